From an optimization exercise on the open Yosys and OpenROAD flow, aimed at small area and a short achievable clock period; shortcuts taken in it are not production practice.
RTL that was checked went through simulation tests only; none was proved equivalent to the original.
Runs are listed by start time; runs that overlapped did not see each other's results, and the first one shown may already differ from the original design.
The series may have gaps, and a smaller design here may also do less where the tests do not look.
Only the layout flow was run in runs 1 to 3, 7 to 11, 20 and 22; the RTL was not checked for function there.

File: flow/design.v
`timescale 1ns / 1ps
module butterfly_top_module_8_point(
    input clk,
    input rst,
    input new_input_flag,
    input [15:0] input_real0,
    input [15:0] input_real1,
    input [15:0] input_real2,
    input [15:0] input_real3,
    input [15:0] input_real4,
    input [15:0] input_real5,
    input [15:0] input_real6,
    input [15:0] input_real7,
    input [15:0] input_imag0,
    input [15:0] input_imag1,
    input [15:0] input_imag2,
    input [15:0] input_imag3,
    input [15:0] input_imag4,
    input [15:0] input_imag5,
    input [15:0] input_imag6,
    input [15:0] input_imag7,
    output [15:0] output_real0,
    output [15:0] output_real1,
    output [15:0] output_real2,
    output [15:0] output_real3,
    output [15:0] output_real4,
    output [15:0] output_real5,
    output [15:0] output_real6,
    output [15:0] output_real7,
    output [15:0] output_imag0,
    output [15:0] output_imag1,
    output [15:0] output_imag2,
    output [15:0] output_imag3,
    output [15:0] output_imag4,
    output [15:0] output_imag5,
    output [15:0] output_imag6,
    output [15:0] output_imag7,
    output fft_ready_flag
);
  wire [15:0] x0r = input_real0;
  wire [15:0] x0i = input_imag0;
  wire [15:0] x1r = input_real1;
  wire [15:0] x1i = input_imag1;
  wire [15:0] x2r = input_real2;
  wire [15:0] x2i = input_imag2;
  wire [15:0] x3r = input_real3;
  wire [15:0] x3i = input_imag3;
  wire [15:0] x4r = input_real4;
  wire [15:0] x4i = input_imag4;
  wire [15:0] x5r = input_real5;
  wire [15:0] x5i = input_imag5;
  wire [15:0] x6r = input_real6;
  wire [15:0] x6i = input_imag6;
  wire [15:0] x7r = input_real7;
  wire [15:0] x7i = input_imag7;
  wire [15:0] l1_04r_g = (~x4r[15] & (|x4r[14:0])) ? x4r - 16'd1 : {x4r[15:1], x4r[0] | (x4r[15] & ~(|x4r[14:0]))};
  wire [15:0] l1_04r_0 = x0r_p1 + l1_04r_g_p1;
  wire [15:0] l1_04r_1 = x0r_p1 - l1_04r_g_p1;
  wire [15:0] l1_04i_g = (~x4i[15] & (|x4i[14:0])) ? x4i - 16'd1 : {x4i[15:1], x4i[0] | (x4i[15] & ~(|x4i[14:0]))};
  wire [15:0] l1_04i_0 = x0i_p1 + l1_04i_g_p1;
  wire [15:0] l1_04i_1 = x0i_p1 - l1_04i_g_p1;
  wire [15:0] l1_26r_g = (~x6r[15] & (|x6r[14:0])) ? x6r - 16'd1 : {x6r[15:1], x6r[0] | (x6r[15] & ~(|x6r[14:0]))};
  wire [15:0] l1_26r_0 = x2r_p1 + l1_26r_g_p1;
  wire [15:0] l1_26r_1 = x2r_p1 - l1_26r_g_p1;
  wire [15:0] l1_26i_g = (~x6i[15] & (|x6i[14:0])) ? x6i - 16'd1 : {x6i[15:1], x6i[0] | (x6i[15] & ~(|x6i[14:0]))};
  wire [15:0] l1_26i_0 = x2i_p1 + l1_26i_g_p1;
  wire [15:0] l1_26i_1 = x2i_p1 - l1_26i_g_p1;
  wire [15:0] l1_15r_g = (~x5r[15] & (|x5r[14:0])) ? x5r - 16'd1 : {x5r[15:1], x5r[0] | (x5r[15] & ~(|x5r[14:0]))};
  wire [15:0] l1_15r_0 = x1r_p1 + l1_15r_g_p1;
  wire [15:0] l1_15r_1 = x1r_p1 - l1_15r_g_p1;
  wire [15:0] l1_15i_g = (~x5i[15] & (|x5i[14:0])) ? x5i - 16'd1 : {x5i[15:1], x5i[0] | (x5i[15] & ~(|x5i[14:0]))};
  wire [15:0] l1_15i_0 = x1i_p1 + l1_15i_g_p1;
  wire [15:0] l1_15i_1 = x1i_p1 - l1_15i_g_p1;
  wire [15:0] l1_37r_g = (~x7r[15] & (|x7r[14:0])) ? x7r - 16'd1 : {x7r[15:1], x7r[0] | (x7r[15] & ~(|x7r[14:0]))};
  wire [15:0] l1_37r_0 = x3r_p1 + l1_37r_g_p1;
  wire [15:0] l1_37r_1 = x3r_p1 - l1_37r_g_p1;
  wire [15:0] l1_37i_g = (~x7i[15] & (|x7i[14:0])) ? x7i - 16'd1 : {x7i[15:1], x7i[0] | (x7i[15] & ~(|x7i[14:0]))};
  wire [15:0] l1_37i_0 = x3i_p1 + l1_37i_g_p1;
  wire [15:0] l1_37i_1 = x3i_p1 - l1_37i_g_p1;
  wire [15:0] l2_02r_g = (~l1_26r_0[15] & (|l1_26r_0[14:0])) ? l1_26r_0 - 16'd1 : {l1_26r_0[15:1], l1_26r_0[0] | (l1_26r_0[15] & ~(|l1_26r_0[14:0]))};
  wire [15:0] l2_02r_0 = l1_04r_0_p2 + l2_02r_g_p2;
  wire [15:0] l2_02r_1 = l1_04r_0_p2 - l2_02r_g_p2;
  wire [15:0] l2_02i_g = (~l1_26i_0[15] & (|l1_26i_0[14:0])) ? l1_26i_0 - 16'd1 : {l1_26i_0[15:1], l1_26i_0[0] | (l1_26i_0[15] & ~(|l1_26i_0[14:0]))};
  wire [15:0] l2_02i_0 = l1_04i_0_p2 + l2_02i_g_p2;
  wire [15:0] l2_02i_1 = l1_04i_0_p2 - l2_02i_g_p2;
  wire [15:0] l2_46r_g = (~l1_26i_1[15] & (|l1_26i_1[14:0])) ? l1_26i_1 - 16'd1 : {l1_26i_1[15:1], l1_26i_1[0] | (l1_26i_1[15] & ~(|l1_26i_1[14:0]))};
  wire [15:0] l2_46r_0 = l1_04r_1_p2 + l2_46r_g_p2;
  wire [15:0] l2_46r_1 = l1_04r_1_p2 - l2_46r_g_p2;
  wire [15:0] l2_46i_0 = l1_04i_1_p2 + ~l1_26r_1_p2 + {15'd0, ~l1_26r_1_p2[15]};
  wire [15:0] l2_46i_1 = l1_04i_1_p2 + l1_26r_1_p2 + {15'd0, l1_26r_1_p2[15]};
  wire [15:0] l2_13r_g = (~l1_37r_0[15] & (|l1_37r_0[14:0])) ? l1_37r_0 - 16'd1 : {l1_37r_0[15:1], l1_37r_0[0] | (l1_37r_0[15] & ~(|l1_37r_0[14:0]))};
  wire [15:0] l2_13r_0 = l1_15r_0_p2 + l2_13r_g_p2;
  wire [15:0] l2_13r_1 = l1_15r_0_p2 - l2_13r_g_p2;
  wire [15:0] l2_13i_g = (~l1_37i_0[15] & (|l1_37i_0[14:0])) ? l1_37i_0 - 16'd1 : {l1_37i_0[15:1], l1_37i_0[0] | (l1_37i_0[15] & ~(|l1_37i_0[14:0]))};
  wire [15:0] l2_13i_0 = l1_15i_0_p2 + l2_13i_g_p2;
  wire [15:0] l2_13i_1 = l1_15i_0_p2 - l2_13i_g_p2;
  wire [15:0] l2_57r_g = (~l1_37i_1[15] & (|l1_37i_1[14:0])) ? l1_37i_1 - 16'd1 : {l1_37i_1[15:1], l1_37i_1[0] | (l1_37i_1[15] & ~(|l1_37i_1[14:0]))};
  wire [15:0] l2_57r_0 = l1_15r_1_p2 + l2_57r_g_p2;
  wire [15:0] l2_57r_1 = l1_15r_1_p2 - l2_57r_g_p2;
  wire [15:0] l2_57i_0 = l1_15i_1_p2 + ~l1_37r_1_p2 + {15'd0, ~l1_37r_1_p2[15]};
  wire [15:0] l2_57i_1 = l1_15i_1_p2 + l1_37r_1_p2 + {15'd0, l1_37r_1_p2[15]};
  wire [15:0] l3_04r_g = (~l2_13r_0[15] & (|l2_13r_0[14:0])) ? l2_13r_0 - 16'd1 : {l2_13r_0[15:1], l2_13r_0[0] | (l2_13r_0[15] & ~(|l2_13r_0[14:0]))};
  wire [15:0] l3_04r_0 = l2_02r_0_p3 + l3_04r_g_p3;
  wire [15:0] l3_04r_1 = l2_02r_0_p3 - l3_04r_g_p3;
  wire [15:0] l3_04i_g = (~l2_13i_0[15] & (|l2_13i_0[14:0])) ? l2_13i_0 - 16'd1 : {l2_13i_0[15:1], l2_13i_0[0] | (l2_13i_0[15] & ~(|l2_13i_0[14:0]))};
  wire [15:0] l3_04i_0 = l2_02i_0_p3 + l3_04i_g_p3;
  wire [15:0] l3_04i_1 = l2_02i_0_p3 - l3_04i_g_p3;
  wire [15:0] l3_26r_g = (~l2_13i_1[15] & (|l2_13i_1[14:0])) ? l2_13i_1 - 16'd1 : {l2_13i_1[15:1], l2_13i_1[0] | (l2_13i_1[15] & ~(|l2_13i_1[14:0]))};
  wire [15:0] l3_26r_0 = l2_02r_1_p3 + l3_26r_g_p3;
  wire [15:0] l3_26r_1 = l2_02r_1_p3 - l3_26r_g_p3;
  wire [15:0] l3_26i_0 = l2_02i_1_p3 + ~l2_13r_1_p3 + {15'd0, ~l2_13r_1_p3[15]};
  wire [15:0] l3_26i_1 = l2_02i_1_p3 + l2_13r_1_p3 + {15'd0, l2_13r_1_p3[15]};
  wire [16:0] s5 = {l2_57r_0[15],l2_57r_0} + {l2_57i_0[15],l2_57i_0};
  wire [16:0] d5 = {l2_57i_0[15],l2_57i_0} - {l2_57r_0[15],l2_57r_0};
  wire [30:0] Ps5 = $signed(s5_p3) * $signed(15'sd11585);
  wire [15:0] Ms5 = Ps5[29:14];
  wire [30:0] Pd5 = $signed(d5_p3) * $signed(15'sd11585);
  wire [15:0] Md5 = Pd5[29:14];
  wire [16:0] s7 = {l2_57r_1[15],l2_57r_1} + {l2_57i_1[15],l2_57i_1};
  wire [16:0] d7 = {l2_57i_1[15],l2_57i_1} - {l2_57r_1[15],l2_57r_1};
  wire [30:0] Ps7 = $signed(s7_p3) * $signed(15'sd11585);
  wire [15:0] Ms7 = Ps7[29:14];
  wire [30:0] Pd7 = $signed(d7_p3) * $signed(15'sd11585);
  wire [15:0] Md7 = Pd7[29:14];
  wire [0:0] nz7 = |s7[13:0];
  wire [15:0] l3_15r_0 = l2_46r_0_p4 + Ms5_p4;
  wire [15:0] l3_15r_1 = l2_46r_0_p4 - Ms5_p4;
  wire [15:0] l3_15i_0 = l2_46i_0_p4 + Md5_p4;
  wire [15:0] l3_15i_1 = l2_46i_0_p4 - Md5_p4;
  wire [15:0] l3_37r_0 = l2_46r_1_p4 + Md7_p4;
  wire [15:0] l3_37r_1 = l2_46r_1_p4 - Md7_p4;
  wire [15:0] l3_37i_0 = l2_46i_1_p4 + ~Ms7_p4 + {15'd0, ~nz7_p4};
  wire [15:0] l3_37i_1 = l2_46i_1_p4 + Ms7_p4 + {15'd0, nz7_p4};
  reg [15:0] x0r_p1;
  reg [15:0] l1_04r_g_p1;
  reg [15:0] x0i_p1;
  reg [15:0] l1_04i_g_p1;
  reg [15:0] x2r_p1;
  reg [15:0] l1_26r_g_p1;
  reg [15:0] x2i_p1;
  reg [15:0] l1_26i_g_p1;
  reg [15:0] x1r_p1;
  reg [15:0] l1_15r_g_p1;
  reg [15:0] x1i_p1;
  reg [15:0] l1_15i_g_p1;
  reg [15:0] x3r_p1;
  reg [15:0] l1_37r_g_p1;
  reg [15:0] x3i_p1;
  reg [15:0] l1_37i_g_p1;
  reg [15:0] l1_04r_0_p2;
  reg [15:0] l2_02r_g_p2;
  reg [15:0] l1_04i_0_p2;
  reg [15:0] l2_02i_g_p2;
  reg [15:0] l1_04r_1_p2;
  reg [15:0] l2_46r_g_p2;
  reg [15:0] l1_26r_1_p2;
  reg [15:0] l1_04i_1_p2;
  reg [15:0] l1_15r_0_p2;
  reg [15:0] l2_13r_g_p2;
  reg [15:0] l1_15i_0_p2;
  reg [15:0] l2_13i_g_p2;
  reg [15:0] l1_15r_1_p2;
  reg [15:0] l2_57r_g_p2;
  reg [15:0] l1_37r_1_p2;
  reg [15:0] l1_15i_1_p2;
  reg [15:0] l2_02r_0_p3;
  reg [15:0] l3_04r_g_p3;
  reg [15:0] l2_02i_0_p3;
  reg [15:0] l3_04i_g_p3;
  reg [15:0] l2_02r_1_p3;
  reg [15:0] l3_26r_g_p3;
  reg [15:0] l2_13r_1_p3;
  reg [15:0] l2_02i_1_p3;
  reg [16:0] s5_p3;
  reg [16:0] d5_p3;
  reg [16:0] s7_p3;
  reg [16:0] d7_p3;
  reg [15:0] l2_46r_0_p3;
  reg [15:0] l2_46r_0_p4;
  reg [15:0] Ms5_p4;
  reg [15:0] l2_46i_0_p3;
  reg [15:0] l2_46i_0_p4;
  reg [15:0] Md5_p4;
  reg [15:0] l2_46r_1_p3;
  reg [15:0] l2_46r_1_p4;
  reg [15:0] Md7_p4;
  reg [0:0] nz7_p3;
  reg [0:0] nz7_p4;
  reg [15:0] l2_46i_1_p3;
  reg [15:0] l2_46i_1_p4;
  reg [15:0] Ms7_p4;
  reg [15:0] l3_04r_0_p4;
  reg [15:0] l3_04r_0_p5;
  reg [15:0] l3_04i_0_p4;
  reg [15:0] l3_04i_0_p5;
  reg [15:0] l3_15r_0_p5;
  reg [15:0] l3_15i_0_p5;
  reg [15:0] l3_26r_0_p4;
  reg [15:0] l3_26r_0_p5;
  reg [15:0] l3_26i_0_p4;
  reg [15:0] l3_26i_0_p5;
  reg [15:0] l3_37r_0_p5;
  reg [15:0] l3_37i_0_p5;
  reg [15:0] l3_04r_1_p4;
  reg [15:0] l3_04r_1_p5;
  reg [15:0] l3_04i_1_p4;
  reg [15:0] l3_04i_1_p5;
  reg [15:0] l3_15r_1_p5;
  reg [15:0] l3_15i_1_p5;
  reg [15:0] l3_26r_1_p4;
  reg [15:0] l3_26r_1_p5;
  reg [15:0] l3_26i_1_p4;
  reg [15:0] l3_26i_1_p5;
  reg [15:0] l3_37r_1_p5;
  reg [15:0] l3_37i_1_p5;
  always @(posedge clk) begin
    x0r_p1 <= x0r;
    l1_04r_g_p1 <= l1_04r_g;
    x0i_p1 <= x0i;
    l1_04i_g_p1 <= l1_04i_g;
    x2r_p1 <= x2r;
    l1_26r_g_p1 <= l1_26r_g;
    x2i_p1 <= x2i;
    l1_26i_g_p1 <= l1_26i_g;
    x1r_p1 <= x1r;
    l1_15r_g_p1 <= l1_15r_g;
    x1i_p1 <= x1i;
    l1_15i_g_p1 <= l1_15i_g;
    x3r_p1 <= x3r;
    l1_37r_g_p1 <= l1_37r_g;
    x3i_p1 <= x3i;
    l1_37i_g_p1 <= l1_37i_g;
    l1_04r_0_p2 <= l1_04r_0;
    l2_02r_g_p2 <= l2_02r_g;
    l1_04i_0_p2 <= l1_04i_0;
    l2_02i_g_p2 <= l2_02i_g;
    l1_04r_1_p2 <= l1_04r_1;
    l2_46r_g_p2 <= l2_46r_g;
    l1_26r_1_p2 <= l1_26r_1;
    l1_04i_1_p2 <= l1_04i_1;
    l1_15r_0_p2 <= l1_15r_0;
    l2_13r_g_p2 <= l2_13r_g;
    l1_15i_0_p2 <= l1_15i_0;
    l2_13i_g_p2 <= l2_13i_g;
    l1_15r_1_p2 <= l1_15r_1;
    l2_57r_g_p2 <= l2_57r_g;
    l1_37r_1_p2 <= l1_37r_1;
    l1_15i_1_p2 <= l1_15i_1;
    l2_02r_0_p3 <= l2_02r_0;
    l3_04r_g_p3 <= l3_04r_g;
    l2_02i_0_p3 <= l2_02i_0;
    l3_04i_g_p3 <= l3_04i_g;
    l2_02r_1_p3 <= l2_02r_1;
    l3_26r_g_p3 <= l3_26r_g;
    l2_13r_1_p3 <= l2_13r_1;
    l2_02i_1_p3 <= l2_02i_1;
    s5_p3 <= s5;
    d5_p3 <= d5;
    s7_p3 <= s7;
    d7_p3 <= d7;
    l2_46r_0_p3 <= l2_46r_0;
    l2_46r_0_p4 <= l2_46r_0_p3;
    Ms5_p4 <= Ms5;
    l2_46i_0_p3 <= l2_46i_0;
    l2_46i_0_p4 <= l2_46i_0_p3;
    Md5_p4 <= Md5;
    l2_46r_1_p3 <= l2_46r_1;
    l2_46r_1_p4 <= l2_46r_1_p3;
    Md7_p4 <= Md7;
    nz7_p3 <= nz7;
    nz7_p4 <= nz7_p3;
    l2_46i_1_p3 <= l2_46i_1;
    l2_46i_1_p4 <= l2_46i_1_p3;
    Ms7_p4 <= Ms7;
    l3_04r_0_p4 <= l3_04r_0;
    l3_04r_0_p5 <= l3_04r_0_p4;
    l3_04i_0_p4 <= l3_04i_0;
    l3_04i_0_p5 <= l3_04i_0_p4;
    l3_15r_0_p5 <= l3_15r_0;
    l3_15i_0_p5 <= l3_15i_0;
    l3_26r_0_p4 <= l3_26r_0;
    l3_26r_0_p5 <= l3_26r_0_p4;
    l3_26i_0_p4 <= l3_26i_0;
    l3_26i_0_p5 <= l3_26i_0_p4;
    l3_37r_0_p5 <= l3_37r_0;
    l3_37i_0_p5 <= l3_37i_0;
    l3_04r_1_p4 <= l3_04r_1;
    l3_04r_1_p5 <= l3_04r_1_p4;
    l3_04i_1_p4 <= l3_04i_1;
    l3_04i_1_p5 <= l3_04i_1_p4;
    l3_15r_1_p5 <= l3_15r_1;
    l3_15i_1_p5 <= l3_15i_1;
    l3_26r_1_p4 <= l3_26r_1;
    l3_26r_1_p5 <= l3_26r_1_p4;
    l3_26i_1_p4 <= l3_26i_1;
    l3_26i_1_p5 <= l3_26i_1_p4;
    l3_37r_1_p5 <= l3_37r_1;
    l3_37i_1_p5 <= l3_37i_1;
  end
  assign output_real0 = l3_04r_0_p5;
  assign output_imag0 = l3_04i_0_p5;
  assign output_real1 = l3_15r_0_p5;
  assign output_imag1 = l3_15i_0_p5;
  assign output_real2 = l3_26r_0_p5;
  assign output_imag2 = l3_26i_0_p5;
  assign output_real3 = l3_37r_0_p5;
  assign output_imag3 = l3_37i_0_p5;
  assign output_real4 = l3_04r_1_p5;
  assign output_imag4 = l3_04i_1_p5;
  assign output_real5 = l3_15r_1_p5;
  assign output_imag5 = l3_15i_1_p5;
  assign output_real6 = l3_26r_1_p5;
  assign output_imag6 = l3_26i_1_p5;
  assign output_real7 = l3_37r_1_p5;
  assign output_imag7 = l3_37i_1_p5;
  reg [4:0] valid;
  always @(posedge clk) begin
    if (rst) valid <= 0;
    else valid <= {valid[3:0], new_input_flag};
  end
  assign fft_ready_flag = valid[4];
endmodule
File: flow/run.sh
#!/bin/bash
# synth_recipe.tcl (not shown) runs the flow's synth.tcl, then flattens the netlist and writes it again
# the make line also repeats each setting of config.mk as NAME=value (left out here)
make -C /OpenROAD-flow-scripts/flow DESIGN_CONFIG=/design/flow/config.mk WORK_HOME=/design/flow/orfs CLKGATE_MAP_FILE= SYNTH_SCRIPT=/design/flow/synth_recipe.tcl finish
File: flow/config.mk
export PLATFORM = sky130hd
export DESIGN_NAME = butterfly_top_module_8_point
export DESIGN_NICKNAME = butterfly_top_module_8_point
export VERILOG_FILES = /design/flow/design.v
export SDC_FILE = /design/flow/constraint.sdc
export NUM_CORES = 4
export LEC_CHECK = 0
export ABC_CLOCK_PERIOD_IN_PS = 3000
export CAP_MARGIN = 20
export CORE_MARGIN = 2
export CORE_UTILIZATION = 40
export SLEW_MARGIN = 20
File: flow/constraint.sdc
create_clock -name core_clock -period 10.0 [get_ports {clk}]
set_input_delay 2.0000 -clock core_clock [delete_from_list [all_inputs] [get_ports {clk}]]
set_output_delay 2.0000 -clock core_clock [all_outputs]
set_load 0.01 [all_outputs]
==> results.json, run 1 <==
{
  "status": "timing/DRC/antenna clean",
  "ys.flop_type": "dfxtp_1",
  "ys_seq_area_share_pct": 31.0,
  "synth_fp_nets": 10705,
  "min_path_type": "reg2reg",
  "hpwl_mm": 196,
  "skew_ns": 0.0682,
  "final_area_um2": 95100,
  "yosysWarnings": 1,
  "crit_fanout": 18,
  "place_congestion": 0.952,
  "crit-reg2reg-launch": "d7_p3[16]",
  "fmax_mhz": 166,
  "nNetsFinal": 11165,
  "wl_met3_mm": 9.55,
  "r2r_setup_slack_ns": 3.99,
  "hold_buffers": 0,
  "antenna_found_initial": 23,
  "wirelength_mm": 233,
  "whs_path_depth": 0,
  "via_per_inst": 5.07,
  "rows": 166,
  "root_buffer": "clkbuf_16",
  "cts.sinks": 1271,
  "yosys-top-cells-area": "dfxtp_1 (31%), ha_1 (20%), fa_1 (7.5%), xnor2_1 (6.9%), inv_1 (5.9%)",
  "synthCells": 8848,
  "initial_core_util_pct": 40.2,
  "grt_pass1_vias": 61138,
  "ctsResizeCount": 0,
  "core_area_um2": 204000,
  "critPathLaunch": "d7_p3[16]",
  "path_class": "reg2reg",
  "synth-seq-cells": 1271,
  "maxSlewHeadroom_pct": 19.5,
  "reg.largest.list": "d5_p3 x17, d7_p3 x17",
  "drtIter0Drc": 3712,
  "synthDominantCellAreaShare_pct": 31.0,
  "crit_chain": "ha_1, fa_1, fa_1, fa_1, fa_1, inv_1, ha_1, ha_1, inv_1, nor3_1, nand2_1, o21ai_0, a31oi_1, a2111oi_0, o21a_1, o21a_1, nor2_1, xnor2_1",
  "grt-ovfl-total": 0,
  "maxUsedRoutingLayer": "met4",
  "hold_ws_ns": 0.301,
  "syn2layout_area_growth_pct": 15.9,
  "crit_path_frequent_cell": "fa_1",
  "worst_pin_slew_ns": 1.19,
  "vias": 61413,
  "finalCritPeriodShare_pct": 60.1,
  "die_width_um": 457,
  "hold_violations": 0,
  "grt_use_total_pct": 21.9,
  "post-cts-setup-buffers": 0,
  "synth_cell_types": 107,
  "drv_cap": 0,
  "setup.worst_path.start_class": "flop",
  "critPathCaptureType": "flop",
  "drt_first_pass_iters": 7,
  "htree_levels": 4,
  "wl_met1_mm": 104,
  "min_period_ns": 6.01,
  "numCtsBuffers": 147,
  "routedWlPerCell_um": 19.3,
  "clock_path_buffers": 3,
  "cpMaxStageDelayCell": "a2111oi_0",
  "cts_tree": "yes",
  "crit_end": "Md7_p4[15]",
  "syn_area_um2": 82100,
  "antenna_left": 0,
  "grt_max_degree": 20,
  "fp.dieH_um": 457,
  "clk_latency_ns": 0.83,
  "r2r_end": "Md7_p4[15]",
  "n_fill_cell": 19478,
  "route.met2.wl_mm": 110,
  "finalSetupViolations": 0,
  "ff2ff_path_depth": 18,
  "grt_pass1_wl_mm": 355,
  "clkTransAtPathRegs_ns": 0.06,
  "dieArea_um2": 209000,
  "cp.required_ns": 10.68,
  "cpPeakStageDelay_ns": 0.93,
  "drv_slew": 0,
  "drive_gt1_share_pct": 3.84,
  "post_dp_cell_area_um2": 89800,
  "post-synth-top-area-cell": "dfxtp_1",
  "numPortBuffers": 515,
  "synth_area_per_cell_um2": 9.28,
  "rsz0062_at_grt": "no",
  "synth_edf_count": 0,
  "min_from": "l3_26i_1_p4[14]",
  "synthArstFlopShare_pct": 0,
  "cp.arrival_ns": 6.68,
  "ios": 516,
  "drc": 0,
  "final.setup.tns_ns": 0
}
## worst max-delay path: cells and delay by family (launching register included)
| kind | cells | cell delay [ns] |
|---|---|---|
| flops | 1 | 0.83 |
| simple gates | 3 | 0.39 |
| buf+inv | 2 | 0.11 |
| fa+ha+maj | 7 | 2.98 |
| xor+xnor | 1 | 0.12 |
| compound gates | 5 | 1.45 |
## layout make-up
class	count	area (um^2)	share of cell area (%)
antenna	3	7.51	0.00789
clock buffer	182	3990	4.19
clock inverter	89	1360	1.43
inverter	1298	4870	5.12
multi-input combinational	6074	50900	53.5
sequential	1271	25400	26.7
tap	2688	3360	3.54
timing repair buffer	516	5160	5.43
## stage by stage
stage | setup WS (ns) | util, % | std cells
floorplan | 4.61 | - | 8848
global placement | 4.02 | 43.9 | 11847
detailed placement | 4.01 | 43.9 | 11847
CTS | 3.98 | 46.5 | 12118
global route | 3.61 | 46.5 | 12120
finish | 3.99 | 46.5 | 12121
## kinds of logic after synthesis
family	after synthesis	share of synthesized area, %
compound gates	1515	12.2
xor+xnor	924	9.87
fa+ha+maj	1598	27.2
buf+inv	1503	6.97
flops	1271	31.0
mux	17	0.210
simple gates	2020	12.6
## layout by cell type (no fill, tap or decap), drive strengths merged, types with 17 or more instances in the layout
master         synthesis  routed
a21oi                472     472
nor4                  74      74
nand2                332     332
a2111oi               26      26
a31o                  34      34
or3                   75      75
and3                 101     101
a211o                 35      35
bufinv                 0      18
ha                  1290    1290
and2                  46      46
dfxtp               1271    1271
a21o                  96      96
o21bai               106     106
or4                   40      40
nand4                 53      53
o31ai                 54      54
nand3                158     158
a31oi                 39      39
xnor2                643     643
a211oi                81      81
o41ai                 41      41
xor2                 281     281
or2                   26      26
nor3                 240     240
nand2b               113     113
clkinv                 1      41
o2111ai               33      33
clkbuf               161     182
nor2b                122     122
o21ai                261     261
o211ai                28      28
inv                 1297    1315
nor3b                 33      33
fa                   308     308
nor2                 537     537
clkdlybuf4s50          0     515
nand3b                25      25
o21a                  48      48
a221oi                17      17
## metal layers
layer	track usage (%)	vias up
li1	-	30472
met1	28.0	29289
met2	37.2	1338
met3	2.74	314
met4	8.86	0
met5	0	-
## cells in the mapped netlist, types with 101 or more instances
library cell  count
nand2b_1        113
inv_1          1296
nor2_1          537
xor2_1          280
dfxtp_1        1271
nor3_1          237
fa_1            308
o21ai_0         257
nor2b_1         122
nand2_1         329
clkbuf_1        161
a21oi_1         468
and3_1          101
o21bai_1        105
nand3_1         158
xnor2_1         643
ha_1           1290
## worst min path at each step
stage / endpoint / slack (ns)
2_1_floorplan: l2_46i_0_p4[0] / 0.31
3_3_place_gp: l2_46r_0_p4[14] / 0.31
3_5_place_dp: l3_26i_0_p5[12] / 0.31
4_1_cts: l3_26i_1_p5[14] / 0.30
5_1_grt: l3_26i_1_p5[14] / 0.31
6_report: l3_26i_1_p5[14] / 0.30
Power of run 1 is not shown: default switching activity piles up to over one toggle a cycle in this logic, so the estimate is an artifact.
==> run 2: changes to the inputs <==
==> flow/design.v (replaced) <==
`timescale 1ns / 1ps
module butterfly_top_module_8_point(
    input clk,
    input rst,
    input new_input_flag,
    input [15:0] input_real0,
    input [15:0] input_real1,
    input [15:0] input_real2,
    input [15:0] input_real3,
    input [15:0] input_real4,
    input [15:0] input_real5,
    input [15:0] input_real6,
    input [15:0] input_real7,
    input [15:0] input_imag0,
    input [15:0] input_imag1,
    input [15:0] input_imag2,
    input [15:0] input_imag3,
    input [15:0] input_imag4,
    input [15:0] input_imag5,
    input [15:0] input_imag6,
    input [15:0] input_imag7,
    output [15:0] output_real0,
    output [15:0] output_real1,
    output [15:0] output_real2,
    output [15:0] output_real3,
    output [15:0] output_real4,
    output [15:0] output_real5,
    output [15:0] output_real6,
    output [15:0] output_real7,
    output [15:0] output_imag0,
    output [15:0] output_imag1,
    output [15:0] output_imag2,
    output [15:0] output_imag3,
    output [15:0] output_imag4,
    output [15:0] output_imag5,
    output [15:0] output_imag6,
    output [15:0] output_imag7,
    output fft_ready_flag
);
  wire [15:0] x0r = input_real0;
  wire [15:0] x0i = input_imag0;
  wire [15:0] x1r = input_real1;
  wire [15:0] x1i = input_imag1;
  wire [15:0] x2r = input_real2;
  wire [15:0] x2i = input_imag2;
  wire [15:0] x3r = input_real3;
  wire [15:0] x3i = input_imag3;
  wire [15:0] x4r = input_real4;
  wire [15:0] x4i = input_imag4;
  wire [15:0] x5r = input_real5;
  wire [15:0] x5i = input_imag5;
  wire [15:0] x6r = input_real6;
  wire [15:0] x6i = input_imag6;
  wire [15:0] x7r = input_real7;
  wire [15:0] x7i = input_imag7;
  wire l1_04r_g_nz = |x4r[14:0];
  wire l1_04r_g_pos = ~x4r[15] & l1_04r_g_nz;
  wire l1_04r_g_mn = x4r[15] & ~l1_04r_g_nz;
  wire [15:0] l1_04r_g = l1_04r_g_pos ? x4r - 16'd1 : {x4r[15:1], x4r[0] | l1_04r_g_mn};
  wire [15:0] l1_04r_0 = x0r + l1_04r_g + {15'd0, 1'b0};
  wire [15:0] l1_04r_1 = x0r + ~l1_04r_g + {15'd0, 1'b1};
  wire l1_04i_g_nz = |x4i[14:0];
  wire l1_04i_g_pos = ~x4i[15] & l1_04i_g_nz;
  wire l1_04i_g_mn = x4i[15] & ~l1_04i_g_nz;
  wire [15:0] l1_04i_g = l1_04i_g_pos ? x4i - 16'd1 : {x4i[15:1], x4i[0] | l1_04i_g_mn};
  wire [15:0] l1_04i_0 = x0i + l1_04i_g + {15'd0, 1'b0};
  wire [15:0] l1_04i_1 = x0i + ~l1_04i_g + {15'd0, 1'b1};
  wire l1_26r_g_nz = |x6r[14:0];
  wire l1_26r_g_pos = ~x6r[15] & l1_26r_g_nz;
  wire l1_26r_g_mn = x6r[15] & ~l1_26r_g_nz;
  wire [15:0] l1_26r_g = l1_26r_g_pos ? x6r - 16'd1 : {x6r[15:1], x6r[0] | l1_26r_g_mn};
  wire [15:0] l1_26r_0 = x2r + l1_26r_g + {15'd0, 1'b0};
  wire [15:0] l1_26r_1 = x2r + ~l1_26r_g + {15'd0, 1'b1};
  wire l1_26i_g_nz = |x6i[14:0];
  wire l1_26i_g_pos = ~x6i[15] & l1_26i_g_nz;
  wire l1_26i_g_mn = x6i[15] & ~l1_26i_g_nz;
  wire [15:0] l1_26i_g = l1_26i_g_pos ? x6i - 16'd1 : {x6i[15:1], x6i[0] | l1_26i_g_mn};
  wire [15:0] l1_26i_0 = x2i + l1_26i_g + {15'd0, 1'b0};
  wire [15:0] l1_26i_1 = x2i + ~l1_26i_g + {15'd0, 1'b1};
  wire l1_15r_g_nz = |x5r[14:0];
  wire l1_15r_g_pos = ~x5r[15] & l1_15r_g_nz;
  wire l1_15r_g_mn = x5r[15] & ~l1_15r_g_nz;
  wire [15:0] l1_15r_g = l1_15r_g_pos ? x5r - 16'd1 : {x5r[15:1], x5r[0] | l1_15r_g_mn};
  wire [15:0] l1_15r_0 = x1r + l1_15r_g + {15'd0, 1'b0};
  wire [15:0] l1_15r_1 = x1r + ~l1_15r_g + {15'd0, 1'b1};
  wire l1_15i_g_nz = |x5i[14:0];
  wire l1_15i_g_pos = ~x5i[15] & l1_15i_g_nz;
  wire l1_15i_g_mn = x5i[15] & ~l1_15i_g_nz;
  wire [15:0] l1_15i_g = l1_15i_g_pos ? x5i - 16'd1 : {x5i[15:1], x5i[0] | l1_15i_g_mn};
  wire [15:0] l1_15i_0 = x1i + l1_15i_g + {15'd0, 1'b0};
  wire [15:0] l1_15i_1 = x1i + ~l1_15i_g + {15'd0, 1'b1};
  wire l1_37r_g_nz = |x7r[14:0];
  wire l1_37r_g_pos = ~x7r[15] & l1_37r_g_nz;
  wire l1_37r_g_mn = x7r[15] & ~l1_37r_g_nz;
  wire [15:0] l1_37r_g = l1_37r_g_pos ? x7r - 16'd1 : {x7r[15:1], x7r[0] | l1_37r_g_mn};
  wire [15:0] l1_37r_0 = x3r + l1_37r_g + {15'd0, 1'b0};
  wire [15:0] l1_37r_1 = x3r + ~l1_37r_g + {15'd0, 1'b1};
  wire l1_37i_g_nz = |x7i[14:0];
  wire l1_37i_g_pos = ~x7i[15] & l1_37i_g_nz;
  wire l1_37i_g_mn = x7i[15] & ~l1_37i_g_nz;
  wire [15:0] l1_37i_g = l1_37i_g_pos ? x7i - 16'd1 : {x7i[15:1], x7i[0] | l1_37i_g_mn};
  wire [15:0] l1_37i_0 = x3i + l1_37i_g + {15'd0, 1'b0};
  wire [15:0] l1_37i_1 = x3i + ~l1_37i_g + {15'd0, 1'b1};
  wire l2_02r_g_nz = |l1_26r_0[14:0];
  wire l2_02r_g_pos = ~l1_26r_0[15] & l2_02r_g_nz;
  wire l2_02r_g_mn = l1_26r_0[15] & ~l2_02r_g_nz;
  wire [15:0] l2_02r_g = l2_02r_g_pos ? l1_26r_0 - 16'd1 : {l1_26r_0[15:1], l1_26r_0[0] | l2_02r_g_mn};
  wire [15:0] l2_02r_0 = l1_04r_0_p1 + l2_02r_g_p1 + {15'd0, 1'b0};
  wire [15:0] l2_02r_1 = l1_04r_0_p1 + ~l2_02r_g_p1 + {15'd0, 1'b1};
  wire l2_02i_g_nz = |l1_26i_0[14:0];
  wire l2_02i_g_pos = ~l1_26i_0[15] & l2_02i_g_nz;
  wire l2_02i_g_mn = l1_26i_0[15] & ~l2_02i_g_nz;
  wire [15:0] l2_02i_g = l2_02i_g_pos ? l1_26i_0 - 16'd1 : {l1_26i_0[15:1], l1_26i_0[0] | l2_02i_g_mn};
  wire [15:0] l2_02i_0 = l1_04i_0_p1 + l2_02i_g_p1 + {15'd0, 1'b0};
  wire [15:0] l2_02i_1 = l1_04i_0_p1 + ~l2_02i_g_p1 + {15'd0, 1'b1};
  wire l2_46r_g_nz = |l1_26i_1[14:0];
  wire l2_46r_g_pos = ~l1_26i_1[15] & l2_46r_g_nz;
  wire l2_46r_g_mn = l1_26i_1[15] & ~l2_46r_g_nz;
  wire [15:0] l2_46r_g = l2_46r_g_pos ? l1_26i_1 - 16'd1 : {l1_26i_1[15:1], l1_26i_1[0] | l2_46r_g_mn};
  wire [15:0] l2_46r_0 = l1_04r_1_p1 + l2_46r_g_p1 + {15'd0, 1'b0};
  wire [15:0] l2_46r_1 = l1_04r_1_p1 + ~l2_46r_g_p1 + {15'd0, 1'b1};
  wire [15:0] l2_46i_0 = l1_04i_1_p1 + ~l1_26r_1_p1 + {15'd0, ~l1_26r_1_p1[15]};
  wire [15:0] l2_46i_1 = l1_04i_1_p1 + l1_26r_1_p1 + {15'd0, l1_26r_1_p1[15]};
  wire l2_13r_g_nz = |l1_37r_0[14:0];
  wire l2_13r_g_pos = ~l1_37r_0[15] & l2_13r_g_nz;
  wire l2_13r_g_mn = l1_37r_0[15] & ~l2_13r_g_nz;
  wire [15:0] l2_13r_g = l2_13r_g_pos ? l1_37r_0 - 16'd1 : {l1_37r_0[15:1], l1_37r_0[0] | l2_13r_g_mn};
  wire [15:0] l2_13r_0 = l1_15r_0_p1 + l2_13r_g_p1 + {15'd0, 1'b0};
  wire [15:0] l2_13r_1 = l1_15r_0_p1 + ~l2_13r_g_p1 + {15'd0, 1'b1};
  wire l2_13i_g_nz = |l1_37i_0[14:0];
  wire l2_13i_g_pos = ~l1_37i_0[15] & l2_13i_g_nz;
  wire l2_13i_g_mn = l1_37i_0[15] & ~l2_13i_g_nz;
  wire [15:0] l2_13i_g = l2_13i_g_pos ? l1_37i_0 - 16'd1 : {l1_37i_0[15:1], l1_37i_0[0] | l2_13i_g_mn};
  wire [15:0] l2_13i_0 = l1_15i_0_p1 + l2_13i_g_p1 + {15'd0, 1'b0};
  wire [15:0] l2_13i_1 = l1_15i_0_p1 + ~l2_13i_g_p1 + {15'd0, 1'b1};
  wire l2_57r_g_nz = |l1_37i_1[14:0];
  wire l2_57r_g_pos = ~l1_37i_1[15] & l2_57r_g_nz;
  wire l2_57r_g_mn = l1_37i_1[15] & ~l2_57r_g_nz;
  wire [15:0] l2_57r_g = l2_57r_g_pos ? l1_37i_1 - 16'd1 : {l1_37i_1[15:1], l1_37i_1[0] | l2_57r_g_mn};
  wire [15:0] l2_57r_0 = l1_15r_1_p1 + l2_57r_g_p1 + {15'd0, 1'b0};
  wire [15:0] l2_57r_1 = l1_15r_1_p1 + ~l2_57r_g_p1 + {15'd0, 1'b1};
  wire [15:0] l2_57i_0 = l1_15i_1_p1 + ~l1_37r_1_p1 + {15'd0, ~l1_37r_1_p1[15]};
  wire [15:0] l2_57i_1 = l1_15i_1_p1 + l1_37r_1_p1 + {15'd0, l1_37r_1_p1[15]};
  wire l3_04r_g_nz = |l2_13r_0[14:0];
  wire l3_04r_g_pos = ~l2_13r_0[15] & l3_04r_g_nz;
  wire l3_04r_g_mn = l2_13r_0[15] & ~l3_04r_g_nz;
  wire [15:0] l3_04r_g = l3_04r_g_pos ? l2_13r_0 - 16'd1 : {l2_13r_0[15:1], l2_13r_0[0] | l3_04r_g_mn};
  wire [15:0] l3_04r_0 = l2_02r_0 + l3_04r_g + {15'd0, 1'b0};
  wire [15:0] l3_04r_1 = l2_02r_0 + ~l3_04r_g + {15'd0, 1'b1};
  wire l3_04i_g_nz = |l2_13i_0[14:0];
  wire l3_04i_g_pos = ~l2_13i_0[15] & l3_04i_g_nz;
  wire l3_04i_g_mn = l2_13i_0[15] & ~l3_04i_g_nz;
  wire [15:0] l3_04i_g = l3_04i_g_pos ? l2_13i_0 - 16'd1 : {l2_13i_0[15:1], l2_13i_0[0] | l3_04i_g_mn};
  wire [15:0] l3_04i_0 = l2_02i_0 + l3_04i_g + {15'd0, 1'b0};
  wire [15:0] l3_04i_1 = l2_02i_0 + ~l3_04i_g + {15'd0, 1'b1};
  wire l3_26r_g_nz = |l2_13i_1[14:0];
  wire l3_26r_g_pos = ~l2_13i_1[15] & l3_26r_g_nz;
  wire l3_26r_g_mn = l2_13i_1[15] & ~l3_26r_g_nz;
  wire [15:0] l3_26r_g = l3_26r_g_pos ? l2_13i_1 - 16'd1 : {l2_13i_1[15:1], l2_13i_1[0] | l3_26r_g_mn};
  wire [15:0] l3_26r_0 = l2_02r_1 + l3_26r_g + {15'd0, 1'b0};
  wire [15:0] l3_26r_1 = l2_02r_1 + ~l3_26r_g + {15'd0, 1'b1};
  wire [15:0] l3_26i_0 = l2_02i_1 + ~l2_13r_1 + {15'd0, ~l2_13r_1[15]};
  wire [15:0] l3_26i_1 = l2_02i_1 + l2_13r_1 + {15'd0, l2_13r_1[15]};
  wire [16:0] s5 = {l2_57r_0[15],l2_57r_0} + {l2_57i_0[15],l2_57i_0};
  wire [16:0] d5 = {l2_57i_0[15],l2_57i_0} - {l2_57r_0[15],l2_57r_0};
  wire ms5_s1 = s5_p2[3] ^ s5_p2[5];
  wire ms5_c1 = s5_p2[3] & s5_p2[5];
  wire ms5_s2 = s5_p2[4] ^ s5_p2[6];
  wire ms5_c2 = s5_p2[4] & s5_p2[6];
  wire ms5_s3 = s5_p2[5] ^ s5_p2[7];
  wire ms5_c3 = s5_p2[5] & s5_p2[7];
  wire ms5_s4 = s5_p2[6] ^ s5_p2[8];
  wire ms5_c4 = s5_p2[6] & s5_p2[8];
  wire ms5_s5 = s5_p2[7] ^ s5_p2[9];
  wire ms5_c5 = s5_p2[7] & s5_p2[9];
  wire ms5_s6 = s5_p2[8] ^ s5_p2[10];
  wire ms5_c6 = s5_p2[8] & s5_p2[10];
  wire ms5_s7 = s5_p2[0] ^ s5_p2[1];
  wire ms5_c7 = s5_p2[0] & s5_p2[1];
  wire ms5_s8 = s5_p2[1] ^ s5_p2[2] ^ s5_p2[4];
  wire ms5_c8 = (s5_p2[1] & s5_p2[2]) | (s5_p2[1] & s5_p2[4]) | (s5_p2[2] & s5_p2[4]);
  wire ms5_s9 = s5_p2[0] ^ s5_p2[2] ^ s5_p2[3];
  wire ms5_c9 = (s5_p2[0] & s5_p2[2]) | (s5_p2[0] & s5_p2[3]) | (s5_p2[2] & s5_p2[3]);
  wire ms5_s10 = s5_p2[5] ^ s5_p2[7];
  wire ms5_c10 = s5_p2[5] & s5_p2[7];
  wire ms5_s11 = s5_p2[1] ^ s5_p2[3] ^ s5_p2[4];
  wire ms5_c11 = (s5_p2[1] & s5_p2[3]) | (s5_p2[1] & s5_p2[4]) | (s5_p2[3] & s5_p2[4]);
  wire ms5_s12 = s5_p2[6] ^ s5_p2[8] ^ s5_p2[14];
  wire ms5_c12 = (s5_p2[6] & s5_p2[8]) | (s5_p2[6] & s5_p2[14]) | (s5_p2[8] & s5_p2[14]);
  wire ms5_s13 = s5_p2[2] ^ s5_p2[4] ^ s5_p2[5];
  wire ms5_c13 = (s5_p2[2] & s5_p2[4]) | (s5_p2[2] & s5_p2[5]) | (s5_p2[4] & s5_p2[5]);
  wire ms5_s14 = s5_p2[7] ^ s5_p2[9] ^ s5_p2[15];
  wire ms5_c14 = (s5_p2[7] & s5_p2[9]) | (s5_p2[7] & s5_p2[15]) | (s5_p2[9] & s5_p2[15]);
  wire ms5_s15 = ms5_s1 ^ s5_p2[6] ^ s5_p2[8];
  wire ms5_c15 = (ms5_s1 & s5_p2[6]) | (ms5_s1 & s5_p2[8]) | (s5_p2[6] & s5_p2[8]);
  wire ms5_s16 = s5_p2[10] ^ ~s5_p2[16] ^ 1'b1;
  wire ms5_c16 = (s5_p2[10] & ~s5_p2[16]) | (s5_p2[10] & 1'b1) | (~s5_p2[16] & 1'b1);
  wire ms5_s17 = ms5_c1 ^ ms5_s2 ^ s5_p2[7];
  wire ms5_c17 = (ms5_c1 & ms5_s2) | (ms5_c1 & s5_p2[7]) | (ms5_s2 & s5_p2[7]);
  wire ms5_s18 = s5_p2[9] ^ s5_p2[11] ^ 1'b1;
  wire ms5_c18 = (s5_p2[9] & s5_p2[11]) | (s5_p2[9] & 1'b1) | (s5_p2[11] & 1'b1);
  wire ms5_s19 = ms5_c2 ^ ms5_s3 ^ s5_p2[8];
  wire ms5_c19 = (ms5_c2 & ms5_s3) | (ms5_c2 & s5_p2[8]) | (ms5_s3 & s5_p2[8]);
  wire ms5_s20 = s5_p2[10] ^ s5_p2[12] ^ 1'b1;
  wire ms5_c20 = (s5_p2[10] & s5_p2[12]) | (s5_p2[10] & 1'b1) | (s5_p2[12] & 1'b1);
  wire ms5_s21 = ms5_c3 ^ ms5_s4 ^ s5_p2[9];
  wire ms5_c21 = (ms5_c3 & ms5_s4) | (ms5_c3 & s5_p2[9]) | (ms5_s4 & s5_p2[9]);
  wire ms5_s22 = s5_p2[11] ^ s5_p2[13] ^ 1'b1;
  wire ms5_c22 = (s5_p2[11] & s5_p2[13]) | (s5_p2[11] & 1'b1) | (s5_p2[13] & 1'b1);
  wire ms5_s23 = ms5_c4 ^ ms5_s5 ^ s5_p2[10];
  wire ms5_c23 = (ms5_c4 & ms5_s5) | (ms5_c4 & s5_p2[10]) | (ms5_s5 & s5_p2[10]);
  wire ms5_s24 = s5_p2[12] ^ s5_p2[14] ^ 1'b1;
  wire ms5_c24 = (s5_p2[12] & s5_p2[14]) | (s5_p2[12] & 1'b1) | (s5_p2[14] & 1'b1);
  wire ms5_s25 = ms5_c5 ^ ms5_s6 ^ s5_p2[11];
  wire ms5_c25 = (ms5_c5 & ms5_s6) | (ms5_c5 & s5_p2[11]) | (ms5_s6 & s5_p2[11]);
  wire ms5_s26 = s5_p2[13] ^ s5_p2[15] ^ 1'b1;
  wire ms5_c26 = (s5_p2[13] & s5_p2[15]) | (s5_p2[13] & 1'b1) | (s5_p2[15] & 1'b1);
  wire ms5_s27 = ms5_c6 ^ s5_p2[9] ^ s5_p2[11];
  wire ms5_c27 = (ms5_c6 & s5_p2[9]) | (ms5_c6 & s5_p2[11]) | (s5_p2[9] & s5_p2[11]);
  wire ms5_s28 = s5_p2[12] ^ s5_p2[14] ^ ~s5_p2[16];
  wire ms5_c28 = (s5_p2[12] & s5_p2[14]) | (s5_p2[12] & ~s5_p2[16]) | (s5_p2[14] & ~s5_p2[16]);
  wire ms5_s29 = s5_p2[10] ^ s5_p2[12] ^ s5_p2[13];
  wire ms5_c29 = (s5_p2[10] & s5_p2[12]) | (s5_p2[10] & s5_p2[13]) | (s5_p2[12] & s5_p2[13]);
  wire ms5_s30 = s5_p2[15] ^ 1'b1;
  wire ms5_c30 = s5_p2[15] & 1'b1;
  wire ms5_s31 = s5_p2[11] ^ s5_p2[13] ^ s5_p2[14];
  wire ms5_c31 = (s5_p2[11] & s5_p2[13]) | (s5_p2[11] & s5_p2[14]) | (s5_p2[13] & s5_p2[14]);
  wire ms5_s32 = s5_p2[12] ^ s5_p2[14];
  wire ms5_c32 = s5_p2[12] & s5_p2[14];
  wire ms5_s33 = s5_p2[0] ^ s5_p2[2];
  wire ms5_c33 = s5_p2[0] & s5_p2[2];
  wire ms5_s34 = ms5_s7 ^ s5_p2[3] ^ s5_p2[5];
  wire ms5_c34 = (ms5_s7 & s5_p2[3]) | (ms5_s7 & s5_p2[5]) | (s5_p2[3] & s5_p2[5]);
  wire ms5_s35 = ms5_c7 ^ ms5_s8 ^ s5_p2[6];
  wire ms5_c35 = (ms5_c7 & ms5_s8) | (ms5_c7 & s5_p2[6]) | (ms5_s8 & s5_p2[6]);
  wire ms5_s36 = ms5_c8 ^ ms5_s9 ^ ms5_s10;
  wire ms5_c36 = (ms5_c8 & ms5_s9) | (ms5_c8 & ms5_s10) | (ms5_s9 & ms5_s10);
  wire ms5_s37 = ms5_c9 ^ ms5_c10 ^ ms5_s11;
  wire ms5_c37 = (ms5_c9 & ms5_c10) | (ms5_c9 & ms5_s11) | (ms5_c10 & ms5_s11);
  wire ms5_s38 = ms5_c11 ^ ms5_c12 ^ ms5_s13;
  wire ms5_c38 = (ms5_c11 & ms5_c12) | (ms5_c11 & ms5_s13) | (ms5_c12 & ms5_s13);
  wire ms5_s39 = ms5_c13 ^ ms5_c14 ^ ms5_s15;
  wire ms5_c39 = (ms5_c13 & ms5_c14) | (ms5_c13 & ms5_s15) | (ms5_c14 & ms5_s15);
  wire ms5_s40 = ms5_c15 ^ ms5_c16 ^ ms5_s17;
  wire ms5_c40 = (ms5_c15 & ms5_c16) | (ms5_c15 & ms5_s17) | (ms5_c16 & ms5_s17);
  wire ms5_s41 = ms5_c17 ^ ms5_c18 ^ ms5_s19;
  wire ms5_c41 = (ms5_c17 & ms5_c18) | (ms5_c17 & ms5_s19) | (ms5_c18 & ms5_s19);
  wire ms5_s42 = ms5_c19 ^ ms5_c20 ^ ms5_s21;
  wire ms5_c42 = (ms5_c19 & ms5_c20) | (ms5_c19 & ms5_s21) | (ms5_c20 & ms5_s21);
  wire ms5_s43 = ms5_c21 ^ ms5_c22 ^ ms5_s23;
  wire ms5_c43 = (ms5_c21 & ms5_c22) | (ms5_c21 & ms5_s23) | (ms5_c22 & ms5_s23);
  wire ms5_s44 = ms5_c23 ^ ms5_c24 ^ ms5_s25;
  wire ms5_c44 = (ms5_c23 & ms5_c24) | (ms5_c23 & ms5_s25) | (ms5_c24 & ms5_s25);
  wire ms5_s45 = ms5_c25 ^ ms5_c26 ^ ms5_s27;
  wire ms5_c45 = (ms5_c25 & ms5_c26) | (ms5_c25 & ms5_s27) | (ms5_c26 & ms5_s27);
  wire ms5_s46 = ms5_c27 ^ ms5_c28 ^ ms5_s29;
  wire ms5_c46 = (ms5_c27 & ms5_c28) | (ms5_c27 & ms5_s29) | (ms5_c28 & ms5_s29);
  wire ms5_s47 = ms5_c29 ^ ms5_c30 ^ ms5_s31;
  wire ms5_c47 = (ms5_c29 & ms5_c30) | (ms5_c29 & ms5_s31) | (ms5_c30 & ms5_s31);
  wire ms5_s48 = ms5_c31 ^ ms5_s32 ^ s5_p2[15];
  wire ms5_c48 = (ms5_c31 & ms5_s32) | (ms5_c31 & s5_p2[15]) | (ms5_s32 & s5_p2[15]);
  wire ms5_s49 = ms5_c32 ^ s5_p2[13] ^ s5_p2[15];
  wire ms5_c49 = (ms5_c32 & s5_p2[13]) | (ms5_c32 & s5_p2[15]) | (s5_p2[13] & s5_p2[15]);
  wire ms5_s50 = s5_p2[0] ^ s5_p2[2];
  wire ms5_c50 = s5_p2[0] & s5_p2[2];
  wire ms5_s51 = s5_p2[1] ^ s5_p2[3] ^ s5_p2[9];
  wire ms5_c51 = (s5_p2[1] & s5_p2[3]) | (s5_p2[1] & s5_p2[9]) | (s5_p2[3] & s5_p2[9]);
  wire ms5_s52 = ms5_s33 ^ s5_p2[4] ^ s5_p2[10];
  wire ms5_c52 = (ms5_s33 & s5_p2[4]) | (ms5_s33 & s5_p2[10]) | (s5_p2[4] & s5_p2[10]);
  wire ms5_s53 = ms5_c33 ^ ms5_s34 ^ s5_p2[11];
  wire ms5_c53 = (ms5_c33 & ms5_s34) | (ms5_c33 & s5_p2[11]) | (ms5_s34 & s5_p2[11]);
  wire ms5_s54 = ms5_c34 ^ ms5_s35 ^ s5_p2[12];
  wire ms5_c54 = (ms5_c34 & ms5_s35) | (ms5_c34 & s5_p2[12]) | (ms5_s35 & s5_p2[12]);
  wire ms5_s55 = ms5_c35 ^ ms5_s36 ^ s5_p2[13];
  wire ms5_c55 = (ms5_c35 & ms5_s36) | (ms5_c35 & s5_p2[13]) | (ms5_s36 & s5_p2[13]);
  wire ms5_s56 = ms5_c36 ^ ms5_s37 ^ ms5_s12;
  wire ms5_c56 = (ms5_c36 & ms5_s37) | (ms5_c36 & ms5_s12) | (ms5_s37 & ms5_s12);
  wire ms5_s57 = ms5_c37 ^ ms5_s38 ^ ms5_s14;
  wire ms5_c57 = (ms5_c37 & ms5_s38) | (ms5_c37 & ms5_s14) | (ms5_s38 & ms5_s14);
  wire ms5_s58 = ms5_c38 ^ ms5_s39 ^ ms5_s16;
  wire ms5_c58 = (ms5_c38 & ms5_s39) | (ms5_c38 & ms5_s16) | (ms5_s39 & ms5_s16);
  wire ms5_s59 = ms5_c39 ^ ms5_s40 ^ ms5_s18;
  wire ms5_c59 = (ms5_c39 & ms5_s40) | (ms5_c39 & ms5_s18) | (ms5_s40 & ms5_s18);
  wire ms5_s60 = ms5_c40 ^ ms5_s41 ^ ms5_s20;
  wire ms5_c60 = (ms5_c40 & ms5_s41) | (ms5_c40 & ms5_s20) | (ms5_s41 & ms5_s20);
  wire ms5_s61 = ms5_c41 ^ ms5_s42 ^ ms5_s22;
  wire ms5_c61 = (ms5_c41 & ms5_s42) | (ms5_c41 & ms5_s22) | (ms5_s42 & ms5_s22);
  wire ms5_s62 = ms5_c42 ^ ms5_s43 ^ ms5_s24;
  wire ms5_c62 = (ms5_c42 & ms5_s43) | (ms5_c42 & ms5_s24) | (ms5_s43 & ms5_s24);
  wire ms5_s63 = ms5_c43 ^ ms5_s44 ^ ms5_s26;
  wire ms5_c63 = (ms5_c43 & ms5_s44) | (ms5_c43 & ms5_s26) | (ms5_s44 & ms5_s26);
  wire ms5_s64 = ms5_c44 ^ ms5_s45 ^ ms5_s28;
  wire ms5_c64 = (ms5_c44 & ms5_s45) | (ms5_c44 & ms5_s28) | (ms5_s45 & ms5_s28);
  wire ms5_s65 = ms5_c45 ^ ms5_s46 ^ ms5_s30;
  wire ms5_c65 = (ms5_c45 & ms5_s46) | (ms5_c45 & ms5_s30) | (ms5_s46 & ms5_s30);
  wire ms5_s66 = ms5_c46 ^ ms5_s47 ^ ~s5_p2[16];
  wire ms5_c66 = (ms5_c46 & ms5_s47) | (ms5_c46 & ~s5_p2[16]) | (ms5_s47 & ~s5_p2[16]);
  wire ms5_s67 = ms5_c47 ^ ms5_s48 ^ 1'b1;
  wire ms5_c67 = (ms5_c47 & ms5_s48) | (ms5_c47 & 1'b1) | (ms5_s48 & 1'b1);
  wire ms5_s68 = ms5_c48 ^ ms5_s49 ^ ~s5_p2[16];
  wire ms5_c68 = (ms5_c48 & ms5_s49) | (ms5_c48 & ~s5_p2[16]) | (ms5_s49 & ~s5_p2[16]);
  wire ms5_s69 = ms5_c49 ^ s5_p2[14] ^ ~s5_p2[16];
  wire ms5_c69 = (ms5_c49 & s5_p2[14]) | (ms5_c49 & ~s5_p2[16]) | (s5_p2[14] & ~s5_p2[16]);
  wire ms5_s70 = s5_p2[15] ^ 1'b1;
  wire ms5_c70 = s5_p2[15] & 1'b1;
  wire [29:0] ms5_X = {ms5_c70, ms5_c69, ms5_c68, ms5_c67, ms5_c66, ms5_c65, ms5_c64, ms5_c63, ms5_c62, ms5_c61, ms5_c60, ms5_c59, ms5_c58, ms5_c57, ms5_c56, ms5_c55, ms5_c54, ms5_c53, ms5_c52, ms5_c51, ms5_c50, ms5_s50, s5_p2[1], s5_p2[0], s5_p2[5], s5_p2[4], s5_p2[3], s5_p2[2], s5_p2[1], s5_p2[0]};
  wire [29:0] ms5_Y = {~s5_p2[16], ms5_s70, ms5_s69, ms5_s68, ms5_s67, ms5_s66, ms5_s65, ms5_s64, ms5_s63, ms5_s62, ms5_s61, ms5_s60, ms5_s59, ms5_s58, ms5_s57, ms5_s56, ms5_s55, ms5_s54, ms5_s53, ms5_s52, ms5_s51, s5_p2[8], s5_p2[7], s5_p2[6], 1'b0, 1'b0, 1'b0, 1'b0, 1'b0, 1'b0};
  wire [14:0] ms5_lo = {1'b0, ms5_X[13:0]} + {1'b0, ms5_Y[13:0]};
  wire [0:0] ms5_c = ms5_lo[14];
  wire [15:0] ms5_xh = ms5_X[29:14];
  wire [15:0] ms5_yh = ms5_Y[29:14];
  wire md5_s1 = d5_p2[3] ^ d5_p2[5];
  wire md5_c1 = d5_p2[3] & d5_p2[5];
  wire md5_s2 = d5_p2[4] ^ d5_p2[6];
  wire md5_c2 = d5_p2[4] & d5_p2[6];
  wire md5_s3 = d5_p2[5] ^ d5_p2[7];
  wire md5_c3 = d5_p2[5] & d5_p2[7];
  wire md5_s4 = d5_p2[6] ^ d5_p2[8];
  wire md5_c4 = d5_p2[6] & d5_p2[8];
  wire md5_s5 = d5_p2[7] ^ d5_p2[9];
  wire md5_c5 = d5_p2[7] & d5_p2[9];
  wire md5_s6 = d5_p2[8] ^ d5_p2[10];
  wire md5_c6 = d5_p2[8] & d5_p2[10];
  wire md5_s7 = d5_p2[0] ^ d5_p2[1];
  wire md5_c7 = d5_p2[0] & d5_p2[1];
  wire md5_s8 = d5_p2[1] ^ d5_p2[2] ^ d5_p2[4];
  wire md5_c8 = (d5_p2[1] & d5_p2[2]) | (d5_p2[1] & d5_p2[4]) | (d5_p2[2] & d5_p2[4]);
  wire md5_s9 = d5_p2[0] ^ d5_p2[2] ^ d5_p2[3];
  wire md5_c9 = (d5_p2[0] & d5_p2[2]) | (d5_p2[0] & d5_p2[3]) | (d5_p2[2] & d5_p2[3]);
  wire md5_s10 = d5_p2[5] ^ d5_p2[7];
  wire md5_c10 = d5_p2[5] & d5_p2[7];
  wire md5_s11 = d5_p2[1] ^ d5_p2[3] ^ d5_p2[4];
  wire md5_c11 = (d5_p2[1] & d5_p2[3]) | (d5_p2[1] & d5_p2[4]) | (d5_p2[3] & d5_p2[4]);
  wire md5_s12 = d5_p2[6] ^ d5_p2[8] ^ d5_p2[14];
  wire md5_c12 = (d5_p2[6] & d5_p2[8]) | (d5_p2[6] & d5_p2[14]) | (d5_p2[8] & d5_p2[14]);
  wire md5_s13 = d5_p2[2] ^ d5_p2[4] ^ d5_p2[5];
  wire md5_c13 = (d5_p2[2] & d5_p2[4]) | (d5_p2[2] & d5_p2[5]) | (d5_p2[4] & d5_p2[5]);
  wire md5_s14 = d5_p2[7] ^ d5_p2[9] ^ d5_p2[15];
  wire md5_c14 = (d5_p2[7] & d5_p2[9]) | (d5_p2[7] & d5_p2[15]) | (d5_p2[9] & d5_p2[15]);
  wire md5_s15 = md5_s1 ^ d5_p2[6] ^ d5_p2[8];
  wire md5_c15 = (md5_s1 & d5_p2[6]) | (md5_s1 & d5_p2[8]) | (d5_p2[6] & d5_p2[8]);
  wire md5_s16 = d5_p2[10] ^ ~d5_p2[16] ^ 1'b1;
  wire md5_c16 = (d5_p2[10] & ~d5_p2[16]) | (d5_p2[10] & 1'b1) | (~d5_p2[16] & 1'b1);
  wire md5_s17 = md5_c1 ^ md5_s2 ^ d5_p2[7];
  wire md5_c17 = (md5_c1 & md5_s2) | (md5_c1 & d5_p2[7]) | (md5_s2 & d5_p2[7]);
  wire md5_s18 = d5_p2[9] ^ d5_p2[11] ^ 1'b1;
  wire md5_c18 = (d5_p2[9] & d5_p2[11]) | (d5_p2[9] & 1'b1) | (d5_p2[11] & 1'b1);
  wire md5_s19 = md5_c2 ^ md5_s3 ^ d5_p2[8];
  wire md5_c19 = (md5_c2 & md5_s3) | (md5_c2 & d5_p2[8]) | (md5_s3 & d5_p2[8]);
  wire md5_s20 = d5_p2[10] ^ d5_p2[12] ^ 1'b1;
  wire md5_c20 = (d5_p2[10] & d5_p2[12]) | (d5_p2[10] & 1'b1) | (d5_p2[12] & 1'b1);
  wire md5_s21 = md5_c3 ^ md5_s4 ^ d5_p2[9];
  wire md5_c21 = (md5_c3 & md5_s4) | (md5_c3 & d5_p2[9]) | (md5_s4 & d5_p2[9]);
  wire md5_s22 = d5_p2[11] ^ d5_p2[13] ^ 1'b1;
  wire md5_c22 = (d5_p2[11] & d5_p2[13]) | (d5_p2[11] & 1'b1) | (d5_p2[13] & 1'b1);
  wire md5_s23 = md5_c4 ^ md5_s5 ^ d5_p2[10];
  wire md5_c23 = (md5_c4 & md5_s5) | (md5_c4 & d5_p2[10]) | (md5_s5 & d5_p2[10]);
  wire md5_s24 = d5_p2[12] ^ d5_p2[14] ^ 1'b1;
  wire md5_c24 = (d5_p2[12] & d5_p2[14]) | (d5_p2[12] & 1'b1) | (d5_p2[14] & 1'b1);
  wire md5_s25 = md5_c5 ^ md5_s6 ^ d5_p2[11];
  wire md5_c25 = (md5_c5 & md5_s6) | (md5_c5 & d5_p2[11]) | (md5_s6 & d5_p2[11]);
  wire md5_s26 = d5_p2[13] ^ d5_p2[15] ^ 1'b1;
  wire md5_c26 = (d5_p2[13] & d5_p2[15]) | (d5_p2[13] & 1'b1) | (d5_p2[15] & 1'b1);
  wire md5_s27 = md5_c6 ^ d5_p2[9] ^ d5_p2[11];
  wire md5_c27 = (md5_c6 & d5_p2[9]) | (md5_c6 & d5_p2[11]) | (d5_p2[9] & d5_p2[11]);
  wire md5_s28 = d5_p2[12] ^ d5_p2[14] ^ ~d5_p2[16];
  wire md5_c28 = (d5_p2[12] & d5_p2[14]) | (d5_p2[12] & ~d5_p2[16]) | (d5_p2[14] & ~d5_p2[16]);
  wire md5_s29 = d5_p2[10] ^ d5_p2[12] ^ d5_p2[13];
  wire md5_c29 = (d5_p2[10] & d5_p2[12]) | (d5_p2[10] & d5_p2[13]) | (d5_p2[12] & d5_p2[13]);
  wire md5_s30 = d5_p2[15] ^ 1'b1;
  wire md5_c30 = d5_p2[15] & 1'b1;
  wire md5_s31 = d5_p2[11] ^ d5_p2[13] ^ d5_p2[14];
  wire md5_c31 = (d5_p2[11] & d5_p2[13]) | (d5_p2[11] & d5_p2[14]) | (d5_p2[13] & d5_p2[14]);
  wire md5_s32 = d5_p2[12] ^ d5_p2[14];
  wire md5_c32 = d5_p2[12] & d5_p2[14];
  wire md5_s33 = d5_p2[0] ^ d5_p2[2];
  wire md5_c33 = d5_p2[0] & d5_p2[2];
  wire md5_s34 = md5_s7 ^ d5_p2[3] ^ d5_p2[5];
  wire md5_c34 = (md5_s7 & d5_p2[3]) | (md5_s7 & d5_p2[5]) | (d5_p2[3] & d5_p2[5]);
  wire md5_s35 = md5_c7 ^ md5_s8 ^ d5_p2[6];
  wire md5_c35 = (md5_c7 & md5_s8) | (md5_c7 & d5_p2[6]) | (md5_s8 & d5_p2[6]);
  wire md5_s36 = md5_c8 ^ md5_s9 ^ md5_s10;
  wire md5_c36 = (md5_c8 & md5_s9) | (md5_c8 & md5_s10) | (md5_s9 & md5_s10);
  wire md5_s37 = md5_c9 ^ md5_c10 ^ md5_s11;
  wire md5_c37 = (md5_c9 & md5_c10) | (md5_c9 & md5_s11) | (md5_c10 & md5_s11);
  wire md5_s38 = md5_c11 ^ md5_c12 ^ md5_s13;
  wire md5_c38 = (md5_c11 & md5_c12) | (md5_c11 & md5_s13) | (md5_c12 & md5_s13);
  wire md5_s39 = md5_c13 ^ md5_c14 ^ md5_s15;
  wire md5_c39 = (md5_c13 & md5_c14) | (md5_c13 & md5_s15) | (md5_c14 & md5_s15);
  wire md5_s40 = md5_c15 ^ md5_c16 ^ md5_s17;
  wire md5_c40 = (md5_c15 & md5_c16) | (md5_c15 & md5_s17) | (md5_c16 & md5_s17);
  wire md5_s41 = md5_c17 ^ md5_c18 ^ md5_s19;
  wire md5_c41 = (md5_c17 & md5_c18) | (md5_c17 & md5_s19) | (md5_c18 & md5_s19);
  wire md5_s42 = md5_c19 ^ md5_c20 ^ md5_s21;
  wire md5_c42 = (md5_c19 & md5_c20) | (md5_c19 & md5_s21) | (md5_c20 & md5_s21);
  wire md5_s43 = md5_c21 ^ md5_c22 ^ md5_s23;
  wire md5_c43 = (md5_c21 & md5_c22) | (md5_c21 & md5_s23) | (md5_c22 & md5_s23);
  wire md5_s44 = md5_c23 ^ md5_c24 ^ md5_s25;
  wire md5_c44 = (md5_c23 & md5_c24) | (md5_c23 & md5_s25) | (md5_c24 & md5_s25);
  wire md5_s45 = md5_c25 ^ md5_c26 ^ md5_s27;
  wire md5_c45 = (md5_c25 & md5_c26) | (md5_c25 & md5_s27) | (md5_c26 & md5_s27);
  wire md5_s46 = md5_c27 ^ md5_c28 ^ md5_s29;
  wire md5_c46 = (md5_c27 & md5_c28) | (md5_c27 & md5_s29) | (md5_c28 & md5_s29);
  wire md5_s47 = md5_c29 ^ md5_c30 ^ md5_s31;
  wire md5_c47 = (md5_c29 & md5_c30) | (md5_c29 & md5_s31) | (md5_c30 & md5_s31);
  wire md5_s48 = md5_c31 ^ md5_s32 ^ d5_p2[15];
  wire md5_c48 = (md5_c31 & md5_s32) | (md5_c31 & d5_p2[15]) | (md5_s32 & d5_p2[15]);
  wire md5_s49 = md5_c32 ^ d5_p2[13] ^ d5_p2[15];
  wire md5_c49 = (md5_c32 & d5_p2[13]) | (md5_c32 & d5_p2[15]) | (d5_p2[13] & d5_p2[15]);
  wire md5_s50 = d5_p2[0] ^ d5_p2[2];
  wire md5_c50 = d5_p2[0] & d5_p2[2];
  wire md5_s51 = d5_p2[1] ^ d5_p2[3] ^ d5_p2[9];
  wire md5_c51 = (d5_p2[1] & d5_p2[3]) | (d5_p2[1] & d5_p2[9]) | (d5_p2[3] & d5_p2[9]);
  wire md5_s52 = md5_s33 ^ d5_p2[4] ^ d5_p2[10];
  wire md5_c52 = (md5_s33 & d5_p2[4]) | (md5_s33 & d5_p2[10]) | (d5_p2[4] & d5_p2[10]);
  wire md5_s53 = md5_c33 ^ md5_s34 ^ d5_p2[11];
  wire md5_c53 = (md5_c33 & md5_s34) | (md5_c33 & d5_p2[11]) | (md5_s34 & d5_p2[11]);
  wire md5_s54 = md5_c34 ^ md5_s35 ^ d5_p2[12];
  wire md5_c54 = (md5_c34 & md5_s35) | (md5_c34 & d5_p2[12]) | (md5_s35 & d5_p2[12]);
  wire md5_s55 = md5_c35 ^ md5_s36 ^ d5_p2[13];
  wire md5_c55 = (md5_c35 & md5_s36) | (md5_c35 & d5_p2[13]) | (md5_s36 & d5_p2[13]);
  wire md5_s56 = md5_c36 ^ md5_s37 ^ md5_s12;
  wire md5_c56 = (md5_c36 & md5_s37) | (md5_c36 & md5_s12) | (md5_s37 & md5_s12);
  wire md5_s57 = md5_c37 ^ md5_s38 ^ md5_s14;
  wire md5_c57 = (md5_c37 & md5_s38) | (md5_c37 & md5_s14) | (md5_s38 & md5_s14);
  wire md5_s58 = md5_c38 ^ md5_s39 ^ md5_s16;
  wire md5_c58 = (md5_c38 & md5_s39) | (md5_c38 & md5_s16) | (md5_s39 & md5_s16);
  wire md5_s59 = md5_c39 ^ md5_s40 ^ md5_s18;
  wire md5_c59 = (md5_c39 & md5_s40) | (md5_c39 & md5_s18) | (md5_s40 & md5_s18);
  wire md5_s60 = md5_c40 ^ md5_s41 ^ md5_s20;
  wire md5_c60 = (md5_c40 & md5_s41) | (md5_c40 & md5_s20) | (md5_s41 & md5_s20);
  wire md5_s61 = md5_c41 ^ md5_s42 ^ md5_s22;
  wire md5_c61 = (md5_c41 & md5_s42) | (md5_c41 & md5_s22) | (md5_s42 & md5_s22);
  wire md5_s62 = md5_c42 ^ md5_s43 ^ md5_s24;
  wire md5_c62 = (md5_c42 & md5_s43) | (md5_c42 & md5_s24) | (md5_s43 & md5_s24);
  wire md5_s63 = md5_c43 ^ md5_s44 ^ md5_s26;
  wire md5_c63 = (md5_c43 & md5_s44) | (md5_c43 & md5_s26) | (md5_s44 & md5_s26);
  wire md5_s64 = md5_c44 ^ md5_s45 ^ md5_s28;
  wire md5_c64 = (md5_c44 & md5_s45) | (md5_c44 & md5_s28) | (md5_s45 & md5_s28);
  wire md5_s65 = md5_c45 ^ md5_s46 ^ md5_s30;
  wire md5_c65 = (md5_c45 & md5_s46) | (md5_c45 & md5_s30) | (md5_s46 & md5_s30);
  wire md5_s66 = md5_c46 ^ md5_s47 ^ ~d5_p2[16];
  wire md5_c66 = (md5_c46 & md5_s47) | (md5_c46 & ~d5_p2[16]) | (md5_s47 & ~d5_p2[16]);
  wire md5_s67 = md5_c47 ^ md5_s48 ^ 1'b1;
  wire md5_c67 = (md5_c47 & md5_s48) | (md5_c47 & 1'b1) | (md5_s48 & 1'b1);
  wire md5_s68 = md5_c48 ^ md5_s49 ^ ~d5_p2[16];
  wire md5_c68 = (md5_c48 & md5_s49) | (md5_c48 & ~d5_p2[16]) | (md5_s49 & ~d5_p2[16]);
  wire md5_s69 = md5_c49 ^ d5_p2[14] ^ ~d5_p2[16];
  wire md5_c69 = (md5_c49 & d5_p2[14]) | (md5_c49 & ~d5_p2[16]) | (d5_p2[14] & ~d5_p2[16]);
  wire md5_s70 = d5_p2[15] ^ 1'b1;
  wire md5_c70 = d5_p2[15] & 1'b1;
  wire [29:0] md5_X = {md5_c70, md5_c69, md5_c68, md5_c67, md5_c66, md5_c65, md5_c64, md5_c63, md5_c62, md5_c61, md5_c60, md5_c59, md5_c58, md5_c57, md5_c56, md5_c55, md5_c54, md5_c53, md5_c52, md5_c51, md5_c50, md5_s50, d5_p2[1], d5_p2[0], d5_p2[5], d5_p2[4], d5_p2[3], d5_p2[2], d5_p2[1], d5_p2[0]};
  wire [29:0] md5_Y = {~d5_p2[16], md5_s70, md5_s69, md5_s68, md5_s67, md5_s66, md5_s65, md5_s64, md5_s63, md5_s62, md5_s61, md5_s60, md5_s59, md5_s58, md5_s57, md5_s56, md5_s55, md5_s54, md5_s53, md5_s52, md5_s51, d5_p2[8], d5_p2[7], d5_p2[6], 1'b0, 1'b0, 1'b0, 1'b0, 1'b0, 1'b0};
  wire [14:0] md5_lo = {1'b0, md5_X[13:0]} + {1'b0, md5_Y[13:0]};
  wire [0:0] md5_c = md5_lo[14];
  wire [15:0] md5_xh = md5_X[29:14];
  wire [15:0] md5_yh = md5_Y[29:14];
  wire [0:0] nz5 = |s5[13:0];
  wire [16:0] s7 = {l2_57r_1[15],l2_57r_1} + {l2_57i_1[15],l2_57i_1};
  wire [16:0] d7 = {l2_57i_1[15],l2_57i_1} - {l2_57r_1[15],l2_57r_1};
  wire ms7_s1 = s7_p2[3] ^ s7_p2[5];
  wire ms7_c1 = s7_p2[3] & s7_p2[5];
  wire ms7_s2 = s7_p2[4] ^ s7_p2[6];
  wire ms7_c2 = s7_p2[4] & s7_p2[6];
  wire ms7_s3 = s7_p2[5] ^ s7_p2[7];
  wire ms7_c3 = s7_p2[5] & s7_p2[7];
  wire ms7_s4 = s7_p2[6] ^ s7_p2[8];
  wire ms7_c4 = s7_p2[6] & s7_p2[8];
  wire ms7_s5 = s7_p2[7] ^ s7_p2[9];
  wire ms7_c5 = s7_p2[7] & s7_p2[9];
  wire ms7_s6 = s7_p2[8] ^ s7_p2[10];
  wire ms7_c6 = s7_p2[8] & s7_p2[10];
  wire ms7_s7 = s7_p2[0] ^ s7_p2[1];
  wire ms7_c7 = s7_p2[0] & s7_p2[1];
  wire ms7_s8 = s7_p2[1] ^ s7_p2[2] ^ s7_p2[4];
  wire ms7_c8 = (s7_p2[1] & s7_p2[2]) | (s7_p2[1] & s7_p2[4]) | (s7_p2[2] & s7_p2[4]);
  wire ms7_s9 = s7_p2[0] ^ s7_p2[2] ^ s7_p2[3];
  wire ms7_c9 = (s7_p2[0] & s7_p2[2]) | (s7_p2[0] & s7_p2[3]) | (s7_p2[2] & s7_p2[3]);
  wire ms7_s10 = s7_p2[5] ^ s7_p2[7];
  wire ms7_c10 = s7_p2[5] & s7_p2[7];
  wire ms7_s11 = s7_p2[1] ^ s7_p2[3] ^ s7_p2[4];
  wire ms7_c11 = (s7_p2[1] & s7_p2[3]) | (s7_p2[1] & s7_p2[4]) | (s7_p2[3] & s7_p2[4]);
  wire ms7_s12 = s7_p2[6] ^ s7_p2[8] ^ s7_p2[14];
  wire ms7_c12 = (s7_p2[6] & s7_p2[8]) | (s7_p2[6] & s7_p2[14]) | (s7_p2[8] & s7_p2[14]);
  wire ms7_s13 = s7_p2[2] ^ s7_p2[4] ^ s7_p2[5];
  wire ms7_c13 = (s7_p2[2] & s7_p2[4]) | (s7_p2[2] & s7_p2[5]) | (s7_p2[4] & s7_p2[5]);
  wire ms7_s14 = s7_p2[7] ^ s7_p2[9] ^ s7_p2[15];
  wire ms7_c14 = (s7_p2[7] & s7_p2[9]) | (s7_p2[7] & s7_p2[15]) | (s7_p2[9] & s7_p2[15]);
  wire ms7_s15 = ms7_s1 ^ s7_p2[6] ^ s7_p2[8];
  wire ms7_c15 = (ms7_s1 & s7_p2[6]) | (ms7_s1 & s7_p2[8]) | (s7_p2[6] & s7_p2[8]);
  wire ms7_s16 = s7_p2[10] ^ ~s7_p2[16] ^ 1'b1;
  wire ms7_c16 = (s7_p2[10] & ~s7_p2[16]) | (s7_p2[10] & 1'b1) | (~s7_p2[16] & 1'b1);
  wire ms7_s17 = ms7_c1 ^ ms7_s2 ^ s7_p2[7];
  wire ms7_c17 = (ms7_c1 & ms7_s2) | (ms7_c1 & s7_p2[7]) | (ms7_s2 & s7_p2[7]);
  wire ms7_s18 = s7_p2[9] ^ s7_p2[11] ^ 1'b1;
  wire ms7_c18 = (s7_p2[9] & s7_p2[11]) | (s7_p2[9] & 1'b1) | (s7_p2[11] & 1'b1);
  wire ms7_s19 = ms7_c2 ^ ms7_s3 ^ s7_p2[8];
  wire ms7_c19 = (ms7_c2 & ms7_s3) | (ms7_c2 & s7_p2[8]) | (ms7_s3 & s7_p2[8]);
  wire ms7_s20 = s7_p2[10] ^ s7_p2[12] ^ 1'b1;
  wire ms7_c20 = (s7_p2[10] & s7_p2[12]) | (s7_p2[10] & 1'b1) | (s7_p2[12] & 1'b1);
  wire ms7_s21 = ms7_c3 ^ ms7_s4 ^ s7_p2[9];
  wire ms7_c21 = (ms7_c3 & ms7_s4) | (ms7_c3 & s7_p2[9]) | (ms7_s4 & s7_p2[9]);
  wire ms7_s22 = s7_p2[11] ^ s7_p2[13] ^ 1'b1;
  wire ms7_c22 = (s7_p2[11] & s7_p2[13]) | (s7_p2[11] & 1'b1) | (s7_p2[13] & 1'b1);
  wire ms7_s23 = ms7_c4 ^ ms7_s5 ^ s7_p2[10];
  wire ms7_c23 = (ms7_c4 & ms7_s5) | (ms7_c4 & s7_p2[10]) | (ms7_s5 & s7_p2[10]);
  wire ms7_s24 = s7_p2[12] ^ s7_p2[14] ^ 1'b1;
  wire ms7_c24 = (s7_p2[12] & s7_p2[14]) | (s7_p2[12] & 1'b1) | (s7_p2[14] & 1'b1);
  wire ms7_s25 = ms7_c5 ^ ms7_s6 ^ s7_p2[11];
  wire ms7_c25 = (ms7_c5 & ms7_s6) | (ms7_c5 & s7_p2[11]) | (ms7_s6 & s7_p2[11]);
  wire ms7_s26 = s7_p2[13] ^ s7_p2[15] ^ 1'b1;
  wire ms7_c26 = (s7_p2[13] & s7_p2[15]) | (s7_p2[13] & 1'b1) | (s7_p2[15] & 1'b1);
  wire ms7_s27 = ms7_c6 ^ s7_p2[9] ^ s7_p2[11];
  wire ms7_c27 = (ms7_c6 & s7_p2[9]) | (ms7_c6 & s7_p2[11]) | (s7_p2[9] & s7_p2[11]);
  wire ms7_s28 = s7_p2[12] ^ s7_p2[14] ^ ~s7_p2[16];
  wire ms7_c28 = (s7_p2[12] & s7_p2[14]) | (s7_p2[12] & ~s7_p2[16]) | (s7_p2[14] & ~s7_p2[16]);
  wire ms7_s29 = s7_p2[10] ^ s7_p2[12] ^ s7_p2[13];
  wire ms7_c29 = (s7_p2[10] & s7_p2[12]) | (s7_p2[10] & s7_p2[13]) | (s7_p2[12] & s7_p2[13]);
  wire ms7_s30 = s7_p2[15] ^ 1'b1;
  wire ms7_c30 = s7_p2[15] & 1'b1;
  wire ms7_s31 = s7_p2[11] ^ s7_p2[13] ^ s7_p2[14];
  wire ms7_c31 = (s7_p2[11] & s7_p2[13]) | (s7_p2[11] & s7_p2[14]) | (s7_p2[13] & s7_p2[14]);
  wire ms7_s32 = s7_p2[12] ^ s7_p2[14];
  wire ms7_c32 = s7_p2[12] & s7_p2[14];
  wire ms7_s33 = s7_p2[0] ^ s7_p2[2];
  wire ms7_c33 = s7_p2[0] & s7_p2[2];
  wire ms7_s34 = ms7_s7 ^ s7_p2[3] ^ s7_p2[5];
  wire ms7_c34 = (ms7_s7 & s7_p2[3]) | (ms7_s7 & s7_p2[5]) | (s7_p2[3] & s7_p2[5]);
  wire ms7_s35 = ms7_c7 ^ ms7_s8 ^ s7_p2[6];
  wire ms7_c35 = (ms7_c7 & ms7_s8) | (ms7_c7 & s7_p2[6]) | (ms7_s8 & s7_p2[6]);
  wire ms7_s36 = ms7_c8 ^ ms7_s9 ^ ms7_s10;
  wire ms7_c36 = (ms7_c8 & ms7_s9) | (ms7_c8 & ms7_s10) | (ms7_s9 & ms7_s10);
  wire ms7_s37 = ms7_c9 ^ ms7_c10 ^ ms7_s11;
  wire ms7_c37 = (ms7_c9 & ms7_c10) | (ms7_c9 & ms7_s11) | (ms7_c10 & ms7_s11);
  wire ms7_s38 = ms7_c11 ^ ms7_c12 ^ ms7_s13;
  wire ms7_c38 = (ms7_c11 & ms7_c12) | (ms7_c11 & ms7_s13) | (ms7_c12 & ms7_s13);
  wire ms7_s39 = ms7_c13 ^ ms7_c14 ^ ms7_s15;
  wire ms7_c39 = (ms7_c13 & ms7_c14) | (ms7_c13 & ms7_s15) | (ms7_c14 & ms7_s15);
  wire ms7_s40 = ms7_c15 ^ ms7_c16 ^ ms7_s17;
  wire ms7_c40 = (ms7_c15 & ms7_c16) | (ms7_c15 & ms7_s17) | (ms7_c16 & ms7_s17);
  wire ms7_s41 = ms7_c17 ^ ms7_c18 ^ ms7_s19;
  wire ms7_c41 = (ms7_c17 & ms7_c18) | (ms7_c17 & ms7_s19) | (ms7_c18 & ms7_s19);
  wire ms7_s42 = ms7_c19 ^ ms7_c20 ^ ms7_s21;
  wire ms7_c42 = (ms7_c19 & ms7_c20) | (ms7_c19 & ms7_s21) | (ms7_c20 & ms7_s21);
  wire ms7_s43 = ms7_c21 ^ ms7_c22 ^ ms7_s23;
  wire ms7_c43 = (ms7_c21 & ms7_c22) | (ms7_c21 & ms7_s23) | (ms7_c22 & ms7_s23);
  wire ms7_s44 = ms7_c23 ^ ms7_c24 ^ ms7_s25;
  wire ms7_c44 = (ms7_c23 & ms7_c24) | (ms7_c23 & ms7_s25) | (ms7_c24 & ms7_s25);
  wire ms7_s45 = ms7_c25 ^ ms7_c26 ^ ms7_s27;
  wire ms7_c45 = (ms7_c25 & ms7_c26) | (ms7_c25 & ms7_s27) | (ms7_c26 & ms7_s27);
  wire ms7_s46 = ms7_c27 ^ ms7_c28 ^ ms7_s29;
  wire ms7_c46 = (ms7_c27 & ms7_c28) | (ms7_c27 & ms7_s29) | (ms7_c28 & ms7_s29);
  wire ms7_s47 = ms7_c29 ^ ms7_c30 ^ ms7_s31;
  wire ms7_c47 = (ms7_c29 & ms7_c30) | (ms7_c29 & ms7_s31) | (ms7_c30 & ms7_s31);
  wire ms7_s48 = ms7_c31 ^ ms7_s32 ^ s7_p2[15];
  wire ms7_c48 = (ms7_c31 & ms7_s32) | (ms7_c31 & s7_p2[15]) | (ms7_s32 & s7_p2[15]);
  wire ms7_s49 = ms7_c32 ^ s7_p2[13] ^ s7_p2[15];
  wire ms7_c49 = (ms7_c32 & s7_p2[13]) | (ms7_c32 & s7_p2[15]) | (s7_p2[13] & s7_p2[15]);
  wire ms7_s50 = s7_p2[0] ^ s7_p2[2];
  wire ms7_c50 = s7_p2[0] & s7_p2[2];
  wire ms7_s51 = s7_p2[1] ^ s7_p2[3] ^ s7_p2[9];
  wire ms7_c51 = (s7_p2[1] & s7_p2[3]) | (s7_p2[1] & s7_p2[9]) | (s7_p2[3] & s7_p2[9]);
  wire ms7_s52 = ms7_s33 ^ s7_p2[4] ^ s7_p2[10];
  wire ms7_c52 = (ms7_s33 & s7_p2[4]) | (ms7_s33 & s7_p2[10]) | (s7_p2[4] & s7_p2[10]);
  wire ms7_s53 = ms7_c33 ^ ms7_s34 ^ s7_p2[11];
  wire ms7_c53 = (ms7_c33 & ms7_s34) | (ms7_c33 & s7_p2[11]) | (ms7_s34 & s7_p2[11]);
  wire ms7_s54 = ms7_c34 ^ ms7_s35 ^ s7_p2[12];
  wire ms7_c54 = (ms7_c34 & ms7_s35) | (ms7_c34 & s7_p2[12]) | (ms7_s35 & s7_p2[12]);
  wire ms7_s55 = ms7_c35 ^ ms7_s36 ^ s7_p2[13];
  wire ms7_c55 = (ms7_c35 & ms7_s36) | (ms7_c35 & s7_p2[13]) | (ms7_s36 & s7_p2[13]);
  wire ms7_s56 = ms7_c36 ^ ms7_s37 ^ ms7_s12;
  wire ms7_c56 = (ms7_c36 & ms7_s37) | (ms7_c36 & ms7_s12) | (ms7_s37 & ms7_s12);
  wire ms7_s57 = ms7_c37 ^ ms7_s38 ^ ms7_s14;
  wire ms7_c57 = (ms7_c37 & ms7_s38) | (ms7_c37 & ms7_s14) | (ms7_s38 & ms7_s14);
  wire ms7_s58 = ms7_c38 ^ ms7_s39 ^ ms7_s16;
  wire ms7_c58 = (ms7_c38 & ms7_s39) | (ms7_c38 & ms7_s16) | (ms7_s39 & ms7_s16);
  wire ms7_s59 = ms7_c39 ^ ms7_s40 ^ ms7_s18;
  wire ms7_c59 = (ms7_c39 & ms7_s40) | (ms7_c39 & ms7_s18) | (ms7_s40 & ms7_s18);
  wire ms7_s60 = ms7_c40 ^ ms7_s41 ^ ms7_s20;
  wire ms7_c60 = (ms7_c40 & ms7_s41) | (ms7_c40 & ms7_s20) | (ms7_s41 & ms7_s20);
  wire ms7_s61 = ms7_c41 ^ ms7_s42 ^ ms7_s22;
  wire ms7_c61 = (ms7_c41 & ms7_s42) | (ms7_c41 & ms7_s22) | (ms7_s42 & ms7_s22);
  wire ms7_s62 = ms7_c42 ^ ms7_s43 ^ ms7_s24;
  wire ms7_c62 = (ms7_c42 & ms7_s43) | (ms7_c42 & ms7_s24) | (ms7_s43 & ms7_s24);
  wire ms7_s63 = ms7_c43 ^ ms7_s44 ^ ms7_s26;
  wire ms7_c63 = (ms7_c43 & ms7_s44) | (ms7_c43 & ms7_s26) | (ms7_s44 & ms7_s26);
  wire ms7_s64 = ms7_c44 ^ ms7_s45 ^ ms7_s28;
  wire ms7_c64 = (ms7_c44 & ms7_s45) | (ms7_c44 & ms7_s28) | (ms7_s45 & ms7_s28);
  wire ms7_s65 = ms7_c45 ^ ms7_s46 ^ ms7_s30;
  wire ms7_c65 = (ms7_c45 & ms7_s46) | (ms7_c45 & ms7_s30) | (ms7_s46 & ms7_s30);
  wire ms7_s66 = ms7_c46 ^ ms7_s47 ^ ~s7_p2[16];
  wire ms7_c66 = (ms7_c46 & ms7_s47) | (ms7_c46 & ~s7_p2[16]) | (ms7_s47 & ~s7_p2[16]);
  wire ms7_s67 = ms7_c47 ^ ms7_s48 ^ 1'b1;
  wire ms7_c67 = (ms7_c47 & ms7_s48) | (ms7_c47 & 1'b1) | (ms7_s48 & 1'b1);
  wire ms7_s68 = ms7_c48 ^ ms7_s49 ^ ~s7_p2[16];
  wire ms7_c68 = (ms7_c48 & ms7_s49) | (ms7_c48 & ~s7_p2[16]) | (ms7_s49 & ~s7_p2[16]);
  wire ms7_s69 = ms7_c49 ^ s7_p2[14] ^ ~s7_p2[16];
  wire ms7_c69 = (ms7_c49 & s7_p2[14]) | (ms7_c49 & ~s7_p2[16]) | (s7_p2[14] & ~s7_p2[16]);
  wire ms7_s70 = s7_p2[15] ^ 1'b1;
  wire ms7_c70 = s7_p2[15] & 1'b1;
  wire [29:0] ms7_X = {ms7_c70, ms7_c69, ms7_c68, ms7_c67, ms7_c66, ms7_c65, ms7_c64, ms7_c63, ms7_c62, ms7_c61, ms7_c60, ms7_c59, ms7_c58, ms7_c57, ms7_c56, ms7_c55, ms7_c54, ms7_c53, ms7_c52, ms7_c51, ms7_c50, ms7_s50, s7_p2[1], s7_p2[0], s7_p2[5], s7_p2[4], s7_p2[3], s7_p2[2], s7_p2[1], s7_p2[0]};
  wire [29:0] ms7_Y = {~s7_p2[16], ms7_s70, ms7_s69, ms7_s68, ms7_s67, ms7_s66, ms7_s65, ms7_s64, ms7_s63, ms7_s62, ms7_s61, ms7_s60, ms7_s59, ms7_s58, ms7_s57, ms7_s56, ms7_s55, ms7_s54, ms7_s53, ms7_s52, ms7_s51, s7_p2[8], s7_p2[7], s7_p2[6], 1'b0, 1'b0, 1'b0, 1'b0, 1'b0, 1'b0};
  wire [14:0] ms7_lo = {1'b0, ms7_X[13:0]} + {1'b0, ms7_Y[13:0]};
  wire [0:0] ms7_c = ms7_lo[14];
  wire [15:0] ms7_xh = ms7_X[29:14];
  wire [15:0] ms7_yh = ms7_Y[29:14];
  wire md7_s1 = d7_p2[3] ^ d7_p2[5];
  wire md7_c1 = d7_p2[3] & d7_p2[5];
  wire md7_s2 = d7_p2[4] ^ d7_p2[6];
  wire md7_c2 = d7_p2[4] & d7_p2[6];
  wire md7_s3 = d7_p2[5] ^ d7_p2[7];
  wire md7_c3 = d7_p2[5] & d7_p2[7];
  wire md7_s4 = d7_p2[6] ^ d7_p2[8];
  wire md7_c4 = d7_p2[6] & d7_p2[8];
  wire md7_s5 = d7_p2[7] ^ d7_p2[9];
  wire md7_c5 = d7_p2[7] & d7_p2[9];
  wire md7_s6 = d7_p2[8] ^ d7_p2[10];
  wire md7_c6 = d7_p2[8] & d7_p2[10];
  wire md7_s7 = d7_p2[0] ^ d7_p2[1];
  wire md7_c7 = d7_p2[0] & d7_p2[1];
  wire md7_s8 = d7_p2[1] ^ d7_p2[2] ^ d7_p2[4];
  wire md7_c8 = (d7_p2[1] & d7_p2[2]) | (d7_p2[1] & d7_p2[4]) | (d7_p2[2] & d7_p2[4]);
  wire md7_s9 = d7_p2[0] ^ d7_p2[2] ^ d7_p2[3];
  wire md7_c9 = (d7_p2[0] & d7_p2[2]) | (d7_p2[0] & d7_p2[3]) | (d7_p2[2] & d7_p2[3]);
  wire md7_s10 = d7_p2[5] ^ d7_p2[7];
  wire md7_c10 = d7_p2[5] & d7_p2[7];
  wire md7_s11 = d7_p2[1] ^ d7_p2[3] ^ d7_p2[4];
  wire md7_c11 = (d7_p2[1] & d7_p2[3]) | (d7_p2[1] & d7_p2[4]) | (d7_p2[3] & d7_p2[4]);
  wire md7_s12 = d7_p2[6] ^ d7_p2[8] ^ d7_p2[14];
  wire md7_c12 = (d7_p2[6] & d7_p2[8]) | (d7_p2[6] & d7_p2[14]) | (d7_p2[8] & d7_p2[14]);
  wire md7_s13 = d7_p2[2] ^ d7_p2[4] ^ d7_p2[5];
  wire md7_c13 = (d7_p2[2] & d7_p2[4]) | (d7_p2[2] & d7_p2[5]) | (d7_p2[4] & d7_p2[5]);
  wire md7_s14 = d7_p2[7] ^ d7_p2[9] ^ d7_p2[15];
  wire md7_c14 = (d7_p2[7] & d7_p2[9]) | (d7_p2[7] & d7_p2[15]) | (d7_p2[9] & d7_p2[15]);
  wire md7_s15 = md7_s1 ^ d7_p2[6] ^ d7_p2[8];
  wire md7_c15 = (md7_s1 & d7_p2[6]) | (md7_s1 & d7_p2[8]) | (d7_p2[6] & d7_p2[8]);
  wire md7_s16 = d7_p2[10] ^ ~d7_p2[16] ^ 1'b1;
  wire md7_c16 = (d7_p2[10] & ~d7_p2[16]) | (d7_p2[10] & 1'b1) | (~d7_p2[16] & 1'b1);
  wire md7_s17 = md7_c1 ^ md7_s2 ^ d7_p2[7];
  wire md7_c17 = (md7_c1 & md7_s2) | (md7_c1 & d7_p2[7]) | (md7_s2 & d7_p2[7]);
  wire md7_s18 = d7_p2[9] ^ d7_p2[11] ^ 1'b1;
  wire md7_c18 = (d7_p2[9] & d7_p2[11]) | (d7_p2[9] & 1'b1) | (d7_p2[11] & 1'b1);
  wire md7_s19 = md7_c2 ^ md7_s3 ^ d7_p2[8];
  wire md7_c19 = (md7_c2 & md7_s3) | (md7_c2 & d7_p2[8]) | (md7_s3 & d7_p2[8]);
  wire md7_s20 = d7_p2[10] ^ d7_p2[12] ^ 1'b1;
  wire md7_c20 = (d7_p2[10] & d7_p2[12]) | (d7_p2[10] & 1'b1) | (d7_p2[12] & 1'b1);
  wire md7_s21 = md7_c3 ^ md7_s4 ^ d7_p2[9];
  wire md7_c21 = (md7_c3 & md7_s4) | (md7_c3 & d7_p2[9]) | (md7_s4 & d7_p2[9]);
  wire md7_s22 = d7_p2[11] ^ d7_p2[13] ^ 1'b1;
  wire md7_c22 = (d7_p2[11] & d7_p2[13]) | (d7_p2[11] & 1'b1) | (d7_p2[13] & 1'b1);
  wire md7_s23 = md7_c4 ^ md7_s5 ^ d7_p2[10];
  wire md7_c23 = (md7_c4 & md7_s5) | (md7_c4 & d7_p2[10]) | (md7_s5 & d7_p2[10]);
  wire md7_s24 = d7_p2[12] ^ d7_p2[14] ^ 1'b1;
  wire md7_c24 = (d7_p2[12] & d7_p2[14]) | (d7_p2[12] & 1'b1) | (d7_p2[14] & 1'b1);
  wire md7_s25 = md7_c5 ^ md7_s6 ^ d7_p2[11];
  wire md7_c25 = (md7_c5 & md7_s6) | (md7_c5 & d7_p2[11]) | (md7_s6 & d7_p2[11]);
  wire md7_s26 = d7_p2[13] ^ d7_p2[15] ^ 1'b1;
  wire md7_c26 = (d7_p2[13] & d7_p2[15]) | (d7_p2[13] & 1'b1) | (d7_p2[15] & 1'b1);
  wire md7_s27 = md7_c6 ^ d7_p2[9] ^ d7_p2[11];
  wire md7_c27 = (md7_c6 & d7_p2[9]) | (md7_c6 & d7_p2[11]) | (d7_p2[9] & d7_p2[11]);
  wire md7_s28 = d7_p2[12] ^ d7_p2[14] ^ ~d7_p2[16];
  wire md7_c28 = (d7_p2[12] & d7_p2[14]) | (d7_p2[12] & ~d7_p2[16]) | (d7_p2[14] & ~d7_p2[16]);
  wire md7_s29 = d7_p2[10] ^ d7_p2[12] ^ d7_p2[13];
  wire md7_c29 = (d7_p2[10] & d7_p2[12]) | (d7_p2[10] & d7_p2[13]) | (d7_p2[12] & d7_p2[13]);
  wire md7_s30 = d7_p2[15] ^ 1'b1;
  wire md7_c30 = d7_p2[15] & 1'b1;
  wire md7_s31 = d7_p2[11] ^ d7_p2[13] ^ d7_p2[14];
  wire md7_c31 = (d7_p2[11] & d7_p2[13]) | (d7_p2[11] & d7_p2[14]) | (d7_p2[13] & d7_p2[14]);
  wire md7_s32 = d7_p2[12] ^ d7_p2[14];
  wire md7_c32 = d7_p2[12] & d7_p2[14];
  wire md7_s33 = d7_p2[0] ^ d7_p2[2];
  wire md7_c33 = d7_p2[0] & d7_p2[2];
  wire md7_s34 = md7_s7 ^ d7_p2[3] ^ d7_p2[5];
  wire md7_c34 = (md7_s7 & d7_p2[3]) | (md7_s7 & d7_p2[5]) | (d7_p2[3] & d7_p2[5]);
  wire md7_s35 = md7_c7 ^ md7_s8 ^ d7_p2[6];
  wire md7_c35 = (md7_c7 & md7_s8) | (md7_c7 & d7_p2[6]) | (md7_s8 & d7_p2[6]);
  wire md7_s36 = md7_c8 ^ md7_s9 ^ md7_s10;
  wire md7_c36 = (md7_c8 & md7_s9) | (md7_c8 & md7_s10) | (md7_s9 & md7_s10);
  wire md7_s37 = md7_c9 ^ md7_c10 ^ md7_s11;
  wire md7_c37 = (md7_c9 & md7_c10) | (md7_c9 & md7_s11) | (md7_c10 & md7_s11);
  wire md7_s38 = md7_c11 ^ md7_c12 ^ md7_s13;
  wire md7_c38 = (md7_c11 & md7_c12) | (md7_c11 & md7_s13) | (md7_c12 & md7_s13);
  wire md7_s39 = md7_c13 ^ md7_c14 ^ md7_s15;
  wire md7_c39 = (md7_c13 & md7_c14) | (md7_c13 & md7_s15) | (md7_c14 & md7_s15);
  wire md7_s40 = md7_c15 ^ md7_c16 ^ md7_s17;
  wire md7_c40 = (md7_c15 & md7_c16) | (md7_c15 & md7_s17) | (md7_c16 & md7_s17);
  wire md7_s41 = md7_c17 ^ md7_c18 ^ md7_s19;
  wire md7_c41 = (md7_c17 & md7_c18) | (md7_c17 & md7_s19) | (md7_c18 & md7_s19);
  wire md7_s42 = md7_c19 ^ md7_c20 ^ md7_s21;
  wire md7_c42 = (md7_c19 & md7_c20) | (md7_c19 & md7_s21) | (md7_c20 & md7_s21);
  wire md7_s43 = md7_c21 ^ md7_c22 ^ md7_s23;
  wire md7_c43 = (md7_c21 & md7_c22) | (md7_c21 & md7_s23) | (md7_c22 & md7_s23);
  wire md7_s44 = md7_c23 ^ md7_c24 ^ md7_s25;
  wire md7_c44 = (md7_c23 & md7_c24) | (md7_c23 & md7_s25) | (md7_c24 & md7_s25);
  wire md7_s45 = md7_c25 ^ md7_c26 ^ md7_s27;
  wire md7_c45 = (md7_c25 & md7_c26) | (md7_c25 & md7_s27) | (md7_c26 & md7_s27);
  wire md7_s46 = md7_c27 ^ md7_c28 ^ md7_s29;
  wire md7_c46 = (md7_c27 & md7_c28) | (md7_c27 & md7_s29) | (md7_c28 & md7_s29);
  wire md7_s47 = md7_c29 ^ md7_c30 ^ md7_s31;
  wire md7_c47 = (md7_c29 & md7_c30) | (md7_c29 & md7_s31) | (md7_c30 & md7_s31);
  wire md7_s48 = md7_c31 ^ md7_s32 ^ d7_p2[15];
  wire md7_c48 = (md7_c31 & md7_s32) | (md7_c31 & d7_p2[15]) | (md7_s32 & d7_p2[15]);
  wire md7_s49 = md7_c32 ^ d7_p2[13] ^ d7_p2[15];
  wire md7_c49 = (md7_c32 & d7_p2[13]) | (md7_c32 & d7_p2[15]) | (d7_p2[13] & d7_p2[15]);
  wire md7_s50 = d7_p2[0] ^ d7_p2[2];
  wire md7_c50 = d7_p2[0] & d7_p2[2];
  wire md7_s51 = d7_p2[1] ^ d7_p2[3] ^ d7_p2[9];
  wire md7_c51 = (d7_p2[1] & d7_p2[3]) | (d7_p2[1] & d7_p2[9]) | (d7_p2[3] & d7_p2[9]);
  wire md7_s52 = md7_s33 ^ d7_p2[4] ^ d7_p2[10];
  wire md7_c52 = (md7_s33 & d7_p2[4]) | (md7_s33 & d7_p2[10]) | (d7_p2[4] & d7_p2[10]);
  wire md7_s53 = md7_c33 ^ md7_s34 ^ d7_p2[11];
  wire md7_c53 = (md7_c33 & md7_s34) | (md7_c33 & d7_p2[11]) | (md7_s34 & d7_p2[11]);
  wire md7_s54 = md7_c34 ^ md7_s35 ^ d7_p2[12];
  wire md7_c54 = (md7_c34 & md7_s35) | (md7_c34 & d7_p2[12]) | (md7_s35 & d7_p2[12]);
  wire md7_s55 = md7_c35 ^ md7_s36 ^ d7_p2[13];
  wire md7_c55 = (md7_c35 & md7_s36) | (md7_c35 & d7_p2[13]) | (md7_s36 & d7_p2[13]);
  wire md7_s56 = md7_c36 ^ md7_s37 ^ md7_s12;
  wire md7_c56 = (md7_c36 & md7_s37) | (md7_c36 & md7_s12) | (md7_s37 & md7_s12);
  wire md7_s57 = md7_c37 ^ md7_s38 ^ md7_s14;
  wire md7_c57 = (md7_c37 & md7_s38) | (md7_c37 & md7_s14) | (md7_s38 & md7_s14);
  wire md7_s58 = md7_c38 ^ md7_s39 ^ md7_s16;
  wire md7_c58 = (md7_c38 & md7_s39) | (md7_c38 & md7_s16) | (md7_s39 & md7_s16);
  wire md7_s59 = md7_c39 ^ md7_s40 ^ md7_s18;
  wire md7_c59 = (md7_c39 & md7_s40) | (md7_c39 & md7_s18) | (md7_s40 & md7_s18);
  wire md7_s60 = md7_c40 ^ md7_s41 ^ md7_s20;
  wire md7_c60 = (md7_c40 & md7_s41) | (md7_c40 & md7_s20) | (md7_s41 & md7_s20);
  wire md7_s61 = md7_c41 ^ md7_s42 ^ md7_s22;
  wire md7_c61 = (md7_c41 & md7_s42) | (md7_c41 & md7_s22) | (md7_s42 & md7_s22);
  wire md7_s62 = md7_c42 ^ md7_s43 ^ md7_s24;
  wire md7_c62 = (md7_c42 & md7_s43) | (md7_c42 & md7_s24) | (md7_s43 & md7_s24);
  wire md7_s63 = md7_c43 ^ md7_s44 ^ md7_s26;
  wire md7_c63 = (md7_c43 & md7_s44) | (md7_c43 & md7_s26) | (md7_s44 & md7_s26);
  wire md7_s64 = md7_c44 ^ md7_s45 ^ md7_s28;
  wire md7_c64 = (md7_c44 & md7_s45) | (md7_c44 & md7_s28) | (md7_s45 & md7_s28);
  wire md7_s65 = md7_c45 ^ md7_s46 ^ md7_s30;
  wire md7_c65 = (md7_c45 & md7_s46) | (md7_c45 & md7_s30) | (md7_s46 & md7_s30);
  wire md7_s66 = md7_c46 ^ md7_s47 ^ ~d7_p2[16];
  wire md7_c66 = (md7_c46 & md7_s47) | (md7_c46 & ~d7_p2[16]) | (md7_s47 & ~d7_p2[16]);
  wire md7_s67 = md7_c47 ^ md7_s48 ^ 1'b1;
  wire md7_c67 = (md7_c47 & md7_s48) | (md7_c47 & 1'b1) | (md7_s48 & 1'b1);
  wire md7_s68 = md7_c48 ^ md7_s49 ^ ~d7_p2[16];
  wire md7_c68 = (md7_c48 & md7_s49) | (md7_c48 & ~d7_p2[16]) | (md7_s49 & ~d7_p2[16]);
  wire md7_s69 = md7_c49 ^ d7_p2[14] ^ ~d7_p2[16];
  wire md7_c69 = (md7_c49 & d7_p2[14]) | (md7_c49 & ~d7_p2[16]) | (d7_p2[14] & ~d7_p2[16]);
  wire md7_s70 = d7_p2[15] ^ 1'b1;
  wire md7_c70 = d7_p2[15] & 1'b1;
  wire [29:0] md7_X = {md7_c70, md7_c69, md7_c68, md7_c67, md7_c66, md7_c65, md7_c64, md7_c63, md7_c62, md7_c61, md7_c60, md7_c59, md7_c58, md7_c57, md7_c56, md7_c55, md7_c54, md7_c53, md7_c52, md7_c51, md7_c50, md7_s50, d7_p2[1], d7_p2[0], d7_p2[5], d7_p2[4], d7_p2[3], d7_p2[2], d7_p2[1], d7_p2[0]};
  wire [29:0] md7_Y = {~d7_p2[16], md7_s70, md7_s69, md7_s68, md7_s67, md7_s66, md7_s65, md7_s64, md7_s63, md7_s62, md7_s61, md7_s60, md7_s59, md7_s58, md7_s57, md7_s56, md7_s55, md7_s54, md7_s53, md7_s52, md7_s51, d7_p2[8], d7_p2[7], d7_p2[6], 1'b0, 1'b0, 1'b0, 1'b0, 1'b0, 1'b0};
  wire [14:0] md7_lo = {1'b0, md7_X[13:0]} + {1'b0, md7_Y[13:0]};
  wire [0:0] md7_c = md7_lo[14];
  wire [15:0] md7_xh = md7_X[29:14];
  wire [15:0] md7_yh = md7_Y[29:14];
  wire [0:0] nz7 = |s7[13:0];
  wire [15:0] y1r_rs = l2_46r_0_p2 ^ ms5_xh ^ ms5_yh;
  wire [15:0] y1r_rc = (l2_46r_0_p2 & ms5_xh) | (l2_46r_0_p2 & ms5_yh) | (ms5_xh & ms5_yh);
  wire [15:0] y1r = y1r_rs + {y1r_rc[14:0], ms5_c} + {15'd0, 1'b0};
  wire [15:0] y5r_rs = l2_46r_0_p2 ^ ~ms5_xh ^ ~ms5_yh;
  wire [15:0] y5r_rc = (l2_46r_0_p2 & ~ms5_xh) | (l2_46r_0_p2 & ~ms5_yh) | (~ms5_xh & ~ms5_yh);
  wire [15:0] y5r = y5r_rs + {y5r_rc[14:0], ~ms5_c} + {15'd0, 1'b1};
  wire [15:0] y1i_rs = l2_46i_0_p2 ^ md5_xh ^ md5_yh;
  wire [15:0] y1i_rc = (l2_46i_0_p2 & md5_xh) | (l2_46i_0_p2 & md5_yh) | (md5_xh & md5_yh);
  wire [15:0] y1i = y1i_rs + {y1i_rc[14:0], md5_c} + {15'd0, 1'b0};
  wire [15:0] y5i_rs = l2_46i_0_p2 ^ ~md5_xh ^ ~md5_yh;
  wire [15:0] y5i_rc = (l2_46i_0_p2 & ~md5_xh) | (l2_46i_0_p2 & ~md5_yh) | (~md5_xh & ~md5_yh);
  wire [15:0] y5i = y5i_rs + {y5i_rc[14:0], ~md5_c} + {15'd0, 1'b1};
  wire [15:0] y3r_rs = l2_46r_1_p2 ^ md7_xh ^ md7_yh;
  wire [15:0] y3r_rc = (l2_46r_1_p2 & md7_xh) | (l2_46r_1_p2 & md7_yh) | (md7_xh & md7_yh);
  wire [15:0] y3r = y3r_rs + {y3r_rc[14:0], md7_c} + {15'd0, 1'b0};
  wire [15:0] y7r_rs = l2_46r_1_p2 ^ ~md7_xh ^ ~md7_yh;
  wire [15:0] y7r_rc = (l2_46r_1_p2 & ~md7_xh) | (l2_46r_1_p2 & ~md7_yh) | (~md7_xh & ~md7_yh);
  wire [15:0] y7r = y7r_rs + {y7r_rc[14:0], ~md7_c} + {15'd0, 1'b1};
  wire [15:0] y3i_rs = l2_46i_1_p2 ^ ~ms7_xh ^ ~ms7_yh;
  wire [15:0] y3i_rc = (l2_46i_1_p2 & ~ms7_xh) | (l2_46i_1_p2 & ~ms7_yh) | (~ms7_xh & ~ms7_yh);
  wire [15:0] y3i = y3i_rs + {y3i_rc[14:0], ~ms7_c} + {15'd0, ~nz7_p2};
  wire [15:0] y7i_rs = l2_46i_1_p2 ^ ms7_xh ^ ms7_yh;
  wire [15:0] y7i_rc = (l2_46i_1_p2 & ms7_xh) | (l2_46i_1_p2 & ms7_yh) | (ms7_xh & ms7_yh);
  wire [15:0] y7i = y7i_rs + {y7i_rc[14:0], ms7_c} + {15'd0, nz7_p2};
  reg [15:0] l1_04r_0_p1;
  reg [15:0] l2_02r_g_p1;
  reg [15:0] l1_04i_0_p1;
  reg [15:0] l2_02i_g_p1;
  reg [15:0] l1_04r_1_p1;
  reg [15:0] l2_46r_g_p1;
  reg [15:0] l1_26r_1_p1;
  reg [15:0] l1_04i_1_p1;
  reg [15:0] l1_15r_0_p1;
  reg [15:0] l2_13r_g_p1;
  reg [15:0] l1_15i_0_p1;
  reg [15:0] l2_13i_g_p1;
  reg [15:0] l1_15r_1_p1;
  reg [15:0] l2_57r_g_p1;
  reg [15:0] l1_37r_1_p1;
  reg [15:0] l1_15i_1_p1;
  reg [16:0] s5_p2;
  reg [16:0] d5_p2;
  reg [16:0] s7_p2;
  reg [16:0] d7_p2;
  reg [15:0] l2_46r_0_p2;
  reg [15:0] l2_46i_0_p2;
  reg [15:0] l2_46r_1_p2;
  reg [15:0] l2_46i_1_p2;
  reg [0:0] nz7_p2;
  reg [15:0] l3_04r_0_p2;
  reg [15:0] l3_04r_0_p3;
  reg [15:0] l3_04i_0_p2;
  reg [15:0] l3_04i_0_p3;
  reg [15:0] y1r_p3;
  reg [15:0] y1i_p3;
  reg [15:0] l3_26r_0_p2;
  reg [15:0] l3_26r_0_p3;
  reg [15:0] l3_26i_0_p2;
  reg [15:0] l3_26i_0_p3;
  reg [15:0] y3r_p3;
  reg [15:0] y3i_p3;
  reg [15:0] l3_04r_1_p2;
  reg [15:0] l3_04r_1_p3;
  reg [15:0] l3_04i_1_p2;
  reg [15:0] l3_04i_1_p3;
  reg [15:0] y5r_p3;
  reg [15:0] y5i_p3;
  reg [15:0] l3_26r_1_p2;
  reg [15:0] l3_26r_1_p3;
  reg [15:0] l3_26i_1_p2;
  reg [15:0] l3_26i_1_p3;
  reg [15:0] y7r_p3;
  reg [15:0] y7i_p3;
  always @(posedge clk) begin
    l1_04r_0_p1 <= l1_04r_0;
    l2_02r_g_p1 <= l2_02r_g;
    l1_04i_0_p1 <= l1_04i_0;
    l2_02i_g_p1 <= l2_02i_g;
    l1_04r_1_p1 <= l1_04r_1;
    l2_46r_g_p1 <= l2_46r_g;
    l1_26r_1_p1 <= l1_26r_1;
    l1_04i_1_p1 <= l1_04i_1;
    l1_15r_0_p1 <= l1_15r_0;
    l2_13r_g_p1 <= l2_13r_g;
    l1_15i_0_p1 <= l1_15i_0;
    l2_13i_g_p1 <= l2_13i_g;
    l1_15r_1_p1 <= l1_15r_1;
    l2_57r_g_p1 <= l2_57r_g;
    l1_37r_1_p1 <= l1_37r_1;
    l1_15i_1_p1 <= l1_15i_1;
    s5_p2 <= s5;
    d5_p2 <= d5;
    s7_p2 <= s7;
    d7_p2 <= d7;
    l2_46r_0_p2 <= l2_46r_0;
    l2_46i_0_p2 <= l2_46i_0;
    l2_46r_1_p2 <= l2_46r_1;
    l2_46i_1_p2 <= l2_46i_1;
    nz7_p2 <= nz7;
    l3_04r_0_p2 <= l3_04r_0;
    l3_04r_0_p3 <= l3_04r_0_p2;
    l3_04i_0_p2 <= l3_04i_0;
    l3_04i_0_p3 <= l3_04i_0_p2;
    y1r_p3 <= y1r;
    y1i_p3 <= y1i;
    l3_26r_0_p2 <= l3_26r_0;
    l3_26r_0_p3 <= l3_26r_0_p2;
    l3_26i_0_p2 <= l3_26i_0;
    l3_26i_0_p3 <= l3_26i_0_p2;
    y3r_p3 <= y3r;
    y3i_p3 <= y3i;
    l3_04r_1_p2 <= l3_04r_1;
    l3_04r_1_p3 <= l3_04r_1_p2;
    l3_04i_1_p2 <= l3_04i_1;
    l3_04i_1_p3 <= l3_04i_1_p2;
    y5r_p3 <= y5r;
    y5i_p3 <= y5i;
    l3_26r_1_p2 <= l3_26r_1;
    l3_26r_1_p3 <= l3_26r_1_p2;
    l3_26i_1_p2 <= l3_26i_1;
    l3_26i_1_p3 <= l3_26i_1_p2;
    y7r_p3 <= y7r;
    y7i_p3 <= y7i;
  end
  assign output_real0 = l3_04r_0_p3;
  assign output_imag0 = l3_04i_0_p3;
  assign output_real1 = y1r_p3;
  assign output_imag1 = y1i_p3;
  assign output_real2 = l3_26r_0_p3;
  assign output_imag2 = l3_26i_0_p3;
  assign output_real3 = y3r_p3;
  assign output_imag3 = y3i_p3;
  assign output_real4 = l3_04r_1_p3;
  assign output_imag4 = l3_04i_1_p3;
  assign output_real5 = y5r_p3;
  assign output_imag5 = y5i_p3;
  assign output_real6 = l3_26r_1_p3;
  assign output_imag6 = l3_26i_1_p3;
  assign output_real7 = y7r_p3;
  assign output_imag7 = y7i_p3;
  reg [2:0] valid;
  always @(posedge clk) begin
    if (rst) valid <= 0;
    else valid <= {valid[1:0], new_input_flag};
  end
  assign fft_ready_flag = valid[2];
endmodule
--- a/flow/config.mk
+++ b/flow/config.mk
@@ -6,7 +6,7 @@
 export NUM_CORES = 4
 export LEC_CHECK = 0
-export ABC_CLOCK_PERIOD_IN_PS = 3000
 export CAP_MARGIN = 20
 export CORE_MARGIN = 2
 export CORE_UTILIZATION = 40
+export SETUP_SLACK_MARGIN = 5
 export SLEW_MARGIN = 20
==> run 2 against run 1 <==
Against the previous run: wire length shrank 4.9%; clock skew shrank 0.018 ns; fmax grew 1.5%; hold slack gained 0.0091 ns; critical path depth grew 1; worst setup slack gained 0.090 ns; cell area shrank 4.7%; final cell count shrank 9.8%; largest cell class unchanged.
==> results.json, run 2 <==
{
  "place_congestion": 0.940,
  "min_period_ns": 5.92,
  "ios": 516,
  "final_common_cell": "inv_1",
  "yosysMostFrequentCell": "inv_1",
  "drv_cap": 0,
  "r2r_end": "l3_04i_1_p2[15]",
  "syn2layout_area_growth_pct": 36.3,
  "ff2ff_path_depth": 27,
  "multi_input_area_um2": 54700,
  "n_fill_cell": 14549,
  "synth_fp_nets": 9127,
  "skew_ns": 0.0505,
  "grt-ovfl-total": 0,
  "wirelength_mm": 222,
  "fp.dieH_um": 412,
  "setup.worst_path.start_class": "input port",
  "yosys-top-cells-area": "dfxtp_1 (23%), ha_1 (17%), fa_1 (12%), xnor2_1 (8.6%), inv_1 (6.5%)",
  "rsz0062_at_grt": "yes",
  "drc": 0,
  "cp.arrival_ns": 6.50,
  "drive_gt1_share_pct": 24.9,
  "syn_area_um2": 66500,
  "critPathCaptureType": "flop",
  "vias": 56482,
  "grt_use_total_pct": 24.9,
  "synthDominantCellAreaShare_pct": 22.8,
  "finalSetupViolations": 0,
  "ys.flop_type": "dfxtp_1",
  "cts.sinks": 757,
  "dieArea_um2": 170000,
  "crit-reg2reg-launch": "l1_15i_1_p1[0]",
  "grt_max_degree": 16,
  "rows": 149,
  "antenna_left": 0,
  "path_class": "in2reg",
  "clkTransAtPathRegs_ns": 0.06,
  "via_per_inst": 5.17,
  "numCtsBuffers": 90,
  "register_area_um2": 15300,
  "drt_first_pass_iters": 6,
  "fmax_mhz": 169,
  "critPathLaunch": "input_real7[10]",
  "clock_path_buffers": 3,
  "grt_pass1_vias": 55808,
  "synth_edf_count": 0,
  "fin_cells": 10931,
  "mostFrequentLayoutCells": "inv_1 (1076), ha_1 (742), dfxtp_1 (706)",
  "synthArstFlopShare_pct": 0,
  "finalCritPeriodShare_pct": 59.2,
  "grt_pass1_wl_mm": 326,
  "drtIter0Drc": 3449,
  "ys_seq_area_share_pct": 22.8,
  "worst_pin_slew_ns": 1.07,
  "synth_cell_types": 92,
  "synthCells": 7572,
  "numPortBuffers": 515,
  "reg.largest.list": "d5_p2 x17, d7_p2 x17",
  "synth_area_per_cell_um2": 8.79,
  "hold_buffers": 0,
  "maxSlewHeadroom_pct": 28.2,
  "crit_fanout": 6,
  "status": "timing/DRC/antenna clean",
  "drv_slew": 0,
  "clk_latency_ns": 0.73,
  "dpl.cell_count": 10121,
  "yosysWarnings": 1,
  "core_area_um2": 165000,
  "synth-seq-cells": 757,
  "routedWlPerCell_um": 20.3,
  "final.setup.tns_ns": 0,
  "r2r_setup_slack_ns": 4.31,
  "cp.required_ns": 10.58,
  "root_buffer": "clkbuf_16",
  "min_path_type": "reg2reg",
  "hpwl_mm": 174,
  "cts_tree": "yes",
  "initial_core_util_pct": 40.3,
  "post-synth-top-area-cell": "dfxtp_1",
  "synth_common_cells": "inv_1 (1153), ha_1 (902), dfxtp_1 (757), xnor2_1 (651), nor2_1 (542)",
  "htree_levels": 3,
  "crit_end": "l2_13r_g_p1[4]",
  "hold_ws_ns": 0.310,
  "antenna_found_initial": 29,
  "die_width_um": 412,
  "hold_violations": 0,
  "nNetsFinal": 10219
}
[run 2: changes by cell type after synthesis, sizes merged, moves of 48 or more]
| cell | previous run | this run |
|---|---|---|
| nor3 | 240 | 192 |
| fa | 308 | 394 |
| dfxtp | 1271 | 757 |
| inv | 1297 | 1153 |
| nand2 | 332 | 252 |
| ha | 1290 | 902 |
[run 2: area by class of cell]
cell class / count / share of cell area [%]
diodes: 6 / 0.0166
clock buffers: 114 / 2.74
clock inverters: 50 / 0.687
inverters: 1155 / 4.85
multi-input cells: 5506 / 60.3
flip-flops and latches: 757 / 16.9
well taps: 2189 / 3.02
repair buffers: 1154 / 11.5
[run 2: worst min-delay path by stage]
stage,startpoint,cells after the start,end,slack (ns)
2_1_floorplan,l3_04i_0_p2[10],0,l3_04i_0_p3[10],0.31
3_3_place_gp,l3_26i_0_p2[9],0,l3_26i_0_p3[9],0.31
3_5_place_dp,l3_04i_1_p2[9],0,l3_04i_1_p3[9],0.31
4_1_cts,l3_26r_0_p2[2],0,l3_26r_0_p3[2],0.32
5_1_grt,l3_26r_0_p2[2],0,l3_26r_0_p3[2],0.33
6_report,l3_26r_0_p2[2],0,l3_26r_0_p3[2],0.31
[run 2: layer usage]
layer  vias to the layer above  share of wire (%)  track usage [%]  routed length [um]
li1                      27432                  -                -                   -
met1                     27292                 45             33.3               99200
met2                      1452                 47             41.3              104000
met3                       298                5.3             3.73               11700
met4                         8                3.2             7.21                7020
met5                         -              0.022                0                  49
[run 2: stage by stage]
step	utilization [%]	cell area [um^2]	setup WS (ns)
after floorplan	-	68000	3.60
after global placement	45.5	75100	2.14
after detailed placement	45.5	75100	2.05
after CTS	51.8	85500	4.17
after global routing	54.9	90600	3.96
final	54.9	90700	4.08
[run 2: worst max-delay path, cell delays in order]
cell and delay, ns:
buf_6 0.09, or4_4 0.54, or4_4 0.46, nor4_4 0.25, buf_4 0.20, xnor2_2 0.12, o21ai_2 0.08, ha_2 0.19
fa_2 0.34, a21o_1 0.18, a211o_1 0.34, a31o_4 0.29, o21a_4 0.25, o311ai_4 0.35, nor4_4 0.09, a41oi_4 0.20
nand4_4 0.20, buf_6 0.20, xor2_1 0.13
[run 2: kinds of logic after synthesis]
| logic type | share of synthesized area, % |
|---|---|
| compound gates | 14.8 |
| xor+xnor | 12.1 |
| fa+ha+maj | 28.8 |
| buf+inv | 7.46 |
| flops | 22.8 |
| mux | 0.365 |
| simple gates | 13.6 |
[run 2: what timing repair did]
| action | CTS | global route |
|---|---|---|
| endpoints found under the setup margin | 312 | 268 |
| gates resized for setup | 1137 | 755 |
| pin swaps | 585 | 608 |
| buffers inserted | 424 | 214 |
| gates cloned | 2 | 0 |
Power of run 2 is left out for the same reason.
==> run 3: too many edits to list; what changed since run 2 <==
flow/design.v: 900 -> 988 lines; modules unchanged: 0
  butterfly_top_module_8_point: edited, 899 -> 987 lines, shown in part
==> module butterfly_top_module_8_point, changes in run 3, first 15 of 1381 lines <==
@@ -56,181 +56,181 @@
   wire l1_04r_g_pos = ~x4r[15] & l1_04r_g_nz;
   wire l1_04r_g_mn = x4r[15] & ~l1_04r_g_nz;
-  wire [15:0] l1_04r_g = l1_04r_g_pos ? x4r - 16'd1 : {x4r[15:1], x4r[0] | l1_04r_g_mn};
-  wire [15:0] l1_04r_0 = x0r + l1_04r_g + {15'd0, 1'b0};
-  wire [15:0] l1_04r_1 = x0r + ~l1_04r_g + {15'd0, 1'b1};
+  wire [15:0] l1_04r_g = {x4r[15] ^ (l1_04r_g_pos & ~|x4r[14:0]), x4r[14] ^ (l1_04r_g_pos & ~|x4r[13:0]), x4r[13] ^ (l1_04r_g_pos & ~|x4r[12:0]), x4r[12] ^ (l1_04r_g_pos & ~|x4r[11:0]), x4r[11] ^ (l1_04r_g_pos & ~|x4r[10:0]), x4r[10] ^ (l1_04r_g_pos & ~|x4r[9:0]), x4r[9] ^ (l1_04r_g_pos & ~|x4r[8:0]), x4r[8] ^ (l1_04r_g_pos & ~|x4r[7:0]), x4r[7] ^ (l1_04r_g_pos & ~|x4r[6:0]), x4r[6] ^ (l1_04r_g_pos & ~|x4r[5:0]), x4r[5] ^ (l1_04r_g_pos & ~|x4r[4:0]), x4r[4] ^ (l1_04r_g_pos & ~|x4r[3:0]), x4r[3] ^ (l1_04r_g_pos & ~|x4r[2:0]), x4r[2] ^ (l1_04r_g_pos & ~|x4r[1:0]), x4r[1] ^ (l1_04r_g_pos & ~|x4r[0:0]), x4r[0] ^ (l1_04r_g_pos | l1_04r_g_mn)};
+  wire [15:0] l1_04r_0 = x0r_p1 + l1_04r_g_p1 + {15'd0, 1'b0};
+  wire [15:0] l1_04r_1 = x0r_p1 + ~l1_04r_g_p1 + {15'd0, 1'b1};
   wire l1_04i_g_nz = |x4i[14:0];
   wire l1_04i_g_pos = ~x4i[15] & l1_04i_g_nz;
   wire l1_04i_g_mn = x4i[15] & ~l1_04i_g_nz;
-  wire [15:0] l1_04i_g = l1_04i_g_pos ? x4i - 16'd1 : {x4i[15:1], x4i[0] | l1_04i_g_mn};
-  wire [15:0] l1_04i_0 = x0i + l1_04i_g + {15'd0, 1'b0};
-  wire [15:0] l1_04i_1 = x0i + ~l1_04i_g + {15'd0, 1'b1};
==> run 3 against run 2 <==
Against the previous run: clock skew shrank 0.011 ns; cell area grew 3.9%; die area grew 21%; non-clock buffer count shrank 617; fmax grew 19%; worst setup slack gained 0.93 ns; register-to-register slack gained 0.94 ns; first-iteration DRC count grew 2.1%; wire length grew 4.4%; global-route usage shrank 2.8 points; flip-flop and latch count grew 634.
==> results.json, run 3 <==
{
  "place_congestion": 0.943,
  "min_path_type": "reg2reg",
  "ios": 516,
  "root_buffer": "clkbuf_16",
  "wirelength_mm": 232,
  "critPathCaptureType": "flop",
  "wl_met3_mm": 9.02,
  "fmax_mhz": 200,
  "multi_input_area_um2": 47600,
  "cp.required_ns": 10.70,
  "drive_gt1_share_pct": 4.41,
  "numPortBuffers": 515,
  "cp.arrival_ns": 5.69,
  "antenna_found_initial": 31,
  "rsz0062_at_grt": "yes",
  "cts.sinks": 1391,
  "drv_slew": 0,
  "min_period_ns": 4.99,
  "synthCells": 8572,
  "worst_pin_slew_ns": 1.44,
  "skew_ns": 0.0398,
  "yosysMostFrequentCell": "dfxtp_1",
  "whs_path_depth": 0,
  "via_per_inst": 5.09,
  "clk_latency_ns": 0.83,
  "crit_chain": "clkdlybuf4s50_1, nor4_1, nand2_1, or3_1, or4_1, ha_1, inv_1, or3_1, nor3_1, xor2_1",
  "post_dp_cell_area_um2": 88500,
  "htree_levels": 4,
  "final_common_cell": "dfxtp_1",
  "hpwl_mm": 194,
  "rows": 164,
  "cpPeakStageDelay_ns": 0.84,
  "synthArstFlopShare_pct": 0,
  "hold_violations": 0,
  "crit_buf_inv": 2,
  "status": "timing/DRC/antenna clean",
  "grt_max_degree": 17,
  "mostFrequentLayoutCells": "dfxtp_1 (1391), inv_1 (1192), ha_1 (897)",
  "initial_core_util_pct": 40.4,
  "maxSlewHeadroom_pct": 3.03,
  "setup.worst_path.start_class": "input port",
  "synth_edf_count": 0,
  "clkTransAtPathRegs_ns": 0.06,
  "fin_cells": 11846,
  "routedWlPerCell_um": 19.6,
  "wl_met1_mm": 98.3,
  "hold_end": "l2_46r_0_p4[11]",
  "grt_use_total_pct": 22.1,
  "synth_fp_nets": 10077,
  "finalCritPeriodShare_pct": 49.9,
  "min_from": "l2_46r_0_p3[11]",
  "cts_tree": "yes",
  "die_width_um": 453,
  "syn_area_um2": 80700,
  "drc": 0,
  "antenna_left": 0,
  "hold_buffers": 0,
  "nNetsFinal": 10554,
  "ff2ff_path_depth": 15,
  "path_class": "in2reg",
  "post-synth-top-area-cell": "dfxtp_1",
  "dieArea_um2": 205000,
  "ys.flop_type": "dfxtp_1",
  "yosys-top-cells-area": "dfxtp_1 (34%), ha_1 (14%), fa_1 (8.6%), xnor2_1 (6.6%), inv_1 (5.5%)",
  "drv_cap": 0,
  "register_area_um2": 27800,
  "fp.dieH_um": 453,
  "finalSetupViolations": 0,
  "grt_pass1_wl_mm": 348,
  "syn2layout_area_growth_pct": 16.7,
  "core_area_um2": 200000,
  "n_fill_cell": 18842,
  "yosysWarnings": 1,
  "r2r_setup_slack_ns": 5.25,
  "drtIter0Drc": 3521,
  "crit_path_frequent_cell": "or3_1",
  "synth_common_cells": "dfxtp_1 (1391), inv_1 (1192), ha_1 (898), xnor2_1 (611), a21oi_1 (473)",
  "dpl.cell_count": 11545,
  "crit_family": "simple AND/OR/NAND/NOR gates",
  "route.met2.wl_mm": 112,
  "cpMaxStageDelayCell": "or4_1",
  "numCtsBuffers": 155,
  "maxUsedRoutingLayer": "met4",
  "vias": 60340,
  "crit_fanout": 7,
  "synth_area_per_cell_um2": 9.42,
  "synthDominantCellAreaShare_pct": 34.5,
  "final_area_um2": 94200,
  "synth-seq-cells": 1391,
  "grt-ovfl-total": 0,
  "crit-reg2reg-launch": "l2_57r_0_p3[0]",
  "r2r_end": "ms5_yh_p4[5]",
  "synth_cell_types": 91,
  "ys_seq_area_share_pct": 34.5,
  "drt_first_pass_iters": 6,
  "final.setup.tns_ns": 0,
  "grt_pass1_vias": 59749,
  "clock_path_buffers": 3
}
run 3: metrics by stage:
step                      utilization, %  hold slack (ns)  worst slack (ns)
final                               47.1            0.318              5.01
after global routing                47.1            0.326              4.98
after CTS                           47.0            0.320              5.02
after detailed placement            44.2            0.312              4.11
after global placement              44.2            0.312              4.14
after floorplan                        -            0.310              5.72
run 3: final cells by class:
cell class / instances / share of cell area (%)
clock inverter: 83 / 1.31
tap: 2656 / 3.53
multi-input combinational: 5762 / 50.6
timing repair buffer: 537 / 5.65
antenna: 19 / 0.0505
inverter: 1202 / 4.79
clock buffer: 196 / 4.54
sequential: 1391 / 29.6
run 3: metal layers:
layer | track usage [%] | vias up
li1 | - | 29856
met1 | 26.8 | 28643
met2 | 38.2 | 1459
met3 | 2.54 | 382
met4 | 11.4 | 0
met5 | 0 | -
run 3: kinds of logic (layout without fill, tap and decap cells):
logic type               count (synthesis)  after routing  share of synthesized area, %
other                                    0             19                             0
AO/OA/AOI/OAI                         1684           1684                          14.1
adder cells (fa/ha/maj)               1251           1251                          22.6
XOR/XNOR                               877            877                          9.54
flip-flops                            1391           1391                          34.5
multiplexers                            22             22                         0.273
AND/OR/NAND/NOR                       1928           1928                          12.3
buffers and inverters                 1419           2018                          6.67
run 3: worst reg2reg max path, stage by stage, from the launching register on:
cell     delay (ns)
dfxtp_1        0.38
ha_1           0.19
inv_1          0.06
fa_1           0.39
nor2_1         0.14
o21ai_0        0.17
a31oi_1        0.43
a21oi_1        0.18
xnor2_2        0.44
inv_1          0.20
ha_1           0.38
fa_1           0.50
fa_1           0.55
inv_1          0.05
fa_1           0.54
inv_1          0.04
run 3: repair_timing:
action                                  4_1_cts  5_1_grt
resized for setup                             2       23
endpoints found under the setup margin        4       29
setup buffers                                 0        3
pin swaps                                     0        3
cloned                                        0        0
run 3: worst max path at each step:
stage          slack (ns)  cells after the start              end            from
5_1_grt              4.98                     19  l2_02i_g_p2[13]  l1_26i_g_p1[0]
6_report             5.01                     10  l1_26r_g_p1[13]  input_real6[2]
4_1_cts              5.02                     19  l2_02i_g_p2[13]  l1_26i_g_p1[0]
3_3_place_gp         4.14                      9   l1_26r_g_p1[7]  input_real6[2]
2_1_floorplan        5.72                     19       y3r_p5[14]     md7_X_p4[7]
3_5_place_dp         4.11                     10  l1_26r_g_p1[13]  input_real6[2]
Power of run 3 is left out for the same reason.
## Run 4: large edit since run 3, in outline
flow/design.v: 988 -> 1086 lines; modules unchanged: 0
  butterfly_top_module_8_point: edited, 987 -> 1015 lines, shown in part
  add16_sk: new, 70 lines
==> module butterfly_top_module_8_point as of run 4, first 58 of 1015 lines <==
module butterfly_top_module_8_point(
    input clk,
    input rst,
    input new_input_flag,
    input [15:0] input_real0,
    input [15:0] input_real1,
    input [15:0] input_real2,
    input [15:0] input_real3,
    input [15:0] input_real4,
    input [15:0] input_real5,
    input [15:0] input_real6,
    input [15:0] input_real7,
    input [15:0] input_imag0,
    input [15:0] input_imag1,
    input [15:0] input_imag2,
    input [15:0] input_imag3,
    input [15:0] input_imag4,
    input [15:0] input_imag5,
    input [15:0] input_imag6,
    input [15:0] input_imag7,
    output [15:0] output_real0,
    output [15:0] output_real1,
    output [15:0] output_real2,
    output [15:0] output_real3,
    output [15:0] output_real4,
    output [15:0] output_real5,
    output [15:0] output_real6,
    output [15:0] output_real7,
    output [15:0] output_imag0,
    output [15:0] output_imag1,
    output [15:0] output_imag2,
    output [15:0] output_imag3,
    output [15:0] output_imag4,
    output [15:0] output_imag5,
    output [15:0] output_imag6,
    output [15:0] output_imag7,
    output fft_ready_flag
);
  wire [15:0] x0r = input_real0;
  wire [15:0] x0i = input_imag0;
  wire [15:0] x1r = input_real1;
  wire [15:0] x1i = input_imag1;
  wire [15:0] x2r = input_real2;
  wire [15:0] x2i = input_imag2;
  wire [15:0] x3r = input_real3;
  wire [15:0] x3i = input_imag3;
  wire [15:0] x4r = input_real4;
  wire [15:0] x4i = input_imag4;
  wire [15:0] x5r = input_real5;
  wire [15:0] x5i = input_imag5;
  wire [15:0] x6r = input_real6;
  wire [15:0] x6i = input_imag6;
  wire [15:0] x7r = input_real7;
  wire [15:0] x7i = input_imag7;
  wire l1_04r_nz = |x4r[14:0];
  wire l1_04r_pos = ~x4r[15] & l1_04r_nz;
  wire l1_04r_mn = x4r[15] & ~l1_04r_nz;
  wire [15:0] l1_04r_s0 = ~(x0r ^ x4r);
==> module add16_sk as of run 4 <==
module add16_sk(input [15:0] a, input [15:0] b, input ci, output [15:0] y);
  wire [15:0] p0 = a ^ b;
  wire [15:0] g0 = a & b;
  wire [15:0] gg0 = {g0[15:1], g0[0] | (p0[0] & ci)};
  wire G1_1 = gg0[1] | (p0[1] & gg0[0]);
  wire P1_1 = p0[1] & p0[0];
  wire G1_3 = gg0[3] | (p0[3] & gg0[2]);
  wire P1_3 = p0[3] & p0[2];
  wire G1_5 = gg0[5] | (p0[5] & gg0[4]);
  wire P1_5 = p0[5] & p0[4];
  wire G1_7 = gg0[7] | (p0[7] & gg0[6]);
  wire P1_7 = p0[7] & p0[6];
  wire G1_9 = gg0[9] | (p0[9] & gg0[8]);
  wire P1_9 = p0[9] & p0[8];
  wire G1_11 = gg0[11] | (p0[11] & gg0[10]);
  wire P1_11 = p0[11] & p0[10];
  wire G1_13 = gg0[13] | (p0[13] & gg0[12]);
  wire P1_13 = p0[13] & p0[12];
  wire G1_15 = gg0[15] | (p0[15] & gg0[14]);
  wire P1_15 = p0[15] & p0[14];
  wire G2_2 = gg0[2] | (p0[2] & G1_1);
  wire P2_2 = p0[2] & P1_1;
  wire G2_3 = G1_3 | (P1_3 & G1_1);
  wire P2_3 = P1_3 & P1_1;
  wire G2_6 = gg0[6] | (p0[6] & G1_5);
  wire P2_6 = p0[6] & P1_5;
  wire G2_7 = G1_7 | (P1_7 & G1_5);
  wire P2_7 = P1_7 & P1_5;
  wire G2_10 = gg0[10] | (p0[10] & G1_9);
  wire P2_10 = p0[10] & P1_9;
  wire G2_11 = G1_11 | (P1_11 & G1_9);
  wire P2_11 = P1_11 & P1_9;
  wire G2_14 = gg0[14] | (p0[14] & G1_13);
  wire P2_14 = p0[14] & P1_13;
  wire G2_15 = G1_15 | (P1_15 & G1_13);
  wire P2_15 = P1_15 & P1_13;
  wire G3_4 = gg0[4] | (p0[4] & G2_3);
  wire P3_4 = p0[4] & P2_3;
  wire G3_5 = G1_5 | (P1_5 & G2_3);
  wire P3_5 = P1_5 & P2_3;
  wire G3_6 = G2_6 | (P2_6 & G2_3);
  wire P3_6 = P2_6 & P2_3;
  wire G3_7 = G2_7 | (P2_7 & G2_3);
  wire P3_7 = P2_7 & P2_3;
  wire G3_12 = gg0[12] | (p0[12] & G2_11);
  wire P3_12 = p0[12] & P2_11;
  wire G3_13 = G1_13 | (P1_13 & G2_11);
  wire P3_13 = P1_13 & P2_11;
  wire G3_14 = G2_14 | (P2_14 & G2_11);
  wire P3_14 = P2_14 & P2_11;
  wire G3_15 = G2_15 | (P2_15 & G2_11);
  wire P3_15 = P2_15 & P2_11;
  wire G4_8 = gg0[8] | (p0[8] & G3_7);
  wire P4_8 = p0[8] & P3_7;
  wire G4_9 = G1_9 | (P1_9 & G3_7);
  wire P4_9 = P1_9 & P3_7;
  wire G4_10 = G2_10 | (P2_10 & G3_7);
  wire P4_10 = P2_10 & P3_7;
  wire G4_11 = G2_11 | (P2_11 & G3_7);
  wire P4_11 = P2_11 & P3_7;
  wire G4_12 = G3_12 | (P3_12 & G3_7);
  wire P4_12 = P3_12 & P3_7;
  wire G4_13 = G3_13 | (P3_13 & G3_7);
  wire P4_13 = P3_13 & P3_7;
  wire G4_14 = G3_14 | (P3_14 & G3_7);
  wire P4_14 = P3_14 & P3_7;
  wire G4_15 = G3_15 | (P3_15 & G3_7);
  wire P4_15 = P3_15 & P3_7;
  assign y = p0 ^ {G4_14, G4_13, G4_12, G4_11, G4_10, G4_9, G4_8, G3_7, G3_6, G3_5, G3_4, G2_3, G2_2, G1_1, gg0[0], ci};
endmodule
removed: flow/run.sh
==> flow/flow/run.sh (new file) <==
#!/bin/bash
set -euo pipefail
bash standard.sh SETUP_SLACK_MARGIN=6.5 finish > standard_sh.log 2>&1
==> flow/standard.sh (new file) <==
#!/bin/bash
# synth_recipe.tcl (not shown) runs the flow's synth.tcl, then flattens the netlist and writes it again
# the make line also repeats each setting of config.mk as NAME=value (left out here)
make -C /OpenROAD-flow-scripts/flow DESIGN_CONFIG=/design/flow/config.mk WORK_HOME=/design/flow/orfs CLKGATE_MAP_FILE= SYNTH_SCRIPT=/design/flow/synth_recipe.tcl "${@:-finish}"
--- a/flow/config.mk
+++ b/flow/config.mk
@@ -9,4 +9,3 @@
 export CORE_MARGIN = 2
 export CORE_UTILIZATION = 40
-export SETUP_SLACK_MARGIN = 5
 export SLEW_MARGIN = 20
==> run 4 against run 3 <==
Against the previous run: wire length down 13%; cell area decreased by 7.6%; critical endpoint is now s5_p2[13]; hold slack improved by 0.13 ns; clock skew fell by 0.0054 ns; flip-flop and latch count decreased by 637; register-to-register slack gained 0.05 ns; utilization increased by 5.0 points; die area shrank 17%; via count fell by 18%; highest routed layer is now met5.
==> results.json, run 4 <==
{
  "grt_pass1_vias": 51729,
  "rsz0062_at_grt": "yes",
  "htree_levels": 3,
  "synth_common_cells": "inv_1 (1925), ha_1 (1296), dfxtp_1 (754), fa_1 (558), xnor2_1 (367)",
  "crit-reg2reg-launch": "l1_37i_1_p1[14]",
  "wirelength_mm": 203,
  "synthMuxAreaShare_pct": 0.0149,
  "synth_fp_nets": 9231,
  "synth_top_family_by_area": "adder cells",
  "synth_cell_types": 77,
  "crit_chain": "nor4_2, nand4_1, nand2_2, buf_6, buf_6, fa_2, fa_2, a211oi_4, o21ai_2, a21oi_2, o21bai_1, fa_2, ha_4, inv_2, o21bai_1, a41o_1, o311ai_4, or4b_1, o311ai_1",
  "clk_latency_ns": 0.72,
  "final_area_um2": 87000,
  "syn2layout_area_growth_pct": 29.6,
  "cp.required_ns": 10.61,
  "syn_area_um2": 67200,
  "post-synth-top-area-cell": "ha_1",
  "die_width_um": 414,
  "synth_edf_count": 0,
  "synthXorXnorAreaFrac_pct": 6.99,
  "maxSlewHeadroom_pct": 50.2,
  "yosysMostFrequentCell": "inv_1",
  "ys_seq_area_share_pct": 22.5,
  "synthCells": 7118,
  "drv_slew": 0,
  "synth-seq-cells": 754,
  "r2r_end": "s5_p2[13]",
  "min_path_type": "reg2reg",
  "drt_first_pass_iters": 5,
  "final.setup.tns_ns": 0,
  "fp.dieH_um": 414,
  "final_common_cell": "inv_1",
  "hold_violations": 0,
  "skew_ns": 0.0344,
  "critPathLaunch": "l1_37i_1_p1[14]",
  "setup.worst_path.start_class": "flop",
  "post_dp_cell_area_um2": 76200,
  "reg.largest.list": "d5_p2 x17, d7_p2 x17",
  "path_class": "reg2reg",
  "drtIter0Drc": 2084,
  "clock_path_buffers": 3,
  "crit_fanout": 5,
  "hold_ws_ns": 0.446,
  "synthArstFlopShare_pct": 0,
  "grt-ovfl-total": 0,
  "via_per_inst": 4.82,
  "rows": 150,
  "yosys-top-cells-area": "ha_1 (24%), dfxtp_1 (22%), fa_1 (17%), inv_1 (11%), xnor2_1 (4.8%)",
  "synth-compound-area-share_pct": 11.0,
  "synth_fa_ha_area_share_pct": 40.8,
  "drv_cap": 0,
  "nNetsFinal": 10145,
  "grt_max_degree": 15,
  "numCtsBuffers": 93,
  "synth_area_per_cell_um2": 9.44,
  "mostFrequentLayoutCells": "inv_1 (1824), ha_1 (1164), dfxtp_1 (675)",
  "whs_path_depth": 1,
  "numPortBuffers": 515,
  "cts_tree": "yes",
  "routedWlPerCell_um": 19.6,
  "root_buffer": "clkbuf_16",
  "min_from": "valid[1]",
  "min_period_ns": 4.70,
  "r2r_setup_slack_ns": 5.30,
  "hold_buffers": 0,
  "cts.sinks": 754,
  "drc": 0,
  "ios": 516,
  "critPathCaptureType": "flop",
  "dieArea_um2": 171000,
  "yosysWarnings": 1,
  "finalCritPeriodShare_pct": 47.0,
  "finalSetupViolations": 0,
  "crit_path_frequent_cell": "fa_2",
  "fmax_mhz": 213,
  "hpwl_mm": 170,
  "grt_use_total_pct": 23.3,
  "hold_end": "valid[2]",
  "antenna_found_initial": 25,
  "vias": 49753,
  "cpMaxStageDelayCell": "fa_2",
  "initial_core_util_pct": 40.2,
  "place_congestion": 0.935,
  "synthSimpleGateAreaFrac_pct": 7.67,
  "status": "timing/DRC/antenna clean",
  "clkTransAtPathRegs_ns": 0.07,
  "ys.flop_type": "dfxtp_1",
  "ff2ff_path_depth": 19,
  "cpPeakStageDelay_ns": 0.63,
  "synthDominantCellAreaShare_pct": 24.1,
  "worst_pin_slew_ns": 0.741,
  "grt_pass1_wl_mm": 301,
  "antenna_left": 0,
  "core_area_um2": 167000,
  "drive_gt1_share_pct": 21.2,
  "final_util_pct": 52.1,
  "cp.arrival_ns": 5.31
}
run 4: changes by cell type in the layout (fill, tap and decap cells not counted), moves of 267 or more:
cell / before / now
dfxtp_1: 1391 / 675
xnor2_1: 605 / 287
a21oi_1: 470 / 124
ha_1: 897 / 1164
inv_1: 1192 / 1824
dlygate4sd2_1: 0 / 307
clkdlybuf4s50_1: 515 / 83
run 4: worst max-delay path by stage:
stage / endpoint / slack [ns] / depth (start not counted)
floorplan: y3r_p3[9] / 5.46 / 15
global placement: l1_15i_0_p1[14] / 4.18 / 14
detailed placement: l1_15i_0_p1[15] / 4.18 / 14
CTS: y3r_p3[15] / 5.27 / 17
global route: y3r_p3[15] / 5.12 / 17
finish: s5_p2[13] / 5.30 / 19
run 4: what timing repair did:
action | in CTS | in global routing
endpoints found under the setup margin | 763 | 473
pin swaps | 480 | 380
gates resized for setup | 1450 | 451
buffers inserted | 217 | 119
run 4: final cells by class:
| cell class | count | area, um^2 |
|---|---|---|
| diodes | 18 | 45.0 |
| well taps | 2204 | 2760 |
| fillers | 15174 | 80000 |
| clock buffers | 119 | 2580 |
| multi-input cells | 4405 | 50700 |
| repair buffers | 852 | 7710 |
| clock inverters | 54 | 617 |
| inverters | 1926 | 7280 |
| flip-flops and latches | 754 | 15300 |
run 4: kinds of logic (layout without fill, tap and decap cells):
kind of cell             Yosys count  after routing
AO/OA/AOI/OAI                   1040           1040
XOR/XNOR                         536            536
adder cells (fa/ha/maj)         1854           1854
buffers and inverters           1959           2951
flip-flops                       754            754
multiplexers                       1              1
other                              0             18
AND/OR/NAND/NOR                  974            974
run 4: per-layer routing:
layer  global-route usage [%]  vias up  wire [um]
met3                     2.57      278       7390
li1                         -    24326          -
met5                        0        -         42
met2                     40.1      918      98500
met1                     28.9    24225      86600
met4                     11.2        6      10000
run 4: critical path, delay by kind of cell (launching register included):
family                   cells  cell delay, ns
AO/OA/AOI/OAI                8            1.47
buffers and inverters        3            0.29
AND/OR/NAND/NOR              4            0.82
flip-flops                   1            0.38
adder cells (fa/ha/maj)      4            1.65
run 4: metrics by stage:
stage                     setup WS, ns  std cells
after floorplan                   5.46       7118
after global placement            4.18       9805
after detailed placement          4.18       9805
after CTS                         5.27      10195
after global routing              5.12      10328
final                             5.30      10332
Power of run 4 is left out for the same reason.
==> run 5: changes to the inputs <==
==> flow/run.sh (new file) <==
#!/bin/bash
# synth_recipe.tcl (not shown) runs the flow's synth.tcl, then flattens the netlist and writes it again
# the make line also repeats each setting of config.mk as NAME=value (left out here)
make -C /OpenROAD-flow-scripts/flow DESIGN_CONFIG=/design/flow/config.mk WORK_HOME=/design/flow/orfs CLKGATE_MAP_FILE= SYNTH_SCRIPT=/design/flow/synth_recipe.tcl finish
--- a/flow/config.mk
+++ b/flow/config.mk
@@ -9,3 +9,4 @@
 export CORE_MARGIN = 2
 export CORE_UTILIZATION = 40
+export SETUP_SLACK_MARGIN = 5
 export SLEW_MARGIN = 20
removed: flow/flow/run.sh
removed: flow/standard.sh
==> run 5 against run 4 <==
Against the previous run: still clean; cell area is 9.3% lower; critical path depth is 4 lower; count of clock-buffer cells in the layout stayed put; hold slack worse by 0.0045 ns; flip-flop and latch count stayed put; synthesized cell count stayed put; wire length is 7.4% lower; fmax is 4.7% lower; first-iteration DRC count is 1.6% higher; area after synthesis stayed put; final cell count is 3.2% lower; largest cell class unchanged.
==> results.json, run 5 <==
{
  "cts.sinks": 754,
  "syn2layout_area_growth_pct": 17.5,
  "min_path_type": "reg2reg",
  "ios": 516,
  "yosysWarnings": 1,
  "vias": 47802,
  "fmax_mhz": 203,
  "grt_pass1_vias": 49713,
  "path_class": "reg2reg",
  "grt_max_degree": 16,
  "htree_levels": 3,
  "initial_core_util_pct": 40.2,
  "wirelength_mm": 188,
  "setup.worst_path.start_class": "flop",
  "numPortBuffers": 515,
  "finalSetupViolations": 0,
  "skew_ns": 0.0293,
  "drv_cap": 0,
  "reg.largest.list": "d5_p2 x17, d7_p2 x17",
  "fp.dieH_um": 414,
  "place_congestion": 0.954,
  "hold_violations": 0,
  "synth_cell_types": 77,
  "syn_area_um2": 67200,
  "routedWlPerCell_um": 18.7,
  "cp.required_ns": 10.53,
  "grt-ovfl-total": 0,
  "register_area_um2": 15200,
  "final_util_pct": 47.3,
  "antenna_left": 0,
  "final.setup.tns_ns": 0,
  "die_width_um": 414,
  "maxSlewHeadroom_pct": 18.4,
  "finalCritPeriodShare_pct": 49.3,
  "final_common_cell": "inv_1",
  "crit_chain": "inv_2, ha_1, inv_1, fa_1, fa_2, buf_4, fa_1, ha_1, o21ai_1, o21bai_1, o31a_1, a41o_1, o311ai_4, or4b_1, o311ai_1",
  "yosysMostFrequentCell": "inv_1",
  "worst_pin_slew_ns": 1.21,
  "antenna_found_initial": 24,
  "synth-seq-cells": 754,
  "nNetsFinal": 9824,
  "critPathCaptureType": "flop",
  "clock_path_buffers": 3,
  "synth_edf_count": 0,
  "crit_fanout": 8,
  "numCtsBuffers": 93,
  "core_area_um2": 167000,
  "cpMaxStageDelayCell": "fa_1",
  "synth_area_per_cell_um2": 9.44,
  "synthDominantCellAreaShare_pct": 24.1,
  "synth_fp_nets": 9231,
  "via_per_inst": 4.78,
  "grt_use_total_pct": 21.9,
  "mostFrequentLayoutCells": "inv_1 (1916), ha_1 (1288), dfxtp_1 (721)",
  "grt_pass1_wl_mm": 285,
  "ys.flop_type": "dfxtp_1",
  "crit-reg2reg-launch": "l1_37i_1_p1[0]",
  "rsz0062_at_grt": "yes",
  "rows": 150,
  "multi_input_area_um2": 45300,
  "critPathLaunch": "l1_37i_1_p1[0]",
  "min_from": "valid[1]",
  "ys_seq_area_share_pct": 22.5,
  "hold_buffers": 0,
  "post-synth-top-area-cell": "ha_1",
  "cts_tree": "yes",
  "synth_common_cells": "inv_1 (1925), ha_1 (1296), dfxtp_1 (754), fa_1 (558), xnor2_1 (367)",
  "min_period_ns": 4.93,
  "yosys-top-cells-area": "ha_1 (24%), dfxtp_1 (22%), fa_1 (17%), inv_1 (11%), xnor2_1 (4.8%)",
  "synthCells": 7118,
  "clkTransAtPathRegs_ns": 0.06,
  "drc": 0,
  "synthArstFlopShare_pct": 0,
  "drive_gt1_share_pct": 5.69,
  "root_buffer": "clkbuf_16",
  "drtIter0Drc": 2118,
  "r2r_setup_slack_ns": 5.07,
  "cp.arrival_ns": 5.46,
  "dieArea_um2": 171000,
  "status": "timing/DRC/antenna clean",
  "drv_slew": 0,
  "hpwl_mm": 164,
  "clk_latency_ns": 0.71,
  "hold_ws_ns": 0.441,
  "n_fill_cell": 15796,
  "cpPeakStageDelay_ns": 0.79,
  "drt_first_pass_iters": 6
}
## run 5: cell types whose count changed in the layout (fill, tap and decap cells not counted), moves of 92 or more
| cell | delta |
|---|---|
| buf_4 | -182 |
| ha_4 | -97 |
| clkdlybuf4s50_1 | +432 |
| ha_1 | +124 |
| fa_2 | -145 |
| buf_6 | -168 |
| dlygate4sd2_1 | -307 |
| inv_1 | +92 |
| fa_1 | +145 |
## run 5: routing by layer
metal  vias to the layer above  GRT usage (%)  wire length (um)
li1                      23706              -                 -
met1                     22901           26.6             79700
met2                       900           38.5             91200
met3                       283           2.79              7520
met4                        12           9.78              8990
met5                         -              0                80
## run 5: cell type report
class / instances / area share [%]
sequential: 754 / 19.2
tap: 2204 / 3.49
timing repair buffer: 531 / 6.68
clock buffer: 119 / 3.36
antenna: 12 / 0.0380
multi-input combinational: 4405 / 57.3
clock inverter: 51 / 0.716
inverter: 1926 / 9.16
## run 5: final timing paths
path	cells past startpoint	end
max	15	s5_p2[13]
min	1	valid[2]
max reg2reg	15	s5_p2[13]
min reg2reg	1	valid[2]
## run 5: kinds of logic after synthesis
family | count (synthesis) | share of synthesized area [%]
AOI/OAI and AO/OA | 1040 | 11.0
and+or+nand+nor | 974 | 7.67
xor gates and xnor gates | 536 | 6.99
DFF | 754 | 22.5
adders and majority gates | 1854 | 40.8
muxes | 1 | 0.0149
buffers and inverters | 1959 | 11.1
## run 5: what timing repair did
item                                    CTS  global route
buffers inserted                          2            14
gates resized for setup                  60           125
pin swaps                                10            65
endpoints found under the setup margin   74           100
## run 5: stage by stage
step / std cells / instance area, um^2 / setup slack [ns]
6_report: 10002 / 78900 / 5.07
5_1_grt: 9996 / 78900 / 4.91
4_1_cts: 9976 / 78300 / 4.97
3_5_place_dp: 9804 / 74900 / 3.87
3_3_place_gp: 9804 / 74900 / 3.88
2_1_floorplan: 7118 / 67200 / 5.27
## run 5: critical path: cells and delay by family, from the launching register on
| kind | cells | cell delay [ns] |
|---|---|---|
| AOI/OAI and AO/OA | 6 | 1.32 |
| adders and majority gates | 5 | 2.33 |
| buffers and inverters | 3 | 0.29 |
| DFF | 1 | 0.36 |
| and+or+nand+nor | 1 | 0.47 |
Power of run 5 is left out for the same reason.
==> run 6: changes to the inputs <==
--- a/flow/config.mk
+++ b/flow/config.mk
@@ -8,5 +8,5 @@
 export CAP_MARGIN = 20
 export CORE_MARGIN = 2
-export CORE_UTILIZATION = 40
+export CORE_UTILIZATION = 60
 export SETUP_SLACK_MARGIN = 5
 export SLEW_MARGIN = 20
==> run 6 against run 5 <==
Against the previous run: still clean on timing, DRC and antenna; area after synthesis stayed put; global-route usage is 8.5 points higher; register-to-register slack better by 0.04 ns; first-iteration DRC count is 5.7% higher; critical path type unchanged; critical endpoint is now y3r_p3[9].
==> results.json, run 6 <==
{
  "post-synth-top-area-cell": "ha_1",
  "grt_pass1_wl_mm": 272,
  "clock_path_buffers": 3,
  "drtIter0Drc": 2238,
  "fmax_mhz": 205,
  "skew_ns": 0.0283,
  "synth_common_cells": "inv_1 (1925), ha_1 (1296), dfxtp_1 (754), fa_1 (558), xnor2_1 (367)",
  "synth_cell_types": 77,
  "hold_ws_ns": 0.443,
  "mostFrequentLayoutCells": "inv_1 (1916), ha_1 (1289), dfxtp_1 (717)",
  "hold_violations": 0,
  "rows": 122,
  "syn_area_um2": 67200,
  "core_area_um2": 111000,
  "ff2ff_path_depth": 15,
  "yosysWarnings": 1,
  "reg.largest.list": "d5_p2 x17, d7_p2 x17",
  "routedWlPerCell_um": 18.8,
  "synth_area_per_cell_um2": 9.44,
  "synthDominantCellAreaShare_pct": 24.1,
  "cp.required_ns": 10.57,
  "register_area_um2": 15200,
  "synth-seq-cells": 754,
  "via_per_inst": 5.16,
  "numPortBuffers": 515,
  "grt-ovfl-total": 0,
  "r2r_end": "y3r_p3[9]",
  "post_dp_cell_area_um2": 74000,
  "numCtsBuffers": 90,
  "drive_gt1_share_pct": 5.78,
  "r2r_setup_slack_ns": 5.12,
  "drt_first_pass_iters": 5,
  "final_common_cell": "inv_1",
  "multi_input_area_um2": 45200,
  "vias": 47987,
  "antenna_left": 0,
  "min_path_type": "reg2reg",
  "drc": 0,
  "min_period_ns": 4.88,
  "htree_levels": 3,
  "ys_seq_area_share_pct": 22.5,
  "finalSetupViolations": 0,
  "grt_use_total_pct": 30.4,
  "syn2layout_area_growth_pct": 16.0,
  "cts.sinks": 754,
  "place_congestion": 0.970,
  "synthArstFlopShare_pct": 0,
  "clk_latency_ns": 0.70,
  "die_width_um": 339,
  "cp.arrival_ns": 5.45,
  "hold_buffers": 0,
  "synth_edf_count": 0,
  "final.setup.tns_ns": 0,
  "n_fill_cell": 8724,
  "finalCritPeriodShare_pct": 48.8,
  "path_class": "reg2reg",
  "drv_cap": 0,
  "worst_pin_slew_ns": 0.758,
  "yosys-top-cells-area": "ha_1 (24%), dfxtp_1 (22%), fa_1 (17%), inv_1 (11%), xnor2_1 (4.8%)",
  "root_buffer": "clkbuf_16",
  "fp.dieH_um": 339,
  "status": "timing/DRC/antenna clean",
  "synthCells": 7118,
  "ys.flop_type": "dfxtp_1",
  "cts_tree": "yes",
  "rsz0062_at_grt": "yes",
  "grt_pass1_vias": 49971,
  "grt_max_degree": 15,
  "synth_fp_nets": 9231,
  "initial_core_util_pct": 60.6,
  "nNetsFinal": 9839,
  "wirelength_mm": 175,
  "hpwl_mm": 150,
  "crit_fanout": 4,
  "dieArea_um2": 115000,
  "antenna_found_initial": 5,
  "clkTransAtPathRegs_ns": 0.06,
  "yosysMostFrequentCell": "inv_1",
  "setup.worst_path.start_class": "flop",
  "final_area_um2": 77900,
  "crit-reg2reg-launch": "d7_p2[3]",
  "drv_slew": 0,
  "crit_end": "y3r_p3[9]",
  "critPathLaunch": "d7_p2[3]",
  "maxSlewHeadroom_pct": 48.7,
  "critPathCaptureType": "flop",
  "ios": 516
}
run 6: metrics by stage:
stage | util [%] | std cells | worst slack (ns)
floorplan | - | 7118 | 5.27
global placement | 66.8 | 9089 | 3.74
detailed placement | 66.8 | 9089 | 3.71
CTS | 69.8 | 9263 | 5.00
global route | 70.3 | 9290 | 4.91
finish | 70.3 | 9292 | 5.12
run 6: worst min-delay path by stage:
stage	start	endpoint	slack, ns	cells after the start
after detailed placement	valid[0]	valid[1]	0.43	1
after global routing	valid[0]	valid[1]	0.47	1
after CTS	valid[0]	valid[1]	0.45	1
after global placement	valid[1]	valid[2]	0.42	1
after floorplan	valid[0]	valid[1]	0.41	1
final	valid[0]	valid[1]	0.44	1
run 6: logic make-up after synthesis:
kind of cell | share of synthesized area [%]
buffers and inverters | 11.1
adders and majority gates | 40.8
AOI/OAI and AO/OA | 11.0
and+or+nand+nor | 7.67
DFF | 22.5
xor gates and xnor gates | 6.99
muxes | 0.0149
run 6: timing repair:
action	4_1_cts	5_1_grt
pin swaps	11	56
buffers inserted	6	27
gates resized for setup	61	126
setup endpoints to repair	78	97
run 6: area by class of cell:
type	instances	area share, %
well taps	1488	2.39
clock inverters	47	0.669
inverters	1926	9.28
multi-input cells	4405	58.0
clock buffers	121	3.24
flip-flops and latches	754	19.5
diodes	2	0.00642
repair buffers	549	6.95
run 6: critical path, stage by stage (launching register included):
cell      delay [ns]
dfxtp_2         0.34
ha_1            0.33
fa_1            0.49
inv_1           0.05
fa_1            0.52
inv_1           0.05
fa_2            0.58
inv_1           0.08
fa_2            0.59
ha_1            0.23
nor2b_1         0.14
o31a_1          0.30
o41ai_4         0.31
nand2b_1        0.14
fa_1            0.45
xor2_1          0.17
run 6: layer usage:
metal  track usage [%]  vias to the layer above  wire, um
li1                  -                    23719         -
met1              39.1                    22873     76700
met2              50.8                     1095     80600
met3              3.82                      300      7790
met4              14.6                        0      9500
met5                 0                        -         0
Power of run 6 is left out for the same reason.
## Run 7: large edit since run 6, in outline
flow/design.v: 1086 -> 1142 lines; modules unchanged: 1
  butterfly_top_module_8_point: edited, 1015 -> 1071 lines, shown in part
==> module butterfly_top_module_8_point as of run 7, first 58 of 1071 lines <==
module butterfly_top_module_8_point(
    input clk,
    input rst,
    input new_input_flag,
    input [15:0] input_real0,
    input [15:0] input_real1,
    input [15:0] input_real2,
    input [15:0] input_real3,
    input [15:0] input_real4,
    input [15:0] input_real5,
    input [15:0] input_real6,
    input [15:0] input_real7,
    input [15:0] input_imag0,
    input [15:0] input_imag1,
    input [15:0] input_imag2,
    input [15:0] input_imag3,
    input [15:0] input_imag4,
    input [15:0] input_imag5,
    input [15:0] input_imag6,
    input [15:0] input_imag7,
    output [15:0] output_real0,
    output [15:0] output_real1,
    output [15:0] output_real2,
    output [15:0] output_real3,
    output [15:0] output_real4,
    output [15:0] output_real5,
    output [15:0] output_real6,
    output [15:0] output_real7,
    output [15:0] output_imag0,
    output [15:0] output_imag1,
    output [15:0] output_imag2,
    output [15:0] output_imag3,
    output [15:0] output_imag4,
    output [15:0] output_imag5,
    output [15:0] output_imag6,
    output [15:0] output_imag7,
    output fft_ready_flag
);
  wire [15:0] x0r = input_real0;
  wire [15:0] x0i = input_imag0;
  wire [15:0] x1r = input_real1;
  wire [15:0] x1i = input_imag1;
  wire [15:0] x2r = input_real2;
  wire [15:0] x2i = input_imag2;
  wire [15:0] x3r = input_real3;
  wire [15:0] x3i = input_imag3;
  wire [15:0] x4r = input_real4;
  wire [15:0] x4i = input_imag4;
  wire [15:0] x5r = input_real5;
  wire [15:0] x5i = input_imag5;
  wire [15:0] x6r = input_real6;
  wire [15:0] x6i = input_imag6;
  wire [15:0] x7r = input_real7;
  wire [15:0] x7i = input_imag7;
  wire l1_04r_nz = |x4r[14:0];
  wire l1_04r_pos = ~x4r[15] & l1_04r_nz;
  wire l1_04r_mn = x4r[15] & ~l1_04r_nz;
  wire [15:0] l1_04r_s0 = ~(x0r ^ x4r);
==> run 7 against run 6 <==
Against the previous run: still clean on timing, DRC and antenna; critical path depth is 1 lower; cell area is 12% higher; final cell count is 10% higher; clock skew is 0.0021 ns higher; register-to-register slack better by 0.14 ns; area after synthesis is 13% higher; largest cell class unchanged.
==> results.json, run 7 <==
{
  "status": "timing/DRC/antenna clean",
  "crit-reg2reg-launch": "l2_57r_1_p2[0]",
  "grt_use_total_pct": 30.0,
  "worst_slack_ns": 5.10,
  "synthArstFlopShare_pct": 0,
  "synth_cell_types": 90,
  "finalCritPeriodShare_pct": 49.0,
  "wirelength_mm": 194,
  "r2r_end": "md5_yh_p3[5]",
  "min_path_type": "reg2reg",
  "gr-usage-met2_pct": 51.0,
  "hold_ws_ns": 0.322,
  "htree_levels": 3,
  "drtIter0Drc": 2803,
  "drv_cap": 0,
  "whs_path_depth": 0,
  "grt_pass1_wl_mm": 300,
  "die_width_um": 360,
  "vias": 52663,
  "n_fill_cell": 9812,
  "hpwl_mm": 165,
  "grt-ovfl-total": 0,
  "crit_chain": "clkdlybuf4s50_1, nor4_2, and4_4, nand2_1, fa_2, fa_1, nor2b_1, o21ai_0, a21o_1, nand2_1, a21o_1, a21oi_1, fa_1, inv_1",
  "r2r_setup_slack_ns": 5.26,
  "rows": 130,
  "fin_cells": 10237,
  "dpl.cell_count": 9998,
  "min_from": "l2_46i_1_p2[0]",
  "path_class": "in2reg",
  "yosysMostFrequentCell": "inv_1",
  "cp.required_ns": 10.62,
  "drc": 0,
  "cts.sinks": 1131,
  "clkTransAtPathRegs_ns": 0.06,
  "synthDominantCellAreaShare_pct": 29.8,
  "via_per_inst": 5.14,
  "dpl_worst_slack_ns": 4.15,
  "routedWlPerCell_um": 19.0,
  "numCtsBuffers": 119,
  "grt_max_degree": 17,
  "fp.dieH_um": 360,
  "final_common_cell": "inv_1",
  "maxSlewHeadroom_pct": 27.8,
  "ios": 516,
  "rsz0062_at_grt": "yes",
  "cpPeakStageDelay_ns": 0.55,
  "crit_fanout": 3,
  "yosysWarnings": 1,
  "hold_buffers": 0,
  "numPortBuffers": 515,
  "post-synth-top-area-cell": "dfxtp_1",
  "synth_fp_nets": 9954,
  "core_area_um2": 126000,
  "hold_violations": 0,
  "syn2layout_area_growth_pct": 15.2,
  "fmax_mhz": 204,
  "ys.flop_type": "dfxtp_1",
  "setup.worst_path.start_class": "input port",
  "critPathCaptureType": "flop",
  "syn_area_um2": 76000,
  "synth_edf_count": 0,
  "yosys-top-cells-area": "dfxtp_1 (30%), ha_1 (22%), fa_1 (14%), inv_1 (9.7%), xnor2_1 (4.4%)",
  "cts_tree": "yes",
  "clk_latency_ns": 0.74,
  "cpMaxStageDelayCell": "fa_1",
  "synth_common_cells": "inv_1 (1961), ha_1 (1310), dfxtp_1 (1131), fa_1 (525), xnor2_1 (383)",
  "use_met3_pct": 3.47,
  "mostFrequentLayoutCells": "inv_1 (1961), ha_1 (1310), dfxtp_1 (1131)",
  "grt_pass1_vias": 54110,
  "ys_seq_area_share_pct": 29.8,
  "cp.arrival_ns": 5.51,
  "synth-seq-cells": 1131,
  "drive_gt1_share_pct": 4.72,
  "clock_path_buffers": 3,
  "synth_area_per_cell_um2": 9.66,
  "crit_buf_inv": 2,
  "min_period_ns": 4.90,
  "ff2ff_path_depth": 13,
  "nNetsFinal": 10565,
  "crit_family": "adder cells",
  "antenna_left": 0,
  "met1_usage_pct": 38.9,
  "grt.busiest_layer": "met2",
  "root_buffer": "clkbuf_16",
  "dieArea_um2": 129000,
  "final.setup.tns_ns": 0,
  "antenna_found_initial": 9,
  "finalSetupViolations": 0,
  "initial_core_util_pct": 60.5,
  "worst_pin_slew_ns": 1.08,
  "synthCells": 7860,
  "hold_end": "l2_46i_1_p3[0]",
  "drt_first_pass_iters": 7,
  "skew_ns": 0.0303,
  "drv_slew": 0,
  "place_congestion": 0.983
}
## run 7: through the flow
stage	cell area (um^2)	utilization [%]
after CTS	87300	69.5
after global placement	83100	66.2
after detailed placement	83100	66.2
final	87500	69.7
after global routing	87500	69.7
after floorplan	76000	-
## run 7: cells by family (layout without fill, tap and decap cells)
group	after synthesis	after routing	synth area share, %
simple gates	1138	1138	7.61
compound gates	1092	1092	9.55
fa+ha+maj	1844	1844	35.5
flops	1131	1131	29.8
mux	21	21	0.278
xor+xnor	614	614	7.19
buf+inv	2020	2735	10.0
other cells	0	12	0
## run 7: area by class of cell
type,count,area (um^2),area share (%)
antenna,12,30.0,0.0343
clock buffer,167,3400,3.88
clock inverter,58,787,0.899
inverter,1979,7430,8.49
multi-input combinational,4709,45900,52.4
sequential,1131,22600,25.9
tap,1650,2060,2.36
timing repair buffer,531,5280,6.03
## run 7: how the worst max path moves through the flow
stage | start | endpoint | slack (ns) | cells past startpoint
global route | input_real5[10] | l1_15r_1_p1[8] | 4.90 | 15
detailed placement | input_real4[3] | l1_04r_1_p1[8] | 4.15 | 15
CTS | input_real4[3] | l1_04r_1_p1[8] | 4.97 | 15
finish | input_real4[3] | l1_04r_0_p1[8] | 5.10 | 14
floorplan | input_imag4[7] | l1_04i_1_p1[8] | 5.11 | 14
global placement | input_real4[3] | l1_04r_1_p1[8] | 4.20 | 15
## run 7: what timing repair did
action | in CTS | in global routing
setup endpoints to repair | 2 | 50
gates resized for setup | 3 | 52
pin swaps | 0 | 18
setup buffers | 0 | 2
gates cloned | 0 | 0
## run 7: per-layer routing
layer / vias up / part of all wire, %
li1: 25981 / -
met1: 25178 / 44
met2: 1190 / 47
met3: 312 / 4.4
met4: 2 / 4.4
met5: - / 0.0067
Power of run 7 is left out for the same reason.
## Run 8: large edit since run 7, in outline
flow/design.v: 1142 -> 1018 lines; modules unchanged: 1
  butterfly_top_module_8_point: edited, 1071 -> 947 lines, shown in part
==> module butterfly_top_module_8_point, changes in run 8, first 27 of 1476 lines <==
@@ -53,292 +53,224 @@
   wire [15:0] x7r = input_real7;
   wire [15:0] x7i = input_imag7;
-  wire l1_04r_nz = |x4r[14:0];
-  wire l1_04r_pos = ~x4r[15] & l1_04r_nz;
-  wire l1_04r_mn = x4r[15] & ~l1_04r_nz;
-  wire [15:0] l1_04r_s0 = ~(x0r ^ x4r);
-  wire [15:0] l1_04r_c0 = x0r | x4r;
-  wire [15:0] l1_04r_s1 = x0r ^ x4r;
-  wire [15:0] l1_04r_c1 = ~x0r | x4r;
+  wire l1_04r_g_nz = |x4r[14:0];
+  wire l1_04r_g_pos = ~x4r[15] & l1_04r_g_nz;
+  wire l1_04r_g_mn = x4r[15] & ~l1_04r_g_nz;
+  wire [15:0] l1_04r_g = {x4r[15] ^ (l1_04r_g_pos & ~|x4r[14:0]), x4r[14] ^ (l1_04r_g_pos & ~|x4r[13:0]), x4r[13] ^ (l1_04r_g_pos & ~|x4r[12:0]), x4r[12] ^ (l1_04r_g_pos & ~|x4r[11:0]), x4r[11] ^ (l1_04r_g_pos & ~|x4r[10:0]), x4r[10] ^ (l1_04r_g_pos & ~|x4r[9:0]), x4r[9] ^ (l1_04r_g_pos & ~|x4r[8:0]), x4r[8] ^ (l1_04r_g_pos & ~|x4r[7:0]), x4r[7] ^ (l1_04r_g_pos & ~|x4r[6:0]), x4r[6] ^ (l1_04r_g_pos & ~|x4r[5:0]), x4r[5] ^ (l1_04r_g_pos & ~|x4r[4:0]), x4r[4] ^ (l1_04r_g_pos & ~|x4r[3:0]), x4r[3] ^ (l1_04r_g_pos & ~|x4r[2:0]), x4r[2] ^ (l1_04r_g_pos & ~|x4r[1:0]), x4r[1] ^ (l1_04r_g_pos & ~|x4r[0:0]), x4r[0] ^ (l1_04r_g_pos | l1_04r_g_mn)};
   wire [15:0] l1_04r_0;
-  add16_sk u_l1_04r_0(.a(l1_04r_s0), .b({l1_04r_c0[14:0], ~l1_04r_pos}), .ci(l1_04r_mn), .y(l1_04r_0));
-  wire [15:0] l1_04r_t1;
-  add16_sk u_l1_04r_t1(.a(l1_04r_s1), .b({l1_04r_c1[14:0], ~l1_04r_pos}), .ci(l1_04r_mn), .y(l1_04r_t1));
-  wire [15:0] l1_04r_1 = ~l1_04r_t1;
-  wire l1_04i_nz = |x4i[14:0];
-  wire l1_04i_pos = ~x4i[15] & l1_04i_nz;
-  wire l1_04i_mn = x4i[15] & ~l1_04i_nz;
-  wire [15:0] l1_04i_s0 = ~(x0i ^ x4i);
-  wire [15:0] l1_04i_c0 = x0i | x4i;
-  wire [15:0] l1_04i_s1 = x0i ^ x4i;
-  wire [15:0] l1_04i_c1 = ~x0i | x4i;
+  add16_sk u_l1_04r_0(.a(x0r), .b(l1_04r_g), .ci(1'b0), .y(l1_04r_0));
==> run 8 against run 7 <==
Against the previous run: clock skew increased by 0.0027 ns; area after synthesis fell by 21%; die area shrank 21%; utilization increased by 4.0 points; global-route usage grew 1.2 points; flip-flop and latch count fell by 377; register-to-register slack got worse by 0.32 ns; fmax decreased by 4.4%; critical path type unchanged; critical endpoint is now l1_04r_1_p1[15]; highest routed layer unchanged; cell area down 16%; synthesized cell count shrank 19%; count of clock-buffer cells in the layout fell by 49; hold slack better by 0.12 ns.
==> results.json, run 8 <==
{
  "post-synth-top-area-cell": "dfxtp_1",
  "drtIter0Drc": 2353,
  "clk_latency_ns": 0.68,
  "die_width_um": 321,
  "initial_core_util_pct": 60.3,
  "dieArea_um2": 103000,
  "vias": 44654,
  "drt_first_pass_iters": 5,
  "synth_common_cells": "inv_1 (1113), ha_1 (839), dfxtp_1 (754), fa_1 (524), xnor2_1 (524)",
  "drv_slew": 0,
  "crit-reg2reg-launch": "l1_37i_1_p1[1]",
  "fp.dieH_um": 321,
  "final.setup.tns_ns": 0,
  "worst_pin_slew_ns": 0.711,
  "critPathCaptureType": "flop",
  "final_common_cell": "inv_1",
  "mostFrequentLayoutCells": "inv_1 (1084), ha_1 (773), dfxtp_1 (696)",
  "path_class": "in2reg",
  "drv_cap": 0,
  "skew_ns": 0.0330,
  "place_congestion": 0.958,
  "ys.flop_type": "dfxtp_1",
  "setup.worst_path.start_class": "input port",
  "hold_violations": 0,
  "numPortBuffers": 515,
  "antenna_found_initial": 12,
  "yosysWarnings": 1,
  "rsz0062_at_grt": "yes",
  "synthCells": 6335,
  "synthDominantCellAreaShare_pct": 25.1,
  "htree_levels": 3,
  "drc": 0,
  "synth_edf_count": 0,
  "r2r_end": "nz7_p2",
  "hpwl_mm": 135,
  "drive_gt1_share_pct": 12.4,
  "fmax_mhz": 195,
  "nNetsFinal": 8637,
  "cts_tree": "yes",
  "yosys-top-cells-area": "dfxtp_1 (25%), ha_1 (17%), fa_1 (17%), xnor2_1 (7.6%), inv_1 (6.9%)",
  "synthArstFlopShare_pct": 0,
  "ff2ff_path_depth": 20,
  "cp.required_ns": 10.59,
  "wirelength_mm": 163,
  "hold_buffers": 0,
  "grt_max_degree": 15,
  "syn2layout_area_growth_pct": 22.1,
  "ios": 516,
  "grt_pass1_wl_mm": 248,
  "grt_pass1_vias": 44959,
  "status": "timing/DRC/antenna clean",
  "root_buffer": "clkbuf_16",
  "synth-seq-cells": 754,
  "yosysMostFrequentCell": "inv_1",
  "cts.sinks": 754,
  "via_per_inst": 5.33,
  "synth_cell_types": 76,
  "maxSlewHeadroom_pct": 52.3,
  "min_period_ns": 5.12,
  "finalCritPeriodShare_pct": 51.2,
  "clkTransAtPathRegs_ns": 0.06,
  "syn_area_um2": 60100,
  "r2r_setup_slack_ns": 4.94,
  "cp.arrival_ns": 5.71,
  "numCtsBuffers": 86,
  "crit_fanout": 6,
  "min_path_type": "reg2reg",
  "finalSetupViolations": 0,
  "core_area_um2": 99700,
  "critPathLaunch": "input_real4[5]",
  "grt_use_total_pct": 31.2,
  "crit_end": "l1_04r_1_p1[15]",
  "synth_fp_nets": 7957,
  "synth_area_per_cell_um2": 9.49,
  "rows": 116,
  "clock_path_buffers": 3,
  "antenna_left": 0,
  "routedWlPerCell_um": 19.4,
  "ys_seq_area_share_pct": 25.1,
  "reg.largest.list": "d5_p2 x17, d7_p2 x17",
  "grt-ovfl-total": 0
}
run 8: cell types whose count changed after synthesis, sizes merged, moves of 40 or more:
cell	previous run	this run
nand2b	49	107
xnor2	390	524
inv	1977	1116
dfxtp	1131	754
clkbuf	20	74
nor2	292	434
or2	49	9
nand2	198	238
ha	1310	839
nor2b	168	74
xor2	223	286
a21o	143	46
a211oi	8	52
run 8: worst min-delay path by stage:
stage	start	endpoint	slack, ns	depth (start not counted)
after floorplan	valid[0]	valid[1]	0.41	1
after global placement	valid[1]	valid[2]	0.43	1
after detailed placement	valid[0]	valid[1]	0.44	1
after CTS	valid[1]	valid[2]	0.46	1
after global routing	valid[1]	valid[2]	0.46	1
final	valid[1]	valid[2]	0.44	1
run 8: final cells by class:
cell class	count	area, um^2
Sequential cell	754	15200
Clock buffer	118	2470
Clock inverter	34	468
Timing Repair Buffer	683	6440
Antenna cell	4	10.0
Tap cell	1298	1620
Fill cell	7450	26200
Inverter	1116	4200
Multi-Input combinational cell	4374	43000
run 8: critical path: stages:
cell	delay (ns)
buf_6	0.09
or3_4	0.37
or3_4	0.39
nor2_4	0.10
nand4b_1	0.17
ha_4	0.23
nand2_4	0.09
nor3_1	0.06
xor2_1	0.24
inv_1	0.08
ha_1	0.21
or4_1	0.53
o21a_2	0.26
a211oi_4	0.28
o31ai_4	0.13
a2111o_1	0.39
o211ai_1	0.08
run 8: kinds of logic (layout without fill, tap and decap cells):
group                      after synthesis  count (layout)  synth area share, %
and+or+nand+nor                       1302            1302                 10.7
adders and majority gates             1363            1363                 34.9
other                                    0               4                    0
buffers and inverters                 1207            1951                 7.59
xor gates and xnor gates               810             810                 11.8
muxes                                    2               2               0.0333
AOI/OAI and AO/OA                      897             897                 9.94
DFF                                    754             754                 25.1
run 8: stage by stage:
step                      area, um^2  utilization (%)  setup WS, ns  cells  hold slack (ns)
final                          73500             73.7          4.88   8381            0.445
after floorplan                60600                -          4.36   6335            0.414
after global placement         67000             67.2          3.69   8057            0.429
after global routing           73500             73.7          4.74   8379            0.464
after detailed placement       67000             67.2          3.63   8057            0.440
after CTS                      71600             71.8          4.80   8304            0.456
run 8: metal layers:
metal | up-vias | wire (um) | GRT usage (%)
met5 | - | 13 | 0
met4 | 2 | 8800 | 15.1
met3 | 293 | 7010 | 3.36
met2 | 1096 | 79900 | 54.6
met1 | 21615 | 67200 | 38.4
li1 | 21648 | - | -
run 8: timing repair:
| action | in CTS | in global routing |
|---|---|---|
| pin swaps | 153 | 220 |
| gates resized for setup | 359 | 362 |
| setup buffers | 95 | 73 |
| setup endpoints to repair | 154 | 141 |
Power of run 8 is left out for the same reason.
==> run 9: changes to the inputs <==
==> flow/flow/run.sh (new file) <==
#!/bin/bash
# The standard layout (standard.sh), with the ports buffered by buf_1 cells instead of
# the larger clkdlybuf4s50_1 that buffer_ports picks on its own; every port still gets a buffer.
set -euo pipefail
bash standard.sh "BUFFER_PORTS_ARGS=-buffer_cell sky130_fd_sc_hd__buf_1" finish > standard_sh.log 2>&1
==> flow/standard.sh (new file) <==
#!/bin/bash
# synth_recipe.tcl (not shown) runs the flow's synth.tcl, then flattens the netlist and writes it again
# the make line also repeats each setting of config.mk as NAME=value (left out here)
make -C /OpenROAD-flow-scripts/flow DESIGN_CONFIG=/design/flow/config.mk WORK_HOME=/design/flow/orfs CLKGATE_MAP_FILE= SYNTH_SCRIPT=/design/flow/synth_recipe.tcl "${@:-finish}"
removed: flow/run.sh
==> run 9 against run 8 <==
Against the previous run: hold slack worse by 0.011 ns; still clean; worst setup slack got worse by 0.062 ns; highest routed layer is now met4; clock skew decreased by 0.0067 ns; non-clock buffer count decreased by 57; via count down 0.94%; wire length fell by 1.5%; area after synthesis did not move; flip-flop and latch count stayed put.
==> results.json, run 9 <==
{
  "r2r_end": "nz7_p2",
  "ff2ff_path_depth": 22,
  "dieArea_um2": 103000,
  "initial_core_util_pct": 60.3,
  "cts_tree": "yes",
  "synth_fp_nets": 7957,
  "antenna_found_initial": 4,
  "clkTransAtPathRegs_ns": 0.06,
  "worst_slack_ns": 4.82,
  "synth_common_cells": "inv_1 (1113), ha_1 (839), dfxtp_1 (754), fa_1 (524), xnor2_1 (524)",
  "synth_cell_types": 76,
  "cp.arrival_ns": 5.77,
  "grt.busiest_layer": "met2",
  "crit_chain": "buf_6, or3_4, or3_4, nor2_4, nand4b_1, ha_4, xnor2_2, ha_2, inv_2, fa_2, nor2b_4, o311a_1, o21a_4, a211oi_4, o31ai_4, a2111o_1, o211ai_1",
  "whs_path_depth": 1,
  "min_from": "valid[1]",
  "setup.worst_path.start_class": "input port",
  "ys_seq_area_share_pct": 25.1,
  "grt_max_degree": 15,
  "clk_latency_ns": 0.68,
  "cp.required_ns": 10.58,
  "fp.dieH_um": 321,
  "maxSlewHeadroom_pct": 50.8,
  "yosys-top-cells-area": "dfxtp_1 (25%), ha_1 (17%), fa_1 (17%), xnor2_1 (7.6%), inv_1 (6.9%)",
  "place_congestion": 0.960,
  "critPathCaptureType": "flop",
  "post-synth-top-area-cell": "dfxtp_1",
  "reg.largest.list": "d5_p2 x17, d7_p2 x17",
  "crit-reg2reg-launch": "l1_37i_1_p1[5]",
  "numCtsBuffers": 85,
  "fmax_mhz": 193,
  "cpMaxStageDelayCell": "or3_4",
  "syn2layout_area_growth_pct": 15.9,
  "grt-ovfl-total": 0,
  "mostFrequentLayoutCells": "inv_1 (1091), ha_1 (780), dfxtp_1 (708)",
  "crit_fanout": 2,
  "drive_gt1_share_pct": 10.5,
  "min_path_type": "reg2reg",
  "skew_ns": 0.0263,
  "synth_area_per_cell_um2": 9.49,
  "ios": 516,
  "final.setup.tns_ns": 0,
  "worst_pin_slew_ns": 0.736,
  "synthArstFlopShare_pct": 0,
  "drt_first_pass_iters": 6,
  "status": "timing/DRC/antenna clean",
  "htree_levels": 3,
  "numPortBuffers": 515,
  "r2r_setup_slack_ns": 4.97,
  "dpl.cell_count": 8058,
  "grt_pass1_wl_mm": 244,
  "gr-usage-met2_pct": 53.2,
  "rsz0062_at_grt": "yes",
  "routedWlPerCell_um": 19.3,
  "vias": 44234,
  "via_per_inst": 5.31,
  "crit_path_frequent_cell": "or3_4",
  "crit_buf_inv": 2,
  "syn_area_um2": 60100,
  "drv_cap": 0,
  "use_met3_pct": 3.10,
  "root_buffer": "clkbuf_16",
  "core_area_um2": 99700,
  "min_period_ns": 5.18,
  "synth_edf_count": 0,
  "antenna_left": 0,
  "ys.flop_type": "dfxtp_1",
  "met1_usage_pct": 39.0,
  "synthCells": 6335,
  "clock_path_buffers": 3,
  "dpl_worst_slack_ns": 3.98,
  "yosysMostFrequentCell": "inv_1",
  "die_width_um": 321,
  "path_class": "in2reg",
  "synthDominantCellAreaShare_pct": 25.1,
  "rows": 116,
  "nNetsFinal": 8579,
  "finalCritPeriodShare_pct": 51.8,
  "cts.sinks": 754,
  "finalSetupViolations": 0,
  "grt_use_total_pct": 30.7,
  "hold_buffers": 0,
  "drc": 0,
  "drv_slew": 0,
  "hold_end": "valid[2]",
  "hpwl_mm": 134,
  "grt_pass1_vias": 43978,
  "hold_violations": 0,
  "crit_family": "compound AO/OA/AOI/OAI gates",
  "drtIter0Drc": 2301,
  "synth-seq-cells": 754,
  "yosysWarnings": 1,
  "final_common_cell": "inv_1",
  "cpPeakStageDelay_ns": 0.39,
  "fin_cells": 8327,
  "wirelength_mm": 161
}
==> run 9: cell counts after synthesis <==
Identical to the previous run, type by type.
==> run 9: worst max path at each step <==
stage | from | end | slack (ns) | cells after the start
floorplan | input_real4[6] | l1_04r_1_p1[15] | 4.36 | 16
global placement | input_real6[10] | l1_26r_1_p1[15] | 4.05 | 17
detailed placement | input_real6[10] | l1_26r_1_p1[15] | 3.98 | 17
CTS | input_real4[5] | l1_04r_1_p1[15] | 4.81 | 17
global route | input_real4[6] | l1_04r_1_p1[15] | 4.72 | 17
finish | input_real4[6] | l1_04r_1_p1[15] | 4.82 | 17
==> run 9: kinds of logic after synthesis <==
logic type / share of synthesized area, %
AND/OR/NAND/NOR: 10.7
multiplexers: 0.0333
AO/OA/AOI/OAI: 9.94
adder cells (fa/ha/maj): 34.9
buffers and inverters: 7.59
XOR/XNOR: 11.8
flip-flops: 25.1
==> run 9: timing repair <==
item,CTS,global route
buffers inserted,29,81
setup endpoints to repair,91,113
gates resized for setup,148,320
pin swaps,51,172
hold endpoints to repair,0,0
==> run 9: area by class of cell <==
type / count / area (um^2)
antenna: 5 / 12.5
clock buffer: 113 / 2420
clock inverter: 41 / 714
fill: 7946 / 30000
inverter: 1116 / 4200
multi-input combinational: 4374 / 42700
sequential: 754 / 15200
tap: 1298 / 1620
timing repair buffer: 626 / 2870
==> run 9: per-layer routing <==
metal / share of wire (%) / vias up
met5: 0 / -
met4: 4.8 / 0
met3: 4.1 / 288
met2: 49 / 1053
met1: 43 / 21307
li1: - / 21586
==> run 9: per-stage QoR <==
stage                     hold WS (ns)  util (%)  cell area (um^2)
after CTS                        0.440      68.0             67800
after global routing             0.444      69.9             69700
final                            0.434      69.9             69700
after global placement           0.424      64.0             63800
after detailed placement         0.430      64.0             63800
after floorplan                  0.414         -             60600
==> run 9: worst reg2reg max path: stages (launching register included) <==
cell,delay (ns)
dfxtp_4,0.36
nor2_4,0.11
nor4b_4,0.24
nand4_1,0.19
ha_4,0.21
nand2b_4,0.08
nor2b_4,0.07
nor2b_1,0.16
xor2_2,0.19
inv_1,0.07
ha_2,0.19
or4_4,0.55
o21ai_4,0.17
fa_2,0.47
inv_2,0.09
ha_4,0.18
inv_4,0.06
nor3_4,0.22
o211ai_1,0.19
a31oi_2,0.29
xnor2_2,0.12
nand4bb_1,0.17
or4_1,0.51
Power of run 9 is left out for the same reason.
==> run 10: changes to the inputs <==
==> flow/flow/run.sh (replaced) <==
#!/bin/bash
set -euo pipefail
bash standard.sh "BUFFER_PORTS_ARGS=-buffer_cell sky130_fd_sc_hd__buf_1" SETUP_SLACK_MARGIN=5.5 finish > standard_sh.log 2>&1
--- a/flow/config.mk
+++ b/flow/config.mk
@@ -9,4 +9,3 @@
 export CORE_MARGIN = 2
 export CORE_UTILIZATION = 60
-export SETUP_SLACK_MARGIN = 5
 export SLEW_MARGIN = 20
==> run 10 against run 9 <==
Against the previous run: wire length increased by 7.0%; sequential share of layout area decreased by 1.9 points; fmax up 0.18%; non-clock buffer count rose by 311; largest cell class unchanged; highest routed layer is now met5.
==> results.json, run 10 <==
{
  "status": "timing/DRC/antenna clean",
  "yosysWarnings": 1,
  "wirelength_mm": 172,
  "min_path_type": "reg2reg",
  "hold_violations": 0,
  "final_common_cell": "inv_1",
  "synth_cell_types": 76,
  "antenna_left": 0,
  "hold_end": "valid[1]",
  "n_fill_cell": 6843,
  "cts.sinks": 754,
  "die_width_um": 321,
  "initial_core_util_pct": 60.3,
  "fp.dieH_um": 321,
  "routedWlPerCell_um": 19.9,
  "grt_pass1_wl_mm": 254,
  "met1_usage_pct": 39.9,
  "synthArstFlopShare_pct": 0,
  "mostFrequentLayoutCells": "inv_1 (1031), ha_1 (686), dfxtp_1 (675)",
  "ios": 516,
  "min_period_ns": 5.18,
  "nNetsFinal": 8891,
  "hold_buffers": 0,
  "clk_latency_ns": 0.68,
  "drv_cap": 0,
  "synthCells": 6335,
  "rsz0062_at_grt": "yes",
  "yosysMostFrequentCell": "inv_1",
  "gr-usage-met2_pct": 55.1,
  "cp.required_ns": 10.58,
  "ff2ff_path_depth": 23,
  "maxSlewHeadroom_pct": 44.1,
  "ys.flop_type": "dfxtp_1",
  "final.setup.tns_ns": 0,
  "path_class": "in2reg",
  "skew_ns": 0.0269,
  "drc": 0,
  "drtIter0Drc": 2413,
  "r2r_end": "d5_p2[15]",
  "numCtsBuffers": 86,
  "crit-reg2reg-launch": "l1_37i_1_p1[4]",
  "synthDominantCellAreaShare_pct": 25.1,
  "synth-seq-cells": 754,
  "clock_path_buffers": 3,
  "critPathCaptureType": "flop",
  "syn2layout_area_growth_pct": 27.8,
  "finalCritPeriodShare_pct": 51.8,
  "min_from": "valid[0]",
  "dieArea_um2": 103000,
  "synth_area_per_cell_um2": 9.49,
  "drv_slew": 0,
  "numPortBuffers": 515,
  "ys_seq_area_share_pct": 25.1,
  "yosys-top-cells-area": "dfxtp_1 (25%), ha_1 (17%), fa_1 (17%), xnor2_1 (7.6%), inv_1 (6.9%)",
  "core_area_um2": 99700,
  "syn_area_um2": 60100,
  "r2r_setup_slack_ns": 4.95,
  "critPathLaunch": "input_real4[5]",
  "synth_fp_nets": 7957,
  "cts_tree": "yes",
  "cp.arrival_ns": 5.75,
  "synth_common_cells": "inv_1 (1113), ha_1 (839), dfxtp_1 (754), fa_1 (524), xnor2_1 (524)",
  "via_per_inst": 5.37,
  "vias": 46399,
  "grt.busiest_layer": "met2",
  "whs_path_depth": 1,
  "grt-ovfl-total": 0,
  "grt_use_total_pct": 32.0,
  "crit_fanout": 2,
  "fmax_mhz": 193,
  "htree_levels": 3,
  "reg.largest.list": "d5_p2 x17, d7_p2 x17",
  "finalSetupViolations": 0,
  "synth_edf_count": 0,
  "antenna_found_initial": 10,
  "hpwl_mm": 133,
  "grt_pass1_vias": 46163,
  "root_buffer": "clkbuf_16",
  "setup.worst_path.start_class": "input port",
  "grt_max_degree": 16,
  "rows": 116,
  "worst_pin_slew_ns": 0.832,
  "clkTransAtPathRegs_ns": 0.06,
  "place_congestion": 0.990,
  "drt_first_pass_iters": 5,
  "drive_gt1_share_pct": 22.9,
  "post-synth-top-area-cell": "dfxtp_1",
  "use_met3_pct": 3.85
}
## run 10: metrics by stage
step | util, % | instances | area, um^2 | hold WS [ns] | setup WS [ns]
CTS | 72.3 | 8442 | 72100 | 0.452 | 4.85
detailed placement | 64.7 | 8058 | 64500 | 0.425 | 4.00
global route | 77.1 | 8638 | 76900 | 0.457 | 4.74
global placement | 64.7 | 8058 | 64500 | 0.429 | 4.03
floorplan | - | 6335 | 61400 | 0.414 | 4.36
finish | 77.1 | 8640 | 76900 | 0.451 | 4.82
## run 10: logic make-up after synthesis
family / count (synthesis) / share of synthesized area (%)
adder cells (fa/ha/maj): 1363 / 34.9
AND/OR/NAND/NOR: 1302 / 10.7
buffers and inverters: 1207 / 7.59
AO/OA/AOI/OAI: 897 / 9.94
XOR/XNOR: 810 / 11.8
flip-flops: 754 / 25.1
multiplexers: 2 / 0.0333
## run 10: metal layers
| layer | share of wire [%] | up-vias |
|---|---|---|
| met2 | 49 | 1169 |
| met1 | 41 | 22663 |
| met5 | 0.016 | - |
| met4 | 5.7 | 4 |
| li1 | - | 22185 |
| met3 | 4.2 | 378 |
## run 10: worst max path at each step
stage	end	cells after the start
after detailed placement	l1_04r_1_p1[15]	17
after floorplan	l1_04r_1_p1[15]	16
final	l1_04r_1_p1[9]	18
after global placement	l1_26r_1_p1[15]	17
after CTS	l1_04r_1_p1[15]	17
after global routing	l1_37i_1_p1[15]	17
## run 10: cell type report
| cell class | instances | area (um^2) | area share [%] |
|---|---|---|---|
| repair buffers | 937 | 5890 | 7.66 |
| clock buffers | 109 | 2370 | 3.08 |
| diodes | 5 | 12.5 | 0.0163 |
| clock inverters | 47 | 576 | 0.749 |
| flip-flops and latches | 754 | 15300 | 19.9 |
| inverters | 1116 | 4230 | 5.51 |
| multi-input cells | 4374 | 46900 | 61.0 |
| well taps | 1298 | 1620 | 2.11 |
## run 10: worst max-delay path, cell delays in order
cell and delay [ns]:
buf_6 0.09, or3_4 0.38, or3_4 0.39, nor2_4 0.09, nand4b_1 0.17, ha_4 0.32
xnor2_4 0.17, ha_2 0.19, inv_2 0.04, fa_2 0.33, nor2b_4 0.14, o311a_1 0.32
o21a_4 0.22, buf_4 0.13, buf_6 0.10, buf_6 0.12, fa_2 0.35, xnor2_1 0.19
## run 10: repair_timing
action | CTS | global route
buffers inserted | 228 | 193
pin swaps | 371 | 383
gates resized for setup | 662 | 657
endpoints found under the setup margin | 228 | 266
Power of run 10 is left out for the same reason.
==> run 11: changes to the inputs <==
--- a/flow/design.v
+++ b/flow/design.v
@@ -496,5 +496,5 @@
   wire [15:0] md5_xh = md5_X[29:14];
   wire [15:0] md5_yh = md5_Y[29:14];
-  wire [0:0] nz5 = |s5[13:0];
+  wire [0:0] nz5 = |s5_p2[13:0];
   wire [16:0] s7 = {l2_57r_1[15],l2_57r_1} + {l2_57i_1[15],l2_57i_1};
   wire [16:0] d7 = {l2_57i_1[15],l2_57i_1} - {l2_57r_1[15],l2_57r_1};
@@ -791,5 +791,5 @@
   wire [15:0] md7_xh = md7_X[29:14];
   wire [15:0] md7_yh = md7_Y[29:14];
-  wire [0:0] nz7 = |s7[13:0];
+  wire [0:0] nz7 = |s7_p2[13:0];
   wire [15:0] y1r_rs = l2_46r_0_p2 ^ ms5_xh ^ ms5_yh;
   wire [15:0] y1r_rc = (l2_46r_0_p2 & ms5_xh) | (l2_46r_0_p2 & ms5_yh) | (ms5_xh & ms5_yh);
@@ -819,9 +819,9 @@
   wire [15:0] y3i_rc = (l2_46i_1_p2 & ~ms7_xh) | (l2_46i_1_p2 & ~ms7_yh) | (~ms7_xh & ~ms7_yh);
   wire [15:0] y3i;
-  add16_sk u_y3i(.a(y3i_rs), .b({y3i_rc[14:0], ~ms7_c}), .ci(~nz7_p2), .y(y3i));
+  add16_sk u_y3i(.a(y3i_rs), .b({y3i_rc[14:0], ~ms7_c}), .ci(~nz7), .y(y3i));
   wire [15:0] y7i_rs = l2_46i_1_p2 ^ ms7_xh ^ ms7_yh;
   wire [15:0] y7i_rc = (l2_46i_1_p2 & ms7_xh) | (l2_46i_1_p2 & ms7_yh) | (ms7_xh & ms7_yh);
   wire [15:0] y7i;
-  add16_sk u_y7i(.a(y7i_rs), .b({y7i_rc[14:0], ms7_c}), .ci(nz7_p2), .y(y7i));
+  add16_sk u_y7i(.a(y7i_rs), .b({y7i_rc[14:0], ms7_c}), .ci(nz7), .y(y7i));
   reg [15:0] l1_26r_0_p1;
   reg [15:0] l1_04r_0_p1;
@@ -856,5 +856,4 @@
   reg [15:0] l2_46r_1_p2;
   reg [15:0] l2_46i_1_p2;
-  reg [0:0] nz7_p2;
   reg [15:0] l3_04r_0_p3;
   reg [15:0] l3_04i_0_p3;
@@ -906,5 +905,4 @@
     l2_46r_1_p2 <= l2_46r_1;
     l2_46i_1_p2 <= l2_46i_1;
-    nz7_p2 <= nz7;
     l3_04r_0_p3 <= l3_04r_0;
     l3_04i_0_p3 <= l3_04i_0;
==> flow/flow/run.sh (replaced) <==
#!/bin/bash
# The standard layout (standard.sh), with the ports buffered by buf_1 cells instead of
# the larger clkdlybuf4s50_1 that buffer_ports picks on its own; every port still gets a buffer.
set -euo pipefail
bash standard.sh "BUFFER_PORTS_ARGS=-buffer_cell sky130_fd_sc_hd__buf_1" finish > standard_sh.log 2>&1
--- a/flow/config.mk
+++ b/flow/config.mk
@@ -9,3 +9,4 @@
 export CORE_MARGIN = 2
 export CORE_UTILIZATION = 60
+export SETUP_SLACK_MARGIN = 5
 export SLEW_MARGIN = 20
==> run 11 against run 10 <==
Against the previous run: non-clock buffer count shrank 322; via count shrank 1.4%; wire length shrank 1.5%; sequential share of layout area grew 1.6 points; critical path type is now reg2reg; critical endpoint is now y7i_p3[13].
==> results.json, run 11 <==
{
  "synth_common_cells": "inv_1 (1165), ha_1 (841), dfxtp_1 (754), xnor2_1 (557), fa_1 (524)",
  "crit_chain": "inv_4, fa_1, inv_2, fa_1, inv_1, fa_1, inv_1, ha_1, or3_4, o21ai_4, a21oi_4, fa_2, fa_2, a21o_1, a311oi_4, a211oi_2, o221a_2, buf_4, o21a_1, nor2_2, xnor2_1",
  "hpwl_mm": 140,
  "drtIter0Drc": 2314,
  "worst_pin_slew_ns": 1.01,
  "ys_seq_area_share_pct": 24.8,
  "n_fill_cell": 7993,
  "fp.dieH_um": 322,
  "initial_core_util_pct": 60.7,
  "drc": 0,
  "path_class": "reg2reg",
  "route.met2.wl_mm": 83.2,
  "hold_violations": 0,
  "grt-ovfl-total": 0,
  "synth_fp_nets": 8046,
  "synthDominantCellAreaShare_pct": 24.8,
  "r2r_setup_slack_ns": 4.77,
  "crit_fanout": 2,
  "maxSlewHeadroom_pct": 32.0,
  "drive_gt1_share_pct": 10.6,
  "numPortBuffers": 515,
  "post-synth-top-area-cell": "dfxtp_1",
  "ys.flop_type": "dfxtp_1",
  "finalSetupViolations": 0,
  "rsz0062_at_grt": "yes",
  "whs_path_depth": 1,
  "cp.arrival_ns": 5.83,
  "cpMaxStageDelayCell": "fa_1",
  "via_per_inst": 5.38,
  "place_congestion": 0.945,
  "numCtsBuffers": 86,
  "min_path_type": "reg2reg",
  "grt_max_degree": 15,
  "vias": 45729,
  "drt_first_pass_iters": 5,
  "final.setup.tns_ns": 0,
  "grt_pass1_wl_mm": 256,
  "synth-seq-cells": 754,
  "nNetsFinal": 8682,
  "cts_tree": "yes",
  "critPathCaptureType": "flop",
  "hold_end": "valid[2]",
  "maxUsedRoutingLayer": "met5",
  "synthArstFlopShare_pct": 0,
  "routedWlPerCell_um": 19.9,
  "wirelength_mm": 169,
  "cts.sinks": 754,
  "clkTransAtPathRegs_ns": 0.06,
  "htree_levels": 3,
  "cp.required_ns": 10.59,
  "yosysMostFrequentCell": "inv_1",
  "min_from": "valid[1]",
  "ff2ff_path_depth": 21,
  "drv_cap": 0,
  "syn2layout_area_growth_pct": 16.1,
  "synth_area_per_cell_um2": 9.47,
  "grt_pass1_vias": 45898,
  "crit_buf_inv": 5,
  "clock_path_buffers": 3,
  "syn_area_um2": 60800,
  "wl_met3_mm": 7.78,
  "final_area_um2": 70600,
  "core_area_um2": 100000,
  "antenna_left": 0,
  "final_common_cell": "inv_1",
  "reg.largest.list": "d5_p2 x17, d7_p2 x17",
  "skew_ns": 0.0268,
  "grt_use_total_pct": 32.1,
  "synth_edf_count": 0,
  "synth_cell_types": 80,
  "antenna_found_initial": 17,
  "yosys-top-cells-area": "dfxtp_1 (25%), ha_1 (17%), fa_1 (17%), xnor2_1 (8.0%), inv_1 (7.2%)",
  "yosysWarnings": 1,
  "crit_family": "adder cells",
  "post_dp_cell_area_um2": 64900,
  "fmax_mhz": 191,
  "clk_latency_ns": 0.68,
  "status": "timing/DRC/antenna clean",
  "cpPeakStageDelay_ns": 0.55,
  "r2r_end": "y7i_p3[13]",
  "drv_slew": 0,
  "dieArea_um2": 104000,
  "mostFrequentLayoutCells": "inv_1 (1134), ha_1 (785), dfxtp_1 (717)",
  "crit-reg2reg-launch": "s7_p2[1]",
  "min_period_ns": 5.23,
  "finalCritPeriodShare_pct": 52.3,
  "ios": 516,
  "rows": 116,
  "die_width_um": 322,
  "crit_path_frequent_cell": "fa_1",
  "hold_buffers": 0,
  "synthCells": 6422,
  "setup.worst_path.start_class": "flop",
  "wl_met1_mm": 70.3,
  "root_buffer": "clkbuf_16",
  "hold_ws_ns": 0.444
}
==> run 11: cell types whose count changed in the layout (fill, tap and decap cells not counted), moves of 75 or more <==
cell	previous run	this run
buf_4	300	93
a21oi_1	188	270
ha_1	686	785
inv_1	1031	1134
buf_6	137	8
nor3_1	107	211
xnor2_1	422	529
ha_4	93	18
==> run 11: logic make-up after synthesis <==
group | count (synthesis) | share of synthesized area, %
flip-flops | 754 | 24.8
XOR/XNOR | 812 | 11.7
buffers and inverters | 1234 | 7.67
multiplexers | 5 | 0.0823
AO/OA/AOI/OAI | 1024 | 11.0
AND/OR/NAND/NOR | 1228 | 10.2
adder cells (fa/ha/maj) | 1365 | 34.5
==> run 11: cell type report <==
class | instances | area [um^2] | share of cell area [%]
diodes | 8 | 20.0 | 0.0283
flip-flops and latches | 754 | 15200 | 21.5
repair buffers | 615 | 2740 | 3.87
clock buffers | 98 | 2260 | 3.20
clock inverters | 63 | 833 | 1.18
inverters | 1167 | 4390 | 6.22
well taps | 1357 | 1700 | 2.40
multi-input cells | 4434 | 43500 | 61.6
==> run 11: what timing repair did <==
item / 4_1_cts / 5_1_grt
endpoints found under the hold margin: 0 / 0
gates cloned: 0 / 0
pin swaps: 72 / 149
setup buffers: 32 / 66
resized for setup: 167 / 263
endpoints found under the setup margin: 112 / 147
==> run 11: how the worst max path moves through the flow <==
| stage | from | end | slack [ns] | cells past startpoint |
|---|---|---|---|---|
| global placement | input_imag7[0] | l1_37i_1_p1[14] | 3.98 | 15 |
| detailed placement | input_imag7[10] | l1_37i_1_p1[14] | 3.84 | 16 |
| floorplan | input_imag5[10] | l1_15i_0_p1[8] | 4.74 | 17 |
| global route | s7_p2[1] | y7i_p3[13] | 4.63 | 21 |
| finish | s7_p2[1] | y7i_p3[13] | 4.77 | 21 |
| CTS | s7_p2[1] | y7i_p3[15] | 4.67 | 20 |
==> run 11: metrics by stage <==
stage                     utilization [%]  setup slack [ns]  cells
final                                70.4              4.77   8496
after global routing                 70.4              4.63   8492
after CTS                            68.7              4.67   8422
after detailed placement             64.7              3.84   8229
after global placement               64.7              3.98   8229
after floorplan                         -              4.74   6422
==> run 11: metal layers <==
layer  GRT usage (%)  up-vias
met5               0        -
met4            13.3       18
met3            4.30      311
met2            56.0     1132
met1            39.8    22212
li1                -    22056
Power of run 11 is left out for the same reason.
==> run 12: changes to the inputs <==
--- a/flow/design.v
+++ b/flow/design.v
@@ -54,120 +54,204 @@
   wire [15:0] x7r = input_real7;
   wire [15:0] x7i = input_imag7;
-  wire l1_04r_g_nz = |x4r[14:0];
-  wire l1_04r_g_pos = ~x4r[15] & l1_04r_g_nz;
-  wire l1_04r_g_mn = x4r[15] & ~l1_04r_g_nz;
-  wire [15:0] l1_04r_g = {x4r[15] ^ (l1_04r_g_pos & ~|x4r[14:0]), x4r[14] ^ (l1_04r_g_pos & ~|x4r[13:0]), x4r[13] ^ (l1_04r_g_pos & ~|x4r[12:0]), x4r[12] ^ (l1_04r_g_pos & ~|x4r[11:0]), x4r[11] ^ (l1_04r_g_pos & ~|x4r[10:0]), x4r[10] ^ (l1_04r_g_pos & ~|x4r[9:0]), x4r[9] ^ (l1_04r_g_pos & ~|x4r[8:0]), x4r[8] ^ (l1_04r_g_pos & ~|x4r[7:0]), x4r[7] ^ (l1_04r_g_pos & ~|x4r[6:0]), x4r[6] ^ (l1_04r_g_pos & ~|x4r[5:0]), x4r[5] ^ (l1_04r_g_pos & ~|x4r[4:0]), x4r[4] ^ (l1_04r_g_pos & ~|x4r[3:0]), x4r[3] ^ (l1_04r_g_pos & ~|x4r[2:0]), x4r[2] ^ (l1_04r_g_pos & ~|x4r[1:0]), x4r[1] ^ (l1_04r_g_pos & ~|x4r[0:0]), x4r[0] ^ (l1_04r_g_pos | l1_04r_g_mn)};
+  wire l1_04r_nz = |x4r[14:0];
+  wire [0:0] l1_04r_pos0 = ~x4r[15] & l1_04r_nz;
+  wire [0:0] l1_04r_mn0 = x4r[15] & ~l1_04r_nz;
+  wire l1_04r_pos = l1_04r_pos0;
+  wire l1_04r_mn = l1_04r_mn0;
+  wire [15:0] l1_04r_s0 = ~(x0r ^ x4r);
+  wire [15:0] l1_04r_c0 = x0r | x4r;
+  wire [15:0] l1_04r_s1 = x0r ^ x4r;
+  wire [15:0] l1_04r_c1 = ~x0r | x4r;
   wire [15:0] l1_04r_0;
-  add16_sk u_l1_04r_0(.a(x0r), .b(l1_04r_g), .ci(1'b0), .y(l1_04r_0));
-  wire [15:0] l1_04r_1;
-  add16_sk u_l1_04r_1(.a(x0r), .b(~l1_04r_g), .ci(1'b1), .y(l1_04r_1));
-  wire l1_04i_g_nz = |x4i[14:0];
-  wire l1_04i_g_pos = ~x4i[15] & l1_04i_g_nz;
-  wire l1_04i_g_mn = x4i[15] & ~l1_04i_g_nz;
-  wire [15:0] l1_04i_g = {x4i[15] ^ (l1_04i_g_pos & ~|x4i[14:0]), x4i[14] ^ (l1_04i_g_pos & ~|x4i[13:0]), x4i[13] ^ (l1_04i_g_pos & ~|x4i[12:0]), x4i[12] ^ (l1_04i_g_pos & ~|x4i[11:0]), x4i[11] ^ (l1_04i_g_pos & ~|x4i[10:0]), x4i[10] ^ (l1_04i_g_pos & ~|x4i[9:0]), x4i[9] ^ (l1_04i_g_pos & ~|x4i[8:0]), x4i[8] ^ (l1_04i_g_pos & ~|x4i[7:0]), x4i[7] ^ (l1_04i_g_pos & ~|x4i[6:0]), x4i[6] ^ (l1_04i_g_pos & ~|x4i[5:0]), x4i[5] ^ (l1_04i_g_pos & ~|x4i[4:0]), x4i[4] ^ (l1_04i_g_pos & ~|x4i[3:0]), x4i[3] ^ (l1_04i_g_pos & ~|x4i[2:0]), x4i[2] ^ (l1_04i_g_pos & ~|x4i[1:0]), x4i[1] ^ (l1_04i_g_pos & ~|x4i[0:0]), x4i[0] ^ (l1_04i_g_pos | l1_04i_g_mn)};
+  add16_sk u_l1_04r_0(.a(l1_04r_s0), .b({l1_04r_c0[14:0], ~l1_04r_pos}), .ci(l1_04r_mn), .y(l1_04r_0));
+  wire [15:0] l1_04r_t1;
+  add16_sk u_l1_04r_t1(.a(l1_04r_s1), .b({l1_04r_c1[14:0], ~l1_04r_pos}), .ci(l1_04r_mn), .y(l1_04r_t1));
+  wire [15:0] l1_04r_1 = ~l1_04r_t1;
+  wire l1_04i_nz = |x4i[14:0];
+  wire [0:0] l1_04i_pos0 = ~x4i[15] & l1_04i_nz;
+  wire [0:0] l1_04i_mn0 = x4i[15] & ~l1_04i_nz;
+  wire l1_04i_pos = l1_04i_pos0;
+  wire l1_04i_mn = l1_04i_mn0;
+  wire [15:0] l1_04i_s0 = ~(x0i ^ x4i);
+  wire [15:0] l1_04i_c0 = x0i | x4i;
+  wire [15:0] l1_04i_s1 = x0i ^ x4i;
+  wire [15:0] l1_04i_c1 = ~x0i | x4i;
   wire [15:0] l1_04i_0;
-  add16_sk u_l1_04i_0(.a(x0i), .b(l1_04i_g), .ci(1'b0), .y(l1_04i_0));
-  wire [15:0] l1_04i_1;
-  add16_sk u_l1_04i_1(.a(x0i), .b(~l1_04i_g), .ci(1'b1), .y(l1_04i_1));
-  wire l1_26r_g_nz = |x6r[14:0];
-  wire l1_26r_g_pos = ~x6r[15] & l1_26r_g_nz;
-  wire l1_26r_g_mn = x6r[15] & ~l1_26r_g_nz;
-  wire [15:0] l1_26r_g = {x6r[15] ^ (l1_26r_g_pos & ~|x6r[14:0]), x6r[14] ^ (l1_26r_g_pos & ~|x6r[13:0]), x6r[13] ^ (l1_26r_g_pos & ~|x6r[12:0]), x6r[12] ^ (l1_26r_g_pos & ~|x6r[11:0]), x6r[11] ^ (l1_26r_g_pos & ~|x6r[10:0]), x6r[10] ^ (l1_26r_g_pos & ~|x6r[9:0]), x6r[9] ^ (l1_26r_g_pos & ~|x6r[8:0]), x6r[8] ^ (l1_26r_g_pos & ~|x6r[7:0]), x6r[7] ^ (l1_26r_g_pos & ~|x6r[6:0]), x6r[6] ^ (l1_26r_g_pos & ~|x6r[5:0]), x6r[5] ^ (l1_26r_g_pos & ~|x6r[4:0]), x6r[4] ^ (l1_26r_g_pos & ~|x6r[3:0]), x6r[3] ^ (l1_26r_g_pos & ~|x6r[2:0]), x6r[2] ^ (l1_26r_g_pos & ~|x6r[1:0]), x6r[1] ^ (l1_26r_g_pos & ~|x6r[0:0]), x6r[0] ^ (l1_26r_g_pos | l1_26r_g_mn)};
+  add16_sk u_l1_04i_0(.a(l1_04i_s0), .b({l1_04i_c0[14:0], ~l1_04i_pos}), .ci(l1_04i_mn), .y(l1_04i_0));
+  wire [15:0] l1_04i_t1;
+  add16_sk u_l1_04i_t1(.a(l1_04i_s1), .b({l1_04i_c1[14:0], ~l1_04i_pos}), .ci(l1_04i_mn), .y(l1_04i_t1));
+  wire [15:0] l1_04i_1 = ~l1_04i_t1;
+  wire l1_26r_nz = |x6r[14:0];
+  wire [0:0] l1_26r_pos0 = ~x6r[15] & l1_26r_nz;
+  wire [0:0] l1_26r_mn0 = x6r[15] & ~l1_26r_nz;
+  wire l1_26r_pos = l1_26r_pos0;
+  wire l1_26r_mn = l1_26r_mn0;
+  wire [15:0] l1_26r_s0 = ~(x2r ^ x6r);
+  wire [15:0] l1_26r_c0 = x2r | x6r;
+  wire [15:0] l1_26r_s1 = x2r ^ x6r;
+  wire [15:0] l1_26r_c1 = ~x2r | x6r;
   wire [15:0] l1_26r_0;
-  add16_sk u_l1_26r_0(.a(x2r), .b(l1_26r_g), .ci(1'b0), .y(l1_26r_0));
-  wire [15:0] l1_26r_1;
-  add16_sk u_l1_26r_1(.a(x2r), .b(~l1_26r_g), .ci(1'b1), .y(l1_26r_1));
-  wire l1_26i_g_nz = |x6i[14:0];
-  wire l1_26i_g_pos = ~x6i[15] & l1_26i_g_nz;
-  wire l1_26i_g_mn = x6i[15] & ~l1_26i_g_nz;
-  wire [15:0] l1_26i_g = {x6i[15] ^ (l1_26i_g_pos & ~|x6i[14:0]), x6i[14] ^ (l1_26i_g_pos & ~|x6i[13:0]), x6i[13] ^ (l1_26i_g_pos & ~|x6i[12:0]), x6i[12] ^ (l1_26i_g_pos & ~|x6i[11:0]), x6i[11] ^ (l1_26i_g_pos & ~|x6i[10:0]), x6i[10] ^ (l1_26i_g_pos & ~|x6i[9:0]), x6i[9] ^ (l1_26i_g_pos & ~|x6i[8:0]), x6i[8] ^ (l1_26i_g_pos & ~|x6i[7:0]), x6i[7] ^ (l1_26i_g_pos & ~|x6i[6:0]), x6i[6] ^ (l1_26i_g_pos & ~|x6i[5:0]), x6i[5] ^ (l1_26i_g_pos & ~|x6i[4:0]), x6i[4] ^ (l1_26i_g_pos & ~|x6i[3:0]), x6i[3] ^ (l1_26i_g_pos & ~|x6i[2:0]), x6i[2] ^ (l1_26i_g_pos & ~|x6i[1:0]), x6i[1] ^ (l1_26i_g_pos & ~|x6i[0:0]), x6i[0] ^ (l1_26i_g_pos | l1_26i_g_mn)};
+  add16_sk u_l1_26r_0(.a(l1_26r_s0), .b({l1_26r_c0[14:0], ~l1_26r_pos}), .ci(l1_26r_mn), .y(l1_26r_0));
+  wire [15:0] l1_26r_t1;
+  add16_sk u_l1_26r_t1(.a(l1_26r_s1), .b({l1_26r_c1[14:0], ~l1_26r_pos}), .ci(l1_26r_mn), .y(l1_26r_t1));
+  wire [15:0] l1_26r_1 = ~l1_26r_t1;
+  wire l1_26i_nz = |x6i[14:0];
+  wire [0:0] l1_26i_pos0 = ~x6i[15] & l1_26i_nz;
+  wire [0:0] l1_26i_mn0 = x6i[15] & ~l1_26i_nz;
+  wire l1_26i_pos = l1_26i_pos0;
+  wire l1_26i_mn = l1_26i_mn0;
+  wire [15:0] l1_26i_s0 = ~(x2i ^ x6i);
+  wire [15:0] l1_26i_c0 = x2i | x6i;
+  wire [15:0] l1_26i_s1 = x2i ^ x6i;
+  wire [15:0] l1_26i_c1 = ~x2i | x6i;
   wire [15:0] l1_26i_0;
-  add16_sk u_l1_26i_0(.a(x2i), .b(l1_26i_g), .ci(1'b0), .y(l1_26i_0));
-  wire [15:0] l1_26i_1;
-  add16_sk u_l1_26i_1(.a(x2i), .b(~l1_26i_g), .ci(1'b1), .y(l1_26i_1));
-  wire l1_15r_g_nz = |x5r[14:0];
-  wire l1_15r_g_pos = ~x5r[15] & l1_15r_g_nz;
-  wire l1_15r_g_mn = x5r[15] & ~l1_15r_g_nz;
-  wire [15:0] l1_15r_g = {x5r[15] ^ (l1_15r_g_pos & ~|x5r[14:0]), x5r[14] ^ (l1_15r_g_pos & ~|x5r[13:0]), x5r[13] ^ (l1_15r_g_pos & ~|x5r[12:0]), x5r[12] ^ (l1_15r_g_pos & ~|x5r[11:0]), x5r[11] ^ (l1_15r_g_pos & ~|x5r[10:0]), x5r[10] ^ (l1_15r_g_pos & ~|x5r[9:0]), x5r[9] ^ (l1_15r_g_pos & ~|x5r[8:0]), x5r[8] ^ (l1_15r_g_pos & ~|x5r[7:0]), x5r[7] ^ (l1_15r_g_pos & ~|x5r[6:0]), x5r[6] ^ (l1_15r_g_pos & ~|x5r[5:0]), x5r[5] ^ (l1_15r_g_pos & ~|x5r[4:0]), x5r[4] ^ (l1_15r_g_pos & ~|x5r[3:0]), x5r[3] ^ (l1_15r_g_pos & ~|x5r[2:0]), x5r[2] ^ (l1_15r_g_pos & ~|x5r[1:0]), x5r[1] ^ (l1_15r_g_pos & ~|x5r[0:0]), x5r[0] ^ (l1_15r_g_pos | l1_15r_g_mn)};
+  add16_sk u_l1_26i_0(.a(l1_26i_s0), .b({l1_26i_c0[14:0], ~l1_26i_pos}), .ci(l1_26i_mn), .y(l1_26i_0));
+  wire [15:0] l1_26i_t1;
+  add16_sk u_l1_26i_t1(.a(l1_26i_s1), .b({l1_26i_c1[14:0], ~l1_26i_pos}), .ci(l1_26i_mn), .y(l1_26i_t1));
+  wire [15:0] l1_26i_1 = ~l1_26i_t1;
+  wire l1_15r_nz = |x5r[14:0];
+  wire [0:0] l1_15r_pos0 = ~x5r[15] & l1_15r_nz;
+  wire [0:0] l1_15r_mn0 = x5r[15] & ~l1_15r_nz;
+  wire l1_15r_pos = l1_15r_pos0;
+  wire l1_15r_mn = l1_15r_mn0;
+  wire [15:0] l1_15r_s0 = ~(x1r ^ x5r);
+  wire [15:0] l1_15r_c0 = x1r | x5r;
+  wire [15:0] l1_15r_s1 = x1r ^ x5r;
+  wire [15:0] l1_15r_c1 = ~x1r | x5r;
   wire [15:0] l1_15r_0;
-  add16_sk u_l1_15r_0(.a(x1r), .b(l1_15r_g), .ci(1'b0), .y(l1_15r_0));
-  wire [15:0] l1_15r_1;
-  add16_sk u_l1_15r_1(.a(x1r), .b(~l1_15r_g), .ci(1'b1), .y(l1_15r_1));
-  wire l1_15i_g_nz = |x5i[14:0];
-  wire l1_15i_g_pos = ~x5i[15] & l1_15i_g_nz;
-  wire l1_15i_g_mn = x5i[15] & ~l1_15i_g_nz;
-  wire [15:0] l1_15i_g = {x5i[15] ^ (l1_15i_g_pos & ~|x5i[14:0]), x5i[14] ^ (l1_15i_g_pos & ~|x5i[13:0]), x5i[13] ^ (l1_15i_g_pos & ~|x5i[12:0]), x5i[12] ^ (l1_15i_g_pos & ~|x5i[11:0]), x5i[11] ^ (l1_15i_g_pos & ~|x5i[10:0]), x5i[10] ^ (l1_15i_g_pos & ~|x5i[9:0]), x5i[9] ^ (l1_15i_g_pos & ~|x5i[8:0]), x5i[8] ^ (l1_15i_g_pos & ~|x5i[7:0]), x5i[7] ^ (l1_15i_g_pos & ~|x5i[6:0]), x5i[6] ^ (l1_15i_g_pos & ~|x5i[5:0]), x5i[5] ^ (l1_15i_g_pos & ~|x5i[4:0]), x5i[4] ^ (l1_15i_g_pos & ~|x5i[3:0]), x5i[3] ^ (l1_15i_g_pos & ~|x5i[2:0]), x5i[2] ^ (l1_15i_g_pos & ~|x5i[1:0]), x5i[1] ^ (l1_15i_g_pos & ~|x5i[0:0]), x5i[0] ^ (l1_15i_g_pos | l1_15i_g_mn)};
+  add16_sk u_l1_15r_0(.a(l1_15r_s0), .b({l1_15r_c0[14:0], ~l1_15r_pos}), .ci(l1_15r_mn), .y(l1_15r_0));
+  wire [15:0] l1_15r_t1;
+  add16_sk u_l1_15r_t1(.a(l1_15r_s1), .b({l1_15r_c1[14:0], ~l1_15r_pos}), .ci(l1_15r_mn), .y(l1_15r_t1));
+  wire [15:0] l1_15r_1 = ~l1_15r_t1;
+  wire l1_15i_nz = |x5i[14:0];
+  wire [0:0] l1_15i_pos0 = ~x5i[15] & l1_15i_nz;
+  wire [0:0] l1_15i_mn0 = x5i[15] & ~l1_15i_nz;
+  wire l1_15i_pos = l1_15i_pos0;
+  wire l1_15i_mn = l1_15i_mn0;
+  wire [15:0] l1_15i_s0 = ~(x1i ^ x5i);
+  wire [15:0] l1_15i_c0 = x1i | x5i;
+  wire [15:0] l1_15i_s1 = x1i ^ x5i;
+  wire [15:0] l1_15i_c1 = ~x1i | x5i;
   wire [15:0] l1_15i_0;
-  add16_sk u_l1_15i_0(.a(x1i), .b(l1_15i_g), .ci(1'b0), .y(l1_15i_0));
-  wire [15:0] l1_15i_1;
-  add16_sk u_l1_15i_1(.a(x1i), .b(~l1_15i_g), .ci(1'b1), .y(l1_15i_1));
-  wire l1_37r_g_nz = |x7r[14:0];
-  wire l1_37r_g_pos = ~x7r[15] & l1_37r_g_nz;
-  wire l1_37r_g_mn = x7r[15] & ~l1_37r_g_nz;
-  wire [15:0] l1_37r_g = {x7r[15] ^ (l1_37r_g_pos & ~|x7r[14:0]), x7r[14] ^ (l1_37r_g_pos & ~|x7r[13:0]), x7r[13] ^ (l1_37r_g_pos & ~|x7r[12:0]), x7r[12] ^ (l1_37r_g_pos & ~|x7r[11:0]), x7r[11] ^ (l1_37r_g_pos & ~|x7r[10:0]), x7r[10] ^ (l1_37r_g_pos & ~|x7r[9:0]), x7r[9] ^ (l1_37r_g_pos & ~|x7r[8:0]), x7r[8] ^ (l1_37r_g_pos & ~|x7r[7:0]), x7r[7] ^ (l1_37r_g_pos & ~|x7r[6:0]), x7r[6] ^ (l1_37r_g_pos & ~|x7r[5:0]), x7r[5] ^ (l1_37r_g_pos & ~|x7r[4:0]), x7r[4] ^ (l1_37r_g_pos & ~|x7r[3:0]), x7r[3] ^ (l1_37r_g_pos & ~|x7r[2:0]), x7r[2] ^ (l1_37r_g_pos & ~|x7r[1:0]), x7r[1] ^ (l1_37r_g_pos & ~|x7r[0:0]), x7r[0] ^ (l1_37r_g_pos | l1_37r_g_mn)};
+  add16_sk u_l1_15i_0(.a(l1_15i_s0), .b({l1_15i_c0[14:0], ~l1_15i_pos}), .ci(l1_15i_mn), .y(l1_15i_0));
+  wire [15:0] l1_15i_t1;
+  add16_sk u_l1_15i_t1(.a(l1_15i_s1), .b({l1_15i_c1[14:0], ~l1_15i_pos}), .ci(l1_15i_mn), .y(l1_15i_t1));
+  wire [15:0] l1_15i_1 = ~l1_15i_t1;
+  wire l1_37r_nz = |x7r[14:0];
+  wire [0:0] l1_37r_pos0 = ~x7r[15] & l1_37r_nz;
+  wire [0:0] l1_37r_mn0 = x7r[15] & ~l1_37r_nz;
+  wire l1_37r_pos = l1_37r_pos0;
+  wire l1_37r_mn = l1_37r_mn0;
+  wire [15:0] l1_37r_s0 = ~(x3r ^ x7r);
+  wire [15:0] l1_37r_c0 = x3r | x7r;
+  wire [15:0] l1_37r_s1 = x3r ^ x7r;
+  wire [15:0] l1_37r_c1 = ~x3r | x7r;
   wire [15:0] l1_37r_0;
-  add16_sk u_l1_37r_0(.a(x3r), .b(l1_37r_g), .ci(1'b0), .y(l1_37r_0));
-  wire [15:0] l1_37r_1;
-  add16_sk u_l1_37r_1(.a(x3r), .b(~l1_37r_g), .ci(1'b1), .y(l1_37r_1));
-  wire l1_37i_g_nz = |x7i[14:0];
-  wire l1_37i_g_pos = ~x7i[15] & l1_37i_g_nz;
-  wire l1_37i_g_mn = x7i[15] & ~l1_37i_g_nz;
-  wire [15:0] l1_37i_g = {x7i[15] ^ (l1_37i_g_pos & ~|x7i[14:0]), x7i[14] ^ (l1_37i_g_pos & ~|x7i[13:0]), x7i[13] ^ (l1_37i_g_pos & ~|x7i[12:0]), x7i[12] ^ (l1_37i_g_pos & ~|x7i[11:0]), x7i[11] ^ (l1_37i_g_pos & ~|x7i[10:0]), x7i[10] ^ (l1_37i_g_pos & ~|x7i[9:0]), x7i[9] ^ (l1_37i_g_pos & ~|x7i[8:0]), x7i[8] ^ (l1_37i_g_pos & ~|x7i[7:0]), x7i[7] ^ (l1_37i_g_pos & ~|x7i[6:0]), x7i[6] ^ (l1_37i_g_pos & ~|x7i[5:0]), x7i[5] ^ (l1_37i_g_pos & ~|x7i[4:0]), x7i[4] ^ (l1_37i_g_pos & ~|x7i[3:0]), x7i[3] ^ (l1_37i_g_pos & ~|x7i[2:0]), x7i[2] ^ (l1_37i_g_pos & ~|x7i[1:0]), x7i[1] ^ (l1_37i_g_pos & ~|x7i[0:0]), x7i[0] ^ (l1_37i_g_pos | l1_37i_g_mn)};
+  add16_sk u_l1_37r_0(.a(l1_37r_s0), .b({l1_37r_c0[14:0], ~l1_37r_pos}), .ci(l1_37r_mn), .y(l1_37r_0));
+  wire [15:0] l1_37r_t1;
+  add16_sk u_l1_37r_t1(.a(l1_37r_s1), .b({l1_37r_c1[14:0], ~l1_37r_pos}), .ci(l1_37r_mn), .y(l1_37r_t1));
+  wire [15:0] l1_37r_1 = ~l1_37r_t1;
+  wire l1_37i_nz = |x7i[14:0];
+  wire [0:0] l1_37i_pos0 = ~x7i[15] & l1_37i_nz;
+  wire [0:0] l1_37i_mn0 = x7i[15] & ~l1_37i_nz;
+  wire l1_37i_pos = l1_37i_pos0;
+  wire l1_37i_mn = l1_37i_mn0;
+  wire [15:0] l1_37i_s0 = ~(x3i ^ x7i);
+  wire [15:0] l1_37i_c0 = x3i | x7i;
+  wire [15:0] l1_37i_s1 = x3i ^ x7i;
+  wire [15:0] l1_37i_c1 = ~x3i | x7i;
   wire [15:0] l1_37i_0;
-  add16_sk u_l1_37i_0(.a(x3i), .b(l1_37i_g), .ci(1'b0), .y(l1_37i_0));
-  wire [15:0] l1_37i_1;
-  add16_sk u_l1_37i_1(.a(x3i), .b(~l1_37i_g), .ci(1'b1), .y(l1_37i_1));
-  wire l2_02r_g_nz = |l1_26r_0_p1[14:0];
-  wire l2_02r_g_pos = ~l1_26r_0_p1[15] & l2_02r_g_nz;
-  wire l2_02r_g_mn = l1_26r_0_p1[15] & ~l2_02r_g_nz;
-  wire [15:0] l2_02r_g = {l1_26r_0_p1[15] ^ (l2_02r_g_pos & ~|l1_26r_0_p1[14:0]), l1_26r_0_p1[14] ^ (l2_02r_g_pos & ~|l1_26r_0_p1[13:0]), l1_26r_0_p1[13] ^ (l2_02r_g_pos & ~|l1_26r_0_p1[12:0]), l1_26r_0_p1[12] ^ (l2_02r_g_pos & ~|l1_26r_0_p1[11:0]), l1_26r_0_p1[11] ^ (l2_02r_g_pos & ~|l1_26r_0_p1[10:0]), l1_26r_0_p1[10] ^ (l2_02r_g_pos & ~|l1_26r_0_p1[9:0]), l1_26r_0_p1[9] ^ (l2_02r_g_pos & ~|l1_26r_0_p1[8:0]), l1_26r_0_p1[8] ^ (l2_02r_g_pos & ~|l1_26r_0_p1[7:0]), l1_26r_0_p1[7] ^ (l2_02r_g_pos & ~|l1_26r_0_p1[6:0]), l1_26r_0_p1[6] ^ (l2_02r_g_pos & ~|l1_26r_0_p1[5:0]), l1_26r_0_p1[5] ^ (l2_02r_g_pos & ~|l1_26r_0_p1[4:0]), l1_26r_0_p1[4] ^ (l2_02r_g_pos & ~|l1_26r_0_p1[3:0]), l1_26r_0_p1[3] ^ (l2_02r_g_pos & ~|l1_26r_0_p1[2:0]), l1_26r_0_p1[2] ^ (l2_02r_g_pos & ~|l1_26r_0_p1[1:0]), l1_26r_0_p1[1] ^ (l2_02r_g_pos & ~|l1_26r_0_p1[0:0]), l1_26r_0_p1[0] ^ (l2_02r_g_pos | l2_02r_g_mn)};
+  add16_sk u_l1_37i_0(.a(l1_37i_s0), .b({l1_37i_c0[14:0], ~l1_37i_pos}), .ci(l1_37i_mn), .y(l1_37i_0));
+  wire [15:0] l1_37i_t1;
+  add16_sk u_l1_37i_t1(.a(l1_37i_s1), .b({l1_37i_c1[14:0], ~l1_37i_pos}), .ci(l1_37i_mn), .y(l1_37i_t1));
+  wire [15:0] l1_37i_1 = ~l1_37i_t1;
+  wire l2_02r_nz = |l1_26r_0_p1[14:0];
+  wire [0:0] l2_02r_pos0 = ~l1_26r_0_p1[15] & l2_02r_nz;
+  wire [0:0] l2_02r_mn0 = l1_26r_0_p1[15] & ~l2_02r_nz;
+  wire l2_02r_pos = l2_02r_pos0;
+  wire l2_02r_mn = l2_02r_mn0;
+  wire [15:0] l2_02r_s0 = ~(l1_04r_0_p1 ^ l1_26r_0_p1);
+  wire [15:0] l2_02r_c0 = l1_04r_0_p1 | l1_26r_0_p1;
+  wire [15:0] l2_02r_s1 = l1_04r_0_p1 ^ l1_26r_0_p1;
+  wire [15:0] l2_02r_c1 = ~l1_04r_0_p1 | l1_26r_0_p1;
   wire [15:0] l2_02r_0;
-  add16_sk u_l2_02r_0(.a(l1_04r_0_p1), .b(l2_02r_g), .ci(1'b0), .y(l2_02r_0));
-  wire [15:0] l2_02r_1;
-  add16_sk u_l2_02r_1(.a(l1_04r_0_p1), .b(~l2_02r_g), .ci(1'b1), .y(l2_02r_1));
-  wire l2_02i_g_nz = |l1_26i_0_p1[14:0];
-  wire l2_02i_g_pos = ~l1_26i_0_p1[15] & l2_02i_g_nz;
-  wire l2_02i_g_mn = l1_26i_0_p1[15] & ~l2_02i_g_nz;
-  wire [15:0] l2_02i_g = {l1_26i_0_p1[15] ^ (l2_02i_g_pos & ~|l1_26i_0_p1[14:0]), l1_26i_0_p1[14] ^ (l2_02i_g_pos & ~|l1_26i_0_p1[13:0]), l1_26i_0_p1[13] ^ (l2_02i_g_pos & ~|l1_26i_0_p1[12:0]), l1_26i_0_p1[12] ^ (l2_02i_g_pos & ~|l1_26i_0_p1[11:0]), l1_26i_0_p1[11] ^ (l2_02i_g_pos & ~|l1_26i_0_p1[10:0]), l1_26i_0_p1[10] ^ (l2_02i_g_pos & ~|l1_26i_0_p1[9:0]), l1_26i_0_p1[9] ^ (l2_02i_g_pos & ~|l1_26i_0_p1[8:0]), l1_26i_0_p1[8] ^ (l2_02i_g_pos & ~|l1_26i_0_p1[7:0]), l1_26i_0_p1[7] ^ (l2_02i_g_pos & ~|l1_26i_0_p1[6:0]), l1_26i_0_p1[6] ^ (l2_02i_g_pos & ~|l1_26i_0_p1[5:0]), l1_26i_0_p1[5] ^ (l2_02i_g_pos & ~|l1_26i_0_p1[4:0]), l1_26i_0_p1[4] ^ (l2_02i_g_pos & ~|l1_26i_0_p1[3:0]), l1_26i_0_p1[3] ^ (l2_02i_g_pos & ~|l1_26i_0_p1[2:0]), l1_26i_0_p1[2] ^ (l2_02i_g_pos & ~|l1_26i_0_p1[1:0]), l1_26i_0_p1[1] ^ (l2_02i_g_pos & ~|l1_26i_0_p1[0:0]), l1_26i_0_p1[0] ^ (l2_02i_g_pos | l2_02i_g_mn)};
+  add16_sk u_l2_02r_0(.a(l2_02r_s0), .b({l2_02r_c0[14:0], ~l2_02r_pos}), .ci(l2_02r_mn), .y(l2_02r_0));
+  wire [15:0] l2_02r_t1;
+  add16_sk u_l2_02r_t1(.a(l2_02r_s1), .b({l2_02r_c1[14:0], ~l2_02r_pos}), .ci(l2_02r_mn), .y(l2_02r_t1));
+  wire [15:0] l2_02r_1 = ~l2_02r_t1;
+  wire l2_02i_nz = |l1_26i_0_p1[14:0];
+  wire [0:0] l2_02i_pos0 = ~l1_26i_0_p1[15] & l2_02i_nz;
+  wire [0:0] l2_02i_mn0 = l1_26i_0_p1[15] & ~l2_02i_nz;
+  wire l2_02i_pos = l2_02i_pos0;
+  wire l2_02i_mn = l2_02i_mn0;
+  wire [15:0] l2_02i_s0 = ~(l1_04i_0_p1 ^ l1_26i_0_p1);
+  wire [15:0] l2_02i_c0 = l1_04i_0_p1 | l1_26i_0_p1;
+  wire [15:0] l2_02i_s1 = l1_04i_0_p1 ^ l1_26i_0_p1;
+  wire [15:0] l2_02i_c1 = ~l1_04i_0_p1 | l1_26i_0_p1;
   wire [15:0] l2_02i_0;
-  add16_sk u_l2_02i_0(.a(l1_04i_0_p1), .b(l2_02i_g), .ci(1'b0), .y(l2_02i_0));
-  wire [15:0] l2_02i_1;
-  add16_sk u_l2_02i_1(.a(l1_04i_0_p1), .b(~l2_02i_g), .ci(1'b1), .y(l2_02i_1));
-  wire l2_46r_g_nz = |l1_26i_1_p1[14:0];
-  wire l2_46r_g_pos = ~l1_26i_1_p1[15] & l2_46r_g_nz;
-  wire l2_46r_g_mn = l1_26i_1_p1[15] & ~l2_46r_g_nz;
-  wire [15:0] l2_46r_g = {l1_26i_1_p1[15] ^ (l2_46r_g_pos & ~|l1_26i_1_p1[14:0]), l1_26i_1_p1[14] ^ (l2_46r_g_pos & ~|l1_26i_1_p1[13:0]), l1_26i_1_p1[13] ^ (l2_46r_g_pos & ~|l1_26i_1_p1[12:0]), l1_26i_1_p1[12] ^ (l2_46r_g_pos & ~|l1_26i_1_p1[11:0]), l1_26i_1_p1[11] ^ (l2_46r_g_pos & ~|l1_26i_1_p1[10:0]), l1_26i_1_p1[10] ^ (l2_46r_g_pos & ~|l1_26i_1_p1[9:0]), l1_26i_1_p1[9] ^ (l2_46r_g_pos & ~|l1_26i_1_p1[8:0]), l1_26i_1_p1[8] ^ (l2_46r_g_pos & ~|l1_26i_1_p1[7:0]), l1_26i_1_p1[7] ^ (l2_46r_g_pos & ~|l1_26i_1_p1[6:0]), l1_26i_1_p1[6] ^ (l2_46r_g_pos & ~|l1_26i_1_p1[5:0]), l1_26i_1_p1[5] ^ (l2_46r_g_pos & ~|l1_26i_1_p1[4:0]), l1_26i_1_p1[4] ^ (l2_46r_g_pos & ~|l1_26i_1_p1[3:0]), l1_26i_1_p1[3] ^ (l2_46r_g_pos & ~|l1_26i_1_p1[2:0]), l1_26i_1_p1[2] ^ (l2_46r_g_pos & ~|l1_26i_1_p1[1:0]), l1_26i_1_p1[1] ^ (l2_46r_g_pos & ~|l1_26i_1_p1[0:0]), l1_26i_1_p1[0] ^ (l2_46r_g_pos | l2_46r_g_mn)};
+  add16_sk u_l2_02i_0(.a(l2_02i_s0), .b({l2_02i_c0[14:0], ~l2_02i_pos}), .ci(l2_02i_mn), .y(l2_02i_0));
+  wire [15:0] l2_02i_t1;
+  add16_sk u_l2_02i_t1(.a(l2_02i_s1), .b({l2_02i_c1[14:0], ~l2_02i_pos}), .ci(l2_02i_mn), .y(l2_02i_t1));
+  wire [15:0] l2_02i_1 = ~l2_02i_t1;
+  wire l2_46r_nz = |l1_26i_1_p1[14:0];
+  wire [0:0] l2_46r_pos0 = ~l1_26i_1_p1[15] & l2_46r_nz;
+  wire [0:0] l2_46r_mn0 = l1_26i_1_p1[15] & ~l2_46r_nz;
+  wire l2_46r_pos = l2_46r_pos0;
+  wire l2_46r_mn = l2_46r_mn0;
+  wire [15:0] l2_46r_s0 = ~(l1_04r_1_p1 ^ l1_26i_1_p1);
+  wire [15:0] l2_46r_c0 = l1_04r_1_p1 | l1_26i_1_p1;
+  wire [15:0] l2_46r_s1 = l1_04r_1_p1 ^ l1_26i_1_p1;
+  wire [15:0] l2_46r_c1 = ~l1_04r_1_p1 | l1_26i_1_p1;
   wire [15:0] l2_46r_0;
-  add16_sk u_l2_46r_0(.a(l1_04r_1_p1), .b(l2_46r_g), .ci(1'b0), .y(l2_46r_0));
-  wire [15:0] l2_46r_1;
-  add16_sk u_l2_46r_1(.a(l1_04r_1_p1), .b(~l2_46r_g), .ci(1'b1), .y(l2_46r_1));
+  add16_sk u_l2_46r_0(.a(l2_46r_s0), .b({l2_46r_c0[14:0], ~l2_46r_pos}), .ci(l2_46r_mn), .y(l2_46r_0));
+  wire [15:0] l2_46r_t1;
+  add16_sk u_l2_46r_t1(.a(l2_46r_s1), .b({l2_46r_c1[14:0], ~l2_46r_pos}), .ci(l2_46r_mn), .y(l2_46r_t1));
+  wire [15:0] l2_46r_1 = ~l2_46r_t1;
   wire [15:0] l2_46i_0;
   add16_sk u_l2_46i_0(.a(l1_04i_1_p1), .b(~l1_26r_1_p1), .ci(~l1_26r_1_p1[15]), .y(l2_46i_0));
   wire [15:0] l2_46i_1;
   add16_sk u_l2_46i_1(.a(l1_04i_1_p1), .b(l1_26r_1_p1), .ci(l1_26r_1_p1[15]), .y(l2_46i_1));
-  wire l2_13r_g_nz = |l1_37r_0_p1[14:0];
-  wire l2_13r_g_pos = ~l1_37r_0_p1[15] & l2_13r_g_nz;
-  wire l2_13r_g_mn = l1_37r_0_p1[15] & ~l2_13r_g_nz;
-  wire [15:0] l2_13r_g = {l1_37r_0_p1[15] ^ (l2_13r_g_pos & ~|l1_37r_0_p1[14:0]), l1_37r_0_p1[14] ^ (l2_13r_g_pos & ~|l1_37r_0_p1[13:0]), l1_37r_0_p1[13] ^ (l2_13r_g_pos & ~|l1_37r_0_p1[12:0]), l1_37r_0_p1[12] ^ (l2_13r_g_pos & ~|l1_37r_0_p1[11:0]), l1_37r_0_p1[11] ^ (l2_13r_g_pos & ~|l1_37r_0_p1[10:0]), l1_37r_0_p1[10] ^ (l2_13r_g_pos & ~|l1_37r_0_p1[9:0]), l1_37r_0_p1[9] ^ (l2_13r_g_pos & ~|l1_37r_0_p1[8:0]), l1_37r_0_p1[8] ^ (l2_13r_g_pos & ~|l1_37r_0_p1[7:0]), l1_37r_0_p1[7] ^ (l2_13r_g_pos & ~|l1_37r_0_p1[6:0]), l1_37r_0_p1[6] ^ (l2_13r_g_pos & ~|l1_37r_0_p1[5:0]), l1_37r_0_p1[5] ^ (l2_13r_g_pos & ~|l1_37r_0_p1[4:0]), l1_37r_0_p1[4] ^ (l2_13r_g_pos & ~|l1_37r_0_p1[3:0]), l1_37r_0_p1[3] ^ (l2_13r_g_pos & ~|l1_37r_0_p1[2:0]), l1_37r_0_p1[2] ^ (l2_13r_g_pos & ~|l1_37r_0_p1[1:0]), l1_37r_0_p1[1] ^ (l2_13r_g_pos & ~|l1_37r_0_p1[0:0]), l1_37r_0_p1[0] ^ (l2_13r_g_pos | l2_13r_g_mn)};
+  wire l2_13r_nz = |l1_37r_0_p1[14:0];
+  wire [0:0] l2_13r_pos0 = ~l1_37r_0_p1[15] & l2_13r_nz;
+  wire [0:0] l2_13r_mn0 = l1_37r_0_p1[15] & ~l2_13r_nz;
+  wire l2_13r_pos = l2_13r_pos0;
+  wire l2_13r_mn = l2_13r_mn0;
+  wire [15:0] l2_13r_s0 = ~(l1_15r_0_p1 ^ l1_37r_0_p1);
+  wire [15:0] l2_13r_c0 = l1_15r_0_p1 | l1_37r_0_p1;
+  wire [15:0] l2_13r_s1 = l1_15r_0_p1 ^ l1_37r_0_p1;
+  wire [15:0] l2_13r_c1 = ~l1_15r_0_p1 | l1_37r_0_p1;
   wire [15:0] l2_13r_0;
-  add16_sk u_l2_13r_0(.a(l1_15r_0_p1), .b(l2_13r_g), .ci(1'b0), .y(l2_13r_0));
-  wire [15:0] l2_13r_1;
-  add16_sk u_l2_13r_1(.a(l1_15r_0_p1), .b(~l2_13r_g), .ci(1'b1), .y(l2_13r_1));
-  wire l2_13i_g_nz = |l1_37i_0_p1[14:0];
-  wire l2_13i_g_pos = ~l1_37i_0_p1[15] & l2_13i_g_nz;
-  wire l2_13i_g_mn = l1_37i_0_p1[15] & ~l2_13i_g_nz;
-  wire [15:0] l2_13i_g = {l1_37i_0_p1[15] ^ (l2_13i_g_pos & ~|l1_37i_0_p1[14:0]), l1_37i_0_p1[14] ^ (l2_13i_g_pos & ~|l1_37i_0_p1[13:0]), l1_37i_0_p1[13] ^ (l2_13i_g_pos & ~|l1_37i_0_p1[12:0]), l1_37i_0_p1[12] ^ (l2_13i_g_pos & ~|l1_37i_0_p1[11:0]), l1_37i_0_p1[11] ^ (l2_13i_g_pos & ~|l1_37i_0_p1[10:0]), l1_37i_0_p1[10] ^ (l2_13i_g_pos & ~|l1_37i_0_p1[9:0]), l1_37i_0_p1[9] ^ (l2_13i_g_pos & ~|l1_37i_0_p1[8:0]), l1_37i_0_p1[8] ^ (l2_13i_g_pos & ~|l1_37i_0_p1[7:0]), l1_37i_0_p1[7] ^ (l2_13i_g_pos & ~|l1_37i_0_p1[6:0]), l1_37i_0_p1[6] ^ (l2_13i_g_pos & ~|l1_37i_0_p1[5:0]), l1_37i_0_p1[5] ^ (l2_13i_g_pos & ~|l1_37i_0_p1[4:0]), l1_37i_0_p1[4] ^ (l2_13i_g_pos & ~|l1_37i_0_p1[3:0]), l1_37i_0_p1[3] ^ (l2_13i_g_pos & ~|l1_37i_0_p1[2:0]), l1_37i_0_p1[2] ^ (l2_13i_g_pos & ~|l1_37i_0_p1[1:0]), l1_37i_0_p1[1] ^ (l2_13i_g_pos & ~|l1_37i_0_p1[0:0]), l1_37i_0_p1[0] ^ (l2_13i_g_pos | l2_13i_g_mn)};
+  add16_sk u_l2_13r_0(.a(l2_13r_s0), .b({l2_13r_c0[14:0], ~l2_13r_pos}), .ci(l2_13r_mn), .y(l2_13r_0));
+  wire [15:0] l2_13r_t1;
+  add16_sk u_l2_13r_t1(.a(l2_13r_s1), .b({l2_13r_c1[14:0], ~l2_13r_pos}), .ci(l2_13r_mn), .y(l2_13r_t1));
+  wire [15:0] l2_13r_1 = ~l2_13r_t1;
+  wire l2_13i_nz = |l1_37i_0_p1[14:0];
+  wire [0:0] l2_13i_pos0 = ~l1_37i_0_p1[15] & l2_13i_nz;
+  wire [0:0] l2_13i_mn0 = l1_37i_0_p1[15] & ~l2_13i_nz;
+  wire l2_13i_pos = l2_13i_pos0;
+  wire l2_13i_mn = l2_13i_mn0;
+  wire [15:0] l2_13i_s0 = ~(l1_15i_0_p1 ^ l1_37i_0_p1);
+  wire [15:0] l2_13i_c0 = l1_15i_0_p1 | l1_37i_0_p1;
+  wire [15:0] l2_13i_s1 = l1_15i_0_p1 ^ l1_37i_0_p1;
+  wire [15:0] l2_13i_c1 = ~l1_15i_0_p1 | l1_37i_0_p1;
   wire [15:0] l2_13i_0;
-  add16_sk u_l2_13i_0(.a(l1_15i_0_p1), .b(l2_13i_g), .ci(1'b0), .y(l2_13i_0));
-  wire [15:0] l2_13i_1;
-  add16_sk u_l2_13i_1(.a(l1_15i_0_p1), .b(~l2_13i_g), .ci(1'b1), .y(l2_13i_1));
-  wire l2_57r_g_nz = |l1_37i_1_p1[14:0];
-  wire l2_57r_g_pos = ~l1_37i_1_p1[15] & l2_57r_g_nz;
-  wire l2_57r_g_mn = l1_37i_1_p1[15] & ~l2_57r_g_nz;
-  wire [15:0] l2_57r_g = {l1_37i_1_p1[15] ^ (l2_57r_g_pos & ~|l1_37i_1_p1[14:0]), l1_37i_1_p1[14] ^ (l2_57r_g_pos & ~|l1_37i_1_p1[13:0]), l1_37i_1_p1[13] ^ (l2_57r_g_pos & ~|l1_37i_1_p1[12:0]), l1_37i_1_p1[12] ^ (l2_57r_g_pos & ~|l1_37i_1_p1[11:0]), l1_37i_1_p1[11] ^ (l2_57r_g_pos & ~|l1_37i_1_p1[10:0]), l1_37i_1_p1[10] ^ (l2_57r_g_pos & ~|l1_37i_1_p1[9:0]), l1_37i_1_p1[9] ^ (l2_57r_g_pos & ~|l1_37i_1_p1[8:0]), l1_37i_1_p1[8] ^ (l2_57r_g_pos & ~|l1_37i_1_p1[7:0]), l1_37i_1_p1[7] ^ (l2_57r_g_pos & ~|l1_37i_1_p1[6:0]), l1_37i_1_p1[6] ^ (l2_57r_g_pos & ~|l1_37i_1_p1[5:0]), l1_37i_1_p1[5] ^ (l2_57r_g_pos & ~|l1_37i_1_p1[4:0]), l1_37i_1_p1[4] ^ (l2_57r_g_pos & ~|l1_37i_1_p1[3:0]), l1_37i_1_p1[3] ^ (l2_57r_g_pos & ~|l1_37i_1_p1[2:0]), l1_37i_1_p1[2] ^ (l2_57r_g_pos & ~|l1_37i_1_p1[1:0]), l1_37i_1_p1[1] ^ (l2_57r_g_pos & ~|l1_37i_1_p1[0:0]), l1_37i_1_p1[0] ^ (l2_57r_g_pos | l2_57r_g_mn)};
+  add16_sk u_l2_13i_0(.a(l2_13i_s0), .b({l2_13i_c0[14:0], ~l2_13i_pos}), .ci(l2_13i_mn), .y(l2_13i_0));
+  wire [15:0] l2_13i_t1;
+  add16_sk u_l2_13i_t1(.a(l2_13i_s1), .b({l2_13i_c1[14:0], ~l2_13i_pos}), .ci(l2_13i_mn), .y(l2_13i_t1));
+  wire [15:0] l2_13i_1 = ~l2_13i_t1;
+  wire l2_57r_nz = |l1_37i_1_p1[14:0];
+  wire [0:0] l2_57r_pos0 = ~l1_37i_1_p1[15] & l2_57r_nz;
+  wire [0:0] l2_57r_mn0 = l1_37i_1_p1[15] & ~l2_57r_nz;
+  wire l2_57r_pos = l2_57r_pos0;
+  wire l2_57r_mn = l2_57r_mn0;
+  wire [15:0] l2_57r_s0 = ~(l1_15r_1_p1 ^ l1_37i_1_p1);
+  wire [15:0] l2_57r_c0 = l1_15r_1_p1 | l1_37i_1_p1;
+  wire [15:0] l2_57r_s1 = l1_15r_1_p1 ^ l1_37i_1_p1;
+  wire [15:0] l2_57r_c1 = ~l1_15r_1_p1 | l1_37i_1_p1;
   wire [15:0] l2_57r_0;
-  add16_sk u_l2_57r_0(.a(l1_15r_1_p1), .b(l2_57r_g), .ci(1'b0), .y(l2_57r_0));
-  wire [15:0] l2_57r_1;
-  add16_sk u_l2_57r_1(.a(l1_15r_1_p1), .b(~l2_57r_g), .ci(1'b1), .y(l2_57r_1));
+  add16_sk u_l2_57r_0(.a(l2_57r_s0), .b({l2_57r_c0[14:0], ~l2_57r_pos}), .ci(l2_57r_mn), .y(l2_57r_0));
+  wire [15:0] l2_57r_t1;
+  add16_sk u_l2_57r_t1(.a(l2_57r_s1), .b({l2_57r_c1[14:0], ~l2_57r_pos}), .ci(l2_57r_mn), .y(l2_57r_t1));
+  wire [15:0] l2_57r_1 = ~l2_57r_t1;
   wire [15:0] l2_57i_0;
   add16_sk u_l2_57i_0(.a(l1_15i_1_p1), .b(~l1_37r_1_p1), .ci(~l1_37r_1_p1[15]), .y(l2_57i_0));
@@ -824,18 +908,18 @@
   wire [15:0] y7i;
   add16_sk u_y7i(.a(y7i_rs), .b({y7i_rc[14:0], ms7_c}), .ci(nz7), .y(y7i));
-  reg [15:0] l1_26r_0_p1;
   reg [15:0] l1_04r_0_p1;
-  reg [15:0] l1_26i_0_p1;
+  reg [15:0] l1_26r_0_p1;
   reg [15:0] l1_04i_0_p1;
-  reg [15:0] l1_26i_1_p1;
+  reg [15:0] l1_26i_0_p1;
   reg [15:0] l1_04r_1_p1;
+  reg [15:0] l1_26i_1_p1;
   reg [15:0] l1_26r_1_p1;
   reg [15:0] l1_04i_1_p1;
-  reg [15:0] l1_37r_0_p1;
   reg [15:0] l1_15r_0_p1;
-  reg [15:0] l1_37i_0_p1;
+  reg [15:0] l1_37r_0_p1;
   reg [15:0] l1_15i_0_p1;
-  reg [15:0] l1_37i_1_p1;
+  reg [15:0] l1_37i_0_p1;
   reg [15:0] l1_15r_1_p1;
+  reg [15:0] l1_37i_1_p1;
   reg [15:0] l1_37r_1_p1;
   reg [15:0] l1_15i_1_p1;
@@ -873,18 +957,18 @@
   reg [15:0] y7i_p3;
   always @(posedge clk) begin
-    l1_26r_0_p1 <= l1_26r_0;
     l1_04r_0_p1 <= l1_04r_0;
-    l1_26i_0_p1 <= l1_26i_0;
+    l1_26r_0_p1 <= l1_26r_0;
     l1_04i_0_p1 <= l1_04i_0;
-    l1_26i_1_p1 <= l1_26i_1;
+    l1_26i_0_p1 <= l1_26i_0;
     l1_04r_1_p1 <= l1_04r_1;
+    l1_26i_1_p1 <= l1_26i_1;
     l1_26r_1_p1 <= l1_26r_1;
     l1_04i_1_p1 <= l1_04i_1;
-    l1_37r_0_p1 <= l1_37r_0;
     l1_15r_0_p1 <= l1_15r_0;
-    l1_37i_0_p1 <= l1_37i_0;
+    l1_37r_0_p1 <= l1_37r_0;
     l1_15i_0_p1 <= l1_15i_0;
-    l1_37i_1_p1 <= l1_37i_1;
+    l1_37i_0_p1 <= l1_37i_0;
     l1_15r_1_p1 <= l1_15r_1;
+    l1_37i_1_p1 <= l1_37i_1;
     l1_37r_1_p1 <= l1_37r_1;
     l1_15i_1_p1 <= l1_15i_1;
==> run 12 against run 11 <==
Against the previous run: still clean; count of clock-buffer cells in the layout increased by 22; hold slack worse by 0.0028 ns; global-route usage fell by 1.5 points; utilization down 3.4 points; critical path type unchanged; critical endpoint is now y7i_p3[15]; highest routed layer unchanged.
==> results.json, run 12 <==
{
  "drc": 0,
  "crit_chain": "inv_1, fa_1, fa_1, inv_1, fa_1, fa_1, inv_1, fa_2, fa_2, a21o_1, a21o_1, a21o_1, nand3_2, a21oi_2, or2_1, o211ai_1",
  "worst_slack_ns": 5.15,
  "dpl_worst_slack_ns": 4.19,
  "drv_cap": 0,
  "synth_fp_nets": 8979,
  "vias": 46915,
  "grt_pass1_vias": 47420,
  "dieArea_um2": 112000,
  "cp.required_ns": 10.59,
  "hold_violations": 0,
  "die_width_um": 334,
  "grt_pass1_wl_mm": 262,
  "grt-ovfl-total": 0,
  "nNetsFinal": 9569,
  "drtIter0Drc": 2502,
  "cpPeakStageDelay_ns": 0.59,
  "skew_ns": 0.0210,
  "crit_family": "adder cells",
  "cpMaxStageDelayCell": "fa_1",
  "root_buffer": "clkbuf_16",
  "critPathCaptureType": "flop",
  "wirelength_mm": 170,
  "drv_slew": 0,
  "rows": 121,
  "ys_seq_area_share_pct": 23.1,
  "grt_use_total_pct": 30.5,
  "maxSlewHeadroom_pct": 48.3,
  "final_util_pct": 67.0,
  "syn2layout_area_growth_pct": 11.2,
  "synthDominantCellAreaShare_pct": 23.3,
  "yosys-top-cells-area": "ha_1 (23%), dfxtp_1 (23%), fa_1 (17%), inv_1 (10%), xnor2_1 (5.9%)",
  "worst_pin_slew_ns": 0.769,
  "clk_latency_ns": 0.68,
  "synthCells": 6952,
  "status": "timing/DRC/antenna clean",
  "final_common_cell": "inv_1",
  "fp.dieH_um": 334,
  "numPortBuffers": 515,
  "finalSetupViolations": 0,
  "reg.largest.list": "d5_p2 x17, d7_p2 x17",
  "drive_gt1_share_pct": 4.53,
  "cts.sinks": 754,
  "antenna_found_initial": 11,
  "rsz0062_at_grt": "yes",
  "setup.worst_path.start_class": "flop",
  "place_congestion": 1.02,
  "crit_path_frequent_cell": "fa_1",
  "core_area_um2": 108000,
  "min_path_type": "reg2reg",
  "final.setup.tns_ns": 0,
  "cts_tree": "yes",
  "initial_core_util_pct": 60.3,
  "clock_path_buffers": 3,
  "post-synth-top-area-cell": "ha_1",
  "ios": 516,
  "synth-seq-cells": 754,
  "path_class": "reg2reg",
  "synth_common_cells": "inv_1 (1797), ha_1 (1216), dfxtp_1 (754), fa_1 (552), xnor2_1 (443)",
  "yosysMostFrequentCell": "inv_1",
  "numCtsBuffers": 87,
  "hpwl_mm": 147,
  "finalCritPeriodShare_pct": 48.5,
  "routedWlPerCell_um": 18.9,
  "grt_max_degree": 18,
  "synth_edf_count": 0,
  "htree_levels": 3,
  "min_period_ns": 4.85,
  "clkTransAtPathRegs_ns": 0.06,
  "synth_cell_types": 71,
  "mostFrequentLayoutCells": "inv_1 (1788), ha_1 (1206), dfxtp_1 (719)",
  "drt_first_pass_iters": 5,
  "cp.arrival_ns": 5.44,
  "yosysWarnings": 1,
  "synth_area_per_cell_um2": 9.40,
  "via_per_inst": 5.19,
  "fmax_mhz": 206,
  "ys.flop_type": "dfxtp_1",
  "crit_fanout": 5,
  "antenna_left": 0,
  "crit_buf_inv": 3,
  "synthArstFlopShare_pct": 0,
  "syn_area_um2": 65300
}
[run 12: routing by layer]
layer / track usage [%] / vias to the layer above / part of all wire (%)
li1: - / 23133 / -
met1: 39.8 / 22549 / 44
met2: 53.0 / 1009 / 49
met3: 2.91 / 222 / 4.1
met4: 10.7 / 2 / 3.5
met5: 0 / - / 0.0065
[run 12: cells by family (layout without fill, tap and decap cells)]
family	after synthesis	after routing	share of synthesized area, %
AO/OA/AOI/OAI	1012	1012	10.1
XOR/XNOR	624	624	8.36
adder cells (fa/ha/maj)	1768	1768	40.2
buffers and inverters	1834	2494	10.6
flip-flops	754	754	23.1
multiplexers	1	1	0.0153
other	0	6	0
AND/OR/NAND/NOR	959	959	7.66
[run 12: worst paths after layout]
path	cells past startpoint	from	slack, ns	to
min	1	valid[1]	0.44	valid[2]
min reg2reg	1	valid[1]	0.44	valid[2]
max	16	s7_p2[3]	5.15	y7i_p3[15]
max reg2reg	16	s7_p2[3]	5.15	y7i_p3[15]
[run 12: area by class of cell]
class	count	area, um^2
multi-input cells	4364	43800
diodes	6	15.0
clock buffers	120	2500
fillers	9109	35700
well taps	1414	1770
inverters	1798	6760
repair buffers	537	2100
flip-flops and latches	754	15200
clock inverters	39	569
[run 12: through the flow]
step           hold slack, ns  area (um^2)  std cells
2_1_floorplan           0.414        65300       6952
3_3_place_gp            0.419        68900       8845
3_5_place_dp            0.427        68900       8845
4_1_cts                 0.444        72200       9012
5_1_grt                 0.468        72700       9030
6_report                0.441        72700       9032
[run 12: timing repair]
item | 4_1_cts | 5_1_grt
resized for setup | 54 | 116
hold buffers | 0 | 0
setup endpoints to repair | 67 | 93
pin swaps | 12 | 38
setup buffers | 8 | 14
Power of run 12 is left out for the same reason.
==> run 13: changes to the inputs <==
--- a/flow/config.mk
+++ b/flow/config.mk
@@ -8,5 +8,5 @@
 export CAP_MARGIN = 20
 export CORE_MARGIN = 2
-export CORE_UTILIZATION = 60
+export CORE_UTILIZATION = 75
 export SETUP_SLACK_MARGIN = 5
 export SLEW_MARGIN = 20
==> run 13 against run 12 <==
Against the previous run: the layout now fails its checks (capacitance limit, slew limit); cell area up 0.21%; final cell count down 2.5%; count of clock-buffer cells in the layout down 10.
==> results.json, run 13 <==
{
  "synthDominantCellAreaShare_pct": 23.3,
  "synth_area_per_cell_um2": 9.40,
  "ff2ff_path_depth": 17,
  "rsz0062_at_grt": "yes",
  "grt_use_total_pct": 41.0,
  "synth_edf_count": 0,
  "synth_cell_types": 71,
  "r2r_setup_slack_ns": 3.81,
  "crit_chain": "buf_4, fa_1, ha_1, nor2b_1, o21ai_0, nand2b_1, a21oi_1, o21ai_4, ha_1, fa_2, a211oi_2, or3_4, a21oi_2, o21ai_1, nand2b_1, a221oi_1, xnor2_1",
  "skew_ns": 0.0245,
  "finalSetupViolations": 0,
  "maxSlewHeadroom_pct": -5.49,
  "cpMaxStageDelayCell": "o21ai_0",
  "critPathLaunch": "s5_p2[1]",
  "grt-ovfl-total": 0,
  "cts_tree": "yes",
  "final.setup.tns_ns": 0,
  "use_met3_pct": 6.49,
  "clock_path_buffers": 3,
  "ios": 516,
  "wirelength_mm": 204,
  "crit_family": "compound AO/OA/AOI/OAI gates",
  "ys_seq_area_share_pct": 23.1,
  "fmax_mhz": 162,
  "core_area_um2": 86600,
  "met1_usage_pct": 47.4,
  "htree_levels": 3,
  "min_path_type": "reg2reg",
  "r2r_end": "y1r_p3[11]",
  "cp.arrival_ns": 6.76,
  "die_width_um": 299,
  "mostFrequentLayoutCells": "inv_1 (1776), ha_1 (1196), dfxtp_1 (712)",
  "crit_buf_inv": 1,
  "grt.busiest_layer": "met2",
  "worst_pin_slew_ns": 1.57,
  "n_fill_cell": 4742,
  "syn2layout_area_growth_pct": 11.5,
  "initial_core_util_pct": 75.4,
  "setup.worst_path.start_class": "flop",
  "hold_ws_ns": 0.468,
  "synthArstFlopShare_pct": 0,
  "cp.depth": 17,
  "grt_pass1_vias": 52947,
  "vias": 52419,
  "grt_max_degree": 18,
  "antenna_left": 0,
  "crit-reg2reg-launch": "s5_p2[1]",
  "numCtsBuffers": 84,
  "violations": "capacitance limit, slew limit",
  "via_per_inst": 5.95,
  "rows": 108,
  "final_common_cell": "inv_1",
  "drc": 0,
  "crit_fanout": 5,
  "syn_area_um2": 65300,
  "min_period_ns": 6.19,
  "numPortBuffers": 515,
  "yosysWarnings": 1,
  "synthCells": 6952,
  "grt_pass1_wl_mm": 284,
  "ys.flop_type": "dfxtp_1",
  "clk_latency_ns": 0.68,
  "synth-seq-cells": 754,
  "critPathCaptureType": "flop",
  "cp.required_ns": 10.57,
  "drv_cap": 1,
  "gr-usage-met2_pct": 70.0,
  "crit_end": "y1r_p3[11]",
  "routedWlPerCell_um": 23.2,
  "post-synth-top-area-cell": "ha_1",
  "dieArea_um2": 89500,
  "finalCritPeriodShare_pct": 61.9,
  "nNetsFinal": 9606,
  "clkTransAtPathRegs_ns": 0.06,
  "root_buffer": "clkbuf_16",
  "path_class": "reg2reg",
  "antenna_found_initial": 14,
  "yosysMostFrequentCell": "inv_1",
  "status": "failed layout checks",
  "yosys-top-cells-area": "ha_1 (23%), dfxtp_1 (23%), fa_1 (17%), inv_1 (10%), xnor2_1 (5.9%)",
  "drive_gt1_share_pct": 5.73,
  "reg.largest.list": "d5_p2 x17, d7_p2 x17",
  "synth_fp_nets": 8979,
  "synth_common_cells": "inv_1 (1797), ha_1 (1216), dfxtp_1 (754), fa_1 (552), xnor2_1 (443)",
  "cts.sinks": 754,
  "hpwl_mm": 148,
  "drtIter0Drc": 4966,
  "fp.dieH_um": 299,
  "place_congestion": 1.06,
  "hold_violations": 0,
  "cpPeakStageDelay_ns": 1.20,
  "drt_first_pass_iters": 13,
  "drv_slew": 2
}
run 13: cell counts after synthesis:
No cell type changed its count.
run 13: metal layers:
layer,wire [um],vias to the layer above
met1,72200,24985
met3,19600,1163
met5,213,-
met4,19000,16
met2,93000,3029
li1,-,23226
run 13: metrics by stage:
stage / instance area, um^2 / utilization (%) / instances / setup slack, ns
3_3_place_gp: 68600 / 79.2 / 8586 / 4.42
6_report: 72800 / 84.1 / 8810 / 3.81
5_1_grt: 72800 / 84.1 / 8805 / 3.84
2_1_floorplan: 65300 / - / 6952 / 5.07
3_5_place_dp: 68600 / 79.2 / 8586 / 4.30
4_1_cts: 71900 / 83.0 / 8760 / 4.91
run 13: worst min path at each step:
stage,start,end,slack (ns),depth (start not counted)
2_1_floorplan,valid[0],valid[1],0.41,1
3_3_place_gp,valid[0],valid[1],0.42,1
3_5_place_dp,valid[1],valid[2],0.44,1
4_1_cts,valid[1],valid[2],0.46,1
5_1_grt,valid[1],valid[2],0.47,1
6_report,valid[1],valid[2],0.47,1
run 13: final cells by class:
type | instances | area (um^2) | share of cell area (%)
multi-input cells | 4364 | 44000 | 60.4
flip-flops and latches | 754 | 15200 | 20.9
inverters | 1798 | 6770 | 9.30
repair buffers | 577 | 2430 | 3.34
clock buffers | 110 | 2370 | 3.26
well taps | 1155 | 1450 | 1.98
clock inverters | 46 | 573 | 0.787
diodes | 6 | 15.0 | 0.0206
run 13: repair_timing:
item | CTS | global route
gates resized for setup | 88 | 161
hold buffers | 0 | 0
endpoints found under the setup margin | 78 | 101
pin swaps | 26 | 70
buffers inserted | 18 | 44
endpoints found under the hold margin | 0 | 0
run 13: logic make-up after synthesis:
family,synth area share [%]
flip-flops,23.1
AND/OR/NAND/NOR,7.66
AO/OA/AOI/OAI,10.1
adder cells (fa/ha/maj),40.2
multiplexers,0.0153
buffers and inverters,10.6
XOR/XNOR,8.36
Power of run 13 is left out for the same reason.
==> run 14: changes to the inputs <==
--- a/flow/config.mk
+++ b/flow/config.mk
@@ -8,5 +8,6 @@
 export CAP_MARGIN = 20
 export CORE_MARGIN = 2
-export CORE_UTILIZATION = 75
+export CORE_UTILIZATION = 60
 export SETUP_SLACK_MARGIN = 5
 export SLEW_MARGIN = 20
+export TNS_END_PERCENT = 0
==> run 14 against run 13 <==
Against the previous run: the run now finishes clean; hold slack got worse by 0.026 ns; area after synthesis unchanged; final cell count increased by 2.4%; highest routed layer unchanged; wire length decreased by 17%.
==> results.json, run 14 <==
{
  "clock_path_buffers": 3,
  "place_congestion": 1.02,
  "fmax_mhz": 201,
  "setup.worst_path.start_class": "flop",
  "whs_path_depth": 1,
  "drive_gt1_share_pct": 3.68,
  "skew_ns": 0.0235,
  "grt-ovfl-total": 0,
  "synthCells": 6952,
  "synth_edf_count": 0,
  "die_width_um": 334,
  "post-synth-top-area-cell": "ha_1",
  "fp.dieH_um": 334,
  "htree_levels": 3,
  "synthArstFlopShare_pct": 0,
  "cp.arrival_ns": 5.57,
  "clk_latency_ns": 0.69,
  "synth_common_cells": "inv_1 (1797), ha_1 (1216), dfxtp_1 (754), fa_1 (552), xnor2_1 (443)",
  "root_buffer": "clkbuf_16",
  "ios": 516,
  "syn2layout_area_growth_pct": 10.7,
  "final_common_cell": "inv_1",
  "min_path_type": "reg2reg",
  "drc": 0,
  "final.setup.tns_ns": 0,
  "syn_area_um2": 65300,
  "maxSlewHeadroom_pct": 41.1,
  "grt.busiest_layer": "met2",
  "via_per_inst": 5.19,
  "finalSetupViolations": 0,
  "cts.sinks": 754,
  "initial_core_util_pct": 60.3,
  "ys_seq_area_share_pct": 23.1,
  "drtIter0Drc": 2489,
  "post_dp_cell_area_um2": 68900,
  "nNetsFinal": 9559,
  "met1_usage_pct": 39.8,
  "clkTransAtPathRegs_ns": 0.06,
  "worst_pin_slew_ns": 0.876,
  "yosys-top-cells-area": "ha_1 (23%), dfxtp_1 (23%), fa_1 (17%), inv_1 (10%), xnor2_1 (5.9%)",
  "grt_use_total_pct": 30.5,
  "drt_first_pass_iters": 5,
  "critPathCaptureType": "flop",
  "antenna_left": 0,
  "wirelength_mm": 170,
  "hold_buffers": 0,
  "grt_pass1_vias": 47346,
  "status": "timing/DRC/antenna clean",
  "gr-usage-met2_pct": 52.9,
  "synth-seq-cells": 754,
  "mostFrequentLayoutCells": "inv_1 (1791), ha_1 (1213), dfxtp_1 (728)",
  "use_met3_pct": 2.86,
  "crit_fanout": 5,
  "core_area_um2": 108000,
  "path_class": "reg2reg",
  "hpwl_mm": 147,
  "numCtsBuffers": 87,
  "drv_cap": 0,
  "numPortBuffers": 515,
  "grt_pass1_wl_mm": 262,
  "reg.largest.list": "d5_p2 x17, d7_p2 x17",
  "ff2ff_path_depth": 16,
  "vias": 46796,
  "min_period_ns": 4.97,
  "dieArea_um2": 112000,
  "synth_cell_types": 71,
  "grt_max_degree": 18,
  "rsz0062_at_grt": "yes",
  "antenna_found_initial": 11,
  "ys.flop_type": "dfxtp_1",
  "r2r_end": "y7i_p3[15]",
  "yosysMostFrequentCell": "inv_1",
  "synth_fp_nets": 8979,
  "cts_tree": "yes",
  "yosysWarnings": 1,
  "drv_slew": 0,
  "r2r_setup_slack_ns": 5.03,
  "min_from": "valid[1]",
  "synthDominantCellAreaShare_pct": 23.3,
  "hold_violations": 0,
  "finalCritPeriodShare_pct": 49.7,
  "final_area_um2": 72300,
  "routedWlPerCell_um": 18.8,
  "synth_area_per_cell_um2": 9.40,
  "rows": 121,
  "crit-reg2reg-launch": "s7_p2[3]",
  "hold_end": "valid[2]",
  "cp.required_ns": 10.60
}
[run 14: cell count changes in the layout (fill, tap and decap cells not counted), moves of 12 or more]
cell     before   now
buf_4        58    12
fa_1        526   547
fa_2         26     5
dfxtp_4      26     7
a21oi_1     319   336
ha_1       1196  1213
dfxtp_1     712   728
a21oi_2      17     2
inv_1      1776  1791
ha_4         12     0
[run 14: cells by family after synthesis]
kind of cell | synth area share [%]
AOI/OAI and AO/OA | 10.1
muxes | 0.0153
xor gates and xnor gates | 8.36
adders and majority gates | 40.2
buffers and inverters | 10.6
DFF | 23.1
and+or+nand+nor | 7.66
[run 14: layout make-up]
| cell class | instances | area, um^2 |
|---|---|---|
| multi-input cells | 4364 | 43500 |
| fillers | 9144 | 36100 |
| flip-flops and latches | 754 | 15100 |
| inverters | 1798 | 6760 |
| clock buffers | 120 | 2500 |
| repair buffers | 527 | 2020 |
| well taps | 1414 | 1770 |
| clock inverters | 39 | 569 |
| diodes | 4 | 10.0 |
[run 14: how the worst max path moves through the flow]
stage	startpoint	end	slack, ns	cells after the start
2_1_floorplan	s7_p2[1]	y3i_p3[15]	5.07	20
6_report	s7_p2[3]	y7i_p3[15]	5.03	16
5_1_grt	l1_37i_1_p1[5]	s7_p2[15]	4.78	22
3_5_place_dp	input_imag6[10]	l1_26i_0_p1[12]	4.19	13
3_3_place_gp	input_imag6[10]	l1_26i_0_p1[12]	4.29	13
4_1_cts	l1_37i_1_p1[0]	s7_p2[15]	4.89	21
[run 14: stage by stage]
step	cells	setup slack, ns	utilization (%)	hold WS, ns
2_1_floorplan	6952	5.07	-	0.414
3_3_place_gp	8845	4.29	63.5	0.419
3_5_place_dp	8845	4.19	63.5	0.427
4_1_cts	9008	4.89	66.5	0.444
5_1_grt	9020	4.78	66.7	0.468
6_report	9020	5.03	66.7	0.441
[run 14: critical path, stage by stage, from the launching register on]
cell      delay [ns]
dfxtp_4         0.39
inv_1           0.09
fa_1            0.50
fa_1            0.54
inv_1           0.05
fa_1            0.50
fa_1            0.61
inv_1           0.07
fa_1            0.47
fa_2            0.42
a21o_1          0.17
a21o_1          0.22
a21o_1          0.21
nand3_2         0.11
a21oi_1         0.11
or2_1           0.27
o211ai_1        0.17
[run 14: what timing repair did]
item                                    in CTS  in global routing
hold endpoints to repair                     0                  0
pin swaps                                    6                 21
endpoints found under the setup margin      67                 98
resized for setup                           30                 61
setup buffers                                4                  8
[run 14: metal layers]
metal	wire length (um)	part of all wire, %	vias to the layer above
met2	82400	49	1032
met5	11	0.0065	-
met3	6840	4.0	213
li1	-	-	23098
met4	5830	3.4	2
met1	74700	44	22451
Power of run 14 is left out for the same reason.
==> run 15: changes to the inputs <==
--- a/flow/config.mk
+++ b/flow/config.mk
@@ -8,6 +8,5 @@
 export CAP_MARGIN = 20
 export CORE_MARGIN = 2
-export CORE_UTILIZATION = 60
+export CORE_UTILIZATION = 66
 export SETUP_SLACK_MARGIN = 5
 export SLEW_MARGIN = 20
-export TNS_END_PERCENT = 0
==> run 15 against run 14 <==
Against the previous run: fmax grew 2.3%; die area fell by 9.0%; critical path depth up 1; critical path type unchanged; count of clock-buffer cells in the layout down 8; highest routed layer unchanged; clock skew is 0.0011 ns higher; register-to-register slack improved by 0.11 ns.
==> results.json, run 15 <==
{
  "synthDominantCellAreaShare_pct": 23.3,
  "place_congestion": 0.997,
  "cts.sinks": 754,
  "yosys-top-cells-area": "ha_1 (23%), dfxtp_1 (23%), fa_1 (17%), inv_1 (10%), xnor2_1 (5.9%)",
  "final.setup.tns_ns": 0,
  "grt-ovfl-total": 0,
  "rsz0062_at_grt": "no",
  "clk_latency_ns": 0.68,
  "ios": 516,
  "synth-seq-cells": 754,
  "numPortBuffers": 515,
  "drv_slew": 0,
  "rows": 115,
  "hold_violations": 0,
  "vias": 47631,
  "die_width_um": 319,
  "fp.dieH_um": 319,
  "numCtsBuffers": 84,
  "wirelength_mm": 169,
  "mostFrequentLayoutCells": "inv_1 (1786), ha_1 (1204), dfxtp_1 (715)",
  "critPathCaptureType": "flop",
  "grt_max_degree": 18,
  "dieArea_um2": 102000,
  "antenna_found_initial": 13,
  "initial_core_util_pct": 66.5,
  "grt_pass1_wl_mm": 261,
  "cts_tree": "yes",
  "grt_pass1_vias": 48781,
  "status": "timing/DRC/antenna clean",
  "nNetsFinal": 9560,
  "cp.required_ns": 10.60,
  "hpwl_mm": 145,
  "yosysWarnings": 1,
  "skew_ns": 0.0246,
  "synth_edf_count": 0,
  "root_buffer": "clkbuf_16",
  "synthCells": 6952,
  "core_area_um2": 98300,
  "min_path_type": "reg2reg",
  "clock_path_buffers": 3,
  "grt_use_total_pct": 33.2,
  "reg.largest.list": "d5_p2 x17, d7_p2 x17",
  "htree_levels": 3,
  "finalCritPeriodShare_pct": 48.6,
  "min_period_ns": 4.86,
  "synth_area_per_cell_um2": 9.40,
  "synth_fp_nets": 8979,
  "post-synth-top-area-cell": "ha_1",
  "synth_common_cells": "inv_1 (1797), ha_1 (1216), dfxtp_1 (754), fa_1 (552), xnor2_1 (443)",
  "via_per_inst": 5.36,
  "fmax_mhz": 206,
  "drv_cap": 0,
  "routedWlPerCell_um": 19.0,
  "worst_pin_slew_ns": 0.815,
  "finalSetupViolations": 0,
  "setup.worst_path.start_class": "flop",
  "final_common_cell": "inv_1",
  "drive_gt1_share_pct": 4.50,
  "synth_cell_types": 71,
  "ys_seq_area_share_pct": 23.1,
  "antenna_left": 0,
  "syn_area_um2": 65300,
  "ys.flop_type": "dfxtp_1",
  "maxSlewHeadroom_pct": 45.2,
  "drc": 0,
  "path_class": "reg2reg",
  "cp.arrival_ns": 5.46,
  "clkTransAtPathRegs_ns": 0.06,
  "synthArstFlopShare_pct": 0,
  "crit_fanout": 5,
  "drtIter0Drc": 2746,
  "yosysMostFrequentCell": "inv_1",
  "syn2layout_area_growth_pct": 10.8,
  "drt_first_pass_iters": 7
}
==> run 15: cell counts after synthesis <==
No cell type changed its count.
==> run 15: what timing repair did <==
item	CTS	global route
pin swaps	12	40
endpoints found under the setup margin	79	86
buffers inserted	8	8
hold buffers	0	0
gates resized for setup	54	124
==> run 15: kinds of logic after synthesis <==
logic type,Yosys count,synth area share [%]
XOR/XNOR,624,8.36
flip-flops,754,23.1
AO/OA/AOI/OAI,1012,10.1
adder cells (fa/ha/maj),1768,40.2
multiplexers,1,0.0153
AND/OR/NAND/NOR,959,7.66
buffers and inverters,1834,10.6
==> run 15: per-stage QoR <==
| stage | instance area, um^2 | std cells | hold WS (ns) | utilization, % | setup WS (ns) |
|---|---|---|---|---|---|
| after detailed placement | 68700 | 8718 | 0.428 | 69.9 | 4.15 |
| after CTS | 71900 | 8875 | 0.445 | 73.2 | 4.92 |
| after global placement | 68700 | 8718 | 0.420 | 69.9 | 4.23 |
| final | 72400 | 8889 | 0.438 | 73.7 | 5.14 |
| after floorplan | 65300 | 6952 | 0.414 | - | 5.07 |
| after global routing | 72400 | 8884 | 0.466 | 73.7 | 4.94 |
==> run 15: per-layer routing <==
layer  global-route usage (%)  share of wire (%)  vias to the layer above
li1                         -                  -                    23110
met1                     41.3                 42                    22991
met2                     58.0                 49                     1187
met3                     4.27                4.7                      337
met4                     14.2                4.7                        6
met5                        0              0.024                        -
==> run 15: final cells by class <==
class                           count  area [um^2]
Sequential cell                   754        15200
Inverter                         1798         6760
Clock buffer                      112         2410
Timing Repair Buffer              531         2070
Tap cell                         1287         1610
Clock inverter                     37          539
Multi-Input combinational cell   4364        43800
Fill cell                        7485        25900
Antenna cell                        6         15.0
==> run 15: path summary, 6_finish.rpt <==
kind              slack [ns]          to      from  cells after the start
hold / removal          0.44    valid[2]  valid[1]                      1
setup reg to reg        5.14  y1i_p3[13]  d5_p2[7]                     17
setup / recovery        5.14  y1i_p3[13]  d5_p2[7]                     17
hold reg to reg         0.44    valid[2]  valid[1]                      1
==> run 15: worst max-delay path: stages (launching register included) <==
cell,delay (ns)
dfxtp_4,0.39
ha_1,0.32
fa_1,0.51
inv_1,0.06
fa_1,0.52
inv_1,0.06
fa_1,0.58
inv_1,0.07
fa_1,0.59
ha_4,0.23
o21ai_0,0.15
nand2b_1,0.14
a31o_2,0.32
a311oi_4,0.35
buf_4,0.16
nor2_1,0.04
nor2_1,0.15
xnor2_1,0.13
Power of run 15 is left out for the same reason.
==> run 16: changes to the inputs <==
==> flow/flow/run.sh (replaced) <==
#!/bin/bash
set -euo pipefail
bash standard.sh "BUFFER_PORTS_ARGS=-buffer_cell sky130_fd_sc_hd__buf_1" SETUP_SLACK_MARGIN=5.8 finish > standard_sh.log 2>&1
--- a/flow/config.mk
+++ b/flow/config.mk
@@ -8,5 +8,6 @@
 export CAP_MARGIN = 20
 export CORE_MARGIN = 2
-export CORE_UTILIZATION = 66
-export SETUP_SLACK_MARGIN = 5
+export CORE_UTILIZATION = 60
+export CTS_BUF_LIST = sky130_fd_sc_hd__clkbuf_4 sky130_fd_sc_hd__clkbuf_8
 export SLEW_MARGIN = 20
+export TNS_END_PERCENT = 0
==> run 16 against run 15 <==
Against the previous run: global-route usage shrank 2.5 points; area after synthesis is the same; die area grew 9.9%; count of clock-buffer cells in the layout grew 83; cell area grew 1.3%; sequential share of layout area shrank 0.26 points; fmax grew 1.9%; utilization shrank 6.0 points; final cell count grew 2.8%; hold slack gained 0.022 ns; still clean.
==> results.json, run 16 <==
{
  "ios": 516,
  "initial_core_util_pct": 60.3,
  "drv_cap": 0,
  "core_area_um2": 108000,
  "place_congestion": 1.08,
  "cp.required_ns": 10.74,
  "drt_first_pass_iters": 10,
  "n_fill_cell": 9076,
  "dieArea_um2": 112000,
  "synthDominantCellAreaShare_pct": 23.3,
  "clk_latency_ns": 0.87,
  "grt_pass1_wl_mm": 264,
  "r2r_setup_slack_ns": 5.23,
  "hpwl_mm": 147,
  "synth_area_per_cell_um2": 9.40,
  "yosysMostFrequentCell": "inv_1",
  "wl_met1_mm": 73.9,
  "min_period_ns": 4.77,
  "numPortBuffers": 515,
  "hold_end": "valid[1]",
  "finalCritPeriodShare_pct": 47.7,
  "min_from": "valid[0]",
  "syn2layout_area_growth_pct": 12.2,
  "mostFrequentLayoutCells": "inv_1 (1784), ha_1 (1199), dfxtp_1 (717)",
  "final_common_cell": "inv_1",
  "skew_ns": 0.0573,
  "synth_edf_count": 0,
  "wirelength_mm": 170,
  "drv_slew": 0,
  "whs_path_depth": 1,
  "route.met2.wl_mm": 80.9,
  "final.setup.tns_ns": 0,
  "cts.sinks": 754,
  "synth_fp_nets": 8979,
  "r2r_end": "y7r_p3[9]",
  "maxSlewHeadroom_pct": 34.2,
  "grt_pass1_vias": 48351,
  "cp.arrival_ns": 5.50,
  "synth-seq-cells": 754,
  "status": "timing/DRC/antenna clean",
  "grt_max_degree": 18,
  "syn_area_um2": 65300,
  "synthArstFlopShare_pct": 0,
  "clkTransAtPathRegs_ns": 0.06,
  "vias": 47462,
  "drive_gt1_share_pct": 7.15,
  "htree_levels": 4,
  "yosys-top-cells-area": "ha_1 (23%), dfxtp_1 (23%), fa_1 (17%), inv_1 (10%), xnor2_1 (5.9%)",
  "crit_fanout": 6,
  "reg.largest.list": "d5_p2 x17, d7_p2 x17",
  "hold_violations": 0,
  "finalSetupViolations": 0,
  "via_per_inst": 5.19,
  "post-synth-top-area-cell": "ha_1",
  "nNetsFinal": 9634,
  "ff2ff_path_depth": 13,
  "fp.dieH_um": 334,
  "clock_path_buffers": 3,
  "synth_common_cells": "inv_1 (1797), ha_1 (1216), dfxtp_1 (754), fa_1 (552), xnor2_1 (443)",
  "rsz0062_at_grt": "yes",
  "routedWlPerCell_um": 18.6,
  "path_class": "reg2reg",
  "grt_use_total_pct": 30.7,
  "synth_cell_types": 71,
  "antenna_left": 0,
  "die_width_um": 334,
  "crit-reg2reg-launch": "d7_p2[6]",
  "grt-ovfl-total": 0,
  "synthCells": 6952,
  "root_buffer": "clkbuf_8",
  "hold_buffers": 0,
  "antenna_found_initial": 11,
  "cts_tree": "yes",
  "yosysWarnings": 1,
  "ys.flop_type": "dfxtp_1",
  "fmax_mhz": 210,
  "setup.worst_path.start_class": "flop",
  "worst_pin_slew_ns": 0.980,
  "rows": 121,
  "numCtsBuffers": 137,
  "min_path_type": "reg2reg",
  "critPathCaptureType": "flop",
  "ys_seq_area_share_pct": 23.1,
  "dpl.cell_count": 8847,
  "final_util_pct": 67.6,
  "wl_met3_mm": 7.27,
  "drc": 0,
  "maxUsedRoutingLayer": "met5",
  "fin_cells": 9139,
  "drtIter0Drc": 2427
}
[run 16: metrics by stage]
step                hold WS, ns  setup WS, ns  instance area, um^2
finish                    0.460          5.23                73300
global route              0.473          5.05                73300
CTS                       0.463          5.26                73100
detailed placement        0.448          4.47                69300
global placement          0.419          4.50                69300
floorplan                 0.414          5.49                65700
[run 16: critical path: stages, from the launching register on]
cell	delay (ns)
dfxtp_2	0.45
ha_1	0.29
fa_1	0.49
fa_1	0.51
fa_1	0.57
inv_1	0.07
fa_1	0.49
ha_1	0.34
o21ai_0	0.18
or3_4	0.44
a21oi_2	0.18
nor2_1	0.08
fa_1	0.43
xnor2_1	0.13
[run 16: worst max-delay path by stage]
stage,from,end,slack (ns),depth (start not counted)
finish,d7_p2[6],y7r_p3[9],5.23,13
global route,d5_p2[1],y5i_p3[8],5.05,18
CTS,s7_p2[1],y3i_p3[15],5.26,20
detailed placement,input_real7[11],l1_37r_1_p1[14],4.47,13
global placement,input_real7[11],l1_37r_1_p1[14],4.50,13
floorplan,input_imag5[10],l1_15i_0_p1[9],5.49,11
[run 16: cell families (layout without fill, tap and decap cells)]
| group | after synthesis | count (layout) | share of synthesized area [%] |
|---|---|---|---|
| XOR/XNOR | 624 | 624 | 8.36 |
| adder cells (fa/ha/maj) | 1768 | 1768 | 40.2 |
| AO/OA/AOI/OAI | 1012 | 1012 | 10.1 |
| multiplexers | 1 | 1 | 0.0153 |
| buffers and inverters | 1834 | 2599 | 10.6 |
| flip-flops | 754 | 754 | 23.1 |
| other | 0 | 8 | 0 |
| AND/OR/NAND/NOR | 959 | 959 | 7.66 |
[run 16: repair_timing]
| item | CTS | global route |
|---|---|---|
| setup endpoints to repair | 199 | 266 |
| pin swaps | 63 | 29 |
| setup buffers | 30 | 5 |
| gates resized for setup | 105 | 43 |
[run 16: layer usage]
layer	vias to the layer above	track usage, %
met5	-	0
met4	4	13.3
met3	280	4.06
met2	1085	52.2
met1	22808	39.2
li1	23285	-
[run 16: layout make-up]
type	count	area (um^2)	share of cell area, %
multi-input cells	4364	44100	60.2
flip-flops and latches	754	15200	20.7
inverters	1798	6760	9.22
clock buffers	195	2540	3.46
repair buffers	552	2210	3.02
well taps	1414	1770	2.41
clock inverters	54	712	0.971
diodes	8	20.0	0.0273
Power of run 16 is left out for the same reason.
==> run 17: changes to the inputs <==
--- a/flow/config.mk
+++ b/flow/config.mk
@@ -8,6 +8,5 @@
 export CAP_MARGIN = 20
 export CORE_MARGIN = 2
-export CORE_UTILIZATION = 60
-export CTS_BUF_LIST = sky130_fd_sc_hd__clkbuf_4 sky130_fd_sc_hd__clkbuf_8
+export CORE_UTILIZATION = 66
 export SLEW_MARGIN = 20
 export TNS_END_PERCENT = 0
==> run 17 against run 16 <==
Against the previous run: count of clock-buffer cells in the layout shrank 86; area after synthesis unchanged; cell area down 0.41%; first-iteration DRC count rose by 6.1%; critical path depth rose by 4; still clean on timing, DRC and antenna.
==> results.json, run 17 <==
{
  "path_class": "reg2reg",
  "vias": 47723,
  "root_buffer": "clkbuf_16",
  "drt_first_pass_iters": 6,
  "antenna_left": 0,
  "multi_input_area_um2": 44100,
  "fp.dieH_um": 319,
  "finalSetupViolations": 0,
  "register_area_um2": 15200,
  "hold_end": "valid[1]",
  "synth_fp_nets": 8979,
  "critPathCaptureType": "flop",
  "synth-seq-cells": 754,
  "synthCells": 6952,
  "clk_latency_ns": 0.68,
  "grt_pass1_wl_mm": 263,
  "cpPeakStageDelay_ns": 0.55,
  "min_from": "valid[0]",
  "cp.required_ns": 10.59,
  "drc": 0,
  "antenna_found_initial": 12,
  "synth_area_per_cell_um2": 9.40,
  "skew_ns": 0.0345,
  "via_per_inst": 5.35,
  "finalCritPeriodShare_pct": 48.1,
  "grt_use_total_pct": 33.3,
  "yosysWarnings": 1,
  "hpwl_mm": 144,
  "ys.flop_type": "dfxtp_1",
  "hold_buffers": 0,
  "numCtsBuffers": 86,
  "reg.largest.list": "d5_p2 x17, d7_p2 x17",
  "grt_pass1_vias": 48761,
  "synth_cell_types": 71,
  "syn_area_um2": 65300,
  "ys_seq_area_share_pct": 23.1,
  "dieArea_um2": 102000,
  "cts_tree": "yes",
  "htree_levels": 3,
  "ios": 516,
  "crit_path_frequent_cell": "fa_1",
  "nNetsFinal": 9582,
  "drtIter0Drc": 2574,
  "cts.sinks": 754,
  "status": "timing/DRC/antenna clean",
  "cp.arrival_ns": 5.39,
  "grt-ovfl-total": 0,
  "syn2layout_area_growth_pct": 11.7,
  "cpMaxStageDelayCell": "fa_1",
  "post-synth-top-area-cell": "ha_1",
  "core_area_um2": 98300,
  "final_common_cell": "inv_1",
  "clock_path_buffers": 3,
  "hold_violations": 0,
  "rsz0062_at_grt": "yes",
  "min_period_ns": 4.81,
  "min_path_type": "reg2reg",
  "initial_core_util_pct": 66.5,
  "setup.worst_path.start_class": "flop",
  "die_width_um": 319,
  "synth_edf_count": 0,
  "n_fill_cell": 7310,
  "r2r_end": "y5r_p3[13]",
  "fmax_mhz": 208,
  "r2r_setup_slack_ns": 5.19,
  "grt_max_degree": 18,
  "drv_slew": 0,
  "yosys-top-cells-area": "ha_1 (23%), dfxtp_1 (23%), fa_1 (17%), inv_1 (10%), xnor2_1 (5.9%)",
  "rows": 115,
  "clkTransAtPathRegs_ns": 0.06,
  "routedWlPerCell_um": 18.9,
  "wirelength_mm": 169,
  "mostFrequentLayoutCells": "inv_1 (1784), ha_1 (1197), dfxtp_1 (715)",
  "whs_path_depth": 1,
  "crit_chain": "ha_1, fa_1, inv_1, fa_1, inv_1, fa_1, inv_1, fa_1, ha_1, o21ai_1, nand2b_1, a31o_2, a311oi_2, buf_4, nor2_1, nor2_1, xnor2_1",
  "maxSlewHeadroom_pct": 44.3,
  "crit_fanout": 6,
  "synth_common_cells": "inv_1 (1797), ha_1 (1216), dfxtp_1 (754), fa_1 (552), xnor2_1 (443)",
  "final.setup.tns_ns": 0,
  "ff2ff_path_depth": 17,
  "worst_pin_slew_ns": 0.825,
  "synthDominantCellAreaShare_pct": 23.3,
  "yosysMostFrequentCell": "inv_1",
  "drv_cap": 0,
  "numPortBuffers": 515,
  "place_congestion": 0.987,
  "drive_gt1_share_pct": 6.01,
  "crit-reg2reg-launch": "s5_p2[8]",
  "synthArstFlopShare_pct": 0
}
run 17: cell counts after synthesis:
Identical to the previous run, type by type.
run 17: area by class of cell:
type | instances | share of cell area (%)
inverters | 1798 | 9.26
flip-flops and latches | 754 | 20.8
repair buffers | 551 | 3.02
clock buffers | 109 | 3.29
diodes | 3 | 0.0103
multi-input cells | 4364 | 60.5
well taps | 1287 | 2.21
clock inverters | 49 | 0.941
run 17: worst max path at each step:
stage                         start         endpoint  slack, ns  cells past startpoint
global route               s7_p2[1]       y3i_p3[15]       5.02                     20
CTS                        s7_p2[3]       y3i_p3[15]       5.28                     16
finish                     s5_p2[8]       y5r_p3[13]       5.19                     17
floorplan           input_imag5[10]   l1_15i_0_p1[9]       5.49                     11
detailed placement   input_real7[7]  l1_37r_0_p1[15]       4.29                     13
global placement     input_real7[7]  l1_37r_1_p1[14]       4.37                     13
run 17: critical path, delay by kind of cell (launching register included):
| kind | cells | cell delay [ns] |
|---|---|---|
| adders and majority gates | 6 | 2.73 |
| DFF | 1 | 0.39 |
| and+or+nand+nor | 3 | 0.34 |
| AOI/OAI and AO/OA | 3 | 0.75 |
| buffers and inverters | 4 | 0.34 |
| xor gates and xnor gates | 1 | 0.15 |
run 17: through the flow:
stage / cells / cell area (um^2) / hold slack (ns) / utilization (%) / setup WS [ns]
after floorplan: 6952 / 65700 / 0.414 / - / 5.49
after global placement: 8719 / 69100 / 0.418 / 70.3 / 4.37
after detailed placement: 8719 / 69100 / 0.429 / 70.3 / 4.29
after CTS: 8911 / 72900 / 0.449 / 74.2 / 5.28
after global routing: 8914 / 73000 / 0.454 / 74.3 / 5.02
final: 8915 / 73000 / 0.444 / 74.3 / 5.19
run 17: repair_timing:
action | 4_1_cts | 5_1_grt
gates resized for setup | 136 | 20
setup buffers | 34 | 1
pin swaps | 76 | 15
setup endpoints to repair | 234 | 308
run 17: cells by family (layout without fill, tap and decap cells):
logic type                 count (synthesis)  after routing  synth area share (%)
xor gates and xnor gates                 624            624                  8.36
other                                      0              3                     0
and+or+nand+nor                          959            959                  7.66
muxes                                      1              1                0.0153
AOI/OAI and AO/OA                       1012           1012                  10.1
adders and majority gates               1768           1768                  40.2
buffers and inverters                   1834           2507                  10.6
DFF                                      754            754                  23.1
run 17: layer usage:
| metal | global-route usage [%] | vias up | wire [um] |
|---|---|---|---|
| li1 | - | 23164 | - |
| met3 | 4.03 | 314 | 8170 |
| met1 | 41.7 | 22980 | 70900 |
| met2 | 57.6 | 1257 | 81400 |
| met4 | 15.1 | 8 | 8360 |
| met5 | 0 | - | 44 |
Power of run 17 is left out for the same reason.
==> run 18: changes to the inputs <==
--- a/flow/config.mk
+++ b/flow/config.mk
@@ -8,5 +8,5 @@
 export CAP_MARGIN = 20
 export CORE_MARGIN = 2
-export CORE_UTILIZATION = 66
+export CORE_UTILIZATION = 55
 export SLEW_MARGIN = 20
 export TNS_END_PERCENT = 0
==> run 18 against run 17 <==
Against the previous run: critical endpoint is now y3i_p3[14]; wire length up 2.4%; count of clock-buffer cells in the layout is 11 higher; worst setup slack gained 0.026 ns; die area increased by 20%; non-clock buffer count up 3; still clean; fmax grew 0.55%; global-route usage fell by 4.7 points.
==> results.json, run 18 <==
{
  "clkTransAtPathRegs_ns": 0.07,
  "drv_slew": 0,
  "grt-ovfl-total": 0,
  "cts_tree": "yes",
  "hpwl_mm": 150,
  "syn2layout_area_growth_pct": 12.5,
  "clk_latency_ns": 0.71,
  "fmax_mhz": 209,
  "multi_input_area_um2": 44200,
  "grt_pass1_vias": 47888,
  "skew_ns": 0.0339,
  "routedWlPerCell_um": 18.8,
  "nNetsFinal": 9589,
  "wirelength_mm": 173,
  "synth_edf_count": 0,
  "cp.required_ns": 10.58,
  "maxSlewHeadroom_pct": 43.1,
  "rsz0062_at_grt": "yes",
  "final_common_cell": "inv_1",
  "clock_path_buffers": 3,
  "numPortBuffers": 515,
  "mostFrequentLayoutCells": "inv_1 (1783), ha_1 (1202), dfxtp_1 (709)",
  "rows": 126,
  "fp.dieH_um": 349,
  "finalCritPeriodShare_pct": 47.8,
  "antenna_found_initial": 25,
  "synth_cell_types": 71,
  "synth_fp_nets": 8979,
  "min_path_type": "reg2reg",
  "path_class": "reg2reg",
  "drt_first_pass_iters": 6,
  "yosysMostFrequentCell": "inv_1",
  "synthDominantCellAreaShare_pct": 23.3,
  "vias": 46764,
  "post-synth-top-area-cell": "ha_1",
  "setup.worst_path.start_class": "flop",
  "die_width_um": 349,
  "final.setup.tns_ns": 0,
  "register_area_um2": 15200,
  "synthArstFlopShare_pct": 0,
  "cp.arrival_ns": 5.36,
  "htree_levels": 3,
  "core_area_um2": 118000,
  "yosysWarnings": 1,
  "synth_common_cells": "inv_1 (1797), ha_1 (1216), dfxtp_1 (754), fa_1 (552), xnor2_1 (443)",
  "root_buffer": "clkbuf_16",
  "hold_violations": 0,
  "critPathCaptureType": "flop",
  "reg.largest.list": "d5_p2 x17, d7_p2 x17",
  "synth_area_per_cell_um2": 9.40,
  "finalSetupViolations": 0,
  "dieArea_um2": 122000,
  "status": "timing/DRC/antenna clean",
  "drive_gt1_share_pct": 6.11,
  "grt_pass1_wl_mm": 267,
  "numCtsBuffers": 90,
  "syn_area_um2": 65300,
  "grt_max_degree": 18,
  "initial_core_util_pct": 55.4,
  "min_period_ns": 4.78,
  "via_per_inst": 5.09,
  "antenna_left": 0,
  "ys_seq_area_share_pct": 23.1,
  "cts.sinks": 754,
  "hold_buffers": 0,
  "drc": 0,
  "place_congestion": 1.02,
  "synth-seq-cells": 754,
  "n_fill_cell": 10387,
  "drtIter0Drc": 2282,
  "synthCells": 6952,
  "grt_use_total_pct": 28.6,
  "ios": 516,
  "crit_fanout": 4,
  "yosys-top-cells-area": "ha_1 (23%), dfxtp_1 (23%), fa_1 (17%), inv_1 (10%), xnor2_1 (5.9%)",
  "ys.flop_type": "dfxtp_1",
  "drv_cap": 0,
  "worst_pin_slew_ns": 0.846
}
## run 18: cell counts after synthesis
No cell type changed its count.
## run 18: per-layer routing
layer  GRT usage, %  part of all wire, %
met1           36.6                   44
met2           50.2                   49
met3           3.09                  4.0
met4           9.50                  3.3
met5              0                0.027
## run 18: cells by family (layout without fill, tap and decap cells)
kind of cell / after synthesis / count (layout) / share of synthesized area (%)
xor+xnor: 624 / 624 / 8.36
mux: 1 / 1 / 0.0153
other cells: 0 / 13 / 0
buf+inv: 1834 / 2515 / 10.6
simple gates: 959 / 959 / 7.66
flops: 754 / 754 / 23.1
fa+ha+maj: 1768 / 1768 / 40.2
compound gates: 1012 / 1012 / 10.1
## run 18: cell type report
type / instances / share of cell area (%)
Sequential cell: 754 / 20.7
Multi-Input combinational cell: 4364 / 60.1
Clock inverter: 43 / 0.856
Tap cell: 1536 / 2.62
Inverter: 1798 / 9.20
Clock buffer: 120 / 3.48
Antenna cell: 13 / 0.0443
Timing Repair Buffer: 554 / 3.03
## run 18: final timing paths
check,start,endpoint,slack [ns],depth (start not counted)
max,s7_p2[5],y3i_p3[14],5.22,14
min,valid[1],valid[2],0.45,1
max reg2reg,s7_p2[5],y3i_p3[14],5.22,14
min reg2reg,valid[1],valid[2],0.45,1
## run 18: critical path, cell delays in order, from the launching register on
cell,delay (ns)
dfxtp_1,0.36
ha_1,0.35
fa_1,0.51
fa_1,0.53
fa_1,0.60
inv_1,0.07
fa_1,0.61
ha_1,0.29
a21o_1,0.16
nand2_1,0.12
nand3_2,0.15
a311oi_4,0.39
o21bai_4,0.13
a21oi_2,0.20
xnor2_2,0.18
## run 18: what timing repair did
item / in CTS / in global routing
endpoints found under the setup margin: 251 / 327
pin swaps: 47 / 43
cloned: 0 / 0
gates resized for setup: 109 / 50
buffers inserted: 26 / 13
## run 18: per-stage QoR
| step | utilization (%) | hold WS, ns | setup WS [ns] | cells | instance area (um^2) |
|---|---|---|---|---|---|
| after CTS | 62.0 | 0.458 | 5.23 | 9156 | 73100 |
| after detailed placement | 58.8 | 0.436 | 4.34 | 8967 | 69400 |
| after floorplan | - | 0.414 | 5.49 | 6952 | 65700 |
| after global placement | 58.8 | 0.436 | 4.19 | 8967 | 69400 |
| after global routing | 62.3 | 0.461 | 5.03 | 9174 | 73500 |
| final | 62.3 | 0.454 | 5.22 | 9182 | 73500 |
Power of run 18 is left out for the same reason.
==> run 19: changes to the inputs <==
--- a/flow/config.mk
+++ b/flow/config.mk
@@ -8,5 +8,5 @@
 export CAP_MARGIN = 20
 export CORE_MARGIN = 2
-export CORE_UTILIZATION = 55
+export CORE_UTILIZATION = 60
 export SLEW_MARGIN = 20
 export TNS_END_PERCENT = 0
==> run 19 against run 18 <==
Against the previous run: still clean; flip-flop and latch count is the same; hold slack gained 0.0063 ns; via count grew 1.0%; critical endpoint is now y5r_p3[13]; highest routed layer unchanged.
==> results.json, run 19 <==
{
  "mostFrequentLayoutCells": "inv_1 (1782), ha_1 (1198), dfxtp_1 (712)",
  "clock_path_buffers": 3,
  "clkTransAtPathRegs_ns": 0.06,
  "drc": 0,
  "ys.flop_type": "dfxtp_1",
  "path_class": "reg2reg",
  "finalSetupViolations": 0,
  "routedWlPerCell_um": 18.8,
  "synth_edf_count": 0,
  "core_area_um2": 108000,
  "root_buffer": "clkbuf_16",
  "grt_max_degree": 18,
  "final_common_cell": "inv_1",
  "synthCells": 6952,
  "setup.worst_path.start_class": "flop",
  "htree_levels": 3,
  "grt_use_total_pct": 30.6,
  "drt_first_pass_iters": 5,
  "synth_common_cells": "inv_1 (1797), ha_1 (1216), dfxtp_1 (754), fa_1 (552), xnor2_1 (443)",
  "hold_ws_ns": 0.460,
  "ios": 516,
  "crit_fanout": 3,
  "synthArstFlopShare_pct": 0,
  "rsz0062_at_grt": "yes",
  "hold_violations": 0,
  "hold_buffers": 0,
  "synthXorXnorAreaFrac_pct": 8.36,
  "yosysWarnings": 1,
  "wirelength_mm": 170,
  "worst_pin_slew_ns": 0.884,
  "maxSlewHeadroom_pct": 40.3,
  "antenna_left": 0,
  "yosys-top-cells-area": "ha_1 (23%), dfxtp_1 (23%), fa_1 (17%), inv_1 (10%), xnor2_1 (5.9%)",
  "numPortBuffers": 515,
  "cp.arrival_ns": 5.35,
  "ff2ff_path_depth": 19,
  "via_per_inst": 5.22,
  "cts.sinks": 754,
  "grt_pass1_vias": 48136,
  "drtIter0Drc": 2404,
  "clk_latency_ns": 0.69,
  "drv_cap": 0,
  "grt_pass1_wl_mm": 263,
  "min_path_type": "reg2reg",
  "n_fill_cell": 9004,
  "dpl_worst_slack_ns": 4.47,
  "worst_slack_ns": 5.24,
  "status": "timing/DRC/antenna clean",
  "drive_gt1_share_pct": 6.22,
  "synth_fa_ha_area_share_pct": 40.2,
  "synthMuxAreaShare_pct": 0.0153,
  "post-synth-top-area-cell": "ha_1",
  "critPathCaptureType": "flop",
  "grt-ovfl-total": 0,
  "vias": 47251,
  "synth_top_family_by_area": "adder cells",
  "fp.dieH_um": 334,
  "hpwl_mm": 147,
  "synth_fp_nets": 8979,
  "syn2layout_area_growth_pct": 12.3,
  "syn_area_um2": 65300,
  "skew_ns": 0.0301,
  "synth_area_per_cell_um2": 9.40,
  "die_width_um": 334,
  "cts_tree": "yes",
  "ys_seq_area_share_pct": 23.1,
  "reg.largest.list": "d5_p2 x17, d7_p2 x17",
  "synthDominantCellAreaShare_pct": 23.3,
  "whs_path_depth": 1,
  "yosysMostFrequentCell": "inv_1",
  "dieArea_um2": 112000,
  "final.setup.tns_ns": 0,
  "synth-compound-area-share_pct": 10.1,
  "min_period_ns": 4.76,
  "numCtsBuffers": 88,
  "nNetsFinal": 9590,
  "synth-seq-cells": 754,
  "cp.required_ns": 10.59,
  "antenna_found_initial": 9,
  "fmax_mhz": 210,
  "synth_cell_types": 71,
  "place_congestion": 1.08,
  "initial_core_util_pct": 60.3,
  "r2r_setup_slack_ns": 5.24,
  "rows": 121,
  "drv_slew": 0,
  "finalCritPeriodShare_pct": 47.6,
  "synthSimpleGateAreaFrac_pct": 7.66
}
run 19: area by class of cell:
class                   instances  area [um^2]  share of cell area [%]
clock inverters                48          768                    1.05
clock buffers                 113         2470                    3.36
repair buffers                557         2250                    3.07
diodes                          7         17.5                  0.0239
well taps                    1414         1770                    2.41
multi-input cells            4364        44200                    60.2
flip-flops and latches        754        15200                    20.7
inverters                    1798         6760                    9.21
run 19: metrics by stage:
step                      instance area [um^2]  utilization, %  instances
after CTS                                73100            67.5       9037
final                                    73400            67.7       9055
after detailed placement                 69300            63.9       8847
after global routing                     73400            67.7       9050
after global placement                   69300            63.9       8847
after floorplan                          65700               -       6952
run 19: cell families (layout without fill, tap and decap cells):
| group | Yosys count | count (layout) |
|---|---|---|
| flops | 754 | 754 |
| other cells | 0 | 7 |
| mux | 1 | 1 |
| fa+ha+maj | 1768 | 1768 |
| xor+xnor | 624 | 624 |
| compound gates | 1012 | 1012 |
| buf+inv | 1834 | 2516 |
| simple gates | 959 | 959 |
run 19: layer usage:
| layer | up-vias | track usage [%] | routed length (um) |
|---|---|---|---|
| met2 | 987 | 52.6 | 81600 |
| met3 | 240 | 3.03 | 6420 |
| met4 | 4 | 12.7 | 7590 |
| li1 | 23186 | - | - |
| met5 | - | 0 | 23 |
| met1 | 22834 | 39.4 | 74500 |
run 19: final timing paths:
| check | startpoint | endpoint |
|---|---|---|
| worst max-delay path | s5_p2[3] | y5r_p3[13] |
| worst min-delay path | valid[0] | valid[1] |
| worst max register to register | s5_p2[3] | y5r_p3[13] |
| worst min register to register | valid[0] | valid[1] |
run 19: worst max-delay path, cell delays in order (launching register included):
cell and delay, ns:
dfxtp_4 0.37, inv_2 0.07, fa_1 0.50, inv_1 0.05, fa_1 0.50, fa_1 0.55
inv_1 0.06, fa_1 0.47, inv_1 0.08, ha_1 0.13, inv_1 0.06, fa_2 0.41
a21o_1 0.20, nand4_1 0.13, nand4_1 0.22, a311oi_4 0.39, buf_4 0.17, nor2_1 0.04
nor2_1 0.15, xnor2_1 0.13
run 19: timing repair:
action	CTS	global route
pin swaps	70	25
resized for setup	118	47
buffers inserted	29	11
setup endpoints to repair	250	304
Power of run 19 is left out for the same reason.
==> run 20: changes to the inputs <==
--- a/flow/design.v
+++ b/flow/design.v
@@ -263,7 +263,7 @@
   wire [15:0] l3_04r_g = {l2_13r_0_p2[15] ^ (l3_04r_g_pos & ~|l2_13r_0_p2[14:0]), l2_13r_0_p2[14] ^ (l3_04r_g_pos & ~|l2_13r_0_p2[13:0]), l2_13r_0_p2[13] ^ (l3_04r_g_pos & ~|l2_13r_0_p2[12:0]), l2_13r_0_p2[12] ^ (l3_04r_g_pos & ~|l2_13r_0_p2[11:0]), l2_13r_0_p2[11] ^ (l3_04r_g_pos & ~|l2_13r_0_p2[10:0]), l2_13r_0_p2[10] ^ (l3_04r_g_pos & ~|l2_13r_0_p2[9:0]), l2_13r_0_p2[9] ^ (l3_04r_g_pos & ~|l2_13r_0_p2[8:0]), l2_13r_0_p2[8] ^ (l3_04r_g_pos & ~|l2_13r_0_p2[7:0]), l2_13r_0_p2[7] ^ (l3_04r_g_pos & ~|l2_13r_0_p2[6:0]), l2_13r_0_p2[6] ^ (l3_04r_g_pos & ~|l2_13r_0_p2[5:0]), l2_13r_0_p2[5] ^ (l3_04r_g_pos & ~|l2_13r_0_p2[4:0]), l2_13r_0_p2[4] ^ (l3_04r_g_pos & ~|l2_13r_0_p2[3:0]), l2_13r_0_p2[3] ^ (l3_04r_g_pos & ~|l2_13r_0_p2[2:0]), l2_13r_0_p2[2] ^ (l3_04r_g_pos & ~|l2_13r_0_p2[1:0]), l2_13r_0_p2[1] ^ (l3_04r_g_pos & ~|l2_13r_0_p2[0:0]), l2_13r_0_p2[0] ^ (l3_04r_g_pos | l3_04r_g_mn)};
   wire [15:0] l3_04r_0;
-  add16_sk u_l3_04r_0(.a(l2_02r_0_p2), .b(l3_04r_g), .ci(1'b0), .y(l3_04r_0));
+  add16_bk u_l3_04r_0(.a(l2_02r_0_p2), .b(l3_04r_g), .ci(1'b0), .y(l3_04r_0));
   wire [15:0] l3_04r_1;
-  add16_sk u_l3_04r_1(.a(l2_02r_0_p2), .b(~l3_04r_g), .ci(1'b1), .y(l3_04r_1));
+  add16_bk u_l3_04r_1(.a(l2_02r_0_p2), .b(~l3_04r_g), .ci(1'b1), .y(l3_04r_1));
   wire l3_04i_g_nz = |l2_13i_0_p2[14:0];
   wire l3_04i_g_pos = ~l2_13i_0_p2[15] & l3_04i_g_nz;
@@ -271,7 +271,7 @@
   wire [15:0] l3_04i_g = {l2_13i_0_p2[15] ^ (l3_04i_g_pos & ~|l2_13i_0_p2[14:0]), l2_13i_0_p2[14] ^ (l3_04i_g_pos & ~|l2_13i_0_p2[13:0]), l2_13i_0_p2[13] ^ (l3_04i_g_pos & ~|l2_13i_0_p2[12:0]), l2_13i_0_p2[12] ^ (l3_04i_g_pos & ~|l2_13i_0_p2[11:0]), l2_13i_0_p2[11] ^ (l3_04i_g_pos & ~|l2_13i_0_p2[10:0]), l2_13i_0_p2[10] ^ (l3_04i_g_pos & ~|l2_13i_0_p2[9:0]), l2_13i_0_p2[9] ^ (l3_04i_g_pos & ~|l2_13i_0_p2[8:0]), l2_13i_0_p2[8] ^ (l3_04i_g_pos & ~|l2_13i_0_p2[7:0]), l2_13i_0_p2[7] ^ (l3_04i_g_pos & ~|l2_13i_0_p2[6:0]), l2_13i_0_p2[6] ^ (l3_04i_g_pos & ~|l2_13i_0_p2[5:0]), l2_13i_0_p2[5] ^ (l3_04i_g_pos & ~|l2_13i_0_p2[4:0]), l2_13i_0_p2[4] ^ (l3_04i_g_pos & ~|l2_13i_0_p2[3:0]), l2_13i_0_p2[3] ^ (l3_04i_g_pos & ~|l2_13i_0_p2[2:0]), l2_13i_0_p2[2] ^ (l3_04i_g_pos & ~|l2_13i_0_p2[1:0]), l2_13i_0_p2[1] ^ (l3_04i_g_pos & ~|l2_13i_0_p2[0:0]), l2_13i_0_p2[0] ^ (l3_04i_g_pos | l3_04i_g_mn)};
   wire [15:0] l3_04i_0;
-  add16_sk u_l3_04i_0(.a(l2_02i_0_p2), .b(l3_04i_g), .ci(1'b0), .y(l3_04i_0));
+  add16_bk u_l3_04i_0(.a(l2_02i_0_p2), .b(l3_04i_g), .ci(1'b0), .y(l3_04i_0));
   wire [15:0] l3_04i_1;
-  add16_sk u_l3_04i_1(.a(l2_02i_0_p2), .b(~l3_04i_g), .ci(1'b1), .y(l3_04i_1));
+  add16_bk u_l3_04i_1(.a(l2_02i_0_p2), .b(~l3_04i_g), .ci(1'b1), .y(l3_04i_1));
   wire l3_26r_g_nz = |l2_13i_1_p2[14:0];
   wire l3_26r_g_pos = ~l2_13i_1_p2[15] & l3_26r_g_nz;
@@ -279,11 +279,11 @@
   wire [15:0] l3_26r_g = {l2_13i_1_p2[15] ^ (l3_26r_g_pos & ~|l2_13i_1_p2[14:0]), l2_13i_1_p2[14] ^ (l3_26r_g_pos & ~|l2_13i_1_p2[13:0]), l2_13i_1_p2[13] ^ (l3_26r_g_pos & ~|l2_13i_1_p2[12:0]), l2_13i_1_p2[12] ^ (l3_26r_g_pos & ~|l2_13i_1_p2[11:0]), l2_13i_1_p2[11] ^ (l3_26r_g_pos & ~|l2_13i_1_p2[10:0]), l2_13i_1_p2[10] ^ (l3_26r_g_pos & ~|l2_13i_1_p2[9:0]), l2_13i_1_p2[9] ^ (l3_26r_g_pos & ~|l2_13i_1_p2[8:0]), l2_13i_1_p2[8] ^ (l3_26r_g_pos & ~|l2_13i_1_p2[7:0]), l2_13i_1_p2[7] ^ (l3_26r_g_pos & ~|l2_13i_1_p2[6:0]), l2_13i_1_p2[6] ^ (l3_26r_g_pos & ~|l2_13i_1_p2[5:0]), l2_13i_1_p2[5] ^ (l3_26r_g_pos & ~|l2_13i_1_p2[4:0]), l2_13i_1_p2[4] ^ (l3_26r_g_pos & ~|l2_13i_1_p2[3:0]), l2_13i_1_p2[3] ^ (l3_26r_g_pos & ~|l2_13i_1_p2[2:0]), l2_13i_1_p2[2] ^ (l3_26r_g_pos & ~|l2_13i_1_p2[1:0]), l2_13i_1_p2[1] ^ (l3_26r_g_pos & ~|l2_13i_1_p2[0:0]), l2_13i_1_p2[0] ^ (l3_26r_g_pos | l3_26r_g_mn)};
   wire [15:0] l3_26r_0;
-  add16_sk u_l3_26r_0(.a(l2_02r_1_p2), .b(l3_26r_g), .ci(1'b0), .y(l3_26r_0));
+  add16_bk u_l3_26r_0(.a(l2_02r_1_p2), .b(l3_26r_g), .ci(1'b0), .y(l3_26r_0));
   wire [15:0] l3_26r_1;
-  add16_sk u_l3_26r_1(.a(l2_02r_1_p2), .b(~l3_26r_g), .ci(1'b1), .y(l3_26r_1));
+  add16_bk u_l3_26r_1(.a(l2_02r_1_p2), .b(~l3_26r_g), .ci(1'b1), .y(l3_26r_1));
   wire [15:0] l3_26i_0;
-  add16_sk u_l3_26i_0(.a(l2_02i_1_p2), .b(~l2_13r_1_p2), .ci(~l2_13r_1_p2[15]), .y(l3_26i_0));
+  add16_bk u_l3_26i_0(.a(l2_02i_1_p2), .b(~l2_13r_1_p2), .ci(~l2_13r_1_p2[15]), .y(l3_26i_0));
   wire [15:0] l3_26i_1;
-  add16_sk u_l3_26i_1(.a(l2_02i_1_p2), .b(l2_13r_1_p2), .ci(l2_13r_1_p2[15]), .y(l3_26i_1));
+  add16_bk u_l3_26i_1(.a(l2_02i_1_p2), .b(l2_13r_1_p2), .ci(l2_13r_1_p2[15]), .y(l3_26i_1));
   wire [16:0] s5 = {l2_57r_0[15],l2_57r_0} + {l2_57i_0[15],l2_57i_0};
   wire [16:0] d5 = {l2_57i_0[15],l2_57i_0} - {l2_57r_0[15],l2_57r_0};
@@ -1029,4 +1029,62 @@
   assign fft_ready_flag = valid[2];
 endmodule
+module add16_bk(input [15:0] a, input [15:0] b, input ci, output [15:0] y);
+  wire [15:0] p0 = a ^ b;
+  wire [15:0] g0 = a & b;
+  wire [15:0] gg0 = {g0[15:1], g0[0] | (p0[0] & ci)};
+  wire G1_1 = gg0[1] | (p0[1] & gg0[0]);
+  wire P1_1 = p0[1] & p0[0];
+  wire G1_3 = gg0[3] | (p0[3] & gg0[2]);
+  wire P1_3 = p0[3] & p0[2];
+  wire G1_5 = gg0[5] | (p0[5] & gg0[4]);
+  wire P1_5 = p0[5] & p0[4];
+  wire G1_7 = gg0[7] | (p0[7] & gg0[6]);
+  wire P1_7 = p0[7] & p0[6];
+  wire G1_9 = gg0[9] | (p0[9] & gg0[8]);
+  wire P1_9 = p0[9] & p0[8];
+  wire G1_11 = gg0[11] | (p0[11] & gg0[10]);
+  wire P1_11 = p0[11] & p0[10];
+  wire G1_13 = gg0[13] | (p0[13] & gg0[12]);
+  wire P1_13 = p0[13] & p0[12];
+  wire G1_15 = gg0[15] | (p0[15] & gg0[14]);
+  wire P1_15 = p0[15] & p0[14];
+  wire G2_3 = G1_3 | (P1_3 & G1_1);
+  wire P2_3 = P1_3 & P1_1;
+  wire G2_7 = G1_7 | (P1_7 & G1_5);
+  wire P2_7 = P1_7 & P1_5;
+  wire G2_11 = G1_11 | (P1_11 & G1_9);
+  wire P2_11 = P1_11 & P1_9;
+  wire G2_15 = G1_15 | (P1_15 & G1_13);
+  wire P2_15 = P1_15 & P1_13;
+  wire G3_7 = G2_7 | (P2_7 & G2_3);
+  wire P3_7 = P2_7 & P2_3;
+  wire G3_15 = G2_15 | (P2_15 & G2_11);
+  wire P3_15 = P2_15 & P2_11;
+  wire G4_15 = G3_15 | (P3_15 & G3_7);
+  wire P4_15 = P3_15 & P3_7;
+  wire G6_11 = G2_11 | (P2_11 & G3_7);
+  wire P6_11 = P2_11 & P3_7;
+  wire G7_5 = G1_5 | (P1_5 & G2_3);
+  wire P7_5 = P1_5 & P2_3;
+  wire G7_9 = G1_9 | (P1_9 & G3_7);
+  wire P7_9 = P1_9 & P3_7;
+  wire G7_13 = G1_13 | (P1_13 & G6_11);
+  wire P7_13 = P1_13 & P6_11;
+  wire G8_2 = gg0[2] | (p0[2] & G1_1);
+  wire P8_2 = p0[2] & P1_1;
+  wire G8_4 = gg0[4] | (p0[4] & G2_3);
+  wire P8_4 = p0[4] & P2_3;
+  wire G8_6 = gg0[6] | (p0[6] & G7_5);
+  wire P8_6 = p0[6] & P7_5;
+  wire G8_8 = gg0[8] | (p0[8] & G3_7);
+  wire P8_8 = p0[8] & P3_7;
+  wire G8_10 = gg0[10] | (p0[10] & G7_9);
+  wire P8_10 = p0[10] & P7_9;
+  wire G8_12 = gg0[12] | (p0[12] & G6_11);
+  wire P8_12 = p0[12] & P6_11;
+  wire G8_14 = gg0[14] | (p0[14] & G7_13);
+  wire P8_14 = p0[14] & P7_13;
+  assign y = p0 ^ {G8_14, G7_13, G8_12, G6_11, G8_10, G7_9, G8_8, G3_7, G8_6, G7_5, G8_4, G2_3, G8_2, G1_1, gg0[0], ci};
+endmodule
 module add16_sk(input [15:0] a, input [15:0] b, input ci, output [15:0] y);
   wire [15:0] p0 = a ^ b;
==> run 20 against run 19 <==
Against the previous run: non-clock buffer count decreased by 10; critical endpoint is now y5r_p3[15]; wire length grew 2.7%; register-to-register slack worse by 0.29 ns; count of clock-buffer cells in the layout decreased by 6; area after synthesis rose by 1.3%; still clean; fmax shrank 5.7%; synthesized cell count is 2.3% higher.
==> results.json, run 20 <==
{
  "nNetsFinal": 9757,
  "numCtsBuffers": 88,
  "finalCritPeriodShare_pct": 50.5,
  "crit-reg2reg-launch": "s5_p2[3]",
  "r2r_end": "y5r_p3[15]",
  "worst_pin_slew_ns": 1.02,
  "status": "timing/DRC/antenna clean",
  "fp.dieH_um": 336,
  "drtIter0Drc": 2416,
  "reg.largest.list": "d7_p2 x17, s5_p2 x17",
  "htree_levels": 3,
  "synth_area_per_cell_um2": 9.31,
  "hold_violations": 0,
  "vias": 47911,
  "synth_fp_nets": 9163,
  "min_from": "valid[1]",
  "drc": 0,
  "clkTransAtPathRegs_ns": 0.06,
  "synth-seq-cells": 754,
  "dieArea_um2": 113000,
  "r2r_setup_slack_ns": 4.95,
  "antenna_found_initial": 8,
  "ios": 516,
  "final_common_cell": "inv_1",
  "via_per_inst": 5.18,
  "clk_latency_ns": 0.69,
  "synth_cell_types": 85,
  "drv_cap": 0,
  "synth_common_cells": "inv_1 (1845), ha_1 (1208), dfxtp_1 (754), fa_1 (584), xnor2_1 (391)",
  "mostFrequentLayoutCells": "inv_1 (1836), ha_1 (1198), dfxtp_1 (727)",
  "cp.arrival_ns": 5.68,
  "routedWlPerCell_um": 18.9,
  "ys_seq_area_share_pct": 22.8,
  "cp.required_ns": 10.63,
  "initial_core_util_pct": 60.6,
  "path_class": "reg2reg",
  "numPortBuffers": 515,
  "hold_end": "valid[2]",
  "syn2layout_area_growth_pct": 11.3,
  "wirelength_mm": 175,
  "grt-ovfl-total": 0,
  "core_area_um2": 109000,
  "place_congestion": 1.02,
  "drive_gt1_share_pct": 5.03,
  "rsz0062_at_grt": "yes",
  "synthCells": 7112,
  "root_buffer": "clkbuf_16",
  "antenna_left": 0,
  "yosys-top-cells-area": "ha_1 (23%), dfxtp_1 (23%), fa_1 (18%), inv_1 (10%), xnor2_1 (5.2%)",
  "final.setup.tns_ns": 0,
  "maxSlewHeadroom_pct": 31.4,
  "grt_max_degree": 16,
  "critPathCaptureType": "flop",
  "min_path_type": "reg2reg",
  "clock_path_buffers": 3,
  "die_width_um": 336,
  "whs_path_depth": 1,
  "crit_fanout": 4,
  "ff2ff_path_depth": 19,
  "rows": 121,
  "finalSetupViolations": 0,
  "post-synth-top-area-cell": "ha_1",
  "syn_area_um2": 66200,
  "skew_ns": 0.0239,
  "synth_edf_count": 0,
  "drt_first_pass_iters": 5,
  "min_period_ns": 5.05,
  "ys.flop_type": "dfxtp_1",
  "setup.worst_path.start_class": "flop",
  "fmax_mhz": 198,
  "hpwl_mm": 151,
  "yosysMostFrequentCell": "inv_1",
  "cts_tree": "yes",
  "drv_slew": 0,
  "grt_use_total_pct": 31.1,
  "yosysWarnings": 1,
  "grt_pass1_wl_mm": 269,
  "cts.sinks": 754,
  "synthDominantCellAreaShare_pct": 22.8,
  "synthArstFlopShare_pct": 0,
  "grt_pass1_vias": 48639
}
run 20: worst max-delay path by stage:
stage | start | end | cells after the start
CTS | s5_p2[3] | y5r_p3[15] | 18
global placement | input_imag5[11] | l1_15i_1_p1[8] | 15
floorplan | d5_p2[1] | y1i_p3[15] | 16
detailed placement | input_imag5[11] | l1_15i_1_p1[8] | 15
finish | s5_p2[3] | y5r_p3[15] | 19
global route | d5_p2[9] | y1i_p3[15] | 15
run 20: area by class of cell:
type                    count  area (um^2)
well taps                1476         1850
diodes                      4         10.0
multi-input cells        4468        44500
repair buffers            547         2170
flip-flops and latches    754        15200
clock buffers             107         2410
inverters                1847         6940
clock inverters            54          677
fillers                  8941        35500
run 20: cells by family after synthesis:
family,synth area share (%)
multiplexers,0.0151
AND/OR/NAND/NOR,8.60
adder cells (fa/ha/maj),40.5
AO/OA/AOI/OAI,9.92
XOR/XNOR,7.41
buffers and inverters,10.8
flip-flops,22.8
run 20: per-layer routing:
layer | wire, um | track usage, % | share of wire, %
met5 | 17 | 0 | 0.0097
met4 | 9560 | 14.8 | 5.5
met3 | 7030 | 3.72 | 4.0
met2 | 82500 | 52.7 | 47
met1 | 75600 | 39.4 | 43
run 20: critical path: stages (launching register included):
cell and delay, ns:
dfxtp_4 0.38, inv_2 0.07, fa_1 0.50, inv_1 0.05
fa_1 0.46, fa_1 0.53, inv_1 0.06, fa_1 0.46
inv_1 0.07, ha_1 0.13, inv_1 0.06, fa_2 0.37
a211o_1 0.37, a2111oi_4 0.37, nor3_2 0.10, o41ai_2 0.35
buf_4 0.18, a21oi_2 0.09, nor4_2 0.24, a311o_1 0.15
run 20: through the flow:
step | hold WS (ns) | setup WS [ns] | cell area [um^2] | instances | utilization, %
CTS | 0.450 | 4.93 | 73300 | 9233 | 67.2
detailed placement | 0.436 | 4.22 | 70000 | 9061 | 64.1
finish | 0.443 | 4.95 | 73700 | 9257 | 67.5
global placement | 0.421 | 4.22 | 70000 | 9061 | 64.1
floorplan | 0.414 | 5.23 | 66400 | 7112 | -
global route | 0.462 | 4.74 | 73700 | 9253 | 67.5
run 20: what timing repair did:
action	in CTS	in global routing
setup buffers	11	20
gates resized for setup	46	50
hold buffers	0	0
setup endpoints to repair	305	366
pin swaps	18	30
Power of run 20 is left out for the same reason.
--- run 21: outline of the changes from run 20 ---
flow/design.v: 1158 -> 1106 lines; modules unchanged: 1
  butterfly_top_module_8_point: edited, 1029 -> 1035 lines, shown in part
  removed: add16_bk
==> module butterfly_top_module_8_point, changes in run 21, first 25 of 1581 lines <==
@@ -53,308 +53,224 @@
   wire [15:0] x7r = input_real7;
   wire [15:0] x7i = input_imag7;
-  wire l1_04r_nz = |x4r[14:0];
-  wire [0:0] l1_04r_pos0 = ~x4r[15] & l1_04r_nz;
-  wire [0:0] l1_04r_mn0 = x4r[15] & ~l1_04r_nz;
-  wire l1_04r_pos = l1_04r_pos0;
-  wire l1_04r_mn = l1_04r_mn0;
-  wire [15:0] l1_04r_s0 = ~(x0r ^ x4r);
-  wire [15:0] l1_04r_c0 = x0r | x4r;
-  wire [15:0] l1_04r_s1 = x0r ^ x4r;
-  wire [15:0] l1_04r_c1 = ~x0r | x4r;
+  wire l1_04r_g_nz = |x4r_p1[14:0];
+  wire l1_04r_g_pos = ~x4r_p1[15] & l1_04r_g_nz;
+  wire l1_04r_g_mn = x4r_p1[15] & ~l1_04r_g_nz;
+  wire [15:0] l1_04r_g = {x4r_p1[15] ^ (l1_04r_g_pos & ~|x4r_p1[14:0]), x4r_p1[14] ^ (l1_04r_g_pos & ~|x4r_p1[13:0]), x4r_p1[13] ^ (l1_04r_g_pos & ~|x4r_p1[12:0]), x4r_p1[12] ^ (l1_04r_g_pos & ~|x4r_p1[11:0]), x4r_p1[11] ^ (l1_04r_g_pos & ~|x4r_p1[10:0]), x4r_p1[10] ^ (l1_04r_g_pos & ~|x4r_p1[9:0]), x4r_p1[9] ^ (l1_04r_g_pos & ~|x4r_p1[8:0]), x4r_p1[8] ^ (l1_04r_g_pos & ~|x4r_p1[7:0]), x4r_p1[7] ^ (l1_04r_g_pos & ~|x4r_p1[6:0]), x4r_p1[6] ^ (l1_04r_g_pos & ~|x4r_p1[5:0]), x4r_p1[5] ^ (l1_04r_g_pos & ~|x4r_p1[4:0]), x4r_p1[4] ^ (l1_04r_g_pos & ~|x4r_p1[3:0]), x4r_p1[3] ^ (l1_04r_g_pos & ~|x4r_p1[2:0]), x4r_p1[2] ^ (l1_04r_g_pos & ~|x4r_p1[1:0]), x4r_p1[1] ^ (l1_04r_g_pos & ~|x4r_p1[0:0]), x4r_p1[0] ^ (l1_04r_g_pos | l1_04r_g_mn)};
   wire [15:0] l1_04r_0;
-  add16_sk u_l1_04r_0(.a(l1_04r_s0), .b({l1_04r_c0[14:0], ~l1_04r_pos}), .ci(l1_04r_mn), .y(l1_04r_0));
-  wire [15:0] l1_04r_t1;
-  add16_sk u_l1_04r_t1(.a(l1_04r_s1), .b({l1_04r_c1[14:0], ~l1_04r_pos}), .ci(l1_04r_mn), .y(l1_04r_t1));
-  wire [15:0] l1_04r_1 = ~l1_04r_t1;
-  wire l1_04i_nz = |x4i[14:0];
-  wire [0:0] l1_04i_pos0 = ~x4i[15] & l1_04i_nz;
-  wire [0:0] l1_04i_mn0 = x4i[15] & ~l1_04i_nz;
-  wire l1_04i_pos = l1_04i_pos0;
==> run 21 against run 20 <==
Against the previous run: synthesized cell count is 3.3% lower; sequential share of layout area is 13 points higher; global-route usage is 2.4 points lower; the layout now fails its checks (antenna rules); highest routed layer is now met4; register-to-register slack improved by 0.87 ns; largest cell class unchanged; critical path type unchanged; cell area up 13%.
==> results.json, run 21 <==
{
  "min_path_type": "reg2reg",
  "skew_ns": 0.0288,
  "drive_gt1_share_pct": 8.17,
  "drv_slew": 0,
  "final_common_cell": "dfxtp_1",
  "drtIter0Drc": 2823,
  "grt-ovfl-total": 0,
  "drc": 0,
  "setup.worst_path.start_class": "flop",
  "synth_fa_ha_area_share_pct": 28.4,
  "synth_cell_types": 86,
  "yosysMostFrequentCell": "dfxtp_1",
  "post-synth-top-area-cell": "dfxtp_1",
  "dpl_worst_slack_ns": 5.19,
  "cp.required_ns": 10.64,
  "cp.arrival_ns": 4.83,
  "root_buffer": "clkbuf_16",
  "ios": 516,
  "yosysWarnings": 1,
  "synth_top_family_by_area": "adder cells",
  "grt_max_degree": 17,
  "path_class": "reg2reg",
  "hold_violations": 0,
  "numCtsBuffers": 146,
  "status": "failed layout checks",
  "drv_cap": 0,
  "syn2layout_area_growth_pct": 15.0,
  "antenna_found_initial": 13,
  "numPortBuffers": 515,
  "worst_pin_slew_ns": 0.841,
  "grt_use_total_pct": 28.7,
  "rsz0062_at_grt": "yes",
  "grt_pass1_vias": 47747,
  "maxSlewHeadroom_pct": 43.5,
  "synthDominantCellAreaShare_pct": 38.4,
  "finalSetupViolations": 0,
  "vias": 47457,
  "mostFrequentLayoutCells": "dfxtp_1 (1372), inv_1 (1072), ha_1 (824)",
  "initial_core_util_pct": 60.4,
  "synth-seq-cells": 1386,
  "fmax_mhz": 239,
  "finalCritPeriodShare_pct": 41.9,
  "drt_first_pass_iters": 5,
  "antenna_left": 1,
  "cts_tree": "yes",
  "synthCells": 6878,
  "cts.sinks": 1386,
  "wirelength_mm": 178,
  "routedWlPerCell_um": 19.2,
  "hold_ws_ns": 0.320,
  "fp.dieH_um": 351,
  "die_width_um": 351,
  "crit_fanout": 3,
  "min_period_ns": 4.19,
  "clk_latency_ns": 0.78,
  "clock_path_buffers": 3,
  "core_area_um2": 120000,
  "critPathCaptureType": "flop",
  "final.setup.tns_ns": 0,
  "nNetsFinal": 9117,
  "htree_levels": 4,
  "rows": 127,
  "ys_seq_area_share_pct": 38.4,
  "synthSimpleGateAreaFrac_pct": 7.65,
  "ff2ff_path_depth": 17,
  "synth_fp_nets": 8479,
  "synthMuxAreaShare_pct": 0,
  "synthArstFlopShare_pct": 0,
  "synth_common_cells": "dfxtp_1 (1386), inv_1 (1081), ha_1 (851), xnor2_1 (538), fa_1 (491)",
  "yosys-top-cells-area": "dfxtp_1 (38%), ha_1 (15%), fa_1 (14%), xnor2_1 (6.5%), inv_1 (5.6%)",
  "syn_area_um2": 72300,
  "synth_area_per_cell_um2": 10.5,
  "whs_path_depth": 0,
  "worst_slack_ns": 5.81,
  "synthXorXnorAreaFrac_pct": 10.8,
  "place_congestion": 0.941,
  "violations": "antenna rules",
  "clkTransAtPathRegs_ns": 0.06,
  "via_per_inst": 5.13,
  "final_util_pct": 69.4,
  "dieArea_um2": 123000,
  "synth_edf_count": 0,
  "hpwl_mm": 145,
  "ys.flop_type": "dfxtp_1",
  "grt_pass1_wl_mm": 268,
  "synth-compound-area-share_pct": 8.44
}
-- run 21: metrics by stage --
step	cells	cell area [um^2]
2_1_floorplan	6878	72400
3_3_place_gp	8906	75900
3_5_place_dp	8906	75900
4_1_cts	9184	81400
5_1_grt	9248	83100
6_report	9256	83100
-- run 21: final cells by class --
class / instances / area, um^2
Timing Repair Buffer: 593 / 2520
Inverter: 1088 / 4100
Sequential cell: 1386 / 27800
Clock buffer: 184 / 4020
Clock inverter: 84 / 1170
Tap cell: 1612 / 2020
Antenna cell: 8 / 20.0
Multi-Input combinational cell: 4301 / 41500
Fill cell: 9284 / 36700
-- run 21: kinds of logic (layout without fill, tap and decap cells) --
family / Yosys count / after routing
adders and majority gates: 1351 / 1351
buffers and inverters: 1191 / 1949
other: 0 / 8
DFF: 1386 / 1386
and+or+nand+nor: 1113 / 1113
AOI/OAI and AO/OA: 955 / 955
xor gates and xnor gates: 882 / 882
-- run 21: worst paths after layout --
path / from / to / slack [ns]
worst max-delay path: l2_57r_1_p3[1] / md7_yh_p4[8] / 5.81
worst min-delay path: l2_46r_0_p3[14] / l2_46r_0_p4[14] / 0.32
worst max register to register: l2_57r_1_p3[1] / md7_yh_p4[8] / 5.81
worst min register to register: l2_46r_0_p3[14] / l2_46r_0_p4[14] / 0.32
-- run 21: metal layers --
layer  global-route usage, %  up-vias  part of all wire [%]
met5                       0        -                     0
met4                    10.4        0                   3.6
met3                    3.46      260                   4.5
met2                    48.0     1134                    47
met1                    38.4    22873                    45
li1                        -    23190                     -
-- run 21: critical path, stage by stage (launching register included) --
cell	delay [ns]
dfxtp_2	0.33
inv_2	0.05
ha_4	0.20
nor2b_1	0.13
o31a_1	0.33
o31a_1	0.29
o21ai_2	0.15
a21oi_2	0.09
o211ai_1	0.17
buf_4	0.15
o311ai_4	0.16
ha_2	0.26
ha_2	0.19
or4_1	0.51
o221ai_2	0.09
fa_1	0.46
inv_2	0.07
fa_1	0.41
-- run 21: repair_timing --
item	4_1_cts	5_1_grt
hold buffers	0	0
buffers inserted	10	64
endpoints found under the setup margin	196	307
pin swaps	10	80
gates resized for setup	63	227
Power of run 21 is left out for the same reason.
==> run 22: changes to the inputs <==
--- a/flow/design.v
+++ b/flow/design.v
@@ -54,148 +54,250 @@
   wire [15:0] x7r = input_real7;
   wire [15:0] x7i = input_imag7;
-  wire l1_04r_g_nz = |x4r_p1[14:0];
-  wire l1_04r_g_pos = ~x4r_p1[15] & l1_04r_g_nz;
-  wire l1_04r_g_mn = x4r_p1[15] & ~l1_04r_g_nz;
-  wire [15:0] l1_04r_g = {x4r_p1[15] ^ (l1_04r_g_pos & ~|x4r_p1[14:0]), x4r_p1[14] ^ (l1_04r_g_pos & ~|x4r_p1[13:0]), x4r_p1[13] ^ (l1_04r_g_pos & ~|x4r_p1[12:0]), x4r_p1[12] ^ (l1_04r_g_pos & ~|x4r_p1[11:0]), x4r_p1[11] ^ (l1_04r_g_pos & ~|x4r_p1[10:0]), x4r_p1[10] ^ (l1_04r_g_pos & ~|x4r_p1[9:0]), x4r_p1[9] ^ (l1_04r_g_pos & ~|x4r_p1[8:0]), x4r_p1[8] ^ (l1_04r_g_pos & ~|x4r_p1[7:0]), x4r_p1[7] ^ (l1_04r_g_pos & ~|x4r_p1[6:0]), x4r_p1[6] ^ (l1_04r_g_pos & ~|x4r_p1[5:0]), x4r_p1[5] ^ (l1_04r_g_pos & ~|x4r_p1[4:0]), x4r_p1[4] ^ (l1_04r_g_pos & ~|x4r_p1[3:0]), x4r_p1[3] ^ (l1_04r_g_pos & ~|x4r_p1[2:0]), x4r_p1[2] ^ (l1_04r_g_pos & ~|x4r_p1[1:0]), x4r_p1[1] ^ (l1_04r_g_pos & ~|x4r_p1[0:0]), x4r_p1[0] ^ (l1_04r_g_pos | l1_04r_g_mn)};
+  wire l1_04r_nz = |x4r_p1[14:0];
+  wire [0:0] l1_04r_pos0 = ~x4r_p1[15] & l1_04r_nz;
+  wire [0:0] l1_04r_mn0 = x4r_p1[15] & ~l1_04r_nz;
+  wire l1_04r_pos = l1_04r_pos0;
+  wire l1_04r_mn = l1_04r_mn0;
+  wire [15:0] l1_04r_s0 = ~(x0r_p1 ^ x4r_p1);
+  wire [15:0] l1_04r_c0 = x0r_p1 | x4r_p1;
+  wire [15:0] l1_04r_s1 = x0r_p1 ^ x4r_p1;
+  wire [15:0] l1_04r_c1 = ~x0r_p1 | x4r_p1;
   wire [15:0] l1_04r_0;
-  add16_sk u_l1_04r_0(.a(x0r_p1), .b(l1_04r_g), .ci(1'b0), .y(l1_04r_0));
-  wire [15:0] l1_04r_1;
-  add16_sk u_l1_04r_1(.a(x0r_p1), .b(~l1_04r_g), .ci(1'b1), .y(l1_04r_1));
-  wire l1_04i_g_nz = |x4i_p1[14:0];
-  wire l1_04i_g_pos = ~x4i_p1[15] & l1_04i_g_nz;
-  wire l1_04i_g_mn = x4i_p1[15] & ~l1_04i_g_nz;
-  wire [15:0] l1_04i_g = {x4i_p1[15] ^ (l1_04i_g_pos & ~|x4i_p1[14:0]), x4i_p1[14] ^ (l1_04i_g_pos & ~|x4i_p1[13:0]), x4i_p1[13] ^ (l1_04i_g_pos & ~|x4i_p1[12:0]), x4i_p1[12] ^ (l1_04i_g_pos & ~|x4i_p1[11:0]), x4i_p1[11] ^ (l1_04i_g_pos & ~|x4i_p1[10:0]), x4i_p1[10] ^ (l1_04i_g_pos & ~|x4i_p1[9:0]), x4i_p1[9] ^ (l1_04i_g_pos & ~|x4i_p1[8:0]), x4i_p1[8] ^ (l1_04i_g_pos & ~|x4i_p1[7:0]), x4i_p1[7] ^ (l1_04i_g_pos & ~|x4i_p1[6:0]), x4i_p1[6] ^ (l1_04i_g_pos & ~|x4i_p1[5:0]), x4i_p1[5] ^ (l1_04i_g_pos & ~|x4i_p1[4:0]), x4i_p1[4] ^ (l1_04i_g_pos & ~|x4i_p1[3:0]), x4i_p1[3] ^ (l1_04i_g_pos & ~|x4i_p1[2:0]), x4i_p1[2] ^ (l1_04i_g_pos & ~|x4i_p1[1:0]), x4i_p1[1] ^ (l1_04i_g_pos & ~|x4i_p1[0:0]), x4i_p1[0] ^ (l1_04i_g_pos | l1_04i_g_mn)};
+  add16_sk u_l1_04r_0(.a(l1_04r_s0), .b({l1_04r_c0[14:0], ~l1_04r_pos}), .ci(l1_04r_mn), .y(l1_04r_0));
+  wire [15:0] l1_04r_t1;
+  add16_sk u_l1_04r_t1(.a(l1_04r_s1), .b({l1_04r_c1[14:0], ~l1_04r_pos}), .ci(l1_04r_mn), .y(l1_04r_t1));
+  wire [15:0] l1_04r_1 = ~l1_04r_t1;
+  wire l1_04i_nz = |x4i_p1[14:0];
+  wire [0:0] l1_04i_pos0 = ~x4i_p1[15] & l1_04i_nz;
+  wire [0:0] l1_04i_mn0 = x4i_p1[15] & ~l1_04i_nz;
+  wire l1_04i_pos = l1_04i_pos0;
+  wire l1_04i_mn = l1_04i_mn0;
+  wire [15:0] l1_04i_s0 = ~(x0i_p1 ^ x4i_p1);
+  wire [15:0] l1_04i_c0 = x0i_p1 | x4i_p1;
+  wire [15:0] l1_04i_s1 = x0i_p1 ^ x4i_p1;
+  wire [15:0] l1_04i_c1 = ~x0i_p1 | x4i_p1;
   wire [15:0] l1_04i_0;
-  add16_sk u_l1_04i_0(.a(x0i_p1), .b(l1_04i_g), .ci(1'b0), .y(l1_04i_0));
-  wire [15:0] l1_04i_1;
-  add16_sk u_l1_04i_1(.a(x0i_p1), .b(~l1_04i_g), .ci(1'b1), .y(l1_04i_1));
-  wire l1_26r_g_nz = |x6r_p1[14:0];
-  wire l1_26r_g_pos = ~x6r_p1[15] & l1_26r_g_nz;
-  wire l1_26r_g_mn = x6r_p1[15] & ~l1_26r_g_nz;
-  wire [15:0] l1_26r_g = {x6r_p1[15] ^ (l1_26r_g_pos & ~|x6r_p1[14:0]), x6r_p1[14] ^ (l1_26r_g_pos & ~|x6r_p1[13:0]), x6r_p1[13] ^ (l1_26r_g_pos & ~|x6r_p1[12:0]), x6r_p1[12] ^ (l1_26r_g_pos & ~|x6r_p1[11:0]), x6r_p1[11] ^ (l1_26r_g_pos & ~|x6r_p1[10:0]), x6r_p1[10] ^ (l1_26r_g_pos & ~|x6r_p1[9:0]), x6r_p1[9] ^ (l1_26r_g_pos & ~|x6r_p1[8:0]), x6r_p1[8] ^ (l1_26r_g_pos & ~|x6r_p1[7:0]), x6r_p1[7] ^ (l1_26r_g_pos & ~|x6r_p1[6:0]), x6r_p1[6] ^ (l1_26r_g_pos & ~|x6r_p1[5:0]), x6r_p1[5] ^ (l1_26r_g_pos & ~|x6r_p1[4:0]), x6r_p1[4] ^ (l1_26r_g_pos & ~|x6r_p1[3:0]), x6r_p1[3] ^ (l1_26r_g_pos & ~|x6r_p1[2:0]), x6r_p1[2] ^ (l1_26r_g_pos & ~|x6r_p1[1:0]), x6r_p1[1] ^ (l1_26r_g_pos & ~|x6r_p1[0:0]), x6r_p1[0] ^ (l1_26r_g_pos | l1_26r_g_mn)};
+  add16_sk u_l1_04i_0(.a(l1_04i_s0), .b({l1_04i_c0[14:0], ~l1_04i_pos}), .ci(l1_04i_mn), .y(l1_04i_0));
+  wire [15:0] l1_04i_t1;
+  add16_sk u_l1_04i_t1(.a(l1_04i_s1), .b({l1_04i_c1[14:0], ~l1_04i_pos}), .ci(l1_04i_mn), .y(l1_04i_t1));
+  wire [15:0] l1_04i_1 = ~l1_04i_t1;
+  wire l1_26r_nz = |x6r_p1[14:0];
+  wire [0:0] l1_26r_pos0 = ~x6r_p1[15] & l1_26r_nz;
+  wire [0:0] l1_26r_mn0 = x6r_p1[15] & ~l1_26r_nz;
+  wire l1_26r_pos = l1_26r_pos0;
+  wire l1_26r_mn = l1_26r_mn0;
+  wire [15:0] l1_26r_s0 = ~(x2r_p1 ^ x6r_p1);
+  wire [15:0] l1_26r_c0 = x2r_p1 | x6r_p1;
+  wire [15:0] l1_26r_s1 = x2r_p1 ^ x6r_p1;
+  wire [15:0] l1_26r_c1 = ~x2r_p1 | x6r_p1;
   wire [15:0] l1_26r_0;
-  add16_sk u_l1_26r_0(.a(x2r_p1), .b(l1_26r_g), .ci(1'b0), .y(l1_26r_0));
-  wire [15:0] l1_26r_1;
-  add16_sk u_l1_26r_1(.a(x2r_p1), .b(~l1_26r_g), .ci(1'b1), .y(l1_26r_1));
-  wire l1_26i_g_nz = |x6i_p1[14:0];
-  wire l1_26i_g_pos = ~x6i_p1[15] & l1_26i_g_nz;
-  wire l1_26i_g_mn = x6i_p1[15] & ~l1_26i_g_nz;
-  wire [15:0] l1_26i_g = {x6i_p1[15] ^ (l1_26i_g_pos & ~|x6i_p1[14:0]), x6i_p1[14] ^ (l1_26i_g_pos & ~|x6i_p1[13:0]), x6i_p1[13] ^ (l1_26i_g_pos & ~|x6i_p1[12:0]), x6i_p1[12] ^ (l1_26i_g_pos & ~|x6i_p1[11:0]), x6i_p1[11] ^ (l1_26i_g_pos & ~|x6i_p1[10:0]), x6i_p1[10] ^ (l1_26i_g_pos & ~|x6i_p1[9:0]), x6i_p1[9] ^ (l1_26i_g_pos & ~|x6i_p1[8:0]), x6i_p1[8] ^ (l1_26i_g_pos & ~|x6i_p1[7:0]), x6i_p1[7] ^ (l1_26i_g_pos & ~|x6i_p1[6:0]), x6i_p1[6] ^ (l1_26i_g_pos & ~|x6i_p1[5:0]), x6i_p1[5] ^ (l1_26i_g_pos & ~|x6i_p1[4:0]), x6i_p1[4] ^ (l1_26i_g_pos & ~|x6i_p1[3:0]), x6i_p1[3] ^ (l1_26i_g_pos & ~|x6i_p1[2:0]), x6i_p1[2] ^ (l1_26i_g_pos & ~|x6i_p1[1:0]), x6i_p1[1] ^ (l1_26i_g_pos & ~|x6i_p1[0:0]), x6i_p1[0] ^ (l1_26i_g_pos | l1_26i_g_mn)};
+  add16_sk u_l1_26r_0(.a(l1_26r_s0), .b({l1_26r_c0[14:0], ~l1_26r_pos}), .ci(l1_26r_mn), .y(l1_26r_0));
+  wire [15:0] l1_26r_t1;
+  add16_sk u_l1_26r_t1(.a(l1_26r_s1), .b({l1_26r_c1[14:0], ~l1_26r_pos}), .ci(l1_26r_mn), .y(l1_26r_t1));
+  wire [15:0] l1_26r_1 = ~l1_26r_t1;
+  wire l1_26i_nz = |x6i_p1[14:0];
+  wire [0:0] l1_26i_pos0 = ~x6i_p1[15] & l1_26i_nz;
+  wire [0:0] l1_26i_mn0 = x6i_p1[15] & ~l1_26i_nz;
+  wire l1_26i_pos = l1_26i_pos0;
+  wire l1_26i_mn = l1_26i_mn0;
+  wire [15:0] l1_26i_s0 = ~(x2i_p1 ^ x6i_p1);
+  wire [15:0] l1_26i_c0 = x2i_p1 | x6i_p1;
+  wire [15:0] l1_26i_s1 = x2i_p1 ^ x6i_p1;
+  wire [15:0] l1_26i_c1 = ~x2i_p1 | x6i_p1;
   wire [15:0] l1_26i_0;
-  add16_sk u_l1_26i_0(.a(x2i_p1), .b(l1_26i_g), .ci(1'b0), .y(l1_26i_0));
-  wire [15:0] l1_26i_1;
-  add16_sk u_l1_26i_1(.a(x2i_p1), .b(~l1_26i_g), .ci(1'b1), .y(l1_26i_1));
-  wire l1_15r_g_nz = |x5r_p1[14:0];
-  wire l1_15r_g_pos = ~x5r_p1[15] & l1_15r_g_nz;
-  wire l1_15r_g_mn = x5r_p1[15] & ~l1_15r_g_nz;
-  wire [15:0] l1_15r_g = {x5r_p1[15] ^ (l1_15r_g_pos & ~|x5r_p1[14:0]), x5r_p1[14] ^ (l1_15r_g_pos & ~|x5r_p1[13:0]), x5r_p1[13] ^ (l1_15r_g_pos & ~|x5r_p1[12:0]), x5r_p1[12] ^ (l1_15r_g_pos & ~|x5r_p1[11:0]), x5r_p1[11] ^ (l1_15r_g_pos & ~|x5r_p1[10:0]), x5r_p1[10] ^ (l1_15r_g_pos & ~|x5r_p1[9:0]), x5r_p1[9] ^ (l1_15r_g_pos & ~|x5r_p1[8:0]), x5r_p1[8] ^ (l1_15r_g_pos & ~|x5r_p1[7:0]), x5r_p1[7] ^ (l1_15r_g_pos & ~|x5r_p1[6:0]), x5r_p1[6] ^ (l1_15r_g_pos & ~|x5r_p1[5:0]), x5r_p1[5] ^ (l1_15r_g_pos & ~|x5r_p1[4:0]), x5r_p1[4] ^ (l1_15r_g_pos & ~|x5r_p1[3:0]), x5r_p1[3] ^ (l1_15r_g_pos & ~|x5r_p1[2:0]), x5r_p1[2] ^ (l1_15r_g_pos & ~|x5r_p1[1:0]), x5r_p1[1] ^ (l1_15r_g_pos & ~|x5r_p1[0:0]), x5r_p1[0] ^ (l1_15r_g_pos | l1_15r_g_mn)};
+  add16_sk u_l1_26i_0(.a(l1_26i_s0), .b({l1_26i_c0[14:0], ~l1_26i_pos}), .ci(l1_26i_mn), .y(l1_26i_0));
+  wire [15:0] l1_26i_t1;
+  add16_sk u_l1_26i_t1(.a(l1_26i_s1), .b({l1_26i_c1[14:0], ~l1_26i_pos}), .ci(l1_26i_mn), .y(l1_26i_t1));
+  wire [15:0] l1_26i_1 = ~l1_26i_t1;
+  wire l1_15r_nz = |x5r_p1[14:0];
+  wire [0:0] l1_15r_pos0 = ~x5r_p1[15] & l1_15r_nz;
+  wire [0:0] l1_15r_mn0 = x5r_p1[15] & ~l1_15r_nz;
+  wire l1_15r_pos = l1_15r_pos0;
+  wire l1_15r_mn = l1_15r_mn0;
+  wire [15:0] l1_15r_s0 = ~(x1r_p1 ^ x5r_p1);
+  wire [15:0] l1_15r_c0 = x1r_p1 | x5r_p1;
+  wire [15:0] l1_15r_s1 = x1r_p1 ^ x5r_p1;
+  wire [15:0] l1_15r_c1 = ~x1r_p1 | x5r_p1;
   wire [15:0] l1_15r_0;
-  add16_sk u_l1_15r_0(.a(x1r_p1), .b(l1_15r_g), .ci(1'b0), .y(l1_15r_0));
-  wire [15:0] l1_15r_1;
-  add16_sk u_l1_15r_1(.a(x1r_p1), .b(~l1_15r_g), .ci(1'b1), .y(l1_15r_1));
-  wire l1_15i_g_nz = |x5i_p1[14:0];
-  wire l1_15i_g_pos = ~x5i_p1[15] & l1_15i_g_nz;
-  wire l1_15i_g_mn = x5i_p1[15] & ~l1_15i_g_nz;
-  wire [15:0] l1_15i_g = {x5i_p1[15] ^ (l1_15i_g_pos & ~|x5i_p1[14:0]), x5i_p1[14] ^ (l1_15i_g_pos & ~|x5i_p1[13:0]), x5i_p1[13] ^ (l1_15i_g_pos & ~|x5i_p1[12:0]), x5i_p1[12] ^ (l1_15i_g_pos & ~|x5i_p1[11:0]), x5i_p1[11] ^ (l1_15i_g_pos & ~|x5i_p1[10:0]), x5i_p1[10] ^ (l1_15i_g_pos & ~|x5i_p1[9:0]), x5i_p1[9] ^ (l1_15i_g_pos & ~|x5i_p1[8:0]), x5i_p1[8] ^ (l1_15i_g_pos & ~|x5i_p1[7:0]), x5i_p1[7] ^ (l1_15i_g_pos & ~|x5i_p1[6:0]), x5i_p1[6] ^ (l1_15i_g_pos & ~|x5i_p1[5:0]), x5i_p1[5] ^ (l1_15i_g_pos & ~|x5i_p1[4:0]), x5i_p1[4] ^ (l1_15i_g_pos & ~|x5i_p1[3:0]), x5i_p1[3] ^ (l1_15i_g_pos & ~|x5i_p1[2:0]), x5i_p1[2] ^ (l1_15i_g_pos & ~|x5i_p1[1:0]), x5i_p1[1] ^ (l1_15i_g_pos & ~|x5i_p1[0:0]), x5i_p1[0] ^ (l1_15i_g_pos | l1_15i_g_mn)};
+  add16_sk u_l1_15r_0(.a(l1_15r_s0), .b({l1_15r_c0[14:0], ~l1_15r_pos}), .ci(l1_15r_mn), .y(l1_15r_0));
+  wire [15:0] l1_15r_t1;
+  add16_sk u_l1_15r_t1(.a(l1_15r_s1), .b({l1_15r_c1[14:0], ~l1_15r_pos}), .ci(l1_15r_mn), .y(l1_15r_t1));
+  wire [15:0] l1_15r_1 = ~l1_15r_t1;
+  wire l1_15i_nz = |x5i_p1[14:0];
+  wire [0:0] l1_15i_pos0 = ~x5i_p1[15] & l1_15i_nz;
+  wire [0:0] l1_15i_mn0 = x5i_p1[15] & ~l1_15i_nz;
+  wire l1_15i_pos = l1_15i_pos0;
+  wire l1_15i_mn = l1_15i_mn0;
+  wire [15:0] l1_15i_s0 = ~(x1i_p1 ^ x5i_p1);
+  wire [15:0] l1_15i_c0 = x1i_p1 | x5i_p1;
+  wire [15:0] l1_15i_s1 = x1i_p1 ^ x5i_p1;
+  wire [15:0] l1_15i_c1 = ~x1i_p1 | x5i_p1;
   wire [15:0] l1_15i_0;
-  add16_sk u_l1_15i_0(.a(x1i_p1), .b(l1_15i_g), .ci(1'b0), .y(l1_15i_0));
-  wire [15:0] l1_15i_1;
-  add16_sk u_l1_15i_1(.a(x1i_p1), .b(~l1_15i_g), .ci(1'b1), .y(l1_15i_1));
-  wire l1_37r_g_nz = |x7r_p1[14:0];
-  wire l1_37r_g_pos = ~x7r_p1[15] & l1_37r_g_nz;
-  wire l1_37r_g_mn = x7r_p1[15] & ~l1_37r_g_nz;
-  wire [15:0] l1_37r_g = {x7r_p1[15] ^ (l1_37r_g_pos & ~|x7r_p1[14:0]), x7r_p1[14] ^ (l1_37r_g_pos & ~|x7r_p1[13:0]), x7r_p1[13] ^ (l1_37r_g_pos & ~|x7r_p1[12:0]), x7r_p1[12] ^ (l1_37r_g_pos & ~|x7r_p1[11:0]), x7r_p1[11] ^ (l1_37r_g_pos & ~|x7r_p1[10:0]), x7r_p1[10] ^ (l1_37r_g_pos & ~|x7r_p1[9:0]), x7r_p1[9] ^ (l1_37r_g_pos & ~|x7r_p1[8:0]), x7r_p1[8] ^ (l1_37r_g_pos & ~|x7r_p1[7:0]), x7r_p1[7] ^ (l1_37r_g_pos & ~|x7r_p1[6:0]), x7r_p1[6] ^ (l1_37r_g_pos & ~|x7r_p1[5:0]), x7r_p1[5] ^ (l1_37r_g_pos & ~|x7r_p1[4:0]), x7r_p1[4] ^ (l1_37r_g_pos & ~|x7r_p1[3:0]), x7r_p1[3] ^ (l1_37r_g_pos & ~|x7r_p1[2:0]), x7r_p1[2] ^ (l1_37r_g_pos & ~|x7r_p1[1:0]), x7r_p1[1] ^ (l1_37r_g_pos & ~|x7r_p1[0:0]), x7r_p1[0] ^ (l1_37r_g_pos | l1_37r_g_mn)};
+  add16_sk u_l1_15i_0(.a(l1_15i_s0), .b({l1_15i_c0[14:0], ~l1_15i_pos}), .ci(l1_15i_mn), .y(l1_15i_0));
+  wire [15:0] l1_15i_t1;
+  add16_sk u_l1_15i_t1(.a(l1_15i_s1), .b({l1_15i_c1[14:0], ~l1_15i_pos}), .ci(l1_15i_mn), .y(l1_15i_t1));
+  wire [15:0] l1_15i_1 = ~l1_15i_t1;
+  wire l1_37r_nz = |x7r_p1[14:0];
+  wire [0:0] l1_37r_pos0 = ~x7r_p1[15] & l1_37r_nz;
+  wire [0:0] l1_37r_mn0 = x7r_p1[15] & ~l1_37r_nz;
+  wire l1_37r_pos = l1_37r_pos0;
+  wire l1_37r_mn = l1_37r_mn0;
+  wire [15:0] l1_37r_s0 = ~(x3r_p1 ^ x7r_p1);
+  wire [15:0] l1_37r_c0 = x3r_p1 | x7r_p1;
+  wire [15:0] l1_37r_s1 = x3r_p1 ^ x7r_p1;
+  wire [15:0] l1_37r_c1 = ~x3r_p1 | x7r_p1;
   wire [15:0] l1_37r_0;
-  add16_sk u_l1_37r_0(.a(x3r_p1), .b(l1_37r_g), .ci(1'b0), .y(l1_37r_0));
-  wire [15:0] l1_37r_1;
-  add16_sk u_l1_37r_1(.a(x3r_p1), .b(~l1_37r_g), .ci(1'b1), .y(l1_37r_1));
-  wire l1_37i_g_nz = |x7i_p1[14:0];
-  wire l1_37i_g_pos = ~x7i_p1[15] & l1_37i_g_nz;
-  wire l1_37i_g_mn = x7i_p1[15] & ~l1_37i_g_nz;
-  wire [15:0] l1_37i_g = {x7i_p1[15] ^ (l1_37i_g_pos & ~|x7i_p1[14:0]), x7i_p1[14] ^ (l1_37i_g_pos & ~|x7i_p1[13:0]), x7i_p1[13] ^ (l1_37i_g_pos & ~|x7i_p1[12:0]), x7i_p1[12] ^ (l1_37i_g_pos & ~|x7i_p1[11:0]), x7i_p1[11] ^ (l1_37i_g_pos & ~|x7i_p1[10:0]), x7i_p1[10] ^ (l1_37i_g_pos & ~|x7i_p1[9:0]), x7i_p1[9] ^ (l1_37i_g_pos & ~|x7i_p1[8:0]), x7i_p1[8] ^ (l1_37i_g_pos & ~|x7i_p1[7:0]), x7i_p1[7] ^ (l1_37i_g_pos & ~|x7i_p1[6:0]), x7i_p1[6] ^ (l1_37i_g_pos & ~|x7i_p1[5:0]), x7i_p1[5] ^ (l1_37i_g_pos & ~|x7i_p1[4:0]), x7i_p1[4] ^ (l1_37i_g_pos & ~|x7i_p1[3:0]), x7i_p1[3] ^ (l1_37i_g_pos & ~|x7i_p1[2:0]), x7i_p1[2] ^ (l1_37i_g_pos & ~|x7i_p1[1:0]), x7i_p1[1] ^ (l1_37i_g_pos & ~|x7i_p1[0:0]), x7i_p1[0] ^ (l1_37i_g_pos | l1_37i_g_mn)};
+  add16_sk u_l1_37r_0(.a(l1_37r_s0), .b({l1_37r_c0[14:0], ~l1_37r_pos}), .ci(l1_37r_mn), .y(l1_37r_0));
+  wire [15:0] l1_37r_t1;
+  add16_sk u_l1_37r_t1(.a(l1_37r_s1), .b({l1_37r_c1[14:0], ~l1_37r_pos}), .ci(l1_37r_mn), .y(l1_37r_t1));
+  wire [15:0] l1_37r_1 = ~l1_37r_t1;
+  wire l1_37i_nz = |x7i_p1[14:0];
+  wire [0:0] l1_37i_pos0 = ~x7i_p1[15] & l1_37i_nz;
+  wire [0:0] l1_37i_mn0 = x7i_p1[15] & ~l1_37i_nz;
+  wire l1_37i_pos = l1_37i_pos0;
+  wire l1_37i_mn = l1_37i_mn0;
+  wire [15:0] l1_37i_s0 = ~(x3i_p1 ^ x7i_p1);
+  wire [15:0] l1_37i_c0 = x3i_p1 | x7i_p1;
+  wire [15:0] l1_37i_s1 = x3i_p1 ^ x7i_p1;
+  wire [15:0] l1_37i_c1 = ~x3i_p1 | x7i_p1;
   wire [15:0] l1_37i_0;
-  add16_sk u_l1_37i_0(.a(x3i_p1), .b(l1_37i_g), .ci(1'b0), .y(l1_37i_0));
-  wire [15:0] l1_37i_1;
-  add16_sk u_l1_37i_1(.a(x3i_p1), .b(~l1_37i_g), .ci(1'b1), .y(l1_37i_1));
-  wire l2_02r_g_nz = |l1_26r_0_p2[14:0];
-  wire l2_02r_g_pos = ~l1_26r_0_p2[15] & l2_02r_g_nz;
-  wire l2_02r_g_mn = l1_26r_0_p2[15] & ~l2_02r_g_nz;
-  wire [15:0] l2_02r_g = {l1_26r_0_p2[15] ^ (l2_02r_g_pos & ~|l1_26r_0_p2[14:0]), l1_26r_0_p2[14] ^ (l2_02r_g_pos & ~|l1_26r_0_p2[13:0]), l1_26r_0_p2[13] ^ (l2_02r_g_pos & ~|l1_26r_0_p2[12:0]), l1_26r_0_p2[12] ^ (l2_02r_g_pos & ~|l1_26r_0_p2[11:0]), l1_26r_0_p2[11] ^ (l2_02r_g_pos & ~|l1_26r_0_p2[10:0]), l1_26r_0_p2[10] ^ (l2_02r_g_pos & ~|l1_26r_0_p2[9:0]), l1_26r_0_p2[9] ^ (l2_02r_g_pos & ~|l1_26r_0_p2[8:0]), l1_26r_0_p2[8] ^ (l2_02r_g_pos & ~|l1_26r_0_p2[7:0]), l1_26r_0_p2[7] ^ (l2_02r_g_pos & ~|l1_26r_0_p2[6:0]), l1_26r_0_p2[6] ^ (l2_02r_g_pos & ~|l1_26r_0_p2[5:0]), l1_26r_0_p2[5] ^ (l2_02r_g_pos & ~|l1_26r_0_p2[4:0]), l1_26r_0_p2[4] ^ (l2_02r_g_pos & ~|l1_26r_0_p2[3:0]), l1_26r_0_p2[3] ^ (l2_02r_g_pos & ~|l1_26r_0_p2[2:0]), l1_26r_0_p2[2] ^ (l2_02r_g_pos & ~|l1_26r_0_p2[1:0]), l1_26r_0_p2[1] ^ (l2_02r_g_pos & ~|l1_26r_0_p2[0:0]), l1_26r_0_p2[0] ^ (l2_02r_g_pos | l2_02r_g_mn)};
+  add16_sk u_l1_37i_0(.a(l1_37i_s0), .b({l1_37i_c0[14:0], ~l1_37i_pos}), .ci(l1_37i_mn), .y(l1_37i_0));
+  wire [15:0] l1_37i_t1;
+  add16_sk u_l1_37i_t1(.a(l1_37i_s1), .b({l1_37i_c1[14:0], ~l1_37i_pos}), .ci(l1_37i_mn), .y(l1_37i_t1));
+  wire [15:0] l1_37i_1 = ~l1_37i_t1;
+  wire l2_02r_nz = |l1_26r_0_p2[14:0];
+  wire [0:0] l2_02r_pos0 = ~l1_26r_0_p2[15] & l2_02r_nz;
+  wire [0:0] l2_02r_mn0 = l1_26r_0_p2[15] & ~l2_02r_nz;
+  wire l2_02r_pos = l2_02r_pos0;
+  wire l2_02r_mn = l2_02r_mn0;
+  wire [15:0] l2_02r_s0 = ~(l1_04r_0_p2 ^ l1_26r_0_p2);
+  wire [15:0] l2_02r_c0 = l1_04r_0_p2 | l1_26r_0_p2;
+  wire [15:0] l2_02r_s1 = l1_04r_0_p2 ^ l1_26r_0_p2;
+  wire [15:0] l2_02r_c1 = ~l1_04r_0_p2 | l1_26r_0_p2;
   wire [15:0] l2_02r_0;
-  add16_sk u_l2_02r_0(.a(l1_04r_0_p2), .b(l2_02r_g), .ci(1'b0), .y(l2_02r_0));
-  wire [15:0] l2_02r_1;
-  add16_sk u_l2_02r_1(.a(l1_04r_0_p2), .b(~l2_02r_g), .ci(1'b1), .y(l2_02r_1));
-  wire l2_02i_g_nz = |l1_26i_0_p2[14:0];
-  wire l2_02i_g_pos = ~l1_26i_0_p2[15] & l2_02i_g_nz;
-  wire l2_02i_g_mn = l1_26i_0_p2[15] & ~l2_02i_g_nz;
-  wire [15:0] l2_02i_g = {l1_26i_0_p2[15] ^ (l2_02i_g_pos & ~|l1_26i_0_p2[14:0]), l1_26i_0_p2[14] ^ (l2_02i_g_pos & ~|l1_26i_0_p2[13:0]), l1_26i_0_p2[13] ^ (l2_02i_g_pos & ~|l1_26i_0_p2[12:0]), l1_26i_0_p2[12] ^ (l2_02i_g_pos & ~|l1_26i_0_p2[11:0]), l1_26i_0_p2[11] ^ (l2_02i_g_pos & ~|l1_26i_0_p2[10:0]), l1_26i_0_p2[10] ^ (l2_02i_g_pos & ~|l1_26i_0_p2[9:0]), l1_26i_0_p2[9] ^ (l2_02i_g_pos & ~|l1_26i_0_p2[8:0]), l1_26i_0_p2[8] ^ (l2_02i_g_pos & ~|l1_26i_0_p2[7:0]), l1_26i_0_p2[7] ^ (l2_02i_g_pos & ~|l1_26i_0_p2[6:0]), l1_26i_0_p2[6] ^ (l2_02i_g_pos & ~|l1_26i_0_p2[5:0]), l1_26i_0_p2[5] ^ (l2_02i_g_pos & ~|l1_26i_0_p2[4:0]), l1_26i_0_p2[4] ^ (l2_02i_g_pos & ~|l1_26i_0_p2[3:0]), l1_26i_0_p2[3] ^ (l2_02i_g_pos & ~|l1_26i_0_p2[2:0]), l1_26i_0_p2[2] ^ (l2_02i_g_pos & ~|l1_26i_0_p2[1:0]), l1_26i_0_p2[1] ^ (l2_02i_g_pos & ~|l1_26i_0_p2[0:0]), l1_26i_0_p2[0] ^ (l2_02i_g_pos | l2_02i_g_mn)};
+  add16_sk u_l2_02r_0(.a(l2_02r_s0), .b({l2_02r_c0[14:0], ~l2_02r_pos}), .ci(l2_02r_mn), .y(l2_02r_0));
+  wire [15:0] l2_02r_t1;
+  add16_sk u_l2_02r_t1(.a(l2_02r_s1), .b({l2_02r_c1[14:0], ~l2_02r_pos}), .ci(l2_02r_mn), .y(l2_02r_t1));
+  wire [15:0] l2_02r_1 = ~l2_02r_t1;
+  wire l2_02i_nz = |l1_26i_0_p2[14:0];
+  wire [0:0] l2_02i_pos0 = ~l1_26i_0_p2[15] & l2_02i_nz;
+  wire [0:0] l2_02i_mn0 = l1_26i_0_p2[15] & ~l2_02i_nz;
+  wire l2_02i_pos = l2_02i_pos0;
+  wire l2_02i_mn = l2_02i_mn0;
+  wire [15:0] l2_02i_s0 = ~(l1_04i_0_p2 ^ l1_26i_0_p2);
+  wire [15:0] l2_02i_c0 = l1_04i_0_p2 | l1_26i_0_p2;
+  wire [15:0] l2_02i_s1 = l1_04i_0_p2 ^ l1_26i_0_p2;
+  wire [15:0] l2_02i_c1 = ~l1_04i_0_p2 | l1_26i_0_p2;
   wire [15:0] l2_02i_0;
-  add16_sk u_l2_02i_0(.a(l1_04i_0_p2), .b(l2_02i_g), .ci(1'b0), .y(l2_02i_0));
-  wire [15:0] l2_02i_1;
-  add16_sk u_l2_02i_1(.a(l1_04i_0_p2), .b(~l2_02i_g), .ci(1'b1), .y(l2_02i_1));
-  wire l2_46r_g_nz = |l1_26i_1_p2[14:0];
-  wire l2_46r_g_pos = ~l1_26i_1_p2[15] & l2_46r_g_nz;
-  wire l2_46r_g_mn = l1_26i_1_p2[15] & ~l2_46r_g_nz;
-  wire [15:0] l2_46r_g = {l1_26i_1_p2[15] ^ (l2_46r_g_pos & ~|l1_26i_1_p2[14:0]), l1_26i_1_p2[14] ^ (l2_46r_g_pos & ~|l1_26i_1_p2[13:0]), l1_26i_1_p2[13] ^ (l2_46r_g_pos & ~|l1_26i_1_p2[12:0]), l1_26i_1_p2[12] ^ (l2_46r_g_pos & ~|l1_26i_1_p2[11:0]), l1_26i_1_p2[11] ^ (l2_46r_g_pos & ~|l1_26i_1_p2[10:0]), l1_26i_1_p2[10] ^ (l2_46r_g_pos & ~|l1_26i_1_p2[9:0]), l1_26i_1_p2[9] ^ (l2_46r_g_pos & ~|l1_26i_1_p2[8:0]), l1_26i_1_p2[8] ^ (l2_46r_g_pos & ~|l1_26i_1_p2[7:0]), l1_26i_1_p2[7] ^ (l2_46r_g_pos & ~|l1_26i_1_p2[6:0]), l1_26i_1_p2[6] ^ (l2_46r_g_pos & ~|l1_26i_1_p2[5:0]), l1_26i_1_p2[5] ^ (l2_46r_g_pos & ~|l1_26i_1_p2[4:0]), l1_26i_1_p2[4] ^ (l2_46r_g_pos & ~|l1_26i_1_p2[3:0]), l1_26i_1_p2[3] ^ (l2_46r_g_pos & ~|l1_26i_1_p2[2:0]), l1_26i_1_p2[2] ^ (l2_46r_g_pos & ~|l1_26i_1_p2[1:0]), l1_26i_1_p2[1] ^ (l2_46r_g_pos & ~|l1_26i_1_p2[0:0]), l1_26i_1_p2[0] ^ (l2_46r_g_pos | l2_46r_g_mn)};
+  add16_sk u_l2_02i_0(.a(l2_02i_s0), .b({l2_02i_c0[14:0], ~l2_02i_pos}), .ci(l2_02i_mn), .y(l2_02i_0));
+  wire [15:0] l2_02i_t1;
+  add16_sk u_l2_02i_t1(.a(l2_02i_s1), .b({l2_02i_c1[14:0], ~l2_02i_pos}), .ci(l2_02i_mn), .y(l2_02i_t1));
+  wire [15:0] l2_02i_1 = ~l2_02i_t1;
+  wire l2_46r_nz = |l1_26i_1_p2[14:0];
+  wire [0:0] l2_46r_pos0 = ~l1_26i_1_p2[15] & l2_46r_nz;
+  wire [0:0] l2_46r_mn0 = l1_26i_1_p2[15] & ~l2_46r_nz;
+  wire l2_46r_pos = l2_46r_pos0;
+  wire l2_46r_mn = l2_46r_mn0;
+  wire [15:0] l2_46r_s0 = ~(l1_04r_1_p2 ^ l1_26i_1_p2);
+  wire [15:0] l2_46r_c0 = l1_04r_1_p2 | l1_26i_1_p2;
+  wire [15:0] l2_46r_s1 = l1_04r_1_p2 ^ l1_26i_1_p2;
+  wire [15:0] l2_46r_c1 = ~l1_04r_1_p2 | l1_26i_1_p2;
   wire [15:0] l2_46r_0;
-  add16_sk u_l2_46r_0(.a(l1_04r_1_p2), .b(l2_46r_g), .ci(1'b0), .y(l2_46r_0));
-  wire [15:0] l2_46r_1;
-  add16_sk u_l2_46r_1(.a(l1_04r_1_p2), .b(~l2_46r_g), .ci(1'b1), .y(l2_46r_1));
+  add16_sk u_l2_46r_0(.a(l2_46r_s0), .b({l2_46r_c0[14:0], ~l2_46r_pos}), .ci(l2_46r_mn), .y(l2_46r_0));
+  wire [15:0] l2_46r_t1;
+  add16_sk u_l2_46r_t1(.a(l2_46r_s1), .b({l2_46r_c1[14:0], ~l2_46r_pos}), .ci(l2_46r_mn), .y(l2_46r_t1));
+  wire [15:0] l2_46r_1 = ~l2_46r_t1;
   wire [15:0] l2_46i_0;
   add16_sk u_l2_46i_0(.a(l1_04i_1_p2), .b(~l1_26r_1_p2), .ci(~l1_26r_1_p2[15]), .y(l2_46i_0));
   wire [15:0] l2_46i_1;
   add16_sk u_l2_46i_1(.a(l1_04i_1_p2), .b(l1_26r_1_p2), .ci(l1_26r_1_p2[15]), .y(l2_46i_1));
-  wire l2_13r_g_nz = |l1_37r_0_p2[14:0];
-  wire l2_13r_g_pos = ~l1_37r_0_p2[15] & l2_13r_g_nz;
-  wire l2_13r_g_mn = l1_37r_0_p2[15] & ~l2_13r_g_nz;
-  wire [15:0] l2_13r_g = {l1_37r_0_p2[15] ^ (l2_13r_g_pos & ~|l1_37r_0_p2[14:0]), l1_37r_0_p2[14] ^ (l2_13r_g_pos & ~|l1_37r_0_p2[13:0]), l1_37r_0_p2[13] ^ (l2_13r_g_pos & ~|l1_37r_0_p2[12:0]), l1_37r_0_p2[12] ^ (l2_13r_g_pos & ~|l1_37r_0_p2[11:0]), l1_37r_0_p2[11] ^ (l2_13r_g_pos & ~|l1_37r_0_p2[10:0]), l1_37r_0_p2[10] ^ (l2_13r_g_pos & ~|l1_37r_0_p2[9:0]), l1_37r_0_p2[9] ^ (l2_13r_g_pos & ~|l1_37r_0_p2[8:0]), l1_37r_0_p2[8] ^ (l2_13r_g_pos & ~|l1_37r_0_p2[7:0]), l1_37r_0_p2[7] ^ (l2_13r_g_pos & ~|l1_37r_0_p2[6:0]), l1_37r_0_p2[6] ^ (l2_13r_g_pos & ~|l1_37r_0_p2[5:0]), l1_37r_0_p2[5] ^ (l2_13r_g_pos & ~|l1_37r_0_p2[4:0]), l1_37r_0_p2[4] ^ (l2_13r_g_pos & ~|l1_37r_0_p2[3:0]), l1_37r_0_p2[3] ^ (l2_13r_g_pos & ~|l1_37r_0_p2[2:0]), l1_37r_0_p2[2] ^ (l2_13r_g_pos & ~|l1_37r_0_p2[1:0]), l1_37r_0_p2[1] ^ (l2_13r_g_pos & ~|l1_37r_0_p2[0:0]), l1_37r_0_p2[0] ^ (l2_13r_g_pos | l2_13r_g_mn)};
+  wire l2_13r_nz = |l1_37r_0_p2[14:0];
+  wire [0:0] l2_13r_pos0 = ~l1_37r_0_p2[15] & l2_13r_nz;
+  wire [0:0] l2_13r_mn0 = l1_37r_0_p2[15] & ~l2_13r_nz;
+  wire l2_13r_pos = l2_13r_pos0;
+  wire l2_13r_mn = l2_13r_mn0;
+  wire [15:0] l2_13r_s0 = ~(l1_15r_0_p2 ^ l1_37r_0_p2);
+  wire [15:0] l2_13r_c0 = l1_15r_0_p2 | l1_37r_0_p2;
+  wire [15:0] l2_13r_s1 = l1_15r_0_p2 ^ l1_37r_0_p2;
+  wire [15:0] l2_13r_c1 = ~l1_15r_0_p2 | l1_37r_0_p2;
   wire [15:0] l2_13r_0;
-  add16_sk u_l2_13r_0(.a(l1_15r_0_p2), .b(l2_13r_g), .ci(1'b0), .y(l2_13r_0));
-  wire [15:0] l2_13r_1;
-  add16_sk u_l2_13r_1(.a(l1_15r_0_p2), .b(~l2_13r_g), .ci(1'b1), .y(l2_13r_1));
-  wire l2_13i_g_nz = |l1_37i_0_p2[14:0];
-  wire l2_13i_g_pos = ~l1_37i_0_p2[15] & l2_13i_g_nz;
-  wire l2_13i_g_mn = l1_37i_0_p2[15] & ~l2_13i_g_nz;
-  wire [15:0] l2_13i_g = {l1_37i_0_p2[15] ^ (l2_13i_g_pos & ~|l1_37i_0_p2[14:0]), l1_37i_0_p2[14] ^ (l2_13i_g_pos & ~|l1_37i_0_p2[13:0]), l1_37i_0_p2[13] ^ (l2_13i_g_pos & ~|l1_37i_0_p2[12:0]), l1_37i_0_p2[12] ^ (l2_13i_g_pos & ~|l1_37i_0_p2[11:0]), l1_37i_0_p2[11] ^ (l2_13i_g_pos & ~|l1_37i_0_p2[10:0]), l1_37i_0_p2[10] ^ (l2_13i_g_pos & ~|l1_37i_0_p2[9:0]), l1_37i_0_p2[9] ^ (l2_13i_g_pos & ~|l1_37i_0_p2[8:0]), l1_37i_0_p2[8] ^ (l2_13i_g_pos & ~|l1_37i_0_p2[7:0]), l1_37i_0_p2[7] ^ (l2_13i_g_pos & ~|l1_37i_0_p2[6:0]), l1_37i_0_p2[6] ^ (l2_13i_g_pos & ~|l1_37i_0_p2[5:0]), l1_37i_0_p2[5] ^ (l2_13i_g_pos & ~|l1_37i_0_p2[4:0]), l1_37i_0_p2[4] ^ (l2_13i_g_pos & ~|l1_37i_0_p2[3:0]), l1_37i_0_p2[3] ^ (l2_13i_g_pos & ~|l1_37i_0_p2[2:0]), l1_37i_0_p2[2] ^ (l2_13i_g_pos & ~|l1_37i_0_p2[1:0]), l1_37i_0_p2[1] ^ (l2_13i_g_pos & ~|l1_37i_0_p2[0:0]), l1_37i_0_p2[0] ^ (l2_13i_g_pos | l2_13i_g_mn)};
+  add16_sk u_l2_13r_0(.a(l2_13r_s0), .b({l2_13r_c0[14:0], ~l2_13r_pos}), .ci(l2_13r_mn), .y(l2_13r_0));
+  wire [15:0] l2_13r_t1;
+  add16_sk u_l2_13r_t1(.a(l2_13r_s1), .b({l2_13r_c1[14:0], ~l2_13r_pos}), .ci(l2_13r_mn), .y(l2_13r_t1));
+  wire [15:0] l2_13r_1 = ~l2_13r_t1;
+  wire l2_13i_nz = |l1_37i_0_p2[14:0];
+  wire [0:0] l2_13i_pos0 = ~l1_37i_0_p2[15] & l2_13i_nz;
+  wire [0:0] l2_13i_mn0 = l1_37i_0_p2[15] & ~l2_13i_nz;
+  wire l2_13i_pos = l2_13i_pos0;
+  wire l2_13i_mn = l2_13i_mn0;
+  wire [15:0] l2_13i_s0 = ~(l1_15i_0_p2 ^ l1_37i_0_p2);
+  wire [15:0] l2_13i_c0 = l1_15i_0_p2 | l1_37i_0_p2;
+  wire [15:0] l2_13i_s1 = l1_15i_0_p2 ^ l1_37i_0_p2;
+  wire [15:0] l2_13i_c1 = ~l1_15i_0_p2 | l1_37i_0_p2;
   wire [15:0] l2_13i_0;
-  add16_sk u_l2_13i_0(.a(l1_15i_0_p2), .b(l2_13i_g), .ci(1'b0), .y(l2_13i_0));
-  wire [15:0] l2_13i_1;
-  add16_sk u_l2_13i_1(.a(l1_15i_0_p2), .b(~l2_13i_g), .ci(1'b1), .y(l2_13i_1));
-  wire l2_57r_g_nz = |l1_37i_1_p2[14:0];
-  wire l2_57r_g_pos = ~l1_37i_1_p2[15] & l2_57r_g_nz;
-  wire l2_57r_g_mn = l1_37i_1_p2[15] & ~l2_57r_g_nz;
-  wire [15:0] l2_57r_g = {l1_37i_1_p2[15] ^ (l2_57r_g_pos & ~|l1_37i_1_p2[14:0]), l1_37i_1_p2[14] ^ (l2_57r_g_pos & ~|l1_37i_1_p2[13:0]), l1_37i_1_p2[13] ^ (l2_57r_g_pos & ~|l1_37i_1_p2[12:0]), l1_37i_1_p2[12] ^ (l2_57r_g_pos & ~|l1_37i_1_p2[11:0]), l1_37i_1_p2[11] ^ (l2_57r_g_pos & ~|l1_37i_1_p2[10:0]), l1_37i_1_p2[10] ^ (l2_57r_g_pos & ~|l1_37i_1_p2[9:0]), l1_37i_1_p2[9] ^ (l2_57r_g_pos & ~|l1_37i_1_p2[8:0]), l1_37i_1_p2[8] ^ (l2_57r_g_pos & ~|l1_37i_1_p2[7:0]), l1_37i_1_p2[7] ^ (l2_57r_g_pos & ~|l1_37i_1_p2[6:0]), l1_37i_1_p2[6] ^ (l2_57r_g_pos & ~|l1_37i_1_p2[5:0]), l1_37i_1_p2[5] ^ (l2_57r_g_pos & ~|l1_37i_1_p2[4:0]), l1_37i_1_p2[4] ^ (l2_57r_g_pos & ~|l1_37i_1_p2[3:0]), l1_37i_1_p2[3] ^ (l2_57r_g_pos & ~|l1_37i_1_p2[2:0]), l1_37i_1_p2[2] ^ (l2_57r_g_pos & ~|l1_37i_1_p2[1:0]), l1_37i_1_p2[1] ^ (l2_57r_g_pos & ~|l1_37i_1_p2[0:0]), l1_37i_1_p2[0] ^ (l2_57r_g_pos | l2_57r_g_mn)};
+  add16_sk u_l2_13i_0(.a(l2_13i_s0), .b({l2_13i_c0[14:0], ~l2_13i_pos}), .ci(l2_13i_mn), .y(l2_13i_0));
+  wire [15:0] l2_13i_t1;
+  add16_sk u_l2_13i_t1(.a(l2_13i_s1), .b({l2_13i_c1[14:0], ~l2_13i_pos}), .ci(l2_13i_mn), .y(l2_13i_t1));
+  wire [15:0] l2_13i_1 = ~l2_13i_t1;
+  wire l2_57r_nz = |l1_37i_1_p2[14:0];
+  wire [0:0] l2_57r_pos0 = ~l1_37i_1_p2[15] & l2_57r_nz;
+  wire [0:0] l2_57r_mn0 = l1_37i_1_p2[15] & ~l2_57r_nz;
+  wire l2_57r_pos = l2_57r_pos0;
+  wire l2_57r_mn = l2_57r_mn0;
+  wire [15:0] l2_57r_s0 = ~(l1_15r_1_p2 ^ l1_37i_1_p2);
+  wire [15:0] l2_57r_c0 = l1_15r_1_p2 | l1_37i_1_p2;
+  wire [15:0] l2_57r_s1 = l1_15r_1_p2 ^ l1_37i_1_p2;
+  wire [15:0] l2_57r_c1 = ~l1_15r_1_p2 | l1_37i_1_p2;
   wire [15:0] l2_57r_0;
-  add16_sk u_l2_57r_0(.a(l1_15r_1_p2), .b(l2_57r_g), .ci(1'b0), .y(l2_57r_0));
-  wire [15:0] l2_57r_1;
-  add16_sk u_l2_57r_1(.a(l1_15r_1_p2), .b(~l2_57r_g), .ci(1'b1), .y(l2_57r_1));
+  add16_sk u_l2_57r_0(.a(l2_57r_s0), .b({l2_57r_c0[14:0], ~l2_57r_pos}), .ci(l2_57r_mn), .y(l2_57r_0));
+  wire [15:0] l2_57r_t1;
+  add16_sk u_l2_57r_t1(.a(l2_57r_s1), .b({l2_57r_c1[14:0], ~l2_57r_pos}), .ci(l2_57r_mn), .y(l2_57r_t1));
+  wire [15:0] l2_57r_1 = ~l2_57r_t1;
   wire [15:0] l2_57i_0;
   add16_sk u_l2_57i_0(.a(l1_15i_1_p2), .b(~l1_37r_1_p2), .ci(~l1_37r_1_p2[15]), .y(l2_57i_0));
   wire [15:0] l2_57i_1;
   add16_sk u_l2_57i_1(.a(l1_15i_1_p2), .b(l1_37r_1_p2), .ci(l1_37r_1_p2[15]), .y(l2_57i_1));
-  wire l3_04r_g_nz = |l2_13r_0_p3[14:0];
-  wire l3_04r_g_pos = ~l2_13r_0_p3[15] & l3_04r_g_nz;
-  wire l3_04r_g_mn = l2_13r_0_p3[15] & ~l3_04r_g_nz;
-  wire [15:0] l3_04r_g = {l2_13r_0_p3[15] ^ (l3_04r_g_pos & ~|l2_13r_0_p3[14:0]), l2_13r_0_p3[14] ^ (l3_04r_g_pos & ~|l2_13r_0_p3[13:0]), l2_13r_0_p3[13] ^ (l3_04r_g_pos & ~|l2_13r_0_p3[12:0]), l2_13r_0_p3[12] ^ (l3_04r_g_pos & ~|l2_13r_0_p3[11:0]), l2_13r_0_p3[11] ^ (l3_04r_g_pos & ~|l2_13r_0_p3[10:0]), l2_13r_0_p3[10] ^ (l3_04r_g_pos & ~|l2_13r_0_p3[9:0]), l2_13r_0_p3[9] ^ (l3_04r_g_pos & ~|l2_13r_0_p3[8:0]), l2_13r_0_p3[8] ^ (l3_04r_g_pos & ~|l2_13r_0_p3[7:0]), l2_13r_0_p3[7] ^ (l3_04r_g_pos & ~|l2_13r_0_p3[6:0]), l2_13r_0_p3[6] ^ (l3_04r_g_pos & ~|l2_13r_0_p3[5:0]), l2_13r_0_p3[5] ^ (l3_04r_g_pos & ~|l2_13r_0_p3[4:0]), l2_13r_0_p3[4] ^ (l3_04r_g_pos & ~|l2_13r_0_p3[3:0]), l2_13r_0_p3[3] ^ (l3_04r_g_pos & ~|l2_13r_0_p3[2:0]), l2_13r_0_p3[2] ^ (l3_04r_g_pos & ~|l2_13r_0_p3[1:0]), l2_13r_0_p3[1] ^ (l3_04r_g_pos & ~|l2_13r_0_p3[0:0]), l2_13r_0_p3[0] ^ (l3_04r_g_pos | l3_04r_g_mn)};
+  wire l3_04r_nz = |l2_13r_0_p3[14:0];
+  wire [0:0] l3_04r_pos0 = ~l2_13r_0_p3[15] & l3_04r_nz;
+  wire [0:0] l3_04r_mn0 = l2_13r_0_p3[15] & ~l3_04r_nz;
+  wire l3_04r_pos = l3_04r_pos0;
+  wire l3_04r_mn = l3_04r_mn0;
+  wire [15:0] l3_04r_s0 = ~(l2_02r_0_p3 ^ l2_13r_0_p3);
+  wire [15:0] l3_04r_c0 = l2_02r_0_p3 | l2_13r_0_p3;
+  wire [15:0] l3_04r_s1 = l2_02r_0_p3 ^ l2_13r_0_p3;
+  wire [15:0] l3_04r_c1 = ~l2_02r_0_p3 | l2_13r_0_p3;
   wire [15:0] l3_04r_0;
-  add16_sk u_l3_04r_0(.a(l2_02r_0_p3), .b(l3_04r_g), .ci(1'b0), .y(l3_04r_0));
-  wire [15:0] l3_04r_1;
-  add16_sk u_l3_04r_1(.a(l2_02r_0_p3), .b(~l3_04r_g), .ci(1'b1), .y(l3_04r_1));
-  wire l3_04i_g_nz = |l2_13i_0_p3[14:0];
-  wire l3_04i_g_pos = ~l2_13i_0_p3[15] & l3_04i_g_nz;
-  wire l3_04i_g_mn = l2_13i_0_p3[15] & ~l3_04i_g_nz;
-  wire [15:0] l3_04i_g = {l2_13i_0_p3[15] ^ (l3_04i_g_pos & ~|l2_13i_0_p3[14:0]), l2_13i_0_p3[14] ^ (l3_04i_g_pos & ~|l2_13i_0_p3[13:0]), l2_13i_0_p3[13] ^ (l3_04i_g_pos & ~|l2_13i_0_p3[12:0]), l2_13i_0_p3[12] ^ (l3_04i_g_pos & ~|l2_13i_0_p3[11:0]), l2_13i_0_p3[11] ^ (l3_04i_g_pos & ~|l2_13i_0_p3[10:0]), l2_13i_0_p3[10] ^ (l3_04i_g_pos & ~|l2_13i_0_p3[9:0]), l2_13i_0_p3[9] ^ (l3_04i_g_pos & ~|l2_13i_0_p3[8:0]), l2_13i_0_p3[8] ^ (l3_04i_g_pos & ~|l2_13i_0_p3[7:0]), l2_13i_0_p3[7] ^ (l3_04i_g_pos & ~|l2_13i_0_p3[6:0]), l2_13i_0_p3[6] ^ (l3_04i_g_pos & ~|l2_13i_0_p3[5:0]), l2_13i_0_p3[5] ^ (l3_04i_g_pos & ~|l2_13i_0_p3[4:0]), l2_13i_0_p3[4] ^ (l3_04i_g_pos & ~|l2_13i_0_p3[3:0]), l2_13i_0_p3[3] ^ (l3_04i_g_pos & ~|l2_13i_0_p3[2:0]), l2_13i_0_p3[2] ^ (l3_04i_g_pos & ~|l2_13i_0_p3[1:0]), l2_13i_0_p3[1] ^ (l3_04i_g_pos & ~|l2_13i_0_p3[0:0]), l2_13i_0_p3[0] ^ (l3_04i_g_pos | l3_04i_g_mn)};
+  add16_sk u_l3_04r_0(.a(l3_04r_s0), .b({l3_04r_c0[14:0], ~l3_04r_pos}), .ci(l3_04r_mn), .y(l3_04r_0));
+  wire [15:0] l3_04r_t1;
+  add16_sk u_l3_04r_t1(.a(l3_04r_s1), .b({l3_04r_c1[14:0], ~l3_04r_pos}), .ci(l3_04r_mn), .y(l3_04r_t1));
+  wire [15:0] l3_04r_1 = ~l3_04r_t1;
+  wire l3_04i_nz = |l2_13i_0_p3[14:0];
+  wire [0:0] l3_04i_pos0 = ~l2_13i_0_p3[15] & l3_04i_nz;
+  wire [0:0] l3_04i_mn0 = l2_13i_0_p3[15] & ~l3_04i_nz;
+  wire l3_04i_pos = l3_04i_pos0;
+  wire l3_04i_mn = l3_04i_mn0;
+  wire [15:0] l3_04i_s0 = ~(l2_02i_0_p3 ^ l2_13i_0_p3);
+  wire [15:0] l3_04i_c0 = l2_02i_0_p3 | l2_13i_0_p3;
+  wire [15:0] l3_04i_s1 = l2_02i_0_p3 ^ l2_13i_0_p3;
+  wire [15:0] l3_04i_c1 = ~l2_02i_0_p3 | l2_13i_0_p3;
   wire [15:0] l3_04i_0;
-  add16_sk u_l3_04i_0(.a(l2_02i_0_p3), .b(l3_04i_g), .ci(1'b0), .y(l3_04i_0));
-  wire [15:0] l3_04i_1;
-  add16_sk u_l3_04i_1(.a(l2_02i_0_p3), .b(~l3_04i_g), .ci(1'b1), .y(l3_04i_1));
-  wire l3_26r_g_nz = |l2_13i_1_p3[14:0];
-  wire l3_26r_g_pos = ~l2_13i_1_p3[15] & l3_26r_g_nz;
-  wire l3_26r_g_mn = l2_13i_1_p3[15] & ~l3_26r_g_nz;
-  wire [15:0] l3_26r_g = {l2_13i_1_p3[15] ^ (l3_26r_g_pos & ~|l2_13i_1_p3[14:0]), l2_13i_1_p3[14] ^ (l3_26r_g_pos & ~|l2_13i_1_p3[13:0]), l2_13i_1_p3[13] ^ (l3_26r_g_pos & ~|l2_13i_1_p3[12:0]), l2_13i_1_p3[12] ^ (l3_26r_g_pos & ~|l2_13i_1_p3[11:0]), l2_13i_1_p3[11] ^ (l3_26r_g_pos & ~|l2_13i_1_p3[10:0]), l2_13i_1_p3[10] ^ (l3_26r_g_pos & ~|l2_13i_1_p3[9:0]), l2_13i_1_p3[9] ^ (l3_26r_g_pos & ~|l2_13i_1_p3[8:0]), l2_13i_1_p3[8] ^ (l3_26r_g_pos & ~|l2_13i_1_p3[7:0]), l2_13i_1_p3[7] ^ (l3_26r_g_pos & ~|l2_13i_1_p3[6:0]), l2_13i_1_p3[6] ^ (l3_26r_g_pos & ~|l2_13i_1_p3[5:0]), l2_13i_1_p3[5] ^ (l3_26r_g_pos & ~|l2_13i_1_p3[4:0]), l2_13i_1_p3[4] ^ (l3_26r_g_pos & ~|l2_13i_1_p3[3:0]), l2_13i_1_p3[3] ^ (l3_26r_g_pos & ~|l2_13i_1_p3[2:0]), l2_13i_1_p3[2] ^ (l3_26r_g_pos & ~|l2_13i_1_p3[1:0]), l2_13i_1_p3[1] ^ (l3_26r_g_pos & ~|l2_13i_1_p3[0:0]), l2_13i_1_p3[0] ^ (l3_26r_g_pos | l3_26r_g_mn)};
+  add16_sk u_l3_04i_0(.a(l3_04i_s0), .b({l3_04i_c0[14:0], ~l3_04i_pos}), .ci(l3_04i_mn), .y(l3_04i_0));
+  wire [15:0] l3_04i_t1;
+  add16_sk u_l3_04i_t1(.a(l3_04i_s1), .b({l3_04i_c1[14:0], ~l3_04i_pos}), .ci(l3_04i_mn), .y(l3_04i_t1));
+  wire [15:0] l3_04i_1 = ~l3_04i_t1;
+  wire l3_26r_nz = |l2_13i_1_p3[14:0];
+  wire [0:0] l3_26r_pos0 = ~l2_13i_1_p3[15] & l3_26r_nz;
+  wire [0:0] l3_26r_mn0 = l2_13i_1_p3[15] & ~l3_26r_nz;
+  wire l3_26r_pos = l3_26r_pos0;
+  wire l3_26r_mn = l3_26r_mn0;
+  wire [15:0] l3_26r_s0 = ~(l2_02r_1_p3 ^ l2_13i_1_p3);
+  wire [15:0] l3_26r_c0 = l2_02r_1_p3 | l2_13i_1_p3;
+  wire [15:0] l3_26r_s1 = l2_02r_1_p3 ^ l2_13i_1_p3;
+  wire [15:0] l3_26r_c1 = ~l2_02r_1_p3 | l2_13i_1_p3;
   wire [15:0] l3_26r_0;
-  add16_sk u_l3_26r_0(.a(l2_02r_1_p3), .b(l3_26r_g), .ci(1'b0), .y(l3_26r_0));
-  wire [15:0] l3_26r_1;
-  add16_sk u_l3_26r_1(.a(l2_02r_1_p3), .b(~l3_26r_g), .ci(1'b1), .y(l3_26r_1));
+  add16_sk u_l3_26r_0(.a(l3_26r_s0), .b({l3_26r_c0[14:0], ~l3_26r_pos}), .ci(l3_26r_mn), .y(l3_26r_0));
+  wire [15:0] l3_26r_t1;
+  add16_sk u_l3_26r_t1(.a(l3_26r_s1), .b({l3_26r_c1[14:0], ~l3_26r_pos}), .ci(l3_26r_mn), .y(l3_26r_t1));
+  wire [15:0] l3_26r_1 = ~l3_26r_t1;
   wire [15:0] l3_26i_0;
   add16_sk u_l3_26i_0(.a(l2_02i_1_p3), .b(~l2_13r_1_p3), .ci(~l2_13r_1_p3[15]), .y(l3_26i_0));
@@ -824,42 +926,42 @@
   wire [15:0] y7i;
   add16_sk u_y7i(.a(y7i_rs), .b({y7i_rc[14:0], ms7_c}), .ci(nz7_p4), .y(y7i));
-  reg [15:0] x4r_p1;
   reg [15:0] x0r_p1;
-  reg [15:0] x4i_p1;
+  reg [15:0] x4r_p1;
   reg [15:0] x0i_p1;
-  reg [15:0] x6r_p1;
+  reg [15:0] x4i_p1;
   reg [15:0] x2r_p1;
-  reg [15:0] x6i_p1;
+  reg [15:0] x6r_p1;
   reg [15:0] x2i_p1;
-  reg [15:0] x5r_p1;
+  reg [15:0] x6i_p1;
   reg [15:0] x1r_p1;
-  reg [15:0] x5i_p1;
+  reg [15:0] x5r_p1;
   reg [15:0] x1i_p1;
-  reg [15:0] x7r_p1;
+  reg [15:0] x5i_p1;
   reg [15:0] x3r_p1;
-  reg [15:0] x7i_p1;
+  reg [15:0] x7r_p1;
   reg [15:0] x3i_p1;
-  reg [15:0] l1_26r_0_p2;
+  reg [15:0] x7i_p1;
   reg [15:0] l1_04r_0_p2;
-  reg [15:0] l1_26i_0_p2;
+  reg [15:0] l1_26r_0_p2;
   reg [15:0] l1_04i_0_p2;
-  reg [15:0] l1_26i_1_p2;
+  reg [15:0] l1_26i_0_p2;
   reg [15:0] l1_04r_1_p2;
+  reg [15:0] l1_26i_1_p2;
   reg [15:0] l1_26r_1_p2;
   reg [15:0] l1_04i_1_p2;
-  reg [15:0] l1_37r_0_p2;
   reg [15:0] l1_15r_0_p2;
-  reg [15:0] l1_37i_0_p2;
+  reg [15:0] l1_37r_0_p2;
   reg [15:0] l1_15i_0_p2;
-  reg [15:0] l1_37i_1_p2;
+  reg [15:0] l1_37i_0_p2;
   reg [15:0] l1_15r_1_p2;
+  reg [15:0] l1_37i_1_p2;
   reg [15:0] l1_37r_1_p2;
   reg [15:0] l1_15i_1_p2;
-  reg [15:0] l2_13r_0_p3;
   reg [15:0] l2_02r_0_p3;
-  reg [15:0] l2_13i_0_p3;
+  reg [15:0] l2_13r_0_p3;
   reg [15:0] l2_02i_0_p3;
-  reg [15:0] l2_13i_1_p3;
+  reg [15:0] l2_13i_0_p3;
   reg [15:0] l2_02r_1_p3;
+  reg [15:0] l2_13i_1_p3;
   reg [15:0] l2_13r_1_p3;
   reg [15:0] l2_02i_1_p3;
@@ -918,42 +1020,42 @@
   reg [15:0] y7i_p5;
   always @(posedge clk) begin
-    x4r_p1 <= x4r;
     x0r_p1 <= x0r;
-    x4i_p1 <= x4i;
+    x4r_p1 <= x4r;
     x0i_p1 <= x0i;
-    x6r_p1 <= x6r;
+    x4i_p1 <= x4i;
     x2r_p1 <= x2r;
-    x6i_p1 <= x6i;
+    x6r_p1 <= x6r;
     x2i_p1 <= x2i;
-    x5r_p1 <= x5r;
+    x6i_p1 <= x6i;
     x1r_p1 <= x1r;
-    x5i_p1 <= x5i;
+    x5r_p1 <= x5r;
     x1i_p1 <= x1i;
-    x7r_p1 <= x7r;
+    x5i_p1 <= x5i;
     x3r_p1 <= x3r;
-    x7i_p1 <= x7i;
+    x7r_p1 <= x7r;
     x3i_p1 <= x3i;
-    l1_26r_0_p2 <= l1_26r_0;
+    x7i_p1 <= x7i;
     l1_04r_0_p2 <= l1_04r_0;
-    l1_26i_0_p2 <= l1_26i_0;
+    l1_26r_0_p2 <= l1_26r_0;
     l1_04i_0_p2 <= l1_04i_0;
-    l1_26i_1_p2 <= l1_26i_1;
+    l1_26i_0_p2 <= l1_26i_0;
     l1_04r_1_p2 <= l1_04r_1;
+    l1_26i_1_p2 <= l1_26i_1;
     l1_26r_1_p2 <= l1_26r_1;
     l1_04i_1_p2 <= l1_04i_1;
-    l1_37r_0_p2 <= l1_37r_0;
     l1_15r_0_p2 <= l1_15r_0;
-    l1_37i_0_p2 <= l1_37i_0;
+    l1_37r_0_p2 <= l1_37r_0;
     l1_15i_0_p2 <= l1_15i_0;
-    l1_37i_1_p2 <= l1_37i_1;
+    l1_37i_0_p2 <= l1_37i_0;
     l1_15r_1_p2 <= l1_15r_1;
+    l1_37i_1_p2 <= l1_37i_1;
     l1_37r_1_p2 <= l1_37r_1;
     l1_15i_1_p2 <= l1_15i_1;
-    l2_13r_0_p3 <= l2_13r_0;
     l2_02r_0_p3 <= l2_02r_0;
-    l2_13i_0_p3 <= l2_13i_0;
+    l2_13r_0_p3 <= l2_13r_0;
     l2_02i_0_p3 <= l2_02i_0;
-    l2_13i_1_p3 <= l2_13i_1;
+    l2_13i_0_p3 <= l2_13i_0;
     l2_02r_1_p3 <= l2_02r_1;
+    l2_13i_1_p3 <= l2_13i_1;
     l2_13r_1_p3 <= l2_13r_1;
     l2_02i_1_p3 <= l2_02i_1;
==> run 22 against run 21 <==
Against the previous run: now clean on timing, DRC and antenna; cell area rose by 7.5%; register-to-register slack got worse by 0.03 ns; sequential share of layout area down 2.3 points; fmax decreased by 0.65%; flip-flop and latch count is 2 higher; final cell count up 11%; via count is 7.9% higher; utilization down 1.3 points; critical path depth shrank 3; critical path type unchanged; largest cell class unchanged.
==> results.json, run 22 <==
{
  "final.setup.tns_ns": 0,
  "cpPeakStageDelay_ns": 0.46,
  "path_class": "reg2reg",
  "wirelength_mm": 190,
  "min_from": "l3_04i_1_p4[1]",
  "n_fill_cell": 10484,
  "clkTransAtPathRegs_ns": 0.06,
  "maxSlewHeadroom_pct": 39.7,
  "synth_fp_nets": 9868,
  "synth_common_cells": "inv_1 (1906), dfxtp_1 (1388), ha_1 (1310), fa_1 (525), xnor2_1 (405)",
  "clock_path_buffers": 3,
  "hpwl_mm": 161,
  "synth-seq-cells": 1388,
  "register_area_um2": 27800,
  "r2r_end": "ms5_yh_p4[8]",
  "fp.dieH_um": 367,
  "place_congestion": 0.945,
  "drtIter0Drc": 2390,
  "worst_pin_slew_ns": 0.898,
  "drv_cap": 0,
  "final_common_cell": "inv_1",
  "synthArstFlopShare_pct": 0,
  "ios": 516,
  "root_buffer": "clkbuf_16",
  "clk_latency_ns": 0.79,
  "finalSetupViolations": 0,
  "numCtsBuffers": 148,
  "synthDominantCellAreaShare_pct": 35.1,
  "routedWlPerCell_um": 18.4,
  "critPathCaptureType": "flop",
  "cts.sinks": 1388,
  "min_period_ns": 4.21,
  "crit_buf_inv": 2,
  "cts_tree": "yes",
  "via_per_inst": 4.96,
  "antenna_found_initial": 18,
  "fmax_mhz": 237,
  "crit_fanout": 10,
  "status": "timing/DRC/antenna clean",
  "mostFrequentLayoutCells": "inv_1 (1905), dfxtp_1 (1386), ha_1 (1293)",
  "yosysWarnings": 1,
  "nNetsFinal": 10527,
  "syn2layout_area_growth_pct": 12.8,
  "finalCritPeriodShare_pct": 42.1,
  "cp.required_ns": 10.66,
  "multi_input_area_um2": 44600,
  "synth_cell_types": 87,
  "synth_area_per_cell_um2": 10.2,
  "post-synth-top-area-cell": "dfxtp_1",
  "dieArea_um2": 135000,
  "whs_path_depth": 0,
  "grt-ovfl-total": 0,
  "r2r_setup_slack_ns": 5.79,
  "synthCells": 7774,
  "grt_max_degree": 18,
  "rsz0062_at_grt": "yes",
  "ff2ff_path_depth": 14,
  "core_area_um2": 131000,
  "post_dp_cell_area_um2": 83100,
  "yosys-top-cells-area": "dfxtp_1 (35%), ha_1 (21%), fa_1 (13%), inv_1 (9.0%), xnor2_1 (4.5%)",
  "vias": 51193,
  "grt_pass1_vias": 52768,
  "hold_end": "l3_04i_1_p5[1]",
  "die_width_um": 367,
  "antenna_left": 0,
  "yosysMostFrequentCell": "inv_1",
  "skew_ns": 0.0212,
  "synth_edf_count": 0,
  "grt_use_total_pct": 28.3,
  "drive_gt1_share_pct": 5.28,
  "numPortBuffers": 515,
  "drc": 0,
  "drv_slew": 0,
  "grt_pass1_wl_mm": 291,
  "syn_area_um2": 79200,
  "min_path_type": "reg2reg",
  "htree_levels": 4,
  "ys_seq_area_share_pct": 35.1,
  "rows": 133,
  "crit_chain": "ha_2, inv_1, fa_2, o21ba_4, o21ai_4, a21oi_4, o311a_4, xnor2_4, nor2_1, ha_1, xnor2_1, fa_1, inv_1, fa_1",
  "crit_family": "adder cells",
  "final_area_um2": 89300,
  "cp.arrival_ns": 4.87,
  "setup.worst_path.start_class": "flop",
  "cpMaxStageDelayCell": "fa_1",
  "hold_violations": 0,
  "drt_first_pass_iters": 7,
  "crit-reg2reg-launch": "l2_57r_1_p3[0]",
  "initial_core_util_pct": 60.3,
  "ys.flop_type": "dfxtp_1"
}
[run 22: cells by family after synthesis]
logic type	synth area share (%)
buffers and inverters	9.40
and+or+nand+nor	6.08
muxes	0.0379
adders and majority gates	34.1
DFF	35.1
xor gates and xnor gates	7.19
AOI/OAI and AO/OA	8.16
[run 22: worst register-to-register path: stages (launching register included)]
cell     delay, ns
dfxtp_4       0.36
ha_2          0.19
inv_1         0.05
fa_2          0.36
o21ba_4       0.25
o21ai_4       0.18
a21oi_4       0.09
o311a_4       0.41
xnor2_4       0.42
nor2_1        0.12
ha_1          0.34
xnor2_1       0.35
fa_1          0.46
inv_1         0.09
fa_1          0.40
[run 22: worst max path at each step]
stage / end / cells after the start / startpoint / slack [ns]
6_report: ms5_yh_p4[8] / 14 / l2_57r_1_p3[0] / 5.79
5_1_grt: ms5_yh_p4[9] / 16 / l2_57r_1_p3[0] / 5.66
4_1_cts: ms7_yh_p4[5] / 15 / l2_57r_1_p3[0] / 5.60
3_5_place_dp: ms7_yh_p4[8] / 16 / l2_57r_1_p3[0] / 5.37
3_3_place_gp: ms7_yh_p4[8] / 16 / l2_57r_1_p3[0] / 5.40
2_1_floorplan: ms5_yh_p4[6] / 17 / l2_57r_0_p3[2] / 5.81
[run 22: final cells by class]
class                   count  area share (%)
multi-input cells        4422            49.9
flip-flops and latches   1388            31.1
inverters                1916            8.05
clock buffers             193            4.71
repair buffers            557            2.53
well taps                1755            2.46
clock inverters            78            1.25
diodes                      8          0.0224
[run 22: timing repair]
action,CTS,global route
endpoints found under the setup margin,68,123
buffers inserted,1,39
gates resized for setup,15,92
pin swaps,0,30
hold buffers,0,0
endpoints found under the hold margin,0,0
[run 22: per-stage QoR]
step                      instances  setup slack (ns)  utilization [%]  hold WS (ns)
after detailed placement       9998              5.37             63.3         0.312
after global routing          10312              5.66             68.0         0.319
after global placement         9998              5.40             63.3         0.310
final                         10317              5.79             68.1         0.320
after CTS                     10270              5.60             67.4         0.323
after floorplan                7774              5.81                -         0.310
[run 22: layer usage]
metal	wire (um)	share of wire (%)	GRT usage (%)
met1	83900	44	36.5
met5	8	0.0042	0
met2	91200	48	48.4
met4	6960	3.7	10.4
met3	7590	4.0	3.62
Power of run 22 is left out for the same reason.
==> run 23: changes to the inputs <==
==> flow/design.v: back to that of run 21 <==
--- a/flow/config.mk
+++ b/flow/config.mk
@@ -8,5 +8,5 @@
 export CAP_MARGIN = 20
 export CORE_MARGIN = 2
-export CORE_UTILIZATION = 60
+export CORE_UTILIZATION = 55
 export SLEW_MARGIN = 20
 export TNS_END_PERCENT = 0
==> run 23 against run 22 <==
Against the previous run: area after synthesis is 8.7% lower; wire length decreased by 4.8%; clock skew is 0.0031 ns higher; critical path depth unchanged; largest cell class unchanged.
==> results.json, run 23 <==
{
  "crit_fanout": 4,
  "crit-reg2reg-launch": "l2_57r_1_p3[0]",
  "drtIter0Drc": 2403,
  "cpPeakStageDelay_ns": 0.54,
  "drc": 0,
  "synthDominantCellAreaShare_pct": 38.4,
  "critPathCaptureType": "flop",
  "hold_violations": 0,
  "die_width_um": 367,
  "drv_cap": 0,
  "synthCells": 6878,
  "rsz0062_at_grt": "yes",
  "final.setup.tns_ns": 0,
  "dpl.cell_count": 9049,
  "hold_end": "l3_04i_1_p5[0]",
  "synth_common_cells": "dfxtp_1 (1386), inv_1 (1081), ha_1 (851), xnor2_1 (538), fa_1 (491)",
  "status": "timing/DRC/antenna clean",
  "r2r_end": "md7_yh_p4[5]",
  "nNetsFinal": 9094,
  "synth-seq-cells": 1386,
  "root_buffer": "clkbuf_16",
  "grt_pass1_wl_mm": 273,
  "ys.flop_type": "dfxtp_1",
  "clkTransAtPathRegs_ns": 0.06,
  "maxSlewHeadroom_pct": 42.1,
  "cpMaxStageDelayCell": "fa_1",
  "numCtsBuffers": 150,
  "post-synth-top-area-cell": "dfxtp_1",
  "ff2ff_path_depth": 14,
  "ys_seq_area_share_pct": 38.4,
  "mostFrequentLayoutCells": "dfxtp_1 (1371), inv_1 (1071), ha_1 (831)",
  "fmax_mhz": 231,
  "yosys-top-cells-area": "dfxtp_1 (38%), ha_1 (15%), fa_1 (14%), xnor2_1 (6.5%), inv_1 (5.6%)",
  "crit_chain": "ha_1, fa_1, nor2b_1, o21ai_1, a21boi_2, nor2_1, xor2_2, inv_2, ha_1, fa_1, fa_1, inv_1, fa_1, inv_1",
  "yosysWarnings": 1,
  "min_path_type": "reg2reg",
  "grt_max_degree": 17,
  "syn2layout_area_growth_pct": 14.9,
  "finalCritPeriodShare_pct": 43.3,
  "fin_cells": 9379,
  "hpwl_mm": 150,
  "core_area_um2": 131000,
  "n_fill_cell": 10914,
  "antenna_left": 0,
  "cts.sinks": 1386,
  "whs_path_depth": 0,
  "hold_buffers": 0,
  "clock_path_buffers": 3,
  "min_period_ns": 4.33,
  "hold_ws_ns": 0.320,
  "finalSetupViolations": 0,
  "cp.required_ns": 10.66,
  "grt_pass1_vias": 47459,
  "vias": 46712,
  "grt-ovfl-total": 0,
  "path_class": "reg2reg",
  "r2r_setup_slack_ns": 5.67,
  "synthArstFlopShare_pct": 0,
  "skew_ns": 0.0243,
  "fp.dieH_um": 367,
  "wirelength_mm": 181,
  "via_per_inst": 4.98,
  "cts_tree": "yes",
  "setup.worst_path.start_class": "flop",
  "synth_fp_nets": 8479,
  "numPortBuffers": 515,
  "yosysMostFrequentCell": "dfxtp_1",
  "synth_cell_types": 86,
  "synth_area_per_cell_um2": 10.5,
  "crit_family": "adder cells",
  "rows": 133,
  "synth_edf_count": 0,
  "crit_path_frequent_cell": "fa_1",
  "min_from": "l3_04i_1_p4[0]",
  "initial_core_util_pct": 55.2,
  "grt_use_total_pct": 26.7,
  "dieArea_um2": 134000,
  "drt_first_pass_iters": 6,
  "syn_area_um2": 72300,
  "ios": 516,
  "antenna_found_initial": 8,
  "worst_pin_slew_ns": 0.866,
  "drive_gt1_share_pct": 7.71,
  "crit_buf_inv": 3,
  "drv_slew": 0,
  "htree_levels": 4,
  "cp.arrival_ns": 4.99,
  "clk_latency_ns": 0.77,
  "final_util_pct": 63.4,
  "routedWlPerCell_um": 19.2,
  "final_common_cell": "dfxtp_1",
  "place_congestion": 0.934
}
==> run 23: kinds of logic (layout without fill, tap and decap cells) <==
group	count (synthesis)	in the layout	share of synthesized area, %
AOI/OAI and AO/OA	955	955	8.44
xor gates and xnor gates	882	882	10.8
adders and majority gates	1351	1351	28.4
buffers and inverters	1191	1930	6.26
DFF	1386	1386	38.4
other	0	7	0
and+or+nand+nor	1113	1113	7.65
==> run 23: worst max-delay path by stage <==
stage | startpoint | depth (start not counted) | slack [ns] | to
final | l2_57r_1_p3[0] | 14 | 5.67 | md7_yh_p4[5]
after global routing | x6i_p1[5] | 19 | 5.58 | l1_26i_1_p2[15]
after CTS | l2_57r_0_p3[9] | 13 | 5.51 | ms5_yh_p4[9]
after detailed placement | x4r_p1[4] | 16 | 5.13 | l1_04r_0_p2[15]
after global placement | x4r_p1[4] | 16 | 5.17 | l1_04r_0_p2[15]
after floorplan | l2_57r_1_p3[1] | 16 | 5.77 | md7_yh_p4[6]
==> run 23: layout make-up <==
type                    instances  area, um^2  area share [%]
multi-input cells            4301       41500            49.9
flip-flops and latches       1386       27800            33.4
clock buffers                 190        4120            4.95
inverters                    1088        4090            4.92
repair buffers                566        2320            2.79
well taps                    1755        2200            2.64
clock inverters                86        1080            1.30
diodes                          7        17.5          0.0211
==> run 23: what timing repair did <==
action | in CTS | in global routing
gates resized for setup | 30 | 247
endpoints found under the setup margin | 190 | 357
buffers inserted | 3 | 44
pin swaps | 3 | 61
gates cloned | 0 | 0
==> run 23: per-stage QoR <==
stage / setup slack, ns / area (um^2)
floorplan: 5.77 / 72400
global placement: 5.17 / 76100
detailed placement: 5.13 / 76100
CTS: 5.51 / 81500
global route: 5.58 / 83100
finish: 5.67 / 83100
==> run 23: routing by layer <==
layer	up-vias	GRT usage, %	routed length [um]
li1	23128	-	-
met2	959	44.3	84400
met1	22382	36.3	83500
met4	2	8.20	5450
met3	241	3.53	7080
met5	-	0	12
Power of run 23 is left out for the same reason.
==> run 24: changes to the inputs <==
==> flow/flow/run.sh (replaced) <==
#!/bin/bash
set -euo pipefail
bash standard.sh "BUFFER_PORTS_ARGS=-buffer_cell sky130_fd_sc_hd__buf_1" SETUP_SLACK_MARGIN=6.3 finish > standard_sh.log 2>&1
==> run 24 against run 23 <==
Against the previous run: global-route usage up 0.17 points; still clean; first-iteration DRC count up 15%; clock skew up 0.0051 ns; synthesized cell count unchanged; count of clock-buffer cells in the layout up 8; die area unchanged; via count up 1.4%.
==> results.json, run 24 <==
{
  "crit_fanout": 3,
  "ff2ff_path_depth": 16,
  "yosysMostFrequentCell": "dfxtp_1",
  "finalSetupViolations": 0,
  "grt_max_degree": 17,
  "crit_end": "l2_46r_1_p3[9]",
  "cts_tree": "yes",
  "min_period_ns": 4.12,
  "fp.dieH_um": 367,
  "dpl.cell_count": 9050,
  "crit-reg2reg-launch": "l1_26i_1_p2[8]",
  "final.setup.tns_ns": 0,
  "core_area_um2": 131000,
  "die_width_um": 367,
  "synthArstFlopShare_pct": 0,
  "synth-seq-cells": 1386,
  "rows": 133,
  "r2r_setup_slack_ns": 5.88,
  "grt_pass1_wl_mm": 276,
  "status": "timing/DRC/antenna clean",
  "drt_first_pass_iters": 8,
  "synth_fp_nets": 8479,
  "grt_use_total_pct": 26.9,
  "clkTransAtPathRegs_ns": 0.06,
  "syn2layout_area_growth_pct": 16.1,
  "final_common_cell": "dfxtp_1",
  "yosysWarnings": 1,
  "routedWlPerCell_um": 19.2,
  "critPathCaptureType": "flop",
  "fmax_mhz": 243,
  "final_util_pct": 64.1,
  "cpMaxStageDelayCell": "fa_1",
  "min_path_type": "reg2reg",
  "cpPeakStageDelay_ns": 0.44,
  "drive_gt1_share_pct": 9.19,
  "critPathLaunch": "l1_26i_1_p2[8]",
  "crit_chain": "or3_4, nor3_4, nand3_1, or3_1, ha_1, xnor2_2, ha_1, inv_1, fa_1, nor2b_1, o21bai_1, a21oi_1, o22ai_2, o21bai_1, fa_1, xnor2_1",
  "vias": 47358,
  "dieArea_um2": 134000,
  "synthCells": 6878,
  "initial_core_util_pct": 55.2,
  "htree_levels": 4,
  "fin_cells": 9427,
  "wl_met1_mm": 82.9,
  "mostFrequentLayoutCells": "dfxtp_1 (1366), inv_1 (1073), ha_1 (815)",
  "drc": 0,
  "skew_ns": 0.0294,
  "maxUsedRoutingLayer": "met4",
  "nNetsFinal": 9145,
  "place_congestion": 0.940,
  "maxSlewHeadroom_pct": 43.2,
  "hpwl_mm": 148,
  "hold_violations": 0,
  "drtIter0Drc": 2761,
  "numCtsBuffers": 150,
  "synthDominantCellAreaShare_pct": 38.4,
  "drv_slew": 0,
  "clk_latency_ns": 0.79,
  "route.met2.wl_mm": 85.8,
  "worst_pin_slew_ns": 0.845,
  "cts.sinks": 1386,
  "wl_met3_mm": 7.27,
  "rsz0062_at_grt": "yes",
  "wirelength_mm": 181,
  "post-synth-top-area-cell": "dfxtp_1",
  "ys_seq_area_share_pct": 38.4,
  "r2r_end": "l2_46r_1_p3[9]",
  "yosys-top-cells-area": "dfxtp_1 (38%), ha_1 (15%), fa_1 (14%), xnor2_1 (6.5%), inv_1 (5.6%)",
  "numPortBuffers": 515,
  "antenna_left": 0,
  "cp.required_ns": 10.66,
  "ios": 516,
  "grt-ovfl-total": 0,
  "grt_pass1_vias": 48065,
  "root_buffer": "clkbuf_16",
  "synth_cell_types": 86,
  "drv_cap": 0,
  "synth_area_per_cell_um2": 10.5,
  "hold_buffers": 0,
  "path_class": "reg2reg",
  "ys.flop_type": "dfxtp_1",
  "antenna_found_initial": 9,
  "syn_area_um2": 72300,
  "synth_edf_count": 0,
  "clock_path_buffers": 3,
  "synth_common_cells": "dfxtp_1 (1386), inv_1 (1081), ha_1 (851), xnor2_1 (538), fa_1 (491)",
  "via_per_inst": 5.02,
  "setup.worst_path.start_class": "flop",
  "finalCritPeriodShare_pct": 41.2,
  "cp.arrival_ns": 4.78
}
-- run 24: changes by cell type in the layout (fill, tap and decap cells not counted), sizes merged --
cell      before   now
buf          566   617
clkinvlp      13    11
clkinv        45    38
diode          7     9
clkbuf       190   198
inv         1099  1095
-- run 24: how the worst min path moves through the flow --
stage | from | endpoint | slack [ns] | depth (start not counted)
CTS | l3_26i_0_p4[8] | l3_26i_0_p5[8] | 0.32 | 0
global route | l3_04i_1_p4[1] | l3_04i_1_p5[1] | 0.33 | 0
global placement | l3_26i_1_p4[0] | l3_26i_1_p5[0] | 0.31 | 0
finish | l3_26i_0_p4[8] | l3_26i_0_p5[8] | 0.31 | 0
floorplan | l2_46i_0_p3[0] | l2_46i_0_p4[0] | 0.31 | 0
detailed placement | l3_04i_1_p4[11] | l3_04i_1_p5[11] | 0.31 | 0
-- run 24: metal layers --
| layer | track usage, % | up-vias |
|---|---|---|
| met3 | 3.21 | 256 |
| met1 | 36.4 | 22812 |
| met4 | 7.83 | 0 |
| li1 | - | 23238 |
| met5 | 0 | - |
| met2 | 45.3 | 1052 |
-- run 24: worst max-delay path: cells and delay by family (launching register included) --
family,cells,cell delay (ns)
flops,1,0.34
xor+xnor,2,0.43
fa+ha+maj,4,1.40
buf+inv,1,0.05
simple gates,5,1.13
compound gates,4,0.66
-- run 24: per-stage QoR --
step	setup slack, ns	cell area, um^2	hold slack, ns
4_1_cts	5.89	82900	0.323
3_5_place_dp	5.17	76100	0.312
2_1_floorplan	5.89	72400	0.310
3_3_place_gp	5.20	76100	0.311
5_1_grt	5.71	84000	0.328
6_report	5.88	84000	0.314
-- run 24: cell type report --
class	count	area [um^2]
multi-input cells	4301	42000
well taps	1755	2200
flip-flops and latches	1386	27800
repair buffers	617	2700
fillers	10890	47000
diodes	9	22.5
clock buffers	198	4210
inverters	1088	4090
clock inverters	73	1010
-- run 24: cell families after synthesis --
family / after synthesis / share of synthesized area, %
flops: 1386 / 38.4
fa+ha+maj: 1351 / 28.4
buf+inv: 1191 / 6.26
simple gates: 1113 / 7.65
compound gates: 955 / 8.44
xor+xnor: 882 / 10.8
-- run 24: repair_timing --
item,in CTS,in global routing
hold endpoints to repair,0,0
endpoints found under the setup margin,471,490
setup buffers,53,44
gates resized for setup,219,164
pin swaps,69,73
Power of run 24 is left out for the same reason.

==> separate check: timing with driven ports <==
The flow's constraints put no driver on any port. The routed layouts listed below were extracted and timed again, unchanged, in two steps.
Step 1: set_driving_cell puts a clkbuf_16 on clk and a buf_2 on each other input, an assumption about the parent block.
Step 2, shift: input delay + t, output delay - t, t = (earliest + latest rising clock arrival at the registers) / 2. This alone moves slack from input paths to output paths.
a / b / c = no drivers / after step 1 / after step 2; a / b = the first two.
run	t, ns	setup WS [ns]	worst hold slack (ns)
run 1	0.886	3.992 / 3.992 / 3.992	0.301 / 0.301 / 0.301
run 2	0.785	4.082 / 4.120 / 3.335	0.310 / 0.310 / 0.310
run 3	0.907	5.010 / 5.073 / 4.166	0.318 / 0.318 / 0.318
run 4	0.786	5.304 / 5.304 / 4.979	0.446 / 0.446 / 0.446
run 5	0.769	5.071 / 5.071 / 4.406	0.441 / 0.441 / 0.441
run 6	0.756	5.115 / 5.115 / 4.411	0.443 / 0.443 / 0.443
run 7	0.802	5.104 / 5.154 / 4.352	0.322 / 0.322 / 0.322
run 8	0.742	4.878 / 4.915 / 4.174	0.445 / 0.445 / 0.445
run 9	0.740	4.815 / 4.852 / 4.113	0.434 / 0.434 / 0.434
run 10	0.750	4.825 / 4.857 / 4.107	0.451 / 0.451 / 0.451
run 11	0.744	4.767 / 4.767 / 4.196	0.444 / 0.444 / 0.444
run 12	0.746	5.152 / 5.152 / 4.471	0.441 / 0.441 / 0.441
run 13	0.748	3.812 / 3.812 / 3.812	0.468 / 0.468 / 0.468
run 14	0.748	5.028 / 5.028 / 4.446	0.441 / 0.441 / 0.441
run 15	0.754	5.142 / 5.142 / 4.519	0.438 / 0.438 / 0.438
run 16	0.913	5.231 / 5.231 / 4.496	0.460 / 0.460 / 0.460
run 17	0.740	5.194 / 5.194 / 4.521	0.444 / 0.444 / 0.444
run 18	0.772	5.220 / 5.220 / 4.533	0.454 / 0.454 / 0.454
run 19	0.752	5.236 / 5.236 / 4.636	0.460 / 0.460 / 0.460
run 20	0.756	4.947 / 4.947 / 4.248	0.443 / 0.443 / 0.443
run 21	0.847	5.813 / 5.813 / 5.813	0.320 / 0.320 / 0.320
run 22	0.857	5.786 / 5.786 / 5.786	0.320 / 0.320 / 0.320
run 23	0.843	5.673 / 5.673 / 5.673	0.320 / 0.320 / 0.320
run 24	0.853	5.879 / 5.879 / 5.879	0.314 / 0.314 / 0.314
The setup slack of run 3, which loses most, moves by +0.063 ns with the drivers and by -0.844 ns with both steps.
